Source: an optimization exercise on an open RTL-to-GDS flow (aim: small area). Production flows keep margins and buffers that such runs may drop.
RTL that was checked went through simulation tests only; none was proved equivalent to the original.
Order is by start time. A run may have started before the one above it ended, and the first run may already hold edits.
Not every run is shown, and edits may drop behaviour that the tests do not exercise.
Function not checked in runs 9, 10, 15 and 16: the RTL went through the layout flow alone.
In runs 13 to 18 the design's own scripts or RTL, not TritonCTS, make the clock network.
The flow treats the clock pin as an ideal source. Dropping or thinning the clock tree relies on that and would not hold on a real chip.
Power and IR drop assume default switching activity.

File: design.v
module Carry_Look_Ahead_64bit(
	input	[63:0]	A, B,
	input		Cin,
	output	[63:0]	S,
	output		Cout
);
	wire	[7:1]	C;
Carry_Look_Ahead_8bit CLA1(.A(A[7:0]),   .B(B[7:0]),   .Cin(Cin), .S(S[7:0]),   .Cout(C1));
Carry_Look_Ahead_8bit CLA2(.A(A[15:8]),  .B(B[15:8]),  .Cin(C1),  .S(S[15:8]),  .Cout(C2));
Carry_Look_Ahead_8bit CLA3(.A(A[23:16]), .B(B[23:16]), .Cin(C2),  .S(S[23:16]), .Cout(C3));
Carry_Look_Ahead_8bit CLA4(.A(A[31:24]), .B(B[31:24]), .Cin(C3),  .S(S[31:24]), .Cout(C4));
Carry_Look_Ahead_8bit CLA5(.A(A[39:32]), .B(B[39:32]), .Cin(C4),  .S(S[39:32]), .Cout(C5));
Carry_Look_Ahead_8bit CLA6(.A(A[47:40]), .B(B[47:40]), .Cin(C5),  .S(S[47:40]), .Cout(C6));
Carry_Look_Ahead_8bit CLA7(.A(A[55:48]), .B(B[55:48]), .Cin(C6),  .S(S[55:48]), .Cout(C7));
Carry_Look_Ahead_8bit CLA8(.A(A[63:56]), .B(B[63:56]), .Cin(C7),  .S(S[63:56]), .Cout(Cout));
endmodule
module Carry_Look_Ahead_8bit(
	input	[7:0]	A, B,
	input		Cin,
	output	[7:0]	S,
	output		Cout
);
	wire	[7:0]	C;
	wire	[7:0]	P, G;
assign	P = A ^ B;  
assign	G = A & B;  
assign C[0] = Cin;
assign C[1] = G[0] | (P[0]&C[0]);
assign C[2] = G[1] | P[1]&G[0] | P[1]&P[0]&C[0];
assign C[3] = G[2] | P[2]&G[1] | P[2]&P[1]&G[0] | P[2]&P[1]&P[0]&C[0];
assign C[4] = G[3] | P[3]&G[2] | P[3]&P[2]&G[1] | P[3]&P[2]&P[1]&G[0] | P[3]&P[2]&P[1]&P[0]&C[0];
assign C[5] = G[4] | P[4]&G[3] | P[4]&P[3]&G[2] | P[4]&P[3]&P[2]&G[1] | P[4]&P[3]&P[2]&P[1]&G[0] | P[4]&P[3]&P[2]&P[1]&P[0]&C[0];
assign C[6] = G[5] | P[5]&G[4] | P[5]&P[4]&G[3] | P[5]&P[4]&P[3]&G[2] | P[5]&P[4]&P[3]&P[2]&G[1] | P[5]&P[4]&P[3]&P[2]&P[1]&G[0] | P[5]&P[4]&P[3]&P[2]&P[1]&P[0]&C[0];
assign C[7] = G[6] | P[6]&G[5] | P[6]&P[5]&G[4] | P[6]&P[5]&P[4]&G[3] | P[6]&P[5]&P[4]&P[3]&G[2] | P[6]&P[5]&P[4]&P[3]&P[2]&G[1] | P[6]&P[5]&P[4]&P[3]&P[2]&P[1]&G[0] | P[6]&P[5]&P[4]&P[3]&P[2]&P[1]&P[0]&C[0];
assign Cout = G[7] | P[7]&G[6] | P[7]&P[6]&G[5] | P[7]&P[6]&P[5]&G[4] | P[7]&P[6]&P[5]&P[4]&G[3] | P[7]&P[6]&P[5]&P[4]&P[3]&G[2] | P[7]&P[6]&P[5]&P[4]&P[3]&P[2]&G[1] | P[7]&P[6]&P[5]&P[4]&P[3]&P[2]&P[1]&G[0] | P[7]&P[6]&P[5]&P[4]&P[3]&P[2]&P[1]&P[0]&C[0];
assign S = P ^ C;
endmodule
module cla64_reg(
	input	wire		clk,
	input	wire	[63:0]	A,
	input	wire	[63:0]	B,
	input	wire		Cin,
	output	reg	[63:0]	S,
	output	reg		Cout
);
	reg	[63:0]	A_r, B_r;
	reg		Cin_r;
	wire	[63:0]	S_w;
	wire		Cout_w;
always @(posedge clk)
	{Cin_r, B_r, A_r} <= {Cin, B, A};
Carry_Look_Ahead_64bit u_cla(.A(A_r), .B(B_r), .Cin(Cin_r), .S(S_w), .Cout(Cout_w));
always @(posedge clk)
	{Cout, S} <= {Cout_w, S_w};
endmodule
File: run.sh
#!/bin/bash
# synth_recipe.tcl (not shown) runs the flow's synth.tcl, then flattens the netlist and writes it again
# the make line also repeats each setting of config.mk as NAME=value (left out here)
make -C /OpenROAD-flow-scripts/flow DESIGN_CONFIG=/design/flow/config.mk WORK_HOME=/design/flow/orfs CLKGATE_MAP_FILE= SYNTH_SCRIPT=/design/flow/synth_recipe.tcl finish
File: config.mk
export PLATFORM = sky130hd
export DESIGN_NAME = cla64_reg
export DESIGN_NICKNAME = cla64_reg
export VERILOG_FILES = /design/flow/design.v
export SDC_FILE = /design/flow/constraint.sdc
export NUM_CORES = 4
export LEC_CHECK = 0
export CAP_MARGIN = 20
export CORE_MARGIN = 2
export CORE_UTILIZATION = 40
export SLEW_MARGIN = 20
File: constraint.sdc
create_clock -name core_clock -period 3.0 [get_ports {clk}]
set_input_delay 0.6000 -clock core_clock [delete_from_list [all_inputs] [get_ports {clk}]]
set_output_delay 0.6000 -clock core_clock [all_outputs]
set_load 0.01 [all_outputs]
==> key figures, run 1 <==
Outcome
  – Status: no timing/DRC/antenna violations

Worst hold path
  – Hold WC Path Type: reg2reg
  – Hold path cells: 2
  – Worst Hold Launch: B_r[63]
  – WHS Endpoint: Cout

Clock tree
  – Worst-path clk slew: 70 ps
  – Max Buffers Root-to-Sink: 2
  – H-Tree Depth: 4
  – Clock sinks: 194
  – CTS buffer count: 17
  – CTS tree: done
  – Root Buffer: clkbuf_16
  – Clock Latency Late Sink: 420 ps

Routing
  – Final wirelength: 14700 µm
  – Vias/cell: 4.55
  – Starting DRT DRC Count: 133
  – Drt first pass iters: 4
  – DR WL/cell: 14.0 µm
  – DRC Markers: 0
  – Post-DRT Antenna Nets: 0
  – Detailed-route via count: 4772

Synth
  – Prevailing post-synth register cell: dfxtp_1
  – Post-synth top area share: 0.576
  – Seq cells post-synth: 194
  – Net Count, Synth: 791
  – Most common library cells after synthesis: dfxtp_1, ha_1, inv_1
  – Leading cell type by number of instances after synthesis: dfxtp_1
  – Post-Syn Instances: 589
  – Async SR Flop Fraction: 0
  – Avg Inst Size Synth: 11.4 µm²
  – Post-synth EDFFs: 0
  – Synth area leader: dfxtp_1
  – Synth cell types: 48
  – Area contributors post-synth: dfxtp_1, ha_1, xnor2_1
  – Sequential fraction of the synthesis area: 0.576
  – Mapped Area: 6740 µm²
  – Synth warnings: 8

Setup path
  – Crit. End Element: flip-flop
  – Worst endpoint required time: 3310 ps
  – Critical path class: reg2reg
  – Worst-path fanout max: 4
  – WP data arrival: 3160 ps
  – Reg2reg start: A_r[36]
  – Crit. Startpoint: A_r[36]
  – R2r setup slk: 150 ps
  – Reg-to-Reg End: S[57]
  – Crit start category: flip-flop
  – Worst r2r path cells: 11

Floorplanning
  – Die height: 134 µm
  – Io pins: 195
  – Core Area: 16500 µm²
  – Die W: 134 µm
  – DIE AREA: 17900 µm²
  – Effective utilization at floorplan: 0.408
  – Row count: 47

Layout
  – Area growth syn-to-layout: 43.9%
  – Layout cells sized above 1: 0.0726
  – # nets final: 1016

Power and ir drop
  – Logic pwr share: 0.197
  – Net Sw Power: 1.61 mW
  – Switching fraction of total power: 0.248
  – P_int: 4.87 mW
  – Pwr dens: 667 nW/µm²
  – Max VDD drop: 375 µV
  – Seq pwr share: 0.455
  – Clock power frac: 0.348
  – LEAKAGE: 4.19 nW

Flow run
  – Max Cap Viol: 0

Timing
  – Skew final: 8.06 ps
  – Max Slew Vio Count: 0
  – Post-route clock period utilization: 0.950
  – Max-slew headroom: 0.742
  – Fmax: 0.351 GHz
  – Setup tns final: 0 ps
  – Final hold vios: 0
  – Worst Max-Slew Pin Slew: 386 ps
  – Final setup margin: 150 ps
  – Final setup fails: 0
  – Tmin final: 2850 ps
  – RSZ-0062 raised after global routing: false

GRT
  – Gr usage total: 0.168
  – Largest net degree at the start of global routing: 18
  – GR Overflow Total: 0
  – Initial antenna violation count: 3
  – First-pass GRT wire length: 23500 µm
  – Vias in the first global route: 4864

Placed design
  – # port buffers: 194
  – Dpl ws: -3.93 ps
  – DP Wirelength: 11600 µm
  – Gpl congestion: 0.837
## logic make-up (layout without fill, tap and decap cells)
kind of cell,Yosys count,after routing,share of synthesized area
AO/OA/AOI/OAI,116,116,0.111
XOR/XNOR,44,44,0.0572
adder cells (fa/ha/maj),72,72,0.143
buffers and inverters,39,277,0.0217
flip-flops,194,194,0.576
other,0,1,0
AND/OR/NAND/NOR,124,124,0.0917
## area by class of cell
type,instances,area [µm²]
Antenna cell,1,2.50
Clock buffer,20,447
Clock inverter,12,141
Fill cell,1396,6820
Inverter,39,146
Multi-Input combinational cell,356,2780
Sequential cell,194,3880
Tap cell,220,275
Timing Repair Buffer,206,2030
## through the flow
step / area (µm²) / total power, mW / std cells / utilization / hold slack, ps
2_1_floorplan: 6740 / 3.58 / 589 / - / 515
3_3_place_gp: 9040 / 4.25 / 1014 / 0.547 / 526
3_5_place_dp: 9040 / 4.27 / 1014 / 0.547 / 535
4_1_cts: 9640 / 6.54 / 1046 / 0.583 / 552
5_1_grt: 9700 / 6.78 / 1047 / 0.587 / 579
6_report: 9700 / 6.48 / 1048 / 0.587 / 544
## power by group through the flow
| stage | registers (mW) | clock network [mW] | logic (mW) |
|---|---|---|---|
| after global routing | 2.97 | 2.42 | 1.39 |
| after detailed placement | 3.01 | 0 | 1.26 |
| after floorplan | 3.09 | 0 | 0.487 |
| after global placement | 3.00 | 0 | 1.25 |
| after CTS | 2.95 | 2.32 | 1.27 |
| final | 2.95 | 2.25 | 1.27 |
## worst max-delay path by stage
| stage | to | depth (start not counted) | slack (ps) |
|---|---|---|---|
| after CTS | S[57] | 10 | 30 |
| final | S[57] | 11 | 150 |
| after global placement | S[56] | 10 | 30 |
| after global routing | S[52] | 12 | 0.1 |
| after floorplan | S[57] | 10 | 290 |
| after detailed placement | S[57] | 10 | -4 |
## worst max-delay path: stages (launching register included)
cell and delay (ps):
dfxtp_1 310, ha_1 340, and3_4 220, and3_4 210, nor3b_1 310, buf_4 180, nand2_1 50, a311o_1 370
a21boi_2 180, nor2_1 70, fa_1 380, xnor2_1 130
## layout by cell type, fill, tap and decap left out, types with 9 or more instances in the layout
cell type / Yosys / final
ha_1: 64 / 63
o21a_1: 9 / 9
o21ai_0: 11 / 10
a21oi_1: 38 / 35
nand3_1: 16 / 16
dfxtp_1: 194 / 194
nor3_1: 10 / 9
clkdlybuf4s50_1: 0 / 194
clkbuf_16: 0 / 17
xor2_1: 11 / 11
buf_4: 0 / 12
and3_1: 9 / 9
a21o_1: 18 / 18
nand2_1: 25 / 25
inv_1: 39 / 39
xnor2_1: 33 / 33
nor2_1: 36 / 36
## what timing repair did
action                     CTS  global route
pin swaps                    0             8
setup endpoints to repair    2            15
setup buffers                0             1
hold buffers                 0             0
gates resized for setup      1            12
## sequential cells by signal (all words and copies together) (netlist names)
signal,cells
A_r,64
Cout,1
S,64
B_r,64
Cin_r,1
## metal layers
metal / global-route usage / vias to the layer above / wire length (µm)
li1: - / 2478 / -
met1: 0.200 / 2128 / 6340
met2: 0.284 / 139 / 7030
met5: 0 / - / 25
met4: 0.0644 / 4 / 287
met3: 0.0563 / 23 / 1010
==> inputs of run 2 (changes only) <==
==> design.v (replaced) <==
module cla64_ci(
	input	wire	[63:0]	A,
	input	wire	[63:0]	B,
	input	wire		Cin,
	output	wire	[64:0]	Sum
);
	wire	[63:0]	p = A ^ B;
	wire	[63:0]	g = A & B;
	wire	[63:0]	h, pp, c;
	wire	[9:0]	C;
	assign C[0] = Cin;
	assign h[0] = 1'b0;
	assign pp[0] = 1'b1;
	assign h[1] = g[0];
	assign pp[1] = p[0];
	assign h[2] = g[1] | p[1] & h[1];
	assign pp[2] = p[1] & pp[1];
	assign h[3] = g[2] | p[2] & h[2];
	assign pp[3] = p[2] & pp[2];
	assign C[1] = g[3] | p[3] & h[3] | p[3] & pp[3] & C[0];
	assign c[0] = h[0] | pp[0] & C[0];
	assign c[1] = h[1] | pp[1] & C[0];
	assign c[2] = h[2] | pp[2] & C[0];
	assign c[3] = h[3] | pp[3] & C[0];
	assign h[4] = 1'b0;
	assign pp[4] = 1'b1;
	assign h[5] = g[4];
	assign pp[5] = p[4];
	assign h[6] = g[5] | p[5] & h[5];
	assign pp[6] = p[5] & pp[5];
	assign h[7] = g[6] | p[6] & h[6];
	assign pp[7] = p[6] & pp[6];
	assign h[8] = g[7] | p[7] & h[7];
	assign pp[8] = p[7] & pp[7];
	assign C[2] = g[8] | p[8] & h[8] | p[8] & pp[8] & C[1];
	assign c[4] = h[4] | pp[4] & C[1];
	assign c[5] = h[5] | pp[5] & C[1];
	assign c[6] = h[6] | pp[6] & C[1];
	assign c[7] = h[7] | pp[7] & C[1];
	assign c[8] = h[8] | pp[8] & C[1];
	assign h[9] = 1'b0;
	assign pp[9] = 1'b1;
	assign h[10] = g[9];
	assign pp[10] = p[9];
	assign h[11] = g[10] | p[10] & h[10];
	assign pp[11] = p[10] & pp[10];
	assign h[12] = g[11] | p[11] & h[11];
	assign pp[12] = p[11] & pp[11];
	assign h[13] = g[12] | p[12] & h[12];
	assign pp[13] = p[12] & pp[12];
	assign h[14] = g[13] | p[13] & h[13];
	assign pp[14] = p[13] & pp[13];
	assign C[3] = g[14] | p[14] & h[14] | p[14] & pp[14] & C[2];
	assign c[9] = h[9] | pp[9] & C[2];
	assign c[10] = h[10] | pp[10] & C[2];
	assign c[11] = h[11] | pp[11] & C[2];
	assign c[12] = h[12] | pp[12] & C[2];
	assign c[13] = h[13] | pp[13] & C[2];
	assign c[14] = h[14] | pp[14] & C[2];
	assign h[15] = 1'b0;
	assign pp[15] = 1'b1;
	assign h[16] = g[15];
	assign pp[16] = p[15];
	assign h[17] = g[16] | p[16] & h[16];
	assign pp[17] = p[16] & pp[16];
	assign h[18] = g[17] | p[17] & h[17];
	assign pp[18] = p[17] & pp[17];
	assign h[19] = g[18] | p[18] & h[18];
	assign pp[19] = p[18] & pp[18];
	assign h[20] = g[19] | p[19] & h[19];
	assign pp[20] = p[19] & pp[19];
	assign h[21] = g[20] | p[20] & h[20];
	assign pp[21] = p[20] & pp[20];
	assign C[4] = g[21] | p[21] & h[21] | p[21] & pp[21] & C[3];
	assign c[15] = h[15] | pp[15] & C[3];
	assign c[16] = h[16] | pp[16] & C[3];
	assign c[17] = h[17] | pp[17] & C[3];
	assign c[18] = h[18] | pp[18] & C[3];
	assign c[19] = h[19] | pp[19] & C[3];
	assign c[20] = h[20] | pp[20] & C[3];
	assign c[21] = h[21] | pp[21] & C[3];
	assign h[22] = 1'b0;
	assign pp[22] = 1'b1;
	assign h[23] = g[22];
	assign pp[23] = p[22];
	assign h[24] = g[23] | p[23] & h[23];
	assign pp[24] = p[23] & pp[23];
	assign h[25] = g[24] | p[24] & h[24];
	assign pp[25] = p[24] & pp[24];
	assign h[26] = g[25] | p[25] & h[25];
	assign pp[26] = p[25] & pp[25];
	assign h[27] = g[26] | p[26] & h[26];
	assign pp[27] = p[26] & pp[26];
	assign h[28] = g[27] | p[27] & h[27];
	assign pp[28] = p[27] & pp[27];
	assign h[29] = g[28] | p[28] & h[28];
	assign pp[29] = p[28] & pp[28];
	assign C[5] = g[29] | p[29] & h[29] | p[29] & pp[29] & C[4];
	assign c[22] = h[22] | pp[22] & C[4];
	assign c[23] = h[23] | pp[23] & C[4];
	assign c[24] = h[24] | pp[24] & C[4];
	assign c[25] = h[25] | pp[25] & C[4];
	assign c[26] = h[26] | pp[26] & C[4];
	assign c[27] = h[27] | pp[27] & C[4];
	assign c[28] = h[28] | pp[28] & C[4];
	assign c[29] = h[29] | pp[29] & C[4];
	assign h[30] = 1'b0;
	assign pp[30] = 1'b1;
	assign h[31] = g[30];
	assign pp[31] = p[30];
	assign h[32] = g[31] | p[31] & h[31];
	assign pp[32] = p[31] & pp[31];
	assign h[33] = g[32] | p[32] & h[32];
	assign pp[33] = p[32] & pp[32];
	assign h[34] = g[33] | p[33] & h[33];
	assign pp[34] = p[33] & pp[33];
	assign h[35] = g[34] | p[34] & h[34];
	assign pp[35] = p[34] & pp[34];
	assign h[36] = g[35] | p[35] & h[35];
	assign pp[36] = p[35] & pp[35];
	assign h[37] = g[36] | p[36] & h[36];
	assign pp[37] = p[36] & pp[36];
	assign h[38] = g[37] | p[37] & h[37];
	assign pp[38] = p[37] & pp[37];
	assign C[6] = g[38] | p[38] & h[38] | p[38] & pp[38] & C[5];
	assign c[30] = h[30] | pp[30] & C[5];
	assign c[31] = h[31] | pp[31] & C[5];
	assign c[32] = h[32] | pp[32] & C[5];
	assign c[33] = h[33] | pp[33] & C[5];
	assign c[34] = h[34] | pp[34] & C[5];
	assign c[35] = h[35] | pp[35] & C[5];
	assign c[36] = h[36] | pp[36] & C[5];
	assign c[37] = h[37] | pp[37] & C[5];
	assign c[38] = h[38] | pp[38] & C[5];
	assign h[39] = 1'b0;
	assign pp[39] = 1'b1;
	assign h[40] = g[39];
	assign pp[40] = p[39];
	assign h[41] = g[40] | p[40] & h[40];
	assign pp[41] = p[40] & pp[40];
	assign h[42] = g[41] | p[41] & h[41];
	assign pp[42] = p[41] & pp[41];
	assign h[43] = g[42] | p[42] & h[42];
	assign pp[43] = p[42] & pp[42];
	assign h[44] = g[43] | p[43] & h[43];
	assign pp[44] = p[43] & pp[43];
	assign h[45] = g[44] | p[44] & h[44];
	assign pp[45] = p[44] & pp[44];
	assign h[46] = g[45] | p[45] & h[45];
	assign pp[46] = p[45] & pp[45];
	assign h[47] = g[46] | p[46] & h[46];
	assign pp[47] = p[46] & pp[46];
	assign h[48] = g[47] | p[47] & h[47];
	assign pp[48] = p[47] & pp[47];
	assign C[7] = g[48] | p[48] & h[48] | p[48] & pp[48] & C[6];
	assign c[39] = h[39] | pp[39] & C[6];
	assign c[40] = h[40] | pp[40] & C[6];
	assign c[41] = h[41] | pp[41] & C[6];
	assign c[42] = h[42] | pp[42] & C[6];
	assign c[43] = h[43] | pp[43] & C[6];
	assign c[44] = h[44] | pp[44] & C[6];
	assign c[45] = h[45] | pp[45] & C[6];
	assign c[46] = h[46] | pp[46] & C[6];
	assign c[47] = h[47] | pp[47] & C[6];
	assign c[48] = h[48] | pp[48] & C[6];
	assign h[49] = 1'b0;
	assign pp[49] = 1'b1;
	assign h[50] = g[49];
	assign pp[50] = p[49];
	assign h[51] = g[50] | p[50] & h[50];
	assign pp[51] = p[50] & pp[50];
	assign h[52] = g[51] | p[51] & h[51];
	assign pp[52] = p[51] & pp[51];
	assign h[53] = g[52] | p[52] & h[52];
	assign pp[53] = p[52] & pp[52];
	assign h[54] = g[53] | p[53] & h[53];
	assign pp[54] = p[53] & pp[53];
	assign h[55] = g[54] | p[54] & h[54];
	assign pp[55] = p[54] & pp[54];
	assign h[56] = g[55] | p[55] & h[55];
	assign pp[56] = p[55] & pp[55];
	assign h[57] = g[56] | p[56] & h[56];
	assign pp[57] = p[56] & pp[56];
	assign h[58] = g[57] | p[57] & h[57];
	assign pp[58] = p[57] & pp[57];
	assign h[59] = g[58] | p[58] & h[58];
	assign pp[59] = p[58] & pp[58];
	assign C[8] = g[59] | p[59] & h[59] | p[59] & pp[59] & C[7];
	assign c[49] = h[49] | pp[49] & C[7];
	assign c[50] = h[50] | pp[50] & C[7];
	assign c[51] = h[51] | pp[51] & C[7];
	assign c[52] = h[52] | pp[52] & C[7];
	assign c[53] = h[53] | pp[53] & C[7];
	assign c[54] = h[54] | pp[54] & C[7];
	assign c[55] = h[55] | pp[55] & C[7];
	assign c[56] = h[56] | pp[56] & C[7];
	assign c[57] = h[57] | pp[57] & C[7];
	assign c[58] = h[58] | pp[58] & C[7];
	assign c[59] = h[59] | pp[59] & C[7];
	assign h[60] = 1'b0;
	assign pp[60] = 1'b1;
	assign h[61] = g[60];
	assign pp[61] = p[60];
	assign h[62] = g[61] | p[61] & h[61];
	assign pp[62] = p[61] & pp[61];
	assign h[63] = g[62] | p[62] & h[62];
	assign pp[63] = p[62] & pp[62];
	assign C[9] = g[63] | p[63] & h[63] | p[63] & pp[63] & C[8];
	assign c[60] = h[60] | pp[60] & C[8];
	assign c[61] = h[61] | pp[61] & C[8];
	assign c[62] = h[62] | pp[62] & C[8];
	assign c[63] = h[63] | pp[63] & C[8];
	assign Sum = {C[9], p ^ c};
endmodule
module cla64_reg(
	input	wire		clk,
	input	wire	[63:0]	A,
	input	wire	[63:0]	B,
	input	wire		Cin,
	output	reg	[63:0]	S,
	output	reg		Cout
);
	wire	[64:0]	sum;
	reg	[64:0]	sum_r;
cla64_ci u_add(.A(A), .B(B), .Cin(Cin), .Sum(sum));
always @(posedge clk) begin
	sum_r <= sum;
	{Cout, S} <= sum_r;
end
endmodule
==> flow/run.sh (new file) <==
#!/bin/bash
# Standard ORFS layout (standard.sh), with the port buffers made
# from the smallest buffer instead of the default choice.
set -euo pipefail
export BUFFER_PORTS_ARGS="-buffer_cell sky130_fd_sc_hd__buf_1"
bash standard.sh > flow_make.log 2>&1
==> standard.sh (new file) <==
#!/bin/bash
# synth_recipe.tcl (not shown) runs the flow's synth.tcl, then flattens the netlist and writes it again
# the make line also repeats each setting of config.mk as NAME=value (left out here)
make -C /OpenROAD-flow-scripts/flow DESIGN_CONFIG=/design/flow/config.mk WORK_HOME=/design/flow/orfs CLKGATE_MAP_FILE= SYNTH_SCRIPT=/design/flow/synth_recipe.tcl "${@:-finish}"
--- a/config.mk
+++ b/config.mk
@@ -7,2 +7,3 @@
 export LEC_CHECK = 0
+export ABC_AREA = 1
 export CAP_MARGIN = 20
removed: run.sh
==> run 2 against run 1 <==
Compared with the run above: still clean on timing, DRC and antenna; register-to-register slack improved by 2400 ps; non-clock buffer count rose by 5; critical path depth rose by 7; combinational power fell by 29%; routed wire length fell by 25%; hold slack got worse by 220 ps; setup slack improved by 230 ps; largest cell class unchanged; critical path type is now in2reg; die area fell by 19%; sequential cell count fell by 64; via count fell by 10%; critical endpoint is now sum_r[61].
==> key figures, run 2 <==
Timing
  – Worst Max-Slew Pin Slew: 357 ps
  – Max-slew headroom: 0.760
  – RSZ-0062 raised after global routing: false
  – Max Slew Vio Count: 0
  – Tmin final: 2620 ps
  – Fmax: 0.382 GHz
  – Final hold vios: 0
  – Skew final: 8.77 ps
  – Final setup margin: 383 ps
  – Final setup fails: 0
  – Hold WS: 324 ps
  – Post-route clock period utilization: 0.872

Placed design
  – DP Wirelength: 9000 µm
  – # port buffers: 194
  – Dpl ws: -13.4 ps
  – Gpl congestion: 0.916
  – DP Cell Count: 947

Synth
  – Post-synth EDFFs: 0
  – Mapped Area: 5440 µm²
  – Synth cell types: 27
  – Synth area leader: dfxtp_1
  – Async SR Flop Fraction: 0
  – Avg Inst Size Synth: 9.71 µm²
  – Seq cells post-synth: 130
  – Post-Syn Instances: 560
  – Area contributors post-synth: dfxtp_1, ha_1, nand2_1
  – Leading cell type by number of instances after synthesis: dfxtp_1
  – Most common library cells after synthesis: dfxtp_1, nand2_1, inv_1
  – Sequential fraction of the synthesis area: 0.479
  – Net Count, Synth: 763
  – Post-synth top area share: 0.479
  – Prevailing post-synth register cell: dfxtp_1
  – Synth warnings: 1

Floorplanning
  – Die W: 121 µm
  – Row count: 42
  – DIE AREA: 14500 µm²
  – Effective utilization at floorplan: 0.410
  – Io pins: 195
  – Core Area: 13200 µm²
  – Die height: 121 µm

Worst hold path
  – Hold WC Path Type: reg2reg

Outcome
  – Status: no timing/DRC/antenna violations

Routing
  – Vias/cell: 4.38
  – Starting DRT DRC Count: 166
  – Detailed-route via count: 4285
  – DRC Markers: 0
  – Post-DRT Antenna Nets: 0
  – Drt first pass iters: 6
  – DR WL/cell: 11.3 µm
  – Final wirelength: 11100 µm

Setup path
  – Critical path class: in2reg
  – Crit. End Element: flip-flop
  – Worst endpoint required time: 3300 ps
  – WP data arrival: 2920 ps
  – Crit start category: primary input
  – Worst-path fanout max: 2

Layout
  – Max reg flops: 65
  – Fill cells: 1265
  – Cell Count, Final, Fillers Out: 978
  – Layout cells sized above 1: 0.0935
  – Commonest non-fill, non-tap cell in the layout: buf_1
  – N_diodes: 0
  – Most frequent cells in the layout: buf_1, dfxtp_1, nand2_1, inv_1, ha_1
  – # nets final: 993
  – Area growth syn-to-layout: 31.6%
  – Top reg by flops: sum_r

Clock tree
  – Post-CTS Setup Bufs: 0
  – Clock sinks: 130
  – CTS resizes: 0
  – Root Buffer: clkbuf_16
  – H-Tree Depth: 4
  – CTS buffer count: 17
  – Max Buffers Root-to-Sink: 2
  – CTS tree: done
  – Clock Latency Late Sink: 410 ps
  – CTS Hold Bufs: 0
  – Worst-path clk slew: 50 ps

GRT
  – Gr usage total: 0.158
  – Vias in the first global route: 4229
  – Largest net degree at the start of global routing: 17
  – First-pass GRT wire length: 18000 µm
  – GR Overflow Total: 0
  – Initial antenna violation count: 0

Power and ir drop
  – Switching fraction of total power: 0.249
  – Seq pwr share: 0.414
  – Pwr dens: 744 nW/µm²
  – Net Sw Power: 1.33 mW
  – P_int: 4.00 mW
  – Total power: 5.32 mW
  – Clock power frac: 0.416
  – Max VDD drop: 320 µV
  – Logic pwr share: 0.170
  – LEAKAGE: 3.42 nW

Flow run
  – Max Cap Viol: 0
## run 2: changes by cell type after synthesis, moves of 6 or more
cell     delta
inv_1      +49
nor3_1      -6
nor2_1     -21
nand2_2    +16
o21a_1      -9
a21o_1     -17
xor2_1     +14
nand2_1    +73
dfxtp_1    -64
nor2b_1     -8
xnor2_1    -11
o21ai_0     -8
and3_1      -8
## run 2: layout make-up
class	count	area [µm²]	share of cell area
inverters	88	330	0.0462
multi-input cells	342	2500	0.350
well taps	176	220	0.0308
flip-flops and latches	130	2600	0.364
clock buffers	20	457	0.0639
clock inverters	11	184	0.0257
repair buffers	211	856	0.120
## run 2: cells by family (layout without fill, tap and decap cells)
family / Yosys count / after routing / share of synthesized area
buf+inv: 88 / 330 / 0.0608
flops: 130 / 130 / 0.479
simple gates: 163 / 163 / 0.142
compound gates: 59 / 59 / 0.0624
fa+ha+maj: 73 / 73 / 0.180
xor+xnor: 47 / 47 / 0.0757
## run 2: power by group through the flow
stage / Clock, mW / Combinational [mW] / Sequential, mW
after floorplan: 0 / 0.462 / 2.32
after global placement: 0 / 0.892 / 2.23
after detailed placement: 0 / 0.911 / 2.24
after CTS: 2.27 / 0.918 / 2.21
after global routing: 2.36 / 1.02 / 2.24
final: 2.22 / 0.905 / 2.20
## run 2: through the flow
step / utilization / TNS [ps] / area, µm²
floorplan: - / 0 / 5440
global placement: 0.492 / 0 / 6510
detailed placement: 0.492 / -20.7 / 6510
CTS: 0.540 / 0 / 7150
global route: 0.540 / 0 / 7150
finish: 0.540 / 0 / 7150
## run 2: routing by layer
layer	global-route usage	wire length, µm	vias up
li1	-	-	2237
met1	0.180	4730	1881
met2	0.262	5250	141
met3	0.0443	754	26
met4	0.0967	329	0
met5	0	0	-
## run 2: worst max-delay path, cell delays in order
cell and delay [ps]:
buf_1 70, ha_1 290, a21oi_1 200, o21bai_1 120, nand2_1 90, nand2_1 50
nand2_1 60, nand2_1 50, a21oi_1 170, o21bai_1 80, a21oi_1 250, nand2_4 90
nand2_4 80, nand2_8 50, nand2_4 60, nand2_4 40, fa_1 380, xor2_1 150
## run 2: path summary, 6_finish.rpt
path | startpoint | end | slack, ps | depth (start not counted)
max | A[31] | sum_r[61] | 380 | 18
max reg2reg | sum_r[2] | S[2] | 2590 | 0
min reg2reg | sum_r[49] | S[49] | 320 | 0
min | sum_r[49] | S[49] | 320 | 0
==> inputs of run 3 (changes only) <==
==> flow/run.sh (replaced) <==
#!/bin/bash
# Standard ORFS layout (standard.sh), with the port buffers made
# from the smallest buffer, and a clock tree of small clock buffers
# without dummy loads.
set -euo pipefail
export BUFFER_PORTS_ARGS="-buffer_cell sky130_fd_sc_hd__buf_1"
export CTS_ARGS="-sink_clustering_enable -repair_clock_nets -buf_list sky130_fd_sc_hd__clkbuf_4 -dont_use_dummy_load"
bash standard.sh > flow_make.log 2>&1
--- a/config.mk
+++ b/config.mk
@@ -10,3 +10,4 @@
 export CORE_MARGIN = 2
-export CORE_UTILIZATION = 40
+export CORE_UTILIZATION = 60
+export GPL_TIMING_DRIVEN = 0
 export SLEW_MARGIN = 20
==> run 3 against run 2 <==
Compared with the run above: final cell count fell by 10%; sequential share of layout area grew 4.1 points; power shrank 28%; core utilization increased by 19 points; final area shrank 10%; sequential power hardly changed; sequential cell count is the same; via count down 0.63%.
==> key figures, run 3 <==
Floorplanning
  – DIE AREA: 9840 µm²
  – Die W: 99.2 µm
  – Effective utilization at floorplan: 0.620
  – Io pins: 195
  – Die height: 99.2 µm
  – Core Area: 8760 µm²
  – Row count: 34

Routing
  – Drt first pass iters: 4
  – Detailed-route via count: 4258
  – Final wirelength: 10300 µm
  – Vias/cell: 4.84
  – DRC Markers: 0
  – Post-DRT Antenna Nets: 0
  – DR WL/cell: 11.7 µm
  – Starting DRT DRC Count: 78

Synth
  – Synth Area in Compound Gates: 0.0624
  – Prevailing post-synth register cell: dfxtp_1
  – Xor and xnor fraction of the mapped netlist area: 0.0757
  – Area contributors post-synth: dfxtp_1, ha_1, nand2_1
  – Synth Area in Simple Gates: 0.142
  – Post-synth top area share: 0.479
  – Synth warnings: 1
  – Post-synthesis mux area share: 0
  – Avg Inst Size Synth: 9.71 µm²
  – Async SR Flop Fraction: 0
  – Seq cells post-synth: 130
  – Adder-Cell Fraction of Synth Area: 0.180
  – Sequential fraction of the synthesis area: 0.479
  – Synth area leader: dfxtp_1
  – Post-Syn Instances: 560
  – Post-synth EDFFs: 0
  – Mapped Area: 5440 µm²
  – Synth cell types: 27
  – Largest family of logic cells by synthesized area: adder cells
  – Leading cell type by number of instances after synthesis: dfxtp_1
  – Most common library cells after synthesis: dfxtp_1, nand2_1, inv_1
  – Net Count, Synth: 763

Clock tree
  – Worst-path clk slew: 90 ps
  – Clock Latency Late Sink: 490 ps
  – Post-CTS Setup Bufs: 0
  – Clock sinks: 130
  – CTS buffer count: 17
  – H-Tree Depth: 4
  – CTS tree: done
  – CTS Hold Bufs: 0
  – Max Buffers Root-to-Sink: 2
  – Root Buffer: clkbuf_4
  – CTS resizes: 0

Layout
  – # nets final: 976
  – Final core occ: 0.733
  – Layout cells sized above 1: 0.0584
  – N_diodes: 0
  – Area growth syn-to-layout: 18.2%
  – Max reg flops: 65
  – Commonest non-fill, non-tap cell in the layout: buf_1
  – Top reg by flops: sum_r
  – Most frequent cells in the layout: buf_1, dfxtp_1, nand2_1, inv_1, ha_1

Placed design
  – Dpl ws: -214 ps
  – DP Wirelength: 8590 µm
  – # port buffers: 194
  – Gpl congestion: 0.838

GRT
  – First-pass GRT wire length: 16800 µm
  – Initial antenna violation count: 0
  – Largest net degree at the start of global routing: 17
  – Gr usage total: 0.214
  – Vias in the first global route: 4198
  – GR Overflow Total: 0

Setup path
  – Worst endpoint required time: 3380 ps
  – Critical path class: in2reg
  – Reg-to-Reg End: S[9]
  – Worst-path fanout max: 7
  – R2r setup slk: 2580 ps
  – WP data arrival: 3100 ps
  – Reg2reg start: sum_r[9]
  – Crit. End Element: flip-flop
  – Crit start category: primary input
  – Worst r2r path cells: 0

Timing
  – Fmax: 0.367 GHz
  – Max-slew headroom: 0.759
  – Max Slew Vio Count: 0
  – Worst Max-Slew Pin Slew: 359 ps
  – Hold WS: 310 ps
  – RSZ-0062 raised after global routing: false
  – Skew final: 22.7 ps
  – Setup tns final: 0 ps
  – Final hold vios: 0
  – Final setup margin: 272 ps
  – Post-route clock period utilization: 0.909
  – Tmin final: 2730 ps
  – Final setup fails: 0

Flow run
  – Max Cap Viol: 0

Worst hold path
  – Hold path cells: 0
  – WHS Endpoint: S[39]
  – Hold WC Path Type: reg2reg
  – Worst Hold Launch: sum_r[39]

Outcome
  – Status: no timing/DRC/antenna violations

Power and ir drop
  – Total power: 3.81 mW
  – Pwr dens: 593 nW/µm²
  – LEAKAGE: 3.09 nW
  – Max VDD drop: 308 µV
run 3: cell count changes in the layout (fill, tap and decap cells not counted):
cell	before	now
clkbuf_1	1	0
clkinv_4	1	0
buf_4	17	0
clkinv_2	5	0
bufinv_16	5	0
clkbuf_4	0	17
clkbuf_16	17	0
clkbuf_8	2	0
run 3: through the flow:
stage                     instances  area [µm²]
final                           879        6430
after global placement          862        6300
after detailed placement        862        6300
after CTS                       879        6430
after floorplan                 560        5440
after global routing            879        6430
run 3: how the worst max path moves through the flow:
stage,slack (ps),startpoint,cells after the start,end
floorplan,210,A[1],23,sum_r[61]
global route,70,A[7],20,sum_r[61]
global placement,-110,A[10],20,sum_r[61]
CTS,320,A[7],20,sum_r[61]
finish,270,A[31],18,sum_r[61]
detailed placement,-210,A[7],20,sum_r[61]
run 3: logic make-up after synthesis:
kind of cell / Yosys count
adder cells (fa/ha/maj): 73
AO/OA/AOI/OAI: 59
flip-flops: 130
AND/OR/NAND/NOR: 163
XOR/XNOR: 47
buffers and inverters: 88
run 3: final cells by class:
cell class | count | area [µm²]
clock buffer | 17 | 128
sequential | 130 | 2600
timing repair buffer | 194 | 728
tap | 108 | 135
fill | 719 | 2340
inverter | 88 | 330
multi-input combinational | 342 | 2500
run 3: power breakdown:
group          internal [mW]  switching (mW)
Sequential              2.11          0.0889
Combinational          0.349           0.521
Clock                  0.259           0.483
run 3: metal layers:
layer / track usage / part of all wire / vias to the layer above
li1: - / - / 2184
met1: 0.226 / 0.39 / 1876
met2: 0.390 / 0.50 / 168
met3: 0.0661 / 0.078 / 30
met4: 0.0969 / 0.027 / 0
met5: 0 / 0 / -
run 3: critical path, cell delays in order:
cell,delay (ps)
buf_1,80
ha_1,340
a21oi_1,200
o21bai_1,110
nand2_1,90
nand2_1,70
nand2_1,70
nand2_1,60
a21oi_1,180
o21bai_1,90
a21oi_1,250
nand2_4,130
nand2_4,100
nand2_8,70
nand2_4,70
nand2_4,60
fa_1,380
xor2_1,150
==> inputs of run 4 (changes only) <==
==> design.v (replaced) <==
module Carry_Look_Ahead_64bit(
	input	wire	[63:0]	A, B,
	input	wire		Cin,
	output	wire	[63:0]	S,
	output	wire		Cout
);
	wire	p0;
	wire	g0;
	wire	cn1;
	wire	pn1;
	wire	gn1;
	wire	c2;
	wire	p2;
	wire	g2;
	wire	cn3;
	wire	pn3;
	wire	gn3;
	wire	c4;
	wire	Cx1;
	wire	Cy1;
	wire	pn4;
	wire	gn4;
	wire	c5;
	wire	pn5;
	wire	gn5;
	wire	h1_2;
	wire	pp1_2;
	wire	cn6;
	wire	p6;
	wire	g6;
	wire	hn1_3;
	wire	ppn1_3;
	wire	c7;
	wire	pn7;
	wire	gn7;
	wire	h1_4;
	wire	pp1_4;
	wire	bc1n;
	wire	Cx2;
	wire	Cy2;
	wire	pn8;
	wire	gn8;
	wire	c9;
	wire	pn9;
	wire	gn9;
	wire	h2_2;
	wire	pp2_2;
	wire	cn10;
	wire	p10;
	wire	g10;
	wire	hn2_3;
	wire	ppn2_3;
	wire	c11;
	wire	pn11;
	wire	gn11;
	wire	h2_4;
	wire	pp2_4;
	wire	cn12;
	wire	p12;
	wire	g12;
	wire	hn2_5;
	wire	ppn2_5;
	wire	bc2;
	wire	Cx3;
	wire	Cy3;
	wire	pn13;
	wire	gn13;
	wire	c14;
	wire	pn14;
	wire	gn14;
	wire	h3_2;
	wire	pp3_2;
	wire	cn15;
	wire	p15;
	wire	g15;
	wire	hn3_3;
	wire	ppn3_3;
	wire	c16;
	wire	pn16;
	wire	gn16;
	wire	h3_4;
	wire	pp3_4;
	wire	cn17;
	wire	p17;
	wire	g17;
	wire	hn3_5;
	wire	ppn3_5;
	wire	c18;
	wire	pn18;
	wire	gn18;
	wire	h3_6;
	wire	pp3_6;
	wire	bc3n;
	wire	Cx4;
	wire	Cy4;
	wire	pn19;
	wire	gn19;
	wire	c20;
	wire	pn20;
	wire	gn20;
	wire	h4_2;
	wire	pp4_2;
	wire	cn21;
	wire	p21;
	wire	g21;
	wire	hn4_3;
	wire	ppn4_3;
	wire	c22;
	wire	pn22;
	wire	gn22;
	wire	h4_4;
	wire	pp4_4;
	wire	cn23;
	wire	p23;
	wire	g23;
	wire	hn4_5;
	wire	ppn4_5;
	wire	c24;
	wire	pn24;
	wire	gn24;
	wire	h4_6;
	wire	pp4_6;
	wire	cn25;
	wire	p25;
	wire	g25;
	wire	hn4_7;
	wire	ppn4_7;
	wire	bc4;
	wire	Cx5;
	wire	Cy5;
	wire	pn26;
	wire	gn26;
	wire	c27;
	wire	pn27;
	wire	gn27;
	wire	h5_2;
	wire	pp5_2;
	wire	cn28;
	wire	p28;
	wire	g28;
	wire	hn5_3;
	wire	ppn5_3;
	wire	c29;
	wire	pn29;
	wire	gn29;
	wire	h5_4;
	wire	pp5_4;
	wire	cn30;
	wire	p30;
	wire	g30;
	wire	hn5_5;
	wire	ppn5_5;
	wire	c31;
	wire	pn31;
	wire	gn31;
	wire	h5_6;
	wire	pp5_6;
	wire	cn32;
	wire	p32;
	wire	g32;
	wire	hn5_7;
	wire	ppn5_7;
	wire	c33;
	wire	pn33;
	wire	gn33;
	wire	h5_8;
	wire	pp5_8;
	wire	bc5n;
	wire	Cx6;
	wire	Cy6;
	wire	pn34;
	wire	gn34;
	wire	c35;
	wire	pn35;
	wire	gn35;
	wire	h6_2;
	wire	pp6_2;
	wire	cn36;
	wire	p36;
	wire	g36;
	wire	hn6_3;
	wire	ppn6_3;
	wire	c37;
	wire	pn37;
	wire	gn37;
	wire	h6_4;
	wire	pp6_4;
	wire	cn38;
	wire	p38;
	wire	g38;
	wire	hn6_5;
	wire	ppn6_5;
	wire	c39;
	wire	pn39;
	wire	gn39;
	wire	h6_6;
	wire	pp6_6;
	wire	cn40;
	wire	p40;
	wire	g40;
	wire	hn6_7;
	wire	ppn6_7;
	wire	c41;
	wire	pn41;
	wire	gn41;
	wire	h6_8;
	wire	pp6_8;
	wire	cn42;
	wire	p42;
	wire	g42;
	wire	hn6_9;
	wire	ppn6_9;
	wire	bc6;
	wire	Cx7;
	wire	Cy7;
	wire	pn43;
	wire	gn43;
	wire	c44;
	wire	pn44;
	wire	gn44;
	wire	h7_2;
	wire	pp7_2;
	wire	cn45;
	wire	p45;
	wire	g45;
	wire	hn7_3;
	wire	ppn7_3;
	wire	c46;
	wire	pn46;
	wire	gn46;
	wire	h7_4;
	wire	pp7_4;
	wire	cn47;
	wire	p47;
	wire	g47;
	wire	hn7_5;
	wire	ppn7_5;
	wire	c48;
	wire	pn48;
	wire	gn48;
	wire	h7_6;
	wire	pp7_6;
	wire	cn49;
	wire	p49;
	wire	g49;
	wire	hn7_7;
	wire	ppn7_7;
	wire	c50;
	wire	pn50;
	wire	gn50;
	wire	h7_8;
	wire	pp7_8;
	wire	cn51;
	wire	p51;
	wire	g51;
	wire	hn7_9;
	wire	ppn7_9;
	wire	c52;
	wire	pn52;
	wire	gn52;
	wire	h7_10;
	wire	pp7_10;
	wire	bc7n;
	wire	Cx8;
	wire	Cy8;
	wire	pn53;
	wire	gn53;
	wire	c54;
	wire	pn54;
	wire	gn54;
	wire	h8_2;
	wire	pp8_2;
	wire	cn55;
	wire	p55;
	wire	g55;
	wire	hn8_3;
	wire	ppn8_3;
	wire	c56;
	wire	pn56;
	wire	gn56;
	wire	h8_4;
	wire	pp8_4;
	wire	cn57;
	wire	p57;
	wire	g57;
	wire	hn8_5;
	wire	ppn8_5;
	wire	c58;
	wire	pn58;
	wire	gn58;
	wire	h8_6;
	wire	pp8_6;
	wire	cn59;
	wire	p59;
	wire	g59;
	wire	hn8_7;
	wire	ppn8_7;
	wire	c60;
	wire	pn60;
	wire	gn60;
	wire	h8_8;
	wire	pp8_8;
	wire	cn61;
	wire	p61;
	wire	g61;
	wire	hn8_9;
	wire	ppn8_9;
	wire	c62;
	wire	pn62;
	wire	gn62;
	wire	h8_10;
	wire	pp8_10;
	wire	cn63;
	wire	p63;
	wire	g63;
	wire	hn8_11;
	wire	ppn8_11;
	wire	bc8;
	ha_pg u1(.a(A[0]), .b(B[0]), .p(p0), .g(g0));
	xor2 u2(.a(p0), .b(Cin), .y(S[0]));
	aoi21 u3(.a1(p0), .a2(Cin), .b1(g0), .y(cn1));
	xnor2 u4(.a(A[1]), .b(B[1]), .y(pn1));
	nand2 u5(.a(A[1]), .b(B[1]), .y(gn1));
	xor2 u6(.a(pn1), .b(cn1), .y(S[1]));
	oai21 u7(.a1(pn1), .a2(cn1), .b1(gn1), .y(c2));
	ha_pg u8(.a(A[2]), .b(B[2]), .p(p2), .g(g2));
	xor2 u9(.a(p2), .b(c2), .y(S[2]));
	aoi21 u10(.a1(p2), .a2(c2), .b1(g2), .y(cn3));
	xnor2 u11(.a(A[3]), .b(B[3]), .y(pn3));
	nand2 u12(.a(A[3]), .b(B[3]), .y(gn3));
	xor2 u13(.a(pn3), .b(cn3), .y(S[3]));
	oai21 u14(.a1(pn3), .a2(cn3), .b1(gn3), .y(c4));
	inv u15(.a(c4), .y(Cx1));
	inv u16(.a(Cx1), .y(Cy1));
	xnor2 u17(.a(A[4]), .b(B[4]), .y(pn4));
	nand2 u18(.a(A[4]), .b(B[4]), .y(gn4));
	xnor2 u19(.a(pn4), .b(Cy1), .y(S[4]));
	oai21 u20(.a1(pn4), .a2(Cx1), .b1(gn4), .y(c5));
	xnor2 u21(.a(A[5]), .b(B[5]), .y(pn5));
	nand2 u22(.a(A[5]), .b(B[5]), .y(gn5));
	xnor2 u23(.a(pn5), .b(c5), .y(S[5]));
	oai21 u24(.a1(pn5), .a2(gn4), .b1(gn5), .y(h1_2));
	nor2 u25(.a(pn4), .b(pn5), .y(pp1_2));
	aoi21 u26(.a1(pp1_2), .a2(Cy1), .b1(h1_2), .y(cn6));
	ha_pg u27(.a(A[6]), .b(B[6]), .p(p6), .g(g6));
	xnor2 u28(.a(p6), .b(cn6), .y(S[6]));
	aoi21 u29(.a1(p6), .a2(h1_2), .b1(g6), .y(hn1_3));
	nand2 u30(.a(pp1_2), .b(p6), .y(ppn1_3));
	oai21 u31(.a1(ppn1_3), .a2(Cx1), .b1(hn1_3), .y(c7));
	xnor2 u32(.a(A[7]), .b(B[7]), .y(pn7));
	nand2 u33(.a(A[7]), .b(B[7]), .y(gn7));
	xnor2 u34(.a(pn7), .b(c7), .y(S[7]));
	oai21 u35(.a1(pn7), .a2(hn1_3), .b1(gn7), .y(h1_4));
	nor2 u36(.a(ppn1_3), .b(pn7), .y(pp1_4));
	aoi21 u37(.a1(pp1_4), .a2(c4), .b1(h1_4), .y(bc1n));
	inv u38(.a(bc1n), .y(Cx2));
	inv u39(.a(Cx2), .y(Cy2));
	xnor2 u40(.a(A[8]), .b(B[8]), .y(pn8));
	nand2 u41(.a(A[8]), .b(B[8]), .y(gn8));
	xnor2 u42(.a(pn8), .b(Cx2), .y(S[8]));
	oai21 u43(.a1(pn8), .a2(Cy2), .b1(gn8), .y(c9));
	xnor2 u44(.a(A[9]), .b(B[9]), .y(pn9));
	nand2 u45(.a(A[9]), .b(B[9]), .y(gn9));
	xnor2 u46(.a(pn9), .b(c9), .y(S[9]));
	oai21 u47(.a1(pn9), .a2(gn8), .b1(gn9), .y(h2_2));
	nor2 u48(.a(pn8), .b(pn9), .y(pp2_2));
	aoi21 u49(.a1(pp2_2), .a2(Cx2), .b1(h2_2), .y(cn10));
	ha_pg u50(.a(A[10]), .b(B[10]), .p(p10), .g(g10));
	xnor2 u51(.a(p10), .b(cn10), .y(S[10]));
	aoi21 u52(.a1(p10), .a2(h2_2), .b1(g10), .y(hn2_3));
	nand2 u53(.a(pp2_2), .b(p10), .y(ppn2_3));
	oai21 u54(.a1(ppn2_3), .a2(Cy2), .b1(hn2_3), .y(c11));
	xnor2 u55(.a(A[11]), .b(B[11]), .y(pn11));
	nand2 u56(.a(A[11]), .b(B[11]), .y(gn11));
	xnor2 u57(.a(pn11), .b(c11), .y(S[11]));
	oai21 u58(.a1(pn11), .a2(hn2_3), .b1(gn11), .y(h2_4));
	nor2 u59(.a(ppn2_3), .b(pn11), .y(pp2_4));
	aoi21 u60(.a1(pp2_4), .a2(Cx2), .b1(h2_4), .y(cn12));
	ha_pg u61(.a(A[12]), .b(B[12]), .p(p12), .g(g12));
	xnor2 u62(.a(p12), .b(cn12), .y(S[12]));
	aoi21 u63(.a1(p12), .a2(h2_4), .b1(g12), .y(hn2_5));
	nand2 u64(.a(pp2_4), .b(p12), .y(ppn2_5));
	oai21 u65(.a1(ppn2_5), .a2(bc1n), .b1(hn2_5), .y(bc2));
	inv u66(.a(bc2), .y(Cx3));
	inv u67(.a(Cx3), .y(Cy3));
	xnor2 u68(.a(A[13]), .b(B[13]), .y(pn13));
	nand2 u69(.a(A[13]), .b(B[13]), .y(gn13));
	xnor2 u70(.a(pn13), .b(Cy3), .y(S[13]));
	oai21 u71(.a1(pn13), .a2(Cx3), .b1(gn13), .y(c14));
	xnor2 u72(.a(A[14]), .b(B[14]), .y(pn14));
	nand2 u73(.a(A[14]), .b(B[14]), .y(gn14));
	xnor2 u74(.a(pn14), .b(c14), .y(S[14]));
	oai21 u75(.a1(pn14), .a2(gn13), .b1(gn14), .y(h3_2));
	nor2 u76(.a(pn13), .b(pn14), .y(pp3_2));
	aoi21 u77(.a1(pp3_2), .a2(Cy3), .b1(h3_2), .y(cn15));
	ha_pg u78(.a(A[15]), .b(B[15]), .p(p15), .g(g15));
	xnor2 u79(.a(p15), .b(cn15), .y(S[15]));
	aoi21 u80(.a1(p15), .a2(h3_2), .b1(g15), .y(hn3_3));
	nand2 u81(.a(pp3_2), .b(p15), .y(ppn3_3));
	oai21 u82(.a1(ppn3_3), .a2(Cx3), .b1(hn3_3), .y(c16));
	xnor2 u83(.a(A[16]), .b(B[16]), .y(pn16));
	nand2 u84(.a(A[16]), .b(B[16]), .y(gn16));
	xnor2 u85(.a(pn16), .b(c16), .y(S[16]));
	oai21 u86(.a1(pn16), .a2(hn3_3), .b1(gn16), .y(h3_4));
	nor2 u87(.a(ppn3_3), .b(pn16), .y(pp3_4));
	aoi21 u88(.a1(pp3_4), .a2(Cy3), .b1(h3_4), .y(cn17));
	ha_pg u89(.a(A[17]), .b(B[17]), .p(p17), .g(g17));
	xnor2 u90(.a(p17), .b(cn17), .y(S[17]));
	aoi21 u91(.a1(p17), .a2(h3_4), .b1(g17), .y(hn3_5));
	nand2 u92(.a(pp3_4), .b(p17), .y(ppn3_5));
	oai21 u93(.a1(ppn3_5), .a2(Cx3), .b1(hn3_5), .y(c18));
	xnor2 u94(.a(A[18]), .b(B[18]), .y(pn18));
	nand2 u95(.a(A[18]), .b(B[18]), .y(gn18));
	xnor2 u96(.a(pn18), .b(c18), .y(S[18]));
	oai21 u97(.a1(pn18), .a2(hn3_5), .b1(gn18), .y(h3_6));
	nor2 u98(.a(ppn3_5), .b(pn18), .y(pp3_6));
	aoi21 u99(.a1(pp3_6), .a2(bc2), .b1(h3_6), .y(bc3n));
	inv u100(.a(bc3n), .y(Cx4));
	inv u101(.a(Cx4), .y(Cy4));
	xnor2 u102(.a(A[19]), .b(B[19]), .y(pn19));
	nand2 u103(.a(A[19]), .b(B[19]), .y(gn19));
	xnor2 u104(.a(pn19), .b(Cx4), .y(S[19]));
	oai21 u105(.a1(pn19), .a2(Cy4), .b1(gn19), .y(c20));
	xnor2 u106(.a(A[20]), .b(B[20]), .y(pn20));
	nand2 u107(.a(A[20]), .b(B[20]), .y(gn20));
	xnor2 u108(.a(pn20), .b(c20), .y(S[20]));
	oai21 u109(.a1(pn20), .a2(gn19), .b1(gn20), .y(h4_2));
	nor2 u110(.a(pn19), .b(pn20), .y(pp4_2));
	aoi21 u111(.a1(pp4_2), .a2(Cx4), .b1(h4_2), .y(cn21));
	ha_pg u112(.a(A[21]), .b(B[21]), .p(p21), .g(g21));
	xnor2 u113(.a(p21), .b(cn21), .y(S[21]));
	aoi21 u114(.a1(p21), .a2(h4_2), .b1(g21), .y(hn4_3));
	nand2 u115(.a(pp4_2), .b(p21), .y(ppn4_3));
	oai21 u116(.a1(ppn4_3), .a2(Cy4), .b1(hn4_3), .y(c22));
	xnor2 u117(.a(A[22]), .b(B[22]), .y(pn22));
	nand2 u118(.a(A[22]), .b(B[22]), .y(gn22));
	xnor2 u119(.a(pn22), .b(c22), .y(S[22]));
	oai21 u120(.a1(pn22), .a2(hn4_3), .b1(gn22), .y(h4_4));
	nor2 u121(.a(ppn4_3), .b(pn22), .y(pp4_4));
	aoi21 u122(.a1(pp4_4), .a2(Cx4), .b1(h4_4), .y(cn23));
	ha_pg u123(.a(A[23]), .b(B[23]), .p(p23), .g(g23));
	xnor2 u124(.a(p23), .b(cn23), .y(S[23]));
	aoi21 u125(.a1(p23), .a2(h4_4), .b1(g23), .y(hn4_5));
	nand2 u126(.a(pp4_4), .b(p23), .y(ppn4_5));
	oai21 u127(.a1(ppn4_5), .a2(Cy4), .b1(hn4_5), .y(c24));
	xnor2 u128(.a(A[24]), .b(B[24]), .y(pn24));
	nand2 u129(.a(A[24]), .b(B[24]), .y(gn24));
	xnor2 u130(.a(pn24), .b(c24), .y(S[24]));
	oai21 u131(.a1(pn24), .a2(hn4_5), .b1(gn24), .y(h4_6));
	nor2 u132(.a(ppn4_5), .b(pn24), .y(pp4_6));
	aoi21 u133(.a1(pp4_6), .a2(Cx4), .b1(h4_6), .y(cn25));
	ha_pg u134(.a(A[25]), .b(B[25]), .p(p25), .g(g25));
	xnor2 u135(.a(p25), .b(cn25), .y(S[25]));
	aoi21 u136(.a1(p25), .a2(h4_6), .b1(g25), .y(hn4_7));
	nand2 u137(.a(pp4_6), .b(p25), .y(ppn4_7));
	oai21 u138(.a1(ppn4_7), .a2(bc3n), .b1(hn4_7), .y(bc4));
	inv u139(.a(bc4), .y(Cx5));
	inv u140(.a(Cx5), .y(Cy5));
	xnor2 u141(.a(A[26]), .b(B[26]), .y(pn26));
	nand2 u142(.a(A[26]), .b(B[26]), .y(gn26));
	xnor2 u143(.a(pn26), .b(Cy5), .y(S[26]));
	oai21 u144(.a1(pn26), .a2(Cx5), .b1(gn26), .y(c27));
	xnor2 u145(.a(A[27]), .b(B[27]), .y(pn27));
	nand2 u146(.a(A[27]), .b(B[27]), .y(gn27));
	xnor2 u147(.a(pn27), .b(c27), .y(S[27]));
	oai21 u148(.a1(pn27), .a2(gn26), .b1(gn27), .y(h5_2));
	nor2 u149(.a(pn26), .b(pn27), .y(pp5_2));
	aoi21 u150(.a1(pp5_2), .a2(Cy5), .b1(h5_2), .y(cn28));
	ha_pg u151(.a(A[28]), .b(B[28]), .p(p28), .g(g28));
	xnor2 u152(.a(p28), .b(cn28), .y(S[28]));
	aoi21 u153(.a1(p28), .a2(h5_2), .b1(g28), .y(hn5_3));
	nand2 u154(.a(pp5_2), .b(p28), .y(ppn5_3));
	oai21 u155(.a1(ppn5_3), .a2(Cx5), .b1(hn5_3), .y(c29));
	xnor2 u156(.a(A[29]), .b(B[29]), .y(pn29));
	nand2 u157(.a(A[29]), .b(B[29]), .y(gn29));
	xnor2 u158(.a(pn29), .b(c29), .y(S[29]));
	oai21 u159(.a1(pn29), .a2(hn5_3), .b1(gn29), .y(h5_4));
	nor2 u160(.a(ppn5_3), .b(pn29), .y(pp5_4));
	aoi21 u161(.a1(pp5_4), .a2(Cy5), .b1(h5_4), .y(cn30));
	ha_pg u162(.a(A[30]), .b(B[30]), .p(p30), .g(g30));
	xnor2 u163(.a(p30), .b(cn30), .y(S[30]));
	aoi21 u164(.a1(p30), .a2(h5_4), .b1(g30), .y(hn5_5));
	nand2 u165(.a(pp5_4), .b(p30), .y(ppn5_5));
	oai21 u166(.a1(ppn5_5), .a2(Cx5), .b1(hn5_5), .y(c31));
	xnor2 u167(.a(A[31]), .b(B[31]), .y(pn31));
	nand2 u168(.a(A[31]), .b(B[31]), .y(gn31));
	xnor2 u169(.a(pn31), .b(c31), .y(S[31]));
	oai21 u170(.a1(pn31), .a2(hn5_5), .b1(gn31), .y(h5_6));
	nor2 u171(.a(ppn5_5), .b(pn31), .y(pp5_6));
	aoi21 u172(.a1(pp5_6), .a2(Cy5), .b1(h5_6), .y(cn32));
	ha_pg u173(.a(A[32]), .b(B[32]), .p(p32), .g(g32));
	xnor2 u174(.a(p32), .b(cn32), .y(S[32]));
	aoi21 u175(.a1(p32), .a2(h5_6), .b1(g32), .y(hn5_7));
	nand2 u176(.a(pp5_6), .b(p32), .y(ppn5_7));
	oai21 u177(.a1(ppn5_7), .a2(Cx5), .b1(hn5_7), .y(c33));
	xnor2 u178(.a(A[33]), .b(B[33]), .y(pn33));
	nand2 u179(.a(A[33]), .b(B[33]), .y(gn33));
	xnor2 u180(.a(pn33), .b(c33), .y(S[33]));
	oai21 u181(.a1(pn33), .a2(hn5_7), .b1(gn33), .y(h5_8));
	nor2 u182(.a(ppn5_7), .b(pn33), .y(pp5_8));
	aoi21 u183(.a1(pp5_8), .a2(bc4), .b1(h5_8), .y(bc5n));
	inv u184(.a(bc5n), .y(Cx6));
	inv u185(.a(Cx6), .y(Cy6));
	xnor2 u186(.a(A[34]), .b(B[34]), .y(pn34));
	nand2 u187(.a(A[34]), .b(B[34]), .y(gn34));
	xnor2 u188(.a(pn34), .b(Cx6), .y(S[34]));
	oai21 u189(.a1(pn34), .a2(Cy6), .b1(gn34), .y(c35));
	xnor2 u190(.a(A[35]), .b(B[35]), .y(pn35));
	nand2 u191(.a(A[35]), .b(B[35]), .y(gn35));
	xnor2 u192(.a(pn35), .b(c35), .y(S[35]));
	oai21 u193(.a1(pn35), .a2(gn34), .b1(gn35), .y(h6_2));
	nor2 u194(.a(pn34), .b(pn35), .y(pp6_2));
	aoi21 u195(.a1(pp6_2), .a2(Cx6), .b1(h6_2), .y(cn36));
	ha_pg u196(.a(A[36]), .b(B[36]), .p(p36), .g(g36));
	xnor2 u197(.a(p36), .b(cn36), .y(S[36]));
	aoi21 u198(.a1(p36), .a2(h6_2), .b1(g36), .y(hn6_3));
	nand2 u199(.a(pp6_2), .b(p36), .y(ppn6_3));
	oai21 u200(.a1(ppn6_3), .a2(Cy6), .b1(hn6_3), .y(c37));
	xnor2 u201(.a(A[37]), .b(B[37]), .y(pn37));
	nand2 u202(.a(A[37]), .b(B[37]), .y(gn37));
	xnor2 u203(.a(pn37), .b(c37), .y(S[37]));
	oai21 u204(.a1(pn37), .a2(hn6_3), .b1(gn37), .y(h6_4));
	nor2 u205(.a(ppn6_3), .b(pn37), .y(pp6_4));
	aoi21 u206(.a1(pp6_4), .a2(Cx6), .b1(h6_4), .y(cn38));
	ha_pg u207(.a(A[38]), .b(B[38]), .p(p38), .g(g38));
	xnor2 u208(.a(p38), .b(cn38), .y(S[38]));
	aoi21 u209(.a1(p38), .a2(h6_4), .b1(g38), .y(hn6_5));
	nand2 u210(.a(pp6_4), .b(p38), .y(ppn6_5));
	oai21 u211(.a1(ppn6_5), .a2(Cy6), .b1(hn6_5), .y(c39));
	xnor2 u212(.a(A[39]), .b(B[39]), .y(pn39));
	nand2 u213(.a(A[39]), .b(B[39]), .y(gn39));
	xnor2 u214(.a(pn39), .b(c39), .y(S[39]));
	oai21 u215(.a1(pn39), .a2(hn6_5), .b1(gn39), .y(h6_6));
	nor2 u216(.a(ppn6_5), .b(pn39), .y(pp6_6));
	aoi21 u217(.a1(pp6_6), .a2(Cx6), .b1(h6_6), .y(cn40));
	ha_pg u218(.a(A[40]), .b(B[40]), .p(p40), .g(g40));
	xnor2 u219(.a(p40), .b(cn40), .y(S[40]));
	aoi21 u220(.a1(p40), .a2(h6_6), .b1(g40), .y(hn6_7));
	nand2 u221(.a(pp6_6), .b(p40), .y(ppn6_7));
	oai21 u222(.a1(ppn6_7), .a2(Cy6), .b1(hn6_7), .y(c41));
	xnor2 u223(.a(A[41]), .b(B[41]), .y(pn41));
	nand2 u224(.a(A[41]), .b(B[41]), .y(gn41));
	xnor2 u225(.a(pn41), .b(c41), .y(S[41]));
	oai21 u226(.a1(pn41), .a2(hn6_7), .b1(gn41), .y(h6_8));
	nor2 u227(.a(ppn6_7), .b(pn41), .y(pp6_8));
	aoi21 u228(.a1(pp6_8), .a2(Cx6), .b1(h6_8), .y(cn42));
	ha_pg u229(.a(A[42]), .b(B[42]), .p(p42), .g(g42));
	xnor2 u230(.a(p42), .b(cn42), .y(S[42]));
	aoi21 u231(.a1(p42), .a2(h6_8), .b1(g42), .y(hn6_9));
	nand2 u232(.a(pp6_8), .b(p42), .y(ppn6_9));
	oai21 u233(.a1(ppn6_9), .a2(bc5n), .b1(hn6_9), .y(bc6));
	inv u234(.a(bc6), .y(Cx7));
	inv u235(.a(Cx7), .y(Cy7));
	xnor2 u236(.a(A[43]), .b(B[43]), .y(pn43));
	nand2 u237(.a(A[43]), .b(B[43]), .y(gn43));
	xnor2 u238(.a(pn43), .b(Cy7), .y(S[43]));
	oai21 u239(.a1(pn43), .a2(Cx7), .b1(gn43), .y(c44));
	xnor2 u240(.a(A[44]), .b(B[44]), .y(pn44));
	nand2 u241(.a(A[44]), .b(B[44]), .y(gn44));
	xnor2 u242(.a(pn44), .b(c44), .y(S[44]));
	oai21 u243(.a1(pn44), .a2(gn43), .b1(gn44), .y(h7_2));
	nor2 u244(.a(pn43), .b(pn44), .y(pp7_2));
	aoi21 u245(.a1(pp7_2), .a2(Cy7), .b1(h7_2), .y(cn45));
	ha_pg u246(.a(A[45]), .b(B[45]), .p(p45), .g(g45));
	xnor2 u247(.a(p45), .b(cn45), .y(S[45]));
	aoi21 u248(.a1(p45), .a2(h7_2), .b1(g45), .y(hn7_3));
	nand2 u249(.a(pp7_2), .b(p45), .y(ppn7_3));
	oai21 u250(.a1(ppn7_3), .a2(Cx7), .b1(hn7_3), .y(c46));
	xnor2 u251(.a(A[46]), .b(B[46]), .y(pn46));
	nand2 u252(.a(A[46]), .b(B[46]), .y(gn46));
	xnor2 u253(.a(pn46), .b(c46), .y(S[46]));
	oai21 u254(.a1(pn46), .a2(hn7_3), .b1(gn46), .y(h7_4));
	nor2 u255(.a(ppn7_3), .b(pn46), .y(pp7_4));
	aoi21 u256(.a1(pp7_4), .a2(Cy7), .b1(h7_4), .y(cn47));
	ha_pg u257(.a(A[47]), .b(B[47]), .p(p47), .g(g47));
	xnor2 u258(.a(p47), .b(cn47), .y(S[47]));
	aoi21 u259(.a1(p47), .a2(h7_4), .b1(g47), .y(hn7_5));
	nand2 u260(.a(pp7_4), .b(p47), .y(ppn7_5));
	oai21 u261(.a1(ppn7_5), .a2(Cx7), .b1(hn7_5), .y(c48));
	xnor2 u262(.a(A[48]), .b(B[48]), .y(pn48));
	nand2 u263(.a(A[48]), .b(B[48]), .y(gn48));
	xnor2 u264(.a(pn48), .b(c48), .y(S[48]));
	oai21 u265(.a1(pn48), .a2(hn7_5), .b1(gn48), .y(h7_6));
	nor2 u266(.a(ppn7_5), .b(pn48), .y(pp7_6));
	aoi21 u267(.a1(pp7_6), .a2(Cy7), .b1(h7_6), .y(cn49));
	ha_pg u268(.a(A[49]), .b(B[49]), .p(p49), .g(g49));
	xnor2 u269(.a(p49), .b(cn49), .y(S[49]));
	aoi21 u270(.a1(p49), .a2(h7_6), .b1(g49), .y(hn7_7));
	nand2 u271(.a(pp7_6), .b(p49), .y(ppn7_7));
	oai21 u272(.a1(ppn7_7), .a2(Cx7), .b1(hn7_7), .y(c50));
	xnor2 u273(.a(A[50]), .b(B[50]), .y(pn50));
	nand2 u274(.a(A[50]), .b(B[50]), .y(gn50));
	xnor2 u275(.a(pn50), .b(c50), .y(S[50]));
	oai21 u276(.a1(pn50), .a2(hn7_7), .b1(gn50), .y(h7_8));
	nor2 u277(.a(ppn7_7), .b(pn50), .y(pp7_8));
	aoi21 u278(.a1(pp7_8), .a2(Cy7), .b1(h7_8), .y(cn51));
	ha_pg u279(.a(A[51]), .b(B[51]), .p(p51), .g(g51));
	xnor2 u280(.a(p51), .b(cn51), .y(S[51]));
	aoi21 u281(.a1(p51), .a2(h7_8), .b1(g51), .y(hn7_9));
	nand2 u282(.a(pp7_8), .b(p51), .y(ppn7_9));
	oai21 u283(.a1(ppn7_9), .a2(Cx7), .b1(hn7_9), .y(c52));
	xnor2 u284(.a(A[52]), .b(B[52]), .y(pn52));
	nand2 u285(.a(A[52]), .b(B[52]), .y(gn52));
	xnor2 u286(.a(pn52), .b(c52), .y(S[52]));
	oai21 u287(.a1(pn52), .a2(hn7_9), .b1(gn52), .y(h7_10));
	nor2 u288(.a(ppn7_9), .b(pn52), .y(pp7_10));
	aoi21 u289(.a1(pp7_10), .a2(bc6), .b1(h7_10), .y(bc7n));
	inv u290(.a(bc7n), .y(Cx8));
	inv u291(.a(Cx8), .y(Cy8));
	xnor2 u292(.a(A[53]), .b(B[53]), .y(pn53));
	nand2 u293(.a(A[53]), .b(B[53]), .y(gn53));
	xnor2 u294(.a(pn53), .b(Cx8), .y(S[53]));
	oai21 u295(.a1(pn53), .a2(Cy8), .b1(gn53), .y(c54));
	xnor2 u296(.a(A[54]), .b(B[54]), .y(pn54));
	nand2 u297(.a(A[54]), .b(B[54]), .y(gn54));
	xnor2 u298(.a(pn54), .b(c54), .y(S[54]));
	oai21 u299(.a1(pn54), .a2(gn53), .b1(gn54), .y(h8_2));
	nor2 u300(.a(pn53), .b(pn54), .y(pp8_2));
	aoi21 u301(.a1(pp8_2), .a2(Cx8), .b1(h8_2), .y(cn55));
	ha_pg u302(.a(A[55]), .b(B[55]), .p(p55), .g(g55));
	xnor2 u303(.a(p55), .b(cn55), .y(S[55]));
	aoi21 u304(.a1(p55), .a2(h8_2), .b1(g55), .y(hn8_3));
	nand2 u305(.a(pp8_2), .b(p55), .y(ppn8_3));
	oai21 u306(.a1(ppn8_3), .a2(Cy8), .b1(hn8_3), .y(c56));
	xnor2 u307(.a(A[56]), .b(B[56]), .y(pn56));
	nand2 u308(.a(A[56]), .b(B[56]), .y(gn56));
	xnor2 u309(.a(pn56), .b(c56), .y(S[56]));
	oai21 u310(.a1(pn56), .a2(hn8_3), .b1(gn56), .y(h8_4));
	nor2 u311(.a(ppn8_3), .b(pn56), .y(pp8_4));
	aoi21 u312(.a1(pp8_4), .a2(Cx8), .b1(h8_4), .y(cn57));
	ha_pg u313(.a(A[57]), .b(B[57]), .p(p57), .g(g57));
	xnor2 u314(.a(p57), .b(cn57), .y(S[57]));
	aoi21 u315(.a1(p57), .a2(h8_4), .b1(g57), .y(hn8_5));
	nand2 u316(.a(pp8_4), .b(p57), .y(ppn8_5));
	oai21 u317(.a1(ppn8_5), .a2(Cy8), .b1(hn8_5), .y(c58));
	xnor2 u318(.a(A[58]), .b(B[58]), .y(pn58));
	nand2 u319(.a(A[58]), .b(B[58]), .y(gn58));
	xnor2 u320(.a(pn58), .b(c58), .y(S[58]));
	oai21 u321(.a1(pn58), .a2(hn8_5), .b1(gn58), .y(h8_6));
	nor2 u322(.a(ppn8_5), .b(pn58), .y(pp8_6));
	aoi21 u323(.a1(pp8_6), .a2(Cx8), .b1(h8_6), .y(cn59));
	ha_pg u324(.a(A[59]), .b(B[59]), .p(p59), .g(g59));
	xnor2 u325(.a(p59), .b(cn59), .y(S[59]));
	aoi21 u326(.a1(p59), .a2(h8_6), .b1(g59), .y(hn8_7));
	nand2 u327(.a(pp8_6), .b(p59), .y(ppn8_7));
	oai21 u328(.a1(ppn8_7), .a2(Cy8), .b1(hn8_7), .y(c60));
	xnor2 u329(.a(A[60]), .b(B[60]), .y(pn60));
	nand2 u330(.a(A[60]), .b(B[60]), .y(gn60));
	xnor2 u331(.a(pn60), .b(c60), .y(S[60]));
	oai21 u332(.a1(pn60), .a2(hn8_7), .b1(gn60), .y(h8_8));
	nor2 u333(.a(ppn8_7), .b(pn60), .y(pp8_8));
	aoi21 u334(.a1(pp8_8), .a2(Cx8), .b1(h8_8), .y(cn61));
	ha_pg u335(.a(A[61]), .b(B[61]), .p(p61), .g(g61));
	xnor2 u336(.a(p61), .b(cn61), .y(S[61]));
	aoi21 u337(.a1(p61), .a2(h8_8), .b1(g61), .y(hn8_9));
	nand2 u338(.a(pp8_8), .b(p61), .y(ppn8_9));
	oai21 u339(.a1(ppn8_9), .a2(Cy8), .b1(hn8_9), .y(c62));
	xnor2 u340(.a(A[62]), .b(B[62]), .y(pn62));
	nand2 u341(.a(A[62]), .b(B[62]), .y(gn62));
	xnor2 u342(.a(pn62), .b(c62), .y(S[62]));
	oai21 u343(.a1(pn62), .a2(hn8_9), .b1(gn62), .y(h8_10));
	nor2 u344(.a(ppn8_9), .b(pn62), .y(pp8_10));
	aoi21 u345(.a1(pp8_10), .a2(Cx8), .b1(h8_10), .y(cn63));
	ha_pg u346(.a(A[63]), .b(B[63]), .p(p63), .g(g63));
	xnor2 u347(.a(p63), .b(cn63), .y(S[63]));
	aoi21 u348(.a1(p63), .a2(h8_10), .b1(g63), .y(hn8_11));
	nand2 u349(.a(pp8_10), .b(p63), .y(ppn8_11));
	oai21 u350(.a1(ppn8_11), .a2(bc7n), .b1(hn8_11), .y(bc8));
	assign Cout = bc8;
endmodule
module ha_pg(input wire a, input wire b, output wire p, output wire g);
	assign p = a ^ b;
	assign g = a & b;
endmodule
module xor2(input wire a, input wire b, output wire y);
	assign y = a ^ b;
endmodule
module xnor2(input wire a, input wire b, output wire y);
	assign y = ~(a ^ b);
endmodule
module nand2(input wire a, input wire b, output wire y);
	assign y = ~(a & b);
endmodule
module nor2(input wire a, input wire b, output wire y);
	assign y = ~(a | b);
endmodule
module inv(input wire a, output wire y);
	assign y = ~a;
endmodule
module aoi21(input wire a1, input wire a2, input wire b1, output wire y);
	assign y = ~(a1 & a2 | b1);
endmodule
module oai21(input wire a1, input wire a2, input wire b1, output wire y);
	assign y = ~((a1 | a2) & b1);
endmodule
module cla64_reg(
	input	wire		clk,
	input	wire	[63:0]	A,
	input	wire	[63:0]	B,
	input	wire		Cin,
	output	reg	[63:0]	S,
	output	reg		Cout
);
	wire	[64:0]	sum;
	reg	[64:0]	sum_r;
Carry_Look_Ahead_64bit u_add(.A(A), .B(B), .Cin(Cin), .S(sum[63:0]), .Cout(sum[64]));
always @(posedge clk) begin
	sum_r <= sum;
	{Cout, S} <= sum_r;
end
endmodule
==> flow/run.sh (replaced) <==
#!/bin/bash
# Standard ORFS layout (standard.sh) with three changes that only
# affect how the layout is built:
#  - port buffers use the smallest buffer cell,
#  - the clock tree uses small clock buffers and no dummy loads,
#  - after global routing, cells on paths with slack are downsized
#    (ORFS's power recovery step).
set -euo pipefail
export BUFFER_PORTS_ARGS="-buffer_cell sky130_fd_sc_hd__buf_1"
export CTS_ARGS="-sink_clustering_enable -repair_clock_nets -buf_list sky130_fd_sc_hd__clkbuf_4 -dont_use_dummy_load"
export RECOVER_POWER=100
bash standard.sh > flow_make.log 2>&1
--- a/config.mk
+++ b/config.mk
@@ -7,3 +7,3 @@
 export LEC_CHECK = 0
-export ABC_AREA = 1
+export ABC_CLOCK_PERIOD_IN_PS = 3000
 export CAP_MARGIN = 20
@@ -13 +13,3 @@
 export SLEW_MARGIN = 20
+export SYNTH_HIERARCHICAL = 1
+export SYNTH_MINIMUM_KEEP_SIZE = 0
==> run 4 against run 3 <==
Compared with the run above: clock skew shrank 4.9 ps; routed wire length shrank 12%; largest cell class unchanged; largest power group unchanged; critical path type unchanged; register-to-register slack gained 20 ps; combinational power is 0.5% higher; highest routed layer unchanged; setup slack worse by 12 ps; final area down 7.8%; power is 0.29% lower; synthesized cell count is 14% lower; still clean; sequential cell count stayed put.
==> key figures, run 4 <==
Outcome
  – Status: no timing/DRC/antenna violations

Layout
  – N_diodes: 0
  – Top reg by flops: sum_r
  – Max reg flops: 65
  – Fin area: 5920 µm²
  – # nets final: 849
  – Most frequent cells in the layout: buf_1, dfxtp_1, xnor2_1, nand2_1, o21ai_1
  – Commonest non-fill, non-tap cell in the layout: buf_1
  – Layout cells sized above 1: 0.0796
  – Area growth syn-to-layout: 18.4%
  – Final core occ: 0.728

Routing
  – Drt first pass iters: 4
  – Post-DRT Antenna Nets: 0
  – Detailed-route via count: 3808
  – Final wirelength: 9030 µm
  – Starting DRT DRC Count: 63
  – Vias/cell: 4.78
  – DR WL/cell: 11.3 µm
  – DRC Markers: 0

Clock tree
  – Clock Latency Late Sink: 490 ps
  – CTS buffer count: 17
  – Root Buffer: clkbuf_4
  – H-Tree Depth: 4
  – Post-CTS Setup Bufs: 0
  – Clock sinks: 130
  – CTS Hold Bufs: 0
  – CTS tree: done
  – Worst-path clk slew: 80 ps
  – Max Buffers Root-to-Sink: 2

Synth
  – Post-Syn Instances: 480
  – Mapped Area: 5000 µm²
  – Post-synth top area share: 0.520
  – Prevailing post-synth register cell: dfxtp_1
  – Seq cells post-synth: 130
  – Most common library cells after synthesis: dfxtp_1, xnor2_1, nand2_1, o21ai_1, a21oi_2
  – Avg Inst Size Synth: 10.4 µm²
  – Synth area leader: dfxtp_1
  – Async SR Flop Fraction: 0
  – Area contributors post-synth: dfxtp_1, xnor2_1, a21oi_2
  – Synth cell types: 9
  – Leading cell type by number of instances after synthesis: dfxtp_1
  – Net Count, Synth: 636
  – Synth warnings: 7
  – Post-synth EDFFs: 0
  – Sequential fraction of the synthesis area: 0.520

Placed design
  – Placed Area: 5860 µm²
  – Gpl congestion: 0.772
  – Dpl ws: -540 ps
  – DP Wirelength: 7620 µm
  – # port buffers: 194

Worst hold path
  – Hold WC Path Type: reg2reg
  – WHS Endpoint: S[29]
  – Hold path cells: 0
  – Worst Hold Launch: sum_r[29]

Setup path
  – Worst-path fanout max: 7
  – Reg2reg start: sum_r[36]
  – R2r setup slk: 2600 ps
  – Worst r2r path cells: 0
  – CP max stage cell: ha_1
  – Crit-path max cell delay: 330 ps
  – WP data arrival: 3090 ps
  – Worst endpoint required time: 3350 ps
  – Critical path class: in2reg
  – Critical Path, Cell by Cell: buf_1, ha_1, a21oi_2, o21ai_1, a21oi_2, o21ai_2, a21oi_2, o21ai_2, a21oi_2, o21ai_2, a21oi_2, o21ai_2, a21oi_2, inv_2, inv_2, o21ai_0, xnor2_1
  – Most used cell, CP: a21oi_2
  – Reg-to-Reg End: S[36]
  – Crit start category: primary input
  – Crit. End Element: flip-flop

Timing
  – Final hold vios: 0
  – Tmin final: 2740 ps
  – Hold WS: 311 ps
  – Skew final: 17.8 ps
  – RSZ-0062 raised after global routing: false
  – Setup tns final: 0 ps
  – Worst Max-Slew Pin Slew: 365 ps
  – Max Slew Vio Count: 0
  – Final setup fails: 0
  – Post-route clock period utilization: 0.914
  – Fmax: 0.365 GHz
  – Max-slew headroom: 0.755
  – Final setup margin: 259 ps

GRT
  – Largest net degree at the start of global routing: 17
  – First-pass GRT wire length: 14200 µm
  – GR Overflow Total: 0
  – Gr usage total: 0.204
  – Initial antenna violation count: 0
  – Vias in the first global route: 3575

Flow run
  – Max Cap Viol: 0

Floorplanning
  – Effective utilization at floorplan: 0.615
  – Row count: 33
  – Die height: 95.3 µm
  – Io pins: 195
  – Core Area: 8130 µm²
  – Die W: 95.3 µm
  – DIE AREA: 9080 µm²

Power and ir drop
  – P_int: 2.74 mW
  – Max VDD drop: 242 µV
  – Clock power frac: 0.189
  – Switching fraction of total power: 0.278
  – Pwr dens: 641 nW/µm²
  – Logic pwr share: 0.230
  – LEAKAGE: 2.24 nW
  – Net Sw Power: 1.06 mW
  – Seq pwr share: 0.581
## run 4: through the flow
step / instances / power [mW]
2_1_floorplan: 480 / 2.83
3_3_place_gp: 779 / 3.12
3_5_place_dp: 779 / 3.16
4_1_cts: 796 / 3.88
5_1_grt: 796 / 4.05
6_report: 796 / 3.80
## run 4: cells by family (layout without fill, tap and decap cells)
logic type / Yosys count / count (layout) / synth area share
xor gates and xnor gates: 102 / 102 / 0.179
DFF: 130 / 130 / 0.520
buffers and inverters: 16 / 227 / 0.0120
adders and majority gates: 26 / 26 / 0.0650
AOI/OAI and AO/OA: 116 / 116 / 0.157
and+or+nand+nor: 90 / 90 / 0.0675
## run 4: power by group through the flow
stage | logic [mW] | registers, mW | clock network [mW]
after detailed placement | 0.904 | 2.25 | 0
final | 0.874 | 2.21 | 0.718
after floorplan | 0.489 | 2.34 | 0
after global placement | 0.881 | 2.23 | 0
after global routing | 0.975 | 2.25 | 0.823
after CTS | 0.908 | 2.21 | 0.760
## run 4: cell type report
| cell class | count | area (µm²) |
|---|---|---|
| Clock buffer | 17 | 128 |
| Fill cell | 658 | 2210 |
| Inverter | 16 | 60.1 |
| Multi-Input combinational cell | 334 | 2270 |
| Sequential cell | 130 | 2600 |
| Tap cell | 105 | 131 |
| Timing Repair Buffer | 194 | 728 |
## run 4: critical path: cells and delay by family
| family | cells | cell delay (ps) |
|---|---|---|
| compound gates | 12 | 1720 |
| xor+xnor | 1 | 130 |
| fa+ha+maj | 1 | 330 |
| buf+inv | 3 | 300 |
## run 4: modules after synthesis, one instance, submodules excluded, excerpt
module / cells / flip-flops and latches / copies in the design / area (µm²)
oai21: 1 / 0 / 62 / 5.00
xnor2: 1 / 0 / 98 / 8.76
nor2: 1 / 0 / 28 / 3.75
aoi21: 1 / 0 / 54 / 8.76
xor2: 1 / 0 / 4 / 8.76
ha_pg: 1 / 0 / 26 / 12.5
nand2: 1 / 0 / 62 / 3.75
cla64_reg: 130 / 130 / 1 / 2600
inv: 1 / 0 / 16 / 3.75
## run 4: worst max-delay path by stage
stage                           end  slack (ps)  cells after the start  start
final                     sum_r[60]         260                     17   A[0]
after global routing      sum_r[60]          50                     17   A[0]
after CTS                 sum_r[62]          60                     17   A[0]
after detailed placement  sum_r[62]        -540                     17   A[0]
after global placement    sum_r[56]        -470                     17   A[0]
after floorplan           sum_r[54]          90                     16   A[0]
## run 4: routing by layer
layer / global-route usage / vias up / wire length (µm)
met2: 0.365 / 135 / 4610
met3: 0.104 / 8 / 915
met5: 0 / - / 0
li1: - / 2009 / -
met1: 0.200 / 1656 / 3410
met4: 0.0785 / 0 / 92
## run 4: what timing repair did
action                                  CTS  global route
hold endpoints to repair                  0             0
endpoints found under the setup margin    2            10
resized for setup                         1             4
==> inputs of run 5 (changes only) <==
--- a/flow/run.sh
+++ b/flow/run.sh
@@ -9,3 +9,3 @@
 export BUFFER_PORTS_ARGS="-buffer_cell sky130_fd_sc_hd__buf_1"
-export CTS_ARGS="-sink_clustering_enable -repair_clock_nets -buf_list sky130_fd_sc_hd__clkbuf_4 -dont_use_dummy_load"
+export CTS_ARGS="-sink_clustering_enable -repair_clock_nets -buf_list sky130_fd_sc_hd__clkbuf_4 -sink_clustering_size 16 -dont_use_dummy_load"
 export RECOVER_POWER=100
==> run 5 against run 4 <==
Compared with the run above: routed wire length did not move; combinational power barely moved; sequential cell count did not move; global-route usage did not move; power did not move.
==> key figures, run 5 <==
Outcome
  – Status: no timing/DRC/antenna violations

Setup path
  – Worst r2r path cells: 0
  – Crit. Startpoint: A[0]
  – Worst endpoint required time: 3350 ps
  – Worst-path fanout max: 7
  – Reg-to-Reg End: S[36]
  – R2r setup slk: 2600 ps
  – Critical Path, Cell by Cell: buf_1, ha_1, a21oi_2, o21ai_1, a21oi_2, o21ai_2, a21oi_2, o21ai_2, a21oi_2, o21ai_2, a21oi_2, o21ai_2, a21oi_2, inv_2, inv_2, o21ai_0, xnor2_1
  – Worst setup path endpoint: sum_r[60]
  – CP max stage cell: ha_1
  – Crit start category: primary input
  – WP data arrival: 3090 ps
  – Most used cell, CP: a21oi_2
  – Critical path class: in2reg
  – Crit-path max cell delay: 330 ps
  – Reg2reg start: sum_r[36]
  – Crit. End Element: flip-flop

Placed design
  – # port buffers: 194
  – DP Wirelength: 7620 µm
  – Placed Area: 5860 µm²
  – DP Cell Count: 779
  – Gpl congestion: 0.772

Layout
  – Fill cells: 658
  – Area occupied by multi-input gates: 2270 µm²
  – N_diodes: 0
  – Commonest non-fill, non-tap cell in the layout: buf_1
  – Sequential cell area: 2600 µm²
  – Layout cells sized above 1: 0.0796
  – Max reg flops: 65
  – Fin area: 5920 µm²
  – # nets final: 849
  – Area growth syn-to-layout: 18.4%
  – Top reg by flops: sum_r
  – Cell Count, Final, Fillers Out: 796
  – Most frequent cells in the layout: buf_1, dfxtp_1, xnor2_1, nand2_1, o21ai_1

Floorplanning
  – DIE AREA: 9080 µm²
  – Effective utilization at floorplan: 0.615
  – Core Area: 8130 µm²
  – Die W: 95.3 µm
  – Io pins: 195
  – Die height: 95.3 µm
  – Row count: 33

Power and ir drop
  – Net Sw Power: 1.06 mW
  – Clock power frac: 0.189
  – Max VDD drop: 242 µV
  – LEAKAGE: 2.24 nW
  – Logic pwr share: 0.230
  – Switching fraction of total power: 0.278
  – P_int: 2.74 mW
  – Seq pwr share: 0.581
  – Pwr dens: 641 nW/µm²

Synth
  – Synth area leader: dfxtp_1
  – Most common library cells after synthesis: dfxtp_1, xnor2_1, nand2_1, o21ai_1, a21oi_2
  – Mapped Area: 5000 µm²
  – Net Count, Synth: 636
  – Seq cells post-synth: 130
  – Area contributors post-synth: dfxtp_1, xnor2_1, a21oi_2
  – Leading cell type by number of instances after synthesis: dfxtp_1
  – Async SR Flop Fraction: 0
  – Avg Inst Size Synth: 10.4 µm²
  – Synth cell types: 9
  – Post-synth EDFFs: 0
  – Post-synth top area share: 0.520
  – Post-Syn Instances: 480
  – Sequential fraction of the synthesis area: 0.520
  – Synth warnings: 7
  – Prevailing post-synth register cell: dfxtp_1

GRT
  – Largest net degree at the start of global routing: 17
  – Vias in the first global route: 3575
  – GR Overflow Total: 0
  – Gr usage total: 0.204
  – First-pass GRT wire length: 14200 µm
  – Initial antenna violation count: 0

Timing
  – Hold WS: 311 ps
  – Tmin final: 2740 ps
  – Skew final: 17.8 ps
  – Fmax: 0.365 GHz
  – Final setup fails: 0
  – Max-slew headroom: 0.755
  – Post-route clock period utilization: 0.914
  – Max Slew Vio Count: 0
  – Setup tns final: 0 ps
  – Worst Max-Slew Pin Slew: 365 ps
  – Final hold vios: 0
  – RSZ-0062 raised after global routing: false

Routing
  – DR WL/cell: 11.3 µm
  – Drt first pass iters: 4
  – Post-DRT Antenna Nets: 0
  – Starting DRT DRC Count: 63
  – DRC Markers: 0
  – Final wirelength: 9030 µm
  – Vias/cell: 4.78
  – Detailed-route via count: 3808

Clock tree
  – Clock sinks: 130
  – Clock Latency Late Sink: 490 ps
  – CTS tree: done
  – Max Buffers Root-to-Sink: 2
  – CTS buffer count: 17
  – H-Tree Depth: 4
  – Worst-path clk slew: 80 ps
  – Root Buffer: clkbuf_4
  – Post-CTS Setup Bufs: 0

Flow run
  – Max Cap Viol: 0

Worst hold path
  – Hold WC Path Type: reg2reg
  – Hold path cells: 0
[run 5: cell counts after synthesis]
Identical to the previous run, type by type.
[run 5: power by group through the flow]
| stage | clock (mW) | sequential [mW] | combinational (mW) |
|---|---|---|---|
| 3_5_place_dp | 0 | 2.25 | 0.904 |
| 3_3_place_gp | 0 | 2.23 | 0.881 |
| 4_1_cts | 0.760 | 2.21 | 0.908 |
| 5_1_grt | 0.823 | 2.25 | 0.975 |
| 6_report | 0.718 | 2.21 | 0.874 |
| 2_1_floorplan | 0 | 2.34 | 0.489 |
[run 5: layout make-up]
class / instances / share of cell area
Multi-Input combinational cell: 334 / 0.384
Sequential cell: 130 / 0.439
Inverter: 16 / 0.0101
Tap cell: 105 / 0.0222
Clock buffer: 17 / 0.0216
Timing Repair Buffer: 194 / 0.123
[run 5: cells by family (layout without fill, tap and decap cells)]
logic type      after synthesis  count (layout)  synth area share
fa+ha+maj                    26              26            0.0650
simple gates                 90              90            0.0675
xor+xnor                    102             102             0.179
buf+inv                      16             227            0.0120
flops                       130             130             0.520
compound gates              116             116             0.157
[run 5: per-module statistics from Yosys, one instance, submodules excluded, excerpt]
module	cell area [µm²]	flip-flops and latches	copies in the design
nor2	3.75	0	28
ha_pg	12.5	0	26
oai21	5.00	0	62
aoi21	8.76	0	54
nand2	3.75	0	62
cla64_reg	2600	130	1
xnor2	8.76	0	98
inv	3.75	0	16
xor2	8.76	0	4
[run 5: repair_timing]
item,CTS,global route
hold buffers,0,0
endpoints found under the setup margin,2,10
gates resized for setup,1,4
[run 5: worst min-delay path by stage]
stage                        to      start  slack [ps]
after detailed placement   Cout  sum_r[64]         310
final                     S[29]  sum_r[29]         310
after floorplan            Cout  sum_r[64]         310
after CTS                 S[31]  sum_r[31]         310
after global routing      S[30]  sum_r[30]         320
after global placement    S[58]  sum_r[58]         310
[run 5: metrics by stage]
stage / util / setup WS (ps) / total power, mW
5_1_grt: 0.728 / 46.9 / 4.05
3_5_place_dp: 0.721 / -540 / 3.16
4_1_cts: 0.737 / 64.7 / 3.88
2_1_floorplan: - / 93.5 / 2.83
3_3_place_gp: 0.721 / -466 / 3.12
6_report: 0.728 / 259 / 3.80
[run 5: worst max-delay path, delay by kind of cell]
kind                       cells  cell delay (ps)
AOI/OAI and AO/OA             12             1720
xor gates and xnor gates       1              130
adders and majority gates      1              330
buffers and inverters          3              300
[run 5: metal layers]
metal  vias to the layer above  track usage  share of wire
met2                       135        0.365           0.51
met4                         0       0.0785          0.010
li1                       2009            -              -
met1                      1656        0.200           0.38
met3                         8        0.104           0.10
met5                         -            0              0
==> inputs of run 6 (changes only) <==
==> flow/run.sh (replaced) <==
#!/bin/bash
# Standard ORFS layout (standard.sh) with changes that only affect
# how the layout is built:
#  - after floorplanning, every combinational cell is swapped for the
#    smallest cell of its family (downsize.tcl); the flow's timing repair
#    then sizes up only the cells that need it,
#  - port buffers use the smallest buffer cell,
#  - the clock tree uses small clock buffers and no dummy loads,
#  - after global routing, cells on paths with slack are downsized
#    (ORFS's power recovery step).
set -euo pipefail
export BUFFER_PORTS_ARGS="-buffer_cell sky130_fd_sc_hd__buf_1"
export CTS_ARGS="-sink_clustering_enable -repair_clock_nets -buf_list sky130_fd_sc_hd__clkbuf_8 -sink_clustering_size 30 -sink_clustering_max_diameter 200 -dont_use_dummy_load"
export RECOVER_POWER=100
here=$(pwd)
bash standard.sh floorplan > flow_make_floorplan.log 2>&1
res=$here/orfs/results/$FLOW_PLATFORM/cla64_reg/base
cp $res/2_floorplan.odb $res/2_floorplan_synth_sizes.odb
ODB_IN=$res/2_floorplan_synth_sizes.odb ODB_OUT=$res/2_floorplan.odb \
  openroad -no_init -exit flow/downsize.tcl > downsize.log 2>&1
bash standard.sh > flow_make.log 2>&1
==> flow/downsize.tcl (new file) <==
# Swap every combinational cell of the synthesized netlist for the smallest
# cell of its family (same function, lower drive strength), so that later
# timing repair sizes up only the cells that need it.
# usage: openroad -exit downsize.tcl   (env ODB_IN, ODB_OUT)
read_db $::env(ODB_IN)
set db [ord::get_db]
set block [ord::get_db_block]
array set best {}
foreach lib [$db getLibs] {
  foreach m [$lib getMasters] {
    set n [$m getName]
    if {![regexp {^(sky130_fd_sc_hd__[a-z0-9]+)_([0-9]+)$} $n -> base drive]} { continue }
    set a [expr {[$m getWidth] * [$m getHeight]}]
    if {![info exists best($base)] || $a < [lindex $best($base) 1]} {
      set best($base) [list $m $a]
    }
  }
}
set n 0
foreach inst [$block getInsts] {
  set m [$inst getMaster]
  set name [$m getName]
  if {![regexp {^(sky130_fd_sc_hd__[a-z0-9]+)_([0-9]+)$} $name -> base drive]} { continue }
  if {[string match "*df*" $base] || [string match "*clk*" $base] || [string match "*tap*" $base]} { continue }
  set a [expr {[$m getWidth] * [$m getHeight]}]
  set b $best($base)
  if {[lindex $b 1] < $a} {
    $inst swapMaster [lindex $b 0]
    incr n
  }
}
puts "downsize: swapped $n instances"
write_db $::env(ODB_OUT)
==> run 6 against run 5 <==
Compared with the run above: final area increased by 0.70%; clock skew shrank 1.8 ps; critical path type unchanged; sequential power barely moved; first-iteration DRC count up 4.8%; count of clock-buffer cells in the layout did not move; hold slack worse by 1.3 ps; via count increased by 1.4%; still clean on timing, DRC and antenna; area after synthesis unchanged; setup slack worse by 88 ps; routed wire length is 2.6% higher; largest power group unchanged.
==> key figures, run 6 <==
Outcome
  – Status: no timing/DRC/antenna violations

Clock tree
  – CTS tree: done
  – CTS buffer count: 17
  – H-Tree Depth: 4
  – Clock Latency Late Sink: 410 ps
  – Clock sinks: 130
  – Max Buffers Root-to-Sink: 2
  – Root Buffer: clkbuf_8
  – CTS Hold Bufs: 0
  – Worst-path clk slew: 70 ps

GRT
  – Initial antenna violation count: 0
  – Vias in the first global route: 3448
  – GR Overflow Total: 0
  – First-pass GRT wire length: 13900 µm
  – Gr usage total: 0.204
  – Largest net degree at the start of global routing: 17

Setup path
  – R2r setup slk: 2580 ps
  – Critical path class: in2reg
  – Worst-path fanout max: 7
  – Crit start category: primary input
  – Worst endpoint required time: 3300 ps
  – Crit. Startpoint: A[0]
  – Reg-to-Reg End: S[63]
  – Worst r2r path cells: 0
  – Worst setup path endpoint: sum_r[54]
  – WP data arrival: 3130 ps
  – Crit. End Element: flip-flop
  – Reg2reg start: sum_r[63]

Layout
  – Top reg by flops: sum_r
  – # nets final: 853
  – Area growth syn-to-layout: 19.2%
  – Cell Count, Final, Fillers Out: 800
  – Commonest non-fill, non-tap cell in the layout: buf_1
  – Fill cells: 634
  – Most frequent cells in the layout: buf_1, dfxtp_1, xnor2_1, nand2_1, o21ai_1
  – Layout cells sized above 1: 0.0475
  – N_diodes: 0
  – Max reg flops: 65

Floorplanning
  – DIE AREA: 9080 µm²
  – Die height: 95.3 µm
  – Effective utilization at floorplan: 0.615
  – Row count: 33
  – Die W: 95.3 µm
  – Io pins: 195
  – Core Area: 8130 µm²

Synth
  – Synth warnings: 7
  – Post-synth EDFFs: 0
  – Area contributors post-synth: dfxtp_1, xnor2_1, a21oi_2
  – Async SR Flop Fraction: 0
  – Prevailing post-synth register cell: dfxtp_1
  – Most common library cells after synthesis: dfxtp_1, xnor2_1, nand2_1, o21ai_1, a21oi_2
  – Sequential fraction of the synthesis area: 0.520
  – Seq cells post-synth: 130
  – Net Count, Synth: 636
  – Avg Inst Size Synth: 10.4 µm²
  – Mapped Area: 5000 µm²
  – Synth area leader: dfxtp_1
  – Synth cell types: 9
  – Post-synth top area share: 0.520
  – Post-Syn Instances: 480
  – Leading cell type by number of instances after synthesis: dfxtp_1

Power and ir drop
  – Max VDD drop: 365 µV
  – LEAKAGE: 2.29 nW
  – Pwr dens: 683 nW/µm²
  – Total power: 4.08 mW

Placed design
  – Gpl congestion: 0.806
  – DP Cell Count: 779
  – # port buffers: 194
  – DP Wirelength: 7470 µm

Timing
  – Fmax: 0.354 GHz
  – Max-slew headroom: 0.752
  – Final setup fails: 0
  – Max Slew Vio Count: 0
  – Tmin final: 2830 ps
  – Post-route clock period utilization: 0.943
  – Worst Max-Slew Pin Slew: 369 ps
  – Skew final: 16.0 ps
  – Final hold vios: 0

Routing
  – Vias/cell: 4.83
  – DRC Markers: 0
  – Starting DRT DRC Count: 66
  – Drt first pass iters: 6
  – Detailed-route via count: 3862
  – Post-DRT Antenna Nets: 0
  – Final wirelength: 9260 µm
  – DR WL/cell: 11.6 µm

Flow run
  – Max Cap Viol: 0

Worst hold path
  – Hold WC Path Type: reg2reg
## run 6: cell count changes in the layout (fill, tap and decap cells not counted)
cell	previous run	this run
a21oi_2	32	6
inv_2	2	1
buf_4	0	4
a21oi_1	22	48
inv_4	0	1
clkbuf_8	0	17
o21ai_0	23	0
o21ai_1	35	58
clkbuf_4	17	0
## run 6: what timing repair did
item                                    in CTS  in global routing
resized for setup                            4                  8
pin swaps                                    0                  6
endpoints found under the setup margin      14                 25
hold endpoints to repair                     0                  0
setup buffers                                0                  4
## run 6: layout make-up
class | count | area, µm² | share of cell area
multi-input cells | 334 | 2170 | 0.365
flip-flops and latches | 130 | 2600 | 0.436
inverters | 16 | 62.6 | 0.0105
well taps | 105 | 131 | 0.0220
clock buffers | 17 | 234 | 0.0392
repair buffers | 198 | 758 | 0.127
## run 6: cells by family (layout without fill, tap and decap cells)
group           after synthesis  in the layout  synth area share
buf+inv                      16            231            0.0120
xor+xnor                    102            102             0.179
flops                       130            130             0.520
simple gates                 90             90            0.0675
compound gates              116            116             0.157
fa+ha+maj                    26             26            0.0650
## run 6: critical path, cell delays in order
cell and delay [ps]:
buf_1 80, ha_1 330, a21oi_2 150, o21ai_1 140
a21oi_2 210, o21ai_2 100, a21oi_2 200, o21ai_2 100
a21oi_2 180, o21ai_2 100, a21oi_2 190, o21ai_2 110
a21oi_2 180, inv_2 110, inv_4 100, o21ai_1 90
xnor2_1 140
## run 6: layer usage
layer / track usage / share of wire / up-vias
met5: 0 / 0 / -
met1: 0.199 / 0.39 / 1697
met3: 0.0854 / 0.097 / 12
met2: 0.362 / 0.50 / 135
met4: 0.111 / 0.013 / 0
li1: - / - / 2018
## run 6: how the worst min path moves through the flow
stage | start | endpoint | slack (ps) | cells past startpoint
detailed placement | sum_r[42] | S[42] | 310 | 0
CTS | sum_r[33] | S[33] | 310 | 0
global placement | sum_r[6] | S[6] | 310 | 0
floorplan | sum_r[64] | Cout | 310 | 0
global route | sum_r[33] | S[33] | 310 | 0
finish | sum_r[26] | S[26] | 310 | 0
## run 6: Yosys stat by module, one instance, submodules excluded, a selection
module | flip-flops and latches | area [µm²] | copies in the design | cells inside
oai21 | 0 | 5.00 | 62 | 1
nand2 | 0 | 3.75 | 62 | 1
xnor2 | 0 | 8.76 | 98 | 1
xor2 | 0 | 8.76 | 4 | 1
inv | 0 | 3.75 | 16 | 1
nor2 | 0 | 3.75 | 28 | 1
## run 6: metrics by stage
step           area (µm²)  utilization  hold WS (ps)  setup WS, ps  TNS [ps]
3_3_place_gp         5660        0.696           310          -629    -11020
6_report             5960        0.733           310           171         0
2_1_floorplan        5000            -           310          93.5         0
5_1_grt              5960        0.733           307         -26.6      -123
4_1_cts              5900        0.726           314          3.80         0
3_5_place_dp         5660        0.696           312          -635    -11230
## run 6: report_power, final
group	internal (mW)	total, mW	switching [mW]
clock network	0.496	1.00	0.506
registers	2.13	2.21	0.0830
logic	0.360	0.865	0.505
total	2.98	4.08	1.09
==> inputs of run 7 (changes only) <==
--- a/flow/run.sh
+++ b/flow/run.sh
@@ -12,3 +12,3 @@
 export BUFFER_PORTS_ARGS="-buffer_cell sky130_fd_sc_hd__buf_1"
-export CTS_ARGS="-sink_clustering_enable -repair_clock_nets -buf_list sky130_fd_sc_hd__clkbuf_8 -sink_clustering_size 30 -sink_clustering_max_diameter 200 -dont_use_dummy_load"
+export CTS_ARGS="-sink_clustering_enable -repair_clock_nets -buf_list sky130_fd_sc_hd__clkbuf_16 -sink_clustering_size 60 -sink_clustering_max_diameter 300 -dont_use_dummy_load"
 export RECOVER_POWER=100
==> run 7 against run 6 <==
Compared with the run above: area after synthesis stayed put; routed wire length is 2.9% higher; still clean; global-route usage is 1.1 points higher; fmax is 1.5% lower; combinational power is 0.5% higher; power is 14% higher; non-clock buffer count stayed put; clock skew is 0.62 ps lower; highest routed layer unchanged; setup slack worse by 44 ps; sequential power hardly changed; critical path type unchanged.
==> key figures, run 7 <==
Outcome
  – Status: no timing/DRC/antenna violations

Layout
  – Fill cells: 604
  – # nets final: 853
  – Layout cells sized above 1: 0.0504
  – Max reg flops: 65
  – Most frequent cells in the layout: buf_1, dfxtp_1, xnor2_1, nand2_1, o21ai_1
  – Fin area: 6160 µm²
  – Commonest non-fill, non-tap cell in the layout: buf_1
  – N_diodes: 0
  – Area growth syn-to-layout: 23.1%
  – Top reg by flops: sum_r
  – Cell Count, Final, Fillers Out: 800

Synth
  – Avg Inst Size Synth: 10.4 µm²
  – Net Count, Synth: 636
  – Post-synth EDFFs: 0
  – Mapped Area: 5000 µm²
  – Async SR Flop Fraction: 0
  – Synth area leader: dfxtp_1
  – Most common library cells after synthesis: dfxtp_1, xnor2_1, nand2_1, o21ai_1, a21oi_2
  – Seq cells post-synth: 130
  – Area contributors post-synth: dfxtp_1, xnor2_1, a21oi_2
  – Leading cell type by number of instances after synthesis: dfxtp_1
  – Post-synth top area share: 0.520
  – Post-Syn Instances: 480
  – Synth cell types: 9
  – Synth warnings: 7
  – Prevailing post-synth register cell: dfxtp_1
  – Sequential fraction of the synthesis area: 0.520

Clock tree
  – Worst-path clk slew: 50 ps
  – Clock Latency Late Sink: 390 ps
  – Root Buffer: clkbuf_16
  – Max Buffers Root-to-Sink: 2
  – CTS tree: done
  – Clock sinks: 130
  – H-Tree Depth: 4
  – CTS buffer count: 17

Timing
  – Max-slew headroom: 0.718
  – Tmin final: 2870 ps
  – Skew final: 15.4 ps
  – Worst Max-Slew Pin Slew: 420 ps
  – Max Slew Vio Count: 0
  – Post-route clock period utilization: 0.958
  – Fmax: 0.348 GHz
  – Final hold vios: 0
  – Setup tns final: 0 ps
  – Final setup fails: 0
  – Hold WS: 313 ps

Power and ir drop
  – Pwr dens: 752 nW/µm²
  – Max VDD drop: 441 µV
  – LEAKAGE: 2.38 nW
  – Total power: 4.63 mW

Routing
  – Starting DRT DRC Count: 98
  – Final wirelength: 9540 µm
  – Drt first pass iters: 4
  – Detailed-route via count: 3887
  – Post-DRT Antenna Nets: 0
  – Vias/cell: 4.86
  – DR WL/cell: 11.9 µm
  – DRC Markers: 0

GRT
  – Vias in the first global route: 3588
  – Initial antenna violation count: 0
  – GR Overflow Total: 0
  – First-pass GRT wire length: 14800 µm
  – Gr usage total: 0.214
  – Largest net degree at the start of global routing: 17

Floorplanning
  – DIE AREA: 9080 µm²
  – Core Area: 8130 µm²
  – Row count: 33
  – Io pins: 195
  – Die height: 95.3 µm
  – Die W: 95.3 µm
  – Effective utilization at floorplan: 0.615

Setup path
  – Critical path class: in2reg
  – Worst r2r path cells: 0
  – Crit start category: primary input
  – Reg2reg start: sum_r[41]
  – Reg-to-Reg End: S[41]
  – R2r setup slk: 2590 ps
  – Crit. End Element: flip-flop
  – Worst-path fanout max: 7
  – WP data arrival: 3150 ps
  – Worst endpoint required time: 3270 ps

Placed design
  – Placed Area: 5660 µm²
  – # port buffers: 194
  – Gpl congestion: 0.806
  – DP Cell Count: 779
  – DP Wirelength: 7470 µm

Worst hold path
  – Worst Hold Launch: sum_r[26]
  – WHS Endpoint: S[26]
  – Hold path cells: 0
  – Hold WC Path Type: reg2reg

Flow run
  – Max Cap Viol: 0
## run 7: final cells by class
cell class	count	area, µm²	area share
sequential	130	2600	0.423
multi-input combinational	334	2180	0.354
timing repair buffer	198	758	0.123
clock buffer	17	425	0.0691
tap	105	131	0.0213
inverter	16	62.6	0.0102
## run 7: cells by family (layout without fill, tap and decap cells)
| logic type | after synthesis | in the layout | synth area share |
|---|---|---|---|
| compound gates | 116 | 116 | 0.157 |
| xor+xnor | 102 | 102 | 0.179 |
| fa+ha+maj | 26 | 26 | 0.0650 |
| buf+inv | 16 | 231 | 0.0120 |
| flops | 130 | 130 | 0.520 |
| simple gates | 90 | 90 | 0.0675 |
## run 7: worst max path at each step
| stage | from | endpoint | slack, ps | cells after the start |
|---|---|---|---|---|
| after floorplan | A[0] | sum_r[54] | 90 | 16 |
| after global placement | A[0] | sum_r[54] | -630 | 17 |
| after global routing | B[0] | sum_r[54] | -50 | 17 |
| after CTS | A[0] | sum_r[54] | 40 | 17 |
| after detailed placement | A[0] | sum_r[58] | -640 | 17 |
| final | B[0] | sum_r[54] | 130 | 17 |
## run 7: worst max-delay path, stage by stage
cell     delay (ps)
buf_1            70
ha_1            320
a21oi_2         200
o21ai_2         110
a21oi_2         200
o21ai_2         100
a21oi_2         210
o21ai_2         100
a21oi_2         180
o21ai_2         100
a21oi_2         190
o21ai_2         120
a21oi_2         190
inv_2           120
inv_4           100
o21ai_1          90
xnor2_1         140
## run 7: layer usage
| metal | up-vias | part of all wire | global-route usage |
|---|---|---|---|
| met5 | - | 0 | 0 |
| met4 | 0 | 0.013 | 0.0809 |
| met3 | 13 | 0.085 | 0.0988 |
| met2 | 130 | 0.51 | 0.391 |
| met1 | 1724 | 0.39 | 0.210 |
| li1 | 2020 | - | - |
## run 7: per-stage QoR
stage | util | setup slack (ps)
after floorplan | - | 93.5
after global placement | 0.696 | -629
after detailed placement | 0.696 | -635
after CTS | 0.750 | 40.8
after global routing | 0.757 | -49.8
final | 0.757 | 127
## run 7: per-module statistics from Yosys (local to each module, per instance), excerpt
| module | area, µm² | copies in the design | flip-flops and latches |
|---|---|---|---|
| oai21 | 5.00 | 62 | 0 |
| ha_pg | 12.5 | 26 | 0 |
| xnor2 | 8.76 | 98 | 0 |
| aoi21 | 8.76 | 54 | 0 |
| inv | 3.75 | 16 | 0 |
| cla64_reg | 2600 | 1 | 130 |
| xor2 | 8.76 | 4 | 0 |
| nor2 | 3.75 | 28 | 0 |
| nand2 | 3.75 | 62 | 0 |
## run 7: power by group
group | leakage, nW | switching [mW] | internal (mW)
Combinational | 1.07 | 0.509 | 0.360
Clock | 0.209 | 0.569 | 0.974
Sequential | 1.10 | 0.0871 | 2.13
Total | 2.38 | 1.17 | 3.46
## run 7: what timing repair did
action	in CTS	in global routing
hold buffers	0	0
gates cloned	0	0
setup buffers	0	4
pin swaps	0	7
resized for setup	6	8
endpoints found under the setup margin	14	26
==> inputs of run 8 (changes only) <==
--- a/flow/run.sh
+++ b/flow/run.sh
@@ -12,3 +12,3 @@
 export BUFFER_PORTS_ARGS="-buffer_cell sky130_fd_sc_hd__buf_1"
-export CTS_ARGS="-sink_clustering_enable -repair_clock_nets -buf_list sky130_fd_sc_hd__clkbuf_16 -sink_clustering_size 60 -sink_clustering_max_diameter 300 -dont_use_dummy_load"
+export CTS_ARGS="-sink_clustering_enable -repair_clock_nets -buf_list {sky130_fd_sc_hd__clkbuf_2 sky130_fd_sc_hd__clkbuf_4 sky130_fd_sc_hd__clkbuf_8} -dont_use_dummy_load"
 export RECOVER_POWER=100
==> run 8 against run 7 <==
Compared with the run above: still clean; non-clock buffer count is the same; clock skew up 0.62 ps; die area unchanged; global-route usage shrank 1.1 points; combinational power is 0.5% lower; core utilization down 2.4 points; final cell count stayed put; setup slack better by 44 ps; fmax increased by 1.6%; clock power shrank 35%; area after synthesis is the same; hold slack worse by 2.9 ps; highest routed layer unchanged.
==> key figures, run 8 <==
Timing
  – Final hold vios: 0
  – Max-slew headroom: 0.752
  – Max Slew Vio Count: 0
  – Tmin final: 2830 ps
  – Final setup fails: 0
  – Worst Max-Slew Pin Slew: 369 ps
  – Skew final: 16.0 ps
  – Final setup margin: 171 ps
  – Fmax: 0.354 GHz
  – Post-route clock period utilization: 0.943
  – Hold WS: 310 ps

Routing
  – DRC Markers: 0
  – DR WL/cell: 11.6 µm
  – Final wirelength: 9260 µm
  – Drt first pass iters: 6
  – Detailed-route via count: 3862
  – Vias/cell: 4.83
  – Starting DRT DRC Count: 66
  – Post-DRT Antenna Nets: 0

Layout
  – Area growth syn-to-layout: 19.2%
  – Fin area: 5960 µm²
  – Most frequent cells in the layout: buf_1, dfxtp_1, xnor2_1, nand2_1, o21ai_1
  – Fill cells: 634
  – Top reg by flops: sum_r
  – Max reg flops: 65
  – Sequential cell area: 2600 µm²
  – N_diodes: 0
  – # nets final: 853
  – Commonest non-fill, non-tap cell in the layout: buf_1
  – Final core occ: 0.733
  – Layout cells sized above 1: 0.0475
  – Area occupied by multi-input gates: 2170 µm²

Synth
  – Xor and xnor fraction of the mapped netlist area: 0.179
  – Adder-Cell Fraction of Synth Area: 0.0650
  – Largest family of logic cells by synthesized area: XOR/XNOR gates
  – Seq cells post-synth: 130
  – Area contributors post-synth: dfxtp_1, xnor2_1, a21oi_2
  – Async SR Flop Fraction: 0
  – Avg Inst Size Synth: 10.4 µm²
  – Synth cell types: 9
  – Prevailing post-synth register cell: dfxtp_1
  – Synth Area in Compound Gates: 0.157
  – Most common library cells after synthesis: dfxtp_1, xnor2_1, nand2_1, o21ai_1, a21oi_2
  – Post-synthesis mux area share: 0
  – Mapped Area: 5000 µm²
  – Synth Area in Simple Gates: 0.0675
  – Net Count, Synth: 636
  – Post-synth top area share: 0.520
  – Leading cell type by number of instances after synthesis: dfxtp_1
  – Synth area leader: dfxtp_1
  – Synth warnings: 7
  – Sequential fraction of the synthesis area: 0.520
  – Post-Syn Instances: 480
  – Post-synth EDFFs: 0

Clock tree
  – Clock Latency Late Sink: 410 ps
  – CTS buffer count: 17
  – Max Buffers Root-to-Sink: 2
  – CTS tree: done
  – Root Buffer: clkbuf_8
  – CTS Hold Bufs: 0
  – Worst-path clk slew: 70 ps
  – Clock sinks: 130
  – H-Tree Depth: 4

Floorplanning
  – Die W: 95.3 µm
  – Effective utilization at floorplan: 0.615
  – Row count: 33
  – Io pins: 195
  – Die height: 95.3 µm
  – Core Area: 8130 µm²
  – DIE AREA: 9080 µm²

Placed design
  – # port buffers: 194
  – DP Wirelength: 7470 µm
  – Placed Area: 5660 µm²
  – Gpl congestion: 0.806
  – Dpl ws: -635 ps

Setup path
  – Worst-path fanout max: 7
  – WP data arrival: 3130 ps
  – Worst endpoint required time: 3300 ps
  – Critical path class: in2reg
  – Crit start category: primary input
  – Crit. End Element: flip-flop

GRT
  – Gr usage total: 0.204
  – Gr busiest metal: met2
  – Met1 usage: 0.199
  – Vias in the first global route: 3448
  – First-pass GRT wire length: 13900 µm
  – Largest net degree at the start of global routing: 17
  – Routing usage on met2: 0.362
  – Met3 usage: 0.0854
  – Initial antenna violation count: 0
  – GR Overflow Total: 0

Flow run
  – Max Cap Viol: 0

Power and ir drop
  – LEAKAGE: 2.29 nW
  – Max VDD drop: 365 µV
  – Pwr dens: 683 nW/µm²

Outcome
  – Status: no timing/DRC/antenna violations

Worst hold path
  – Hold WC Path Type: reg2reg
run 8: through the flow:
stage	power, mW	cells	setup TNS, ps
after floorplan	2.83	480	0
after global placement	3.06	779	-11020
after detailed placement	3.10	779	-11230
after CTS	4.10	796	0
after global routing	4.31	800	-123
final	4.08	800	0
run 8: worst max-delay path, cell delays in order:
cell and delay, ps:
buf_1 80, ha_1 330, a21oi_2 150, o21ai_1 140
a21oi_2 210, o21ai_2 100, a21oi_2 200, o21ai_2 100
a21oi_2 180, o21ai_2 100, a21oi_2 190, o21ai_2 110
a21oi_2 180, inv_2 110, inv_4 100, o21ai_1 90
xnor2_1 140
run 8: metal layers:
metal / share of wire / wire length (µm)
met1: 0.39 / 3590
met2: 0.50 / 4650
met3: 0.097 / 897
met4: 0.013 / 122
met5: 0 / 0
run 8: power by group:
group / switching, mW / total (mW) / internal, mW
clock network: 0.506 / 1.00 / 0.496
logic: 0.505 / 0.865 / 0.360
registers: 0.0830 / 2.21 / 2.13
run 8: logic make-up (layout without fill, tap and decap cells):
kind of cell	Yosys count	after routing
xor gates and xnor gates	102	102
DFF	130	130
AOI/OAI and AO/OA	116	116
buffers and inverters	16	231
and+or+nand+nor	90	90
adders and majority gates	26	26
run 8: modules after synthesis, one instance, submodules excluded, a selection:
module     area, µm²  flip-flops and latches  cells inside
inv             3.75                       0             1
nor2            3.75                       0             1
oai21           5.00                       0             1
ha_pg           12.5                       0             1
xnor2           8.76                       0             1
aoi21           8.76                       0             1
nand2           3.75                       0             1
cla64_reg       2600                     130           130
xor2            8.76                       0             1
run 8: final cells by class:
class | instances | area share
Inverter | 16 | 0.0105
Sequential cell | 130 | 0.436
Tap cell | 105 | 0.0220
Clock buffer | 17 | 0.0392
Multi-Input combinational cell | 334 | 0.365
Timing Repair Buffer | 198 | 0.127
run 8: timing repair:
action                                  in CTS  in global routing
pin swaps                                    0                  6
endpoints found under the setup margin      14                 25
gates resized for setup                      4                  8
setup buffers                                0                  4
run 8: path summary, 6_finish.rpt:
check,start,endpoint,slack (ps),cells after the start
setup / recovery,A[0],sum_r[54],170,17
hold / removal,sum_r[26],S[26],310,0
setup reg to reg,sum_r[63],S[63],2580,0
hold reg to reg,sum_r[26],S[26],310,0
==> inputs of run 9 (changes only) <==
==> design.v (replaced) <==
module Carry_Look_Ahead_64bit(
	input	wire	[63:0]	A, B,
	input	wire		Cin,
	output	wire	[63:0]	S,
	output	wire		Cout
);
	wire	p0;
	wire	g0;
	wire	cn1;
	wire	pn1;
	wire	gn1;
	wire	c2;
	wire	p2;
	wire	g2;
	wire	cn3;
	wire	pn3;
	wire	gn3;
	wire	c4;
	wire	Cx1;
	wire	pn4;
	wire	gn4;
	wire	c5;
	wire	pn5;
	wire	gn5;
	wire	h1_2;
	wire	pp1_2;
	wire	cn6;
	wire	p6;
	wire	g6;
	wire	hn1_3;
	wire	ppn1_3;
	wire	c7;
	wire	pn7;
	wire	gn7;
	wire	h1_4;
	wire	pp1_4;
	wire	bc1n;
	wire	Cx2;
	wire	pn8;
	wire	gn8;
	wire	c9;
	wire	pn9;
	wire	gn9;
	wire	h2_2;
	wire	pp2_2;
	wire	cn10;
	wire	p10;
	wire	g10;
	wire	hn2_3;
	wire	ppn2_3;
	wire	c11;
	wire	pn11;
	wire	gn11;
	wire	h2_4;
	wire	pp2_4;
	wire	cn12;
	wire	p12;
	wire	g12;
	wire	hn2_5;
	wire	ppn2_5;
	wire	bc2;
	wire	Cx3;
	wire	pn13;
	wire	gn13;
	wire	c14;
	wire	pn14;
	wire	gn14;
	wire	h3_2;
	wire	pp3_2;
	wire	cn15;
	wire	p15;
	wire	g15;
	wire	hn3_3;
	wire	ppn3_3;
	wire	c16;
	wire	pn16;
	wire	gn16;
	wire	h3_4;
	wire	pp3_4;
	wire	cn17;
	wire	p17;
	wire	g17;
	wire	hn3_5;
	wire	ppn3_5;
	wire	c18;
	wire	pn18;
	wire	gn18;
	wire	h3_6;
	wire	pp3_6;
	wire	bc3n;
	wire	Cx4;
	wire	pn19;
	wire	gn19;
	wire	c20;
	wire	pn20;
	wire	gn20;
	wire	h4_2;
	wire	pp4_2;
	wire	cn21;
	wire	p21;
	wire	g21;
	wire	hn4_3;
	wire	ppn4_3;
	wire	c22;
	wire	pn22;
	wire	gn22;
	wire	h4_4;
	wire	pp4_4;
	wire	cn23;
	wire	p23;
	wire	g23;
	wire	hn4_5;
	wire	ppn4_5;
	wire	c24;
	wire	pn24;
	wire	gn24;
	wire	h4_6;
	wire	pp4_6;
	wire	cn25;
	wire	p25;
	wire	g25;
	wire	hn4_7;
	wire	ppn4_7;
	wire	bc4;
	wire	Cx5;
	wire	pn26;
	wire	gn26;
	wire	c27;
	wire	pn27;
	wire	gn27;
	wire	h5_2;
	wire	pp5_2;
	wire	cn28;
	wire	p28;
	wire	g28;
	wire	hn5_3;
	wire	ppn5_3;
	wire	c29;
	wire	pn29;
	wire	gn29;
	wire	h5_4;
	wire	pp5_4;
	wire	cn30;
	wire	p30;
	wire	g30;
	wire	hn5_5;
	wire	ppn5_5;
	wire	c31;
	wire	pn31;
	wire	gn31;
	wire	h5_6;
	wire	pp5_6;
	wire	bc5n;
	wire	Cx6;
	wire	pn32;
	wire	gn32;
	wire	c33;
	wire	pn33;
	wire	gn33;
	wire	h6_2;
	wire	pp6_2;
	wire	cn34;
	wire	p34;
	wire	g34;
	wire	hn6_3;
	wire	ppn6_3;
	wire	c35;
	wire	pn35;
	wire	gn35;
	wire	h6_4;
	wire	pp6_4;
	wire	cn36;
	wire	p36;
	wire	g36;
	wire	hn6_5;
	wire	ppn6_5;
	wire	c37;
	wire	pn37;
	wire	gn37;
	wire	h6_6;
	wire	pp6_6;
	wire	cn38;
	wire	p38;
	wire	g38;
	wire	hn6_7;
	wire	ppn6_7;
	wire	bc6;
	wire	Cx7;
	wire	pn39;
	wire	gn39;
	wire	c40;
	wire	pn40;
	wire	gn40;
	wire	h7_2;
	wire	pp7_2;
	wire	cn41;
	wire	p41;
	wire	g41;
	wire	hn7_3;
	wire	ppn7_3;
	wire	c42;
	wire	pn42;
	wire	gn42;
	wire	h7_4;
	wire	pp7_4;
	wire	cn43;
	wire	p43;
	wire	g43;
	wire	hn7_5;
	wire	ppn7_5;
	wire	c44;
	wire	pn44;
	wire	gn44;
	wire	h7_6;
	wire	pp7_6;
	wire	cn45;
	wire	p45;
	wire	g45;
	wire	hn7_7;
	wire	ppn7_7;
	wire	c46;
	wire	pn46;
	wire	gn46;
	wire	h7_8;
	wire	pp7_8;
	wire	bc7n;
	wire	Cx8;
	wire	pn47;
	wire	gn47;
	wire	c48;
	wire	pn48;
	wire	gn48;
	wire	h8_2;
	wire	pp8_2;
	wire	cn49;
	wire	p49;
	wire	g49;
	wire	hn8_3;
	wire	ppn8_3;
	wire	c50;
	wire	pn50;
	wire	gn50;
	wire	h8_4;
	wire	pp8_4;
	wire	cn51;
	wire	p51;
	wire	g51;
	wire	hn8_5;
	wire	ppn8_5;
	wire	c52;
	wire	pn52;
	wire	gn52;
	wire	h8_6;
	wire	pp8_6;
	wire	cn53;
	wire	p53;
	wire	g53;
	wire	hn8_7;
	wire	ppn8_7;
	wire	c54;
	wire	pn54;
	wire	gn54;
	wire	h8_8;
	wire	pp8_8;
	wire	cn55;
	wire	p55;
	wire	g55;
	wire	hn8_9;
	wire	ppn8_9;
	wire	bc8;
	wire	Cx9;
	wire	pn56;
	wire	gn56;
	wire	c57;
	wire	pn57;
	wire	gn57;
	wire	h9_2;
	wire	pp9_2;
	wire	cn58;
	wire	p58;
	wire	g58;
	wire	hn9_3;
	wire	ppn9_3;
	wire	c59;
	wire	pn59;
	wire	gn59;
	wire	h9_4;
	wire	pp9_4;
	wire	cn60;
	wire	p60;
	wire	g60;
	wire	hn9_5;
	wire	ppn9_5;
	wire	c61;
	wire	pn61;
	wire	gn61;
	wire	h9_6;
	wire	pp9_6;
	wire	cn62;
	wire	p62;
	wire	g62;
	wire	hn9_7;
	wire	ppn9_7;
	wire	c63;
	wire	pn63;
	wire	gn63;
	wire	h9_8;
	wire	pp9_8;
	wire	bc9n;
	ha_pg u1(.a(A[0]), .b(B[0]), .p(p0), .g(g0));
	xor2 u2(.a(p0), .b(Cin), .y(S[0]));
	aoi21 u3(.a1(p0), .a2(Cin), .b1(g0), .y(cn1));
	xnor2 u4(.a(A[1]), .b(B[1]), .y(pn1));
	nand2 u5(.a(A[1]), .b(B[1]), .y(gn1));
	xor2 u6(.a(pn1), .b(cn1), .y(S[1]));
	oai21 u7(.a1(pn1), .a2(cn1), .b1(gn1), .y(c2));
	ha_pg u8(.a(A[2]), .b(B[2]), .p(p2), .g(g2));
	xor2 u9(.a(p2), .b(c2), .y(S[2]));
	aoi21 u10(.a1(p2), .a2(c2), .b1(g2), .y(cn3));
	xnor2 u11(.a(A[3]), .b(B[3]), .y(pn3));
	nand2 u12(.a(A[3]), .b(B[3]), .y(gn3));
	xor2 u13(.a(pn3), .b(cn3), .y(S[3]));
	oai21 u14(.a1(pn3), .a2(cn3), .b1(gn3), .y(c4));
	inv u15(.a(c4), .y(Cx1));
	xnor2 u16(.a(A[4]), .b(B[4]), .y(pn4));
	nand2 u17(.a(A[4]), .b(B[4]), .y(gn4));
	xnor2 u18(.a(pn4), .b(c4), .y(S[4]));
	oai21 u19(.a1(pn4), .a2(Cx1), .b1(gn4), .y(c5));
	xnor2 u20(.a(A[5]), .b(B[5]), .y(pn5));
	nand2 u21(.a(A[5]), .b(B[5]), .y(gn5));
	xnor2 u22(.a(pn5), .b(c5), .y(S[5]));
	oai21 u23(.a1(pn5), .a2(gn4), .b1(gn5), .y(h1_2));
	nor2 u24(.a(pn4), .b(pn5), .y(pp1_2));
	aoi21 u25(.a1(pp1_2), .a2(c4), .b1(h1_2), .y(cn6));
	ha_pg u26(.a(A[6]), .b(B[6]), .p(p6), .g(g6));
	xnor2 u27(.a(p6), .b(cn6), .y(S[6]));
	aoi21 u28(.a1(p6), .a2(h1_2), .b1(g6), .y(hn1_3));
	nand2 u29(.a(pp1_2), .b(p6), .y(ppn1_3));
	oai21 u30(.a1(ppn1_3), .a2(Cx1), .b1(hn1_3), .y(c7));
	xnor2 u31(.a(A[7]), .b(B[7]), .y(pn7));
	nand2 u32(.a(A[7]), .b(B[7]), .y(gn7));
	xnor2 u33(.a(pn7), .b(c7), .y(S[7]));
	oai21 u34(.a1(pn7), .a2(hn1_3), .b1(gn7), .y(h1_4));
	nor2 u35(.a(ppn1_3), .b(pn7), .y(pp1_4));
	aoi21 u36(.a1(pp1_4), .a2(c4), .b1(h1_4), .y(bc1n));
	inv u37(.a(bc1n), .y(Cx2));
	xnor2 u38(.a(A[8]), .b(B[8]), .y(pn8));
	nand2 u39(.a(A[8]), .b(B[8]), .y(gn8));
	xnor2 u40(.a(pn8), .b(Cx2), .y(S[8]));
	oai21 u41(.a1(pn8), .a2(bc1n), .b1(gn8), .y(c9));
	xnor2 u42(.a(A[9]), .b(B[9]), .y(pn9));
	nand2 u43(.a(A[9]), .b(B[9]), .y(gn9));
	xnor2 u44(.a(pn9), .b(c9), .y(S[9]));
	oai21 u45(.a1(pn9), .a2(gn8), .b1(gn9), .y(h2_2));
	nor2 u46(.a(pn8), .b(pn9), .y(pp2_2));
	aoi21 u47(.a1(pp2_2), .a2(Cx2), .b1(h2_2), .y(cn10));
	ha_pg u48(.a(A[10]), .b(B[10]), .p(p10), .g(g10));
	xnor2 u49(.a(p10), .b(cn10), .y(S[10]));
	aoi21 u50(.a1(p10), .a2(h2_2), .b1(g10), .y(hn2_3));
	nand2 u51(.a(pp2_2), .b(p10), .y(ppn2_3));
	oai21 u52(.a1(ppn2_3), .a2(bc1n), .b1(hn2_3), .y(c11));
	xnor2 u53(.a(A[11]), .b(B[11]), .y(pn11));
	nand2 u54(.a(A[11]), .b(B[11]), .y(gn11));
	xnor2 u55(.a(pn11), .b(c11), .y(S[11]));
	oai21 u56(.a1(pn11), .a2(hn2_3), .b1(gn11), .y(h2_4));
	nor2 u57(.a(ppn2_3), .b(pn11), .y(pp2_4));
	aoi21 u58(.a1(pp2_4), .a2(Cx2), .b1(h2_4), .y(cn12));
	ha_pg u59(.a(A[12]), .b(B[12]), .p(p12), .g(g12));
	xnor2 u60(.a(p12), .b(cn12), .y(S[12]));
	aoi21 u61(.a1(p12), .a2(h2_4), .b1(g12), .y(hn2_5));
	nand2 u62(.a(pp2_4), .b(p12), .y(ppn2_5));
	oai21 u63(.a1(ppn2_5), .a2(bc1n), .b1(hn2_5), .y(bc2));
	inv u64(.a(bc2), .y(Cx3));
	xnor2 u65(.a(A[13]), .b(B[13]), .y(pn13));
	nand2 u66(.a(A[13]), .b(B[13]), .y(gn13));
	xnor2 u67(.a(pn13), .b(bc2), .y(S[13]));
	oai21 u68(.a1(pn13), .a2(Cx3), .b1(gn13), .y(c14));
	xnor2 u69(.a(A[14]), .b(B[14]), .y(pn14));
	nand2 u70(.a(A[14]), .b(B[14]), .y(gn14));
	xnor2 u71(.a(pn14), .b(c14), .y(S[14]));
	oai21 u72(.a1(pn14), .a2(gn13), .b1(gn14), .y(h3_2));
	nor2 u73(.a(pn13), .b(pn14), .y(pp3_2));
	aoi21 u74(.a1(pp3_2), .a2(bc2), .b1(h3_2), .y(cn15));
	ha_pg u75(.a(A[15]), .b(B[15]), .p(p15), .g(g15));
	xnor2 u76(.a(p15), .b(cn15), .y(S[15]));
	aoi21 u77(.a1(p15), .a2(h3_2), .b1(g15), .y(hn3_3));
	nand2 u78(.a(pp3_2), .b(p15), .y(ppn3_3));
	oai21 u79(.a1(ppn3_3), .a2(Cx3), .b1(hn3_3), .y(c16));
	xnor2 u80(.a(A[16]), .b(B[16]), .y(pn16));
	nand2 u81(.a(A[16]), .b(B[16]), .y(gn16));
	xnor2 u82(.a(pn16), .b(c16), .y(S[16]));
	oai21 u83(.a1(pn16), .a2(hn3_3), .b1(gn16), .y(h3_4));
	nor2 u84(.a(ppn3_3), .b(pn16), .y(pp3_4));
	aoi21 u85(.a1(pp3_4), .a2(bc2), .b1(h3_4), .y(cn17));
	ha_pg u86(.a(A[17]), .b(B[17]), .p(p17), .g(g17));
	xnor2 u87(.a(p17), .b(cn17), .y(S[17]));
	aoi21 u88(.a1(p17), .a2(h3_4), .b1(g17), .y(hn3_5));
	nand2 u89(.a(pp3_4), .b(p17), .y(ppn3_5));
	oai21 u90(.a1(ppn3_5), .a2(Cx3), .b1(hn3_5), .y(c18));
	xnor2 u91(.a(A[18]), .b(B[18]), .y(pn18));
	nand2 u92(.a(A[18]), .b(B[18]), .y(gn18));
	xnor2 u93(.a(pn18), .b(c18), .y(S[18]));
	oai21 u94(.a1(pn18), .a2(hn3_5), .b1(gn18), .y(h3_6));
	nor2 u95(.a(ppn3_5), .b(pn18), .y(pp3_6));
	aoi21 u96(.a1(pp3_6), .a2(bc2), .b1(h3_6), .y(bc3n));
	inv u97(.a(bc3n), .y(Cx4));
	xnor2 u98(.a(A[19]), .b(B[19]), .y(pn19));
	nand2 u99(.a(A[19]), .b(B[19]), .y(gn19));
	xnor2 u100(.a(pn19), .b(Cx4), .y(S[19]));
	oai21 u101(.a1(pn19), .a2(bc3n), .b1(gn19), .y(c20));
	xnor2 u102(.a(A[20]), .b(B[20]), .y(pn20));
	nand2 u103(.a(A[20]), .b(B[20]), .y(gn20));
	xnor2 u104(.a(pn20), .b(c20), .y(S[20]));
	oai21 u105(.a1(pn20), .a2(gn19), .b1(gn20), .y(h4_2));
	nor2 u106(.a(pn19), .b(pn20), .y(pp4_2));
	aoi21 u107(.a1(pp4_2), .a2(Cx4), .b1(h4_2), .y(cn21));
	ha_pg u108(.a(A[21]), .b(B[21]), .p(p21), .g(g21));
	xnor2 u109(.a(p21), .b(cn21), .y(S[21]));
	aoi21 u110(.a1(p21), .a2(h4_2), .b1(g21), .y(hn4_3));
	nand2 u111(.a(pp4_2), .b(p21), .y(ppn4_3));
	oai21 u112(.a1(ppn4_3), .a2(bc3n), .b1(hn4_3), .y(c22));
	xnor2 u113(.a(A[22]), .b(B[22]), .y(pn22));
	nand2 u114(.a(A[22]), .b(B[22]), .y(gn22));
	xnor2 u115(.a(pn22), .b(c22), .y(S[22]));
	oai21 u116(.a1(pn22), .a2(hn4_3), .b1(gn22), .y(h4_4));
	nor2 u117(.a(ppn4_3), .b(pn22), .y(pp4_4));
	aoi21 u118(.a1(pp4_4), .a2(Cx4), .b1(h4_4), .y(cn23));
	ha_pg u119(.a(A[23]), .b(B[23]), .p(p23), .g(g23));
	xnor2 u120(.a(p23), .b(cn23), .y(S[23]));
	aoi21 u121(.a1(p23), .a2(h4_4), .b1(g23), .y(hn4_5));
	nand2 u122(.a(pp4_4), .b(p23), .y(ppn4_5));
	oai21 u123(.a1(ppn4_5), .a2(bc3n), .b1(hn4_5), .y(c24));
	xnor2 u124(.a(A[24]), .b(B[24]), .y(pn24));
	nand2 u125(.a(A[24]), .b(B[24]), .y(gn24));
	xnor2 u126(.a(pn24), .b(c24), .y(S[24]));
	oai21 u127(.a1(pn24), .a2(hn4_5), .b1(gn24), .y(h4_6));
	nor2 u128(.a(ppn4_5), .b(pn24), .y(pp4_6));
	aoi21 u129(.a1(pp4_6), .a2(Cx4), .b1(h4_6), .y(cn25));
	ha_pg u130(.a(A[25]), .b(B[25]), .p(p25), .g(g25));
	xnor2 u131(.a(p25), .b(cn25), .y(S[25]));
	aoi21 u132(.a1(p25), .a2(h4_6), .b1(g25), .y(hn4_7));
	nand2 u133(.a(pp4_6), .b(p25), .y(ppn4_7));
	oai21 u134(.a1(ppn4_7), .a2(bc3n), .b1(hn4_7), .y(bc4));
	inv u135(.a(bc4), .y(Cx5));
	xnor2 u136(.a(A[26]), .b(B[26]), .y(pn26));
	nand2 u137(.a(A[26]), .b(B[26]), .y(gn26));
	xnor2 u138(.a(pn26), .b(bc4), .y(S[26]));
	oai21 u139(.a1(pn26), .a2(Cx5), .b1(gn26), .y(c27));
	xnor2 u140(.a(A[27]), .b(B[27]), .y(pn27));
	nand2 u141(.a(A[27]), .b(B[27]), .y(gn27));
	xnor2 u142(.a(pn27), .b(c27), .y(S[27]));
	oai21 u143(.a1(pn27), .a2(gn26), .b1(gn27), .y(h5_2));
	nor2 u144(.a(pn26), .b(pn27), .y(pp5_2));
	aoi21 u145(.a1(pp5_2), .a2(bc4), .b1(h5_2), .y(cn28));
	ha_pg u146(.a(A[28]), .b(B[28]), .p(p28), .g(g28));
	xnor2 u147(.a(p28), .b(cn28), .y(S[28]));
	aoi21 u148(.a1(p28), .a2(h5_2), .b1(g28), .y(hn5_3));
	nand2 u149(.a(pp5_2), .b(p28), .y(ppn5_3));
	oai21 u150(.a1(ppn5_3), .a2(Cx5), .b1(hn5_3), .y(c29));
	xnor2 u151(.a(A[29]), .b(B[29]), .y(pn29));
	nand2 u152(.a(A[29]), .b(B[29]), .y(gn29));
	xnor2 u153(.a(pn29), .b(c29), .y(S[29]));
	oai21 u154(.a1(pn29), .a2(hn5_3), .b1(gn29), .y(h5_4));
	nor2 u155(.a(ppn5_3), .b(pn29), .y(pp5_4));
	aoi21 u156(.a1(pp5_4), .a2(bc4), .b1(h5_4), .y(cn30));
	ha_pg u157(.a(A[30]), .b(B[30]), .p(p30), .g(g30));
	xnor2 u158(.a(p30), .b(cn30), .y(S[30]));
	aoi21 u159(.a1(p30), .a2(h5_4), .b1(g30), .y(hn5_5));
	nand2 u160(.a(pp5_4), .b(p30), .y(ppn5_5));
	oai21 u161(.a1(ppn5_5), .a2(Cx5), .b1(hn5_5), .y(c31));
	xnor2 u162(.a(A[31]), .b(B[31]), .y(pn31));
	nand2 u163(.a(A[31]), .b(B[31]), .y(gn31));
	xnor2 u164(.a(pn31), .b(c31), .y(S[31]));
	oai21 u165(.a1(pn31), .a2(hn5_5), .b1(gn31), .y(h5_6));
	nor2 u166(.a(ppn5_5), .b(pn31), .y(pp5_6));
	aoi21 u167(.a1(pp5_6), .a2(bc4), .b1(h5_6), .y(bc5n));
	inv u168(.a(bc5n), .y(Cx6));
	xnor2 u169(.a(A[32]), .b(B[32]), .y(pn32));
	nand2 u170(.a(A[32]), .b(B[32]), .y(gn32));
	xnor2 u171(.a(pn32), .b(Cx6), .y(S[32]));
	oai21 u172(.a1(pn32), .a2(bc5n), .b1(gn32), .y(c33));
	xnor2 u173(.a(A[33]), .b(B[33]), .y(pn33));
	nand2 u174(.a(A[33]), .b(B[33]), .y(gn33));
	xnor2 u175(.a(pn33), .b(c33), .y(S[33]));
	oai21 u176(.a1(pn33), .a2(gn32), .b1(gn33), .y(h6_2));
	nor2 u177(.a(pn32), .b(pn33), .y(pp6_2));
	aoi21 u178(.a1(pp6_2), .a2(Cx6), .b1(h6_2), .y(cn34));
	ha_pg u179(.a(A[34]), .b(B[34]), .p(p34), .g(g34));
	xnor2 u180(.a(p34), .b(cn34), .y(S[34]));
	aoi21 u181(.a1(p34), .a2(h6_2), .b1(g34), .y(hn6_3));
	nand2 u182(.a(pp6_2), .b(p34), .y(ppn6_3));
	oai21 u183(.a1(ppn6_3), .a2(bc5n), .b1(hn6_3), .y(c35));
	xnor2 u184(.a(A[35]), .b(B[35]), .y(pn35));
	nand2 u185(.a(A[35]), .b(B[35]), .y(gn35));
	xnor2 u186(.a(pn35), .b(c35), .y(S[35]));
	oai21 u187(.a1(pn35), .a2(hn6_3), .b1(gn35), .y(h6_4));
	nor2 u188(.a(ppn6_3), .b(pn35), .y(pp6_4));
	aoi21 u189(.a1(pp6_4), .a2(Cx6), .b1(h6_4), .y(cn36));
	ha_pg u190(.a(A[36]), .b(B[36]), .p(p36), .g(g36));
	xnor2 u191(.a(p36), .b(cn36), .y(S[36]));
	aoi21 u192(.a1(p36), .a2(h6_4), .b1(g36), .y(hn6_5));
	nand2 u193(.a(pp6_4), .b(p36), .y(ppn6_5));
	oai21 u194(.a1(ppn6_5), .a2(bc5n), .b1(hn6_5), .y(c37));
	xnor2 u195(.a(A[37]), .b(B[37]), .y(pn37));
	nand2 u196(.a(A[37]), .b(B[37]), .y(gn37));
	xnor2 u197(.a(pn37), .b(c37), .y(S[37]));
	oai21 u198(.a1(pn37), .a2(hn6_5), .b1(gn37), .y(h6_6));
	nor2 u199(.a(ppn6_5), .b(pn37), .y(pp6_6));
	aoi21 u200(.a1(pp6_6), .a2(Cx6), .b1(h6_6), .y(cn38));
	ha_pg u201(.a(A[38]), .b(B[38]), .p(p38), .g(g38));
	xnor2 u202(.a(p38), .b(cn38), .y(S[38]));
	aoi21 u203(.a1(p38), .a2(h6_6), .b1(g38), .y(hn6_7));
	nand2 u204(.a(pp6_6), .b(p38), .y(ppn6_7));
	oai21 u205(.a1(ppn6_7), .a2(bc5n), .b1(hn6_7), .y(bc6));
	inv u206(.a(bc6), .y(Cx7));
	xnor2 u207(.a(A[39]), .b(B[39]), .y(pn39));
	nand2 u208(.a(A[39]), .b(B[39]), .y(gn39));
	xnor2 u209(.a(pn39), .b(bc6), .y(S[39]));
	oai21 u210(.a1(pn39), .a2(Cx7), .b1(gn39), .y(c40));
	xnor2 u211(.a(A[40]), .b(B[40]), .y(pn40));
	nand2 u212(.a(A[40]), .b(B[40]), .y(gn40));
	xnor2 u213(.a(pn40), .b(c40), .y(S[40]));
	oai21 u214(.a1(pn40), .a2(gn39), .b1(gn40), .y(h7_2));
	nor2 u215(.a(pn39), .b(pn40), .y(pp7_2));
	aoi21 u216(.a1(pp7_2), .a2(bc6), .b1(h7_2), .y(cn41));
	ha_pg u217(.a(A[41]), .b(B[41]), .p(p41), .g(g41));
	xnor2 u218(.a(p41), .b(cn41), .y(S[41]));
	aoi21 u219(.a1(p41), .a2(h7_2), .b1(g41), .y(hn7_3));
	nand2 u220(.a(pp7_2), .b(p41), .y(ppn7_3));
	oai21 u221(.a1(ppn7_3), .a2(Cx7), .b1(hn7_3), .y(c42));
	xnor2 u222(.a(A[42]), .b(B[42]), .y(pn42));
	nand2 u223(.a(A[42]), .b(B[42]), .y(gn42));
	xnor2 u224(.a(pn42), .b(c42), .y(S[42]));
	oai21 u225(.a1(pn42), .a2(hn7_3), .b1(gn42), .y(h7_4));
	nor2 u226(.a(ppn7_3), .b(pn42), .y(pp7_4));
	aoi21 u227(.a1(pp7_4), .a2(bc6), .b1(h7_4), .y(cn43));
	ha_pg u228(.a(A[43]), .b(B[43]), .p(p43), .g(g43));
	xnor2 u229(.a(p43), .b(cn43), .y(S[43]));
	aoi21 u230(.a1(p43), .a2(h7_4), .b1(g43), .y(hn7_5));
	nand2 u231(.a(pp7_4), .b(p43), .y(ppn7_5));
	oai21 u232(.a1(ppn7_5), .a2(Cx7), .b1(hn7_5), .y(c44));
	xnor2 u233(.a(A[44]), .b(B[44]), .y(pn44));
	nand2 u234(.a(A[44]), .b(B[44]), .y(gn44));
	xnor2 u235(.a(pn44), .b(c44), .y(S[44]));
	oai21 u236(.a1(pn44), .a2(hn7_5), .b1(gn44), .y(h7_6));
	nor2 u237(.a(ppn7_5), .b(pn44), .y(pp7_6));
	aoi21 u238(.a1(pp7_6), .a2(bc6), .b1(h7_6), .y(cn45));
	ha_pg u239(.a(A[45]), .b(B[45]), .p(p45), .g(g45));
	xnor2 u240(.a(p45), .b(cn45), .y(S[45]));
	aoi21 u241(.a1(p45), .a2(h7_6), .b1(g45), .y(hn7_7));
	nand2 u242(.a(pp7_6), .b(p45), .y(ppn7_7));
	oai21 u243(.a1(ppn7_7), .a2(Cx7), .b1(hn7_7), .y(c46));
	xnor2 u244(.a(A[46]), .b(B[46]), .y(pn46));
	nand2 u245(.a(A[46]), .b(B[46]), .y(gn46));
	xnor2 u246(.a(pn46), .b(c46), .y(S[46]));
	oai21 u247(.a1(pn46), .a2(hn7_7), .b1(gn46), .y(h7_8));
	nor2 u248(.a(ppn7_7), .b(pn46), .y(pp7_8));
	aoi21 u249(.a1(pp7_8), .a2(bc6), .b1(h7_8), .y(bc7n));
	inv u250(.a(bc7n), .y(Cx8));
	xnor2 u251(.a(A[47]), .b(B[47]), .y(pn47));
	nand2 u252(.a(A[47]), .b(B[47]), .y(gn47));
	xnor2 u253(.a(pn47), .b(Cx8), .y(S[47]));
	oai21 u254(.a1(pn47), .a2(bc7n), .b1(gn47), .y(c48));
	xnor2 u255(.a(A[48]), .b(B[48]), .y(pn48));
	nand2 u256(.a(A[48]), .b(B[48]), .y(gn48));
	xnor2 u257(.a(pn48), .b(c48), .y(S[48]));
	oai21 u258(.a1(pn48), .a2(gn47), .b1(gn48), .y(h8_2));
	nor2 u259(.a(pn47), .b(pn48), .y(pp8_2));
	aoi21 u260(.a1(pp8_2), .a2(Cx8), .b1(h8_2), .y(cn49));
	ha_pg u261(.a(A[49]), .b(B[49]), .p(p49), .g(g49));
	xnor2 u262(.a(p49), .b(cn49), .y(S[49]));
	aoi21 u263(.a1(p49), .a2(h8_2), .b1(g49), .y(hn8_3));
	nand2 u264(.a(pp8_2), .b(p49), .y(ppn8_3));
	oai21 u265(.a1(ppn8_3), .a2(bc7n), .b1(hn8_3), .y(c50));
	xnor2 u266(.a(A[50]), .b(B[50]), .y(pn50));
	nand2 u267(.a(A[50]), .b(B[50]), .y(gn50));
	xnor2 u268(.a(pn50), .b(c50), .y(S[50]));
	oai21 u269(.a1(pn50), .a2(hn8_3), .b1(gn50), .y(h8_4));
	nor2 u270(.a(ppn8_3), .b(pn50), .y(pp8_4));
	aoi21 u271(.a1(pp8_4), .a2(Cx8), .b1(h8_4), .y(cn51));
	ha_pg u272(.a(A[51]), .b(B[51]), .p(p51), .g(g51));
	xnor2 u273(.a(p51), .b(cn51), .y(S[51]));
	aoi21 u274(.a1(p51), .a2(h8_4), .b1(g51), .y(hn8_5));
	nand2 u275(.a(pp8_4), .b(p51), .y(ppn8_5));
	oai21 u276(.a1(ppn8_5), .a2(bc7n), .b1(hn8_5), .y(c52));
	xnor2 u277(.a(A[52]), .b(B[52]), .y(pn52));
	nand2 u278(.a(A[52]), .b(B[52]), .y(gn52));
	xnor2 u279(.a(pn52), .b(c52), .y(S[52]));
	oai21 u280(.a1(pn52), .a2(hn8_5), .b1(gn52), .y(h8_6));
	nor2 u281(.a(ppn8_5), .b(pn52), .y(pp8_6));
	aoi21 u282(.a1(pp8_6), .a2(Cx8), .b1(h8_6), .y(cn53));
	ha_pg u283(.a(A[53]), .b(B[53]), .p(p53), .g(g53));
	xnor2 u284(.a(p53), .b(cn53), .y(S[53]));
	aoi21 u285(.a1(p53), .a2(h8_6), .b1(g53), .y(hn8_7));
	nand2 u286(.a(pp8_6), .b(p53), .y(ppn8_7));
	oai21 u287(.a1(ppn8_7), .a2(bc7n), .b1(hn8_7), .y(c54));
	xnor2 u288(.a(A[54]), .b(B[54]), .y(pn54));
	nand2 u289(.a(A[54]), .b(B[54]), .y(gn54));
	xnor2 u290(.a(pn54), .b(c54), .y(S[54]));
	oai21 u291(.a1(pn54), .a2(hn8_7), .b1(gn54), .y(h8_8));
	nor2 u292(.a(ppn8_7), .b(pn54), .y(pp8_8));
	aoi21 u293(.a1(pp8_8), .a2(Cx8), .b1(h8_8), .y(cn55));
	ha_pg u294(.a(A[55]), .b(B[55]), .p(p55), .g(g55));
	xnor2 u295(.a(p55), .b(cn55), .y(S[55]));
	aoi21 u296(.a1(p55), .a2(h8_8), .b1(g55), .y(hn8_9));
	nand2 u297(.a(pp8_8), .b(p55), .y(ppn8_9));
	oai21 u298(.a1(ppn8_9), .a2(bc7n), .b1(hn8_9), .y(bc8));
	inv u299(.a(bc8), .y(Cx9));
	xnor2 u300(.a(A[56]), .b(B[56]), .y(pn56));
	nand2 u301(.a(A[56]), .b(B[56]), .y(gn56));
	xnor2 u302(.a(pn56), .b(bc8), .y(S[56]));
	oai21 u303(.a1(pn56), .a2(Cx9), .b1(gn56), .y(c57));
	xnor2 u304(.a(A[57]), .b(B[57]), .y(pn57));
	nand2 u305(.a(A[57]), .b(B[57]), .y(gn57));
	xnor2 u306(.a(pn57), .b(c57), .y(S[57]));
	oai21 u307(.a1(pn57), .a2(gn56), .b1(gn57), .y(h9_2));
	nor2 u308(.a(pn56), .b(pn57), .y(pp9_2));
	aoi21 u309(.a1(pp9_2), .a2(bc8), .b1(h9_2), .y(cn58));
	ha_pg u310(.a(A[58]), .b(B[58]), .p(p58), .g(g58));
	xnor2 u311(.a(p58), .b(cn58), .y(S[58]));
	aoi21 u312(.a1(p58), .a2(h9_2), .b1(g58), .y(hn9_3));
	nand2 u313(.a(pp9_2), .b(p58), .y(ppn9_3));
	oai21 u314(.a1(ppn9_3), .a2(Cx9), .b1(hn9_3), .y(c59));
	xnor2 u315(.a(A[59]), .b(B[59]), .y(pn59));
	nand2 u316(.a(A[59]), .b(B[59]), .y(gn59));
	xnor2 u317(.a(pn59), .b(c59), .y(S[59]));
	oai21 u318(.a1(pn59), .a2(hn9_3), .b1(gn59), .y(h9_4));
	nor2 u319(.a(ppn9_3), .b(pn59), .y(pp9_4));
	aoi21 u320(.a1(pp9_4), .a2(bc8), .b1(h9_4), .y(cn60));
	ha_pg u321(.a(A[60]), .b(B[60]), .p(p60), .g(g60));
	xnor2 u322(.a(p60), .b(cn60), .y(S[60]));
	aoi21 u323(.a1(p60), .a2(h9_4), .b1(g60), .y(hn9_5));
	nand2 u324(.a(pp9_4), .b(p60), .y(ppn9_5));
	oai21 u325(.a1(ppn9_5), .a2(Cx9), .b1(hn9_5), .y(c61));
	xnor2 u326(.a(A[61]), .b(B[61]), .y(pn61));
	nand2 u327(.a(A[61]), .b(B[61]), .y(gn61));
	xnor2 u328(.a(pn61), .b(c61), .y(S[61]));
	oai21 u329(.a1(pn61), .a2(hn9_5), .b1(gn61), .y(h9_6));
	nor2 u330(.a(ppn9_5), .b(pn61), .y(pp9_6));
	aoi21 u331(.a1(pp9_6), .a2(bc8), .b1(h9_6), .y(cn62));
	ha_pg u332(.a(A[62]), .b(B[62]), .p(p62), .g(g62));
	xnor2 u333(.a(p62), .b(cn62), .y(S[62]));
	aoi21 u334(.a1(p62), .a2(h9_6), .b1(g62), .y(hn9_7));
	nand2 u335(.a(pp9_6), .b(p62), .y(ppn9_7));
	oai21 u336(.a1(ppn9_7), .a2(Cx9), .b1(hn9_7), .y(c63));
	xnor2 u337(.a(A[63]), .b(B[63]), .y(pn63));
	nand2 u338(.a(A[63]), .b(B[63]), .y(gn63));
	xnor2 u339(.a(pn63), .b(c63), .y(S[63]));
	oai21 u340(.a1(pn63), .a2(hn9_7), .b1(gn63), .y(h9_8));
	nor2 u341(.a(ppn9_7), .b(pn63), .y(pp9_8));
	aoi21 u342(.a1(pp9_8), .a2(bc8), .b1(h9_8), .y(bc9n));
	inv u343(.a(bc9n), .y(Cout));
endmodule
module ha_pg(input wire a, input wire b, output wire p, output wire g);
	assign p = a ^ b;
	assign g = a & b;
endmodule
module xor2(input wire a, input wire b, output wire y);
	assign y = a ^ b;
endmodule
module xnor2(input wire a, input wire b, output wire y);
	assign y = ~(a ^ b);
endmodule
module nand2(input wire a, input wire b, output wire y);
	assign y = ~(a & b);
endmodule
module nor2(input wire a, input wire b, output wire y);
	assign y = ~(a | b);
endmodule
module inv(input wire a, output wire y);
	assign y = ~a;
endmodule
module aoi21(input wire a1, input wire a2, input wire b1, output wire y);
	assign y = ~(a1 & a2 | b1);
endmodule
module oai21(input wire a1, input wire a2, input wire b1, output wire y);
	assign y = ~((a1 | a2) & b1);
endmodule
module cla64_reg(
	input	wire		clk,
	input	wire	[63:0]	A,
	input	wire	[63:0]	B,
	input	wire		Cin,
	output	reg	[63:0]	S,
	output	reg		Cout
);
	wire	[64:0]	sum;
	reg	[64:0]	sum_r;
Carry_Look_Ahead_64bit u_add(.A(A), .B(B), .Cin(Cin), .S(sum[63:0]), .Cout(sum[64]));
always @(posedge clk) begin
	sum_r <= sum;
	{Cout, S} <= sum_r;
end
endmodule
--- a/flow/run.sh
+++ b/flow/run.sh
@@ -12,3 +12,3 @@
 export BUFFER_PORTS_ARGS="-buffer_cell sky130_fd_sc_hd__buf_1"
-export CTS_ARGS="-sink_clustering_enable -repair_clock_nets -buf_list {sky130_fd_sc_hd__clkbuf_2 sky130_fd_sc_hd__clkbuf_4 sky130_fd_sc_hd__clkbuf_8} -dont_use_dummy_load"
+export CTS_ARGS="-sink_clustering_enable -repair_clock_nets -buf_list sky130_fd_sc_hd__clkbuf_4 -dont_use_dummy_load"
 export RECOVER_POWER=100
==> run 9 against run 8 <==
Compared with the run above: sequential share of layout area about the same; core utilization about the same; final cell count up 0.25%; synthesized cell count down 1.5%; hold slack better by 2.5 ps; fmax down 4.0%; area after synthesis down 0.70%; register-to-register slack about the same; routed wire length down 1.2%; clock skew up 2.7 ps.
==> key figures, run 9 <==
Outcome
  – Status: no timing/DRC/antenna violations

Placed design
  – Dpl ws: -3330 ps
  – Gpl congestion: 0.829
  – # port buffers: 194
  – DP Wirelength: 7200 µm

Floorplanning
  – Row count: 33
  – Io pins: 195
  – DIE AREA: 9020 µm²
  – Die W: 95.0 µm
  – Die height: 95.0 µm
  – Core Area: 8130 µm²
  – Effective utilization at floorplan: 0.611

Clock tree
  – Root Buffer: clkbuf_4
  – Clock Latency Late Sink: 470 ps
  – Max Buffers Root-to-Sink: 2
  – H-Tree Depth: 4
  – CTS buffer count: 17
  – CTS tree: done
  – Worst-path clk slew: 90 ps
  – Clock sinks: 130

Layout
  – Area growth syn-to-layout: 20.1%
  – # nets final: 854
  – Fill cells: 613
  – Commonest non-fill, non-tap cell in the layout: buf_1
  – Most frequent cells in the layout: buf_1, dfxtp_1, xnor2_1, nand2_1, o21ai_1
  – Layout cells sized above 1: 0.0617
  – Final core occ: 0.733
  – N_diodes: 0
  – Max reg flops: 65
  – Area occupied by multi-input gates: 2240 µm²
  – Sequential cell area: 2600 µm²
  – Top reg by flops: sum_r

Timing
  – Final setup margin: 52.5 ps
  – Fmax: 0.339 GHz
  – Worst Max-Slew Pin Slew: 378 ps
  – Post-route clock period utilization: 0.982
  – Hold WS: 312 ps
  – Max-slew headroom: 0.746
  – Skew final: 18.8 ps
  – Tmin final: 2950 ps
  – Setup tns final: 0 ps
  – Final setup fails: 0
  – Final hold vios: 0
  – Max Slew Vio Count: 0

Synth
  – Post-synth EDFFs: 0
  – Area contributors post-synth: dfxtp_1, xnor2_1, a21oi_2
  – Most common library cells after synthesis: dfxtp_1, xnor2_1, nand2_1, o21ai_1, a21oi_2
  – Seq cells post-synth: 130
  – Synth cell types: 9
  – Async SR Flop Fraction: 0
  – Prevailing post-synth register cell: dfxtp_1
  – Synth area leader: dfxtp_1
  – Leading cell type by number of instances after synthesis: dfxtp_1
  – Synth warnings: 7
  – Post-Syn Instances: 473
  – Sequential fraction of the synthesis area: 0.524
  – Post-synth top area share: 0.524
  – Avg Inst Size Synth: 10.5 µm²
  – Net Count, Synth: 628
  – Mapped Area: 4970 µm²

Setup path
  – R2r setup slk: 2580 ps
  – WP data arrival: 3350 ps
  – Crit. End Element: flip-flop
  – Worst-path fanout max: 5
  – Most used cell, CP: o21ai_4
  – Worst endpoint required time: 3400 ps
  – Worst setup path endpoint: sum_r[60]
  – Critical Path, Cell by Cell: buf_1, ha_1, a21oi_2, o21ai_2, a21oi_2, o21ai_4, a21oi_4, o21ai_4, a21oi_4, o21ai_4, a21oi_4, o21ai_4, a21oi_4, o21ai_4, buf_4, a21oi_1, xnor2_1
  – Crit. Startpoint: B[0]
  – Reg2reg start: sum_r[52]
  – Critical path class: in2reg
  – Crit start category: primary input
  – Reg-to-Reg End: S[52]
  – CP max stage cell: ha_1
  – Worst r2r path cells: 0
  – Crit-path max cell delay: 330 ps

GRT
  – Vias in the first global route: 3434
  – First-pass GRT wire length: 13900 µm
  – GR Overflow Total: 0
  – Gr usage total: 0.202
  – Largest net degree at the start of global routing: 17
  – Initial antenna violation count: 0

Routing
  – Final wirelength: 9150 µm
  – Vias/cell: 4.77
  – Detailed-route via count: 3827
  – DR WL/cell: 11.4 µm
  – Starting DRT DRC Count: 61
  – DRC Markers: 0
  – Post-DRT Antenna Nets: 0
  – Drt first pass iters: 6

Power and ir drop
  – Total power: 3.83 mW
  – Pwr dens: 642 nW/µm²
  – LEAKAGE: 2.27 nW
  – Max VDD drop: 250 µV

Flow run
  – Max Cap Viol: 0

Worst hold path
  – Hold WC Path Type: reg2reg
-- run 9: layer usage --
| layer | up-vias | global-route usage | share of wire |
|---|---|---|---|
| met5 | - | 0 | 0 |
| met4 | 0 | 0.0906 | 0.020 |
| met3 | 19 | 0.109 | 0.11 |
| met2 | 150 | 0.358 | 0.50 |
| met1 | 1643 | 0.191 | 0.37 |
| li1 | 2015 | - | - |
-- run 9: per-stage QoR --
step | std cells | cell area, µm²
after CTS | 793 | 5900
after floorplan | 473 | 5050
after global placement | 772 | 5630
final | 802 | 5970
after global routing | 802 | 5970
after detailed placement | 772 | 5630
-- run 9: critical path, delay by kind of cell --
kind	cells	cell delay (ps)
adders and majority gates	1	330
xor gates and xnor gates	1	130
AOI/OAI and AO/OA	13	2040
buffers and inverters	2	220
-- run 9: logic make-up (layout without fill, tap and decap cells) --
| family | Yosys count | after routing | share of synthesized area |
|---|---|---|---|
| adder cells (fa/ha/maj) | 25 | 25 | 0.0630 |
| XOR/XNOR | 103 | 103 | 0.182 |
| AO/OA/AOI/OAI | 115 | 115 | 0.156 |
| buffers and inverters | 10 | 234 | 0.00756 |
| flip-flops | 130 | 130 | 0.524 |
| AND/OR/NAND/NOR | 90 | 90 | 0.0680 |
-- run 9: final cells by class --
cell class,count,share of cell area
flip-flops and latches,130,0.436
multi-input cells,333,0.376
repair buffers,207,0.138
well taps,105,0.0220
clock buffers,17,0.0214
inverters,10,0.00629
-- run 9: how the worst min path moves through the flow --
stage                     depth (start not counted)      start  endpoint  slack, ps
final                                             0   sum_r[4]      S[4]        310
after global routing                              0  sum_r[24]     S[24]        310
after CTS                                         0  sum_r[24]     S[24]        320
after detailed placement                          0  sum_r[23]     S[23]        310
after global placement                            0  sum_r[28]     S[28]        310
after floorplan                                   0  sum_r[64]      Cout        310
-- run 9: where the power goes --
group / internal, mW / switching [mW]
Clock: 0.260 / 0.461
Sequential: 2.12 / 0.0839
Combinational: 0.383 / 0.519
-- run 9: Yosys stat by module (local to each module, per instance), excerpt --
module     times used  cells inside
aoi21              53             1
cla64_reg           1           130
ha_pg              25             1
inv                10             1
nand2              62             1
nor2               28             1
oai21              62             1
xnor2              99             1
xor2                4             1
-- run 9: timing repair --
action                                  4_1_cts  5_1_grt
gates resized for setup                      27        3
buffers inserted                              4        9
endpoints found under the setup margin       45        9
hold buffers                                  0        0
pin swaps                                     5        6
hold endpoints to repair                      0        0
==> inputs of run 10 (changes only) <==
--- a/design.v
+++ b/design.v
@@ -152,6 +152,7 @@
 	wire	pp5_6;
-	wire	bc5n;
-	wire	Cx6;
-	wire	pn32;
-	wire	gn32;
+	wire	cn32;
+	wire	p32;
+	wire	g32;
+	wire	hn5_7;
+	wire	ppn5_7;
 	wire	c33;
@@ -159,9 +160,8 @@
 	wire	gn33;
-	wire	h6_2;
-	wire	pp6_2;
-	wire	cn34;
-	wire	p34;
-	wire	g34;
-	wire	hn6_3;
-	wire	ppn6_3;
+	wire	h5_8;
+	wire	pp5_8;
+	wire	bc5n;
+	wire	Cx6;
+	wire	pn34;
+	wire	gn34;
 	wire	c35;
@@ -169,4 +169,4 @@
 	wire	gn35;
-	wire	h6_4;
-	wire	pp6_4;
+	wire	h6_2;
+	wire	pp6_2;
 	wire	cn36;
@@ -174,4 +174,4 @@
 	wire	g36;
-	wire	hn6_5;
-	wire	ppn6_5;
+	wire	hn6_3;
+	wire	ppn6_3;
 	wire	c37;
@@ -179,4 +179,4 @@
 	wire	gn37;
-	wire	h6_6;
-	wire	pp6_6;
+	wire	h6_4;
+	wire	pp6_4;
 	wire	cn38;
@@ -184,28 +184,28 @@
 	wire	g38;
+	wire	hn6_5;
+	wire	ppn6_5;
+	wire	c39;
+	wire	pn39;
+	wire	gn39;
+	wire	h6_6;
+	wire	pp6_6;
+	wire	cn40;
+	wire	p40;
+	wire	g40;
 	wire	hn6_7;
 	wire	ppn6_7;
+	wire	c41;
+	wire	pn41;
+	wire	gn41;
+	wire	h6_8;
+	wire	pp6_8;
+	wire	cn42;
+	wire	p42;
+	wire	g42;
+	wire	hn6_9;
+	wire	ppn6_9;
 	wire	bc6;
 	wire	Cx7;
-	wire	pn39;
-	wire	gn39;
-	wire	c40;
-	wire	pn40;
-	wire	gn40;
-	wire	h7_2;
-	wire	pp7_2;
-	wire	cn41;
-	wire	p41;
-	wire	g41;
-	wire	hn7_3;
-	wire	ppn7_3;
-	wire	c42;
-	wire	pn42;
-	wire	gn42;
-	wire	h7_4;
-	wire	pp7_4;
-	wire	cn43;
-	wire	p43;
-	wire	g43;
-	wire	hn7_5;
-	wire	ppn7_5;
+	wire	pn43;
+	wire	gn43;
 	wire	c44;
@@ -213,4 +213,4 @@
 	wire	gn44;
-	wire	h7_6;
-	wire	pp7_6;
+	wire	h7_2;
+	wire	pp7_2;
 	wire	cn45;
@@ -218,4 +218,4 @@
 	wire	g45;
-	wire	hn7_7;
-	wire	ppn7_7;
+	wire	hn7_3;
+	wire	ppn7_3;
 	wire	c46;
@@ -223,8 +223,9 @@
 	wire	gn46;
-	wire	h7_8;
-	wire	pp7_8;
-	wire	bc7n;
-	wire	Cx8;
-	wire	pn47;
-	wire	gn47;
+	wire	h7_4;
+	wire	pp7_4;
+	wire	cn47;
+	wire	p47;
+	wire	g47;
+	wire	hn7_5;
+	wire	ppn7_5;
 	wire	c48;
@@ -232,4 +233,4 @@
 	wire	gn48;
-	wire	h8_2;
-	wire	pp8_2;
+	wire	h7_6;
+	wire	pp7_6;
 	wire	cn49;
@@ -237,4 +238,4 @@
 	wire	g49;
-	wire	hn8_3;
-	wire	ppn8_3;
+	wire	hn7_7;
+	wire	ppn7_7;
 	wire	c50;
@@ -242,4 +243,4 @@
 	wire	gn50;
-	wire	h8_4;
-	wire	pp8_4;
+	wire	h7_8;
+	wire	pp7_8;
 	wire	cn51;
@@ -247,4 +248,4 @@
 	wire	g51;
-	wire	hn8_5;
-	wire	ppn8_5;
+	wire	hn7_9;
+	wire	ppn7_9;
 	wire	c52;
@@ -252,9 +253,8 @@
 	wire	gn52;
-	wire	h8_6;
-	wire	pp8_6;
-	wire	cn53;
-	wire	p53;
-	wire	g53;
-	wire	hn8_7;
-	wire	ppn8_7;
+	wire	h7_10;
+	wire	pp7_10;
+	wire	bc7n;
+	wire	Cx8;
+	wire	pn53;
+	wire	gn53;
 	wire	c54;
@@ -262,4 +262,4 @@
 	wire	gn54;
-	wire	h8_8;
-	wire	pp8_8;
+	wire	h8_2;
+	wire	pp8_2;
 	wire	cn55;
@@ -267,44 +267,45 @@
 	wire	g55;
+	wire	hn8_3;
+	wire	ppn8_3;
+	wire	c56;
+	wire	pn56;
+	wire	gn56;
+	wire	h8_4;
+	wire	pp8_4;
+	wire	cn57;
+	wire	p57;
+	wire	g57;
+	wire	hn8_5;
+	wire	ppn8_5;
+	wire	c58;
+	wire	pn58;
+	wire	gn58;
+	wire	h8_6;
+	wire	pp8_6;
+	wire	cn59;
+	wire	p59;
+	wire	g59;
+	wire	hn8_7;
+	wire	ppn8_7;
+	wire	c60;
+	wire	pn60;
+	wire	gn60;
+	wire	h8_8;
+	wire	pp8_8;
+	wire	cn61;
+	wire	p61;
+	wire	g61;
 	wire	hn8_9;
 	wire	ppn8_9;
+	wire	c62;
+	wire	pn62;
+	wire	gn62;
+	wire	h8_10;
+	wire	pp8_10;
+	wire	cn63;
+	wire	p63;
+	wire	g63;
+	wire	hn8_11;
+	wire	ppn8_11;
 	wire	bc8;
-	wire	Cx9;
-	wire	pn56;
-	wire	gn56;
-	wire	c57;
-	wire	pn57;
-	wire	gn57;
-	wire	h9_2;
-	wire	pp9_2;
-	wire	cn58;
-	wire	p58;
-	wire	g58;
-	wire	hn9_3;
-	wire	ppn9_3;
-	wire	c59;
-	wire	pn59;
-	wire	gn59;
-	wire	h9_4;
-	wire	pp9_4;
-	wire	cn60;
-	wire	p60;
-	wire	g60;
-	wire	hn9_5;
-	wire	ppn9_5;
-	wire	c61;
-	wire	pn61;
-	wire	gn61;
-	wire	h9_6;
-	wire	pp9_6;
-	wire	cn62;
-	wire	p62;
-	wire	g62;
-	wire	hn9_7;
-	wire	ppn9_7;
-	wire	c63;
-	wire	pn63;
-	wire	gn63;
-	wire	h9_8;
-	wire	pp9_8;
-	wire	bc9n;
 	ha_pg u1(.a(A[0]), .b(B[0]), .p(p0), .g(g0));
@@ -475,8 +476,8 @@
 	nor2 u166(.a(ppn5_5), .b(pn31), .y(pp5_6));
-	aoi21 u167(.a1(pp5_6), .a2(bc4), .b1(h5_6), .y(bc5n));
-	inv u168(.a(bc5n), .y(Cx6));
-	xnor2 u169(.a(A[32]), .b(B[32]), .y(pn32));
-	nand2 u170(.a(A[32]), .b(B[32]), .y(gn32));
-	xnor2 u171(.a(pn32), .b(Cx6), .y(S[32]));
-	oai21 u172(.a1(pn32), .a2(bc5n), .b1(gn32), .y(c33));
+	aoi21 u167(.a1(pp5_6), .a2(bc4), .b1(h5_6), .y(cn32));
+	ha_pg u168(.a(A[32]), .b(B[32]), .p(p32), .g(g32));
+	xnor2 u169(.a(p32), .b(cn32), .y(S[32]));
+	aoi21 u170(.a1(p32), .a2(h5_6), .b1(g32), .y(hn5_7));
+	nand2 u171(.a(pp5_6), .b(p32), .y(ppn5_7));
+	oai21 u172(.a1(ppn5_7), .a2(Cx5), .b1(hn5_7), .y(c33));
 	xnor2 u173(.a(A[33]), .b(B[33]), .y(pn33));
@@ -484,10 +485,10 @@
 	xnor2 u175(.a(pn33), .b(c33), .y(S[33]));
-	oai21 u176(.a1(pn33), .a2(gn32), .b1(gn33), .y(h6_2));
-	nor2 u177(.a(pn32), .b(pn33), .y(pp6_2));
-	aoi21 u178(.a1(pp6_2), .a2(Cx6), .b1(h6_2), .y(cn34));
-	ha_pg u179(.a(A[34]), .b(B[34]), .p(p34), .g(g34));
-	xnor2 u180(.a(p34), .b(cn34), .y(S[34]));
-	aoi21 u181(.a1(p34), .a2(h6_2), .b1(g34), .y(hn6_3));
-	nand2 u182(.a(pp6_2), .b(p34), .y(ppn6_3));
-	oai21 u183(.a1(ppn6_3), .a2(bc5n), .b1(hn6_3), .y(c35));
+	oai21 u176(.a1(pn33), .a2(hn5_7), .b1(gn33), .y(h5_8));
+	nor2 u177(.a(ppn5_7), .b(pn33), .y(pp5_8));
+	aoi21 u178(.a1(pp5_8), .a2(bc4), .b1(h5_8), .y(bc5n));
+	inv u179(.a(bc5n), .y(Cx6));
+	xnor2 u180(.a(A[34]), .b(B[34]), .y(pn34));
+	nand2 u181(.a(A[34]), .b(B[34]), .y(gn34));
+	xnor2 u182(.a(pn34), .b(Cx6), .y(S[34]));
+	oai21 u183(.a1(pn34), .a2(bc5n), .b1(gn34), .y(c35));
 	xnor2 u184(.a(A[35]), .b(B[35]), .y(pn35));
@@ -495,10 +496,10 @@
 	xnor2 u186(.a(pn35), .b(c35), .y(S[35]));
-	oai21 u187(.a1(pn35), .a2(hn6_3), .b1(gn35), .y(h6_4));
-	nor2 u188(.a(ppn6_3), .b(pn35), .y(pp6_4));
-	aoi21 u189(.a1(pp6_4), .a2(Cx6), .b1(h6_4), .y(cn36));
+	oai21 u187(.a1(pn35), .a2(gn34), .b1(gn35), .y(h6_2));
+	nor2 u188(.a(pn34), .b(pn35), .y(pp6_2));
+	aoi21 u189(.a1(pp6_2), .a2(Cx6), .b1(h6_2), .y(cn36));
 	ha_pg u190(.a(A[36]), .b(B[36]), .p(p36), .g(g36));
 	xnor2 u191(.a(p36), .b(cn36), .y(S[36]));
-	aoi21 u192(.a1(p36), .a2(h6_4), .b1(g36), .y(hn6_5));
-	nand2 u193(.a(pp6_4), .b(p36), .y(ppn6_5));
-	oai21 u194(.a1(ppn6_5), .a2(bc5n), .b1(hn6_5), .y(c37));
+	aoi21 u192(.a1(p36), .a2(h6_2), .b1(g36), .y(hn6_3));
+	nand2 u193(.a(pp6_2), .b(p36), .y(ppn6_3));
+	oai21 u194(.a1(ppn6_3), .a2(bc5n), .b1(hn6_3), .y(c37));
 	xnor2 u195(.a(A[37]), .b(B[37]), .y(pn37));
@@ -506,37 +507,37 @@
 	xnor2 u197(.a(pn37), .b(c37), .y(S[37]));
-	oai21 u198(.a1(pn37), .a2(hn6_5), .b1(gn37), .y(h6_6));
-	nor2 u199(.a(ppn6_5), .b(pn37), .y(pp6_6));
-	aoi21 u200(.a1(pp6_6), .a2(Cx6), .b1(h6_6), .y(cn38));
+	oai21 u198(.a1(pn37), .a2(hn6_3), .b1(gn37), .y(h6_4));
+	nor2 u199(.a(ppn6_3), .b(pn37), .y(pp6_4));
+	aoi21 u200(.a1(pp6_4), .a2(Cx6), .b1(h6_4), .y(cn38));
 	ha_pg u201(.a(A[38]), .b(B[38]), .p(p38), .g(g38));
 	xnor2 u202(.a(p38), .b(cn38), .y(S[38]));
-	aoi21 u203(.a1(p38), .a2(h6_6), .b1(g38), .y(hn6_7));
-	nand2 u204(.a(pp6_6), .b(p38), .y(ppn6_7));
-	oai21 u205(.a1(ppn6_7), .a2(bc5n), .b1(hn6_7), .y(bc6));
-	inv u206(.a(bc6), .y(Cx7));
-	xnor2 u207(.a(A[39]), .b(B[39]), .y(pn39));
-	nand2 u208(.a(A[39]), .b(B[39]), .y(gn39));
-	xnor2 u209(.a(pn39), .b(bc6), .y(S[39]));
-	oai21 u210(.a1(pn39), .a2(Cx7), .b1(gn39), .y(c40));
-	xnor2 u211(.a(A[40]), .b(B[40]), .y(pn40));
-	nand2 u212(.a(A[40]), .b(B[40]), .y(gn40));
-	xnor2 u213(.a(pn40), .b(c40), .y(S[40]));
-	oai21 u214(.a1(pn40), .a2(gn39), .b1(gn40), .y(h7_2));
-	nor2 u215(.a(pn39), .b(pn40), .y(pp7_2));
-	aoi21 u216(.a1(pp7_2), .a2(bc6), .b1(h7_2), .y(cn41));
-	ha_pg u217(.a(A[41]), .b(B[41]), .p(p41), .g(g41));
-	xnor2 u218(.a(p41), .b(cn41), .y(S[41]));
-	aoi21 u219(.a1(p41), .a2(h7_2), .b1(g41), .y(hn7_3));
-	nand2 u220(.a(pp7_2), .b(p41), .y(ppn7_3));
-	oai21 u221(.a1(ppn7_3), .a2(Cx7), .b1(hn7_3), .y(c42));
-	xnor2 u222(.a(A[42]), .b(B[42]), .y(pn42));
-	nand2 u223(.a(A[42]), .b(B[42]), .y(gn42));
-	xnor2 u224(.a(pn42), .b(c42), .y(S[42]));
-	oai21 u225(.a1(pn42), .a2(hn7_3), .b1(gn42), .y(h7_4));
-	nor2 u226(.a(ppn7_3), .b(pn42), .y(pp7_4));
-	aoi21 u227(.a1(pp7_4), .a2(bc6), .b1(h7_4), .y(cn43));
-	ha_pg u228(.a(A[43]), .b(B[43]), .p(p43), .g(g43));
-	xnor2 u229(.a(p43), .b(cn43), .y(S[43]));
-	aoi21 u230(.a1(p43), .a2(h7_4), .b1(g43), .y(hn7_5));
-	nand2 u231(.a(pp7_4), .b(p43), .y(ppn7_5));
-	oai21 u232(.a1(ppn7_5), .a2(Cx7), .b1(hn7_5), .y(c44));
+	aoi21 u203(.a1(p38), .a2(h6_4), .b1(g38), .y(hn6_5));
+	nand2 u204(.a(pp6_4), .b(p38), .y(ppn6_5));
+	oai21 u205(.a1(ppn6_5), .a2(bc5n), .b1(hn6_5), .y(c39));
+	xnor2 u206(.a(A[39]), .b(B[39]), .y(pn39));
+	nand2 u207(.a(A[39]), .b(B[39]), .y(gn39));
+	xnor2 u208(.a(pn39), .b(c39), .y(S[39]));
+	oai21 u209(.a1(pn39), .a2(hn6_5), .b1(gn39), .y(h6_6));
+	nor2 u210(.a(ppn6_5), .b(pn39), .y(pp6_6));
+	aoi21 u211(.a1(pp6_6), .a2(Cx6), .b1(h6_6), .y(cn40));
+	ha_pg u212(.a(A[40]), .b(B[40]), .p(p40), .g(g40));
+	xnor2 u213(.a(p40), .b(cn40), .y(S[40]));
+	aoi21 u214(.a1(p40), .a2(h6_6), .b1(g40), .y(hn6_7));
+	nand2 u215(.a(pp6_6), .b(p40), .y(ppn6_7));
+	oai21 u216(.a1(ppn6_7), .a2(bc5n), .b1(hn6_7), .y(c41));
+	xnor2 u217(.a(A[41]), .b(B[41]), .y(pn41));
+	nand2 u218(.a(A[41]), .b(B[41]), .y(gn41));
+	xnor2 u219(.a(pn41), .b(c41), .y(S[41]));
+	oai21 u220(.a1(pn41), .a2(hn6_7), .b1(gn41), .y(h6_8));
+	nor2 u221(.a(ppn6_7), .b(pn41), .y(pp6_8));
+	aoi21 u222(.a1(pp6_8), .a2(Cx6), .b1(h6_8), .y(cn42));
+	ha_pg u223(.a(A[42]), .b(B[42]), .p(p42), .g(g42));
+	xnor2 u224(.a(p42), .b(cn42), .y(S[42]));
+	aoi21 u225(.a1(p42), .a2(h6_8), .b1(g42), .y(hn6_9));
+	nand2 u226(.a(pp6_8), .b(p42), .y(ppn6_9));
+	oai21 u227(.a1(ppn6_9), .a2(bc5n), .b1(hn6_9), .y(bc6));
+	inv u228(.a(bc6), .y(Cx7));
+	xnor2 u229(.a(A[43]), .b(B[43]), .y(pn43));
+	nand2 u230(.a(A[43]), .b(B[43]), .y(gn43));
+	xnor2 u231(.a(pn43), .b(bc6), .y(S[43]));
+	oai21 u232(.a1(pn43), .a2(Cx7), .b1(gn43), .y(c44));
 	xnor2 u233(.a(A[44]), .b(B[44]), .y(pn44));
@@ -544,10 +545,10 @@
 	xnor2 u235(.a(pn44), .b(c44), .y(S[44]));
-	oai21 u236(.a1(pn44), .a2(hn7_5), .b1(gn44), .y(h7_6));
-	nor2 u237(.a(ppn7_5), .b(pn44), .y(pp7_6));
-	aoi21 u238(.a1(pp7_6), .a2(bc6), .b1(h7_6), .y(cn45));
+	oai21 u236(.a1(pn44), .a2(gn43), .b1(gn44), .y(h7_2));
+	nor2 u237(.a(pn43), .b(pn44), .y(pp7_2));
+	aoi21 u238(.a1(pp7_2), .a2(bc6), .b1(h7_2), .y(cn45));
 	ha_pg u239(.a(A[45]), .b(B[45]), .p(p45), .g(g45));
 	xnor2 u240(.a(p45), .b(cn45), .y(S[45]));
-	aoi21 u241(.a1(p45), .a2(h7_6), .b1(g45), .y(hn7_7));
-	nand2 u242(.a(pp7_6), .b(p45), .y(ppn7_7));
-	oai21 u243(.a1(ppn7_7), .a2(Cx7), .b1(hn7_7), .y(c46));
+	aoi21 u241(.a1(p45), .a2(h7_2), .b1(g45), .y(hn7_3));
+	nand2 u242(.a(pp7_2), .b(p45), .y(ppn7_3));
+	oai21 u243(.a1(ppn7_3), .a2(Cx7), .b1(hn7_3), .y(c46));
 	xnor2 u244(.a(A[46]), .b(B[46]), .y(pn46));
@@ -555,10 +556,10 @@
 	xnor2 u246(.a(pn46), .b(c46), .y(S[46]));
-	oai21 u247(.a1(pn46), .a2(hn7_7), .b1(gn46), .y(h7_8));
-	nor2 u248(.a(ppn7_7), .b(pn46), .y(pp7_8));
-	aoi21 u249(.a1(pp7_8), .a2(bc6), .b1(h7_8), .y(bc7n));
-	inv u250(.a(bc7n), .y(Cx8));
-	xnor2 u251(.a(A[47]), .b(B[47]), .y(pn47));
-	nand2 u252(.a(A[47]), .b(B[47]), .y(gn47));
-	xnor2 u253(.a(pn47), .b(Cx8), .y(S[47]));
-	oai21 u254(.a1(pn47), .a2(bc7n), .b1(gn47), .y(c48));
+	oai21 u247(.a1(pn46), .a2(hn7_3), .b1(gn46), .y(h7_4));
+	nor2 u248(.a(ppn7_3), .b(pn46), .y(pp7_4));
+	aoi21 u249(.a1(pp7_4), .a2(bc6), .b1(h7_4), .y(cn47));
+	ha_pg u250(.a(A[47]), .b(B[47]), .p(p47), .g(g47));
+	xnor2 u251(.a(p47), .b(cn47), .y(S[47]));
+	aoi21 u252(.a1(p47), .a2(h7_4), .b1(g47), .y(hn7_5));
+	nand2 u253(.a(pp7_4), .b(p47), .y(ppn7_5));
+	oai21 u254(.a1(ppn7_5), .a2(Cx7), .b1(hn7_5), .y(c48));
 	xnor2 u255(.a(A[48]), .b(B[48]), .y(pn48));
@@ -566,10 +567,10 @@
 	xnor2 u257(.a(pn48), .b(c48), .y(S[48]));
-	oai21 u258(.a1(pn48), .a2(gn47), .b1(gn48), .y(h8_2));
-	nor2 u259(.a(pn47), .b(pn48), .y(pp8_2));
-	aoi21 u260(.a1(pp8_2), .a2(Cx8), .b1(h8_2), .y(cn49));
+	oai21 u258(.a1(pn48), .a2(hn7_5), .b1(gn48), .y(h7_6));
+	nor2 u259(.a(ppn7_5), .b(pn48), .y(pp7_6));
+	aoi21 u260(.a1(pp7_6), .a2(bc6), .b1(h7_6), .y(cn49));
 	ha_pg u261(.a(A[49]), .b(B[49]), .p(p49), .g(g49));
 	xnor2 u262(.a(p49), .b(cn49), .y(S[49]));
-	aoi21 u263(.a1(p49), .a2(h8_2), .b1(g49), .y(hn8_3));
-	nand2 u264(.a(pp8_2), .b(p49), .y(ppn8_3));
-	oai21 u265(.a1(ppn8_3), .a2(bc7n), .b1(hn8_3), .y(c50));
+	aoi21 u263(.a1(p49), .a2(h7_6), .b1(g49), .y(hn7_7));
+	nand2 u264(.a(pp7_6), .b(p49), .y(ppn7_7));
+	oai21 u265(.a1(ppn7_7), .a2(Cx7), .b1(hn7_7), .y(c50));
 	xnor2 u266(.a(A[50]), .b(B[50]), .y(pn50));
@@ -577,10 +578,10 @@
 	xnor2 u268(.a(pn50), .b(c50), .y(S[50]));
-	oai21 u269(.a1(pn50), .a2(hn8_3), .b1(gn50), .y(h8_4));
-	nor2 u270(.a(ppn8_3), .b(pn50), .y(pp8_4));
-	aoi21 u271(.a1(pp8_4), .a2(Cx8), .b1(h8_4), .y(cn51));
+	oai21 u269(.a1(pn50), .a2(hn7_7), .b1(gn50), .y(h7_8));
+	nor2 u270(.a(ppn7_7), .b(pn50), .y(pp7_8));
+	aoi21 u271(.a1(pp7_8), .a2(bc6), .b1(h7_8), .y(cn51));
 	ha_pg u272(.a(A[51]), .b(B[51]), .p(p51), .g(g51));
 	xnor2 u273(.a(p51), .b(cn51), .y(S[51]));
-	aoi21 u274(.a1(p51), .a2(h8_4), .b1(g51), .y(hn8_5));
-	nand2 u275(.a(pp8_4), .b(p51), .y(ppn8_5));
-	oai21 u276(.a1(ppn8_5), .a2(bc7n), .b1(hn8_5), .y(c52));
+	aoi21 u274(.a1(p51), .a2(h7_8), .b1(g51), .y(hn7_9));
+	nand2 u275(.a(pp7_8), .b(p51), .y(ppn7_9));
+	oai21 u276(.a1(ppn7_9), .a2(Cx7), .b1(hn7_9), .y(c52));
 	xnor2 u277(.a(A[52]), .b(B[52]), .y(pn52));
@@ -588,10 +589,10 @@
 	xnor2 u279(.a(pn52), .b(c52), .y(S[52]));
-	oai21 u280(.a1(pn52), .a2(hn8_5), .b1(gn52), .y(h8_6));
-	nor2 u281(.a(ppn8_5), .b(pn52), .y(pp8_6));
-	aoi21 u282(.a1(pp8_6), .a2(Cx8), .b1(h8_6), .y(cn53));
-	ha_pg u283(.a(A[53]), .b(B[53]), .p(p53), .g(g53));
-	xnor2 u284(.a(p53), .b(cn53), .y(S[53]));
-	aoi21 u285(.a1(p53), .a2(h8_6), .b1(g53), .y(hn8_7));
-	nand2 u286(.a(pp8_6), .b(p53), .y(ppn8_7));
-	oai21 u287(.a1(ppn8_7), .a2(bc7n), .b1(hn8_7), .y(c54));
+	oai21 u280(.a1(pn52), .a2(hn7_9), .b1(gn52), .y(h7_10));
+	nor2 u281(.a(ppn7_9), .b(pn52), .y(pp7_10));
+	aoi21 u282(.a1(pp7_10), .a2(bc6), .b1(h7_10), .y(bc7n));
+	inv u283(.a(bc7n), .y(Cx8));
+	xnor2 u284(.a(A[53]), .b(B[53]), .y(pn53));
+	nand2 u285(.a(A[53]), .b(B[53]), .y(gn53));
+	xnor2 u286(.a(pn53), .b(Cx8), .y(S[53]));
+	oai21 u287(.a1(pn53), .a2(bc7n), .b1(gn53), .y(c54));
 	xnor2 u288(.a(A[54]), .b(B[54]), .y(pn54));
@@ -599,55 +600,55 @@
 	xnor2 u290(.a(pn54), .b(c54), .y(S[54]));
-	oai21 u291(.a1(pn54), .a2(hn8_7), .b1(gn54), .y(h8_8));
-	nor2 u292(.a(ppn8_7), .b(pn54), .y(pp8_8));
-	aoi21 u293(.a1(pp8_8), .a2(Cx8), .b1(h8_8), .y(cn55));
+	oai21 u291(.a1(pn54), .a2(gn53), .b1(gn54), .y(h8_2));
+	nor2 u292(.a(pn53), .b(pn54), .y(pp8_2));
+	aoi21 u293(.a1(pp8_2), .a2(Cx8), .b1(h8_2), .y(cn55));
 	ha_pg u294(.a(A[55]), .b(B[55]), .p(p55), .g(g55));
 	xnor2 u295(.a(p55), .b(cn55), .y(S[55]));
-	aoi21 u296(.a1(p55), .a2(h8_8), .b1(g55), .y(hn8_9));
-	nand2 u297(.a(pp8_8), .b(p55), .y(ppn8_9));
-	oai21 u298(.a1(ppn8_9), .a2(bc7n), .b1(hn8_9), .y(bc8));
-	inv u299(.a(bc8), .y(Cx9));
-	xnor2 u300(.a(A[56]), .b(B[56]), .y(pn56));
-	nand2 u301(.a(A[56]), .b(B[56]), .y(gn56));
-	xnor2 u302(.a(pn56), .b(bc8), .y(S[56]));
-	oai21 u303(.a1(pn56), .a2(Cx9), .b1(gn56), .y(c57));
-	xnor2 u304(.a(A[57]), .b(B[57]), .y(pn57));
-	nand2 u305(.a(A[57]), .b(B[57]), .y(gn57));
-	xnor2 u306(.a(pn57), .b(c57), .y(S[57]));
-	oai21 u307(.a1(pn57), .a2(gn56), .b1(gn57), .y(h9_2));
-	nor2 u308(.a(pn56), .b(pn57), .y(pp9_2));
-	aoi21 u309(.a1(pp9_2), .a2(bc8), .b1(h9_2), .y(cn58));
-	ha_pg u310(.a(A[58]), .b(B[58]), .p(p58), .g(g58));
-	xnor2 u311(.a(p58), .b(cn58), .y(S[58]));
-	aoi21 u312(.a1(p58), .a2(h9_2), .b1(g58), .y(hn9_3));
-	nand2 u313(.a(pp9_2), .b(p58), .y(ppn9_3));
-	oai21 u314(.a1(ppn9_3), .a2(Cx9), .b1(hn9_3), .y(c59));
-	xnor2 u315(.a(A[59]), .b(B[59]), .y(pn59));
-	nand2 u316(.a(A[59]), .b(B[59]), .y(gn59));
-	xnor2 u317(.a(pn59), .b(c59), .y(S[59]));
-	oai21 u318(.a1(pn59), .a2(hn9_3), .b1(gn59), .y(h9_4));
-	nor2 u319(.a(ppn9_3), .b(pn59), .y(pp9_4));
-	aoi21 u320(.a1(pp9_4), .a2(bc8), .b1(h9_4), .y(cn60));
-	ha_pg u321(.a(A[60]), .b(B[60]), .p(p60), .g(g60));
-	xnor2 u322(.a(p60), .b(cn60), .y(S[60]));
-	aoi21 u323(.a1(p60), .a2(h9_4), .b1(g60), .y(hn9_5));
-	nand2 u324(.a(pp9_4), .b(p60), .y(ppn9_5));
-	oai21 u325(.a1(ppn9_5), .a2(Cx9), .b1(hn9_5), .y(c61));
-	xnor2 u326(.a(A[61]), .b(B[61]), .y(pn61));
-	nand2 u327(.a(A[61]), .b(B[61]), .y(gn61));
-	xnor2 u328(.a(pn61), .b(c61), .y(S[61]));
-	oai21 u329(.a1(pn61), .a2(hn9_5), .b1(gn61), .y(h9_6));
-	nor2 u330(.a(ppn9_5), .b(pn61), .y(pp9_6));
-	aoi21 u331(.a1(pp9_6), .a2(bc8), .b1(h9_6), .y(cn62));
-	ha_pg u332(.a(A[62]), .b(B[62]), .p(p62), .g(g62));
-	xnor2 u333(.a(p62), .b(cn62), .y(S[62]));
-	aoi21 u334(.a1(p62), .a2(h9_6), .b1(g62), .y(hn9_7));
-	nand2 u335(.a(pp9_6), .b(p62), .y(ppn9_7));
-	oai21 u336(.a1(ppn9_7), .a2(Cx9), .b1(hn9_7), .y(c63));
-	xnor2 u337(.a(A[63]), .b(B[63]), .y(pn63));
-	nand2 u338(.a(A[63]), .b(B[63]), .y(gn63));
-	xnor2 u339(.a(pn63), .b(c63), .y(S[63]));
-	oai21 u340(.a1(pn63), .a2(hn9_7), .b1(gn63), .y(h9_8));
-	nor2 u341(.a(ppn9_7), .b(pn63), .y(pp9_8));
-	aoi21 u342(.a1(pp9_8), .a2(bc8), .b1(h9_8), .y(bc9n));
-	inv u343(.a(bc9n), .y(Cout));
+	aoi21 u296(.a1(p55), .a2(h8_2), .b1(g55), .y(hn8_3));
+	nand2 u297(.a(pp8_2), .b(p55), .y(ppn8_3));
+	oai21 u298(.a1(ppn8_3), .a2(bc7n), .b1(hn8_3), .y(c56));
+	xnor2 u299(.a(A[56]), .b(B[56]), .y(pn56));
+	nand2 u300(.a(A[56]), .b(B[56]), .y(gn56));
+	xnor2 u301(.a(pn56), .b(c56), .y(S[56]));
+	oai21 u302(.a1(pn56), .a2(hn8_3), .b1(gn56), .y(h8_4));
+	nor2 u303(.a(ppn8_3), .b(pn56), .y(pp8_4));
+	aoi21 u304(.a1(pp8_4), .a2(Cx8), .b1(h8_4), .y(cn57));
+	ha_pg u305(.a(A[57]), .b(B[57]), .p(p57), .g(g57));
+	xnor2 u306(.a(p57), .b(cn57), .y(S[57]));
+	aoi21 u307(.a1(p57), .a2(h8_4), .b1(g57), .y(hn8_5));
+	nand2 u308(.a(pp8_4), .b(p57), .y(ppn8_5));
+	oai21 u309(.a1(ppn8_5), .a2(bc7n), .b1(hn8_5), .y(c58));
+	xnor2 u310(.a(A[58]), .b(B[58]), .y(pn58));
+	nand2 u311(.a(A[58]), .b(B[58]), .y(gn58));
+	xnor2 u312(.a(pn58), .b(c58), .y(S[58]));
+	oai21 u313(.a1(pn58), .a2(hn8_5), .b1(gn58), .y(h8_6));
+	nor2 u314(.a(ppn8_5), .b(pn58), .y(pp8_6));
+	aoi21 u315(.a1(pp8_6), .a2(Cx8), .b1(h8_6), .y(cn59));
+	ha_pg u316(.a(A[59]), .b(B[59]), .p(p59), .g(g59));
+	xnor2 u317(.a(p59), .b(cn59), .y(S[59]));
+	aoi21 u318(.a1(p59), .a2(h8_6), .b1(g59), .y(hn8_7));
+	nand2 u319(.a(pp8_6), .b(p59), .y(ppn8_7));
+	oai21 u320(.a1(ppn8_7), .a2(bc7n), .b1(hn8_7), .y(c60));
+	xnor2 u321(.a(A[60]), .b(B[60]), .y(pn60));
+	nand2 u322(.a(A[60]), .b(B[60]), .y(gn60));
+	xnor2 u323(.a(pn60), .b(c60), .y(S[60]));
+	oai21 u324(.a1(pn60), .a2(hn8_7), .b1(gn60), .y(h8_8));
+	nor2 u325(.a(ppn8_7), .b(pn60), .y(pp8_8));
+	aoi21 u326(.a1(pp8_8), .a2(Cx8), .b1(h8_8), .y(cn61));
+	ha_pg u327(.a(A[61]), .b(B[61]), .p(p61), .g(g61));
+	xnor2 u328(.a(p61), .b(cn61), .y(S[61]));
+	aoi21 u329(.a1(p61), .a2(h8_8), .b1(g61), .y(hn8_9));
+	nand2 u330(.a(pp8_8), .b(p61), .y(ppn8_9));
+	oai21 u331(.a1(ppn8_9), .a2(bc7n), .b1(hn8_9), .y(c62));
+	xnor2 u332(.a(A[62]), .b(B[62]), .y(pn62));
+	nand2 u333(.a(A[62]), .b(B[62]), .y(gn62));
+	xnor2 u334(.a(pn62), .b(c62), .y(S[62]));
+	oai21 u335(.a1(pn62), .a2(hn8_9), .b1(gn62), .y(h8_10));
+	nor2 u336(.a(ppn8_9), .b(pn62), .y(pp8_10));
+	aoi21 u337(.a1(pp8_10), .a2(Cx8), .b1(h8_10), .y(cn63));
+	ha_pg u338(.a(A[63]), .b(B[63]), .p(p63), .g(g63));
+	xnor2 u339(.a(p63), .b(cn63), .y(S[63]));
+	aoi21 u340(.a1(p63), .a2(h8_10), .b1(g63), .y(hn8_11));
+	nand2 u341(.a(pp8_10), .b(p63), .y(ppn8_11));
+	oai21 u342(.a1(ppn8_11), .a2(bc7n), .b1(hn8_11), .y(bc8));
+	assign Cout = bc8;
 endmodule
==> run 10 against run 9 <==
Compared with the run above: synthesized cell count down 0.21%; area after synthesis up 0.10%; final cell count down 1.0%; setup slack better by 59 ps; global-route usage up 0.99 points; power down 0.41%; critical path depth down 1; via count up 0.47%; final area down 1.2%.
==> key figures, run 10 <==
Synth
  – Most common library cells after synthesis: dfxtp_1, xnor2_1, nand2_1, o21ai_1, a21oi_2
  – Net Count, Synth: 628
  – Leading cell type by number of instances after synthesis: dfxtp_1
  – Mapped Area: 4970 µm²
  – Area contributors post-synth: dfxtp_1, xnor2_1, a21oi_2
  – Post-Syn Instances: 472
  – Async SR Flop Fraction: 0
  – Post-synth top area share: 0.523
  – Seq cells post-synth: 130
  – Sequential fraction of the synthesis area: 0.523
  – Synth cell types: 9
  – Synth warnings: 7
  – Avg Inst Size Synth: 10.5 µm²
  – Post-synth EDFFs: 0
  – Prevailing post-synth register cell: dfxtp_1
  – Synth area leader: dfxtp_1

Layout
  – # nets final: 847
  – Sequential cell area: 2600 µm²
  – Final core occ: 0.725
  – Most frequent cells in the layout: buf_1, dfxtp_1, xnor2_1, nand2_1, a21oi_1
  – Area growth syn-to-layout: 18.6%
  – Top reg by flops: sum_r
  – Commonest non-fill, non-tap cell in the layout: buf_1
  – Layout cells sized above 1: 0.0479
  – N_diodes: 0
  – Fill cells: 636
  – Area occupied by multi-input gates: 2230 µm²
  – Max reg flops: 65

Power and ir drop
  – Max VDD drop: 313 µV
  – Net Sw Power: 1.07 mW
  – LEAKAGE: 2.22 nW
  – Seq pwr share: 0.579
  – Logic pwr share: 0.229
  – Pwr dens: 647 nW/µm²
  – P_int: 2.74 mW
  – Clock power frac: 0.193
  – Switching fraction of total power: 0.280

Timing
  – Max-slew headroom: 0.743
  – Max Slew Vio Count: 0
  – Worst Max-Slew Pin Slew: 383 ps
  – Final hold vios: 0
  – Final setup margin: 111 ps
  – Final setup fails: 0
  – Skew final: 27.8 ps
  – RSZ-0062 raised after global routing: false
  – Tmin final: 2890 ps
  – Post-route clock period utilization: 0.963
  – Fmax: 0.346 GHz

Routing
  – Final wirelength: 9230 µm
  – Starting DRT DRC Count: 71
  – DRC Markers: 0
  – Detailed-route via count: 3845
  – DR WL/cell: 11.6 µm
  – Vias/cell: 4.84
  – Drt first pass iters: 4
  – Post-DRT Antenna Nets: 0

Clock tree
  – H-Tree Depth: 4
  – CTS Hold Bufs: 0
  – CTS tree: done
  – Clock sinks: 130
  – Worst-path clk slew: 100 ps
  – Clock Latency Late Sink: 470 ps
  – CTS buffer count: 17
  – Root Buffer: clkbuf_4
  – Max Buffers Root-to-Sink: 2

Setup path
  – Crit start category: primary input
  – Worst endpoint required time: 3370 ps
  – Critical path class: in2reg
  – Crit. End Element: flip-flop
  – Worst-path fanout max: 6
  – WP data arrival: 3260 ps

GRT
  – Vias in the first global route: 3603
  – Gr usage total: 0.212
  – Initial antenna violation count: 0
  – First-pass GRT wire length: 14600 µm
  – GR Overflow Total: 0
  – Largest net degree at the start of global routing: 17

Floorplanning
  – Die height: 95.0 µm
  – Core Area: 8130 µm²
  – Row count: 33
  – DIE AREA: 9030 µm²
  – Io pins: 195
  – Die W: 95.0 µm
  – Effective utilization at floorplan: 0.611

Flow run
  – Max Cap Viol: 0

Outcome
  – Status: no timing/DRC/antenna violations

Placed design
  – Gpl congestion: 0.905
  – # port buffers: 194
  – Dpl ws: -3170 ps
  – DP Wirelength: 7440 µm

Worst hold path
  – Hold WC Path Type: reg2reg
run 10: cell types whose count changed in the layout (fill, tap and decap cells not counted), sizes merged:
cell | before | now
inv | 10 | 8
buf | 207 | 198
clkbuf | 17 | 19
a21oi | 53 | 54
xnor2 | 99 | 98
ha | 25 | 26
run 10: final cells by class:
| cell class | count | share of cell area |
|---|---|---|
| flip-flops and latches | 130 | 0.441 |
| multi-input cells | 334 | 0.379 |
| repair buffers | 200 | 0.131 |
| well taps | 105 | 0.0223 |
| clock buffers | 17 | 0.0216 |
| inverters | 8 | 0.00509 |
run 10: what timing repair did:
action	in CTS	in global routing
gates resized for setup	22	2
endpoints found under the setup margin	46	16
endpoints found under the hold margin	0	0
setup buffers	2	4
pin swaps	3	4
run 10: metrics by stage:
stage | setup TNS [ps] | power, mW | instance area, µm² | std cells | hold slack, ps
final | 0 | 3.81 | 5900 | 794 | 311
after detailed placement | -94890 | 3.09 | 5630 | 771 | 312
after global routing | 0 | 4.05 | 5900 | 794 | 322
after global placement | -88240 | 3.06 | 5630 | 771 | 310
after CTS | 0 | 3.86 | 5870 | 790 | 315
after floorplan | -108 | 2.85 | 5060 | 472 | 310
run 10: layer usage:
| metal | track usage | routed length, µm |
|---|---|---|
| met5 | 0 | 0 |
| met4 | 0.107 | 199 |
| met3 | 0.0870 | 810 |
| met2 | 0.373 | 4640 |
| met1 | 0.216 | 3580 |
run 10: cell families (layout without fill, tap and decap cells):
| kind of cell | after synthesis | count (layout) | share of synthesized area |
|---|---|---|---|
| compound gates | 116 | 116 | 0.158 |
| xor+xnor | 102 | 102 | 0.180 |
| fa+ha+maj | 26 | 26 | 0.0654 |
| buf+inv | 8 | 225 | 0.00604 |
| flops | 130 | 130 | 0.523 |
| simple gates | 90 | 90 | 0.0679 |
run 10: modules after synthesis, one instance, submodules excluded, a selection:
module     cells inside  cell area [µm²]  flip-flops and latches
cla64_reg           130             2600                     130
ha_pg                 1             12.5                       0
aoi21                 1             8.76                       0
xnor2                 1             8.76                       0
xor2                  1             8.76                       0
oai21                 1             5.00                       0
inv                   1             3.75                       0
nand2                 1             3.75                       0
nor2                  1             3.75                       0
run 10: final timing paths:
kind / start / end / slack (ps) / cells after the start
worst max register to register: sum_r[17] / S[17] / 2560 / 0
worst min-delay path: sum_r[37] / S[37] / 310 / 0
worst min register to register: sum_r[37] / S[37] / 310 / 0
worst max-delay path: A[0] / sum_r[56] / 110 / 16
run 10: power groups by stage:
stage | Combinational [mW] | Sequential (mW) | Clock [mW]
after floorplan | 0.506 | 2.34 | 0
after global placement | 0.824 | 2.23 | 0
after detailed placement | 0.839 | 2.25 | 0
after CTS | 0.874 | 2.21 | 0.771
after global routing | 0.973 | 2.25 | 0.833
final | 0.872 | 2.21 | 0.734
run 10: worst max-delay path: stages:
cell and delay, ps:
buf_1 80, ha_1 310, a21oi_2 80, o21ai_1 240
a21oi_2 120, o21ai_4 220, a21oi_4 110, o21ai_4 240
a21oi_4 130, o21ai_4 240, a21oi_4 90, o21ai_4 220
a21oi_4 90, buf_4 170, o21ai_0 220, xnor2_1 100
==> inputs of run 11 (changes only) <==
==> design.v: back to that of run 4 <==
==> run 11 against run 10 <==
Compared with the run above: still clean on timing, DRC and antenna; non-clock buffer count decreased by 6; final area is 1.3% lower; sequential power hardly changed; register-to-register slack barely moved; count of clock-buffer cells in the layout unchanged; clock skew fell by 1.0 ps; synthesized cell count grew 1.7%; critical path type unchanged; critical endpoint is now sum_r[62].
==> key figures, run 11 <==
Floorplanning
  – Core Area: 8130 µm²
  – Effective utilization at floorplan: 0.615
  – Die height: 95.3 µm
  – Io pins: 195
  – DIE AREA: 9080 µm²
  – Die W: 95.3 µm
  – Row count: 33

Setup path
  – Worst-path fanout max: 7
  – Crit start category: primary input
  – Crit. End Element: flip-flop
  – Crit. Startpoint: A[0]
  – Reg2reg start: sum_r[63]
  – Critical path class: in2reg
  – Worst endpoint required time: 3410 ps
  – WP data arrival: 3170 ps

Clock tree
  – Clock Latency Late Sink: 480 ps
  – CTS buffer count: 17
  – Root Buffer: clkbuf_4
  – Post-CTS Setup Bufs: 0
  – Clock sinks: 130
  – Max Buffers Root-to-Sink: 2
  – CTS Hold Bufs: 0
  – H-Tree Depth: 4
  – Worst-path clk slew: 100 ps
  – CTS tree: done

Synth
  – Async SR Flop Fraction: 0
  – Net Count, Synth: 636
  – Post-Syn Instances: 480
  – Post-synth top area share: 0.520
  – Area contributors post-synth: dfxtp_1, xnor2_1, a21oi_2
  – Post-synth EDFFs: 0
  – Synth area leader: dfxtp_1
  – Prevailing post-synth register cell: dfxtp_1
  – Avg Inst Size Synth: 10.4 µm²
  – Sequential fraction of the synthesis area: 0.520
  – Most common library cells after synthesis: dfxtp_1, xnor2_1, nand2_1, o21ai_1, a21oi_2
  – Leading cell type by number of instances after synthesis: dfxtp_1
  – Synth warnings: 7
  – Synth cell types: 9
  – Seq cells post-synth: 130
  – Mapped Area: 5000 µm²

Routing
  – Final wirelength: 8960 µm
  – Post-DRT Antenna Nets: 0
  – Starting DRT DRC Count: 63
  – Drt first pass iters: 5
  – Detailed-route via count: 3796
  – DRC Markers: 0
  – DR WL/cell: 11.3 µm
  – Vias/cell: 4.77

Power and ir drop
  – Max VDD drop: 263 µV
  – LEAKAGE: 2.23 nW
  – Pwr dens: 647 nW/µm²

Placed design
  – DP Cell Count: 779
  – Gpl congestion: 0.806
  – # port buffers: 194
  – Placed Area: 5660 µm²
  – DP Wirelength: 7470 µm

Timing
  – RSZ-0062 raised after global routing: false
  – Fmax: 0.363 GHz
  – Max-slew headroom: 0.767
  – Skew final: 26.8 ps
  – Hold WS: 308 ps
  – Final setup fails: 0
  – Worst Max-Slew Pin Slew: 347 ps
  – Tmin final: 2760 ps
  – Final hold vios: 0
  – Setup tns final: 0 ps
  – Post-route clock period utilization: 0.919
  – Max Slew Vio Count: 0

Layout
  – Final core occ: 0.716
  – # nets final: 849
  – Area growth syn-to-layout: 16.4%
  – Top reg by flops: sum_r
  – Commonest non-fill, non-tap cell in the layout: buf_1
  – Max reg flops: 65
  – N_diodes: 0
  – Layout cells sized above 1: 0.0405
  – Fin area: 5820 µm²
  – Most frequent cells in the layout: buf_1, dfxtp_1, xnor2_1, nand2_1, a21oi_1
  – Cell Count, Final, Fillers Out: 796

GRT
  – GR Overflow Total: 0
  – Largest net degree at the start of global routing: 17
  – Initial antenna violation count: 0
  – First-pass GRT wire length: 13800 µm
  – Vias in the first global route: 3452
  – Gr usage total: 0.201

Worst hold path
  – Hold WC Path Type: reg2reg
  – Worst Hold Launch: sum_r[33]

Flow run
  – Max Cap Viol: 0

Outcome
  – Status: no timing/DRC/antenna violations
-- run 11: report_power, final --
group	total, mW	internal (mW)	leakage, nW	switching (mW)
Sequential	2.20	2.12	1.10	0.0827
Clock	0.719	0.259	0.0782	0.460
Combinational	0.844	0.349	1.05	0.494
Total	3.77	2.73	2.23	1.04
-- run 11: stage by stage --
stage                     total power, mW  setup WS, ps
after floorplan                      2.83          93.5
after global placement               3.06          -629
after detailed placement             3.10          -635
after CTS                            3.82          63.4
after global routing                 4.01          34.4
final                                3.77           243
-- run 11: logic make-up after synthesis --
kind of cell / synth area share
DFF: 0.520
buffers and inverters: 0.0120
xor gates and xnor gates: 0.179
and+or+nand+nor: 0.0675
adders and majority gates: 0.0650
AOI/OAI and AO/OA: 0.157
-- run 11: worst paths after layout --
kind               endpoint  cells after the start  slack (ps)
hold reg to reg       S[33]                      0         310
setup / recovery  sum_r[62]                     17         240
hold / removal        S[33]                      0         310
setup reg to reg      S[63]                      0        2560
-- run 11: layer usage --
| layer | track usage | up-vias | part of all wire | wire (µm) |
|---|---|---|---|---|
| met1 | 0.195 | 1644 | 0.39 | 3500 |
| met5 | 0 | - | 0 | 0 |
| met3 | 0.0917 | 11 | 0.092 | 828 |
| met4 | 0.0942 | 0 | 0.013 | 113 |
| li1 | - | 2009 | - | - |
| met2 | 0.362 | 132 | 0.50 | 4520 |
-- run 11: final cells by class --
class	count	area, µm²
clock buffers	17	128
repair buffers	194	728
flip-flops and latches	130	2600
multi-input cells	334	2170
fillers	664	2310
well taps	105	131
inverters	16	60.1
-- run 11: worst max-delay path, cell delays in order --
cell and delay [ps]:
buf_1 80, ha_1 320, a21oi_2 80, o21ai_1 220, a21oi_2 100, o21ai_1 240
a21oi_2 110, o21ai_2 190, a21oi_2 90, o21ai_2 190, a21oi_2 90, o21ai_2 210
a21oi_2 90, inv_2 150, inv_2 90, o21ai_1 180, xnor2_1 140
-- run 11: modules after synthesis, one instance, submodules excluded, a selection --
module	copies in the design	cell area, µm²
aoi21	54	8.76
inv	16	3.75
nand2	62	3.75
nor2	28	3.75
oai21	62	5.00
xnor2	98	8.76
xor2	4	8.76
-- run 11: timing repair --
item                                    in CTS  in global routing
gates cloned                                 0                  0
endpoints found under the setup margin       5                 25
resized for setup                            3                  7
endpoints found under the hold margin        0                  0
==> inputs of run 12 (changes only) <==
--- a/config.mk
+++ b/config.mk
@@ -10,3 +10,3 @@
 export CORE_MARGIN = 2
-export CORE_UTILIZATION = 60
+export CORE_UTILIZATION = 80
 export GPL_TIMING_DRIVEN = 0
==> run 12 against run 11 <==
Compared with the run above: the run now fails in global routing; synthesized cell count did not move; area after synthesis stayed put.
==> key figures, run 12 <==
Outcome
  – Status: aborted with a tool error
  – Halt Stage: global routing
  – Error: [ERROR GRT-0116] Global routing finished with congestion. Check the congestion regions in the DRC Viewer.

GRT
  – Vias in the first global route: 6623
  – Gr usage total: 0.740
  – GR Overflow Total: 88
  – Largest net degree at the start of global routing: 17
  – First-pass GRT wire length: 38900 µm

Synth
  – Seq cells post-synth: 130
  – Synth area leader: dfxtp_1
  – Synth Area in Compound Gates: 0.157
  – Prevailing post-synth register cell: dfxtp_1
  – Net Count, Synth: 636
  – Avg Inst Size Synth: 10.4 µm²
  – Largest family of logic cells by synthesized area: XOR/XNOR gates
  – Sequential fraction of the synthesis area: 0.520
  – Synth warnings: 7
  – Post-synth top area share: 0.520
  – Most common library cells after synthesis: dfxtp_1, xnor2_1, nand2_1, o21ai_1, a21oi_2
  – Adder-Cell Fraction of Synth Area: 0.0650
  – Synth Area in Simple Gates: 0.0675
  – Xor and xnor fraction of the mapped netlist area: 0.179
  – Post-synth EDFFs: 0
  – Mapped Area: 5000 µm²
  – Async SR Flop Fraction: 0
  – Synth cell types: 9
  – Area contributors post-synth: dfxtp_1, xnor2_1, a21oi_2
  – Leading cell type by number of instances after synthesis: dfxtp_1
  – Post-Syn Instances: 480
  – Post-synthesis mux area share: 0

Placed design
  – Gpl congestion: 0.932
  – # port buffers: 194
  – DP Wirelength: 10600 µm
  – Dpl ws: -809 ps
  – DP Cell Count: 749

Floorplanning
  – Io pins: 195
  – Die W: 83.1 µm
  – Die height: 83.1 µm
  – Row count: 28
  – Effective utilization at floorplan: 0.835

Clock tree
  – Root Buffer: clkbuf_4
  – CTS buffer count: 17
  – CTS Hold Bufs: 0
  – Clock sinks: 130
  – H-Tree Depth: 4
  – Max Buffers Root-to-Sink: 2
## run 12: what timing repair did
action	4_1_cts
pin swaps	1
buffers inserted	1
resized for setup	14
setup endpoints to repair	29
## run 12: Yosys stat by module (local to each module, per instance), a selection
module     cells inside  times used  flops+latches
ha_pg                 1          26              0
nor2                  1          28              0
nand2                 1          62              0
aoi21                 1          54              0
oai21                 1          62              0
inv                   1          16              0
cla64_reg           130           1            130
xor2                  1           4              0
xnor2                 1          98              0
## run 12: through the flow
stage               hold WS (ps)  cell area (µm²)
floorplan                    310             5000
global placement             310             5620
detailed placement           312             5620
CTS                          303             5820
## run 12: kinds of logic after synthesis
family                     after synthesis
buffers and inverters                   16
DFF                                    130
adders and majority gates               26
xor gates and xnor gates               102
AOI/OAI and AO/OA                      116
and+or+nand+nor                         90
## run 12: metal layers
layer  GRT overflow  track usage
met2             52        0.977
met3              1        0.489
met4             35        0.878
met5              0       0.0379
met1              0        0.694
## run 12: how the worst min path moves through the flow
stage / slack, ps / end
after floorplan: 310 / Cout
after global placement: 310 / S[7]
after detailed placement: 310 / S[32]
after CTS: 300 / S[17]
## run 12: power groups by stage
| stage | Clock, mW | Combinational, mW | Sequential (mW) |
|---|---|---|---|
| after detailed placement | 0 | 0.890 | 2.27 |
| after CTS | 0.781 | 0.970 | 2.25 |
| after floorplan | 0 | 0.489 | 2.34 |
| after global placement | 0 | 0.815 | 2.23 |
==> inputs of run 13 (changes only) <==
--- a/flow/run.sh
+++ b/flow/run.sh
@@ -7,3 +7,4 @@
 #  - port buffers use the smallest buffer cell,
-#  - the clock tree uses small clock buffers and no dummy loads,
+#  - the clock tree is a balanced two-level tree of small clock buffers
+#    (mycts.tcl, through ORFS's PRE_CTS_TCL hook) instead of TritonCTS's,
 #  - after global routing, cells on paths with slack are downsized
@@ -11,6 +12,9 @@
 set -euo pipefail
+here=$(pwd)
 export BUFFER_PORTS_ARGS="-buffer_cell sky130_fd_sc_hd__buf_1"
-export CTS_ARGS="-sink_clustering_enable -repair_clock_nets -buf_list sky130_fd_sc_hd__clkbuf_4 -dont_use_dummy_load"
+export PRE_CTS_TCL=$here/flow/cts_hook.tcl
+export MYCTS_DIR=$here/flow
+export MYCTS_NX=3 MYCTS_NY=4
+export MYCTS_LEAF=sky130_fd_sc_hd__clkbuf_4 MYCTS_ROOT=sky130_fd_sc_hd__clkbuf_4
 export RECOVER_POWER=100
-here=$(pwd)
 bash standard.sh floorplan > flow_make_floorplan.log 2>&1
==> flow/cts_hook.tcl (new file) <==
# PRE_CTS_TCL hook: build the clock tree with mycts.tcl instead of TritonCTS.
# The rest of ORFS's CTS step (timing repair, detailed placement) runs as usual.
source $::env(MYCTS_DIR)/mycts.tcl
rename clock_tree_synthesis tritoncts_clock_tree_synthesis
proc clock_tree_synthesis { args } {
  mycts_build
  set_propagated_clock [all_clocks]
}
==> flow/mycts.tcl (new file) <==
# A small two-level clock tree, used in place of TritonCTS: the clock port
# drives one root clock buffer, which drives one leaf clock buffer per group
# of flip-flops; the flip-flops are split into groups by position (columns,
# then rows within a column).  Leaves sit at their group's centroid, the root
# at the centroid of the leaves.  Settings (environment):
#   MYCTS_NX, MYCTS_NY   groups across and up (default 2 x 2)
#   MYCTS_LEAF, MYCTS_ROOT  buffer cells
proc mycts_env { name default } {
  if { [info exists ::env($name)] && $::env($name) ne "" } { return $::env($name) }
  return $default
}

proc mycts_build { } {
  set nx [mycts_env MYCTS_NX 2]
  set ny [mycts_env MYCTS_NY 2]
  set leafm_name [mycts_env MYCTS_LEAF sky130_fd_sc_hd__clkbuf_8]
  set rootm_name [mycts_env MYCTS_ROOT sky130_fd_sc_hd__clkbuf_4]
  set db [ord::get_db]
  set block [ord::get_db_block]
  set leafm [$db findMaster $leafm_name]
  set rootm [$db findMaster $rootm_name]
  set clknet [$block findNet clk]
  set sinks {}
  foreach it [$clknet getITerms] {
    set inst [$it getInst]
    set loc [$inst getLocation]
    lappend sinks [list $it [lindex $loc 0] [lindex $loc 1]]
  }
  set n [llength $sinks]
  set sinks [lsort -integer -index 1 $sinks]
  set groups {}
  for { set cx 0 } { $cx < $nx } { incr cx } {
    set lo [expr { $cx * $n / $nx }]
    set hi [expr { ($cx + 1) * $n / $nx - 1 }]
    set col [lsort -integer -index 2 [lrange $sinks $lo $hi]]
    set m [llength $col]
    for { set cy 0 } { $cy < $ny } { incr cy } {
      set l2 [expr { $cy * $m / $ny }]
      set h2 [expr { ($cy + 1) * $m / $ny - 1 }]
      lappend groups [lrange $col $l2 $h2]
    }
  }
  # root buffer, fed by the clock port
  set root [odb::dbInst_create $block $rootm "mycts_root"]
  set rootnet [odb::dbNet_create $block "mycts_root_net"]
  $rootnet setSigType CLOCK
  [$root findITerm A] connect $clknet
  [$root findITerm X] connect $rootnet
  set sx 0; set sy 0; set k 0
  foreach g $groups {
    set gx 0; set gy 0
    foreach s $g { incr gx [lindex $s 1]; incr gy [lindex $s 2] }
    set gx [expr { $gx / [llength $g] }]
    set gy [expr { $gy / [llength $g] }]
    set leaf [odb::dbInst_create $block $leafm "mycts_leaf_$k"]
    set net [odb::dbNet_create $block "mycts_leaf_net_$k"]
    $net setSigType CLOCK
    [$leaf findITerm A] connect $rootnet
    [$leaf findITerm X] connect $net
    foreach s $g {
      set it [lindex $s 0]
      $it disconnect
      $it connect $net
    }
    $leaf setLocation $gx $gy
    $leaf setPlacementStatus PLACED
    incr sx $gx; incr sy $gy; incr k
  }
  $root setLocation [expr { $sx / $k }] [expr { $sy / $k }]
  $root setPlacementStatus PLACED
  $clknet setSigType CLOCK
  puts "mycts: $n sinks, $k leaf buffers ($leafm_name), root $rootm_name"
}
--- a/config.mk
+++ b/config.mk
@@ -10,3 +10,3 @@
 export CORE_MARGIN = 2
-export CORE_UTILIZATION = 80
+export CORE_UTILIZATION = 60
 export GPL_TIMING_DRIVEN = 0
==> run 13 against run 12 <==
Compared with the run above: now clean on timing, DRC and antenna; area after synthesis is the same; synthesized cell count is the same.
==> key figures, run 13 <==
Timing
  – Worst Max-Slew Pin Slew: 369 ps
  – Max Slew Vio Count: 0
  – Hold WS: 332 ps
  – Skew final: 5.01 ps
  – Final hold vios: 0
  – Final setup fails: 0
  – RSZ-0062 raised after global routing: false
  – Post-route clock period utilization: 0.921
  – Max-slew headroom: 0.752
  – Fmax: 0.362 GHz
  – Tmin final: 2760 ps

Synth
  – Mapped Area: 5000 µm²
  – Post-synth top area share: 0.520
  – Leading cell type by number of instances after synthesis: dfxtp_1
  – Avg Inst Size Synth: 10.4 µm²
  – Area contributors post-synth: dfxtp_1, xnor2_1, a21oi_2
  – Prevailing post-synth register cell: dfxtp_1
  – Synth cell types: 9
  – Async SR Flop Fraction: 0
  – Most common library cells after synthesis: dfxtp_1, xnor2_1, nand2_1, o21ai_1, a21oi_2
  – Post-synth EDFFs: 0
  – Synth warnings: 7
  – Seq cells post-synth: 130
  – Synth area leader: dfxtp_1
  – Post-Syn Instances: 480
  – Net Count, Synth: 636
  – Sequential fraction of the synthesis area: 0.520

Placed design
  – # port buffers: 194
  – Gpl congestion: 0.806
  – DP Wirelength: 7470 µm

Routing
  – Starting DRT DRC Count: 53
  – DRC Markers: 0
  – DR WL/cell: 11.4 µm
  – Post-DRT Antenna Nets: 0
  – Detailed-route via count: 3780
  – Vias/cell: 4.77
  – Drt first pass iters: 4
  – Final wirelength: 9050 µm

Worst hold path
  – Hold WC Path Type: reg2reg
  – Hold path cells: 0

Power and ir drop
  – Logic pwr share: 0.228
  – Clock power frac: 0.179
  – LEAKAGE: 2.21 nW
  – Net Sw Power: 1.05 mW
  – Total power: 3.72 mW
  – Switching fraction of total power: 0.282
  – Max VDD drop: 346 µV
  – Pwr dens: 642 nW/µm²
  – Seq pwr share: 0.592
  – P_int: 2.67 mW

Layout
  – Top reg by flops: sum_r
  – Area occupied by multi-input gates: 2170 µm²
  – Most frequent cells in the layout: buf_1, dfxtp_1, xnor2_1, nand2_1, o21ai_1
  – N_diodes: 0
  – Max reg flops: 65
  – # nets final: 845
  – Fill cells: 666
  – Layout cells sized above 1: 0.0349
  – Commonest non-fill, non-tap cell in the layout: buf_1
  – Area growth syn-to-layout: 15.8%
  – Sequential cell area: 2600 µm²

Setup path
  – Critical path class: in2reg
  – WP data arrival: 3180 ps
  – Worst r2r path cells: 0
  – Worst-path fanout max: 7
  – Worst endpoint required time: 3410 ps
  – Crit start category: primary input
  – Crit. End Element: flip-flop

GRT
  – First-pass GRT wire length: 13700 µm
  – Gr usage total: 0.186
  – GR Overflow Total: 0
  – Largest net degree at the start of global routing: 13
  – Initial antenna violation count: 0
  – Vias in the first global route: 3406

Floorplanning
  – Die W: 95.3 µm
  – DIE AREA: 9080 µm²
  – Core Area: 8130 µm²
  – Row count: 33
  – Die height: 95.3 µm
  – Io pins: 195
  – Effective utilization at floorplan: 0.615

Clock tree
  – CTS Hold Bufs: 0
  – Clock Latency Late Sink: 480 ps
  – Post-CTS Setup Bufs: 0
  – Worst-path clk slew: 110 ps

Flow run
  – Max Cap Viol: 0

Outcome
  – Status: no timing/DRC/antenna violations
-- run 13: cell counts after synthesis --
No cell type changed its count.
-- run 13: per-layer routing --
layer,vias to the layer above,routed length [µm],GRT usage
li1,2008,-,-
met1,1643,3530,0.197
met2,115,4470,0.358
met3,14,891,0.0545
met4,0,154,0.0423
met5,-,0,0
-- run 13: Yosys stat by module (local to each module, per instance), a selection --
module | times used | cell area (µm²)
inv | 16 | 3.75
xnor2 | 98 | 8.76
nor2 | 28 | 3.75
cla64_reg | 1 | 2600
aoi21 | 54 | 8.76
xor2 | 4 | 8.76
oai21 | 62 | 5.00
ha_pg | 26 | 12.5
nand2 | 62 | 3.75
-- run 13: kinds of logic after synthesis --
logic type	share of synthesized area
compound gates	0.157
flops	0.520
fa+ha+maj	0.0650
simple gates	0.0675
xor+xnor	0.179
buf+inv	0.0120
-- run 13: metrics by stage --
stage,cell area [µm²],TNS [ps],setup slack [ps],util,cells
6_report,5790,0,236,0.712,792
3_3_place_gp,5660,-11020,-629,0.696,779
3_5_place_dp,5660,-11230,-635,0.696,779
5_1_grt,5790,0,3.85,0.712,792
4_1_cts,5760,0,49.3,0.709,792
2_1_floorplan,5000,0,93.5,-,480
-- run 13: area by class of cell --
class                   count  share of cell area
inverters                  16              0.0104
well taps                 105              0.0227
multi-input cells         334               0.375
flip-flops and latches    130               0.449
plain buffers              13              0.0169
repair buffers            194               0.126
-- run 13: critical path: stages --
cell and delay, ps:
buf_1 80, ha_1 320, a21oi_2 80, o21ai_1 220
a21oi_2 100, o21ai_1 240, a21oi_2 110, o21ai_2 200
a21oi_2 90, o21ai_2 200, a21oi_2 90, o21ai_2 210
a21oi_2 90, inv_2 150, inv_2 100, o21ai_1 170
xnor2_1 130
-- run 13: worst paths after layout --
| kind | to | slack [ps] | start |
|---|---|---|---|
| max | sum_r[54] | 240 | A[0] |
| min | S[29] | 330 | sum_r[29] |
| max reg2reg | Cout | 2590 | sum_r[64] |
| min reg2reg | S[29] | 330 | sum_r[29] |
-- run 13: power groups by stage --
stage / clock (mW) / sequential [mW] / combinational, mW
floorplan: 0 / 2.34 / 0.489
global placement: 0 / 2.24 / 0.826
detailed placement: 0 / 2.25 / 0.845
CTS: 0.692 / 2.21 / 0.851
global route: 0.749 / 2.24 / 0.949
finish: 0.667 / 2.20 / 0.850
-- run 13: repair_timing --
item,4_1_cts,5_1_grt
gates resized for setup,3,7
setup endpoints to repair,5,25
pin swaps,0,0
==> inputs of run 14 (changes only) <==
--- a/config.mk
+++ b/config.mk
@@ -10,3 +10,3 @@
 export CORE_MARGIN = 2
-export CORE_UTILIZATION = 60
+export CORE_UTILIZATION = 66
 export GPL_TIMING_DRIVEN = 0
==> run 14 against run 13 <==
Compared with the run above: register-to-register slack is essentially flat; sequential share of layout area is the same; clock skew grew 5.6 ps; power grew 0.41%; synthesized cell count is the same; hold slack lost 3.6 ps; still clean; final cell count shrank 0.76%; clock power grew 1%; sequential power is essentially flat; routed wire length grew 5.8%; setup slack lost 31 ps.
==> key figures, run 14 <==
Power and ir drop
  – Max VDD drop: 316 µV
  – Total power: 3.73 mW
  – Logic pwr share: 0.228
  – Switching fraction of total power: 0.285
  – Net Sw Power: 1.06 mW
  – P_int: 2.67 mW
  – LEAKAGE: 2.22 nW
  – Clock power frac: 0.181
  – Seq pwr share: 0.591
  – Pwr dens: 645 nW/µm²

Floorplanning
  – Effective utilization at floorplan: 0.686
  – Io pins: 195
  – Core Area: 7290 µm²
  – Row count: 31
  – Die height: 91.1 µm
  – Die W: 91.1 µm
  – DIE AREA: 8290 µm²

Synth
  – Async SR Flop Fraction: 0
  – Area contributors post-synth: dfxtp_1, xnor2_1, a21oi_2
  – Net Count, Synth: 636
  – Sequential fraction of the synthesis area: 0.520
  – Post-synth EDFFs: 0
  – Synth area leader: dfxtp_1
  – Most common library cells after synthesis: dfxtp_1, xnor2_1, nand2_1, o21ai_1, a21oi_2
  – Post-synth top area share: 0.520
  – Post-Syn Instances: 480
  – Leading cell type by number of instances after synthesis: dfxtp_1
  – Synth cell types: 9
  – Avg Inst Size Synth: 10.4 µm²
  – Prevailing post-synth register cell: dfxtp_1
  – Seq cells post-synth: 130
  – Synth warnings: 7
  – Mapped Area: 5000 µm²

Setup path
  – Crit. End Element: flip-flop
  – Critical path class: in2reg
  – Critical Path, Cell by Cell: buf_1, ha_1, a21oi_2, o21ai_1, a21oi_2, o21ai_2, a21oi_2, o21ai_1, a21oi_2, o21ai_2, a21oi_2, o21ai_2, a21oi_2, inv_2, inv_2, o21ai_0, xnor2_1
  – Worst r2r path cells: 0
  – CP max stage cell: ha_1
  – WP data arrival: 3170 ps
  – Worst-path fanout max: 7
  – Worst endpoint required time: 3370 ps
  – Most used cell, CP: a21oi_2
  – Crit-path max cell delay: 330 ps
  – R2r setup slk: 2580 ps
  – Crit start category: primary input

Timing
  – Final setup fails: 0
  – Post-route clock period utilization: 0.932
  – Final setup margin: 205 ps
  – Setup tns final: 0 ps
  – Tmin final: 2800 ps
  – RSZ-0062 raised after global routing: false
  – Worst Max-Slew Pin Slew: 408 ps
  – Fmax: 0.358 GHz
  – Max Slew Vio Count: 0
  – Final hold vios: 0
  – Max-slew headroom: 0.726
  – Skew final: 10.6 ps

Flow run
  – Max Cap Viol: 0

GRT
  – Gr usage total: 0.216
  – Largest net degree at the start of global routing: 13
  – Vias in the first global route: 3750
  – First-pass GRT wire length: 15100 µm
  – Initial antenna violation count: 0
  – GR Overflow Total: 0

Layout
  – Top reg by flops: sum_r
  – Area growth syn-to-layout: 15.8%
  – # nets final: 845
  – Max reg flops: 65
  – N_diodes: 0
  – Cell Count, Final, Fillers Out: 786
  – Layout cells sized above 1: 0.0364
  – Commonest non-fill, non-tap cell in the layout: buf_1
  – Fin area: 5790 µm²
  – Most frequent cells in the layout: buf_1, dfxtp_1, xnor2_1, nand2_1, a21oi_1

Routing
  – Starting DRT DRC Count: 116
  – DR WL/cell: 12.2 µm
  – Detailed-route via count: 3892
  – Vias/cell: 4.95
  – Post-DRT Antenna Nets: 0
  – Final wirelength: 9570 µm
  – Drt first pass iters: 5
  – DRC Markers: 0

Placed design
  – Gpl congestion: 0.889
  – Dpl ws: -599 ps
  – DP Wirelength: 7740 µm
  – Placed Area: 5650 µm²
  – # port buffers: 194
  – DP Cell Count: 773

Clock tree
  – Post-CTS Setup Bufs: 0
  – Worst-path clk slew: 120 ps
  – Clock Latency Late Sink: 480 ps
  – CTS Hold Bufs: 0

Outcome
  – Status: no timing/DRC/antenna violations

Worst hold path
  – Hold WC Path Type: reg2reg
  – Hold path cells: 0
[run 14: cell counts after synthesis]
No cell type changed its count.
[run 14: logic make-up after synthesis]
logic type / Yosys count / synth area share
fa+ha+maj: 26 / 0.0650
xor+xnor: 102 / 0.179
compound gates: 116 / 0.157
flops: 130 / 0.520
buf+inv: 16 / 0.0120
simple gates: 90 / 0.0675
[run 14: cell type report]
cell class | count | area (µm²)
Buffer | 13 | 97.6
Timing Repair Buffer | 194 | 728
Multi-Input combinational cell | 334 | 2180
Inverter | 16 | 60.1
Fill cell | 489 | 1500
Tap cell | 99 | 124
Sequential cell | 130 | 2600
[run 14: path summary, 6_finish.rpt]
kind	startpoint	end
min	sum_r[42]	S[42]
min reg2reg	sum_r[42]	S[42]
max reg2reg	sum_r[11]	S[11]
max	A[0]	sum_r[56]
[run 14: stage by stage]
stage          utilization  hold WS (ps)
2_1_floorplan            -           310
3_3_place_gp         0.775           310
3_5_place_dp         0.775           312
4_1_cts              0.789           311
5_1_grt              0.794           336
6_report             0.794           328
[run 14: layer usage]
layer,vias to the layer above,track usage,share of wire
li1,2002,-,-
met1,1728,0.234,0.39
met2,144,0.408,0.50
met3,18,0.0581,0.085
met4,0,0.0644,0.026
met5,-,0,0
[run 14: power by group through the flow]
stage	registers [mW]	logic, mW	clock network [mW]
final	2.21	0.852	0.676
after global routing	2.24	0.940	0.753
after CTS	2.21	0.854	0.695
after detailed placement	2.25	0.846	0
after global placement	2.23	0.821	0
after floorplan	2.34	0.489	0
[run 14: critical path, delay by kind of cell]
kind / cells / cell delay, ps
AOI/OAI and AO/OA: 12 / 1790
xor gates and xnor gates: 1 / 140
adders and majority gates: 1 / 330
buffers and inverters: 3 / 300
[run 14: what timing repair did]
action / CTS / global route
resized for setup: 2 / 9
pin swaps: 0 / 1
setup endpoints to repair: 6 / 20
[run 14: per-module statistics from Yosys, one instance, submodules excluded, excerpt]
module / cell area, µm² / flops+latches / times used
ha_pg: 12.5 / 0 / 26
xor2: 8.76 / 0 / 4
oai21: 5.00 / 0 / 62
xnor2: 8.76 / 0 / 98
nand2: 3.75 / 0 / 62
aoi21: 8.76 / 0 / 54
inv: 3.75 / 0 / 16
nor2: 3.75 / 0 / 28
cla64_reg: 2600 / 130 / 1
==> inputs of run 15 (changes only) <==
--- a/design.v
+++ b/design.v
@@ -297,23 +297,23 @@
 	wire	ppn8_7;
-	wire	c60;
+	wire	bc8;
+	wire	Cx9;
+	wire	Cy9;
 	wire	pn60;
 	wire	gn60;
-	wire	h8_8;
-	wire	pp8_8;
-	wire	cn61;
-	wire	p61;
-	wire	g61;
-	wire	hn8_9;
-	wire	ppn8_9;
-	wire	c62;
-	wire	pn62;
-	wire	gn62;
-	wire	h8_10;
-	wire	pp8_10;
-	wire	cn63;
-	wire	p63;
-	wire	g63;
-	wire	hn8_11;
-	wire	ppn8_11;
-	wire	bc8;
+	wire	c61;
+	wire	pn61;
+	wire	gn61;
+	wire	h9_2;
+	wire	pp9_2;
+	wire	cn62;
+	wire	p62;
+	wire	g62;
+	wire	hn9_3;
+	wire	ppn9_3;
+	wire	c63;
+	wire	pn63;
+	wire	gn63;
+	wire	h9_4;
+	wire	pp9_4;
+	wire	bc9n;
 	ha_pg u1(.a(A[0]), .b(B[0]), .p(p0), .g(g0));
@@ -645,26 +645,27 @@
 	nand2 u327(.a(pp8_6), .b(p59), .y(ppn8_7));
-	oai21 u328(.a1(ppn8_7), .a2(Cy8), .b1(hn8_7), .y(c60));
-	xnor2 u329(.a(A[60]), .b(B[60]), .y(pn60));
-	nand2 u330(.a(A[60]), .b(B[60]), .y(gn60));
-	xnor2 u331(.a(pn60), .b(c60), .y(S[60]));
-	oai21 u332(.a1(pn60), .a2(hn8_7), .b1(gn60), .y(h8_8));
-	nor2 u333(.a(ppn8_7), .b(pn60), .y(pp8_8));
-	aoi21 u334(.a1(pp8_8), .a2(Cx8), .b1(h8_8), .y(cn61));
-	ha_pg u335(.a(A[61]), .b(B[61]), .p(p61), .g(g61));
-	xnor2 u336(.a(p61), .b(cn61), .y(S[61]));
-	aoi21 u337(.a1(p61), .a2(h8_8), .b1(g61), .y(hn8_9));
-	nand2 u338(.a(pp8_8), .b(p61), .y(ppn8_9));
-	oai21 u339(.a1(ppn8_9), .a2(Cy8), .b1(hn8_9), .y(c62));
-	xnor2 u340(.a(A[62]), .b(B[62]), .y(pn62));
-	nand2 u341(.a(A[62]), .b(B[62]), .y(gn62));
-	xnor2 u342(.a(pn62), .b(c62), .y(S[62]));
-	oai21 u343(.a1(pn62), .a2(hn8_9), .b1(gn62), .y(h8_10));
-	nor2 u344(.a(ppn8_9), .b(pn62), .y(pp8_10));
-	aoi21 u345(.a1(pp8_10), .a2(Cx8), .b1(h8_10), .y(cn63));
-	ha_pg u346(.a(A[63]), .b(B[63]), .p(p63), .g(g63));
-	xnor2 u347(.a(p63), .b(cn63), .y(S[63]));
-	aoi21 u348(.a1(p63), .a2(h8_10), .b1(g63), .y(hn8_11));
-	nand2 u349(.a(pp8_10), .b(p63), .y(ppn8_11));
-	oai21 u350(.a1(ppn8_11), .a2(bc7n), .b1(hn8_11), .y(bc8));
-	assign Cout = bc8;
+	oai21 u328(.a1(ppn8_7), .a2(bc7n), .b1(hn8_7), .y(bc8));
+	inv u329(.a(bc8), .y(Cx9));
+	inv u330(.a(Cx9), .y(Cy9));
+	xnor2 u331(.a(A[60]), .b(B[60]), .y(pn60));
+	nand2 u332(.a(A[60]), .b(B[60]), .y(gn60));
+	xnor2 u333(.a(pn60), .b(Cy9), .y(S[60]));
+	oai21 u334(.a1(pn60), .a2(Cx9), .b1(gn60), .y(c61));
+	xnor2 u335(.a(A[61]), .b(B[61]), .y(pn61));
+	nand2 u336(.a(A[61]), .b(B[61]), .y(gn61));
+	xnor2 u337(.a(pn61), .b(c61), .y(S[61]));
+	oai21 u338(.a1(pn61), .a2(gn60), .b1(gn61), .y(h9_2));
+	nor2 u339(.a(pn60), .b(pn61), .y(pp9_2));
+	aoi21 u340(.a1(pp9_2), .a2(Cy9), .b1(h9_2), .y(cn62));
+	ha_pg u341(.a(A[62]), .b(B[62]), .p(p62), .g(g62));
+	xnor2 u342(.a(p62), .b(cn62), .y(S[62]));
+	aoi21 u343(.a1(p62), .a2(h9_2), .b1(g62), .y(hn9_3));
+	nand2 u344(.a(pp9_2), .b(p62), .y(ppn9_3));
+	oai21 u345(.a1(ppn9_3), .a2(Cx9), .b1(hn9_3), .y(c63));
+	xnor2 u346(.a(A[63]), .b(B[63]), .y(pn63));
+	nand2 u347(.a(A[63]), .b(B[63]), .y(gn63));
+	xnor2 u348(.a(pn63), .b(c63), .y(S[63]));
+	oai21 u349(.a1(pn63), .a2(hn9_3), .b1(gn63), .y(h9_4));
+	nor2 u350(.a(ppn9_3), .b(pn63), .y(pp9_4));
+	aoi21 u351(.a1(pp9_4), .a2(bc8), .b1(h9_4), .y(bc9n));
+	inv u352(.a(bc9n), .y(Cout));
 endmodule
--- a/config.mk
+++ b/config.mk
@@ -10,3 +10,3 @@
 export CORE_MARGIN = 2
-export CORE_UTILIZATION = 66
+export CORE_UTILIZATION = 60
 export GPL_TIMING_DRIVEN = 0
==> run 15 against run 14 <==
Compared with the run above: first-iteration DRC count up 35%; largest power group unchanged; final area increased by 0.24%; setup slack better by 4.2 ps; core utilization decreased by 8.1 points.
==> key figures, run 15 <==
Outcome
  – Status: no timing/DRC/antenna violations

Setup path
  – Critical Path, Cell by Cell: buf_1, ha_1, a21oi_2, o21ai_2, a21oi_2, o21ai_1, a21oi_2, o21ai_2, a21oi_2, o21ai_2, a21oi_2, o21ai_2, a21oi_1, o21ai_1, inv_1, inv_1, a21oi_2, xnor2_1
  – Delay-heaviest family, CP: compound AO/OA/AOI/OAI gates
  – Worst-path fanout max: 3
  – R2r setup slk: 2590 ps
  – Crit start category: primary input
  – WP buf/inv: 3
  – WP data arrival: 3210 ps
  – Crit. End Element: flip-flop
  – CP max stage cell: ha_1
  – Critical path class: in2reg
  – Crit-path max cell delay: 330 ps
  – Most used cell, CP: a21oi_2
  – Worst endpoint required time: 3420 ps

Placed design
  – DP Cell Count: 781
  – DP Wirelength: 7330 µm
  – Gpl congestion: 0.845
  – # port buffers: 194
  – Dpl ws: -682 ps

Timing
  – Final hold vios: 0
  – Skew final: 8.13 ps
  – Max-slew headroom: 0.738
  – Post-route clock period utilization: 0.930
  – Fmax: 0.358 GHz
  – Setup tns final: 0 ps
  – Tmin final: 2790 ps
  – Max Slew Vio Count: 0
  – Worst Max-Slew Pin Slew: 390 ps
  – Final setup fails: 0
  – Final setup margin: 209 ps
  – Hold WS: 332 ps

Clock tree
  – Worst-path clk slew: 110 ps
  – CTS Hold Bufs: 0
  – Clock Latency Late Sink: 490 ps

Routing
  – Vias/cell: 4.78
  – Final wirelength: 8920 µm
  – Drt first pass iters: 5
  – Starting DRT DRC Count: 157
  – DR WL/cell: 11.2 µm
  – Post-DRT Antenna Nets: 0
  – Detailed-route via count: 3798
  – DRC Markers: 0

Flow run
  – Max Cap Viol: 0

Floorplanning
  – Core Area: 8130 µm²
  – Row count: 33
  – Effective utilization at floorplan: 0.615
  – Io pins: 195
  – DIE AREA: 9080 µm²
  – Die W: 95.3 µm
  – Die height: 95.3 µm

Synth
  – Post-synth top area share: 0.520
  – Synth warnings: 7
  – Post-synth EDFFs: 0
  – Avg Inst Size Synth: 10.4 µm²
  – Leading cell type by number of instances after synthesis: dfxtp_1
  – Prevailing post-synth register cell: dfxtp_1
  – Sequential fraction of the synthesis area: 0.520
  – Async SR Flop Fraction: 0
  – Synth cell types: 9
  – Synth area leader: dfxtp_1
  – Seq cells post-synth: 130
  – Post-Syn Instances: 482
  – Most common library cells after synthesis: dfxtp_1, xnor2_1, nand2_1, o21ai_1, a21oi_2
  – Mapped Area: 5000 µm²
  – Net Count, Synth: 637
  – Area contributors post-synth: dfxtp_1, xnor2_1, a21oi_2

Layout
  – Fill cells: 677
  – N_diodes: 0
  – Top reg by flops: sum_r
  – Commonest non-fill, non-tap cell in the layout: buf_1
  – Area occupied by multi-input gates: 2170 µm²
  – Sequential cell area: 2600 µm²
  – Area growth syn-to-layout: 16.1%
  – Layout cells sized above 1: 0.0362
  – Most frequent cells in the layout: buf_1, dfxtp_1, xnor2_1, nand2_1, o21ai_1
  – Cell Count, Final, Fillers Out: 795
  – # nets final: 847
  – Max reg flops: 65

GRT
  – First-pass GRT wire length: 13700 µm
  – GR Overflow Total: 0
  – Initial antenna violation count: 0
  – Gr usage total: 0.184
  – Largest net degree at the start of global routing: 13
  – Vias in the first global route: 3343

Power and ir drop
  – LEAKAGE: 2.23 nW
  – Pwr dens: 640 nW/µm²
  – Max VDD drop: 310 µV
  – Total power: 3.72 mW

Worst hold path
  – Hold WC Path Type: reg2reg
run 15: cell count changes after synthesis, sizes merged:
cell	delta
a21oi	-1
ha	-1
inv	+3
xnor2	+1
run 15: cells by family after synthesis:
group | synth area share
DFF | 0.520
AOI/OAI and AO/OA | 0.155
xor gates and xnor gates | 0.180
and+or+nand+nor | 0.0675
adders and majority gates | 0.0625
buffers and inverters | 0.0143
run 15: where the power goes:
group | internal [mW] | switching, mW | leakage [nW]
Sequential | 2.12 | 0.0789 | 1.10
Clock | 0.199 | 0.459 | 0.0598
Combinational | 0.355 | 0.504 | 1.07
run 15: layout make-up:
cell class | instances | share of cell area
buffer | 13 | 0.0168
inverter | 19 | 0.0123
multi-input combinational | 333 | 0.373
sequential | 130 | 0.448
tap | 105 | 0.0226
timing repair buffer | 195 | 0.127
run 15: final timing paths:
kind / startpoint / to / depth (start not counted)
max: A[0] / sum_r[62] / 18
min: sum_r[55] / S[55] / 0
max reg2reg: sum_r[32] / S[32] / 0
min reg2reg: sum_r[55] / S[55] / 0
run 15: timing repair:
item	CTS	global route
resized for setup	4	7
buffers inserted	0	1
pin swaps	1	2
endpoints found under the setup margin	14	14
run 15: per-layer routing:
| layer | share of wire | track usage |
|---|---|---|
| met1 | 0.40 | 0.219 |
| met3 | 0.11 | 0.0514 |
| met4 | 0.039 | 0.0785 |
| met2 | 0.45 | 0.312 |
| met5 | 0 | 0 |
run 15: metrics by stage:
stage	util	area (µm²)
floorplan	-	5000
global placement	0.696	5660
detailed placement	0.696	5660
CTS	0.710	5770
global route	0.714	5800
finish	0.714	5800
run 15: per-module statistics from Yosys (local to each module, per instance), a selection:
module / cells / flops+latches / copies in the design
xnor2: 1 / 0 / 99
cla64_reg: 130 / 130 / 1
oai21: 1 / 0 / 62
xor2: 1 / 0 / 4
nand2: 1 / 0 / 62
nor2: 1 / 0 / 28
aoi21: 1 / 0 / 53
ha_pg: 1 / 0 / 25
inv: 1 / 0 / 19
==> inputs of run 16 (changes only) <==
--- a/design.v
+++ b/design.v
@@ -157,12 +157,2 @@
 	wire	pp5_6;
-	wire	cn32;
-	wire	p32;
-	wire	g32;
-	wire	hn5_7;
-	wire	ppn5_7;
-	wire	c33;
-	wire	pn33;
-	wire	gn33;
-	wire	h5_8;
-	wire	pp5_8;
 	wire	bc5n;
@@ -170,4 +160,14 @@
 	wire	Cy6;
-	wire	pn34;
-	wire	gn34;
+	wire	pn32;
+	wire	gn32;
+	wire	c33;
+	wire	pn33;
+	wire	gn33;
+	wire	h6_2;
+	wire	pp6_2;
+	wire	cn34;
+	wire	p34;
+	wire	g34;
+	wire	hn6_3;
+	wire	ppn6_3;
 	wire	c35;
@@ -175,4 +175,4 @@
 	wire	gn35;
-	wire	h6_2;
-	wire	pp6_2;
+	wire	h6_4;
+	wire	pp6_4;
 	wire	cn36;
@@ -180,4 +180,4 @@
 	wire	g36;
-	wire	hn6_3;
-	wire	ppn6_3;
+	wire	hn6_5;
+	wire	ppn6_5;
 	wire	c37;
@@ -185,4 +185,4 @@
 	wire	gn37;
-	wire	h6_4;
-	wire	pp6_4;
+	wire	h6_6;
+	wire	pp6_6;
 	wire	cn38;
@@ -190,24 +190,4 @@
 	wire	g38;
-	wire	hn6_5;
-	wire	ppn6_5;
-	wire	c39;
-	wire	pn39;
-	wire	gn39;
-	wire	h6_6;
-	wire	pp6_6;
-	wire	cn40;
-	wire	p40;
-	wire	g40;
 	wire	hn6_7;
 	wire	ppn6_7;
-	wire	c41;
-	wire	pn41;
-	wire	gn41;
-	wire	h6_8;
-	wire	pp6_8;
-	wire	cn42;
-	wire	p42;
-	wire	g42;
-	wire	hn6_9;
-	wire	ppn6_9;
 	wire	bc6;
@@ -215,4 +195,24 @@
 	wire	Cy7;
-	wire	pn43;
-	wire	gn43;
+	wire	pn39;
+	wire	gn39;
+	wire	c40;
+	wire	pn40;
+	wire	gn40;
+	wire	h7_2;
+	wire	pp7_2;
+	wire	cn41;
+	wire	p41;
+	wire	g41;
+	wire	hn7_3;
+	wire	ppn7_3;
+	wire	c42;
+	wire	pn42;
+	wire	gn42;
+	wire	h7_4;
+	wire	pp7_4;
+	wire	cn43;
+	wire	p43;
+	wire	g43;
+	wire	hn7_5;
+	wire	ppn7_5;
 	wire	c44;
@@ -220,4 +220,4 @@
 	wire	gn44;
-	wire	h7_2;
-	wire	pp7_2;
+	wire	h7_6;
+	wire	pp7_6;
 	wire	cn45;
@@ -225,4 +225,4 @@
 	wire	g45;
-	wire	hn7_3;
-	wire	ppn7_3;
+	wire	hn7_7;
+	wire	ppn7_7;
 	wire	c46;
@@ -230,9 +230,9 @@
 	wire	gn46;
-	wire	h7_4;
-	wire	pp7_4;
-	wire	cn47;
-	wire	p47;
-	wire	g47;
-	wire	hn7_5;
-	wire	ppn7_5;
+	wire	h7_8;
+	wire	pp7_8;
+	wire	bc7n;
+	wire	Cx8;
+	wire	Cy8;
+	wire	pn47;
+	wire	gn47;
 	wire	c48;
@@ -240,4 +240,4 @@
 	wire	gn48;
-	wire	h7_6;
-	wire	pp7_6;
+	wire	h8_2;
+	wire	pp8_2;
 	wire	cn49;
@@ -245,4 +245,4 @@
 	wire	g49;
-	wire	hn7_7;
-	wire	ppn7_7;
+	wire	hn8_3;
+	wire	ppn8_3;
 	wire	c50;
@@ -250,4 +250,4 @@
 	wire	gn50;
-	wire	h7_8;
-	wire	pp7_8;
+	wire	h8_4;
+	wire	pp8_4;
 	wire	cn51;
@@ -255,4 +255,4 @@
 	wire	g51;
-	wire	hn7_9;
-	wire	ppn7_9;
+	wire	hn8_5;
+	wire	ppn8_5;
 	wire	c52;
@@ -260,9 +260,9 @@
 	wire	gn52;
-	wire	h7_10;
-	wire	pp7_10;
-	wire	bc7n;
-	wire	Cx8;
-	wire	Cy8;
-	wire	pn53;
-	wire	gn53;
+	wire	h8_6;
+	wire	pp8_6;
+	wire	cn53;
+	wire	p53;
+	wire	g53;
+	wire	hn8_7;
+	wire	ppn8_7;
 	wire	c54;
@@ -270,4 +270,4 @@
 	wire	gn54;
-	wire	h8_2;
-	wire	pp8_2;
+	wire	h8_8;
+	wire	pp8_8;
 	wire	cn55;
@@ -275,24 +275,4 @@
 	wire	g55;
-	wire	hn8_3;
-	wire	ppn8_3;
-	wire	c56;
-	wire	pn56;
-	wire	gn56;
-	wire	h8_4;
-	wire	pp8_4;
-	wire	cn57;
-	wire	p57;
-	wire	g57;
-	wire	hn8_5;
-	wire	ppn8_5;
-	wire	c58;
-	wire	pn58;
-	wire	gn58;
-	wire	h8_6;
-	wire	pp8_6;
-	wire	cn59;
-	wire	p59;
-	wire	g59;
-	wire	hn8_7;
-	wire	ppn8_7;
+	wire	hn8_9;
+	wire	ppn8_9;
 	wire	bc8;
@@ -300,4 +280,24 @@
 	wire	Cy9;
-	wire	pn60;
-	wire	gn60;
+	wire	pn56;
+	wire	gn56;
+	wire	c57;
+	wire	pn57;
+	wire	gn57;
+	wire	h9_2;
+	wire	pp9_2;
+	wire	cn58;
+	wire	p58;
+	wire	g58;
+	wire	hn9_3;
+	wire	ppn9_3;
+	wire	c59;
+	wire	pn59;
+	wire	gn59;
+	wire	h9_4;
+	wire	pp9_4;
+	wire	cn60;
+	wire	p60;
+	wire	g60;
+	wire	hn9_5;
+	wire	ppn9_5;
 	wire	c61;
@@ -305,4 +305,4 @@
 	wire	gn61;
-	wire	h9_2;
-	wire	pp9_2;
+	wire	h9_6;
+	wire	pp9_6;
 	wire	cn62;
@@ -310,4 +310,4 @@
 	wire	g62;
-	wire	hn9_3;
-	wire	ppn9_3;
+	wire	hn9_7;
+	wire	ppn9_7;
 	wire	c63;
@@ -315,4 +315,4 @@
 	wire	gn63;
-	wire	h9_4;
-	wire	pp9_4;
+	wire	h9_8;
+	wire	pp9_8;
 	wire	bc9n;
@@ -489,20 +489,20 @@
 	nor2 u171(.a(ppn5_5), .b(pn31), .y(pp5_6));
-	aoi21 u172(.a1(pp5_6), .a2(Cy5), .b1(h5_6), .y(cn32));
-	ha_pg u173(.a(A[32]), .b(B[32]), .p(p32), .g(g32));
-	xnor2 u174(.a(p32), .b(cn32), .y(S[32]));
-	aoi21 u175(.a1(p32), .a2(h5_6), .b1(g32), .y(hn5_7));
-	nand2 u176(.a(pp5_6), .b(p32), .y(ppn5_7));
-	oai21 u177(.a1(ppn5_7), .a2(Cx5), .b1(hn5_7), .y(c33));
-	xnor2 u178(.a(A[33]), .b(B[33]), .y(pn33));
-	nand2 u179(.a(A[33]), .b(B[33]), .y(gn33));
-	xnor2 u180(.a(pn33), .b(c33), .y(S[33]));
-	oai21 u181(.a1(pn33), .a2(hn5_7), .b1(gn33), .y(h5_8));
-	nor2 u182(.a(ppn5_7), .b(pn33), .y(pp5_8));
-	aoi21 u183(.a1(pp5_8), .a2(bc4), .b1(h5_8), .y(bc5n));
-	inv u184(.a(bc5n), .y(Cx6));
-	inv u185(.a(Cx6), .y(Cy6));
-	xnor2 u186(.a(A[34]), .b(B[34]), .y(pn34));
-	nand2 u187(.a(A[34]), .b(B[34]), .y(gn34));
-	xnor2 u188(.a(pn34), .b(Cx6), .y(S[34]));
-	oai21 u189(.a1(pn34), .a2(Cy6), .b1(gn34), .y(c35));
+	aoi21 u172(.a1(pp5_6), .a2(bc4), .b1(h5_6), .y(bc5n));
+	inv u173(.a(bc5n), .y(Cx6));
+	inv u174(.a(Cx6), .y(Cy6));
+	xnor2 u175(.a(A[32]), .b(B[32]), .y(pn32));
+	nand2 u176(.a(A[32]), .b(B[32]), .y(gn32));
+	xnor2 u177(.a(pn32), .b(Cx6), .y(S[32]));
+	oai21 u178(.a1(pn32), .a2(Cy6), .b1(gn32), .y(c33));
+	xnor2 u179(.a(A[33]), .b(B[33]), .y(pn33));
+	nand2 u180(.a(A[33]), .b(B[33]), .y(gn33));
+	xnor2 u181(.a(pn33), .b(c33), .y(S[33]));
+	oai21 u182(.a1(pn33), .a2(gn32), .b1(gn33), .y(h6_2));
+	nor2 u183(.a(pn32), .b(pn33), .y(pp6_2));
+	aoi21 u184(.a1(pp6_2), .a2(Cx6), .b1(h6_2), .y(cn34));
+	ha_pg u185(.a(A[34]), .b(B[34]), .p(p34), .g(g34));
+	xnor2 u186(.a(p34), .b(cn34), .y(S[34]));
+	aoi21 u187(.a1(p34), .a2(h6_2), .b1(g34), .y(hn6_3));
+	nand2 u188(.a(pp6_2), .b(p34), .y(ppn6_3));
+	oai21 u189(.a1(ppn6_3), .a2(Cy6), .b1(hn6_3), .y(c35));
 	xnor2 u190(.a(A[35]), .b(B[35]), .y(pn35));
@@ -510,10 +510,10 @@
 	xnor2 u192(.a(pn35), .b(c35), .y(S[35]));
-	oai21 u193(.a1(pn35), .a2(gn34), .b1(gn35), .y(h6_2));
-	nor2 u194(.a(pn34), .b(pn35), .y(pp6_2));
-	aoi21 u195(.a1(pp6_2), .a2(Cx6), .b1(h6_2), .y(cn36));
+	oai21 u193(.a1(pn35), .a2(hn6_3), .b1(gn35), .y(h6_4));
+	nor2 u194(.a(ppn6_3), .b(pn35), .y(pp6_4));
+	aoi21 u195(.a1(pp6_4), .a2(Cx6), .b1(h6_4), .y(cn36));
 	ha_pg u196(.a(A[36]), .b(B[36]), .p(p36), .g(g36));
 	xnor2 u197(.a(p36), .b(cn36), .y(S[36]));
-	aoi21 u198(.a1(p36), .a2(h6_2), .b1(g36), .y(hn6_3));
-	nand2 u199(.a(pp6_2), .b(p36), .y(ppn6_3));
-	oai21 u200(.a1(ppn6_3), .a2(Cy6), .b1(hn6_3), .y(c37));
+	aoi21 u198(.a1(p36), .a2(h6_4), .b1(g36), .y(hn6_5));
+	nand2 u199(.a(pp6_4), .b(p36), .y(ppn6_5));
+	oai21 u200(.a1(ppn6_5), .a2(Cy6), .b1(hn6_5), .y(c37));
 	xnor2 u201(.a(A[37]), .b(B[37]), .y(pn37));
@@ -521,38 +521,38 @@
 	xnor2 u203(.a(pn37), .b(c37), .y(S[37]));
-	oai21 u204(.a1(pn37), .a2(hn6_3), .b1(gn37), .y(h6_4));
-	nor2 u205(.a(ppn6_3), .b(pn37), .y(pp6_4));
-	aoi21 u206(.a1(pp6_4), .a2(Cx6), .b1(h6_4), .y(cn38));
+	oai21 u204(.a1(pn37), .a2(hn6_5), .b1(gn37), .y(h6_6));
+	nor2 u205(.a(ppn6_5), .b(pn37), .y(pp6_6));
+	aoi21 u206(.a1(pp6_6), .a2(Cx6), .b1(h6_6), .y(cn38));
 	ha_pg u207(.a(A[38]), .b(B[38]), .p(p38), .g(g38));
 	xnor2 u208(.a(p38), .b(cn38), .y(S[38]));
-	aoi21 u209(.a1(p38), .a2(h6_4), .b1(g38), .y(hn6_5));
-	nand2 u210(.a(pp6_4), .b(p38), .y(ppn6_5));
-	oai21 u211(.a1(ppn6_5), .a2(Cy6), .b1(hn6_5), .y(c39));
-	xnor2 u212(.a(A[39]), .b(B[39]), .y(pn39));
-	nand2 u213(.a(A[39]), .b(B[39]), .y(gn39));
-	xnor2 u214(.a(pn39), .b(c39), .y(S[39]));
-	oai21 u215(.a1(pn39), .a2(hn6_5), .b1(gn39), .y(h6_6));
-	nor2 u216(.a(ppn6_5), .b(pn39), .y(pp6_6));
-	aoi21 u217(.a1(pp6_6), .a2(Cx6), .b1(h6_6), .y(cn40));
-	ha_pg u218(.a(A[40]), .b(B[40]), .p(p40), .g(g40));
-	xnor2 u219(.a(p40), .b(cn40), .y(S[40]));
-	aoi21 u220(.a1(p40), .a2(h6_6), .b1(g40), .y(hn6_7));
-	nand2 u221(.a(pp6_6), .b(p40), .y(ppn6_7));
-	oai21 u222(.a1(ppn6_7), .a2(Cy6), .b1(hn6_7), .y(c41));
-	xnor2 u223(.a(A[41]), .b(B[41]), .y(pn41));
-	nand2 u224(.a(A[41]), .b(B[41]), .y(gn41));
-	xnor2 u225(.a(pn41), .b(c41), .y(S[41]));
-	oai21 u226(.a1(pn41), .a2(hn6_7), .b1(gn41), .y(h6_8));
-	nor2 u227(.a(ppn6_7), .b(pn41), .y(pp6_8));
-	aoi21 u228(.a1(pp6_8), .a2(Cx6), .b1(h6_8), .y(cn42));
-	ha_pg u229(.a(A[42]), .b(B[42]), .p(p42), .g(g42));
-	xnor2 u230(.a(p42), .b(cn42), .y(S[42]));
-	aoi21 u231(.a1(p42), .a2(h6_8), .b1(g42), .y(hn6_9));
-	nand2 u232(.a(pp6_8), .b(p42), .y(ppn6_9));
-	oai21 u233(.a1(ppn6_9), .a2(bc5n), .b1(hn6_9), .y(bc6));
-	inv u234(.a(bc6), .y(Cx7));
-	inv u235(.a(Cx7), .y(Cy7));
-	xnor2 u236(.a(A[43]), .b(B[43]), .y(pn43));
-	nand2 u237(.a(A[43]), .b(B[43]), .y(gn43));
-	xnor2 u238(.a(pn43), .b(Cy7), .y(S[43]));
-	oai21 u239(.a1(pn43), .a2(Cx7), .b1(gn43), .y(c44));
+	aoi21 u209(.a1(p38), .a2(h6_6), .b1(g38), .y(hn6_7));
+	nand2 u210(.a(pp6_6), .b(p38), .y(ppn6_7));
+	oai21 u211(.a1(ppn6_7), .a2(bc5n), .b1(hn6_7), .y(bc6));
+	inv u212(.a(bc6), .y(Cx7));
+	inv u213(.a(Cx7), .y(Cy7));
+	xnor2 u214(.a(A[39]), .b(B[39]), .y(pn39));
+	nand2 u215(.a(A[39]), .b(B[39]), .y(gn39));
+	xnor2 u216(.a(pn39), .b(Cy7), .y(S[39]));
+	oai21 u217(.a1(pn39), .a2(Cx7), .b1(gn39), .y(c40));
+	xnor2 u218(.a(A[40]), .b(B[40]), .y(pn40));
+	nand2 u219(.a(A[40]), .b(B[40]), .y(gn40));
+	xnor2 u220(.a(pn40), .b(c40), .y(S[40]));
+	oai21 u221(.a1(pn40), .a2(gn39), .b1(gn40), .y(h7_2));
+	nor2 u222(.a(pn39), .b(pn40), .y(pp7_2));
+	aoi21 u223(.a1(pp7_2), .a2(Cy7), .b1(h7_2), .y(cn41));
+	ha_pg u224(.a(A[41]), .b(B[41]), .p(p41), .g(g41));
+	xnor2 u225(.a(p41), .b(cn41), .y(S[41]));
+	aoi21 u226(.a1(p41), .a2(h7_2), .b1(g41), .y(hn7_3));
+	nand2 u227(.a(pp7_2), .b(p41), .y(ppn7_3));
+	oai21 u228(.a1(ppn7_3), .a2(Cx7), .b1(hn7_3), .y(c42));
+	xnor2 u229(.a(A[42]), .b(B[42]), .y(pn42));
+	nand2 u230(.a(A[42]), .b(B[42]), .y(gn42));
+	xnor2 u231(.a(pn42), .b(c42), .y(S[42]));
+	oai21 u232(.a1(pn42), .a2(hn7_3), .b1(gn42), .y(h7_4));
+	nor2 u233(.a(ppn7_3), .b(pn42), .y(pp7_4));
+	aoi21 u234(.a1(pp7_4), .a2(Cy7), .b1(h7_4), .y(cn43));
+	ha_pg u235(.a(A[43]), .b(B[43]), .p(p43), .g(g43));
+	xnor2 u236(.a(p43), .b(cn43), .y(S[43]));
+	aoi21 u237(.a1(p43), .a2(h7_4), .b1(g43), .y(hn7_5));
+	nand2 u238(.a(pp7_4), .b(p43), .y(ppn7_5));
+	oai21 u239(.a1(ppn7_5), .a2(Cx7), .b1(hn7_5), .y(c44));
 	xnor2 u240(.a(A[44]), .b(B[44]), .y(pn44));
@@ -560,10 +560,10 @@
 	xnor2 u242(.a(pn44), .b(c44), .y(S[44]));
-	oai21 u243(.a1(pn44), .a2(gn43), .b1(gn44), .y(h7_2));
-	nor2 u244(.a(pn43), .b(pn44), .y(pp7_2));
-	aoi21 u245(.a1(pp7_2), .a2(Cy7), .b1(h7_2), .y(cn45));
+	oai21 u243(.a1(pn44), .a2(hn7_5), .b1(gn44), .y(h7_6));
+	nor2 u244(.a(ppn7_5), .b(pn44), .y(pp7_6));
+	aoi21 u245(.a1(pp7_6), .a2(Cy7), .b1(h7_6), .y(cn45));
 	ha_pg u246(.a(A[45]), .b(B[45]), .p(p45), .g(g45));
 	xnor2 u247(.a(p45), .b(cn45), .y(S[45]));
-	aoi21 u248(.a1(p45), .a2(h7_2), .b1(g45), .y(hn7_3));
-	nand2 u249(.a(pp7_2), .b(p45), .y(ppn7_3));
-	oai21 u250(.a1(ppn7_3), .a2(Cx7), .b1(hn7_3), .y(c46));
+	aoi21 u248(.a1(p45), .a2(h7_6), .b1(g45), .y(hn7_7));
+	nand2 u249(.a(pp7_6), .b(p45), .y(ppn7_7));
+	oai21 u250(.a1(ppn7_7), .a2(Cx7), .b1(hn7_7), .y(c46));
 	xnor2 u251(.a(A[46]), .b(B[46]), .y(pn46));
@@ -571,44 +571,44 @@
 	xnor2 u253(.a(pn46), .b(c46), .y(S[46]));
-	oai21 u254(.a1(pn46), .a2(hn7_3), .b1(gn46), .y(h7_4));
-	nor2 u255(.a(ppn7_3), .b(pn46), .y(pp7_4));
-	aoi21 u256(.a1(pp7_4), .a2(Cy7), .b1(h7_4), .y(cn47));
-	ha_pg u257(.a(A[47]), .b(B[47]), .p(p47), .g(g47));
-	xnor2 u258(.a(p47), .b(cn47), .y(S[47]));
-	aoi21 u259(.a1(p47), .a2(h7_4), .b1(g47), .y(hn7_5));
-	nand2 u260(.a(pp7_4), .b(p47), .y(ppn7_5));
-	oai21 u261(.a1(ppn7_5), .a2(Cx7), .b1(hn7_5), .y(c48));
-	xnor2 u262(.a(A[48]), .b(B[48]), .y(pn48));
-	nand2 u263(.a(A[48]), .b(B[48]), .y(gn48));
-	xnor2 u264(.a(pn48), .b(c48), .y(S[48]));
-	oai21 u265(.a1(pn48), .a2(hn7_5), .b1(gn48), .y(h7_6));
-	nor2 u266(.a(ppn7_5), .b(pn48), .y(pp7_6));
-	aoi21 u267(.a1(pp7_6), .a2(Cy7), .b1(h7_6), .y(cn49));
-	ha_pg u268(.a(A[49]), .b(B[49]), .p(p49), .g(g49));
-	xnor2 u269(.a(p49), .b(cn49), .y(S[49]));
-	aoi21 u270(.a1(p49), .a2(h7_6), .b1(g49), .y(hn7_7));
-	nand2 u271(.a(pp7_6), .b(p49), .y(ppn7_7));
-	oai21 u272(.a1(ppn7_7), .a2(Cx7), .b1(hn7_7), .y(c50));
-	xnor2 u273(.a(A[50]), .b(B[50]), .y(pn50));
-	nand2 u274(.a(A[50]), .b(B[50]), .y(gn50));
-	xnor2 u275(.a(pn50), .b(c50), .y(S[50]));
-	oai21 u276(.a1(pn50), .a2(hn7_7), .b1(gn50), .y(h7_8));
-	nor2 u277(.a(ppn7_7), .b(pn50), .y(pp7_8));
-	aoi21 u278(.a1(pp7_8), .a2(Cy7), .b1(h7_8), .y(cn51));
-	ha_pg u279(.a(A[51]), .b(B[51]), .p(p51), .g(g51));
-	xnor2 u280(.a(p51), .b(cn51), .y(S[51]));
-	aoi21 u281(.a1(p51), .a2(h7_8), .b1(g51), .y(hn7_9));
-	nand2 u282(.a(pp7_8), .b(p51), .y(ppn7_9));
-	oai21 u283(.a1(ppn7_9), .a2(Cx7), .b1(hn7_9), .y(c52));
-	xnor2 u284(.a(A[52]), .b(B[52]), .y(pn52));
-	nand2 u285(.a(A[52]), .b(B[52]), .y(gn52));
-	xnor2 u286(.a(pn52), .b(c52), .y(S[52]));
-	oai21 u287(.a1(pn52), .a2(hn7_9), .b1(gn52), .y(h7_10));
-	nor2 u288(.a(ppn7_9), .b(pn52), .y(pp7_10));
-	aoi21 u289(.a1(pp7_10), .a2(bc6), .b1(h7_10), .y(bc7n));
-	inv u290(.a(bc7n), .y(Cx8));
-	inv u291(.a(Cx8), .y(Cy8));
-	xnor2 u292(.a(A[53]), .b(B[53]), .y(pn53));
-	nand2 u293(.a(A[53]), .b(B[53]), .y(gn53));
-	xnor2 u294(.a(pn53), .b(Cx8), .y(S[53]));
-	oai21 u295(.a1(pn53), .a2(Cy8), .b1(gn53), .y(c54));
+	oai21 u254(.a1(pn46), .a2(hn7_7), .b1(gn46), .y(h7_8));
+	nor2 u255(.a(ppn7_7), .b(pn46), .y(pp7_8));
+	aoi21 u256(.a1(pp7_8), .a2(bc6), .b1(h7_8), .y(bc7n));
+	inv u257(.a(bc7n), .y(Cx8));
+	inv u258(.a(Cx8), .y(Cy8));
+	xnor2 u259(.a(A[47]), .b(B[47]), .y(pn47));
+	nand2 u260(.a(A[47]), .b(B[47]), .y(gn47));
+	xnor2 u261(.a(pn47), .b(Cx8), .y(S[47]));
+	oai21 u262(.a1(pn47), .a2(Cy8), .b1(gn47), .y(c48));
+	xnor2 u263(.a(A[48]), .b(B[48]), .y(pn48));
+	nand2 u264(.a(A[48]), .b(B[48]), .y(gn48));
+	xnor2 u265(.a(pn48), .b(c48), .y(S[48]));
+	oai21 u266(.a1(pn48), .a2(gn47), .b1(gn48), .y(h8_2));
+	nor2 u267(.a(pn47), .b(pn48), .y(pp8_2));
+	aoi21 u268(.a1(pp8_2), .a2(Cx8), .b1(h8_2), .y(cn49));
+	ha_pg u269(.a(A[49]), .b(B[49]), .p(p49), .g(g49));
+	xnor2 u270(.a(p49), .b(cn49), .y(S[49]));
+	aoi21 u271(.a1(p49), .a2(h8_2), .b1(g49), .y(hn8_3));
+	nand2 u272(.a(pp8_2), .b(p49), .y(ppn8_3));
+	oai21 u273(.a1(ppn8_3), .a2(Cy8), .b1(hn8_3), .y(c50));
+	xnor2 u274(.a(A[50]), .b(B[50]), .y(pn50));
+	nand2 u275(.a(A[50]), .b(B[50]), .y(gn50));
+	xnor2 u276(.a(pn50), .b(c50), .y(S[50]));
+	oai21 u277(.a1(pn50), .a2(hn8_3), .b1(gn50), .y(h8_4));
+	nor2 u278(.a(ppn8_3), .b(pn50), .y(pp8_4));
+	aoi21 u279(.a1(pp8_4), .a2(Cx8), .b1(h8_4), .y(cn51));
+	ha_pg u280(.a(A[51]), .b(B[51]), .p(p51), .g(g51));
+	xnor2 u281(.a(p51), .b(cn51), .y(S[51]));
+	aoi21 u282(.a1(p51), .a2(h8_4), .b1(g51), .y(hn8_5));
+	nand2 u283(.a(pp8_4), .b(p51), .y(ppn8_5));
+	oai21 u284(.a1(ppn8_5), .a2(Cy8), .b1(hn8_5), .y(c52));
+	xnor2 u285(.a(A[52]), .b(B[52]), .y(pn52));
+	nand2 u286(.a(A[52]), .b(B[52]), .y(gn52));
+	xnor2 u287(.a(pn52), .b(c52), .y(S[52]));
+	oai21 u288(.a1(pn52), .a2(hn8_5), .b1(gn52), .y(h8_6));
+	nor2 u289(.a(ppn8_5), .b(pn52), .y(pp8_6));
+	aoi21 u290(.a1(pp8_6), .a2(Cx8), .b1(h8_6), .y(cn53));
+	ha_pg u291(.a(A[53]), .b(B[53]), .p(p53), .g(g53));
+	xnor2 u292(.a(p53), .b(cn53), .y(S[53]));
+	aoi21 u293(.a1(p53), .a2(h8_6), .b1(g53), .y(hn8_7));
+	nand2 u294(.a(pp8_6), .b(p53), .y(ppn8_7));
+	oai21 u295(.a1(ppn8_7), .a2(Cy8), .b1(hn8_7), .y(c54));
 	xnor2 u296(.a(A[54]), .b(B[54]), .y(pn54));
@@ -616,38 +616,38 @@
 	xnor2 u298(.a(pn54), .b(c54), .y(S[54]));
-	oai21 u299(.a1(pn54), .a2(gn53), .b1(gn54), .y(h8_2));
-	nor2 u300(.a(pn53), .b(pn54), .y(pp8_2));
-	aoi21 u301(.a1(pp8_2), .a2(Cx8), .b1(h8_2), .y(cn55));
+	oai21 u299(.a1(pn54), .a2(hn8_7), .b1(gn54), .y(h8_8));
+	nor2 u300(.a(ppn8_7), .b(pn54), .y(pp8_8));
+	aoi21 u301(.a1(pp8_8), .a2(Cx8), .b1(h8_8), .y(cn55));
 	ha_pg u302(.a(A[55]), .b(B[55]), .p(p55), .g(g55));
 	xnor2 u303(.a(p55), .b(cn55), .y(S[55]));
-	aoi21 u304(.a1(p55), .a2(h8_2), .b1(g55), .y(hn8_3));
-	nand2 u305(.a(pp8_2), .b(p55), .y(ppn8_3));
-	oai21 u306(.a1(ppn8_3), .a2(Cy8), .b1(hn8_3), .y(c56));
-	xnor2 u307(.a(A[56]), .b(B[56]), .y(pn56));
-	nand2 u308(.a(A[56]), .b(B[56]), .y(gn56));
-	xnor2 u309(.a(pn56), .b(c56), .y(S[56]));
-	oai21 u310(.a1(pn56), .a2(hn8_3), .b1(gn56), .y(h8_4));
-	nor2 u311(.a(ppn8_3), .b(pn56), .y(pp8_4));
-	aoi21 u312(.a1(pp8_4), .a2(Cx8), .b1(h8_4), .y(cn57));
-	ha_pg u313(.a(A[57]), .b(B[57]), .p(p57), .g(g57));
-	xnor2 u314(.a(p57), .b(cn57), .y(S[57]));
-	aoi21 u315(.a1(p57), .a2(h8_4), .b1(g57), .y(hn8_5));
-	nand2 u316(.a(pp8_4), .b(p57), .y(ppn8_5));
-	oai21 u317(.a1(ppn8_5), .a2(Cy8), .b1(hn8_5), .y(c58));
-	xnor2 u318(.a(A[58]), .b(B[58]), .y(pn58));
-	nand2 u319(.a(A[58]), .b(B[58]), .y(gn58));
-	xnor2 u320(.a(pn58), .b(c58), .y(S[58]));
-	oai21 u321(.a1(pn58), .a2(hn8_5), .b1(gn58), .y(h8_6));
-	nor2 u322(.a(ppn8_5), .b(pn58), .y(pp8_6));
-	aoi21 u323(.a1(pp8_6), .a2(Cx8), .b1(h8_6), .y(cn59));
-	ha_pg u324(.a(A[59]), .b(B[59]), .p(p59), .g(g59));
-	xnor2 u325(.a(p59), .b(cn59), .y(S[59]));
-	aoi21 u326(.a1(p59), .a2(h8_6), .b1(g59), .y(hn8_7));
-	nand2 u327(.a(pp8_6), .b(p59), .y(ppn8_7));
-	oai21 u328(.a1(ppn8_7), .a2(bc7n), .b1(hn8_7), .y(bc8));
-	inv u329(.a(bc8), .y(Cx9));
-	inv u330(.a(Cx9), .y(Cy9));
-	xnor2 u331(.a(A[60]), .b(B[60]), .y(pn60));
-	nand2 u332(.a(A[60]), .b(B[60]), .y(gn60));
-	xnor2 u333(.a(pn60), .b(Cy9), .y(S[60]));
-	oai21 u334(.a1(pn60), .a2(Cx9), .b1(gn60), .y(c61));
+	aoi21 u304(.a1(p55), .a2(h8_8), .b1(g55), .y(hn8_9));
+	nand2 u305(.a(pp8_8), .b(p55), .y(ppn8_9));
+	oai21 u306(.a1(ppn8_9), .a2(bc7n), .b1(hn8_9), .y(bc8));
+	inv u307(.a(bc8), .y(Cx9));
+	inv u308(.a(Cx9), .y(Cy9));
+	xnor2 u309(.a(A[56]), .b(B[56]), .y(pn56));
+	nand2 u310(.a(A[56]), .b(B[56]), .y(gn56));
+	xnor2 u311(.a(pn56), .b(Cy9), .y(S[56]));
+	oai21 u312(.a1(pn56), .a2(Cx9), .b1(gn56), .y(c57));
+	xnor2 u313(.a(A[57]), .b(B[57]), .y(pn57));
+	nand2 u314(.a(A[57]), .b(B[57]), .y(gn57));
+	xnor2 u315(.a(pn57), .b(c57), .y(S[57]));
+	oai21 u316(.a1(pn57), .a2(gn56), .b1(gn57), .y(h9_2));
+	nor2 u317(.a(pn56), .b(pn57), .y(pp9_2));
+	aoi21 u318(.a1(pp9_2), .a2(Cy9), .b1(h9_2), .y(cn58));
+	ha_pg u319(.a(A[58]), .b(B[58]), .p(p58), .g(g58));
+	xnor2 u320(.a(p58), .b(cn58), .y(S[58]));
+	aoi21 u321(.a1(p58), .a2(h9_2), .b1(g58), .y(hn9_3));
+	nand2 u322(.a(pp9_2), .b(p58), .y(ppn9_3));
+	oai21 u323(.a1(ppn9_3), .a2(Cx9), .b1(hn9_3), .y(c59));
+	xnor2 u324(.a(A[59]), .b(B[59]), .y(pn59));
+	nand2 u325(.a(A[59]), .b(B[59]), .y(gn59));
+	xnor2 u326(.a(pn59), .b(c59), .y(S[59]));
+	oai21 u327(.a1(pn59), .a2(hn9_3), .b1(gn59), .y(h9_4));
+	nor2 u328(.a(ppn9_3), .b(pn59), .y(pp9_4));
+	aoi21 u329(.a1(pp9_4), .a2(Cy9), .b1(h9_4), .y(cn60));
+	ha_pg u330(.a(A[60]), .b(B[60]), .p(p60), .g(g60));
+	xnor2 u331(.a(p60), .b(cn60), .y(S[60]));
+	aoi21 u332(.a1(p60), .a2(h9_4), .b1(g60), .y(hn9_5));
+	nand2 u333(.a(pp9_4), .b(p60), .y(ppn9_5));
+	oai21 u334(.a1(ppn9_5), .a2(Cx9), .b1(hn9_5), .y(c61));
 	xnor2 u335(.a(A[61]), .b(B[61]), .y(pn61));
@@ -655,10 +655,10 @@
 	xnor2 u337(.a(pn61), .b(c61), .y(S[61]));
-	oai21 u338(.a1(pn61), .a2(gn60), .b1(gn61), .y(h9_2));
-	nor2 u339(.a(pn60), .b(pn61), .y(pp9_2));
-	aoi21 u340(.a1(pp9_2), .a2(Cy9), .b1(h9_2), .y(cn62));
+	oai21 u338(.a1(pn61), .a2(hn9_5), .b1(gn61), .y(h9_6));
+	nor2 u339(.a(ppn9_5), .b(pn61), .y(pp9_6));
+	aoi21 u340(.a1(pp9_6), .a2(Cy9), .b1(h9_6), .y(cn62));
 	ha_pg u341(.a(A[62]), .b(B[62]), .p(p62), .g(g62));
 	xnor2 u342(.a(p62), .b(cn62), .y(S[62]));
-	aoi21 u343(.a1(p62), .a2(h9_2), .b1(g62), .y(hn9_3));
-	nand2 u344(.a(pp9_2), .b(p62), .y(ppn9_3));
-	oai21 u345(.a1(ppn9_3), .a2(Cx9), .b1(hn9_3), .y(c63));
+	aoi21 u343(.a1(p62), .a2(h9_6), .b1(g62), .y(hn9_7));
+	nand2 u344(.a(pp9_6), .b(p62), .y(ppn9_7));
+	oai21 u345(.a1(ppn9_7), .a2(Cx9), .b1(hn9_7), .y(c63));
 	xnor2 u346(.a(A[63]), .b(B[63]), .y(pn63));
@@ -666,5 +666,5 @@
 	xnor2 u348(.a(pn63), .b(c63), .y(S[63]));
-	oai21 u349(.a1(pn63), .a2(hn9_3), .b1(gn63), .y(h9_4));
-	nor2 u350(.a(ppn9_3), .b(pn63), .y(pp9_4));
-	aoi21 u351(.a1(pp9_4), .a2(bc8), .b1(h9_4), .y(bc9n));
+	oai21 u349(.a1(pn63), .a2(hn9_7), .b1(gn63), .y(h9_8));
+	nor2 u350(.a(ppn9_7), .b(pn63), .y(pp9_8));
+	aoi21 u351(.a1(pp9_8), .a2(bc8), .b1(h9_8), .y(bc9n));
 	inv u352(.a(bc9n), .y(Cout));
==> run 16 against run 15 <==
Compared with the run above: clock skew rose by 2.5 ps; critical path type unchanged; hold slack worse by 10 ps; still clean; sequential power barely moved; register-to-register slack hardly changed; routed wire length fell by 1.4%; sequential cell count unchanged; core utilization increased by 0.092 points; combinational power about the same; power down 0.12%; die area unchanged.
==> key figures, run 16 <==
Outcome
  – Status: no timing/DRC/antenna violations

Placed design
  – Dpl ws: -780 ps
  – Gpl congestion: 0.830
  – DP Wirelength: 7290 µm
  – # port buffers: 194

Timing
  – Setup tns final: 0 ps
  – Final setup margin: 131 ps
  – Post-route clock period utilization: 0.956
  – Worst Max-Slew Pin Slew: 341 ps
  – Fmax: 0.348 GHz
  – Tmin final: 2870 ps
  – Max-slew headroom: 0.771
  – Max Slew Vio Count: 0
  – Final setup fails: 0
  – Skew final: 10.6 ps
  – Final hold vios: 0
  – RSZ-0062 raised after global routing: true

Setup path
  – Worst endpoint required time: 3400 ps
  – Worst-path fanout max: 5
  – R2r setup slk: 2590 ps
  – Worst setup path endpoint: sum_r[60]
  – Worst r2r path cells: 0
  – CP max stage cell: ha_1
  – WP data arrival: 3270 ps
  – Reg-to-Reg End: S[41]
  – Crit. End Element: flip-flop
  – Crit-path max cell delay: 330 ps
  – Most used cell, CP: a21oi_2
  – Reg2reg start: sum_r[41]
  – Critical Path, Cell by Cell: buf_1, ha_1, a21oi_2, o21ai_1, a21oi_2, o21ai_1, a21oi_2, o21ai_2, a21oi_2, o21ai_2, a21oi_2, o21ai_2, a21oi_2, o21ai_2, inv_2, inv_2, a21oi_1, xnor2_1
  – Crit start category: primary input
  – Critical path class: in2reg
  – Crit. Startpoint: A[0]

Synth
  – Prevailing post-synth register cell: dfxtp_1
  – Synth warnings: 7
  – Synth area leader: dfxtp_1
  – Mapped Area: 5000 µm²
  – Avg Inst Size Synth: 10.4 µm²
  – Post-synth EDFFs: 0
  – Most common library cells after synthesis: dfxtp_1, xnor2_1, nand2_1, o21ai_1, a21oi_2
  – Synth cell types: 9
  – Post-synth top area share: 0.520
  – Post-Syn Instances: 482
  – Sequential fraction of the synthesis area: 0.520
  – Seq cells post-synth: 130
  – Leading cell type by number of instances after synthesis: dfxtp_1
  – Async SR Flop Fraction: 0
  – Net Count, Synth: 637
  – Area contributors post-synth: dfxtp_1, xnor2_1, a21oi_2

GRT
  – Largest net degree at the start of global routing: 13
  – Vias in the first global route: 3467
  – Gr usage total: 0.180
  – First-pass GRT wire length: 13400 µm
  – GR Overflow Total: 0
  – Initial antenna violation count: 0

Power and ir drop
  – Max VDD drop: 303 µV
  – LEAKAGE: 2.23 nW
  – Pwr dens: 639 nW/µm²

Floorplanning
  – Io pins: 195
  – Effective utilization at floorplan: 0.615
  – Die W: 95.3 µm
  – Row count: 33
  – DIE AREA: 9080 µm²
  – Die height: 95.3 µm
  – Core Area: 8130 µm²

Routing
  – Starting DRT DRC Count: 49
  – Final wirelength: 8800 µm
  – DRC Markers: 0
  – Drt first pass iters: 4
  – DR WL/cell: 11.1 µm
  – Post-DRT Antenna Nets: 0
  – Detailed-route via count: 3760
  – Vias/cell: 4.72

Clock tree
  – CTS Hold Bufs: 0
  – Worst-path clk slew: 110 ps
  – Clock Latency Late Sink: 470 ps

Layout
  – # nets final: 848
  – Commonest non-fill, non-tap cell in the layout: buf_1
  – Max reg flops: 65
  – Top reg by flops: sum_r
  – Area growth syn-to-layout: 16.2%
  – N_diodes: 0
  – Layout cells sized above 1: 0.0405
  – Fill cells: 659
  – Most frequent cells in the layout: buf_1, dfxtp_1, xnor2_1, nand2_1, o21ai_1

Worst hold path
  – Hold WC Path Type: reg2reg
  – Hold path cells: 0

Flow run
  – Max Cap Viol: 0
[run 16: worst min-delay path by stage]
stage	start	end	slack (ps)
after CTS	sum_r[55]	S[55]	330
after detailed placement	sum_r[1]	S[1]	310
after floorplan	sum_r[64]	Cout	310
after global routing	sum_r[55]	S[55]	330
final	sum_r[48]	S[48]	320
after global placement	sum_r[20]	S[20]	310
[run 16: cell families (layout without fill, tap and decap cells)]
| group | after synthesis | after routing | share of synthesized area |
|---|---|---|---|
| flip-flops | 130 | 130 | 0.520 |
| AO/OA/AOI/OAI | 115 | 115 | 0.155 |
| XOR/XNOR | 103 | 103 | 0.180 |
| AND/OR/NAND/NOR | 90 | 90 | 0.0675 |
| adder cells (fa/ha/maj) | 25 | 25 | 0.0625 |
| buffers and inverters | 19 | 228 | 0.0143 |
[run 16: per-module statistics from Yosys (local to each module, per instance), excerpt]
module     times used  cells inside
cla64_reg           1           130
ha_pg              25             1
aoi21              53             1
xnor2              99             1
xor2                4             1
oai21              62             1
inv                19             1
nand2              62             1
nor2               28             1
[run 16: what timing repair did]
item / 4_1_cts / 5_1_grt
gates cloned: 0 / 0
pin swaps: 1 / 2
gates resized for setup: 6 / 7
endpoints found under the hold margin: 0 / 0
buffers inserted: 1 / 1
endpoints found under the setup margin: 16 / 19
[run 16: stage by stage]
step / utilization / instance area (µm²) / std cells / hold slack (ps) / total power, mW
final: 0.715 / 5810 / 796 / 322 / 3.71
after global routing: 0.715 / 5810 / 796 / 333 / 3.96
after CTS: 0.711 / 5780 / 795 / 327 / 3.75
after detailed placement: 0.696 / 5660 / 781 / 312 / 3.10
after global placement: 0.696 / 5660 / 781 / 310 / 3.07
after floorplan: - / 5000 / 482 / 310 / 2.83
[run 16: metal layers]
metal  vias to the layer above  wire, µm  GRT usage
li1                       2008         -          -
met1                      1598      3360      0.184
met2                       130      4270      0.346
met3                        24       890     0.0522
met4                         0       275     0.0604
met5                         -         0          0
[run 16: power breakdown]
group | switching, mW | internal (mW) | leakage, nW
clock | 0.445 | 0.200 | 0.0598
sequential | 0.0843 | 2.12 | 1.10
combinational | 0.504 | 0.357 | 1.07
total | 1.03 | 2.68 | 2.23
[run 16: worst max-delay path, delay by kind of cell]
| kind | cells | cell delay [ps] |
|---|---|---|
| adder cells (fa/ha/maj) | 1 | 330 |
| AO/OA/AOI/OAI | 13 | 1960 |
| XOR/XNOR | 1 | 130 |
| buffers and inverters | 3 | 260 |
[run 16: layout make-up]
class	count	area, µm²	share of cell area
well taps	105	131	0.0226
inverters	19	71.3	0.0123
multi-input cells	333	2170	0.373
repair buffers	196	743	0.128
flip-flops and latches	130	2600	0.448
plain buffers	13	97.6	0.0168
==> inputs of run 17 (changes only) <==
==> design.v: back to that of run 4 <==
--- a/config.mk
+++ b/config.mk
@@ -11,3 +11,3 @@
 export CORE_UTILIZATION = 60
-export GPL_TIMING_DRIVEN = 0
+export GPL_TIMING_DRIVEN = 1
 export SLEW_MARGIN = 20
==> run 17 against run 16 <==
Compared with the run above: still clean; routed wire length grew 7.8%; fmax grew 3.0%; setup slack gained 84 ps; synthesized cell count shrank 0.41%; power grew 2.4%; combinational power grew 5.9%; final area grew 4.0%; sequential power is essentially flat; critical endpoint is now sum_r[50].
==> key figures, run 17 <==
Floorplanning
  – Die W: 95.3 µm
  – Effective utilization at floorplan: 0.615
  – Row count: 33
  – DIE AREA: 9080 µm²
  – Die height: 95.3 µm
  – Io pins: 195
  – Core Area: 8130 µm²

Synth
  – Leading cell type by number of instances after synthesis: dfxtp_1
  – Mapped Area: 5000 µm²
  – Area contributors post-synth: dfxtp_1, xnor2_1, a21oi_2
  – Async SR Flop Fraction: 0
  – Synth warnings: 7
  – Net Count, Synth: 636
  – Post-synth EDFFs: 0
  – Most common library cells after synthesis: dfxtp_1, xnor2_1, nand2_1, o21ai_1, a21oi_2
  – Seq cells post-synth: 130
  – Synth cell types: 9
  – Post-synth top area share: 0.520
  – Avg Inst Size Synth: 10.4 µm²
  – Synth area leader: dfxtp_1
  – Prevailing post-synth register cell: dfxtp_1
  – Sequential fraction of the synthesis area: 0.520
  – Post-Syn Instances: 480

Layout
  – Area occupied by multi-input gates: 2150 µm²
  – Area growth syn-to-layout: 20.8%
  – Top reg by flops: sum_r
  – Max reg flops: 65
  – Commonest non-fill, non-tap cell in the layout: buf_1
  – Layout cells sized above 1: 0.0761
  – Fill cells: 632
  – Final core occ: 0.743
  – N_diodes: 0
  – Most frequent cells in the layout: buf_1, dfxtp_1, xnor2_1, nand2_1, a21oi_1
  – Sequential cell area: 2600 µm²
  – # nets final: 881

Power and ir drop
  – Switching fraction of total power: 0.283
  – P_int: 2.73 mW
  – Logic pwr share: 0.240
  – Net Sw Power: 1.07 mW
  – Pwr dens: 629 nW/µm²
  – Seq pwr share: 0.582
  – Clock power frac: 0.178
  – LEAKAGE: 2.38 nW
  – Max VDD drop: 419 µV

Timing
  – Post-route clock period utilization: 0.929
  – Max Slew Vio Count: 0
  – Tmin final: 2790 ps
  – Final setup fails: 0
  – Worst Max-Slew Pin Slew: 384 ps
  – Skew final: 15.8 ps
  – Final hold vios: 0
  – Fmax: 0.359 GHz
  – Setup tns final: 0 ps
  – Max-slew headroom: 0.742
  – RSZ-0062 raised after global routing: false

Flow run
  – Max Cap Viol: 0

Clock tree
  – CTS Hold Bufs: 0
  – Worst-path clk slew: 110 ps
  – Post-CTS Setup Bufs: 0
  – Clock Latency Late Sink: 480 ps

Setup path
  – Critical path class: in2reg
  – Crit. Startpoint: A[0]
  – Worst-path fanout max: 4
  – R2r setup slk: 2570 ps
  – Reg-to-Reg End: S[16]
  – WP data arrival: 3150 ps
  – Worst endpoint required time: 3370 ps
  – Worst r2r path cells: 0
  – Crit. End Element: flip-flop
  – Crit start category: primary input
  – Worst setup path endpoint: sum_r[50]
  – Reg2reg start: sum_r[16]

Placed design
  – # port buffers: 194
  – DP Wirelength: 7820 µm
  – Gpl congestion: 0.864

Routing
  – Final wirelength: 9480 µm
  – Post-DRT Antenna Nets: 0
  – Detailed-route via count: 3969
  – DRC Markers: 0
  – DR WL/cell: 11.5 µm
  – Drt first pass iters: 5
  – Vias/cell: 4.79
  – Starting DRT DRC Count: 61

Outcome
  – Status: no timing/DRC/antenna violations

GRT
  – Vias in the first global route: 3693
  – Gr usage total: 0.199
  – GR Overflow Total: 0
  – Largest net degree at the start of global routing: 13
  – Initial antenna violation count: 0
  – First-pass GRT wire length: 14800 µm

Worst hold path
  – Hold WC Path Type: reg2reg
==> run 17: stage by stage <==
stage	worst slack, ps	std cells	hold slack [ps]	total power, mW	cell area, µm²
3_5_place_dp	-499	815	312	3.17	5930
4_1_cts	49.4	828	333	3.84	6030
2_1_floorplan	93.5	480	310	2.83	5000
5_1_grt	19.3	828	331	4.04	6040
6_report	214	828	329	3.80	6040
3_3_place_gp	-353	815	310	3.13	5930
==> run 17: critical path, stage by stage <==
cell and delay, ps:
buf_1 70, ha_1 290, a21oi_1 80, o21ai_1 180, a21oi_1 110, o21ai_1 240, a21oi_2 110, o21ai_1 200
a21oi_1 120, o21ai_1 230, a21oi_2 100, o21ai_2 190, buf_4 130, inv_1 50, buf_4 140, o21ai_0 210
xnor2_1 100
==> run 17: final cells by class <==
type / count / area share
Inverter: 16 / 0.00994
Tap cell: 105 / 0.0217
Timing Repair Buffer: 230 / 0.165
Multi-Input combinational cell: 334 / 0.356
Sequential cell: 130 / 0.431
Buffer: 13 / 0.0162
==> run 17: metal layers <==
layer / GRT usage / share of wire
met5: 0 / 0
met4: 0.0700 / 0.036
met3: 0.0506 / 0.094
met2: 0.366 / 0.48
met1: 0.220 / 0.39
==> run 17: Yosys stat by module, one instance, submodules excluded, a selection <==
module     cells inside  flops+latches  copies in the design
nor2                  1              0                    28
cla64_reg           130            130                     1
nand2                 1              0                    62
ha_pg                 1              0                    26
inv                   1              0                    16
aoi21                 1              0                    54
oai21                 1              0                    62
xor2                  1              0                     4
xnor2                 1              0                    98
==> run 17: cells by family (layout without fill, tap and decap cells) <==
logic type	Yosys count	in the layout	share of synthesized area
AOI/OAI and AO/OA	116	116	0.157
xor gates and xnor gates	102	102	0.179
adders and majority gates	26	26	0.0650
buffers and inverters	16	259	0.0120
DFF	130	130	0.520
and+or+nand+nor	90	90	0.0675
==> run 17: worst min-delay path by stage <==
stage               startpoint  endpoint  cells past startpoint
floorplan            sum_r[64]      Cout                      0
global placement     sum_r[12]     S[12]                      0
detailed placement    sum_r[3]      S[3]                      0
CTS                  sum_r[17]     S[17]                      0
global route          sum_r[7]      S[7]                      0
finish               sum_r[17]     S[17]                      0
==> run 17: what timing repair did <==
action | CTS | global route
resized for setup | 1 | 6
pin swaps | 0 | 0
endpoints found under the setup margin | 1 | 12
==> run 17: power groups by stage <==
stage               sequential, mW  clock [mW]  combinational [mW]
CTS                           2.22       0.704               0.922
detailed placement            2.26           0               0.915
global route                  2.25       0.773                1.01
global placement              2.24           0               0.893
finish                        2.21       0.676               0.912
floorplan                     2.34           0               0.489
==> inputs of run 18 (changes only) <==
--- a/config.mk
+++ b/config.mk
@@ -11,3 +11,4 @@
 export CORE_UTILIZATION = 60
-export GPL_TIMING_DRIVEN = 1
+export GPL_TIMING_DRIVEN = 0
+export PLACE_DENSITY = 0.8
 export SLEW_MARGIN = 20
==> run 18 against run 17 <==
Compared with the run above: via count decreased by 3.3%; setup slack gained 71 ps; area after synthesis is the same; power down 1.6%; sequential power hardly changed; fmax rose by 2.6%; highest routed layer unchanged; core utilization down 3.0 points; largest cell class unchanged; die area stayed put; still clean; final cell count shrank 4.3%; critical path depth did not move; critical endpoint is now sum_r[62]; clock skew shrank 2.7 ps.
==> key figures, run 18 <==
Outcome
  – Status: no timing/DRC/antenna violations

Layout
  – Sequential cell area: 2600 µm²
  – Top reg by flops: sum_r
  – Final core occ: 0.712
  – Max reg flops: 65
  – Layout cells sized above 1: 0.0364
  – Area growth syn-to-layout: 15.8%
  – Most frequent cells in the layout: buf_1, dfxtp_1, xnor2_1, nand2_1, o21ai_1
  – Area occupied by multi-input gates: 2170 µm²
  – # nets final: 845
  – Fill cells: 645
  – N_diodes: 0
  – Commonest non-fill, non-tap cell in the layout: buf_1
  – Fin area: 5790 µm²

GRT
  – Vias in the first global route: 3576
  – Initial antenna violation count: 0
  – GR Overflow Total: 0
  – Gr usage total: 0.198
  – Gr busiest metal: met2
  – Met3 usage: 0.0427
  – Largest net degree at the start of global routing: 13
  – Met1 usage: 0.215
  – First-pass GRT wire length: 14700 µm
  – Routing usage on met2: 0.377

Synth
  – Post-synthesis mux area share: 0
  – Most common library cells after synthesis: dfxtp_1, xnor2_1, nand2_1, o21ai_1, a21oi_2
  – Area contributors post-synth: dfxtp_1, xnor2_1, a21oi_2
  – Post-synth EDFFs: 0
  – Adder-Cell Fraction of Synth Area: 0.0650
  – Synth warnings: 7
  – Mapped Area: 5000 µm²
  – Synth cell types: 9
  – Xor and xnor fraction of the mapped netlist area: 0.179
  – Synth Area in Compound Gates: 0.157
  – Avg Inst Size Synth: 10.4 µm²
  – Largest family of logic cells by synthesized area: XOR/XNOR gates
  – Post-synth top area share: 0.520
  – Post-Syn Instances: 480
  – Leading cell type by number of instances after synthesis: dfxtp_1
  – Synth area leader: dfxtp_1
  – Synth Area in Simple Gates: 0.0675
  – Seq cells post-synth: 130
  – Net Count, Synth: 636
  – Prevailing post-synth register cell: dfxtp_1
  – Async SR Flop Fraction: 0
  – Sequential fraction of the synthesis area: 0.520

Floorplanning
  – Die W: 95.3 µm
  – Die height: 95.3 µm
  – Effective utilization at floorplan: 0.615
  – Core Area: 8130 µm²
  – Row count: 33
  – DIE AREA: 9080 µm²
  – Io pins: 195

Timing
  – Hold WS: 321 ps
  – Final setup fails: 0
  – Worst Max-Slew Pin Slew: 364 ps
  – Max-slew headroom: 0.755
  – Final hold vios: 0
  – Skew final: 13.2 ps
  – Max Slew Vio Count: 0
  – Fmax: 0.368 GHz
  – Post-route clock period utilization: 0.905
  – Tmin final: 2710 ps
  – RSZ-0062 raised after global routing: false

Routing
  – DRC Markers: 0
  – Starting DRT DRC Count: 88
  – DR WL/cell: 12.1 µm
  – Detailed-route via count: 3839
  – Post-DRT Antenna Nets: 0
  – Final wirelength: 9540 µm
  – Vias/cell: 4.85
  – Drt first pass iters: 4

Setup path
  – Worst endpoint required time: 3370 ps
  – Worst-path fanout max: 7
  – Critical path class: in2reg
  – Crit. End Element: flip-flop
  – Crit start category: primary input
  – Critical Path, Cell by Cell: buf_1, ha_1, a21oi_2, o21ai_2, a21oi_2, o21ai_2, a21oi_2, o21ai_2, a21oi_2, o21ai_1, a21oi_2, o21ai_2, a21oi_2, inv_2, inv_2, o21ai_1, xnor2_1
  – CP max stage cell: ha_1
  – Most used cell, CP: a21oi_2
  – Crit-path max cell delay: 330 ps
  – WP data arrival: 3090 ps

Placed design
  – # port buffers: 194
  – Placed Area: 5660 µm²
  – Gpl congestion: 0.947
  – DP Wirelength: 7790 µm

Clock tree
  – CTS Hold Bufs: 0
  – Worst-path clk slew: 110 ps
  – Post-CTS Setup Bufs: 0
  – Clock Latency Late Sink: 490 ps

Power and ir drop
  – LEAKAGE: 2.21 nW
  – Max VDD drop: 407 µV
  – Pwr dens: 646 nW/µm²

Worst hold path
  – Hold WC Path Type: reg2reg

Flow run
  – Max Cap Viol: 0
run 18: worst max-delay path: cells and delay by family:
kind,cells,cell delay [ps]
compound gates,12,1720
xor+xnor,1,140
fa+ha+maj,1,330
buf+inv,3,280
run 18: cell type report:
type	instances	area share
tap	105	0.0227
inverter	16	0.0104
sequential	130	0.449
multi-input combinational	334	0.375
timing repair buffer	194	0.126
buffer	13	0.0168
run 18: worst paths after layout:
check            start   endpoint  slack [ps]  cells after the start
max               A[0]  sum_r[62]         290                     17
min          sum_r[17]      S[17]         320                      0
max reg2reg  sum_r[21]      S[21]        2580                      0
min reg2reg  sum_r[17]      S[17]         320                      0
run 18: routing by layer:
layer  routed length, µm  up-vias
met2                4710      133
li1                    -     2002
met3                 781       31
met4                 327        0
met5                   0        -
met1                3730     1673
run 18: through the flow:
stage | power (mW) | setup slack, ps | setup TNS, ps | instances
2_1_floorplan | 2.83 | 93.5 | 0 | 480
3_3_place_gp | 3.06 | -622 | -11170 | 779
3_5_place_dp | 3.10 | -653 | -12280 | 779
4_1_cts | 3.77 | 31.8 | 0 | 792
5_1_grt | 3.96 | 15.9 | 0 | 792
6_report | 3.74 | 286 | 0 | 792
run 18: power by group:
group	switching [mW]	total, mW	internal [mW]
Sequential	0.0849	2.21	2.12
Clock	0.474	0.674	0.200
Combinational	0.509	0.862	0.353
run 18: kinds of logic (layout without fill, tap and decap cells):
kind of cell,after synthesis,after routing
AOI/OAI and AO/OA,116,116
xor gates and xnor gates,102,102
adders and majority gates,26,26
buffers and inverters,16,223
DFF,130,130
and+or+nand+nor,90,90
run 18: Yosys stat by module (local to each module, per instance), excerpt:
module / times used / area (µm²) / cells
nand2: 62 / 3.75 / 1
ha_pg: 26 / 12.5 / 1
xor2: 4 / 8.76 / 1
oai21: 62 / 5.00 / 1
aoi21: 54 / 8.76 / 1
nor2: 28 / 3.75 / 1
xnor2: 98 / 8.76 / 1
inv: 16 / 3.75 / 1
run 18: repair_timing:
item / in CTS / in global routing
setup endpoints to repair: 5 / 20
pin swaps: 0 / 1
gates resized for setup: 3 / 8

afterwards: timing with drivers on the ports:
The results above use ideal ports. As a check the final layouts listed here were re-extracted and re-timed, cells and wires unchanged.
Step 1 (the two cells are an assumption about what drives the block):
set clk [get_ports {clk}]
set_driving_cell -lib_cell sky130_fd_sc_hd__clkbuf_16 $clk
set_driving_cell -lib_cell sky130_fd_sc_hd__buf_2 [delete_from_list [all_inputs] $clk]
Step 2 also shifts input and output timing later by t, the mid clock arrival at the registers, as if the neighbouring blocks saw the same clock.
a / b / c = no drivers / after step 1 / after step 2; a / b = the first two.
run	t (ns)	setup WS [ns]	worst register clock-pin slew, ns
run 1	0.465	0.150 / 0.150 / 0.150	0.07 / 0.07
run 2	0.446	0.383 / 0.399 / -0.046	0.06 / 0.06
run 3	0.500	0.272 / 0.278 / -0.222	0.11 / 0.11
run 4	0.495	0.259 / 0.263 / -0.233	0.10 / 0.10
run 5	0.495	0.259 / 0.263 / -0.233	0.10 / 0.10
run 6	0.436	0.171 / 0.173 / -0.263	0.07 / 0.07
run 7	0.420	0.127 / 0.141 / -0.280	0.05 / 0.05
run 8	0.436	0.171 / 0.173 / -0.263	0.07 / 0.07
run 9	0.489	0.053 / 0.062 / -0.427	0.11 / 0.11
run 10	0.491	0.111 / 0.121 / -0.370	0.10 / 0.10
run 11	0.494	0.243 / 0.243 / -0.251	0.10 / 0.10
run 13	0.504	0.236 / 0.237 / -0.267	0.11 / 0.11
run 14	0.504	0.205 / 0.205 / -0.299	0.12 / 0.12
run 15	0.506	0.209 / 0.216 / -0.291	0.11 / 0.11
run 16	0.488	0.131 / 0.126 / -0.362	0.11 / 0.11
run 17	0.504	0.214 / 0.225 / -0.278	0.11 / 0.11
run 18	0.516	0.286 / 0.294 / -0.221	0.11 / 0.11
With both steps, setup timing fails in 16 of these runs, where it was met with ideal ports. The setup slack of run 18, which loses most, moves by +0.008 ns with the drivers and by -0.507 ns with both steps.
